Background: an optimization exercise with open tools, aiming at small area and a short achievable clock period. Do not read the settings as production practice. Where RTL was checked, it was by simulation tests only, not by an equivalence proof against the original. Order is by start time. A run may have started before the one above it ended, and the first run may already hold edits. The series may have gaps, and a smaller design here may also do less where the tests do not look. Function not checked in runs 2, 7 to 10, 12, 13, 16 and 18: the RTL went through the layout flow alone. Power figures rest on the tool's default switching activity, not on a simulated workload.

--- flow/design.v ---
module float_adder(clk,rst_n,add_a,add_b,adder_out);
parameter E_ref = {(8-1){1'b1}};
parameter E_max = {(8){1'b1}};
input wire[8+23:0] add_a,add_b;			 
output wire[8+23:0] adder_out;
input rst_n,clk;
assign adder_out = {add_s2,add_e2,add_f2};
wire [8-1:0] a_e = add_a[8+23-1:23];
wire [8-1:0] b_e = add_b[8+23-1:23];
wire [2*23+1:0] a_f = {2'b01,add_a[23-1:0],{23{1'b0}}};	 
wire [2*23+1:0] b_f = {2'b01,add_b[23-1:0],{23{1'b0}}};	 
wire 				  a_s = add_a[8+23];
wire 				  b_s = add_b[8+23];
reg a_s0,b_s0,add_s1,add_s2;
reg sub_eq1;
reg[8-1:0] add_e0;					 
reg[8-1:0] add_e1;
reg[8-1:0] add_e2;
reg[2*23+1:0] a_f0,b_f0;					  
reg[2*23+1:0] add_f1;									
reg[23-1:0] add_f2;
wire[2*23+1:0] sub_shift_f1 = (add_f1 << (sub_shift-1'b1));
reg[8-1:0] sub_shift;
always @(posedge clk or negedge rst_n) begin
	if(!rst_n) begin					 
		a_s0 <= 0;
		b_s0 <= 0;
		add_e0 <= 23;
		a_f0 <= 0;
		b_f0 <= 0;
	end
	else begin
		if(add_a == 0 && add_b == 0)begin
			a_s0 <= 0;
			b_s0 <= 0;
			add_e0 <= 23;
			a_f0 <= 0;
			b_f0 <= 0;
		end
		else begin
			if((a_e < b_e)|| (a_e == b_e && a_f < b_f)) begin			
				a_s0 <= b_s;				 
				b_s0 <= a_s;				 
				add_e0 <= b_e;				 
				a_f0 <= b_f;				 
				b_f0 <= a_f>>(b_e-a_e);	 
			end
			else begin
				a_s0 <= a_s;			 
				b_s0 <= b_s;
				add_e0 <= a_e;
				a_f0 <= a_f;
				b_f0 <= b_f>>(a_e-b_e);	 
			end
		end
	end
end
always @(posedge clk or negedge rst_n) begin
	if(!rst_n) begin					 
		add_e1 <= 23;
		add_f1 <= 0;
		add_s1 <= 0;
		sub_eq1 <= 0;
	end
	else begin
		sub_eq1 <= 0;
		if(a_s0 == b_s0) begin		 
			add_f1 <= a_f0 + b_f0;
		end
		else begin  
			add_f1 <= a_f0 - b_f0;
			if(a_f0 == b_f0) begin		 
				sub_eq1 <= 1;
			end
		end
		add_s1 <= a_s0;
		add_e1 <= add_e0;
	end
end
always @(posedge clk or negedge rst_n) begin
	if(!rst_n) begin					 
		add_e2 <= 0;
		add_f2 <= 0;
		add_s2 <= 0;
	end
	else begin
		add_s2 <= add_s1;
		if(add_e1 == E_max) begin		 
				add_f2 <= 1;
				add_e2 <= {8{1'b1}};
		end
		else begin							 
			if(add_f1[2*23+1]) begin			 
				add_f2 <= add_f1[2*23:23+1]+add_f1[23];
				add_e2 <= add_e1+1'b1;
			end
			else begin
				if(sub_eq1 == 1) begin			 
					add_s2 <= 0;
					add_e2 <= 0;
					add_f2 <= 0;
				end
				else begin
					add_f2 <= sub_shift_f1[2*23-1:23]+sub_shift_f1[23-1];
					add_e2 <= add_e1 - (sub_shift-1'b1);
				end
			end
		end
	end
end
always @(add_f1) begin
	casex(add_f1[2*23+1:23+1])
		24'b1xxxxxxxxxxxxxxxxxxxxxxx: sub_shift=8'd0;
		24'b01xxxxxxxxxxxxxxxxxxxxxx: sub_shift=8'd1;
		24'b001xxxxxxxxxxxxxxxxxxxxx: sub_shift=8'd2;
		24'b0001xxxxxxxxxxxxxxxxxxxx: sub_shift=8'd3;
		24'b00001xxxxxxxxxxxxxxxxxxx: sub_shift=8'd4;
		24'b000001xxxxxxxxxxxxxxxxxx: sub_shift=8'd5;
		24'b0000001xxxxxxxxxxxxxxxxx: sub_shift=8'd6;
		24'b00000001xxxxxxxxxxxxxxxx: sub_shift=8'd7;
		24'b000000001xxxxxxxxxxxxxxx: sub_shift=8'd8;
		24'b0000000001xxxxxxxxxxxxxx: sub_shift=8'd9;
		24'b00000000001xxxxxxxxxxxxx: sub_shift=8'd10;
		24'b000000000001xxxxxxxxxxxx: sub_shift=8'd11;
		24'b0000000000001xxxxxxxxxxx: sub_shift=8'd12;
		24'b00000000000001xxxxxxxxxx: sub_shift=8'd13;
		24'b000000000000001xxxxxxxxx: sub_shift=8'd14;
		24'b0000000000000001xxxxxxxx: sub_shift=8'd15;
		24'b00000000000000001xxxxxxx: sub_shift=8'd16;
		24'b000000000000000001xxxxxx: sub_shift=8'd17;
		24'b0000000000000000001xxxxx: sub_shift=8'd18;
		24'b00000000000000000001xxxx: sub_shift=8'd19;
		24'b000000000000000000001xxx: sub_shift=8'd20;
		24'b0000000000000000000001xx: sub_shift=8'd21;
		24'b00000000000000000000001x: sub_shift=8'd22;
		24'b000000000000000000000001: sub_shift=8'd23;
		default: sub_shift = 8'd24;
	endcase
end
endmodule
module float_mult(clk,rst_n,mul_a,mul_b,out_a);
parameter E_ref = {(8-1){1'b1}};			 
parameter E_add_max = {(8){1'b1}}+E_ref-1;
input wire[8+23:0] mul_a,mul_b;			 
output wire[8+23:0] out_a;
input rst_n,clk;
assign out_a = {S[2],e2,f2};
wire[8:0] mul_a_e,mul_b_e;		 
wire[23:0] mul_a_f,mul_b_f;
wire S0;
assign S0 = mul_a[8+23]^mul_b[8+23];			 
assign mul_a_e = {1'b0,mul_a[8+23-1:23]};		 
assign mul_b_e = {1'b0,mul_b[8+23-1:23]};		 
assign mul_a_f = {1'b1,mul_a[23-1:0]};						 
assign mul_b_f = {1'b1,mul_b[23-1:0]};						 
reg[23*2+1:0] f0;								 
reg[23+1:0] f1;
reg[23-1:0] f2;
reg[8:0] e0,e1;							 
reg[8-1:0]e2;
reg[2:0] S;											 
always @(posedge clk or negedge rst_n) begin
	if(!rst_n) begin					 
		f0 <= 0;
		e0 <= 0;
		S <= 0;
	end
	else begin
		S <= {S[1:0],S0};			 
		if(mul_a_e == {1'b0,{(8){1'b1}}} || mul_b_e == {1'b0,{(8){1'b1}}})begin		 
			f0 <= 1;
			e0 <= E_add_max;
		end
		else begin
			f0 <= mul_a_f*mul_b_f;
			e0 <= mul_a_e+mul_b_e;
		end
	end
end
always @(posedge clk or negedge rst_n)begin
		if(!rst_n) begin					 
		f1 <= 0;
		e1 <= 0;
	end
	else begin
		if(e0 > E_ref) begin
			if(e0 >= E_add_max) begin		 
				e1 <= {(8+1){1'b1}};	 
				f1 <= 1;							 
			end
			else begin				 
				e1 <= (e0 - E_ref);
				f1 <= f0[23*2+1:23]+f0[23-1];			 
			end
		end
		else begin					 
			e1 <= 0;			 
			f1 <= 0;			 
		end
	end
end
always @(posedge clk or negedge rst_n)begin
	if(!rst_n) begin					 
		f2 <= 0;
		e2 <= 0;
	end
	else begin
		if(f1[23+1]) begin	 
			f2 <= f1[23:1];
			e2 <= e1[8-1:0]+1'b1;
		end
		else begin
			f2 <= f1[23-1:0];
			e2 <= e1[8-1:0];
		end
	end
end
endmodule
module float_comp(rst_n,clk,float_a,float_b,gt,eq,lt);
parameter E_bit = 8,F_bit = 23;
input clk,rst_n;
input [F_bit+E_bit:0] float_a,float_b;
output wire gt,eq,lt;
wire a_s = float_a[F_bit+E_bit];
wire b_s = float_b[F_bit+E_bit];
wire[E_bit-1:0] a_e = float_a[F_bit+E_bit-1:F_bit];
wire[E_bit-1:0] b_e = float_b[F_bit+E_bit-1:F_bit];
wire[F_bit-1:0] a_f = float_a[F_bit-1:0];
wire[F_bit-1:0] b_f = float_b[F_bit-1:0];
reg great_than,equal;
assign gt = great_than;
assign eq = equal;
assign lt = (~great_than)&(~equal);
always @(posedge clk or negedge rst_n)begin
	if(!rst_n)begin
		great_than <= 0;
		equal <= 0;
	end
	else begin
		great_than <= 0;
		equal <= 0;
		if(a_s == b_s) begin										 
			if(a_e > b_e) great_than <= 1'b1^a_s; 			 
			else if(a_e < b_e) great_than <= 1'b0^a_s;	 
			else begin												 
				if(a_f > b_f) great_than <= 1'b1^a_s;		 
				else if(a_f < b_f) great_than <= 1'b0^a_s;	 
				else	equal <= 1'b1;								 
			end
		end
		else if(a_s == 0)										 
			great_than <= 1'b1;
		else
			great_than <= 1'b0;
	end
end
endmodule
module float2int(clk,rst_n,float_in,int_out);
parameter E_bit = 8,F_bit = 23,INT_WIDTH = 32;
parameter E_int_ref = {(E_bit-1){1'b1}}+F_bit;			 
input wire clk,rst_n;
input wire[E_bit+F_bit:0] float_in;
output reg[INT_WIDTH-1:0] int_out;
reg [INT_WIDTH-1:0] abs_buf;
wire [E_bit-1:0] f_e = float_in[E_bit+F_bit-1:F_bit];
wire [F_bit:0] f_f = {1'b1,float_in[F_bit-1:0]};	 
wire f_s = float_in[E_bit+F_bit];
always @(posedge clk or negedge rst_n) begin
	if(!rst_n) begin
		abs_buf <= 0;
		int_out <= 0;
	end
	else begin
		if (f_e == E_int_ref)begin
			abs_buf = f_f;
		end
		else if(f_e > E_int_ref) begin
			abs_buf = f_f << (f_e-E_int_ref);
		end
		else begin
			abs_buf = f_f >> (E_int_ref-f_e);
		end
		if(f_s) begin
			int_out <= ~abs_buf+1;
		end
		else begin
			int_out <= abs_buf;
		end
	end
end
endmodule
module int2float(clk,rst_n,int_in,float_out);
parameter E_bit = 8,F_bit = 23,INT_WIDTH = 32;
parameter E_ref = {(E_bit-1){1'b1}};			 
input wire clk,rst_n;
input wire[INT_WIDTH-1:0] int_in;
output wire[E_bit+F_bit:0] float_out;
reg f_s;
reg[E_bit-1:0] f_e;
reg[F_bit-1:0] f_f;
assign float_out = {f_s,f_e,f_f};		 
wire int_s = int_in[INT_WIDTH-1];		 
wire[INT_WIDTH-1:0] abs_int = int_s?(~int_in+1):int_in;
reg[INT_WIDTH-1:0] int_shift_buf;
reg[E_bit-1:0] e_shift;
always @(posedge clk or negedge rst_n) begin
	if(!rst_n) begin
		f_s <= 0;
		f_e <= E_ref;
		f_f <= 0;
	end
	else begin
		if(e_shift > F_bit) begin		 
			int_shift_buf = abs_int>>(e_shift-F_bit);
		end
		else begin							 
			int_shift_buf = abs_int<<(F_bit-e_shift);
		end
		f_e <= E_ref + e_shift;
		f_f = int_shift_buf[F_bit-1:0];
		f_s <= int_s;
	end
end
always @(abs_int) begin
	casex(abs_int)
		32'b1xxxxxxxxxxxxxxxxxxxxxxxxxxxxxxx: e_shift=7'd31;
		32'b01xxxxxxxxxxxxxxxxxxxxxxxxxxxxxx: e_shift=7'd30;
		32'b001xxxxxxxxxxxxxxxxxxxxxxxxxxxxx: e_shift=7'd29;
		32'b0001xxxxxxxxxxxxxxxxxxxxxxxxxxxx: e_shift=7'd28;
		32'b00001xxxxxxxxxxxxxxxxxxxxxxxxxxx: e_shift=7'd27;
		32'b000001xxxxxxxxxxxxxxxxxxxxxxxxxx: e_shift=7'd26;
		32'b0000001xxxxxxxxxxxxxxxxxxxxxxxxx: e_shift=7'd25;
		32'b00000001xxxxxxxxxxxxxxxxxxxxxxxx: e_shift=7'd24;
		32'b000000001xxxxxxxxxxxxxxxxxxxxxxx: e_shift=7'd23;
		32'b0000000001xxxxxxxxxxxxxxxxxxxxxx: e_shift=7'd22;
		32'b00000000001xxxxxxxxxxxxxxxxxxxxx: e_shift=7'd21;
		32'b000000000001xxxxxxxxxxxxxxxxxxxx: e_shift=7'd20;
		32'b0000000000001xxxxxxxxxxxxxxxxxxx: e_shift=7'd19;
		32'b00000000000001xxxxxxxxxxxxxxxxxx: e_shift=7'd18;
		32'b000000000000001xxxxxxxxxxxxxxxxx: e_shift=7'd17;
		32'b0000000000000001xxxxxxxxxxxxxxxx: e_shift=7'd16;
		32'b00000000000000001xxxxxxxxxxxxxxx: e_shift=7'd15;
		32'b000000000000000001xxxxxxxxxxxxxx: e_shift=7'd14;
		32'b0000000000000000001xxxxxxxxxxxxx: e_shift=7'd13;
		32'b00000000000000000001xxxxxxxxxxxx: e_shift=7'd12;
		32'b000000000000000000001xxxxxxxxxxx: e_shift=7'd11;
		32'b0000000000000000000001xxxxxxxxxx: e_shift=7'd10;
		32'b00000000000000000000001xxxxxxxxx: e_shift=7'd9;
		32'b000000000000000000000001xxxxxxxx: e_shift=7'd8;
		32'b0000000000000000000000001xxxxxxx: e_shift=7'd7;
		32'b00000000000000000000000001xxxxxx: e_shift=7'd6;
		32'b000000000000000000000000001xxxxx: e_shift=7'd5;
		32'b0000000000000000000000000001xxxx: e_shift=7'd4;
		32'b00000000000000000000000000001xxx: e_shift=7'd3;
		32'b000000000000000000000000000001xx: e_shift=7'd2;
		32'b0000000000000000000000000000001x: e_shift=7'd1;
		32'b00000000000000000000000000000001: e_shift=7'd0;
		default: e_shift = 7'd0;
	endcase
end
endmodule
module float_ops(
	input         clk,
	input         rst_n,
	input  [31:0] add_a,
	input  [31:0] add_b,
	output [31:0] add_out,
	input  [31:0] mul_a,
	input  [31:0] mul_b,
	output [31:0] mul_out,
	input  [31:0] cmp_a,
	input  [31:0] cmp_b,
	output        cmp_gt,
	output        cmp_eq,
	output        cmp_lt,
	input  [31:0] f2i_in,
	output [31:0] f2i_out,
	input  [31:0] i2f_in,
	output [31:0] i2f_out
);
	float_adder u_add(.clk(clk), .rst_n(rst_n), .add_a(add_a), .add_b(add_b), .adder_out(add_out));
	float_mult  u_mul(.clk(clk), .rst_n(rst_n), .mul_a(mul_a), .mul_b(mul_b), .out_a(mul_out));
	float_comp  u_cmp(.rst_n(rst_n), .clk(clk), .float_a(cmp_a), .float_b(cmp_b), .gt(cmp_gt), .eq(cmp_eq), .lt(cmp_lt));
	float2int   u_f2i(.clk(clk), .rst_n(rst_n), .float_in(f2i_in), .int_out(f2i_out));
	int2float   u_i2f(.clk(clk), .rst_n(rst_n), .int_in(i2f_in), .float_out(i2f_out));
endmodule
--- flow/run.sh ---
#!/bin/bash
# synth_recipe.tcl (not shown) runs the flow's synth.tcl, then flattens the netlist and writes it again
# the make line also repeats each setting of config.mk as NAME=value (left out here)
make -C /OpenROAD-flow-scripts/flow DESIGN_CONFIG=/design/flow/config.mk WORK_HOME=/design/flow/orfs CLKGATE_MAP_FILE= SYNTH_SCRIPT=/design/flow/synth_recipe.tcl finish
--- flow/config.mk ---
export PLATFORM = sky130hd
export DESIGN_NAME = float_ops
export DESIGN_NICKNAME = float_ops
export VERILOG_FILES = /design/flow/design.v
export SDC_FILE = /design/flow/constraint.sdc
export NUM_CORES = 4
export LEC_CHECK = 0
export CAP_MARGIN = 20
export CORE_MARGIN = 2
export CORE_UTILIZATION = 40
export SLEW_MARGIN = 20
--- flow/constraint.sdc ---
create_clock -name core_clock -period 10.0 [get_ports {clk}]
set_input_delay 2.0000 -clock core_clock [delete_from_list [all_inputs] [get_ports {clk}]]
set_output_delay 2.0000 -clock core_clock [all_outputs]
set_load 0.01 [all_outputs]
==> summary.txt, run 1 <==
RSZ-0062 raised after global routing - false
EDFF count, synth - 0
Drt wl/cell - 21.96 microns
Initial antenna violation count - 12
CP Class - in -> reg
Routed via count - 45972
DRC violations left - 0
Slowest stage delay, CP - 0.56 ns
Wire length on met2 - 84.16 mm
Fin worst setup slack - 0.4534 ns
P_sw - 0.01089 W
Placed cells - 7947
Tmin final - 9.547 ns
Post-Route M1 WL - 75.26 mm
CTS Sinks - 339
Max-Cap Viols - 0
Gate power share - 82.0%
CTS tree - done
Slew @ Worst Pin - 1.120 ns
Crit path top cell by count - fa_1
Layout cell share with drive strength beyond 1 - 9.581%
Status - finished clean
Leak - 26.79 nW
Max Used Layer - met5
Hold Crit Class - reg -> reg
Largest net degree at the start of global routing - 94
Commonest non-fill, non-tap cell in the layout - inv_1
CP max FO - 12
Internal Pwr Total - 0.01090 W
Clock latency on the worst-skew pair - 0.60 ns
Slew Limit Fails - 0
Via density - 5.727
Clk network pwr share - 7.0%
Die H - 362.5 microns
Nets@finish - 7394
CP arrival - 9.98 ns
Peak supply drop - 0.8323 mV
PwrDens - 367.4 nW/um^2
Synth unique cells - 108
Final Skew - 0.04374 ns
Syn Std Cell Area - 51410 sq um
Fmax achieved - 0.1048 GHz
First-pass GRT wire length - 271.3 mm
Tot GR Track Use - 26.38%
Synthesis-to-finish area growth - 15.34%
Die Wd - 362.5 microns
TritonRoute pass-1 iters - 6
Gr ovfl total - 0
I/O pin count - 389
Share of synthesized registers carrying an async set or reset - 100.0%
Worst Hold Slack - 0.3295 ns
WL met3 - 10.42 mm
Ys flop type - dfrtp_1
GPL Wtd Cong - 0.9680
Hold_buf cts - 0
Seq pwr share - 11.0%
Most frequent cells in the layout - 741 x inv_1, 593 x nand2_1, 486 x fa_1
Setup TNS - 0 ns
Worst-case clock buffer depth - 3
Syn Area/Cell - 8.505 sq um
Sequential element share of the synthesized area - 16.54%
Worst slack, placed - -0.4606 ns
CP Capture Type - flop
Core area - 127500 sq um
Cells after Synth - 6044
Starting DRC count in detailed routing - 4189
Root Buffer - clkbuf_16
Final Cell Area - 59290 sq um
CP Data Required Time - 10.43 ns
Std cell rows - 131
Crit share post-route - 95.47%
Synth warnings - 5
Yosys reg bits - 339
Max transition margin - 24.37%
Top cell type by total area after synthesis - fa_1
Final hold viol count - 0
Finished Layout Cells - 8027
CTS buffer count - 39
Net Sw Frac - 49.98%
IO buf count - 388
Final antenna-violating net count - 0
# H-tree levels - 2
Overall routed net length - 176.3 mm
Yosys top cell area share - 18.93%
CP max-delay cell - fa_1
Initial core utilization - 40.31%
Worst setup SP type - input port
Final setup fails - 0
Placed cell areas - 57850 sq um
Synth area leaders - fa_1 19%, dfrtp_1 16%, ha_1 7.8%
DP HPWL - 143.2 mm
Worst-path clk slew - 0.06 ns
Vias in the first global route - 45293
Die area - 131400 sq um
[kinds of logic after synthesis]
kind of cell             count (synthesis)  share of synthesized area, %
AO/OA/AOI/OAI                         1196                         15.60
XOR/XNOR                               254                         4.342
adder cells (fa/ha/maj)                808                         26.76
buffers and inverters                 1153                         8.684
flip-flops                             339                         16.54
multiplexers                           361                         9.514
AND/OR/NAND/NOR                       1933                         18.56
[metrics by stage]
step	power [W]	util (%)
after floorplan	0.01352	-
after CTS	0.02210	46.44
final	0.02179	46.50
after detailed placement	0.02041	45.37
after global routing	0.02422	46.50
after global placement	0.02032	45.35
[cells in the mapped netlist, types with 17 or more instances]
master,count
nand2b_1,45
buf_1,37
xnor2_1,153
a21o_1,72
o22ai_1,38
or3_1,33
o221ai_1,22
a21oi_1,317
nor4_1,43
a22o_1,33
o21ai_0,237
o31ai_1,34
o211ai_1,40
o21bai_1,24
fa_1,486
nand4_1,56
nor2b_1,43
buf_2,32
mux2_2,78
a211oi_1,67
nor2_1,353
xor2_1,100
inv_1,741
clkbuf_1,315
nand2_1,593
dfrtp_1,324
and3_1,46
nand3_1,209
mux2i_1,189
o21a_1,30
ha_1,322
nor3_1,122
mux4_2,93
a211o_1,17
and2_1,280
a22oi_1,18
a31oi_1,31
[final timing paths]
path | slack [ns] | cells after the start | start | to
worst min register to register | 0.33 | 0 | u_add.add_e0[4]$_DFF_PN1_ | u_add.add_e1[4]$_DFF_PN1_
worst min-delay path | 0.33 | 0 | u_add.add_e0[4]$_DFF_PN1_ | u_add.add_e1[4]$_DFF_PN1_
min in group asynchronous | 1.41 | 1 | rst_n | u_add.add_s2$_DFF_PN0_
worst max-delay path | 0.45 | 31 | mul_b[0] | u_mul.f0[46]$_DFF_PN0_
max in group asynchronous | 6.68 | 3 | rst_n | u_mul.f2[21]$_DFF_PN0_
worst max register to register | 3.16 | 23 | u_add.add_f1[47]$_DFF_PN0_ | u_add.add_f2[18]$_DFF_PN0_
[sequential cells by signal, summed over array words and instances (netlist names), 9 cells and up]
register and flops:
u_f2i.int_out 32, u_mul.e0 9, u_add.add_f2 23, u_add.b_f0 47, u_i2f.f_f 23, u_mul.f1 25, u_add.a_f0 24, u_mul.f2 23
u_mul.f0 26, u_add.add_f1 48
[what timing repair did]
action / CTS / global route
resized for setup: 0 / 10
buffers inserted: 0 / 1
setup endpoints to repair: 0 / 9
[critical path: cells and delay by family]
family / cells / cell delay, ns
AO/OA/AOI/OAI: 10 / 2.01
XOR/XNOR: 1 / 0.17
adder cells (fa/ha/maj): 8 / 3.84
buffers and inverters: 9 / 1.27
AND/OR/NAND/NOR: 3 / 0.67
[power groups by stage]
stage,logic (W),clock network [W],registers (W)
floorplan,0.0112,0,0.00232
global placement,0.0179,0,0.00240
detailed placement,0.0180,0,0.00241
CTS,0.0181,0.00157,0.00239
global route,0.0201,0.00163,0.00246
finish,0.0179,0.00153,0.00240
[per-layer routing]
layer,track usage [%],vias to the layer above
li1,-,21207
met1,35.31,22764
met2,44.25,1680
met3,3.130,315
met4,8.706,6
met5,0,-
[layout make-up]
type | count | area [sq um]
Sequential cell | 339 | 8502
Multi-Input combinational cell | 4552 | 38610
Antenna cell | 9 | 22.52
Fill cell | 12457 | 68230
Timing Repair Buffer | 643 | 5879
Tap cell | 1662 | 2079
Clock inverter | 25 | 332.8
Inverter | 753 | 2829
Clock buffer | 44 | 1035
==> run 2: changes to the inputs <==
==> flow/design.v (replaced) <==
module float_adder(clk,rst_n,add_a,add_b,adder_out);
input wire [31:0] add_a,add_b;
output wire [31:0] adder_out;
input rst_n,clk;
wire a_lt_b = add_a[30:0] < add_b[30:0];
wire [31:0] bg   = a_lt_b ? add_b : add_a;
wire [31:0] sml = a_lt_b ? add_a : add_b;
wire [7:0]  d     = bg[30:23] - sml[30:23];
reg        s0, sub0, bz0, hb0;
reg [7:0]  e0;
reg [4:0]  d0;
reg [22:0] fa0, fb0;
always @(posedge clk) begin
	s0   <= bg[31];
	sub0 <= add_a[31] ^ add_b[31];
	bz0  <= ~|{add_a, add_b};
	e0   <= bg[30:23];
	d0   <= (d > 8'd27) ? 5'd31 : d[4:0];
	fa0  <= bg[22:0];
	hb0  <= (d <= 8'd46);
	fb0  <= (d <= 8'd46) ? sml[22:0] : 23'd0;
end
wire [26:0] ar = {2'b01, fa0, 2'b00};
wire [57:0] bw = {1'b0, hb0, fb0, 2'b00, 31'd0} >> d0;
wire        st = |bw[30:10];    
wire [26:0] br = bw[57:31];
wire [26:0] r  = sub0 ? (ar - br - {26'd0, st}) : (ar + br);
reg [26:0] r1;
reg        s1, bz1, nan1;
reg [7:0]  e1;
always @(posedge clk) begin
	r1   <= r;
	s1   <= s0;
	bz1  <= bz0;
	nan1 <= &e0;
	e1   <= e0;
end
reg [4:0] ss;
integer i;
always @(*) begin
	ss = 5'd24;
	for (i = 3; i <= 26; i = i + 1)
		if (r1[i]) ss = 26 - i;
end
wire [26:0] n    = r1 << ss;
wire [22:0] frac = n[25:3] + {22'd0, n[2]};
wire        zero = bz1 | ~|r1;
reg        s2;
reg [7:0]  e2;
reg [22:0] f2;
always @(posedge clk) begin
	if (nan1) begin
		s2 <= s1;
		e2 <= 8'hff;
		f2 <= 23'd1;
	end else if (zero) begin
		s2 <= 1'b0;
		e2 <= 8'd0;
		f2 <= 23'd0;
	end else begin
		s2 <= s1;
		e2 <= e1 + 8'd1 - {3'd0, ss};
		f2 <= frac;
	end
end
assign adder_out = {s2, e2, f2};
endmodule
module float_mult(clk,rst_n,mul_a,mul_b,out_a);
input wire [31:0] mul_a,mul_b;
output wire [31:0] out_a;
input rst_n,clk;
wire [8:0] esum = {1'b0, mul_a[30:23]} + {1'b0, mul_b[30:23]};
wire nan_in = (&mul_a[30:23]) | (&mul_b[30:23]);
reg [22:0] fa0, fb0;
reg        s0, ovf0, unf0;
reg [7:0]  e0;
always @(posedge clk) begin
	fa0  <= mul_a[22:0];
	fb0  <= mul_b[22:0];
	s0   <= mul_a[31] ^ mul_b[31];
	ovf0 <= nan_in | (esum >= 9'd381);
	unf0 <= ~nan_in & (esum <= 9'd127);
	e0   <= esum[7:0] - 8'd127;
end
wire [47:0] prod = {1'b1, fa0} * {1'b1, fb0} + 48'h400000;
reg [24:0] p1;
reg        s1, ovf1, unf1;
reg [7:0]  e1;
always @(posedge clk) begin
	p1   <= prod[47:23];
	s1   <= s0;
	ovf1 <= ovf0;
	unf1 <= unf0;
	e1   <= e0;
end
reg        s2;
reg [7:0]  e2;
reg [22:0] f2;
always @(posedge clk) begin
	s2 <= s1;
	if (ovf1) begin
		e2 <= 8'hff;
		f2 <= 23'd1;
	end else if (unf1) begin
		e2 <= 8'd0;
		f2 <= 23'd0;
	end else if (p1[24]) begin
		e2 <= e1 + 8'd1;
		f2 <= p1[23:1];
	end else begin
		e2 <= e1;
		f2 <= p1[22:0];
	end
end
assign out_a = {s2, e2, f2};
endmodule
module float_comp(rst_n,clk,float_a,float_b,gt,eq,lt);
input clk,rst_n;
input [31:0] float_a,float_b;
output wire gt,eq,lt;
reg gt_r, eq_r;
wire mag_gt = float_a[30:0] > float_b[30:0];
wire mag_lt = float_a[30:0] < float_b[30:0];
wire gt_d = (float_a[31] ^ float_b[31]) ? ~float_a[31] :
            (float_a[31] ? mag_lt : mag_gt);
always @(posedge clk) begin
	gt_r <= gt_d;
	eq_r <= (float_a == float_b);
end
assign gt = gt_r;
assign eq = eq_r;
assign lt = ~(gt_r | eq_r);
endmodule
module float2int(clk,rst_n,float_in,int_out);
input wire clk,rst_n;
input wire [31:0] float_in;
output reg [31:0] int_out;
wire [7:0]  e   = float_in[30:23];
wire [54:0] v   = {1'b1, float_in[22:0], 31'b0};
wire [7:0]  r   = 8'd181 - e;
wire        inr = (e >= 8'd127) && (e <= 8'd181);
wire [54:0] sh  = v >> r[5:0];
wire [31:0] mag = inr ? sh[31:0] : 32'd0;
always @(posedge clk)
	int_out <= float_in[31] ? (~mag + 32'd1) : mag;
endmodule
module int2float(clk,rst_n,int_in,float_out);
input wire clk,rst_n;
input wire [31:0] int_in;
output wire [31:0] float_out;
reg        f_s;
reg [7:0]  f_e;
reg [22:0] f_f;
assign float_out = {f_s, f_e, f_f};
wire        s   = int_in[31];
wire [31:0] x0  = s ? (~int_in + 32'd1) : int_in;
wire z4 = ~|x0[31:16];
wire [31:0] x1 = z4 ? {x0[15:0], 16'd0} : x0;
wire z3 = ~|x1[31:24];
wire [31:0] x2 = z3 ? {x1[23:0], 8'd0} : x1;
wire z2 = ~|x2[31:28];
wire [31:0] x3 = z2 ? {x2[27:0], 4'd0} : x2;
wire z1 = ~|x3[31:30];
wire [31:0] x4 = z1 ? {x3[29:0], 2'd0} : x3;
wire z0 = ~x4[31];
wire [31:0] x5 = z0 ? {x4[30:0], 1'b0} : x4;
wire [4:0] lz = {z4, z3, z2, z1, z0};
always @(posedge clk) begin
	f_s <= s;
	f_e <= 8'd158 - {3'd0, lz};
	f_f <= x5[30:8];
end
endmodule
module float_ops(
	input         clk,
	input         rst_n,
	input  [31:0] add_a,
	input  [31:0] add_b,
	output [31:0] add_out,
	input  [31:0] mul_a,
	input  [31:0] mul_b,
	output [31:0] mul_out,
	input  [31:0] cmp_a,
	input  [31:0] cmp_b,
	output        cmp_gt,
	output        cmp_eq,
	output        cmp_lt,
	input  [31:0] f2i_in,
	output [31:0] f2i_out,
	input  [31:0] i2f_in,
	output [31:0] i2f_out
);
	float_adder u_add(.clk(clk), .rst_n(rst_n), .add_a(add_a), .add_b(add_b), .adder_out(add_out));
	float_mult  u_mul(.clk(clk), .rst_n(rst_n), .mul_a(mul_a), .mul_b(mul_b), .out_a(mul_out));
	float_comp  u_cmp(.rst_n(rst_n), .clk(clk), .float_a(cmp_a), .float_b(cmp_b), .gt(cmp_gt), .eq(cmp_eq), .lt(cmp_lt));
	float2int   u_f2i(.clk(clk), .rst_n(rst_n), .float_in(f2i_in), .int_out(f2i_out));
	int2float   u_i2f(.clk(clk), .rst_n(rst_n), .int_in(i2f_in), .float_out(i2f_out));
endmodule
==> summary.txt, run 2 <==
Status - finished clean
Syn Area/Cell - 8.702 sq um (+2.3%)
Max-Cap Viols - 0 (unchanged)
Net Sw Frac - 49.48% (-0.50 points)
IO buf count - 387 (-0.26%)
TritonRoute pass-1 iters - 7 (+1)
CP Class - reg -> reg
Setup TNS - 0 ns (unchanged)
Share of synthesized registers carrying an async set or reset - 0% (-100 points)
Syn Std Cell Area - 40410 sq um (-21%)
Final hold viol count - 0 (unchanged)
Yosys top cell area share - 24.03% (+5.1 points)
DRC violations left - 0 (unchanged)
Worst setup SP type - flop
Worst Hold Slack - 0.3255 ns (-0.003925 ns)
Layout cell share with drive strength beyond 1 - 5.521% (-4.1 points)
Commonest non-fill, non-tap cell in the layout - inv_1
CP arrival - 9.19 ns (-0.79 ns)
Hold Crit Class - reg -> reg
First-pass GRT wire length - 185.5 mm (-32%)
Post-CTS setup buffers - 0 (unchanged)
DP HPWL - 93.93 mm (-34%)
P_sw - 0.007935 W (-27%)
Leak - 21.82 nW (-19%)
Nets@finish - 6024 (-19%)
Gr ovfl total - 0 (unchanged)
CP Data Required Time - 10.54 ns (+0.11 ns)
Die Wd - 321.9 microns (-11%)
Synthesis-to-finish area growth - 16.62%
Fill count - 9766 (-22%)
Clock latency on the worst-skew pair - 0.66 ns (+0.06 ns)
Overall routed net length - 117.7 mm (-33%)
Drt wl/cell - 18.79 microns (-14%)
Synth area leaders - fa_1 24%, dfxtp_1 16%, ha_1 11%
Synth warnings - 5 (unchanged)
Worst-path clk slew - 0.06 ns (about the same)
Synth top cells by count - 720 x inv_1, 506 x nand2_1, 485 x fa_1, 350 x ha_1, 324 x dfxtp_1
Peak supply drop - 0.7340 mV (-12%)
Core area - 100100 sq um (-21%)
GRT busiest layer - met2
Via density - 5.326 (-7.0%)
Ys flop type - dfxtp_1
CP max FO - 13 (+1)
Post_cts resized - 0 (unchanged)
Slew @ Worst Pin - 1.103 ns (-0.01772 ns)
Cells after Synth - 4644 (-23%)
Std cell rows - 116 (-11%)
Die area - 103600 sq um (-21%)
Final core utilization - 47.06% (+0.56 points)
Top cell type by total area after synthesis - fa_1
Count leader, synth - inv_1
Hold_buf cts - 0 (unchanged)
Most frequent cells in the layout - 720 x inv_1, 506 x nand2_1, 485 x fa_1
Initial antenna violation count - 7 (-5)
Placed cell areas - 45590 sq um (-21%)
Worst-case clock buffer depth - 3 (unchanged)
CTS tree - done
Starting DRC count in detailed routing - 2113 (-50%)
CTS Sinks - 324 (-4.4%)
Slew Limit Fails - 0 (unchanged)
GR Util met2 - 38.38% (-5.9 points)
Clk network pwr share - 10.3% (+3.3 points)
I/O pin count - 389 (unchanged)
Yosys reg bits - 324 (-4.4%)
Final setup fails - 0 (unchanged)
Synth unique cells - 101 (-6.5%)
Tot GR Track Use - 22.69% (-3.7 points)
Biggest register - u_f2i.int_out
Final Cell Area - 47130 sq um (-21%)
# H-tree levels - 2 (unchanged)
EDFF count, synth - 0 (unchanged)
Max transition margin - 24.59% (+0.23 points)
Sequential element share of the synthesized area - 16.05% (-0.49 points)
CTS buffer count - 42 (+7.7%)
PwrDens - 340.3 nW/um^2 (-7.4%)
Routed via count - 33354 (-27%)
Crit share post-route - 86.54% (-8.9 points)
Gate power share - 76.9% (-5.1 points)
Fmax achieved - 0.1155 GHz (+10%)
Largest register FFs - 32 (-33%)
Seq pwr share - 12.8% (+1.8 points)
Final Skew - 0.05185 ns (+0.008107 ns)
Tmin final - 8.654 ns (-0.8922 ns)
Root Buffer - clkbuf_16
GRT met3 Usage - 3.760% (+0.63 points)
Largest regs - u_f2i.int_out: 32 flops, u_add.r1: 27 flops, u_mul.p1: 25 flops
GPL Wtd Cong - 0.9085 (-6.1%)
Final antenna-violating net count - 0 (unchanged)
Global Route met1 Usage - 29.77% (-5.5 points)
Initial core utilization - 40.35% (+0.041 points)
Die H - 321.9 microns (-11%)
Internal Pwr Total - 0.008102 W (-26%)
RSZ-0062 raised after global routing - false
Largest net degree at the start of global routing - 88 (-6.4%)
CP Capture Type - flop
Vias in the first global route - 33425 (-26%)
run 2: through the flow:
step | setup slack [ns] | total power [W] | cells
3_5_place_dp | 1.415 | 0.01434 | 6185
2_1_floorplan | 2.971 | 0.01063 | 4644
4_1_cts | 1.310 | 0.01615 | 6261
6_report | 1.346 | 0.01604 | 6263
3_3_place_gp | 1.453 | 0.01418 | 6185
5_1_grt | 1.031 | 0.01779 | 6263
run 2: worst paths after layout:
kind | startpoint | endpoint | slack [ns] | cells after the start
worst min-delay path | u_mul.e0[2]$_DFF_P_ | u_mul.e1[2]$_DFF_P_ | 0.33 | 0
worst max register to register | u_mul.fb0[9]$_DFF_P_ | u_mul.p1[24]$_DFF_P_ | 1.35 | 26
worst max-delay path | u_mul.fb0[9]$_DFF_P_ | u_mul.p1[24]$_DFF_P_ | 1.35 | 26
worst min register to register | u_mul.e0[2]$_DFF_P_ | u_mul.e1[2]$_DFF_P_ | 0.33 | 0
run 2: logic make-up (layout without fill, tap and decap cells):
| logic type | Yosys count | in the layout | share of synthesized area (%) |
|---|---|---|---|
| compound gates | 736 | 736 | 12.29 |
| xor+xnor | 180 | 180 | 3.901 |
| fa+ha+maj | 835 | 835 | 34.86 |
| buf+inv | 949 | 1268 | 9.028 |
| flops | 324 | 324 | 16.05 |
| mux | 254 | 254 | 7.375 |
| other cells | 0 | 2 | 0 |
| simple gates | 1366 | 1366 | 16.50 |
run 2: area by class of cell:
type	instances	area, sq um	share of cell area (%)
Clock buffer	50	1131	2.400
Antenna cell	2	5.005	0.01062
Clock inverter	26	387.9	0.8230
Tap cell	1298	1624	3.446
Multi-Input combinational cell	3371	30310	64.32
Timing Repair Buffer	463	4444	9.430
Inverter	729	2736	5.806
Sequential cell	324	6486	13.76
run 2: routing by layer:
metal	share of wire (%)	vias up	wire, microns
li1	-	15826	-
met5	0.037	-	43
met4	2.8	8	3272
met3	6.3	189	7396
met2	48	1012	56200
met1	43	16319	50770
run 2: power groups by stage:
stage	Combinational [W]	Sequential, W	Clock [W]
after floorplan	0.00859	0.00204	0
after global placement	0.0121	0.00207	0
after detailed placement	0.0123	0.00208	0
after CTS	0.0124	0.00205	0.00172
after global routing	0.0139	0.00208	0.00176
final	0.0123	0.00205	0.00166
run 2: critical path, cell delays in order, from the launching register on:
cell and delay, ns:
dfxtp_1 0.77, buf_4 0.34, nand2_1 0.10, fa_1 0.55
fa_1 0.55, inv_1 0.05, fa_1 0.50, inv_1 0.05
fa_1 0.58, inv_1 0.07, fa_1 0.46, fa_1 0.50
inv_1 0.06, fa_1 0.49, inv_1 0.04, ha_1 0.30
a2111oi_0 0.50, o21ai_0 0.33, a32oi_1 0.54, a211oi_1 0.27
nand2_1 0.18, a311o_1 0.19, nand3_1 0.12, a41o_1 0.31
o41a_1 0.36, a21oi_1 0.21, xnor2_1 0.14
==> run 3: changes to the inputs <==
--- a/flow/design.v
+++ b/flow/design.v
@@ -4,6 +4,10 @@
 input rst_n,clk;
+wire [7:0] ea = add_a[30:23];
+wire [7:0] eb = add_b[30:23];
+wire [8:0] dab = {1'b0, ea} - {1'b0, eb};
+wire [8:0] dba = {1'b0, eb} - {1'b0, ea};
 wire a_lt_b = add_a[30:0] < add_b[30:0];
-wire [31:0] bg   = a_lt_b ? add_b : add_a;
-wire [31:0] sml = a_lt_b ? add_a : add_b;
-wire [7:0]  d     = bg[30:23] - sml[30:23];
+wire [7:0] d   = a_lt_b ? dba[7:0] : dab[7:0];
+wire [31:0] bg  = a_lt_b ? add_b : add_a;
+wire [22:0] sf  = a_lt_b ? add_a[22:0] : add_b[22:0];
 reg        s0, sub0, bz0, hb0;
@@ -20,9 +24,15 @@
 	hb0  <= (d <= 8'd46);
-	fb0  <= (d <= 8'd46) ? sml[22:0] : 23'd0;
+	fb0  <= (d <= 8'd46) ? sf : 23'd0;
 end
+wire [23:0] bm = {hb0, fb0};
 wire [26:0] ar = {2'b01, fa0, 2'b00};
-wire [57:0] bw = {1'b0, hb0, fb0, 2'b00, 31'd0} >> d0;
-wire        st = |bw[30:10];    
-wire [26:0] br = bw[57:31];
-wire [26:0] r  = sub0 ? (ar - br - {26'd0, st}) : (ar + br);
+wire [26:0] br = {1'b0, bm, 2'b00} >> d0;
+reg st;
+integer k;
+always @(*) begin
+	st = 1'b0;
+	for (k = 0; k < 24; k = k + 1)
+		if ((k + 3 <= d0) && (k + 23 >= d0)) st = st | bm[k];
+end
+wire [26:0] r = sub0 ? (ar - br - {26'd0, st}) : (ar + br);
 reg [26:0] r1;
@@ -44,4 +54,6 @@
 end
+wire [23:0] q    = r1[26] ? r1[25:2] : (r1[25] ? r1[24:1] : r1[23:0]);
+wire [22:0] fr   = q[23:1] + {22'd0, q[0]};
 wire [26:0] n    = r1 << ss;
-wire [22:0] frac = n[25:3] + {22'd0, n[2]};
+wire [22:0] frac = (r1[26] | r1[25] | r1[24]) ? fr : n[25:3];
 wire        zero = bz1 | ~|r1;
@@ -73,8 +85,15 @@
 wire nan_in = (&mul_a[30:23]) | (&mul_b[30:23]);
-reg [22:0] fa0, fb0;
+wire [25:0] y = {2'b01, mul_b[22:0], 1'b0};    
+reg [22:0] fa0;
+reg [11:0] neg, one, two;
 reg        s0, ovf0, unf0;
 reg [7:0]  e0;
+integer k;
 always @(posedge clk) begin
 	fa0  <= mul_a[22:0];
-	fb0  <= mul_b[22:0];
+	for (k = 0; k < 12; k = k + 1) begin
+		neg[k] <= y[2*k+2];
+		one[k] <= y[2*k+1] ^ y[2*k];
+		two[k] <= (y[2*k+2] & ~y[2*k+1] & ~y[2*k]) | (~y[2*k+2] & y[2*k+1] & y[2*k]);
+	end
 	s0   <= mul_a[31] ^ mul_b[31];
@@ -84,4 +103,634 @@
 end
-wire [47:0] prod = {1'b1, fa0} * {1'b1, fb0} + 48'h400000;
-reg [24:0] p1;
+wire [23:0] x = {1'b1, fa0};
+wire [25:0] xe = {1'b0, x, 1'b0};    
+wire [24:0] pp0, pp1, pp2, pp3, pp4, pp5, pp6, pp7, pp8, pp9, pp10, pp11;
+genvar gi, gj;
+generate for (gj = 0; gj < 25; gj = gj + 1) begin : g_pp
+	assign pp0[gj]  = ((one[0]  & xe[gj+1]) | (two[0]  & xe[gj])) ^ neg[0];
+	assign pp1[gj]  = ((one[1]  & xe[gj+1]) | (two[1]  & xe[gj])) ^ neg[1];
+	assign pp2[gj]  = ((one[2]  & xe[gj+1]) | (two[2]  & xe[gj])) ^ neg[2];
+	assign pp3[gj]  = ((one[3]  & xe[gj+1]) | (two[3]  & xe[gj])) ^ neg[3];
+	assign pp4[gj]  = ((one[4]  & xe[gj+1]) | (two[4]  & xe[gj])) ^ neg[4];
+	assign pp5[gj]  = ((one[5]  & xe[gj+1]) | (two[5]  & xe[gj])) ^ neg[5];
+	assign pp6[gj]  = ((one[6]  & xe[gj+1]) | (two[6]  & xe[gj])) ^ neg[6];
+	assign pp7[gj]  = ((one[7]  & xe[gj+1]) | (two[7]  & xe[gj])) ^ neg[7];
+	assign pp8[gj]  = ((one[8]  & xe[gj+1]) | (two[8]  & xe[gj])) ^ neg[8];
+	assign pp9[gj]  = ((one[9]  & xe[gj+1]) | (two[9]  & xe[gj])) ^ neg[9];
+	assign pp10[gj] = ((one[10] & xe[gj+1]) | (two[10] & xe[gj])) ^ neg[10];
+	assign pp11[gj] = ((one[11] & xe[gj+1]) | (two[11] & xe[gj])) ^ neg[11];
+end endgenerate
+wire hs1, hc1, hs2, hc2, fs1, fc1, hs3, hc3, fs2, fc2, hs4, hc4, fs3, fc3, fs4, fc4, hs5, hc5, fs5, fc5, fs6, fc6, hs6, hc6, fs7, fc7, fs8, fc8, fs9, fc9, hs7, hc7, fs10, fc10, fs11, fc11, fs12, fc12, fs13, fc13, fs14, fc14, fs15, fc15, hs8, hc8, fs16, fc16, fs17, fc17, fs18, fc18, hs9, hc9, fs19, fc19, fs20, fc20, fs21, fc21, fs22, fc22, hs10, hc10, fs23, fc23, fs24, fc24, fs25, fc25, fs26, fc26, hs11, hc11, fs27, fc27, fs28, fc28, fs29, fc29, fs30, fc30, fs31, fc31, hs12, hc12, fs32, fc32, fs33, fc33, fs34, fc34, fs35, fc35, fs36, fc36, hs13, hc13, fs37, fc37, fs38, fc38, fs39, fc39, fs40, fc40, fs41, fc41, fs42, fc42, hs14, hc14, fs43, fc43, fs44, fc44, fs45, fc45, fs46, fc46, fs47, fc47, fs48, fc48, hs15, hc15, fs49, fc49, fs50, fc50, fs51, fc51, fs52, fc52, fs53, fc53, fs54, fc54, fs55, fc55, hs16, hc16, fs56, fc56, fs57, fc57, fs58, fc58, fs59, fc59, fs60, fc60, fs61, fc61, fs62, fc62, hs17, hc17, fs63, fc63, fs64, fc64, fs65, fc65, fs66, fc66, fs67, fc67, fs68, fc68, fs69, fc69, fs70, fc70, hs18, hc18, fs71, fc71, fs72, fc72, fs73, fc73, fs74, fc74, fs75, fc75, fs76, fc76, fs77, fc77, fs78, fc78, hs19, hc19, fs79, fc79, fs80, fc80, fs81, fc81, fs82, fc82, fs83, fc83, fs84, fc84, fs85, fc85, fs86, fc86, fs87, fc87, hs20, hc20, fs88, fc88, fs89, fc89, fs90, fc90, fs91, fc91, fs92, fc92, fs93, fc93, fs94, fc94, fs95, fc95, fs96, fc96, hs21, hc21, fs97, fc97, fs98, fc98, fs99, fc99, fs100, fc100, fs101, fc101, fs102, fc102, fs103, fc103, fs104, fc104, fs105, fc105, fs106, fc106, fs107, fc107, fs108, fc108, fs109, fc109, fs110, fc110, fs111, fc111, fs112, fc112, fs113, fc113, fs114, fc114, fs115, fc115, fs116, fc116, fs117, fc117, hs22, hc22, fs118, fc118, fs119, fc119, fs120, fc120, fs121, fc121, fs122, fc122, fs123, fc123, fs124, fc124, fs125, fc125, fs126, fc126, fs127, fc127, fs128, fc128, fs129, fc129, fs130, fc130, fs131, fc131, fs132, fc132, fs133, fc133, fs134, fc134, fs135, fc135, fs136, fc136, fs137, fc137, fs138, fc138, fs139, fc139, hs23, hc23, fs140, fc140, fs141, fc141, fs142, fc142, fs143, fc143, fs144, fc144, fs145, fc145, fs146, fc146, fs147, fc147, fs148, fc148, fs149, fc149, fs150, fc150, hs24, hc24, fs151, fc151, fs152, fc152, fs153, fc153, fs154, fc154, fs155, fc155, fs156, fc156, fs157, fc157, fs158, fc158, fs159, fc159, fs160, fc160, fs161, fc161, fs162, fc162, fs163, fc163, fs164, fc164, fs165, fc165, fs166, fc166, fs167, fc167, fs168, fc168, fs169, fc169, fs170, fc170, fs171, fc171, hs25, hc25, fs172, fc172, fs173, fc173, fs174, fc174, fs175, fc175, fs176, fc176, fs177, fc177, fs178, fc178, fs179, fc179, fs180, fc180, fs181, fc181, fs182, fc182, fs183, fc183, fs184, fc184, fs185, fc185, fs186, fc186, fs187, fc187, fs188, fc188, fs189, fc189, fs190, fc190, hs26, hc26, fs191, fc191, fs192, fc192, fs193, fc193, fs194, fc194, fs195, fc195, fs196, fc196, fs197, fc197, fs198, fc198, fs199, fc199, fs200, fc200, fs201, fc201, fs202, fc202, fs203, fc203, fs204, fc204, fs205, fc205, fs206, fc206, fs207, fc207, hs27, hc27, fs208, fc208, fs209, fc209, fs210, fc210, fs211, fc211, fs212, fc212, fs213, fc213, fs214, fc214, fs215, fc215, fs216, fc216, fs217, fc217, fs218, fc218, fs219, fc219, fs220, fc220, fs221, fc221, fs222, fc222, hs28, hc28, fs223, fc223, fs224, fc224, fs225, fc225, fs226, fc226, fs227, fc227, fs228, fc228, fs229, fc229, fs230, fc230, fs231, fc231, fs232, fc232, fs233, fc233, fs234, fc234, fs235, fc235, hs29, hc29, fs236, fc236, fs237, fc237, fs238, fc238, fs239, fc239, fs240, fc240, fs241, fc241, fs242, fc242, fs243, fc243, fs244, fc244, fs245, fc245, fs246, fc246, hs30, hc30, fs247, fc247, fs248, fc248, fs249, fc249, fs250, fc250, fs251, fc251, fs252, fc252, fs253, fc253, fs254, fc254, fs255, fc255, hs31, hc31, fs256, fc256, fs257, fc257, fs258, fc258, fs259, fc259, fs260, fc260, fs261, fc261, fs262, fc262, hs32, hc32, fs263, fc263, fs264, fc264, fs265, fc265, fs266, fc266, fs267, fc267, hs33, hc33, fs268, fc268, fs269, fc269, fs270, fc270, hs34, hc34, fs271, fc271;
+assign hs1 = neg[0] ^ pp0[0];
+assign hc1 = neg[0] & pp0[0];
+assign hs2 = pp0[1] ^ hc1;
+assign hc2 = pp0[1] & hc1;
+assign fs1 = neg[1] ^ pp0[2] ^ pp1[0];
+assign fc1 = (neg[1] & pp0[2]) | (neg[1] & pp1[0]) | (pp0[2] & pp1[0]);
+assign hs3 = hc2 ^ fs1;
+assign hc3 = hc2 & fs1;
+assign fs2 = pp0[3] ^ pp1[1] ^ fc1;
+assign fc2 = (pp0[3] & pp1[1]) | (pp0[3] & fc1) | (pp1[1] & fc1);
+assign hs4 = fs2 ^ hc3;
+assign hc4 = fs2 & hc3;
+assign fs3 = neg[2] ^ pp0[4] ^ pp1[2];
+assign fc3 = (neg[2] & pp0[4]) | (neg[2] & pp1[2]) | (pp0[4] & pp1[2]);
+assign fs4 = pp2[0] ^ fs3 ^ fc2;
+assign fc4 = (pp2[0] & fs3) | (pp2[0] & fc2) | (fs3 & fc2);
+assign hs5 = hc4 ^ fs4;
+assign hc5 = hc4 & fs4;
+assign fs5 = pp0[5] ^ pp1[3] ^ pp2[1];
+assign fc5 = (pp0[5] & pp1[3]) | (pp0[5] & pp2[1]) | (pp1[3] & pp2[1]);
+assign fs6 = fc3 ^ fs5 ^ hc5;
+assign fc6 = (fc3 & fs5) | (fc3 & hc5) | (fs5 & hc5);
+assign hs6 = fs6 ^ fc4;
+assign hc6 = fs6 & fc4;
+assign fs7 = neg[3] ^ pp0[6] ^ pp1[4];
+assign fc7 = (neg[3] & pp0[6]) | (neg[3] & pp1[4]) | (pp0[6] & pp1[4]);
+assign fs8 = pp2[2] ^ pp3[0] ^ fc5;
+assign fc8 = (pp2[2] & pp3[0]) | (pp2[2] & fc5) | (pp3[0] & fc5);
+assign fs9 = fs7 ^ fs8 ^ hc6;
+assign fc9 = (fs7 & fs8) | (fs7 & hc6) | (fs8 & hc6);
+assign hs7 = fs9 ^ fc6;
+assign hc7 = fs9 & fc6;
+assign fs10 = pp0[7] ^ pp1[5] ^ pp2[3];
+assign fc10 = (pp0[7] & pp1[5]) | (pp0[7] & pp2[3]) | (pp1[5] & pp2[3]);
+assign fs11 = pp3[1] ^ fc7 ^ fs10;
+assign fc11 = (pp3[1] & fc7) | (pp3[1] & fs10) | (fc7 & fs10);
+assign fs12 = fc8 ^ fs11 ^ hc7;
+assign fc12 = (fc8 & fs11) | (fc8 & hc7) | (fs11 & hc7);
+assign fs13 = neg[4] ^ pp0[8] ^ pp1[6];
+assign fc13 = (neg[4] & pp0[8]) | (neg[4] & pp1[6]) | (pp0[8] & pp1[6]);
+assign fs14 = pp2[4] ^ pp3[2] ^ pp4[0];
+assign fc14 = (pp2[4] & pp3[2]) | (pp2[4] & pp4[0]) | (pp3[2] & pp4[0]);
+assign fs15 = fc10 ^ fs13 ^ fs14;
+assign fc15 = (fc10 & fs13) | (fc10 & fs14) | (fs13 & fs14);
+assign hs8 = fc11 ^ fs15;
+assign hc8 = fc11 & fs15;
+assign fs16 = pp0[9] ^ pp1[7] ^ pp2[5];
+assign fc16 = (pp0[9] & pp1[7]) | (pp0[9] & pp2[5]) | (pp1[7] & pp2[5]);
+assign fs17 = pp3[3] ^ pp4[1] ^ fc13;
+assign fc17 = (pp3[3] & pp4[1]) | (pp3[3] & fc13) | (pp4[1] & fc13);
+assign fs18 = fc14 ^ fs16 ^ fs17;
+assign fc18 = (fc14 & fs16) | (fc14 & fs17) | (fs16 & fs17);
+assign hs9 = fc15 ^ fs18;
+assign hc9 = fc15 & fs18;
+assign fs19 = neg[5] ^ pp0[10] ^ pp1[8];
+assign fc19 = (neg[5] & pp0[10]) | (neg[5] & pp1[8]) | (pp0[10] & pp1[8]);
+assign fs20 = pp2[6] ^ pp3[4] ^ pp4[2];
+assign fc20 = (pp2[6] & pp3[4]) | (pp2[6] & pp4[2]) | (pp3[4] & pp4[2]);
+assign fs21 = pp5[0] ^ fc16 ^ fs19;
+assign fc21 = (pp5[0] & fc16) | (pp5[0] & fs19) | (fc16 & fs19);
+assign fs22 = fs20 ^ fc17 ^ fc18;
+assign fc22 = (fs20 & fc17) | (fs20 & fc18) | (fc17 & fc18);
+assign hs10 = fs21 ^ hc9;
+assign hc10 = fs21 & hc9;
+assign fs23 = pp0[11] ^ pp1[9] ^ pp2[7];
+assign fc23 = (pp0[11] & pp1[9]) | (pp0[11] & pp2[7]) | (pp1[9] & pp2[7]);
+assign fs24 = pp3[5] ^ pp4[3] ^ pp5[1];
+assign fc24 = (pp3[5] & pp4[3]) | (pp3[5] & pp5[1]) | (pp4[3] & pp5[1]);
+assign fs25 = fc19 ^ fc20 ^ fs23;
+assign fc25 = (fc19 & fc20) | (fc19 & fs23) | (fc20 & fs23);
+assign fs26 = fs24 ^ fc21 ^ fs25;
+assign fc26 = (fs24 & fc21) | (fs24 & fs25) | (fc21 & fs25);
+assign hs11 = fc22 ^ fs26;
+assign hc11 = fc22 & fs26;
+assign fs27 = neg[6] ^ pp0[12] ^ pp1[10];
+assign fc27 = (neg[6] & pp0[12]) | (neg[6] & pp1[10]) | (pp0[12] & pp1[10]);
+assign fs28 = pp2[8] ^ pp3[6] ^ pp4[4];
+assign fc28 = (pp2[8] & pp3[6]) | (pp2[8] & pp4[4]) | (pp3[6] & pp4[4]);
+assign fs29 = pp5[2] ^ pp6[0] ^ fc23;
+assign fc29 = (pp5[2] & pp6[0]) | (pp5[2] & fc23) | (pp6[0] & fc23);
+assign fs30 = fc24 ^ fs27 ^ fs28;
+assign fc30 = (fc24 & fs27) | (fc24 & fs28) | (fs27 & fs28);
+assign fs31 = fs29 ^ fc25 ^ fs30;
+assign fc31 = (fs29 & fc25) | (fs29 & fs30) | (fc25 & fs30);
+assign hs12 = fc26 ^ fs31;
+assign hc12 = fc26 & fs31;
+assign fs32 = pp0[13] ^ pp1[11] ^ pp2[9];
+assign fc32 = (pp0[13] & pp1[11]) | (pp0[13] & pp2[9]) | (pp1[11] & pp2[9]);
+assign fs33 = pp3[7] ^ pp4[5] ^ pp5[3];
+assign fc33 = (pp3[7] & pp4[5]) | (pp3[7] & pp5[3]) | (pp4[5] & pp5[3]);
+assign fs34 = pp6[1] ^ fc27 ^ fc28;
+assign fc34 = (pp6[1] & fc27) | (pp6[1] & fc28) | (fc27 & fc28);
+assign fs35 = fs32 ^ fs33 ^ fc29;
+assign fc35 = (fs32 & fs33) | (fs32 & fc29) | (fs33 & fc29);
+assign fs36 = fc30 ^ fs34 ^ fs35;
+assign fc36 = (fc30 & fs34) | (fc30 & fs35) | (fs34 & fs35);
+assign hs13 = fc31 ^ fs36;
+assign hc13 = fc31 & fs36;
+assign fs37 = neg[7] ^ pp0[14] ^ pp1[12];
+assign fc37 = (neg[7] & pp0[14]) | (neg[7] & pp1[12]) | (pp0[14] & pp1[12]);
+assign fs38 = pp2[10] ^ pp3[8] ^ pp4[6];
+assign fc38 = (pp2[10] & pp3[8]) | (pp2[10] & pp4[6]) | (pp3[8] & pp4[6]);
+assign fs39 = pp5[4] ^ pp6[2] ^ pp7[0];
+assign fc39 = (pp5[4] & pp6[2]) | (pp5[4] & pp7[0]) | (pp6[2] & pp7[0]);
+assign fs40 = fc32 ^ fc33 ^ fs37;
+assign fc40 = (fc32 & fc33) | (fc32 & fs37) | (fc33 & fs37);
+assign fs41 = fs38 ^ fs39 ^ fc34;
+assign fc41 = (fs38 & fs39) | (fs38 & fc34) | (fs39 & fc34);
+assign fs42 = fs40 ^ fs41 ^ fc35;
+assign fc42 = (fs40 & fs41) | (fs40 & fc35) | (fs41 & fc35);
+assign hs14 = fc36 ^ fs42;
+assign hc14 = fc36 & fs42;
+assign fs43 = pp0[15] ^ pp1[13] ^ pp2[11];
+assign fc43 = (pp0[15] & pp1[13]) | (pp0[15] & pp2[11]) | (pp1[13] & pp2[11]);
+assign fs44 = pp3[9] ^ pp4[7] ^ pp5[5];
+assign fc44 = (pp3[9] & pp4[7]) | (pp3[9] & pp5[5]) | (pp4[7] & pp5[5]);
+assign fs45 = pp6[3] ^ pp7[1] ^ fc37;
+assign fc45 = (pp6[3] & pp7[1]) | (pp6[3] & fc37) | (pp7[1] & fc37);
+assign fs46 = fc38 ^ fc39 ^ fs43;
+assign fc46 = (fc38 & fc39) | (fc38 & fs43) | (fc39 & fs43);
+assign fs47 = fs44 ^ fs45 ^ fc40;
+assign fc47 = (fs44 & fs45) | (fs44 & fc40) | (fs45 & fc40);
+assign fs48 = fs46 ^ fs47 ^ fc41;
+assign fc48 = (fs46 & fs47) | (fs46 & fc41) | (fs47 & fc41);
+assign hs15 = fs48 ^ fc42;
+assign hc15 = fs48 & fc42;
+assign fs49 = neg[8] ^ pp0[16] ^ pp1[14];
+assign fc49 = (neg[8] & pp0[16]) | (neg[8] & pp1[14]) | (pp0[16] & pp1[14]);
+assign fs50 = pp2[12] ^ pp3[10] ^ pp4[8];
+assign fc50 = (pp2[12] & pp3[10]) | (pp2[12] & pp4[8]) | (pp3[10] & pp4[8]);
+assign fs51 = pp5[6] ^ pp6[4] ^ pp7[2];
+assign fc51 = (pp5[6] & pp6[4]) | (pp5[6] & pp7[2]) | (pp6[4] & pp7[2]);
+assign fs52 = pp8[0] ^ fc43 ^ fc44;
+assign fc52 = (pp8[0] & fc43) | (pp8[0] & fc44) | (fc43 & fc44);
+assign fs53 = fs49 ^ fs50 ^ fs51;
+assign fc53 = (fs49 & fs50) | (fs49 & fs51) | (fs50 & fs51);
+assign fs54 = fc45 ^ fc46 ^ fs52;
+assign fc54 = (fc45 & fc46) | (fc45 & fs52) | (fc46 & fs52);
+assign fs55 = fs53 ^ fc47 ^ fs54;
+assign fc55 = (fs53 & fc47) | (fs53 & fs54) | (fc47 & fs54);
+assign hs16 = fc48 ^ fs55;
+assign hc16 = fc48 & fs55;
+assign fs56 = pp0[17] ^ pp1[15] ^ pp2[13];
+assign fc56 = (pp0[17] & pp1[15]) | (pp0[17] & pp2[13]) | (pp1[15] & pp2[13]);
+assign fs57 = pp3[11] ^ pp4[9] ^ pp5[7];
+assign fc57 = (pp3[11] & pp4[9]) | (pp3[11] & pp5[7]) | (pp4[9] & pp5[7]);
+assign fs58 = pp6[5] ^ pp7[3] ^ pp8[1];
+assign fc58 = (pp6[5] & pp7[3]) | (pp6[5] & pp8[1]) | (pp7[3] & pp8[1]);
+assign fs59 = fc49 ^ fc50 ^ fc51;
+assign fc59 = (fc49 & fc50) | (fc49 & fc51) | (fc50 & fc51);
+assign fs60 = fs56 ^ fs57 ^ fs58;
+assign fc60 = (fs56 & fs57) | (fs56 & fs58) | (fs57 & fs58);
+assign fs61 = fc52 ^ fc53 ^ fs59;
+assign fc61 = (fc52 & fc53) | (fc52 & fs59) | (fc53 & fs59);
+assign fs62 = fs60 ^ fc54 ^ fs61;
+assign fc62 = (fs60 & fc54) | (fs60 & fs61) | (fc54 & fs61);
+assign hs17 = fc55 ^ fs62;
+assign hc17 = fc55 & fs62;
+assign fs63 = neg[9] ^ pp0[18] ^ pp1[16];
+assign fc63 = (neg[9] & pp0[18]) | (neg[9] & pp1[16]) | (pp0[18] & pp1[16]);
+assign fs64 = pp2[14] ^ pp3[12] ^ pp4[10];
+assign fc64 = (pp2[14] & pp3[12]) | (pp2[14] & pp4[10]) | (pp3[12] & pp4[10]);
+assign fs65 = pp5[8] ^ pp6[6] ^ pp7[4];
+assign fc65 = (pp5[8] & pp6[6]) | (pp5[8] & pp7[4]) | (pp6[6] & pp7[4]);
+assign fs66 = pp8[2] ^ pp9[0] ^ fc56;
+assign fc66 = (pp8[2] & pp9[0]) | (pp8[2] & fc56) | (pp9[0] & fc56);
+assign fs67 = fc57 ^ fc58 ^ fs63;
+assign fc67 = (fc57 & fc58) | (fc57 & fs63) | (fc58 & fs63);
+assign fs68 = fs64 ^ fs65 ^ fs66;
+assign fc68 = (fs64 & fs65) | (fs64 & fs66) | (fs65 & fs66);
+assign fs69 = fc59 ^ fc60 ^ fs67;
+assign fc69 = (fc59 & fc60) | (fc59 & fs67) | (fc60 & fs67);
+assign fs70 = fs68 ^ fc61 ^ fs69;
+assign fc70 = (fs68 & fc61) | (fs68 & fs69) | (fc61 & fs69);
+assign hs18 = fc62 ^ fs70;
+assign hc18 = fc62 & fs70;
+assign fs71 = pp0[19] ^ pp1[17] ^ pp2[15];
+assign fc71 = (pp0[19] & pp1[17]) | (pp0[19] & pp2[15]) | (pp1[17] & pp2[15]);
+assign fs72 = pp3[13] ^ pp4[11] ^ pp5[9];
+assign fc72 = (pp3[13] & pp4[11]) | (pp3[13] & pp5[9]) | (pp4[11] & pp5[9]);
+assign fs73 = pp6[7] ^ pp7[5] ^ pp8[3];
+assign fc73 = (pp6[7] & pp7[5]) | (pp6[7] & pp8[3]) | (pp7[5] & pp8[3]);
+assign fs74 = pp9[1] ^ fc63 ^ fc64;
+assign fc74 = (pp9[1] & fc63) | (pp9[1] & fc64) | (fc63 & fc64);
+assign fs75 = fc65 ^ fs71 ^ fs72;
+assign fc75 = (fc65 & fs71) | (fc65 & fs72) | (fs71 & fs72);
+assign fs76 = fs73 ^ fc66 ^ fc67;
+assign fc76 = (fs73 & fc66) | (fs73 & fc67) | (fc66 & fc67);
+assign fs77 = fc68 ^ fs74 ^ fs75;
+assign fc77 = (fc68 & fs74) | (fc68 & fs75) | (fs74 & fs75);
+assign fs78 = fs76 ^ fc69 ^ fs77;
+assign fc78 = (fs76 & fc69) | (fs76 & fs77) | (fc69 & fs77);
+assign hs19 = fc70 ^ fs78;
+assign hc19 = fc70 & fs78;
+assign fs79 = neg[10] ^ pp0[20] ^ pp1[18];
+assign fc79 = (neg[10] & pp0[20]) | (neg[10] & pp1[18]) | (pp0[20] & pp1[18]);
+assign fs80 = pp2[16] ^ pp3[14] ^ pp4[12];
+assign fc80 = (pp2[16] & pp3[14]) | (pp2[16] & pp4[12]) | (pp3[14] & pp4[12]);
+assign fs81 = pp5[10] ^ pp6[8] ^ pp7[6];
+assign fc81 = (pp5[10] & pp6[8]) | (pp5[10] & pp7[6]) | (pp6[8] & pp7[6]);
+assign fs82 = pp8[4] ^ pp9[2] ^ pp10[0];
+assign fc82 = (pp8[4] & pp9[2]) | (pp8[4] & pp10[0]) | (pp9[2] & pp10[0]);
+assign fs83 = fc71 ^ fc72 ^ fc73;
+assign fc83 = (fc71 & fc72) | (fc71 & fc73) | (fc72 & fc73);
+assign fs84 = fs79 ^ fs80 ^ fs81;
+assign fc84 = (fs79 & fs80) | (fs79 & fs81) | (fs80 & fs81);
+assign fs85 = fs82 ^ fc74 ^ fc75;
+assign fc85 = (fs82 & fc74) | (fs82 & fc75) | (fc74 & fc75);
+assign fs86 = fs83 ^ fs84 ^ fs85;
+assign fc86 = (fs83 & fs84) | (fs83 & fs85) | (fs84 & fs85);
+assign fs87 = fc76 ^ fc77 ^ fs86;
+assign fc87 = (fc76 & fc77) | (fc76 & fs86) | (fc77 & fs86);
+assign hs20 = fc78 ^ fs87;
+assign hc20 = fc78 & fs87;
+assign fs88 = pp0[21] ^ pp1[19] ^ pp2[17];
+assign fc88 = (pp0[21] & pp1[19]) | (pp0[21] & pp2[17]) | (pp1[19] & pp2[17]);
+assign fs89 = pp3[15] ^ pp4[13] ^ pp5[11];
+assign fc89 = (pp3[15] & pp4[13]) | (pp3[15] & pp5[11]) | (pp4[13] & pp5[11]);
+assign fs90 = pp6[9] ^ pp7[7] ^ pp8[5];
+assign fc90 = (pp6[9] & pp7[7]) | (pp6[9] & pp8[5]) | (pp7[7] & pp8[5]);
+assign fs91 = pp9[3] ^ pp10[1] ^ fc79;
+assign fc91 = (pp9[3] & pp10[1]) | (pp9[3] & fc79) | (pp10[1] & fc79);
+assign fs92 = fc80 ^ fc81 ^ fc82;
+assign fc92 = (fc80 & fc81) | (fc80 & fc82) | (fc81 & fc82);
+assign fs93 = fs88 ^ fs89 ^ fs90;
+assign fc93 = (fs88 & fs89) | (fs88 & fs90) | (fs89 & fs90);
+assign fs94 = fs91 ^ fc83 ^ fc84;
+assign fc94 = (fs91 & fc83) | (fs91 & fc84) | (fc83 & fc84);
+assign fs95 = fs92 ^ fs93 ^ fs94;
+assign fc95 = (fs92 & fs93) | (fs92 & fs94) | (fs93 & fs94);
+assign fs96 = fc85 ^ fs95 ^ fc86;
+assign fc96 = (fc85 & fs95) | (fc85 & fc86) | (fs95 & fc86);
+assign hs21 = fc87 ^ fs96;
+assign hc21 = fc87 & fs96;
+assign fs97 = 1'b1 ^ neg[11] ^ pp0[22];
+assign fc97 = (1'b1 & neg[11]) | (1'b1 & pp0[22]) | (neg[11] & pp0[22]);
+assign fs98 = fs97 ^ pp1[20] ^ pp2[18];
+assign fc98 = (fs97 & pp1[20]) | (fs97 & pp2[18]) | (pp1[20] & pp2[18]);
+assign fs99 = pp3[16] ^ pp4[14] ^ pp5[12];
+assign fc99 = (pp3[16] & pp4[14]) | (pp3[16] & pp5[12]) | (pp4[14] & pp5[12]);
+assign fs100 = pp6[10] ^ pp7[8] ^ pp8[6];
+assign fc100 = (pp6[10] & pp7[8]) | (pp6[10] & pp8[6]) | (pp7[8] & pp8[6]);
+assign fs101 = pp9[4] ^ pp10[2] ^ pp11[0];
+assign fc101 = (pp9[4] & pp10[2]) | (pp9[4] & pp11[0]) | (pp10[2] & pp11[0]);
+assign fs102 = fc88 ^ fc89 ^ fc90;
+assign fc102 = (fc88 & fc89) | (fc88 & fc90) | (fc89 & fc90);
+assign fs103 = fs98 ^ fs99 ^ fs100;
+assign fc103 = (fs98 & fs99) | (fs98 & fs100) | (fs99 & fs100);
+assign fs104 = fs101 ^ fc91 ^ fc92;
+assign fc104 = (fs101 & fc91) | (fs101 & fc92) | (fc91 & fc92);
+assign fs105 = fc93 ^ fs102 ^ fs103;
+assign fc105 = (fc93 & fs102) | (fc93 & fs103) | (fs102 & fs103);
+assign fs106 = fs104 ^ fc94 ^ fs105;
+assign fc106 = (fs104 & fc94) | (fs104 & fs105) | (fc94 & fs105);
+assign fs107 = fc95 ^ fs106 ^ fc96;
+assign fc107 = (fc95 & fs106) | (fc95 & fc96) | (fs106 & fc96);
+assign fs108 = pp0[23] ^ pp1[21] ^ pp2[19];
+assign fc108 = (pp0[23] & pp1[21]) | (pp0[23] & pp2[19]) | (pp1[21] & pp2[19]);
+assign fs109 = pp3[17] ^ pp4[15] ^ pp5[13];
+assign fc109 = (pp3[17] & pp4[15]) | (pp3[17] & pp5[13]) | (pp4[15] & pp5[13]);
+assign fs110 = pp6[11] ^ pp7[9] ^ pp8[7];
+assign fc110 = (pp6[11] & pp7[9]) | (pp6[11] & pp8[7]) | (pp7[9] & pp8[7]);
+assign fs111 = pp9[5] ^ pp10[3] ^ pp11[1];
+assign fc111 = (pp9[5] & pp10[3]) | (pp9[5] & pp11[1]) | (pp10[3] & pp11[1]);
+assign fs112 = fc97 ^ fc98 ^ fc99;
+assign fc112 = (fc97 & fc98) | (fc97 & fc99) | (fc98 & fc99);
+assign fs113 = fc100 ^ fc101 ^ fs108;
+assign fc113 = (fc100 & fc101) | (fc100 & fs108) | (fc101 & fs108);
+assign fs114 = fs109 ^ fs110 ^ fs111;
+assign fc114 = (fs109 & fs110) | (fs109 & fs111) | (fs110 & fs111);
+assign fs115 = fc102 ^ fc103 ^ fs112;
+assign fc115 = (fc102 & fc103) | (fc102 & fs112) | (fc103 & fs112);
+assign fs116 = fs113 ^ fs114 ^ fc104;
+assign fc116 = (fs113 & fs114) | (fs113 & fc104) | (fs114 & fc104);
+assign fs117 = fc105 ^ fs115 ^ fs116;
+assign fc117 = (fc105 & fs115) | (fc105 & fs116) | (fs115 & fs116);
+assign hs22 = fc106 ^ fs117;
+assign hc22 = fc106 & fs117;
+assign fs118 = x[0] ^ pp0[24] ^ pp1[22];
+assign fc118 = (x[0] & pp0[24]) | (x[0] & pp1[22]) | (pp0[24] & pp1[22]);
+assign fs119 = pp2[20] ^ pp3[18] ^ pp4[16];
+assign fc119 = (pp2[20] & pp3[18]) | (pp2[20] & pp4[16]) | (pp3[18] & pp4[16]);
+assign fs120 = pp5[14] ^ pp6[12] ^ pp7[10];
+assign fc120 = (pp5[14] & pp6[12]) | (pp5[14] & pp7[10]) | (pp6[12] & pp7[10]);
+assign fs121 = pp8[8] ^ pp9[6] ^ pp10[4];
+assign fc121 = (pp8[8] & pp9[6]) | (pp8[8] & pp10[4]) | (pp9[6] & pp10[4]);
+assign fs122 = pp11[2] ^ fc108 ^ fc109;
+assign fc122 = (pp11[2] & fc108) | (pp11[2] & fc109) | (fc108 & fc109);
+assign fs123 = fc110 ^ fc111 ^ fs118;
+assign fc123 = (fc110 & fc111) | (fc110 & fs118) | (fc111 & fs118);
+assign fs124 = fs119 ^ fs120 ^ fs121;
+assign fc124 = (fs119 & fs120) | (fs119 & fs121) | (fs120 & fs121);
+assign fs125 = fc112 ^ fc113 ^ fc114;
+assign fc125 = (fc112 & fc113) | (fc112 & fc114) | (fc113 & fc114);
+assign fs126 = fs122 ^ fs123 ^ fs124;
+assign fc126 = (fs122 & fs123) | (fs122 & fs124) | (fs123 & fs124);
+assign fs127 = fc115 ^ fs125 ^ fs126;
+assign fc127 = (fc115 & fs125) | (fc115 & fs126) | (fs125 & fs126);
+assign fs128 = fc116 ^ fc117 ^ fs127;
+assign fc128 = (fc116 & fc117) | (fc116 & fs127) | (fc117 & fs127);
+assign fs129 = 1'b1 ^ x[1] ^ ~neg[0];
+assign fc129 = (1'b1 & x[1]) | (1'b1 & ~neg[0]) | (x[1] & ~neg[0]);
+assign fs130 = fs129 ^ pp1[23] ^ pp2[21];
+assign fc130 = (fs129 & pp1[23]) | (fs129 & pp2[21]) | (pp1[23] & pp2[21]);
+assign fs131 = pp3[19] ^ pp4[17] ^ pp5[15];
+assign fc131 = (pp3[19] & pp4[17]) | (pp3[19] & pp5[15]) | (pp4[17] & pp5[15]);
+assign fs132 = pp6[13] ^ pp7[11] ^ pp8[9];
+assign fc132 = (pp6[13] & pp7[11]) | (pp6[13] & pp8[9]) | (pp7[11] & pp8[9]);
+assign fs133 = pp9[7] ^ pp10[5] ^ pp11[3];
+assign fc133 = (pp9[7] & pp10[5]) | (pp9[7] & pp11[3]) | (pp10[5] & pp11[3]);
+assign fs134 = fc118 ^ fc119 ^ fc120;
+assign fc134 = (fc118 & fc119) | (fc118 & fc120) | (fc119 & fc120);
+assign fs135 = fc121 ^ fs130 ^ fs131;
+assign fc135 = (fc121 & fs130) | (fc121 & fs131) | (fs130 & fs131);
+assign fs136 = fs132 ^ fs133 ^ fc122;
+assign fc136 = (fs132 & fs133) | (fs132 & fc122) | (fs133 & fc122);
+assign fs137 = fc123 ^ fc124 ^ fs134;
+assign fc137 = (fc123 & fc124) | (fc123 & fs134) | (fc124 & fs134);
+assign fs138 = fs135 ^ fs136 ^ fc125;
+assign fc138 = (fs135 & fs136) | (fs135 & fc125) | (fs136 & fc125);
+assign fs139 = fc126 ^ fs137 ^ fs138;
+assign fc139 = (fc126 & fs137) | (fc126 & fs138) | (fs137 & fs138);
+assign hs23 = fc127 ^ fs139;
+assign hc23 = fc127 & fs139;
+assign fs140 = 1'b1 ^ x[2] ^ fc129;
+assign fc140 = (1'b1 & x[2]) | (1'b1 & fc129) | (x[2] & fc129);
+assign fs141 = fs140 ^ pp1[24] ^ pp2[22];
+assign fc141 = (fs140 & pp1[24]) | (fs140 & pp2[22]) | (pp1[24] & pp2[22]);
+assign fs142 = pp3[20] ^ pp4[18] ^ pp5[16];
+assign fc142 = (pp3[20] & pp4[18]) | (pp3[20] & pp5[16]) | (pp4[18] & pp5[16]);
+assign fs143 = pp6[14] ^ pp7[12] ^ pp8[10];
+assign fc143 = (pp6[14] & pp7[12]) | (pp6[14] & pp8[10]) | (pp7[12] & pp8[10]);
+assign fs144 = pp9[8] ^ pp10[6] ^ pp11[4];
+assign fc144 = (pp9[8] & pp10[6]) | (pp9[8] & pp11[4]) | (pp10[6] & pp11[4]);
+assign fs145 = fc130 ^ fc131 ^ fc132;
+assign fc145 = (fc130 & fc131) | (fc130 & fc132) | (fc131 & fc132);
+assign fs146 = fc133 ^ fs141 ^ fs142;
+assign fc146 = (fc133 & fs141) | (fc133 & fs142) | (fs141 & fs142);
+assign fs147 = fs143 ^ fs144 ^ fc134;
+assign fc147 = (fs143 & fs144) | (fs143 & fc134) | (fs144 & fc134);
+assign fs148 = fc135 ^ fs145 ^ fs146;
+assign fc148 = (fc135 & fs145) | (fc135 & fs146) | (fs145 & fs146);
+assign fs149 = fs147 ^ fc136 ^ fc137;
+assign fc149 = (fs147 & fc136) | (fs147 & fc137) | (fc136 & fc137);
+assign fs150 = fs148 ^ fc138 ^ fs149;
+assign fc150 = (fs148 & fc138) | (fs148 & fs149) | (fc138 & fs149);
+assign hs24 = fc139 ^ hc23;
+assign hc24 = fc139 & hc23;
+assign fs151 = x[3] ^ ~neg[1] ^ pp2[23];
+assign fc151 = (x[3] & ~neg[1]) | (x[3] & pp2[23]) | (~neg[1] & pp2[23]);
+assign fs152 = pp3[21] ^ pp4[19] ^ pp5[17];
+assign fc152 = (pp3[21] & pp4[19]) | (pp3[21] & pp5[17]) | (pp4[19] & pp5[17]);
+assign fs153 = pp6[15] ^ pp7[13] ^ pp8[11];
+assign fc153 = (pp6[15] & pp7[13]) | (pp6[15] & pp8[11]) | (pp7[13] & pp8[11]);
+assign fs154 = pp9[9] ^ pp10[7] ^ pp11[5];
+assign fc154 = (pp9[9] & pp10[7]) | (pp9[9] & pp11[5]) | (pp10[7] & pp11[5]);
+assign fs155 = fs151 ^ fc140 ^ fc141;
+assign fc155 = (fs151 & fc140) | (fs151 & fc141) | (fc140 & fc141);
+assign fs156 = fc142 ^ fc143 ^ fc144;
+assign fc156 = (fc142 & fc143) | (fc142 & fc144) | (fc143 & fc144);
+assign fs157 = fs152 ^ fs153 ^ fs154;
+assign fc157 = (fs152 & fs153) | (fs152 & fs154) | (fs153 & fs154);
+assign fs158 = fc145 ^ fs155 ^ fc146;
+assign fc158 = (fc145 & fs155) | (fc145 & fc146) | (fs155 & fc146);
+assign fs159 = fs156 ^ fs157 ^ fc147;
+assign fc159 = (fs156 & fs157) | (fs156 & fc147) | (fs157 & fc147);
+assign fs160 = fs158 ^ fc148 ^ fs159;
+assign fc160 = (fs158 & fc148) | (fs158 & fs159) | (fc148 & fs159);
+assign fs161 = fc149 ^ fs160 ^ fc150;
+assign fc161 = (fc149 & fs160) | (fc149 & fc150) | (fs160 & fc150);
+assign fs162 = 1'b1 ^ x[4] ^ pp2[24];
+assign fc162 = (1'b1 & x[4]) | (1'b1 & pp2[24]) | (x[4] & pp2[24]);
+assign fs163 = fs162 ^ pp3[22] ^ pp4[20];
+assign fc163 = (fs162 & pp3[22]) | (fs162 & pp4[20]) | (pp3[22] & pp4[20]);
+assign fs164 = pp5[18] ^ pp6[16] ^ pp7[14];
+assign fc164 = (pp5[18] & pp6[16]) | (pp5[18] & pp7[14]) | (pp6[16] & pp7[14]);
+assign fs165 = pp8[12] ^ pp9[10] ^ pp10[8];
+assign fc165 = (pp8[12] & pp9[10]) | (pp8[12] & pp10[8]) | (pp9[10] & pp10[8]);
+assign fs166 = pp11[6] ^ fc151 ^ fc152;
+assign fc166 = (pp11[6] & fc151) | (pp11[6] & fc152) | (fc151 & fc152);
+assign fs167 = fc153 ^ fc154 ^ fs163;
+assign fc167 = (fc153 & fc154) | (fc153 & fs163) | (fc154 & fs163);
+assign fs168 = fs164 ^ fs165 ^ fc155;
+assign fc168 = (fs164 & fs165) | (fs164 & fc155) | (fs165 & fc155);
+assign fs169 = fc156 ^ fc157 ^ fs166;
+assign fc169 = (fc156 & fc157) | (fc156 & fs166) | (fc157 & fs166);
+assign fs170 = fs167 ^ fs168 ^ fc158;
+assign fc170 = (fs167 & fs168) | (fs167 & fc158) | (fs168 & fc158);
+assign fs171 = fs169 ^ fs170 ^ fc159;
+assign fc171 = (fs169 & fs170) | (fs169 & fc159) | (fs170 & fc159);
+assign hs25 = fc160 ^ fs171;
+assign hc25 = fc160 & fs171;
+assign fs172 = x[5] ^ ~neg[2] ^ pp3[23];
+assign fc172 = (x[5] & ~neg[2]) | (x[5] & pp3[23]) | (~neg[2] & pp3[23]);
+assign fs173 = pp4[21] ^ pp5[19] ^ pp6[17];
+assign fc173 = (pp4[21] & pp5[19]) | (pp4[21] & pp6[17]) | (pp5[19] & pp6[17]);
+assign fs174 = pp7[15] ^ pp8[13] ^ pp9[11];
+assign fc174 = (pp7[15] & pp8[13]) | (pp7[15] & pp9[11]) | (pp8[13] & pp9[11]);
+assign fs175 = pp10[9] ^ pp11[7] ^ fs172;
+assign fc175 = (pp10[9] & pp11[7]) | (pp10[9] & fs172) | (pp11[7] & fs172);
+assign fs176 = fc162 ^ fc163 ^ fc164;
+assign fc176 = (fc162 & fc163) | (fc162 & fc164) | (fc163 & fc164);
+assign fs177 = fc165 ^ fs173 ^ fs174;
+assign fc177 = (fc165 & fs173) | (fc165 & fs174) | (fs173 & fs174);
+assign fs178 = fs175 ^ fc166 ^ fc167;
+assign fc178 = (fs175 & fc166) | (fs175 & fc167) | (fc166 & fc167);
+assign fs179 = fs176 ^ fs177 ^ fc168;
+assign fc179 = (fs176 & fs177) | (fs176 & fc168) | (fs177 & fc168);
+assign fs180 = fs178 ^ fc169 ^ fs179;
+assign fc180 = (fs178 & fc169) | (fs178 & fs179) | (fc169 & fs179);
+assign fs181 = fc170 ^ fs180 ^ fc171;
+assign fc181 = (fc170 & fs180) | (fc170 & fc171) | (fs180 & fc171);
+assign fs182 = 1'b1 ^ x[6] ^ pp3[24];
+assign fc182 = (1'b1 & x[6]) | (1'b1 & pp3[24]) | (x[6] & pp3[24]);
+assign fs183 = fs182 ^ pp4[22] ^ pp5[20];
+assign fc183 = (fs182 & pp4[22]) | (fs182 & pp5[20]) | (pp4[22] & pp5[20]);
+assign fs184 = pp6[18] ^ pp7[16] ^ pp8[14];
+assign fc184 = (pp6[18] & pp7[16]) | (pp6[18] & pp8[14]) | (pp7[16] & pp8[14]);
+assign fs185 = pp9[12] ^ pp10[10] ^ pp11[8];
+assign fc185 = (pp9[12] & pp10[10]) | (pp9[12] & pp11[8]) | (pp10[10] & pp11[8]);
+assign fs186 = fc172 ^ fc173 ^ fc174;
+assign fc186 = (fc172 & fc173) | (fc172 & fc174) | (fc173 & fc174);
+assign fs187 = fc175 ^ fs183 ^ fs184;
+assign fc187 = (fc175 & fs183) | (fc175 & fs184) | (fs183 & fs184);
+assign fs188 = fs185 ^ fc176 ^ fc177;
+assign fc188 = (fs185 & fc176) | (fs185 & fc177) | (fc176 & fc177);
+assign fs189 = fs186 ^ fs187 ^ fs188;
+assign fc189 = (fs186 & fs187) | (fs186 & fs188) | (fs187 & fs188);
+assign fs190 = fc178 ^ fs189 ^ fc179;
+assign fc190 = (fc178 & fs189) | (fc178 & fc179) | (fs189 & fc179);
+assign hs26 = fc180 ^ fs190;
+assign hc26 = fc180 & fs190;
+assign fs191 = x[7] ^ ~neg[3] ^ pp4[23];
+assign fc191 = (x[7] & ~neg[3]) | (x[7] & pp4[23]) | (~neg[3] & pp4[23]);
+assign fs192 = pp5[21] ^ pp6[19] ^ pp7[17];
+assign fc192 = (pp5[21] & pp6[19]) | (pp5[21] & pp7[17]) | (pp6[19] & pp7[17]);
+assign fs193 = pp8[15] ^ pp9[13] ^ pp10[11];
+assign fc193 = (pp8[15] & pp9[13]) | (pp8[15] & pp10[11]) | (pp9[13] & pp10[11]);
+assign fs194 = pp11[9] ^ fs191 ^ fc182;
+assign fc194 = (pp11[9] & fs191) | (pp11[9] & fc182) | (fs191 & fc182);
+assign fs195 = fc183 ^ fc184 ^ fc185;
+assign fc195 = (fc183 & fc184) | (fc183 & fc185) | (fc184 & fc185);
+assign fs196 = fs192 ^ fs193 ^ fs194;
+assign fc196 = (fs192 & fs193) | (fs192 & fs194) | (fs193 & fs194);
+assign fs197 = fc186 ^ fc187 ^ fs195;
+assign fc197 = (fc186 & fc187) | (fc186 & fs195) | (fc187 & fs195);
+assign fs198 = fs196 ^ fc188 ^ fs197;
+assign fc198 = (fs196 & fc188) | (fs196 & fs197) | (fc188 & fs197);
+assign fs199 = fc189 ^ fs198 ^ fc190;
+assign fc199 = (fc189 & fs198) | (fc189 & fc190) | (fs198 & fc190);
+assign fs200 = 1'b1 ^ x[8] ^ pp4[24];
+assign fc200 = (1'b1 & x[8]) | (1'b1 & pp4[24]) | (x[8] & pp4[24]);
+assign fs201 = fs200 ^ pp5[22] ^ pp6[20];
+assign fc201 = (fs200 & pp5[22]) | (fs200 & pp6[20]) | (pp5[22] & pp6[20]);
+assign fs202 = pp7[18] ^ pp8[16] ^ pp9[14];
+assign fc202 = (pp7[18] & pp8[16]) | (pp7[18] & pp9[14]) | (pp8[16] & pp9[14]);
+assign fs203 = pp10[12] ^ pp11[10] ^ fc191;
+assign fc203 = (pp10[12] & pp11[10]) | (pp10[12] & fc191) | (pp11[10] & fc191);
+assign fs204 = fc192 ^ fc193 ^ fs201;
+assign fc204 = (fc192 & fc193) | (fc192 & fs201) | (fc193 & fs201);
+assign fs205 = fs202 ^ fs203 ^ fc194;
+assign fc205 = (fs202 & fs203) | (fs202 & fc194) | (fs203 & fc194);
+assign fs206 = fc195 ^ fc196 ^ fs204;
+assign fc206 = (fc195 & fc196) | (fc195 & fs204) | (fc196 & fs204);
+assign fs207 = fs205 ^ fc197 ^ fs206;
+assign fc207 = (fs205 & fc197) | (fs205 & fs206) | (fc197 & fs206);
+assign hs27 = fc198 ^ fs207;
+assign hc27 = fc198 & fs207;
+assign fs208 = x[9] ^ ~neg[4] ^ pp5[23];
+assign fc208 = (x[9] & ~neg[4]) | (x[9] & pp5[23]) | (~neg[4] & pp5[23]);
+assign fs209 = pp6[21] ^ pp7[19] ^ pp8[17];
+assign fc209 = (pp6[21] & pp7[19]) | (pp6[21] & pp8[17]) | (pp7[19] & pp8[17]);
+assign fs210 = pp9[15] ^ pp10[13] ^ pp11[11];
+assign fc210 = (pp9[15] & pp10[13]) | (pp9[15] & pp11[11]) | (pp10[13] & pp11[11]);
+assign fs211 = fs208 ^ fc200 ^ fc201;
+assign fc211 = (fs208 & fc200) | (fs208 & fc201) | (fc200 & fc201);
+assign fs212 = fc202 ^ fs209 ^ fs210;
+assign fc212 = (fc202 & fs209) | (fc202 & fs210) | (fs209 & fs210);
+assign fs213 = fc203 ^ fc204 ^ fs211;
+assign fc213 = (fc203 & fc204) | (fc203 & fs211) | (fc204 & fs211);
+assign fs214 = fs212 ^ fc205 ^ fc206;
+assign fc214 = (fs212 & fc205) | (fs212 & fc206) | (fc205 & fc206);
+assign fs215 = fs213 ^ fs214 ^ fc207;
+assign fc215 = (fs213 & fs214) | (fs213 & fc207) | (fs214 & fc207);
+assign fs216 = 1'b1 ^ x[10] ^ pp5[24];
+assign fc216 = (1'b1 & x[10]) | (1'b1 & pp5[24]) | (x[10] & pp5[24]);
+assign fs217 = fs216 ^ pp6[22] ^ pp7[20];
+assign fc217 = (fs216 & pp6[22]) | (fs216 & pp7[20]) | (pp6[22] & pp7[20]);
+assign fs218 = pp8[18] ^ pp9[16] ^ pp10[14];
+assign fc218 = (pp8[18] & pp9[16]) | (pp8[18] & pp10[14]) | (pp9[16] & pp10[14]);
+assign fs219 = pp11[12] ^ fc208 ^ fc209;
+assign fc219 = (pp11[12] & fc208) | (pp11[12] & fc209) | (fc208 & fc209);
+assign fs220 = fc210 ^ fs217 ^ fs218;
+assign fc220 = (fc210 & fs217) | (fc210 & fs218) | (fs217 & fs218);
+assign fs221 = fc211 ^ fc212 ^ fs219;
+assign fc221 = (fc211 & fc212) | (fc211 & fs219) | (fc212 & fs219);
+assign fs222 = fs220 ^ fc213 ^ fs221;
+assign fc222 = (fs220 & fc213) | (fs220 & fs221) | (fc213 & fs221);
+assign hs28 = fc214 ^ fs222;
+assign hc28 = fc214 & fs222;
+assign fs223 = x[11] ^ ~neg[5] ^ pp6[23];
+assign fc223 = (x[11] & ~neg[5]) | (x[11] & pp6[23]) | (~neg[5] & pp6[23]);
+assign fs224 = pp7[21] ^ pp8[19] ^ pp9[17];
+assign fc224 = (pp7[21] & pp8[19]) | (pp7[21] & pp9[17]) | (pp8[19] & pp9[17]);
+assign fs225 = pp10[15] ^ pp11[13] ^ fs223;
+assign fc225 = (pp10[15] & pp11[13]) | (pp10[15] & fs223) | (pp11[13] & fs223);
+assign fs226 = fc216 ^ fc217 ^ fc218;
+assign fc226 = (fc216 & fc217) | (fc216 & fc218) | (fc217 & fc218);
+assign fs227 = fs224 ^ fs225 ^ fc219;
+assign fc227 = (fs224 & fs225) | (fs224 & fc219) | (fs225 & fc219);
+assign fs228 = fc220 ^ fs226 ^ fs227;
+assign fc228 = (fc220 & fs226) | (fc220 & fs227) | (fs226 & fs227);
+assign fs229 = fc221 ^ fs228 ^ fc222;
+assign fc229 = (fc221 & fs228) | (fc221 & fc222) | (fs228 & fc222);
+assign fs230 = 1'b1 ^ x[12] ^ pp6[24];
+assign fc230 = (1'b1 & x[12]) | (1'b1 & pp6[24]) | (x[12] & pp6[24]);
+assign fs231 = fs230 ^ pp7[22] ^ pp8[20];
+assign fc231 = (fs230 & pp7[22]) | (fs230 & pp8[20]) | (pp7[22] & pp8[20]);
+assign fs232 = pp9[18] ^ pp10[16] ^ pp11[14];
+assign fc232 = (pp9[18] & pp10[16]) | (pp9[18] & pp11[14]) | (pp10[16] & pp11[14]);
+assign fs233 = fc223 ^ fc224 ^ fc225;
+assign fc233 = (fc223 & fc224) | (fc223 & fc225) | (fc224 & fc225);
+assign fs234 = fs231 ^ fs232 ^ fc226;
+assign fc234 = (fs231 & fs232) | (fs231 & fc226) | (fs232 & fc226);
+assign fs235 = fs233 ^ fs234 ^ fc227;
+assign fc235 = (fs233 & fs234) | (fs233 & fc227) | (fs234 & fc227);
+assign hs29 = fc228 ^ fs235;
+assign hc29 = fc228 & fs235;
+assign fs236 = x[13] ^ ~neg[6] ^ pp7[23];
+assign fc236 = (x[13] & ~neg[6]) | (x[13] & pp7[23]) | (~neg[6] & pp7[23]);
+assign fs237 = pp8[21] ^ pp9[19] ^ pp10[17];
+assign fc237 = (pp8[21] & pp9[19]) | (pp8[21] & pp10[17]) | (pp9[19] & pp10[17]);
+assign fs238 = pp11[15] ^ fs236 ^ fc230;
+assign fc238 = (pp11[15] & fs236) | (pp11[15] & fc230) | (fs236 & fc230);
+assign fs239 = fc231 ^ fc232 ^ fs237;
+assign fc239 = (fc231 & fc232) | (fc231 & fs237) | (fc232 & fs237);
+assign fs240 = fs238 ^ fc233 ^ fs239;
+assign fc240 = (fs238 & fc233) | (fs238 & fs239) | (fc233 & fs239);
+assign fs241 = fc234 ^ fs240 ^ fc235;
+assign fc241 = (fc234 & fs240) | (fc234 & fc235) | (fs240 & fc235);
+assign fs242 = 1'b1 ^ x[14] ^ pp7[24];
+assign fc242 = (1'b1 & x[14]) | (1'b1 & pp7[24]) | (x[14] & pp7[24]);
+assign fs243 = fs242 ^ pp8[22] ^ pp9[20];
+assign fc243 = (fs242 & pp8[22]) | (fs242 & pp9[20]) | (pp8[22] & pp9[20]);
+assign fs244 = pp10[18] ^ pp11[16] ^ fc236;
+assign fc244 = (pp10[18] & pp11[16]) | (pp10[18] & fc236) | (pp11[16] & fc236);
+assign fs245 = fc237 ^ fs243 ^ fs244;
+assign fc245 = (fc237 & fs243) | (fc237 & fs244) | (fs243 & fs244);
+assign fs246 = fc238 ^ fc239 ^ fs245;
+assign fc246 = (fc238 & fc239) | (fc238 & fs245) | (fc239 & fs245);
+assign hs30 = fc240 ^ fs246;
+assign hc30 = fc240 & fs246;
+assign fs247 = x[15] ^ ~neg[7] ^ pp8[23];
+assign fc247 = (x[15] & ~neg[7]) | (x[15] & pp8[23]) | (~neg[7] & pp8[23]);
+assign fs248 = pp9[21] ^ pp10[19] ^ pp11[17];
+assign fc248 = (pp9[21] & pp10[19]) | (pp9[21] & pp11[17]) | (pp10[19] & pp11[17]);
+assign fs249 = fs247 ^ fc242 ^ fc243;
+assign fc249 = (fs247 & fc242) | (fs247 & fc243) | (fc242 & fc243);
+assign fs250 = fs248 ^ fc244 ^ fc245;
+assign fc250 = (fs248 & fc244) | (fs248 & fc245) | (fc244 & fc245);
+assign fs251 = fs249 ^ fs250 ^ fc246;
+assign fc251 = (fs249 & fs250) | (fs249 & fc246) | (fs250 & fc246);
+assign fs252 = 1'b1 ^ x[16] ^ pp8[24];
+assign fc252 = (1'b1 & x[16]) | (1'b1 & pp8[24]) | (x[16] & pp8[24]);
+assign fs253 = fs252 ^ pp9[22] ^ pp10[20];
+assign fc253 = (fs252 & pp9[22]) | (fs252 & pp10[20]) | (pp9[22] & pp10[20]);
+assign fs254 = pp11[18] ^ fc247 ^ fc248;
+assign fc254 = (pp11[18] & fc247) | (pp11[18] & fc248) | (fc247 & fc248);
+assign fs255 = fs253 ^ fc249 ^ fs254;
+assign fc255 = (fs253 & fc249) | (fs253 & fs254) | (fc249 & fs254);
+assign hs31 = fs255 ^ fc250;
+assign hc31 = fs255 & fc250;
+assign fs256 = x[17] ^ ~neg[8] ^ pp9[23];
+assign fc256 = (x[17] & ~neg[8]) | (x[17] & pp9[23]) | (~neg[8] & pp9[23]);
+assign fs257 = pp10[21] ^ pp11[19] ^ fs256;
+assign fc257 = (pp10[21] & pp11[19]) | (pp10[21] & fs256) | (pp11[19] & fs256);
+assign fs258 = fc252 ^ fc253 ^ fs257;
+assign fc258 = (fc252 & fc253) | (fc252 & fs257) | (fc253 & fs257);
+assign fs259 = fc254 ^ fs258 ^ fc255;
+assign fc259 = (fc254 & fs258) | (fc254 & fc255) | (fs258 & fc255);
+assign fs260 = 1'b1 ^ x[18] ^ pp9[24];
+assign fc260 = (1'b1 & x[18]) | (1'b1 & pp9[24]) | (x[18] & pp9[24]);
+assign fs261 = fs260 ^ pp10[22] ^ pp11[20];
+assign fc261 = (fs260 & pp10[22]) | (fs260 & pp11[20]) | (pp10[22] & pp11[20]);
+assign fs262 = fc256 ^ fc257 ^ fs261;
+assign fc262 = (fc256 & fc257) | (fc256 & fs261) | (fc257 & fs261);
+assign hs32 = fc258 ^ fs262;
+assign hc32 = fc258 & fs262;
+assign fs263 = x[19] ^ ~neg[9] ^ pp10[23];
+assign fc263 = (x[19] & ~neg[9]) | (x[19] & pp10[23]) | (~neg[9] & pp10[23]);
+assign fs264 = pp11[21] ^ fs263 ^ fc260;
+assign fc264 = (pp11[21] & fs263) | (pp11[21] & fc260) | (fs263 & fc260);
+assign fs265 = fc261 ^ fs264 ^ fc262;
+assign fc265 = (fc261 & fs264) | (fc261 & fc262) | (fs264 & fc262);
+assign fs266 = 1'b1 ^ x[20] ^ pp10[24];
+assign fc266 = (1'b1 & x[20]) | (1'b1 & pp10[24]) | (x[20] & pp10[24]);
+assign fs267 = fs266 ^ pp11[22] ^ fc263;
+assign fc267 = (fs266 & pp11[22]) | (fs266 & fc263) | (pp11[22] & fc263);
+assign hs33 = fs267 ^ fc264;
+assign hc33 = fs267 & fc264;
+assign fs268 = x[21] ^ ~neg[10] ^ pp11[23];
+assign fc268 = (x[21] & ~neg[10]) | (x[21] & pp11[23]) | (~neg[10] & pp11[23]);
+assign fs269 = fs268 ^ fc266 ^ fc267;
+assign fc269 = (fs268 & fc266) | (fs268 & fc267) | (fc266 & fc267);
+assign fs270 = 1'b1 ^ x[22] ^ pp11[24];
+assign fc270 = (1'b1 & x[22]) | (1'b1 & pp11[24]) | (x[22] & pp11[24]);
+assign hs34 = fs270 ^ fc268;
+assign hc34 = fs270 & fc268;
+assign fs271 = x[23] ^ ~neg[11] ^ fc270;
+assign fc271 = (x[23] & ~neg[11]) | (x[23] & fc270) | (~neg[11] & fc270);
+wire [40:0] rowa = {hc34, fc269, hc33, fc265, hc32, fc259, hc31, fc251, hc30, fc241, hc29, fc229, hc28, fc215, hc27, fc199, hc26, fc181, hc25, fc161, hc24, fs150, fc128, hc22, fc107, hc21, hc20, hc19, hc18, hc17, hc16, hc15, hc14, hc13, hc12, hc11, hc10, fs22, hc8, fc12, fc9};
+wire [40:0] rowb = {fs271, hs34, fs269, hs33, fs265, hs32, fs259, hs31, fs251, hs30, fs241, hs29, fs229, hs28, fs215, hs27, fs199, hs26, fs181, hs25, fs161, hs24, hs23, fs128, hs22, fs107, hs21, hs20, hs19, hs18, hs17, hs16, hs15, hs14, hs13, hs12, hs11, hs10, hs9, hs8, fs12};
+reg [40:0] ra1, rb1;
 reg        s1, ovf1, unf1;
@@ -89,3 +738,4 @@
 always @(posedge clk) begin
-	p1   <= prod[47:23];
+	ra1  <= rowa;
+	rb1  <= rowb;
 	s1   <= s0;
@@ -95,2 +745,4 @@
 end
+wire [40:0] psum = ra1 + rb1;
+wire [24:0] p1 = psum[40:16];
 reg        s2;
@@ -138,7 +790,5 @@
 wire [7:0]  e   = float_in[30:23];
-wire [54:0] v   = {1'b1, float_in[22:0], 31'b0};
-wire [7:0]  r   = 8'd181 - e;
-wire        inr = (e >= 8'd127) && (e <= 8'd181);
-wire [54:0] sh  = v >> r[5:0];
-wire [31:0] mag = inr ? sh[31:0] : 32'd0;
+wire [86:0] w   = {63'd0, 1'b1, float_in[22:0]} << e[5:0];
+wire        mid = (e[7:6] == 2'b10) && (e[5:0] <= 6'd53);
+wire [31:0] mag = mid ? w[53:22] : {31'd0, e == 8'd127};
 always @(posedge clk)
@@ -155,18 +805,16 @@
 wire        s   = int_in[31];
-wire [31:0] x0  = s ? (~int_in + 32'd1) : int_in;
-wire z4 = ~|x0[31:16];
-wire [31:0] x1 = z4 ? {x0[15:0], 16'd0} : x0;
-wire z3 = ~|x1[31:24];
-wire [31:0] x2 = z3 ? {x1[23:0], 8'd0} : x1;
-wire z2 = ~|x2[31:28];
-wire [31:0] x3 = z2 ? {x2[27:0], 4'd0} : x2;
-wire z1 = ~|x3[31:30];
-wire [31:0] x4 = z1 ? {x3[29:0], 2'd0} : x3;
-wire z0 = ~x4[31];
-wire [31:0] x5 = z0 ? {x4[30:0], 1'b0} : x4;
-wire [4:0] lz = {z4, z3, z2, z1, z0};
+wire [31:0] y   = int_in ^ {32{s}};
+wire [31:0] mag = s ? (~int_in + 32'd1) : int_in;
+reg  [5:0]  c;
+integer i;
+always @(*) begin
+	c = 6'd32;
+	for (i = 0; i < 32; i = i + 1)
+		if (y[i]) c = 31 - i;
+end
+wire [31:0] n = mag << c;
 always @(posedge clk) begin
 	f_s <= s;
-	f_e <= 8'd158 - {3'd0, lz};
-	f_f <= x5[30:8];
+	f_e <= n[31] ? (8'd158 - {2'd0, c}) : (8'd159 - {2'd0, c});
+	f_f <= n[30:8];
 end
==> summary.txt, run 3 <==
Status - finished clean
Hold Crit Class - reg -> reg
Gate power share - 61.0% (-16 points)
Worst setup SP type - input port
Seq pwr share - 22.3% (+9.5 points)
Cells after Synth - 4538 (-2.3%)
CP arrival - 7.54 ns (-1.65 ns)
Most frequent cells in the layout - 462 x inv_1, 390 x dfxtp_1, 386 x clkdlybuf4s50_1
Die Wd - 315.0 microns (-2.1%)
Largest regs - u_mul.ra1: 41 flops, u_mul.rb1: 41 flops, u_f2i.int_out: 32 flops
RSZ-0062 raised after global routing - false
Final Skew - 0.02851 ns (-0.02334 ns)
CP Capture Type - flop
Tmin final - 7.004 ns (-1.650 ns)
Leak - 19.06 nW (-13%)
Hold_buf cts - 0 (unchanged)
Count leader, synth - inv_1
Yosys top cell area share - 20.33% (-3.7 points)
Largest net degree at the start of global routing - 98 (+11%)
Slew Limit Fails - 0 (unchanged)
Overall routed net length - 126.3 mm (+7.3%)
Synth unique cells - 89 (-12%)
Layout cell share with drive strength beyond 1 - 6.395% (+0.87 points)
Placed cell areas - 43560 sq um (-4.5%)
Nets@finish - 5498 (-8.7%)
Die H - 315.0 microns (-2.1%)
CTS Sinks - 393 (+21%)
Drt wl/cell - 20.88 microns (+11%)
GPL Wtd Cong - 0.9528 (+4.9%)
Core area - 96280 sq um (-3.9%)
Final setup fails - 0 (unchanged)
Setup TNS - 0 ns (unchanged)
Post-CTS setup buffers - 0 (unchanged)
Worst-path clk slew - 0.06 ns (about the same)
Initial core utilization - 40.19% (-0.17 points)
Syn Area/Cell - 8.527 sq um (-2.0%)
Initial antenna violation count - 13 (+6)
Final hold viol count - 0 (unchanged)
Yosys reg bits - 393 (+21%)
Worst-case clock buffer depth - 3 (unchanged)
Synth top cells by count - 462 x inv_1, 393 x dfxtp_1, 313 x xnor2_1, 276 x a22oi_1, 270 x clkbuf_1
Crit share post-route - 70.04% (-17 points)
Final core utilization - 46.94% (-0.12 points)
Synth area leaders - dfxtp_1 20%, fa_1 13%, ha_1 8.0%
# H-tree levels - 2 (unchanged)
I/O pin count - 389 (unchanged)
CP Data Required Time - 10.53 ns (about the same)
Max transition margin - 24.79% (+0.19 points)
Gr ovfl total - 0 (unchanged)
PwrDens - 236.7 nW/um^2 (-30%)
Slew @ Worst Pin - 1.128 ns (+0.02565 ns)
Share of synthesized registers carrying an async set or reset - 0% (unchanged)
Clk network pwr share - 16.7% (+6.4 points)
Die area - 99240 sq um (-4.2%)
Max-Cap Viols - 0 (unchanged)
Via density - 5.641 (+5.9%)
Vias in the first global route - 33361 (-0.19%)
Commonest non-fill, non-tap cell in the layout - inv_1
Fmax achieved - 0.1428 GHz (+24%)
CP Class - in -> reg
Net Sw Frac - 44.00% (-5.5 points)
CTS buffer count - 48 (+14%)
IO buf count - 387 (unchanged)
Peak supply drop - 0.1597 mV (-78%)
Final antenna-violating net count - 0 (unchanged)
Internal Pwr Total - 0.005991 W (-26%)
Syn Std Cell Area - 38690 sq um (-4.3%)
Final Cell Area - 45190 sq um (-4.1%)
DP HPWL - 93.44 mm (-0.52%)
CTS tree - done
Finished Layout Cells - 6049 (-3.4%)
Top cell type by total area after synthesis - dfxtp_1
Synthesis-to-finish area growth - 16.80%
Tot GR Track Use - 25.01% (+2.3 points)
Clock latency on the worst-skew pair - 0.65 ns (about the same)
CP max FO - 97 (+84)
Post_cts resized - 0 (unchanged)
Ys flop type - dfxtp_1
DRC violations left - 0 (unchanged)
P_sw - 0.004708 W (-41%)
Root Buffer - clkbuf_16
EDFF count, synth - 0 (unchanged)
Fill count - 9432 (-3.4%)
First-pass GRT wire length - 195.5 mm (+5.4%)
Placed cells - 5958 (-3.7%)
Synth warnings - 5 (unchanged)
Sequential element share of the synthesized area - 20.33% (+4.3 points)
Std cell rows - 114 (-1.7%)
TritonRoute pass-1 iters - 6 (-1)
Routed via count - 34124 (+2.3%)
Starting DRC count in detailed routing - 2920 (+38%)
==> run 3: cell count changes after synthesis, sizes merged, moves of 195 or more <==
cell   delta
a22oi   +256
fa      -225
xnor2   +195
inv     -254
and2    -216
nand2   -242
==> run 3: worst max-delay path: stages <==
cell and delay, ns:
clkdlybuf4s50_1 0.48, inv_1 0.11, ha_1 0.31, a21o_1 0.16, a21o_1 0.17, a221oi_1 0.26
o21ai_0 0.28, a2111o_1 0.50, a21oi_1 0.60, nand2_4 0.22, buf_4 0.42, a21o_1 0.28
a211o_1 0.23, mux2_2 0.23, nand3_1 0.72, a211oi_1 0.53
==> run 3: routing by layer <==
metal | global-route usage, % | share of wire, %
met3 | 5.532 | 8.8
met5 | 0 | 0.12
met2 | 38.91 | 44
met1 | 34.68 | 44
met4 | 7.175 | 2.8
==> run 3: cell families (layout without fill, tap and decap cells) <==
group	Yosys count	in the layout	synth area share, %
multiplexers	250	250	7.838
other	0	4	0
XOR/XNOR	446	446	10.10
AO/OA/AOI/OAI	1172	1172	20.23
buffers and inverters	794	1025	7.816
AND/OR/NAND/NOR	974	974	12.19
flip-flops	393	393	20.33
adder cells (fa/ha/maj)	509	509	21.50
==> run 3: power groups by stage <==
stage	registers, W	logic, W	clock network, W
6_report	0.00238	0.00653	0.00178
5_1_grt	0.00243	0.00745	0.00191
4_1_cts	0.00239	0.00657	0.00185
3_5_place_dp	0.00242	0.00654	0
3_3_place_gp	0.00241	0.00644	0
2_1_floorplan	0.00237	0.00431	0
==> run 3: worst paths after layout <==
path                           from                       end  slack [ns]  cells past startpoint
max                       add_b[12]  u_add.fb0[10]$_SDFF_PN0_        3.00                     16
min             u_mul.e0[3]$_DFF_P_       u_mul.e1[3]$_DFF_P_        0.33                      0
max reg2reg  u_add.d0[2]$_SDFF_PN1_      u_add.r1[25]$_DFF_P_        3.54                     23
min reg2reg     u_mul.e0[3]$_DFF_P_       u_mul.e1[3]$_DFF_P_        0.33                      0
==> run 3: final cells by class <==
cell class / instances / area (sq um) / area share, %
Clock inverter: 32 / 346.6 / 0.7669
Multi-Input combinational cell: 3351 / 27870 / 61.66
Clock buffer: 55 / 1277 / 2.827
Tap cell: 1276 / 1597 / 3.533
Antenna cell: 4 / 10.01 / 0.02215
Timing Repair Buffer: 464 / 4447 / 9.839
Inverter: 474 / 1779 / 3.937
Sequential cell: 393 / 7871 / 17.42
==> run 3: per-stage QoR <==
stage	worst slack [ns]	hold slack [ns]	power, W
2_1_floorplan	3.812	0.3096	0.006677
3_3_place_gp	2.392	0.3112	0.008848
3_5_place_dp	2.282	0.3121	0.008953
4_1_cts	2.967	0.3273	0.01080
5_1_grt	2.542	0.3297	0.01179
6_report	2.996	0.3266	0.01070
==> run 4: changes to the inputs <==
--- a/flow/config.mk
+++ b/flow/config.mk
@@ -9,3 +9,5 @@
 export CORE_MARGIN = 2
-export CORE_UTILIZATION = 40
+export CORE_UTILIZATION = 60
+export PLACE_DENSITY = 0.7
+export SETUP_SLACK_MARGIN = 5
 export SLEW_MARGIN = 20
==> summary.txt, run 4 <==
Net Sw Frac - 44.57% (+0.57 points)
Tmin final - 5.843 ns (-1.161 ns)
R2R Path End - u_mul.rb1[13]$_DFF_P_
DP HPWL - 86.55 mm (-7.4%)
Status - finished clean
CP arrival - 6.33 ns (-1.21 ns)
Syn Area/Cell - 8.527 sq um (unchanged)
Synth area leaders - dfxtp_1 20%, fa_1 13%, ha_1 8.0%
Share of synthesized registers carrying an async set or reset - 0% (unchanged)
Worst slack, placed - 2.312 ns (+0.03091 ns)
CTS Sinks - 393 (unchanged)
Max transition margin - 16.82% (-8.0 points)
Core area - 64120 sq um (-33%)
TritonRoute pass-1 iters - 7 (+1)
Count leader, synth - inv_1
Critical hold path startpoint - u_add.bz0$_DFF_P_
Root Buffer - clkbuf_16
Finished Layout Cells - 5799 (-4.1%)
Cells after Synth - 4538 (unchanged)
Main combinational cell family by area after synthesis - adder cells
Peak supply drop - 0.2013 mV (+26%)
Final hold viol count - 0 (unchanged)
RSZ-0062 raised after global routing - true
Sink of the worst hold path - u_add.bz1$_DFF_P_
Overall routed net length - 128.8 mm (+2.0%)
GPL Wtd Cong - 0.9909 (+4.0%)
Largest net degree at the start of global routing - 71 (-28%)
Synth Area in Compound Gates - 20.23% (unchanged)
Footprint of the multi-input gates - 29300 sq um (+5.1%)
Hold Crit Depth - 0 (unchanged)
R2r worst-path depth - 10 (-57%)
CTS tree - done
PwrDens - 233.4 nW/um^2 (-1.4%)
CP max FO - 5 (-95%)
CTS buffer count - 45 (-6.3%)
Reg-to-Reg Start - u_mul.neg[4]$_DFF_P_
Vias in the first global route - 35025 (+5.0%)
Std cell rows - 93 (-18%)
Gate power share - 63.2% (+2.2 points)
Die H - 257.9 microns (-18%)
Layout cell share with drive strength beyond 1 - 14.86% (+8.5 points)
Drt wl/cell - 22.21 microns (+6.4%)
I/O pin count - 389 (unchanged)
CP Class - in -> reg
First-pass GRT wire length - 193.8 mm (-0.85%)
Initial antenna violation count - 10 (-3)
Setup TNS - 0 ns (unchanged)
DRC violations left - 0 (unchanged)
Ys flop type - dfxtp_1
Max-Cap Viols - 0 (unchanged)
IO buf count - 387 (unchanged)
Final antenna-violating net count - 0 (unchanged)
Crit share post-route - 58.43% (-12 points)
Gr ovfl total - 0 (unchanged)
Post-synthesis xor/xnor area fraction - 10.10% (unchanged)
Yosys top cell area share - 20.33% (unchanged)
Final setup fails - 0 (unchanged)
Synth warnings - 5 (unchanged)
Routed via count - 36610 (+7.3%)
Yosys reg bits - 393 (unchanged)
Hold Crit Class - reg -> reg
Commonest non-fill, non-tap cell in the layout - inv_1
Slew Limit Fails - 0 (unchanged)
Die Wd - 257.9 microns (-18%)
Syn Std Cell Area - 38690 sq um (unchanged)
Final Skew - 0.02345 ns (-0.005066 ns)
Fin worst setup slack - 4.157 ns (+1.161 ns)
Fill count - 4809 (-49%)
Largest regs - u_mul.ra1: 41 flops, u_mul.rb1: 41 flops, u_f2i.int_out: 32 flops
Clk network pwr share - 15.4% (-1.3 points)
Internal Pwr Total - 0.006176 W (+3.1%)
Nets@finish - 5669 (+3.1%)
Slew @ Worst Pin - 1.243 ns (+0.1152 ns)
Leak - 20.54 nW (+7.7%)
Synthesis-to-finish area growth - 23.38%
Placed cells - 5535 (-7.1%)
Worst-path clk slew - 0.06 ns (about the same)
Sequential element share of the synthesized area - 20.33% (unchanged)
Initial core utilization - 60.35% (+20 points)
Top cell type by total area after synthesis - dfxtp_1
Reg area - 7886 sq um (+0.19%)
Post-synthesis simple-gate area fraction - 12.19% (unchanged)
Worst setup SP type - input port
Tot GR Track Use - 36.48% (+11 points)
Via density - 6.313 (+12%)
CP Data Required Time - 10.48 ns (-0.05 ns)
Seq pwr share - 21.4% (-0.9 points)
Worst R2R Setup Slack - 5.13 ns (+1.59 ns)
Worst-case clock buffer depth - 3 (unchanged)
Multiplexer area fraction after synthesis - 7.838% (unchanged)
Starting DRC count in detailed routing - 4443 (+52%)
Synth top cells by count - 462 x inv_1, 393 x dfxtp_1, 313 x xnor2_1, 276 x a22oi_1, 270 x clkbuf_1
EDFF count, synth - 0 (unchanged)
Hold_buf cts - 0 (unchanged)
Fmax achieved - 0.1711 GHz (+20%)
Most frequent cells in the layout - 436 x inv_1, 386 x dfxtp_1, 306 x xnor2_1
# H-tree levels - 2 (unchanged)
Post-Synth Adder-Cell Area - 21.50% (unchanged)
Die area - 66540 sq um (-33%)
Clock latency on the worst-skew pair - 0.61 ns (-0.04 ns)
P_sw - 0.004966 W (+5.5%)
CP Capture Type - flop
Synth unique cells - 89 (unchanged)
==> run 4: cell type report <==
| cell class | instances | share of cell area, % |
|---|---|---|
| Clock buffer | 56 | 2.571 |
| Timing Repair inverter | 2 | 0.03407 |
| Timing Repair Buffer | 629 | 12.66 |
| Inverter | 474 | 3.897 |
| Multi-Input combinational cell | 3358 | 61.37 |
| Clock inverter | 27 | 0.6788 |
| Sequential cell | 393 | 16.52 |
| Tap cell | 855 | 2.241 |
| Antenna cell | 5 | 0.02621 |
==> run 4: worst max path at each step <==
stage / from / end / slack [ns] / depth (start not counted)
floorplan: f2i_in[24] / u_f2i.int_out[27]$_DFF_P_ / 3.83 / 15
global placement: f2i_in[25] / u_f2i.int_out[27]$_DFF_P_ / 2.33 / 13
detailed placement: f2i_in[25] / u_f2i.int_out[27]$_DFF_P_ / 2.31 / 13
CTS: f2i_in[24] / u_f2i.int_out[27]$_DFF_P_ / 4.39 / 13
global route: f2i_in[24] / u_f2i.int_out[11]$_DFF_P_ / 4.15 / 27
finish: f2i_in[17] / u_f2i.int_out[11]$_DFF_P_ / 4.16 / 27
==> run 4: power by group through the flow <==
stage	combinational (W)	sequential, W	clock (W)
6_report	0.00704	0.00238	0.00172
5_1_grt	0.00781	0.00242	0.00181
4_1_cts	0.00678	0.00237	0.00174
3_5_place_dp	0.00653	0.00240	0
3_3_place_gp	0.00636	0.00239	0
2_1_floorplan	0.00432	0.00237	0
==> run 4: worst max-delay path: stages <==
cell     delay (ns)
buf_2          0.15
mux4_2         0.51
mux4_2         0.51
a22oi_2        0.21
o22ai_2        0.10
buf_4          0.15
buf_4          0.13
buf_4          0.12
buf_4          0.13
buf_4          0.12
buf_4          0.12
buf_4          0.13
buf_4          0.12
buf_4          0.13
buf_6          0.12
buf_4          0.13
buf_4          0.13
buf_4          0.15
buf_4          0.17
buf_4          0.14
buf_4          0.14
buf_4          0.13
buf_4          0.12
buf_4          0.12
buf_6          0.11
buf_6          0.11
xnor2_4        0.11
==> run 4: layer usage <==
| metal | GRT usage (%) | routed length [microns] | share of wire (%) | up-vias |
|---|---|---|---|---|
| met5 | 0 | 51 | 0.040 | - |
| met4 | 16.44 | 7027 | 5.5 | 8 |
| met3 | 8.431 | 13940 | 11 | 546 |
| met2 | 58.29 | 57430 | 45 | 2317 |
| met1 | 47.16 | 50380 | 39 | 17195 |
| li1 | - | - | - | 16544 |
==> run 4: kinds of logic (layout without fill, tap and decap cells) <==
logic type	Yosys count	after routing
AO/OA/AOI/OAI	1172	1172
AND/OR/NAND/NOR	974	979
XOR/XNOR	446	448
other	0	5
buffers and inverters	794	1188
multiplexers	250	250
flip-flops	393	393
adder cells (fa/ha/maj)	509	509
==> run 4: what timing repair did <==
action / CTS / global route
setup buffers: 106 / 49
gates resized for setup: 405 / 227
cloned: 13 / 8
setup endpoints to repair: 160 / 97
hold endpoints to repair: 0 / 0
pin swaps: 91 / 81
==> run 4: metrics by stage <==
step           hold slack, ns  total power [W]  instance area, sq um  utilization, %
3_5_place_dp           0.3121         0.008932                 43130           67.28
2_1_floorplan          0.3096         0.006695                 38940               -
4_1_cts                0.3173          0.01090                 46510           72.53
6_report               0.3172          0.01114                 47740           74.46
5_1_grt                0.3301          0.01204                 47740           74.46
3_3_place_gp           0.3103         0.008754                 43130           67.28
==> run 5: changes to the inputs <==
==> flow/flow/run.sh (new file) <==
#!/bin/bash
set -euo pipefail
export SETUP_SLACK_MARGIN=6
export BUFFER_PORTS_ARGS="-buffer_cell sky130_fd_sc_hd__buf_1"
bash standard.sh finish > standard_flow.log 2>&1
==> flow/standard.sh (new file) <==
#!/bin/bash
# synth_recipe.tcl (not shown) runs the flow's synth.tcl, then flattens the netlist and writes it again
# the make line also repeats each setting of config.mk as NAME=value (left out here)
make -C /OpenROAD-flow-scripts/flow DESIGN_CONFIG=/design/flow/config.mk WORK_HOME=/design/flow/orfs CLKGATE_MAP_FILE= SYNTH_SCRIPT=/design/flow/synth_recipe.tcl "${@:-finish}"
--- a/flow/config.mk
+++ b/flow/config.mk
@@ -9,5 +9,5 @@
 export CORE_MARGIN = 2
-export CORE_UTILIZATION = 60
-export PLACE_DENSITY = 0.7
-export SETUP_SLACK_MARGIN = 5
+export CORE_UTILIZATION = 40
 export SLEW_MARGIN = 20
+export SYNTH_HIERARCHICAL = 1
+export SYNTH_MINIMUM_KEEP_SIZE = 0
removed: flow/run.sh
==> summary.txt, run 5 <==
CTS buffer count - 49 (+8.9%)
Setup TNS - 0 ns (unchanged)
Synthesis-to-finish area growth - 27.11%
Share of synthesized registers carrying an async set or reset - 0% (unchanged)
Yosys reg bits - 393 (unchanged)
Starting DRC count in detailed routing - 3472 (-22%)
Final Cell Area - 51350 sq um (+7.6%)
Footprint of the multi-input gates - 32570 sq um (+11%)
Routed via count - 38137 (+4.2%)
Final antenna-violating net count - 0 (unchanged)
Die Wd - 321.8 microns (+25%)
First-pass GRT wire length - 217.5 mm (+12%)
Drt wl/cell - 22.14 microns (-0.34%)
Reg area - 7935 sq um (+0.62%)
Syn Area/Cell - 8.513 sq um (-0.15%)
Worst setup SP type - input port
Core area - 100100 sq um (+56%)
EDFF count, synth - 0 (unchanged)
Layout cell share with drive strength beyond 1 - 21.68% (+6.8 points)
Nets@finish - 5943 (+4.8%)
Fmax achieved - 0.2203 GHz (+29%)
CTS tree - done
Synth warnings - 11 (+6)
Hold Crit Class - reg -> reg
IO buf count - 387 (unchanged)
CP max FO - 5 (unchanged)
Vias in the first global route - 37152 (+6.1%)
Root Buffer - clkbuf_16
Via density - 5.847 (-7.4%)
Finished Layout Cells - 6523 (+12%)
Cells after Synth - 4745 (+4.6%)
Die H - 321.8 microns (+25%)
Worst-path clk slew - 0.06 ns (about the same)
Fill count - 9321 (+94%)
PwrDens - 235.9 nW/um^2 (+1.1%)
Overall routed net length - 144.4 mm (+12%)
Placed cell areas - 43140 sq um (about the same)
Max-Cap Viols - 0 (unchanged)
Clock latency on the worst-skew pair - 0.64 ns (+0.03 ns)
# H-tree levels - 2 (unchanged)
Final hold viol count - 0 (unchanged)
Synth top cells by count - 475 x inv_1, 393 x dfxtp_1, 319 x nand2_1, 301 x xnor2_1, 277 x a22oi_1
DRC violations left - 0 (unchanged)
Top cell type by total area after synthesis - dfxtp_1
RSZ-0062 raised after global routing - true
Slew Limit Fails - 0 (unchanged)
CP Class - in -> reg
Tot GR Track Use - 26.52% (-10 points)
Leak - 21.03 nW (+2.4%)
CP arrival - 5.05 ns (-1.28 ns)
Largest net degree at the start of global routing - 56 (-21%)
Yosys top cell area share - 19.48% (-0.86 points)
Sequential element share of the synthesized area - 19.48% (-0.86 points)
Peak supply drop - 0.2018 mV (+0.21%)
Largest regs - u_mul.ra1: 41 flops, u_mul.rb1: 41 flops, u_f2i.int_out: 32 flops
Max transition margin - 16.91% (+0.082 points)
Count leader, synth - inv_1
GPL Wtd Cong - 0.9595 (-3.2%)
Worst slack, placed - 2.730 ns (+0.4178 ns)
Synth area leaders - dfxtp_1 19%, fa_1 13%, ha_1 7.7%
Die area - 103500 sq um (+56%)
DP HPWL - 99.18 mm (+15%)
Synth unique cells - 123 (+38%)
Final Skew - 0.02424 ns (+0.0007887 ns)
Ys flop type - dfxtp_1
Std cell rows - 116 (+25%)
Tmin final - 4.539 ns (-1.304 ns)
CTS Sinks - 393 (unchanged)
Most frequent cells in the layout - 450 x inv_1, 373 x dfxtp_1, 322 x buf_1
Status - finished clean
Crit share post-route - 45.39% (-13 points)
Placed cells - 6182 (+12%)
TritonRoute pass-1 iters - 6 (-1)
Fin worst setup slack - 5.461 ns (+1.304 ns)
Slew @ Worst Pin - 1.246 ns (+0.002983 ns)
Initial core utilization - 40.34% (-20 points)
CP Capture Type - flop
Initial antenna violation count - 12 (+2)
Gr ovfl total - 0 (unchanged)
Syn Std Cell Area - 40400 sq um (+4.4%)
Worst-case clock buffer depth - 3 (unchanged)
I/O pin count - 389 (unchanged)
CP Data Required Time - 10.51 ns (+0.03 ns)
Commonest non-fill, non-tap cell in the layout - inv_1
Final setup fails - 0 (unchanged)
[run 5: cell count changes in the layout (fill, tap and decap cells not counted), moves of 23 or more]
cell             change
clkdlybuf4s50_1    -287
buf_6               +29
nor3_2              +23
mux2i_4             +27
buf_1              +322
o21ai_0             -58
buf_12              +38
nand2_1             +46
[run 5: Yosys stat by module (local to each module, per instance), excerpt]
module,cells inside,copies in the design,cell area [sq um],flip-flops and latches
int2float,644,1,4471,32
float_comp,117,1,898.4,2
float_adder,1635,1,12630,133
float_mult,1953,1,18950,194
float2int,396,1,3447,32
[run 5: report_power, final]
group          internal, W  switching [W]  total [W]
logic              0.00326        0.00452    0.00778
clock network      0.00111       0.000778    0.00189
registers          0.00213       0.000315    0.00245
total              0.00650        0.00561     0.0121
[run 5: logic make-up after synthesis]
logic type / Yosys count / share of synthesized area (%)
multiplexers: 274 / 7.880
XOR/XNOR: 451 / 9.778
AO/OA/AOI/OAI: 1215 / 20.85
flip-flops: 393 / 19.48
buffers and inverters: 820 / 8.084
AND/OR/NAND/NOR: 1084 / 13.37
adder cells (fa/ha/maj): 508 / 20.57
[run 5: final cells by class]
cell class,instances,area share (%)
Multi-Input combinational cell,3539,63.43
Sequential cell,393,15.45
Timing Repair Buffer,702,10.75
Inverter,490,3.806
Tap cell,1298,3.163
Clock buffer,56,2.561
Clock inverter,35,0.7675
Antenna cell,8,0.03899
Timing Repair inverter,2,0.03168
[run 5: timing repair]
action	4_1_cts	5_1_grt
hold endpoints to repair	0	0
pin swaps	148	137
buffers inserted	148	55
hold buffers	0	0
endpoints found under the setup margin	148	135
cloned	24	15
gates resized for setup	583	376
[run 5: worst paths after layout]
kind	from	to	slack, ns	cells after the start
min reg2reg	u_mul.e0[6]$_DFF_P_	u_mul.e1[6]$_DFF_P_	0.33	0
max reg2reg	u_add.d0[0]$_SDFF_PN1_	u_add.r1[26]$_DFF_P_	5.67	16
min	u_mul.e0[6]$_DFF_P_	u_mul.e1[6]$_DFF_P_	0.33	0
max	i2f_in[4]	u_i2f.f_f[18]$_SDFF_PP0_	5.46	13
[run 5: per-layer routing]
metal / track usage, % / wire, microns / up-vias
met1: 35.51 / 61270 / 18335
met5: 0 / 45 / -
li1: - / - / 17592
met2: 42.13 / 64940 / 1864
met3: 5.194 / 13080 / 340
met4: 10.08 / 5072 / 6
[run 5: critical path, cell delays in order]
cell     delay (ns)
buf_12         0.10
or4_4          0.53
or4_4          0.49
or2_4          0.32
buf_12         0.14
o31ai_4        0.20
xor2_2         0.21
mux2i_1        0.15
mux2i_1        0.27
buf_4          0.17
buf_4          0.09
a21oi_1        0.07
a311o_1        0.28
[run 5: through the flow]
stage	utilization, %	power (W)	hold slack, ns
after floorplan	-	0.007255	0.3096
after global placement	43.06	0.009391	0.3121
after detailed placement	43.08	0.009494	0.3135
after CTS	48.96	0.01189	0.3259
after global routing	51.27	0.01319	0.3302
final	51.27	0.01211	0.3255
==> run 6: changes to the inputs <==
==> flow/run.sh (new file) <==
#!/bin/bash
# synth_recipe.tcl (not shown) runs the flow's synth.tcl, then flattens the netlist and writes it again
# the make line also repeats each setting of config.mk as NAME=value (left out here)
make -C /OpenROAD-flow-scripts/flow DESIGN_CONFIG=/design/flow/config.mk WORK_HOME=/design/flow/orfs CLKGATE_MAP_FILE= SYNTH_SCRIPT=/design/flow/synth_recipe.tcl finish
--- a/flow/config.mk
+++ b/flow/config.mk
@@ -10,2 +10,3 @@
 export CORE_UTILIZATION = 40
+export SETUP_SLACK_MARGIN = 5
 export SLEW_MARGIN = 20
removed: flow/flow/run.sh
removed: flow/standard.sh
==> summary.txt, run 6 <==
Clk network pwr share - 16.5% (+0.9 points)
RSZ-0062 raised after global routing - true
First-pass GRT wire length - 208.1 mm (-4.3%)
Worst setup SP type - input port
Clock latency on the worst-skew pair - 0.64 ns (about the same)
Layout cell share with drive strength beyond 1 - 9.504% (-12 points)
Post-synthesis xor/xnor area fraction - 9.778% (unchanged)
Initial antenna violation count - 10 (-2)
Slew @ Worst Pin - 1.116 ns (-0.1305 ns)
Worst Hold Slack - 0.3250 ns (-0.0004670 ns)
Worst-path clk slew - 0.06 ns (about the same)
CTS Sinks - 393 (unchanged)
Most frequent cells in the layout - 471 x inv_1, 391 x dfxtp_1, 359 x clkdlybuf4s50_1
Finished Layout Cells - 6299 (-3.4%)
Routed via count - 36369 (-4.6%)
Synth warnings - 11 (unchanged)
Worst-case clock buffer depth - 3 (unchanged)
Max transition margin - 25.50% (+8.6 points)
DRC violations left - 0 (unchanged)
Tot GR Track Use - 25.56% (-0.96 points)
Share of synthesized registers carrying an async set or reset - 0% (unchanged)
Nets@finish - 5728 (-3.6%)
Drt wl/cell - 21.60 microns (-2.4%)
Slew Limit Fails - 0 (unchanged)
Overall routed net length - 136.1 mm (-5.8%)
Hold_buf cts - 0 (unchanged)
Root Buffer - clkbuf_16
Largest net degree at the start of global routing - 73 (+30%)
R2r worst-path depth - 18 (+2)
Seq pwr share - 20.8% (+0.6 points)
Fill count - 9656 (+3.6%)
Core area - 100100 sq um (unchanged)
Yosys top cell area share - 19.48% (unchanged)
Net Sw Frac - 45.02% (-1.3 points)
Synth area leaders - dfxtp_1 19%, fa_1 13%, ha_1 7.7%
I/O pin count - 389 (unchanged)
Sink of the worst hold path - u_mul.e1[1]$_DFF_P_
Crit share post-route - 49.52% (+4.1 points)
Synth top cells by count - 475 x inv_1, 393 x dfxtp_1, 319 x nand2_1, 301 x xnor2_1, 277 x a22oi_1
Max-Cap Viols - 0 (unchanged)
# H-tree levels - 2 (unchanged)
Vias in the first global route - 34958 (-5.9%)
Final Cell Area - 47740 sq um (-7.0%)
Multiplexer area fraction after synthesis - 7.880% (unchanged)
Syn Area/Cell - 8.513 sq um (unchanged)
CP arrival - 5.46 ns (+0.41 ns)
Peak supply drop - 0.1687 mV (-16%)
Hold Crit Class - reg -> reg
Power, Total - 0.01168 W (-3.6%)
Count leader, synth - inv_1
Std cell rows - 116 (unchanged)
Reg-to-Reg Start - u_add.d0[0]$_SDFF_PN1_
Yosys reg bits - 393 (unchanged)
Largest regs - u_mul.ra1: 41 flops, u_mul.rb1: 41 flops, u_f2i.int_out: 32 flops
CTS tree - done
TritonRoute pass-1 iters - 6 (unchanged)
CP max FO - 21 (+16)
CP Capture Type - flop
Top cell type by total area after synthesis - dfxtp_1
Main combinational cell family by area after synthesis - compound AO/OA/AOI/OAI gates
Leak - 19.94 nW (-5.2%)
Post-Synth Adder-Cell Area - 20.57% (unchanged)
Final antenna-violating net count - 0 (unchanged)
Final Skew - 0.01443 ns (-0.009804 ns)
Initial core utilization - 40.34% (unchanged)
IO buf count - 387 (unchanged)
Synth unique cells - 123 (unchanged)
Hold Crit Depth - 0 (unchanged)
Tmin final - 4.952 ns (+0.4131 ns)
Worst R2R Setup Slack - 5.19 ns (-0.48 ns)
CTS buffer count - 48 (-2.0%)
Status - finished clean
Post-synthesis simple-gate area fraction - 13.37% (unchanged)
R2R Path End - u_add.r1[26]$_DFF_P_
Final hold viol count - 0 (unchanged)
Die H - 321.8 microns (unchanged)
Commonest non-fill, non-tap cell in the layout - inv_1
EDFF count, synth - 0 (unchanged)
Setup TNS - 0 ns (unchanged)
Fmax achieved - 0.2020 GHz (-8.3%)
Critical hold path startpoint - u_mul.e0[1]$_DFF_P_
Die Wd - 321.8 microns (unchanged)
Cells after Synth - 4745 (unchanged)
Gate power share - 62.7% (-1.5 points)
GPL Wtd Cong - 0.9504 (-0.95%)
Die area - 103500 sq um (unchanged)
Via density - 5.774 (-1.2%)
Sequential element share of the synthesized area - 19.48% (unchanged)
Synth Area in Compound Gates - 20.84% (unchanged)
Synthesis-to-finish area growth - 18.17%
Placed cell areas - 45070 sq um (+4.5%)
Final setup fails - 0 (unchanged)
Gr ovfl total - 0 (unchanged)
Placed cells - 6180 (-0.032%)
PwrDens - 244.6 nW/um^2 (+3.7%)
Ys flop type - dfxtp_1
DP HPWL - 100.8 mm (+1.6%)
Internal Pwr Total - 0.006420 W (-1.2%)
Starting DRC count in detailed routing - 3241 (-6.7%)
Syn Std Cell Area - 40400 sq um (unchanged)
P_sw - 0.005257 W (-6.3%)
CP Class - in -> reg
CP Data Required Time - 10.50 ns (about the same)
==> run 6: cell count changes in the layout (fill, tap and decap cells not counted), moves of 42 or more <==
| cell | change |
|---|---|
| buf_12 | -46 |
| buf_4 | -87 |
| buf_1 | -322 |
| o21ai_0 | +60 |
| mux2i_1 | +42 |
| clkdlybuf4s50_1 | +359 |
| buf_6 | -59 |
==> run 6: kinds of logic (layout without fill, tap and decap cells) <==
| logic type | count (synthesis) | count (layout) |
|---|---|---|
| other | 0 | 3 |
| flip-flops | 393 | 393 |
| multiplexers | 274 | 274 |
| adder cells (fa/ha/maj) | 508 | 508 |
| AO/OA/AOI/OAI | 1215 | 1216 |
| AND/OR/NAND/NOR | 1084 | 1084 |
| buffers and inverters | 820 | 1072 |
| XOR/XNOR | 451 | 451 |
==> run 6: modules after synthesis, one instance, submodules excluded, a selection <==
module / cells inside / area (sq um) / flops+latches / copies in the design
float_mult: 1953 / 18950 / 194 / 1
float_adder: 1635 / 12630 / 133 / 1
int2float: 644 / 4471 / 32 / 1
float2int: 396 / 3447 / 32 / 1
float_comp: 117 / 898.4 / 2 / 1
==> run 6: critical path: stages <==
cell	delay [ns]
clkdlybuf4s50_1	0.57
nor2b_1	0.10
a2bb2oi_2	0.22
or4b_4	0.62
o21a_1	0.24
buf_12	0.17
clkinvlp_4	0.12
buf_4	0.14
mux2_2	0.37
o211a_1	0.21
o32ai_1	0.13
a211o_2	0.28
nand3_1	0.11
xnor2_1	0.16
==> run 6: metal layers <==
metal	vias to the layer above	part of all wire (%)	track usage, %
li1	17099	-	-
met3	267	7.6	4.332
met1	17475	44	35.29
met4	2	3.2	8.255
met2	1526	45	40.49
met5	-	0.0096	0
==> run 6: repair_timing <==
action / 4_1_cts / 5_1_grt
gates cloned: 4 / 2
gates resized for setup: 72 / 102
buffers inserted: 12 / 12
setup endpoints to repair: 82 / 75
pin swaps: 5 / 7
==> run 6: layout make-up <==
| cell class | count | area (sq um) | area share (%) |
|---|---|---|---|
| Antenna cell | 3 | 7.507 | 0.01573 |
| Clock buffer | 60 | 1328 | 2.781 |
| Clock inverter | 26 | 412.9 | 0.8650 |
| Inverter | 490 | 1867 | 3.911 |
| Multi-Input combinational cell | 3533 | 29880 | 62.59 |
| Sequential cell | 393 | 7870 | 16.49 |
| Tap cell | 1298 | 1624 | 3.402 |
| Timing Repair Buffer | 492 | 4723 | 9.895 |
| Timing Repair inverter | 4 | 27.53 | 0.05766 |
==> run 6: per-stage QoR <==
| stage | setup WS (ns) | utilization (%) |
|---|---|---|
| floorplan | 4.990 | - |
| global placement | 3.187 | 45.01 |
| detailed placement | 3.190 | 45.01 |
| CTS | 4.983 | 47.13 |
| global route | 4.957 | 47.67 |
| finish | 5.048 | 47.67 |
==> run 6: how the worst max path moves through the flow <==
stage                                       from                    to  slack [ns]  cells after the start
after floorplan                        i2f_in[5]  u_i2f.f_e[6]$_DFF_P_        4.99                     13
after global placement                i2f_in[20]  u_i2f.f_e[2]$_DFF_P_        3.19                     14
after detailed placement               i2f_in[0]  u_i2f.f_e[2]$_DFF_P_        3.19                     13
after CTS                              i2f_in[1]  u_i2f.f_e[2]$_DFF_P_        4.98                     14
after global routing      u_add.d0[0]$_SDFF_PN1_  u_add.r1[26]$_DFF_P_        4.96                     18
final                                 i2f_in[27]  u_i2f.f_e[3]$_DFF_P_        5.05                     14
==> run 6: power groups by stage <==
stage               combinational, W  clock [W]  sequential (W)
floorplan                    0.00481          0         0.00239
global route                 0.00825    0.00205         0.00247
global placement             0.00711          0         0.00245
detailed placement           0.00721          0         0.00246
finish                       0.00732    0.00193         0.00243
CTS                          0.00728    0.00200         0.00242
==> run 7: changes to the inputs <==
==> flow/design.v (replaced) <==
module float_adder(clk,rst_n,add_a,add_b,adder_out);
input wire [31:0] add_a,add_b;
output wire [31:0] adder_out;
input rst_n,clk;
wire [7:0] ea = add_a[30:23];
wire [7:0] eb = add_b[30:23];
wire [8:0] dab = {1'b0, ea} - {1'b0, eb};
wire [8:0] dba = {1'b0, eb} - {1'b0, ea};
wire a_lt_b = add_a[30:0] < add_b[30:0];
wire [7:0] d   = a_lt_b ? dba[7:0] : dab[7:0];
wire [31:0] bg  = a_lt_b ? add_b : add_a;
wire [22:0] sf  = a_lt_b ? add_a[22:0] : add_b[22:0];
reg        s0, sub0, bz0, hb0;
reg [7:0]  e0;
reg [4:0]  d0;
reg [22:0] fa0, fb0;
always @(posedge clk) begin
	s0   <= bg[31];
	sub0 <= add_a[31] ^ add_b[31];
	bz0  <= ~|{add_a, add_b};
	e0   <= bg[30:23];
	d0   <= (d > 8'd27) ? 5'd31 : d[4:0];
	fa0  <= bg[22:0];
	hb0  <= (d <= 8'd46);
	fb0  <= (d <= 8'd46) ? sf : 23'd0;
end
wire [23:0] bm = {hb0, fb0};
wire [26:0] ar = {2'b01, fa0, 2'b00};
wire [26:0] br = {1'b0, bm, 2'b00} >> d0;
reg st;
integer k;
always @(*) begin
	st = 1'b0;
	for (k = 0; k < 24; k = k + 1)
		if ((k + 3 <= d0) && (k + 23 >= d0)) st = st | bm[k];
end
wire [26:0] r = sub0 ? (ar - br - {26'd0, st}) : (ar + br);
reg [26:0] r1;
reg        s1, bz1, nan1;
reg [7:0]  e1;
always @(posedge clk) begin
	r1   <= r;
	s1   <= s0;
	bz1  <= bz0;
	nan1 <= &e0;
	e1   <= e0;
end
reg [4:0] ss;
integer i;
always @(*) begin
	ss = 5'd24;
	for (i = 3; i <= 26; i = i + 1)
		if (r1[i]) ss = 26 - i;
end
wire [23:0] q    = r1[26] ? r1[25:2] : (r1[25] ? r1[24:1] : r1[23:0]);
wire [22:0] fr   = q[23:1] + {22'd0, q[0]};
wire [26:0] n    = r1 << ss;
wire [22:0] frac = (r1[26] | r1[25] | r1[24]) ? fr : n[25:3];
wire        zero = bz1 | ~|r1;
reg        s2;
reg [7:0]  e2;
reg [22:0] f2;
always @(posedge clk) begin
	if (nan1) begin
		s2 <= s1;
		e2 <= 8'hff;
		f2 <= 23'd1;
	end else if (zero) begin
		s2 <= 1'b0;
		e2 <= 8'd0;
		f2 <= 23'd0;
	end else begin
		s2 <= s1;
		e2 <= e1 + 8'd1 - {3'd0, ss};
		f2 <= frac;
	end
end
assign adder_out = {s2, e2, f2};
endmodule
module float_mult(clk,rst_n,mul_a,mul_b,out_a);
input wire [31:0] mul_a,mul_b;
output wire [31:0] out_a;
input rst_n,clk;
wire [8:0] esum = {1'b0, mul_a[30:23]} + {1'b0, mul_b[30:23]};
wire nan_in = (&mul_a[30:23]) | (&mul_b[30:23]);
wire [25:0] y = {2'b01, mul_b[22:0], 1'b0};    
reg [22:0] fa0;
reg [11:0] neg, one, two;
reg        s0, ovf0, unf0;
reg [7:0]  e0;
integer k;
always @(posedge clk) begin
	fa0  <= mul_a[22:0];
	for (k = 0; k < 12; k = k + 1) begin
		neg[k] <= y[2*k+2];
		one[k] <= y[2*k+1] ^ y[2*k];
		two[k] <= (y[2*k+2] & ~y[2*k+1] & ~y[2*k]) | (~y[2*k+2] & y[2*k+1] & y[2*k]);
	end
	s0   <= mul_a[31] ^ mul_b[31];
	ovf0 <= nan_in | (esum >= 9'd381);
	unf0 <= ~nan_in & (esum <= 9'd127);
	e0   <= esum[7:0] - 8'd127;
end
wire [23:0] x = {1'b1, fa0};
wire [25:0] xe = {1'b0, x, 1'b0};    
wire [24:0] pp0, pp1, pp2, pp3, pp4, pp5, pp6, pp7, pp8, pp9, pp10, pp11;
genvar gi, gj;
generate for (gj = 0; gj < 25; gj = gj + 1) begin : g_pp
	assign pp0[gj]  = ((one[0]  & xe[gj+1]) | (two[0]  & xe[gj])) ^ neg[0];
	assign pp1[gj]  = ((one[1]  & xe[gj+1]) | (two[1]  & xe[gj])) ^ neg[1];
	assign pp2[gj]  = ((one[2]  & xe[gj+1]) | (two[2]  & xe[gj])) ^ neg[2];
	assign pp3[gj]  = ((one[3]  & xe[gj+1]) | (two[3]  & xe[gj])) ^ neg[3];
	assign pp4[gj]  = ((one[4]  & xe[gj+1]) | (two[4]  & xe[gj])) ^ neg[4];
	assign pp5[gj]  = ((one[5]  & xe[gj+1]) | (two[5]  & xe[gj])) ^ neg[5];
	assign pp6[gj]  = ((one[6]  & xe[gj+1]) | (two[6]  & xe[gj])) ^ neg[6];
	assign pp7[gj]  = ((one[7]  & xe[gj+1]) | (two[7]  & xe[gj])) ^ neg[7];
	assign pp8[gj]  = ((one[8]  & xe[gj+1]) | (two[8]  & xe[gj])) ^ neg[8];
	assign pp9[gj]  = ((one[9]  & xe[gj+1]) | (two[9]  & xe[gj])) ^ neg[9];
	assign pp10[gj] = ((one[10] & xe[gj+1]) | (two[10] & xe[gj])) ^ neg[10];
	assign pp11[gj] = ((one[11] & xe[gj+1]) | (two[11] & xe[gj])) ^ neg[11];
end endgenerate
wire hs1, hc1, hs2, hc2, fs1, fc1, hs3, hc3, fs2, fc2, hs4, hc4, fs3, fc3, fs4, fc4, hs5, hc5, fs5, fc5, fs6, fc6, hs6, hc6, fs7, fc7, fs8, fc8, fs9, fc9, hs7, hc7, fs10, fc10, fs11, fc11, fs12, fc12, fs13, fc13, fs14, fc14, fs15, fc15, hs8, hc8, fs16, fc16, fs17, fc17, fs18, fc18, hs9, hc9, fs19, fc19, fs20, fc20, fs21, fc21, fs22, fc22, hs10, hc10, fs23, fc23, fs24, fc24, fs25, fc25, fs26, fc26, hs11, hc11, fs27, fc27, fs28, fc28, fs29, fc29, fs30, fc30, fs31, fc31, hs12, hc12, fs32, fc32, fs33, fc33, fs34, fc34, fs35, fc35, fs36, fc36, hs13, hc13, fs37, fc37, fs38, fc38, fs39, fc39, fs40, fc40, fs41, fc41, fs42, fc42, hs14, hc14, fs43, fc43, fs44, fc44, fs45, fc45, fs46, fc46, fs47, fc47, fs48, fc48, hs15, hc15, fs49, fc49, fs50, fc50, fs51, fc51, fs52, fc52, fs53, fc53, fs54, fc54, fs55, fc55, hs16, hc16, fs56, fc56, fs57, fc57, fs58, fc58, fs59, fc59, fs60, fc60, fs61, fc61, fs62, fc62, hs17, hc17, fs63, fc63, fs64, fc64, fs65, fc65, fs66, fc66, fs67, fc67, fs68, fc68, fs69, fc69, fs70, fc70, hs18, hc18, fs71, fc71, fs72, fc72, fs73, fc73, fs74, fc74, fs75, fc75, fs76, fc76, fs77, fc77, fs78, fc78, hs19, hc19, fs79, fc79, fs80, fc80, fs81, fc81, fs82, fc82, fs83, fc83, fs84, fc84, fs85, fc85, fs86, fc86, fs87, fc87, hs20, hc20, fs88, fc88, fs89, fc89, fs90, fc90, fs91, fc91, fs92, fc92, fs93, fc93, fs94, fc94, fs95, fc95, fs96, fc96, hs21, hc21, fs97, fc97, fs98, fc98, fs99, fc99, fs100, fc100, fs101, fc101, fs102, fc102, fs103, fc103, fs104, fc104, fs105, fc105, fs106, fc106, fs107, fc107, fs108, fc108, fs109, fc109, fs110, fc110, fs111, fc111, fs112, fc112, fs113, fc113, fs114, fc114, fs115, fc115, fs116, fc116, fs117, fc117, hs22, hc22, fs118, fc118, fs119, fc119, fs120, fc120, fs121, fc121, fs122, fc122, fs123, fc123, fs124, fc124, fs125, fc125, fs126, fc126, fs127, fc127, fs128, fc128, fs129, fc129, fs130, fc130, fs131, fc131, fs132, fc132, fs133, fc133, fs134, fc134, fs135, fc135, fs136, fc136, fs137, fc137, fs138, fc138, fs139, fc139, hs23, hc23, fs140, fc140, fs141, fc141, fs142, fc142, fs143, fc143, fs144, fc144, fs145, fc145, fs146, fc146, fs147, fc147, fs148, fc148, fs149, fc149, fs150, fc150, hs24, hc24, fs151, fc151, fs152, fc152, fs153, fc153, fs154, fc154, fs155, fc155, fs156, fc156, fs157, fc157, fs158, fc158, fs159, fc159, fs160, fc160, fs161, fc161, fs162, fc162, fs163, fc163, fs164, fc164, fs165, fc165, fs166, fc166, fs167, fc167, fs168, fc168, fs169, fc169, fs170, fc170, fs171, fc171, hs25, hc25, fs172, fc172, fs173, fc173, fs174, fc174, fs175, fc175, fs176, fc176, fs177, fc177, fs178, fc178, fs179, fc179, fs180, fc180, fs181, fc181, fs182, fc182, fs183, fc183, fs184, fc184, fs185, fc185, fs186, fc186, fs187, fc187, fs188, fc188, fs189, fc189, fs190, fc190, hs26, hc26, fs191, fc191, fs192, fc192, fs193, fc193, fs194, fc194, fs195, fc195, fs196, fc196, fs197, fc197, fs198, fc198, fs199, fc199, fs200, fc200, fs201, fc201, fs202, fc202, fs203, fc203, fs204, fc204, fs205, fc205, fs206, fc206, fs207, fc207, hs27, hc27, fs208, fc208, fs209, fc209, fs210, fc210, fs211, fc211, fs212, fc212, fs213, fc213, fs214, fc214, fs215, fc215, fs216, fc216, fs217, fc217, fs218, fc218, fs219, fc219, fs220, fc220, fs221, fc221, fs222, fc222, hs28, hc28, fs223, fc223, fs224, fc224, fs225, fc225, fs226, fc226, fs227, fc227, fs228, fc228, fs229, fc229, fs230, fc230, fs231, fc231, fs232, fc232, fs233, fc233, fs234, fc234, fs235, fc235, hs29, hc29, fs236, fc236, fs237, fc237, fs238, fc238, fs239, fc239, fs240, fc240, fs241, fc241, fs242, fc242, fs243, fc243, fs244, fc244, fs245, fc245, fs246, fc246, hs30, hc30, fs247, fc247, fs248, fc248, fs249, fc249, fs250, fc250, fs251, fc251, fs252, fc252, fs253, fc253, fs254, fc254, fs255, fc255, hs31, hc31, fs256, fc256, fs257, fc257, fs258, fc258, fs259, fc259, fs260, fc260, fs261, fc261, fs262, fc262, hs32, hc32, fs263, fc263, fs264, fc264, fs265, fc265, fs266, fc266, fs267, fc267, hs33, hc33, fs268, fc268, fs269, fc269, fs270, fc270, hs34, hc34, fs271, fc271;
mul_ha u_ha1(.a(neg[0]), .b(pp0[0]), .s(hs1), .co(hc1));
mul_ha u_ha2(.a(pp0[1]), .b(hc1), .s(hs2), .co(hc2));
mul_fa u_fa1(.a(neg[1]), .b(pp0[2]), .ci(pp1[0]), .s(fs1), .co(fc1));
mul_ha u_ha3(.a(hc2), .b(fs1), .s(hs3), .co(hc3));
mul_fa u_fa2(.a(pp0[3]), .b(pp1[1]), .ci(fc1), .s(fs2), .co(fc2));
mul_ha u_ha4(.a(fs2), .b(hc3), .s(hs4), .co(hc4));
mul_fa u_fa3(.a(neg[2]), .b(pp0[4]), .ci(pp1[2]), .s(fs3), .co(fc3));
mul_fa u_fa4(.a(pp2[0]), .b(fs3), .ci(fc2), .s(fs4), .co(fc4));
mul_ha u_ha5(.a(hc4), .b(fs4), .s(hs5), .co(hc5));
mul_fa u_fa5(.a(pp0[5]), .b(pp1[3]), .ci(pp2[1]), .s(fs5), .co(fc5));
mul_fa u_fa6(.a(fc3), .b(fs5), .ci(hc5), .s(fs6), .co(fc6));
mul_ha u_ha6(.a(fs6), .b(fc4), .s(hs6), .co(hc6));
mul_fa u_fa7(.a(neg[3]), .b(pp0[6]), .ci(pp1[4]), .s(fs7), .co(fc7));
mul_fa u_fa8(.a(pp2[2]), .b(pp3[0]), .ci(fc5), .s(fs8), .co(fc8));
mul_fa u_fa9(.a(fs7), .b(fs8), .ci(hc6), .s(fs9), .co(fc9));
mul_ha u_ha7(.a(fs9), .b(fc6), .s(hs7), .co(hc7));
mul_fa u_fa10(.a(pp0[7]), .b(pp1[5]), .ci(pp2[3]), .s(fs10), .co(fc10));
mul_fa u_fa11(.a(pp3[1]), .b(fc7), .ci(fs10), .s(fs11), .co(fc11));
mul_fa u_fa12(.a(fc8), .b(fs11), .ci(hc7), .s(fs12), .co(fc12));
mul_fa u_fa13(.a(neg[4]), .b(pp0[8]), .ci(pp1[6]), .s(fs13), .co(fc13));
mul_fa u_fa14(.a(pp2[4]), .b(pp3[2]), .ci(pp4[0]), .s(fs14), .co(fc14));
mul_fa u_fa15(.a(fc10), .b(fs13), .ci(fs14), .s(fs15), .co(fc15));
mul_ha u_ha8(.a(fc11), .b(fs15), .s(hs8), .co(hc8));
mul_fa u_fa16(.a(pp0[9]), .b(pp1[7]), .ci(pp2[5]), .s(fs16), .co(fc16));
mul_fa u_fa17(.a(pp3[3]), .b(pp4[1]), .ci(fc13), .s(fs17), .co(fc17));
mul_fa u_fa18(.a(fc14), .b(fs16), .ci(fs17), .s(fs18), .co(fc18));
mul_ha u_ha9(.a(fc15), .b(fs18), .s(hs9), .co(hc9));
mul_fa u_fa19(.a(neg[5]), .b(pp0[10]), .ci(pp1[8]), .s(fs19), .co(fc19));
mul_fa u_fa20(.a(pp2[6]), .b(pp3[4]), .ci(pp4[2]), .s(fs20), .co(fc20));
mul_fa u_fa21(.a(pp5[0]), .b(fc16), .ci(fs19), .s(fs21), .co(fc21));
mul_fa u_fa22(.a(fs20), .b(fc17), .ci(fc18), .s(fs22), .co(fc22));
mul_ha u_ha10(.a(fs21), .b(hc9), .s(hs10), .co(hc10));
mul_fa u_fa23(.a(pp0[11]), .b(pp1[9]), .ci(pp2[7]), .s(fs23), .co(fc23));
mul_fa u_fa24(.a(pp3[5]), .b(pp4[3]), .ci(pp5[1]), .s(fs24), .co(fc24));
mul_fa u_fa25(.a(fc19), .b(fc20), .ci(fs23), .s(fs25), .co(fc25));
mul_fa u_fa26(.a(fs24), .b(fc21), .ci(fs25), .s(fs26), .co(fc26));
mul_ha u_ha11(.a(fc22), .b(fs26), .s(hs11), .co(hc11));
mul_fa u_fa27(.a(neg[6]), .b(pp0[12]), .ci(pp1[10]), .s(fs27), .co(fc27));
mul_fa u_fa28(.a(pp2[8]), .b(pp3[6]), .ci(pp4[4]), .s(fs28), .co(fc28));
mul_fa u_fa29(.a(pp5[2]), .b(pp6[0]), .ci(fc23), .s(fs29), .co(fc29));
mul_fa u_fa30(.a(fc24), .b(fs27), .ci(fs28), .s(fs30), .co(fc30));
mul_fa u_fa31(.a(fs29), .b(fc25), .ci(fs30), .s(fs31), .co(fc31));
mul_ha u_ha12(.a(fc26), .b(fs31), .s(hs12), .co(hc12));
mul_fa u_fa32(.a(pp0[13]), .b(pp1[11]), .ci(pp2[9]), .s(fs32), .co(fc32));
mul_fa u_fa33(.a(pp3[7]), .b(pp4[5]), .ci(pp5[3]), .s(fs33), .co(fc33));
mul_fa u_fa34(.a(pp6[1]), .b(fc27), .ci(fc28), .s(fs34), .co(fc34));
mul_fa u_fa35(.a(fs32), .b(fs33), .ci(fc29), .s(fs35), .co(fc35));
mul_fa u_fa36(.a(fc30), .b(fs34), .ci(fs35), .s(fs36), .co(fc36));
mul_ha u_ha13(.a(fc31), .b(fs36), .s(hs13), .co(hc13));
mul_fa u_fa37(.a(neg[7]), .b(pp0[14]), .ci(pp1[12]), .s(fs37), .co(fc37));
mul_fa u_fa38(.a(pp2[10]), .b(pp3[8]), .ci(pp4[6]), .s(fs38), .co(fc38));
mul_fa u_fa39(.a(pp5[4]), .b(pp6[2]), .ci(pp7[0]), .s(fs39), .co(fc39));
mul_fa u_fa40(.a(fc32), .b(fc33), .ci(fs37), .s(fs40), .co(fc40));
mul_fa u_fa41(.a(fs38), .b(fs39), .ci(fc34), .s(fs41), .co(fc41));
mul_fa u_fa42(.a(fs40), .b(fs41), .ci(fc35), .s(fs42), .co(fc42));
mul_ha u_ha14(.a(fc36), .b(fs42), .s(hs14), .co(hc14));
mul_fa u_fa43(.a(pp0[15]), .b(pp1[13]), .ci(pp2[11]), .s(fs43), .co(fc43));
mul_fa u_fa44(.a(pp3[9]), .b(pp4[7]), .ci(pp5[5]), .s(fs44), .co(fc44));
mul_fa u_fa45(.a(pp6[3]), .b(pp7[1]), .ci(fc37), .s(fs45), .co(fc45));
mul_fa u_fa46(.a(fc38), .b(fc39), .ci(fs43), .s(fs46), .co(fc46));
mul_fa u_fa47(.a(fs44), .b(fs45), .ci(fc40), .s(fs47), .co(fc47));
mul_fa u_fa48(.a(fs46), .b(fs47), .ci(fc41), .s(fs48), .co(fc48));
mul_ha u_ha15(.a(fs48), .b(fc42), .s(hs15), .co(hc15));
mul_fa u_fa49(.a(neg[8]), .b(pp0[16]), .ci(pp1[14]), .s(fs49), .co(fc49));
mul_fa u_fa50(.a(pp2[12]), .b(pp3[10]), .ci(pp4[8]), .s(fs50), .co(fc50));
mul_fa u_fa51(.a(pp5[6]), .b(pp6[4]), .ci(pp7[2]), .s(fs51), .co(fc51));
mul_fa u_fa52(.a(pp8[0]), .b(fc43), .ci(fc44), .s(fs52), .co(fc52));
mul_fa u_fa53(.a(fs49), .b(fs50), .ci(fs51), .s(fs53), .co(fc53));
mul_fa u_fa54(.a(fc45), .b(fc46), .ci(fs52), .s(fs54), .co(fc54));
mul_fa u_fa55(.a(fs53), .b(fc47), .ci(fs54), .s(fs55), .co(fc55));
mul_ha u_ha16(.a(fc48), .b(fs55), .s(hs16), .co(hc16));
mul_fa u_fa56(.a(pp0[17]), .b(pp1[15]), .ci(pp2[13]), .s(fs56), .co(fc56));
mul_fa u_fa57(.a(pp3[11]), .b(pp4[9]), .ci(pp5[7]), .s(fs57), .co(fc57));
mul_fa u_fa58(.a(pp6[5]), .b(pp7[3]), .ci(pp8[1]), .s(fs58), .co(fc58));
mul_fa u_fa59(.a(fc49), .b(fc50), .ci(fc51), .s(fs59), .co(fc59));
mul_fa u_fa60(.a(fs56), .b(fs57), .ci(fs58), .s(fs60), .co(fc60));
mul_fa u_fa61(.a(fc52), .b(fc53), .ci(fs59), .s(fs61), .co(fc61));
mul_fa u_fa62(.a(fs60), .b(fc54), .ci(fs61), .s(fs62), .co(fc62));
mul_ha u_ha17(.a(fc55), .b(fs62), .s(hs17), .co(hc17));
mul_fa u_fa63(.a(neg[9]), .b(pp0[18]), .ci(pp1[16]), .s(fs63), .co(fc63));
mul_fa u_fa64(.a(pp2[14]), .b(pp3[12]), .ci(pp4[10]), .s(fs64), .co(fc64));
mul_fa u_fa65(.a(pp5[8]), .b(pp6[6]), .ci(pp7[4]), .s(fs65), .co(fc65));
mul_fa u_fa66(.a(pp8[2]), .b(pp9[0]), .ci(fc56), .s(fs66), .co(fc66));
mul_fa u_fa67(.a(fc57), .b(fc58), .ci(fs63), .s(fs67), .co(fc67));
mul_fa u_fa68(.a(fs64), .b(fs65), .ci(fs66), .s(fs68), .co(fc68));
mul_fa u_fa69(.a(fc59), .b(fc60), .ci(fs67), .s(fs69), .co(fc69));
mul_fa u_fa70(.a(fs68), .b(fc61), .ci(fs69), .s(fs70), .co(fc70));
mul_ha u_ha18(.a(fc62), .b(fs70), .s(hs18), .co(hc18));
mul_fa u_fa71(.a(pp0[19]), .b(pp1[17]), .ci(pp2[15]), .s(fs71), .co(fc71));
mul_fa u_fa72(.a(pp3[13]), .b(pp4[11]), .ci(pp5[9]), .s(fs72), .co(fc72));
mul_fa u_fa73(.a(pp6[7]), .b(pp7[5]), .ci(pp8[3]), .s(fs73), .co(fc73));
mul_fa u_fa74(.a(pp9[1]), .b(fc63), .ci(fc64), .s(fs74), .co(fc74));
mul_fa u_fa75(.a(fc65), .b(fs71), .ci(fs72), .s(fs75), .co(fc75));
mul_fa u_fa76(.a(fs73), .b(fc66), .ci(fc67), .s(fs76), .co(fc76));
mul_fa u_fa77(.a(fc68), .b(fs74), .ci(fs75), .s(fs77), .co(fc77));
mul_fa u_fa78(.a(fs76), .b(fc69), .ci(fs77), .s(fs78), .co(fc78));
mul_ha u_ha19(.a(fc70), .b(fs78), .s(hs19), .co(hc19));
mul_fa u_fa79(.a(neg[10]), .b(pp0[20]), .ci(pp1[18]), .s(fs79), .co(fc79));
mul_fa u_fa80(.a(pp2[16]), .b(pp3[14]), .ci(pp4[12]), .s(fs80), .co(fc80));
mul_fa u_fa81(.a(pp5[10]), .b(pp6[8]), .ci(pp7[6]), .s(fs81), .co(fc81));
mul_fa u_fa82(.a(pp8[4]), .b(pp9[2]), .ci(pp10[0]), .s(fs82), .co(fc82));
mul_fa u_fa83(.a(fc71), .b(fc72), .ci(fc73), .s(fs83), .co(fc83));
mul_fa u_fa84(.a(fs79), .b(fs80), .ci(fs81), .s(fs84), .co(fc84));
mul_fa u_fa85(.a(fs82), .b(fc74), .ci(fc75), .s(fs85), .co(fc85));
mul_fa u_fa86(.a(fs83), .b(fs84), .ci(fs85), .s(fs86), .co(fc86));
mul_fa u_fa87(.a(fc76), .b(fc77), .ci(fs86), .s(fs87), .co(fc87));
mul_ha u_ha20(.a(fc78), .b(fs87), .s(hs20), .co(hc20));
mul_fa u_fa88(.a(pp0[21]), .b(pp1[19]), .ci(pp2[17]), .s(fs88), .co(fc88));
mul_fa u_fa89(.a(pp3[15]), .b(pp4[13]), .ci(pp5[11]), .s(fs89), .co(fc89));
mul_fa u_fa90(.a(pp6[9]), .b(pp7[7]), .ci(pp8[5]), .s(fs90), .co(fc90));
mul_fa u_fa91(.a(pp9[3]), .b(pp10[1]), .ci(fc79), .s(fs91), .co(fc91));
mul_fa u_fa92(.a(fc80), .b(fc81), .ci(fc82), .s(fs92), .co(fc92));
mul_fa u_fa93(.a(fs88), .b(fs89), .ci(fs90), .s(fs93), .co(fc93));
mul_fa u_fa94(.a(fs91), .b(fc83), .ci(fc84), .s(fs94), .co(fc94));
mul_fa u_fa95(.a(fs92), .b(fs93), .ci(fs94), .s(fs95), .co(fc95));
mul_fa u_fa96(.a(fc85), .b(fs95), .ci(fc86), .s(fs96), .co(fc96));
mul_ha u_ha21(.a(fc87), .b(fs96), .s(hs21), .co(hc21));
assign fs97 = ~(neg[11] ^ pp0[22]);
assign fc97 = neg[11] | pp0[22];
mul_fa u_fa98(.a(fs97), .b(pp1[20]), .ci(pp2[18]), .s(fs98), .co(fc98));
mul_fa u_fa99(.a(pp3[16]), .b(pp4[14]), .ci(pp5[12]), .s(fs99), .co(fc99));
mul_fa u_fa100(.a(pp6[10]), .b(pp7[8]), .ci(pp8[6]), .s(fs100), .co(fc100));
mul_fa u_fa101(.a(pp9[4]), .b(pp10[2]), .ci(pp11[0]), .s(fs101), .co(fc101));
mul_fa u_fa102(.a(fc88), .b(fc89), .ci(fc90), .s(fs102), .co(fc102));
mul_fa u_fa103(.a(fs98), .b(fs99), .ci(fs100), .s(fs103), .co(fc103));
mul_fa u_fa104(.a(fs101), .b(fc91), .ci(fc92), .s(fs104), .co(fc104));
mul_fa u_fa105(.a(fc93), .b(fs102), .ci(fs103), .s(fs105), .co(fc105));
mul_fa u_fa106(.a(fs104), .b(fc94), .ci(fs105), .s(fs106), .co(fc106));
mul_fa u_fa107(.a(fc95), .b(fs106), .ci(fc96), .s(fs107), .co(fc107));
mul_fa u_fa108(.a(pp0[23]), .b(pp1[21]), .ci(pp2[19]), .s(fs108), .co(fc108));
mul_fa u_fa109(.a(pp3[17]), .b(pp4[15]), .ci(pp5[13]), .s(fs109), .co(fc109));
mul_fa u_fa110(.a(pp6[11]), .b(pp7[9]), .ci(pp8[7]), .s(fs110), .co(fc110));
mul_fa u_fa111(.a(pp9[5]), .b(pp10[3]), .ci(pp11[1]), .s(fs111), .co(fc111));
mul_fa u_fa112(.a(fc97), .b(fc98), .ci(fc99), .s(fs112), .co(fc112));
mul_fa u_fa113(.a(fc100), .b(fc101), .ci(fs108), .s(fs113), .co(fc113));
mul_fa u_fa114(.a(fs109), .b(fs110), .ci(fs111), .s(fs114), .co(fc114));
mul_fa u_fa115(.a(fc102), .b(fc103), .ci(fs112), .s(fs115), .co(fc115));
mul_fa u_fa116(.a(fs113), .b(fs114), .ci(fc104), .s(fs116), .co(fc116));
mul_fa u_fa117(.a(fc105), .b(fs115), .ci(fs116), .s(fs117), .co(fc117));
mul_ha u_ha22(.a(fc106), .b(fs117), .s(hs22), .co(hc22));
mul_fa u_fa118(.a(x[0]), .b(pp0[24]), .ci(pp1[22]), .s(fs118), .co(fc118));
mul_fa u_fa119(.a(pp2[20]), .b(pp3[18]), .ci(pp4[16]), .s(fs119), .co(fc119));
mul_fa u_fa120(.a(pp5[14]), .b(pp6[12]), .ci(pp7[10]), .s(fs120), .co(fc120));
mul_fa u_fa121(.a(pp8[8]), .b(pp9[6]), .ci(pp10[4]), .s(fs121), .co(fc121));
mul_fa u_fa122(.a(pp11[2]), .b(fc108), .ci(fc109), .s(fs122), .co(fc122));
mul_fa u_fa123(.a(fc110), .b(fc111), .ci(fs118), .s(fs123), .co(fc123));
mul_fa u_fa124(.a(fs119), .b(fs120), .ci(fs121), .s(fs124), .co(fc124));
mul_fa u_fa125(.a(fc112), .b(fc113), .ci(fc114), .s(fs125), .co(fc125));
mul_fa u_fa126(.a(fs122), .b(fs123), .ci(fs124), .s(fs126), .co(fc126));
mul_fa u_fa127(.a(fc115), .b(fs125), .ci(fs126), .s(fs127), .co(fc127));
mul_fa u_fa128(.a(fc116), .b(fc117), .ci(fs127), .s(fs128), .co(fc128));
assign fs129 = ~(x[1] ^ ~neg[0]);
assign fc129 = x[1] | ~neg[0];
mul_fa u_fa130(.a(fs129), .b(pp1[23]), .ci(pp2[21]), .s(fs130), .co(fc130));
mul_fa u_fa131(.a(pp3[19]), .b(pp4[17]), .ci(pp5[15]), .s(fs131), .co(fc131));
mul_fa u_fa132(.a(pp6[13]), .b(pp7[11]), .ci(pp8[9]), .s(fs132), .co(fc132));
mul_fa u_fa133(.a(pp9[7]), .b(pp10[5]), .ci(pp11[3]), .s(fs133), .co(fc133));
mul_fa u_fa134(.a(fc118), .b(fc119), .ci(fc120), .s(fs134), .co(fc134));
mul_fa u_fa135(.a(fc121), .b(fs130), .ci(fs131), .s(fs135), .co(fc135));
mul_fa u_fa136(.a(fs132), .b(fs133), .ci(fc122), .s(fs136), .co(fc136));
mul_fa u_fa137(.a(fc123), .b(fc124), .ci(fs134), .s(fs137), .co(fc137));
mul_fa u_fa138(.a(fs135), .b(fs136), .ci(fc125), .s(fs138), .co(fc138));
mul_fa u_fa139(.a(fc126), .b(fs137), .ci(fs138), .s(fs139), .co(fc139));
mul_ha u_ha23(.a(fc127), .b(fs139), .s(hs23), .co(hc23));
assign fs140 = ~(x[2] ^ fc129);
assign fc140 = x[2] | fc129;
mul_fa u_fa141(.a(fs140), .b(pp1[24]), .ci(pp2[22]), .s(fs141), .co(fc141));
mul_fa u_fa142(.a(pp3[20]), .b(pp4[18]), .ci(pp5[16]), .s(fs142), .co(fc142));
mul_fa u_fa143(.a(pp6[14]), .b(pp7[12]), .ci(pp8[10]), .s(fs143), .co(fc143));
mul_fa u_fa144(.a(pp9[8]), .b(pp10[6]), .ci(pp11[4]), .s(fs144), .co(fc144));
mul_fa u_fa145(.a(fc130), .b(fc131), .ci(fc132), .s(fs145), .co(fc145));
mul_fa u_fa146(.a(fc133), .b(fs141), .ci(fs142), .s(fs146), .co(fc146));
mul_fa u_fa147(.a(fs143), .b(fs144), .ci(fc134), .s(fs147), .co(fc147));
mul_fa u_fa148(.a(fc135), .b(fs145), .ci(fs146), .s(fs148), .co(fc148));
mul_fa u_fa149(.a(fs147), .b(fc136), .ci(fc137), .s(fs149), .co(fc149));
mul_fa u_fa150(.a(fs148), .b(fc138), .ci(fs149), .s(fs150), .co(fc150));
mul_ha u_ha24(.a(fc139), .b(hc23), .s(hs24), .co(hc24));
mul_fa u_fa151(.a(x[3]), .b(~neg[1]), .ci(pp2[23]), .s(fs151), .co(fc151));
mul_fa u_fa152(.a(pp3[21]), .b(pp4[19]), .ci(pp5[17]), .s(fs152), .co(fc152));
mul_fa u_fa153(.a(pp6[15]), .b(pp7[13]), .ci(pp8[11]), .s(fs153), .co(fc153));
mul_fa u_fa154(.a(pp9[9]), .b(pp10[7]), .ci(pp11[5]), .s(fs154), .co(fc154));
mul_fa u_fa155(.a(fs151), .b(fc140), .ci(fc141), .s(fs155), .co(fc155));
mul_fa u_fa156(.a(fc142), .b(fc143), .ci(fc144), .s(fs156), .co(fc156));
mul_fa u_fa157(.a(fs152), .b(fs153), .ci(fs154), .s(fs157), .co(fc157));
mul_fa u_fa158(.a(fc145), .b(fs155), .ci(fc146), .s(fs158), .co(fc158));
mul_fa u_fa159(.a(fs156), .b(fs157), .ci(fc147), .s(fs159), .co(fc159));
mul_fa u_fa160(.a(fs158), .b(fc148), .ci(fs159), .s(fs160), .co(fc160));
mul_fa u_fa161(.a(fc149), .b(fs160), .ci(fc150), .s(fs161), .co(fc161));
assign fs162 = ~(x[4] ^ pp2[24]);
assign fc162 = x[4] | pp2[24];
mul_fa u_fa163(.a(fs162), .b(pp3[22]), .ci(pp4[20]), .s(fs163), .co(fc163));
mul_fa u_fa164(.a(pp5[18]), .b(pp6[16]), .ci(pp7[14]), .s(fs164), .co(fc164));
mul_fa u_fa165(.a(pp8[12]), .b(pp9[10]), .ci(pp10[8]), .s(fs165), .co(fc165));
mul_fa u_fa166(.a(pp11[6]), .b(fc151), .ci(fc152), .s(fs166), .co(fc166));
mul_fa u_fa167(.a(fc153), .b(fc154), .ci(fs163), .s(fs167), .co(fc167));
mul_fa u_fa168(.a(fs164), .b(fs165), .ci(fc155), .s(fs168), .co(fc168));
mul_fa u_fa169(.a(fc156), .b(fc157), .ci(fs166), .s(fs169), .co(fc169));
mul_fa u_fa170(.a(fs167), .b(fs168), .ci(fc158), .s(fs170), .co(fc170));
mul_fa u_fa171(.a(fs169), .b(fs170), .ci(fc159), .s(fs171), .co(fc171));
mul_ha u_ha25(.a(fc160), .b(fs171), .s(hs25), .co(hc25));
mul_fa u_fa172(.a(x[5]), .b(~neg[2]), .ci(pp3[23]), .s(fs172), .co(fc172));
mul_fa u_fa173(.a(pp4[21]), .b(pp5[19]), .ci(pp6[17]), .s(fs173), .co(fc173));
mul_fa u_fa174(.a(pp7[15]), .b(pp8[13]), .ci(pp9[11]), .s(fs174), .co(fc174));
mul_fa u_fa175(.a(pp10[9]), .b(pp11[7]), .ci(fs172), .s(fs175), .co(fc175));
mul_fa u_fa176(.a(fc162), .b(fc163), .ci(fc164), .s(fs176), .co(fc176));
mul_fa u_fa177(.a(fc165), .b(fs173), .ci(fs174), .s(fs177), .co(fc177));
mul_fa u_fa178(.a(fs175), .b(fc166), .ci(fc167), .s(fs178), .co(fc178));
mul_fa u_fa179(.a(fs176), .b(fs177), .ci(fc168), .s(fs179), .co(fc179));
mul_fa u_fa180(.a(fs178), .b(fc169), .ci(fs179), .s(fs180), .co(fc180));
mul_fa u_fa181(.a(fc170), .b(fs180), .ci(fc171), .s(fs181), .co(fc181));
assign fs182 = ~(x[6] ^ pp3[24]);
assign fc182 = x[6] | pp3[24];
mul_fa u_fa183(.a(fs182), .b(pp4[22]), .ci(pp5[20]), .s(fs183), .co(fc183));
mul_fa u_fa184(.a(pp6[18]), .b(pp7[16]), .ci(pp8[14]), .s(fs184), .co(fc184));
mul_fa u_fa185(.a(pp9[12]), .b(pp10[10]), .ci(pp11[8]), .s(fs185), .co(fc185));
mul_fa u_fa186(.a(fc172), .b(fc173), .ci(fc174), .s(fs186), .co(fc186));
mul_fa u_fa187(.a(fc175), .b(fs183), .ci(fs184), .s(fs187), .co(fc187));
mul_fa u_fa188(.a(fs185), .b(fc176), .ci(fc177), .s(fs188), .co(fc188));
mul_fa u_fa189(.a(fs186), .b(fs187), .ci(fs188), .s(fs189), .co(fc189));
mul_fa u_fa190(.a(fc178), .b(fs189), .ci(fc179), .s(fs190), .co(fc190));
mul_ha u_ha26(.a(fc180), .b(fs190), .s(hs26), .co(hc26));
mul_fa u_fa191(.a(x[7]), .b(~neg[3]), .ci(pp4[23]), .s(fs191), .co(fc191));
mul_fa u_fa192(.a(pp5[21]), .b(pp6[19]), .ci(pp7[17]), .s(fs192), .co(fc192));
mul_fa u_fa193(.a(pp8[15]), .b(pp9[13]), .ci(pp10[11]), .s(fs193), .co(fc193));
mul_fa u_fa194(.a(pp11[9]), .b(fs191), .ci(fc182), .s(fs194), .co(fc194));
mul_fa u_fa195(.a(fc183), .b(fc184), .ci(fc185), .s(fs195), .co(fc195));
mul_fa u_fa196(.a(fs192), .b(fs193), .ci(fs194), .s(fs196), .co(fc196));
mul_fa u_fa197(.a(fc186), .b(fc187), .ci(fs195), .s(fs197), .co(fc197));
mul_fa u_fa198(.a(fs196), .b(fc188), .ci(fs197), .s(fs198), .co(fc198));
mul_fa u_fa199(.a(fc189), .b(fs198), .ci(fc190), .s(fs199), .co(fc199));
assign fs200 = ~(x[8] ^ pp4[24]);
assign fc200 = x[8] | pp4[24];
mul_fa u_fa201(.a(fs200), .b(pp5[22]), .ci(pp6[20]), .s(fs201), .co(fc201));
mul_fa u_fa202(.a(pp7[18]), .b(pp8[16]), .ci(pp9[14]), .s(fs202), .co(fc202));
mul_fa u_fa203(.a(pp10[12]), .b(pp11[10]), .ci(fc191), .s(fs203), .co(fc203));
mul_fa u_fa204(.a(fc192), .b(fc193), .ci(fs201), .s(fs204), .co(fc204));
mul_fa u_fa205(.a(fs202), .b(fs203), .ci(fc194), .s(fs205), .co(fc205));
mul_fa u_fa206(.a(fc195), .b(fc196), .ci(fs204), .s(fs206), .co(fc206));
mul_fa u_fa207(.a(fs205), .b(fc197), .ci(fs206), .s(fs207), .co(fc207));
mul_ha u_ha27(.a(fc198), .b(fs207), .s(hs27), .co(hc27));
mul_fa u_fa208(.a(x[9]), .b(~neg[4]), .ci(pp5[23]), .s(fs208), .co(fc208));
mul_fa u_fa209(.a(pp6[21]), .b(pp7[19]), .ci(pp8[17]), .s(fs209), .co(fc209));
mul_fa u_fa210(.a(pp9[15]), .b(pp10[13]), .ci(pp11[11]), .s(fs210), .co(fc210));
mul_fa u_fa211(.a(fs208), .b(fc200), .ci(fc201), .s(fs211), .co(fc211));
mul_fa u_fa212(.a(fc202), .b(fs209), .ci(fs210), .s(fs212), .co(fc212));
mul_fa u_fa213(.a(fc203), .b(fc204), .ci(fs211), .s(fs213), .co(fc213));
mul_fa u_fa214(.a(fs212), .b(fc205), .ci(fc206), .s(fs214), .co(fc214));
mul_fa u_fa215(.a(fs213), .b(fs214), .ci(fc207), .s(fs215), .co(fc215));
assign fs216 = ~(x[10] ^ pp5[24]);
assign fc216 = x[10] | pp5[24];
mul_fa u_fa217(.a(fs216), .b(pp6[22]), .ci(pp7[20]), .s(fs217), .co(fc217));
mul_fa u_fa218(.a(pp8[18]), .b(pp9[16]), .ci(pp10[14]), .s(fs218), .co(fc218));
mul_fa u_fa219(.a(pp11[12]), .b(fc208), .ci(fc209), .s(fs219), .co(fc219));
mul_fa u_fa220(.a(fc210), .b(fs217), .ci(fs218), .s(fs220), .co(fc220));
mul_fa u_fa221(.a(fc211), .b(fc212), .ci(fs219), .s(fs221), .co(fc221));
mul_fa u_fa222(.a(fs220), .b(fc213), .ci(fs221), .s(fs222), .co(fc222));
mul_ha u_ha28(.a(fc214), .b(fs222), .s(hs28), .co(hc28));
mul_fa u_fa223(.a(x[11]), .b(~neg[5]), .ci(pp6[23]), .s(fs223), .co(fc223));
mul_fa u_fa224(.a(pp7[21]), .b(pp8[19]), .ci(pp9[17]), .s(fs224), .co(fc224));
mul_fa u_fa225(.a(pp10[15]), .b(pp11[13]), .ci(fs223), .s(fs225), .co(fc225));
mul_fa u_fa226(.a(fc216), .b(fc217), .ci(fc218), .s(fs226), .co(fc226));
mul_fa u_fa227(.a(fs224), .b(fs225), .ci(fc219), .s(fs227), .co(fc227));
mul_fa u_fa228(.a(fc220), .b(fs226), .ci(fs227), .s(fs228), .co(fc228));
mul_fa u_fa229(.a(fc221), .b(fs228), .ci(fc222), .s(fs229), .co(fc229));
assign fs230 = ~(x[12] ^ pp6[24]);
assign fc230 = x[12] | pp6[24];
mul_fa u_fa231(.a(fs230), .b(pp7[22]), .ci(pp8[20]), .s(fs231), .co(fc231));
mul_fa u_fa232(.a(pp9[18]), .b(pp10[16]), .ci(pp11[14]), .s(fs232), .co(fc232));
mul_fa u_fa233(.a(fc223), .b(fc224), .ci(fc225), .s(fs233), .co(fc233));
mul_fa u_fa234(.a(fs231), .b(fs232), .ci(fc226), .s(fs234), .co(fc234));
mul_fa u_fa235(.a(fs233), .b(fs234), .ci(fc227), .s(fs235), .co(fc235));
mul_ha u_ha29(.a(fc228), .b(fs235), .s(hs29), .co(hc29));
mul_fa u_fa236(.a(x[13]), .b(~neg[6]), .ci(pp7[23]), .s(fs236), .co(fc236));
mul_fa u_fa237(.a(pp8[21]), .b(pp9[19]), .ci(pp10[17]), .s(fs237), .co(fc237));
mul_fa u_fa238(.a(pp11[15]), .b(fs236), .ci(fc230), .s(fs238), .co(fc238));
mul_fa u_fa239(.a(fc231), .b(fc232), .ci(fs237), .s(fs239), .co(fc239));
mul_fa u_fa240(.a(fs238), .b(fc233), .ci(fs239), .s(fs240), .co(fc240));
mul_fa u_fa241(.a(fc234), .b(fs240), .ci(fc235), .s(fs241), .co(fc241));
assign fs242 = ~(x[14] ^ pp7[24]);
assign fc242 = x[14] | pp7[24];
mul_fa u_fa243(.a(fs242), .b(pp8[22]), .ci(pp9[20]), .s(fs243), .co(fc243));
mul_fa u_fa244(.a(pp10[18]), .b(pp11[16]), .ci(fc236), .s(fs244), .co(fc244));
mul_fa u_fa245(.a(fc237), .b(fs243), .ci(fs244), .s(fs245), .co(fc245));
mul_fa u_fa246(.a(fc238), .b(fc239), .ci(fs245), .s(fs246), .co(fc246));
mul_ha u_ha30(.a(fc240), .b(fs246), .s(hs30), .co(hc30));
mul_fa u_fa247(.a(x[15]), .b(~neg[7]), .ci(pp8[23]), .s(fs247), .co(fc247));
mul_fa u_fa248(.a(pp9[21]), .b(pp10[19]), .ci(pp11[17]), .s(fs248), .co(fc248));
mul_fa u_fa249(.a(fs247), .b(fc242), .ci(fc243), .s(fs249), .co(fc249));
mul_fa u_fa250(.a(fs248), .b(fc244), .ci(fc245), .s(fs250), .co(fc250));
mul_fa u_fa251(.a(fs249), .b(fs250), .ci(fc246), .s(fs251), .co(fc251));
assign fs252 = ~(x[16] ^ pp8[24]);
assign fc252 = x[16] | pp8[24];
mul_fa u_fa253(.a(fs252), .b(pp9[22]), .ci(pp10[20]), .s(fs253), .co(fc253));
mul_fa u_fa254(.a(pp11[18]), .b(fc247), .ci(fc248), .s(fs254), .co(fc254));
mul_fa u_fa255(.a(fs253), .b(fc249), .ci(fs254), .s(fs255), .co(fc255));
mul_ha u_ha31(.a(fs255), .b(fc250), .s(hs31), .co(hc31));
mul_fa u_fa256(.a(x[17]), .b(~neg[8]), .ci(pp9[23]), .s(fs256), .co(fc256));
mul_fa u_fa257(.a(pp10[21]), .b(pp11[19]), .ci(fs256), .s(fs257), .co(fc257));
mul_fa u_fa258(.a(fc252), .b(fc253), .ci(fs257), .s(fs258), .co(fc258));
mul_fa u_fa259(.a(fc254), .b(fs258), .ci(fc255), .s(fs259), .co(fc259));
assign fs260 = ~(x[18] ^ pp9[24]);
assign fc260 = x[18] | pp9[24];
mul_fa u_fa261(.a(fs260), .b(pp10[22]), .ci(pp11[20]), .s(fs261), .co(fc261));
mul_fa u_fa262(.a(fc256), .b(fc257), .ci(fs261), .s(fs262), .co(fc262));
mul_ha u_ha32(.a(fc258), .b(fs262), .s(hs32), .co(hc32));
mul_fa u_fa263(.a(x[19]), .b(~neg[9]), .ci(pp10[23]), .s(fs263), .co(fc263));
mul_fa u_fa264(.a(pp11[21]), .b(fs263), .ci(fc260), .s(fs264), .co(fc264));
mul_fa u_fa265(.a(fc261), .b(fs264), .ci(fc262), .s(fs265), .co(fc265));
assign fs266 = ~(x[20] ^ pp10[24]);
assign fc266 = x[20] | pp10[24];
mul_fa u_fa267(.a(fs266), .b(pp11[22]), .ci(fc263), .s(fs267), .co(fc267));
mul_ha u_ha33(.a(fs267), .b(fc264), .s(hs33), .co(hc33));
mul_fa u_fa268(.a(x[21]), .b(~neg[10]), .ci(pp11[23]), .s(fs268), .co(fc268));
mul_fa u_fa269(.a(fs268), .b(fc266), .ci(fc267), .s(fs269), .co(fc269));
assign fs270 = ~(x[22] ^ pp11[24]);
assign fc270 = x[22] | pp11[24];
mul_ha u_ha34(.a(fs270), .b(fc268), .s(hs34), .co(hc34));
mul_fa u_fa271(.a(x[23]), .b(~neg[11]), .ci(fc270), .s(fs271), .co(fc271));
wire [40:0] rowa = {hc34, fc269, hc33, fc265, hc32, fc259, hc31, fc251, hc30, fc241, hc29, fc229, hc28, fc215, hc27, fc199, hc26, fc181, hc25, fc161, hc24, fs150, fc128, hc22, fc107, hc21, hc20, hc19, hc18, hc17, hc16, hc15, hc14, hc13, hc12, hc11, hc10, fs22, hc8, fc12, fc9};
wire [40:0] rowb = {fs271, hs34, fs269, hs33, fs265, hs32, fs259, hs31, fs251, hs30, fs241, hs29, fs229, hs28, fs215, hs27, fs199, hs26, fs181, hs25, fs161, hs24, hs23, fs128, hs22, fs107, hs21, hs20, hs19, hs18, hs17, hs16, hs15, hs14, hs13, hs12, hs11, hs10, hs9, hs8, fs12};
reg [40:0] ra1, rb1;
reg        s1, ovf1, unf1;
reg [7:0]  e1;
always @(posedge clk) begin
	ra1  <= rowa;
	rb1  <= rowb;
	s1   <= s0;
	ovf1 <= ovf0;
	unf1 <= unf0;
	e1   <= e0;
end
wire [40:0] psum = ra1 + rb1;
wire [24:0] p1 = psum[40:16];
reg        s2;
reg [7:0]  e2;
reg [22:0] f2;
always @(posedge clk) begin
	s2 <= s1;
	if (ovf1) begin
		e2 <= 8'hff;
		f2 <= 23'd1;
	end else if (unf1) begin
		e2 <= 8'd0;
		f2 <= 23'd0;
	end else if (p1[24]) begin
		e2 <= e1 + 8'd1;
		f2 <= p1[23:1];
	end else begin
		e2 <= e1;
		f2 <= p1[22:0];
	end
end
assign out_a = {s2, e2, f2};
endmodule
module mul_fa(a, b, ci, s, co);
input  wire a, b, ci;
output wire s, co;
assign s  = a ^ b ^ ci;
assign co = (a & b) | (a & ci) | (b & ci);
endmodule
module mul_ha(a, b, s, co);
input  wire a, b;
output wire s, co;
assign s  = a ^ b;
assign co = a & b;
endmodule
module float_comp(rst_n,clk,float_a,float_b,gt,eq,lt);
input clk,rst_n;
input [31:0] float_a,float_b;
output wire gt,eq,lt;
reg gt_r, eq_r;
wire mag_gt = float_a[30:0] > float_b[30:0];
wire mag_lt = float_a[30:0] < float_b[30:0];
wire gt_d = (float_a[31] ^ float_b[31]) ? ~float_a[31] :
            (float_a[31] ? mag_lt : mag_gt);
always @(posedge clk) begin
	gt_r <= gt_d;
	eq_r <= (float_a == float_b);
end
assign gt = gt_r;
assign eq = eq_r;
assign lt = ~(gt_r | eq_r);
endmodule
module float2int(clk,rst_n,float_in,int_out);
input wire clk,rst_n;
input wire [31:0] float_in;
output wire [31:0] int_out;
wire [7:0]  e   = float_in[30:23];
wire [86:0] w   = {63'd0, 1'b1, float_in[22:0]} << e[5:0];
wire        mid = (e[7:6] == 2'b10) && (e[5:0] <= 6'd53);
wire [31:0] mag = mid ? w[53:22] : {31'd0, e == 8'd127};
reg        s_r;
reg [31:0] m_r;
always @(posedge clk) begin
	s_r <= float_in[31];
	m_r <= mag;
end
assign int_out = s_r ? (~m_r + 32'd1) : m_r;
endmodule
module int2float(clk,rst_n,int_in,float_out);
input wire clk,rst_n;
input wire [31:0] int_in;
output wire [31:0] float_out;
wire        s   = int_in[31];
wire [31:0] y   = int_in ^ {32{s}};
wire [31:0] mag = s ? (~int_in + 32'd1) : int_in;
reg  [5:0]  c;
integer i;
always @(*) begin
	c = 6'd32;
	for (i = 0; i < 32; i = i + 1)
		if (y[i]) c = 31 - i;
end
wire [31:0] m8 = mag << {c[5:3], 3'b000};
reg        s_r;
reg [5:0]  c_r;
reg [31:0] m_r;
always @(posedge clk) begin
	s_r <= s;
	c_r <= c;
	m_r <= m8;
end
wire [31:0] n = m_r << c_r[2:0];
assign float_out = {s_r, n[31] ? (8'd158 - {2'd0, c_r}) : (8'd159 - {2'd0, c_r}), n[30:8]};
endmodule
module float_ops(
	input         clk,
	input         rst_n,
	input  [31:0] add_a,
	input  [31:0] add_b,
	output [31:0] add_out,
	input  [31:0] mul_a,
	input  [31:0] mul_b,
	output [31:0] mul_out,
	input  [31:0] cmp_a,
	input  [31:0] cmp_b,
	output        cmp_gt,
	output        cmp_eq,
	output        cmp_lt,
	input  [31:0] f2i_in,
	output [31:0] f2i_out,
	input  [31:0] i2f_in,
	output [31:0] i2f_out
);
	float_adder u_add(.clk(clk), .rst_n(rst_n), .add_a(add_a), .add_b(add_b), .adder_out(add_out));
	float_mult  u_mul(.clk(clk), .rst_n(rst_n), .mul_a(mul_a), .mul_b(mul_b), .out_a(mul_out));
	float_comp  u_cmp(.rst_n(rst_n), .clk(clk), .float_a(cmp_a), .float_b(cmp_b), .gt(cmp_gt), .eq(cmp_eq), .lt(cmp_lt));
	float2int   u_f2i(.clk(clk), .rst_n(rst_n), .float_in(f2i_in), .int_out(f2i_out));
	int2float   u_i2f(.clk(clk), .rst_n(rst_n), .int_in(i2f_in), .float_out(i2f_out));
endmodule
==> summary.txt, run 7 <==
Status - finished clean
Global Route met1 Usage - 31.95% (-3.3 points)
Syn Area/Cell - 8.937 sq um (+5.0%)
Synth Area in Compound Gates - 19.38% (-1.5 points)
I/O pin count - 389 (unchanged)
Count leader, synth - dfxtp_1
Worst-case clock buffer depth - 3 (unchanged)
Hold_buf cts - 0 (unchanged)
Commonest non-fill, non-tap cell in the layout - dfxtp_1
TritonRoute pass-1 iters - 6 (unchanged)
Syn Std Cell Area - 38260 sq um (-5.3%)
Synthesis-to-finish area growth - 17.81%
Gr ovfl total - 0 (unchanged)
CTS buffer count - 49 (+2.1%)
GPL Wtd Cong - 0.9704 (+2.1%)
Slew Limit Fails - 0 (unchanged)
DP HPWL - 89.71 mm (-11%)
Ys flop type - dfxtp_1
EDFF count, synth - 0 (unchanged)
Post-synthesis simple-gate area fraction - 12.19% (-1.2 points)
CTS tree - done
Worst-path clk slew - 0.06 ns (about the same)
Fmax achieved - 0.2019 GHz (about the same)
Main combinational cell family by area after synthesis - adder cells
Die Wd - 313.3 microns (-2.6%)
Cells after Synth - 4281 (-9.8%)
Yosys top cell area share - 20.93% (+1.5 points)
CP Class - reg -> out
Largest net degree at the start of global routing - 78 (+6.8%)
Tot GR Track Use - 24.20% (-1.4 points)
Synth area leaders - dfxtp_1 21%, fa_1 14%, xnor2_1 8.9%
Overall routed net length - 123.1 mm (-9.6%)
Post-synthesis xor/xnor area fraction - 10.62% (+0.84 points)
PwrDens - 249.9 nW/um^2 (+2.1%)
Root Buffer - clkbuf_16
Via density - 5.682 (-1.6%)
RSZ-0062 raised after global routing - true
DRC violations left - 0 (unchanged)
Die H - 313.3 microns (-2.6%)
GR Util met2 - 38.80% (-1.7 points)
Most frequent cells in the layout - 399 x dfxtp_1, 386 x xnor2_1, 368 x clkdlybuf4s50_1
Synth warnings - 11 (unchanged)
Sequential element share of the synthesized area - 20.93% (+1.5 points)
CTS Sinks - 400 (+1.8%)
Core area - 94870 sq um (-5.3%)
Routed via count - 32975 (-9.3%)
GRT met3 Usage - 6.795% (+2.5 points)
Nets@finish - 5275 (-7.9%)
Setup TNS - 0 ns (unchanged)
Initial core utilization - 40.33% (about the same)
Multiplexer area fraction after synthesis - 8.814% (+0.93 points)
Largest regs - u_mul.ra1: 41 flops, u_mul.rb1: 41 flops, u_f2i.m_r: 32 flops
Synth unique cells - 111 (-9.8%)
Final core utilization - 47.51% (-0.16 points)
Final setup fails - 0 (unchanged)
CP max FO - 6 (-71%)
Final antenna-violating net count - 0 (unchanged)
Drt wl/cell - 21.21 microns (-1.8%)
Clock latency on the worst-skew pair - 0.64 ns (about the same)
Starting DRC count in detailed routing - 2817 (-13%)
Std cell rows - 113 (-2.6%)
Tmin final - 4.953 ns (+0.001710 ns)
Layout cell share with drive strength beyond 1 - 9.369% (-0.13 points)
Hold Crit Class - reg -> reg
Worst setup SP type - flop
Share of synthesized registers carrying an async set or reset - 0% (unchanged)
Crit share post-route - 49.53% (about the same)
Leak - 18.30 nW (-8.2%)
Vias in the first global route - 32198 (-7.9%)
Synth top cells by count - 400 x dfxtp_1, 387 x xnor2_1, 271 x a22oi_1, 270 x nor2_1, 266 x nand2_1
Yosys reg bits - 400 (+1.8%)
Die area - 98140 sq um (-5.2%)
Max-Cap Viols - 0 (unchanged)
Peak supply drop - 0.2597 mV (+54%)
Slew @ Worst Pin - 0.9622 ns (-0.1538 ns)
Top cell type by total area after synthesis - dfxtp_1
Post-Synth Adder-Cell Area - 22.07% (+1.5 points)
GRT busiest layer - met2
Worst Hold Slack - 0.3244 ns (-0.0006350 ns)
Final Skew - 0.03272 ns (+0.01829 ns)
First-pass GRT wire length - 187.9 mm (-9.7%)
CP arrival - 2.95 ns (-2.51 ns)
Final hold viol count - 0 (unchanged)
CP Data Required Time - 8.00 ns (-2.50 ns)
IO buf count - 387 (unchanged)
Max transition margin - 34.20% (+8.7 points)
CP Capture Type - output pin
# H-tree levels - 2 (unchanged)
Initial antenna violation count - 16 (+6)
## run 7: cell count changes in the layout (fill, tap and decap cells not counted), moves of 27 or more
cell     previous run  this run
mux2_2             53        80
xor2_1            145        77
nand2_1           318       263
inv_1             471       243
xnor2_1           297       386
nand4_1            55        27
## run 7: metal layers
layer / share of wire (%) / wire [microns] / vias to the layer above
met4: 2.3 / 2885 / 26
met5: 0.13 / 164 / -
li1: - / - / 15542
met2: 45 / 55640 / 1375
met3: 9.7 / 11930 / 197
met1: 43 / 52450 / 15835
## run 7: stage by stage
step | worst slack [ns] | cell area (sq um) | std cells | total power (W)
after floorplan | 5.344 | 38260 | 4282 | 0.006790
after global placement | 3.574 | 42990 | 5702 | 0.009211
after detailed placement | 3.578 | 42990 | 5702 | 0.009271
after CTS | 4.907 | 44810 | 5792 | 0.01118
after global routing | 4.881 | 45070 | 5802 | 0.01219
final | 5.047 | 45070 | 5803 | 0.01126
## run 7: logic make-up (layout without fill, tap and decap cells)
family / after synthesis / after routing
other: 2 / 5
AO/OA/AOI/OAI: 1089 / 1089
XOR/XNOR: 464 / 464
AND/OR/NAND/NOR: 952 / 952
buffers and inverters: 563 / 817
multiplexers: 294 / 294
adder cells (fa/ha/maj): 517 / 517
flip-flops: 400 / 400
## run 7: what timing repair did
item,in CTS,in global routing
endpoints found under the setup margin,79,62
resized for setup,44,47
endpoints found under the hold margin,0,0
pin swaps,3,6
gates cloned,0,1
setup buffers,3,7
## run 7: layout make-up
cell class,count,area (sq um)
antenna,2,5.005
inverter,251,958.4
fill,9085,49800
multi-input combinational,3319,28200
tap,1265,1583
clock buffer,58,1310
clock inverter,29,345.3
timing repair buffer,479,4664
sequential,400,8011
## run 7: path summary, 6_finish.rpt
kind,start,to,slack (ns),cells after the start
setup / recovery,u_f2i.m_r[8]$_SDFF_PP0_,f2i_out[17],5.05,6
hold / removal,u_mul.e0[2]$_DFF_P_,u_mul.e1[2]$_DFF_P_,0.32,0
setup reg to reg,u_add.d0[0]$_SDFF_PN1_,u_add.r1[24]$_DFF_P_,5.26,17
hold reg to reg,u_mul.e0[2]$_DFF_P_,u_mul.e1[2]$_DFF_P_,0.32,0
## run 7: modules after synthesis, one instance, submodules excluded, excerpt
module       flops+latches  copies in the design  cells  cell area [sq um]
float2int               33                     1    379               3174
float_adder            133                     1   1564              12340
float_comp               2                     1    117              898.4
int2float               38                     1    514               3829
mul_fa                   0                   258      1              20.02
mul_ha                   0                    34      1              12.51
## run 7: worst max-delay path, cell delays in order (launching register included)
cell     delay (ns)
dfxtp_1        0.35
or4_4          0.59
or4_4          0.54
or3_4          0.36
o31ai_4        0.21
xnor2_2        0.14
buf_2          0.15
## run 7: power by group
part	internal, W	switching [W]
Sequential	0.00213	0.000265
Clock	0.00106	0.000766
Combinational	0.00308	0.00396
Total	0.00627	0.00499
==> run 8: changes to the inputs <==
--- a/flow/design.v
+++ b/flow/design.v
@@ -36,3 +36,3 @@
 end
-wire [26:0] r = sub0 ? (ar - br - {26'd0, st}) : (ar + br);
+wire [26:0] r = ar + (br ^ {27{sub0}}) + {26'd0, sub0 & ~st};
 reg [26:0] r1;
@@ -453,4 +453,153 @@
 end
-wire [40:0] psum = ra1 + rb1;
-wire [24:0] p1 = psum[40:16];
+wire [40:0] bk_g0, bk_p0;
+assign bk_g0 = ra1 & rb1;
+assign bk_p0 = ra1 ^ rb1;
+wire bk_g1 = bk_g0[1] | (bk_p0[1] & bk_g0[0]);
+wire bk_p1 = bk_p0[1] & bk_p0[0];
+wire bk_g2 = bk_g0[3] | (bk_p0[3] & bk_g0[2]);
+wire bk_p2 = bk_p0[3] & bk_p0[2];
+wire bk_g3 = bk_g0[5] | (bk_p0[5] & bk_g0[4]);
+wire bk_p3 = bk_p0[5] & bk_p0[4];
+wire bk_g4 = bk_g0[7] | (bk_p0[7] & bk_g0[6]);
+wire bk_p4 = bk_p0[7] & bk_p0[6];
+wire bk_g5 = bk_g0[9] | (bk_p0[9] & bk_g0[8]);
+wire bk_p5 = bk_p0[9] & bk_p0[8];
+wire bk_g6 = bk_g0[11] | (bk_p0[11] & bk_g0[10]);
+wire bk_p6 = bk_p0[11] & bk_p0[10];
+wire bk_g7 = bk_g0[13] | (bk_p0[13] & bk_g0[12]);
+wire bk_p7 = bk_p0[13] & bk_p0[12];
+wire bk_g8 = bk_g0[15] | (bk_p0[15] & bk_g0[14]);
+wire bk_p8 = bk_p0[15] & bk_p0[14];
+wire bk_g9 = bk_g0[17] | (bk_p0[17] & bk_g0[16]);
+wire bk_p9 = bk_p0[17] & bk_p0[16];
+wire bk_g10 = bk_g0[19] | (bk_p0[19] & bk_g0[18]);
+wire bk_p10 = bk_p0[19] & bk_p0[18];
+wire bk_g11 = bk_g0[21] | (bk_p0[21] & bk_g0[20]);
+wire bk_p11 = bk_p0[21] & bk_p0[20];
+wire bk_g12 = bk_g0[23] | (bk_p0[23] & bk_g0[22]);
+wire bk_p12 = bk_p0[23] & bk_p0[22];
+wire bk_g13 = bk_g0[25] | (bk_p0[25] & bk_g0[24]);
+wire bk_p13 = bk_p0[25] & bk_p0[24];
+wire bk_g14 = bk_g0[27] | (bk_p0[27] & bk_g0[26]);
+wire bk_p14 = bk_p0[27] & bk_p0[26];
+wire bk_g15 = bk_g0[29] | (bk_p0[29] & bk_g0[28]);
+wire bk_p15 = bk_p0[29] & bk_p0[28];
+wire bk_g16 = bk_g0[31] | (bk_p0[31] & bk_g0[30]);
+wire bk_p16 = bk_p0[31] & bk_p0[30];
+wire bk_g17 = bk_g0[33] | (bk_p0[33] & bk_g0[32]);
+wire bk_p17 = bk_p0[33] & bk_p0[32];
+wire bk_g18 = bk_g0[35] | (bk_p0[35] & bk_g0[34]);
+wire bk_p18 = bk_p0[35] & bk_p0[34];
+wire bk_g19 = bk_g0[37] | (bk_p0[37] & bk_g0[36]);
+wire bk_p19 = bk_p0[37] & bk_p0[36];
+wire bk_g20 = bk_g0[39] | (bk_p0[39] & bk_g0[38]);
+wire bk_p20 = bk_p0[39] & bk_p0[38];
+wire bk_g21 = bk_g2 | (bk_p2 & bk_g1);
+wire bk_p21 = bk_p2 & bk_p1;
+wire bk_g22 = bk_g4 | (bk_p4 & bk_g3);
+wire bk_p22 = bk_p4 & bk_p3;
+wire bk_g23 = bk_g6 | (bk_p6 & bk_g5);
+wire bk_p23 = bk_p6 & bk_p5;
+wire bk_g24 = bk_g8 | (bk_p8 & bk_g7);
+wire bk_p24 = bk_p8 & bk_p7;
+wire bk_g25 = bk_g10 | (bk_p10 & bk_g9);
+wire bk_p25 = bk_p10 & bk_p9;
+wire bk_g26 = bk_g12 | (bk_p12 & bk_g11);
+wire bk_p26 = bk_p12 & bk_p11;
+wire bk_g27 = bk_g14 | (bk_p14 & bk_g13);
+wire bk_p27 = bk_p14 & bk_p13;
+wire bk_g28 = bk_g16 | (bk_p16 & bk_g15);
+wire bk_p28 = bk_p16 & bk_p15;
+wire bk_g29 = bk_g18 | (bk_p18 & bk_g17);
+wire bk_p29 = bk_p18 & bk_p17;
+wire bk_g30 = bk_g20 | (bk_p20 & bk_g19);
+wire bk_p30 = bk_p20 & bk_p19;
+wire bk_g31 = bk_g22 | (bk_p22 & bk_g21);
+wire bk_p31 = bk_p22 & bk_p21;
+wire bk_g32 = bk_g24 | (bk_p24 & bk_g23);
+wire bk_p32 = bk_p24 & bk_p23;
+wire bk_g33 = bk_g26 | (bk_p26 & bk_g25);
+wire bk_p33 = bk_p26 & bk_p25;
+wire bk_g34 = bk_g28 | (bk_p28 & bk_g27);
+wire bk_p34 = bk_p28 & bk_p27;
+wire bk_g35 = bk_g30 | (bk_p30 & bk_g29);
+wire bk_p35 = bk_p30 & bk_p29;
+wire bk_g36 = bk_g32 | (bk_p32 & bk_g31);
+wire bk_p36 = bk_p32 & bk_p31;
+wire bk_g37 = bk_g34 | (bk_p34 & bk_g33);
+wire bk_p37 = bk_p34 & bk_p33;
+wire bk_g38 = bk_g37 | (bk_p37 & bk_g36);
+wire bk_p38 = bk_p37 & bk_p36;
+wire bk_g39 = bk_g33 | (bk_p33 & bk_g36);
+wire bk_p39 = bk_p33 & bk_p36;
+wire bk_g40 = bk_g35 | (bk_p35 & bk_g38);
+wire bk_p40 = bk_p35 & bk_p38;
+wire bk_g41 = bk_g23 | (bk_p23 & bk_g31);
+wire bk_p41 = bk_p23 & bk_p31;
+wire bk_g42 = bk_g25 | (bk_p25 & bk_g36);
+wire bk_p42 = bk_p25 & bk_p36;
+wire bk_g43 = bk_g27 | (bk_p27 & bk_g39);
+wire bk_p43 = bk_p27 & bk_p39;
+wire bk_g44 = bk_g29 | (bk_p29 & bk_g38);
+wire bk_p44 = bk_p29 & bk_p38;
+wire bk_g45 = bk_g3 | (bk_p3 & bk_g21);
+wire bk_p45 = bk_p3 & bk_p21;
+wire bk_g46 = bk_g5 | (bk_p5 & bk_g31);
+wire bk_p46 = bk_p5 & bk_p31;
+wire bk_g47 = bk_g7 | (bk_p7 & bk_g41);
+wire bk_p47 = bk_p7 & bk_p41;
+wire bk_g48 = bk_g9 | (bk_p9 & bk_g36);
+wire bk_p48 = bk_p9 & bk_p36;
+wire bk_g49 = bk_g11 | (bk_p11 & bk_g42);
+wire bk_p49 = bk_p11 & bk_p42;
+wire bk_g50 = bk_g13 | (bk_p13 & bk_g39);
+wire bk_p50 = bk_p13 & bk_p39;
+wire bk_g51 = bk_g15 | (bk_p15 & bk_g43);
+wire bk_p51 = bk_p15 & bk_p43;
+wire bk_g52 = bk_g17 | (bk_p17 & bk_g38);
+wire bk_p52 = bk_p17 & bk_p38;
+wire bk_g53 = bk_g19 | (bk_p19 & bk_g44);
+wire bk_p53 = bk_p19 & bk_p44;
+wire bk_g54 = bk_g0[2] | (bk_p0[2] & bk_g1);
+wire bk_p54 = bk_p0[2] & bk_p1;
+wire bk_g55 = bk_g0[4] | (bk_p0[4] & bk_g21);
+wire bk_p55 = bk_p0[4] & bk_p21;
+wire bk_g56 = bk_g0[6] | (bk_p0[6] & bk_g45);
+wire bk_p56 = bk_p0[6] & bk_p45;
+wire bk_g57 = bk_g0[8] | (bk_p0[8] & bk_g31);
+wire bk_p57 = bk_p0[8] & bk_p31;
+wire bk_g58 = bk_g0[10] | (bk_p0[10] & bk_g46);
+wire bk_p58 = bk_p0[10] & bk_p46;
+wire bk_g59 = bk_g0[12] | (bk_p0[12] & bk_g41);
+wire bk_p59 = bk_p0[12] & bk_p41;
+wire bk_g60 = bk_g0[14] | (bk_p0[14] & bk_g47);
+wire bk_p60 = bk_p0[14] & bk_p47;
+wire bk_g61 = bk_g0[16] | (bk_p0[16] & bk_g36);
+wire bk_p61 = bk_p0[16] & bk_p36;
+wire bk_g62 = bk_g0[18] | (bk_p0[18] & bk_g48);
+wire bk_p62 = bk_p0[18] & bk_p48;
+wire bk_g63 = bk_g0[20] | (bk_p0[20] & bk_g42);
+wire bk_p63 = bk_p0[20] & bk_p42;
+wire bk_g64 = bk_g0[22] | (bk_p0[22] & bk_g49);
+wire bk_p64 = bk_p0[22] & bk_p49;
+wire bk_g65 = bk_g0[24] | (bk_p0[24] & bk_g39);
+wire bk_p65 = bk_p0[24] & bk_p39;
+wire bk_g66 = bk_g0[26] | (bk_p0[26] & bk_g50);
+wire bk_p66 = bk_p0[26] & bk_p50;
+wire bk_g67 = bk_g0[28] | (bk_p0[28] & bk_g43);
+wire bk_p67 = bk_p0[28] & bk_p43;
+wire bk_g68 = bk_g0[30] | (bk_p0[30] & bk_g51);
+wire bk_p68 = bk_p0[30] & bk_p51;
+wire bk_g69 = bk_g0[32] | (bk_p0[32] & bk_g38);
+wire bk_p69 = bk_p0[32] & bk_p38;
+wire bk_g70 = bk_g0[34] | (bk_p0[34] & bk_g52);
+wire bk_p70 = bk_p0[34] & bk_p52;
+wire bk_g71 = bk_g0[36] | (bk_p0[36] & bk_g44);
+wire bk_p71 = bk_p0[36] & bk_p44;
+wire bk_g72 = bk_g0[38] | (bk_p0[38] & bk_g53);
+wire bk_p72 = bk_p0[38] & bk_p53;
+wire bk_g73 = bk_g0[40] | (bk_p0[40] & bk_g40);
+wire bk_p73 = bk_p0[40] & bk_p40;
+wire [24:0] bk_sum = {bk_p0[40] ^ bk_g40, bk_p0[39] ^ bk_g72, bk_p0[38] ^ bk_g53, bk_p0[37] ^ bk_g71, bk_p0[36] ^ bk_g44, bk_p0[35] ^ bk_g70, bk_p0[34] ^ bk_g52, bk_p0[33] ^ bk_g69, bk_p0[32] ^ bk_g38, bk_p0[31] ^ bk_g68, bk_p0[30] ^ bk_g51, bk_p0[29] ^ bk_g67, bk_p0[28] ^ bk_g43, bk_p0[27] ^ bk_g66, bk_p0[26] ^ bk_g50, bk_p0[25] ^ bk_g65, bk_p0[24] ^ bk_g39, bk_p0[23] ^ bk_g64, bk_p0[22] ^ bk_g49, bk_p0[21] ^ bk_g63, bk_p0[20] ^ bk_g42, bk_p0[19] ^ bk_g62, bk_p0[18] ^ bk_g48, bk_p0[17] ^ bk_g61, bk_p0[16] ^ bk_g36};
+wire [24:0] p1 = bk_sum;
 reg        s2;
==> flow/flow/run.sh (new file) <==
#!/bin/bash
# Own layout flow: the standard flow (standard synthesis unchanged), with
# the ports buffered by the smallest plain buffer instead of the default
# delay-cell buffer; timing repair upsizes it where a path needs it.
set -euo pipefail
export BUFFER_PORTS_ARGS="-buffer_cell sky130_fd_sc_hd__buf_1"
bash standard.sh finish > standard_flow.log 2>&1
==> flow/standard.sh (new file) <==
#!/bin/bash
# synth_recipe.tcl (not shown) runs the flow's synth.tcl, then flattens the netlist and writes it again
# the make line also repeats each setting of config.mk as NAME=value (left out here)
make -C /OpenROAD-flow-scripts/flow DESIGN_CONFIG=/design/flow/config.mk WORK_HOME=/design/flow/orfs CLKGATE_MAP_FILE= SYNTH_SCRIPT=/design/flow/synth_recipe.tcl "${@:-finish}"
removed: flow/run.sh
==> summary.txt, run 8 <==
Fill count - 8844 (-2.7%)
Final Cell Area - 40770 sq um (-9.5%)
Slew @ Worst Pin - 1.010 ns (+0.04816 ns)
Cells after Synth - 4009 (-6.4%)
Initial core utilization - 40.49% (+0.17 points)
Largest regs - u_mul.ra1: 41 flops, u_mul.rb1: 41 flops, u_f2i.m_r: 32 flops
DRC violations left - 0 (unchanged)
CP max-delay cell - or3b_2
Buf/Inv on CP - 3 (+2)
Leak - 16.20 nW (-11%)
Largest net degree at the start of global routing - 84 (+7.7%)
Fmax achieved - 0.2017 GHz (about the same)
Syn Area/Cell - 9.133 sq um (+2.2%)
Drt wl/cell - 20.68 microns (-2.5%)
Most frequent cells in the layout - 396 x dfxtp_1, 382 x buf_1, 370 x xnor2_1
Synthesis-to-finish area growth - 11.35%
Syn Std Cell Area - 36620 sq um (-4.3%)
IO buf count - 387 (unchanged)
Synth area leaders - dfxtp_1 22%, fa_1 15%, xnor2_1 8.9%
Root Buffer - clkbuf_16
Ordered list of cells on the worst path - buf_1 -> inv_1 -> ha_1 -> nand3_1 -> nor3_4 -> nand2_1 -> a2111o_1 -> o21ai_4 -> buf_12 -> mux2i_4 -> xor2_2 -> or3b_2
Die Wd - 306.6 microns (-2.1%)
Hold_buf cts - 0 (unchanged)
Tmin final - 4.958 ns (+0.004270 ns)
Synth top cells by count - 400 x dfxtp_1, 370 x xnor2_1, 274 x a22oi_1, 274 x fa_1, 271 x nand2_1
Hold Crit Class - reg -> reg
Std cell rows - 110 (-2.7%)
Delay-heaviest family, CP - simple AND/OR/NAND/NOR gates
First-pass GRT wire length - 174.1 mm (-7.3%)
CP Capture Type - flop
PwrDens - 272.0 nW/um^2 (+8.9%)
Worst setup SP type - input port
Vias in the first global route - 30344 (-5.8%)
Layout cell share with drive strength beyond 1 - 8.329% (-1.0 points)
Core area - 90420 sq um (-4.7%)
Die area - 93970 sq um (-4.2%)
Clock latency on the worst-skew pair - 0.64 ns (about the same)
Max-Cap Viols - 0 (unchanged)
Crit share post-route - 49.58% (about the same)
Overall routed net length - 112.4 mm (-8.7%)
Tot GR Track Use - 23.28% (-0.92 points)
Placed cell areas - 38830 sq um (-9.7%)
Status - finished clean
Reg area - 8018 sq um (about the same)
Final hold viol count - 0 (unchanged)
Nets@finish - 4948 (-6.2%)
Starting DRC count in detailed routing - 2553 (-9.4%)
Footprint of the multi-input gates - 26670 sq um (-5.4%)
Worst-path clk slew - 0.06 ns (about the same)
CP Class - in -> reg
Slowest stage delay, CP - 0.53 ns (-0.06 ns)
CP max FO - 14 (+8)
Top cell type by total area after synthesis - dfxtp_1
CTS buffer count - 49 (unchanged)
Yosys top cell area share - 21.87% (+0.94 points)
Synth unique cells - 109 (-1.8%)
Worst-case clock buffer depth - 3 (unchanged)
# H-tree levels - 2 (unchanged)
Setup TNS - 0 ns (unchanged)
CTS Sinks - 400 (unchanged)
Sequential element share of the synthesized area - 21.87% (+0.94 points)
CTS tree - done
Share of synthesized registers carrying an async set or reset - 0% (unchanged)
Via density - 5.682 (about the same)
DP HPWL - 81.06 mm (-9.6%)
Initial antenna violation count - 12 (-4)
Count leader, synth - dfxtp_1
Yosys reg bits - 400 (unchanged)
TritonRoute pass-1 iters - 8 (+2)
Ys flop type - dfxtp_1
Peak supply drop - 0.1938 mV (-25%)
Final core utilization - 45.09% (-2.4 points)
Routed via count - 30871 (-6.4%)
EDFF count, synth - 0 (unchanged)
Final Skew - 0.03105 ns (-0.001669 ns)
Final setup fails - 0 (unchanged)
Max transition margin - 32.65% (-1.6 points)
Slew Limit Fails - 0 (unchanged)
Gr ovfl total - 0 (unchanged)
CP Data Required Time - 10.50 ns (+2.50 ns)
Synth warnings - 11 (unchanged)
I/O pin count - 389 (unchanged)
CP arrival - 5.46 ns (+2.51 ns)
Die H - 306.6 microns (-2.1%)
Final antenna-violating net count - 0 (unchanged)
GPL Wtd Cong - 0.9302 (-4.1%)
RSZ-0062 raised after global routing - true
Commonest non-fill, non-tap cell in the layout - dfxtp_1
## run 8: metal layers
layer	share of wire, %	global-route usage [%]	up-vias
li1	-	-	14632
met1	44	31.65	14831
met2	46	37.12	1210
met3	7.6	4.583	194
met4	2.9	7.524	4
met5	0.024	0	-
## run 8: repair_timing
action | in CTS | in global routing
gates cloned | 0 | 1
resized for setup | 7 | 12
pin swaps | 0 | 2
setup buffers | 0 | 3
endpoints found under the setup margin | 45 | 49
## run 8: cell type report
type | instances | area share (%)
Inverter | 193 | 1.798
Multi-Input combinational cell | 3099 | 65.43
Tap cell | 1176 | 3.609
Antenna cell | 7 | 0.04296
Sequential cell | 400 | 19.67
Timing Repair Buffer | 466 | 5.122
Clock buffer | 62 | 3.250
Clock inverter | 30 | 1.086
## run 8: per-stage QoR
step	total power [W]	std cells	setup slack (ns)	hold WS, ns
floorplan	0.007103	4010	5.310	0.3096
global placement	0.009009	5330	3.821	0.3095
detailed placement	0.009104	5330	3.816	0.3121
CTS	0.01113	5422	5.014	0.3256
global route	0.01213	5429	4.923	0.3285
finish	0.01109	5433	5.042	0.3249
## run 8: path summary, 6_finish.rpt
kind                            slack (ns)  cells past startpoint                     end                   start
worst min-delay path                  0.32                      0     u_mul.e1[4]$_DFF_P_     u_mul.e0[4]$_DFF_P_
worst max register to register        5.18                     16    u_add.r1[25]$_DFF_P_  u_add.d0[2]$_SDFF_PN1_
worst min register to register        0.32                      0     u_mul.e1[4]$_DFF_P_     u_mul.e0[4]$_DFF_P_
worst max-delay path                  5.04                     12  u_add.d0[4]$_SDFF_PN1_               add_a[26]
## run 8: power breakdown
part / internal (W) / leakage [nW] / total (W) / switching (W)
combinational: 0.00288 / 12.0 / 0.00664 / 0.00376
sequential: 0.00216 / 3.35 / 0.00252 / 0.000362
clock: 0.00116 / 0.849 / 0.00193 / 0.000770
## run 8: cells by family (layout without fill, tap and decap cells)
group           count (synthesis)  after routing  share of synthesized area, %
compound gates               1005           1005                         18.86
fa+ha+maj                     482            482                         22.08
flops                         400            400                         21.87
mux                           278            278                         8.663
other cells                     2             10                       0.02051
xor+xnor                      461            462                         11.05
simple gates                  869            869                         11.79
buf+inv                       512            751                         5.662
## run 8: modules after synthesis, one instance, submodules excluded, excerpt
module	area, sq um	flops+latches
float_mult	12030	194
float_adder	11090	133
int2float	3829	38
float2int	3174	33
float_comp	898.4	2
mul_fa	20.02	0
mul_ha	12.51	0
==> run 9: changes to the inputs <==
--- a/flow/design.v
+++ b/flow/design.v
@@ -664,7 +664,26 @@
 reg [31:0] m_r;
+reg [2:0]  any_r;
 always @(posedge clk) begin
-	s_r <= float_in[31];
-	m_r <= mag;
+	s_r   <= float_in[31];
+	m_r   <= mag;
+	any_r <= {|mag[23:16], |mag[15:8], |mag[7:0]};
 end
-assign int_out = s_r ? (~m_r + 32'd1) : m_r;
+wire [31:0] below;
+genvar i;
+generate for (i = 0; i < 32; i = i + 1) begin : g_below
+	if (i % 8 == 0) begin : g_first
+		if (i == 0) begin : g_zero
+			assign below[i] = 1'b0;
+		end else begin : g_lower
+			assign below[i] = |any_r[i/8-1:0];
+		end
+	end else begin : g_rest
+		if (i < 8) begin : g_byte0
+			assign below[i] = |m_r[i-1:0];
+		end else begin : g_upper
+			assign below[i] = (|m_r[i-1:(i/8)*8]) | (|any_r[i/8-1:0]);
+		end
+	end
+end endgenerate
+assign int_out = m_r ^ ({32{s_r}} & below);
 endmodule
==> summary.txt, run 9 <==
Status - finished clean
Largest regs - u_mul.ra1: 41 flops, u_mul.rb1: 41 flops, u_f2i.m_r: 32 flops
Slew Limit Fails - 0 (unchanged)
Die H - 308.5 microns (+0.62%)
Worst-case clock buffer depth - 3 (unchanged)
Final hold viol count - 0 (unchanged)
Gr ovfl total - 0 (unchanged)
Crit. Startpoint - add_a[28]
Layout cell share with drive strength beyond 1 - 8.641% (+0.31 points)
Starting DRC count in detailed routing - 3044 (+19%)
Syn Std Cell Area - 37080 sq um (+1.3%)
Core area - 91800 sq um (+1.5%)
Worst-path clk slew - 0.06 ns (about the same)
CTS Sinks - 403 (+0.75%)
Most frequent cells in the layout - 401 x dfxtp_1, 384 x buf_1, 362 x xnor2_1
CP Capture Type - flop
Yosys top cell area share - 21.76% (-0.11 points)
CP Class - in -> reg
Synthesis-to-finish area growth - 10.93%
Final setup fails - 0 (unchanged)
Synth top cells by count - 403 x dfxtp_1, 363 x xnor2_1, 281 x a22oi_1, 274 x fa_1, 240 x nand2_1
Tot GR Track Use - 24.05% (+0.77 points)
Critical hold path startpoint - u_add.bz0$_DFF_P_
Worst setup SP type - input port
CP Data Required Time - 10.52 ns (+0.02 ns)
Reg-to-Reg Start - u_add.d0[1]$_SDFF_PN1_
Drt wl/cell - 21.19 microns (+2.5%)
PwrDens - 272.1 nW/um^2 (about the same)
Synth warnings - 11 (unchanged)
RSZ-0062 raised after global routing - true
Max transition margin - 29.47% (-3.2 points)
Peak supply drop - 0.2506 mV (+29%)
CTS tree - done
Sequential element share of the synthesized area - 21.76% (-0.11 points)
Max-Cap Viols - 0 (unchanged)
Setup TNS - 0 ns (unchanged)
# H-tree levels - 2 (unchanged)
Syn Area/Cell - 9.117 sq um (-0.18%)
DP HPWL - 84.44 mm (+4.2%)
Fin worst setup slack - 5.220 ns (+0.1775 ns)
Crit share post-route - 47.80% (-1.8 points)
CTS buffer count - 47 (-4.1%)
Worst slack, placed - 4.108 ns (+0.2920 ns)
Slew @ Worst Pin - 1.044 ns (+0.03338 ns)
CP max FO - 32 (+18)
Synth unique cells - 108 (-0.92%)
Clock latency on the worst-skew pair - 0.62 ns (-0.02 ns)
DRC violations left - 0 (unchanged)
Top cell type by total area after synthesis - dfxtp_1
I/O pin count - 389 (unchanged)
Overall routed net length - 117.6 mm (+4.7%)
IO buf count - 387 (unchanged)
GPL Wtd Cong - 0.9410 (+1.2%)
Count leader, synth - dfxtp_1
Fmax achieved - 0.2092 GHz (+3.7%)
Via density - 5.732 (+0.87%)
Leak - 16.34 nW (+0.86%)
First-pass GRT wire length - 179.7 mm (+3.2%)
Die area - 95150 sq um (+1.3%)
Hold Crit Class - reg -> reg
Hold_buf cts - 0 (unchanged)
Cells after Synth - 4067 (+1.4%)
Die Wd - 308.5 microns (+0.62%)
Commonest non-fill, non-tap cell in the layout - dfxtp_1
Root Buffer - clkbuf_16
Nets@finish - 5006 (+1.2%)
Ys flop type - dfxtp_1
Std cell rows - 111 (+0.91%)
CP arrival - 5.30 ns (-0.16 ns)
Tmin final - 4.780 ns (-0.1775 ns)
Share of synthesized registers carrying an async set or reset - 0% (unchanged)
Yosys reg bits - 403 (+0.75%)
Vias in the first global route - 30827 (+1.6%)
Final Skew - 0.02980 ns (-0.001253 ns)
Final antenna-violating net count - 0 (unchanged)
Initial antenna violation count - 11 (-1)
Routed via count - 31806 (+3.0%)
EDFF count, synth - 0 (unchanged)
Synth area leaders - dfxtp_1 22%, fa_1 15%, xnor2_1 8.6%
Initial core utilization - 40.39% (-0.10 points)
Largest net degree at the start of global routing - 78 (-7.1%)
TritonRoute pass-1 iters - 8 (unchanged)
==> run 9: changes by cell type in the layout (fill, tap and decap cells not counted), moves of 17 or more <==
cell / previous run / this run
nor3_1: 49 / 98
a21oi_1: 161 / 209
nand2_1: 270 / 240
mux2i_1: 181 / 153
o21ai_0: 189 / 162
mux2_2: 70 / 90
a211oi_1: 57 / 40
==> run 9: logic make-up (layout without fill, tap and decap cells) <==
logic type / after synthesis / after routing / share of synthesized area [%]
other cells: 2 / 4 / 0.02025
fa+ha+maj: 482 / 482 / 21.80
buf+inv: 519 / 756 / 5.635
simple gates: 909 / 909 / 12.23
xor+xnor: 458 / 458 / 10.82
compound gates: 1008 / 1008 / 18.52
mux: 286 / 286 / 9.212
flops: 403 / 403 / 21.76
==> run 9: critical path, cell delays in order <==
cell and delay [ns]:
buf_1 0.14, inv_1 0.07, ha_1 0.43, nand4_1 0.23, nor2_1 0.14, nand3_1 0.14
nor4b_1 0.66, nor2_4 0.17, buf_12 0.23, mux2_2 0.31, xnor2_2 0.20, o32ai_2 0.12
buf_4 0.23, nor3_1 0.21
==> run 9: worst paths after layout <==
check	slack [ns]	cells after the start	to
worst min-delay path	0.32	0	u_add.bz1$_DFF_P_
worst max-delay path	5.22	14	u_add.fb0[13]$_SDFF_PN0_
worst min register to register	0.32	0	u_add.bz1$_DFF_P_
worst max register to register	5.23	19	u_add.r1[24]$_DFF_P_
==> run 9: power breakdown <==
| group | total, W | switching (W) | internal, W |
|---|---|---|---|
| clock network | 0.00181 | 0.000756 | 0.00105 |
| logic | 0.00687 | 0.00396 | 0.00290 |
| registers | 0.00251 | 0.000346 | 0.00217 |
==> run 9: per-layer routing <==
metal / share of wire, % / GRT usage, % / vias to the layer above / wire [microns]
met3: 8.8 / 5.628 / 215 / 10330
met2: 44 / 37.06 / 1380 / 51470
met4: 2.9 / 7.533 / 16 / 3365
met1: 45 / 33.21 / 15332 / 52340
li1: - / - / 14863 / -
met5: 0.094 / 0 / - / 110
==> run 9: timing repair <==
| action | 4_1_cts | 5_1_grt |
|---|---|---|
| endpoints found under the setup margin | 32 | 43 |
| setup buffers | 0 | 3 |
| pin swaps | 0 | 1 |
| gates cloned | 1 | 2 |
| resized for setup | 7 | 13 |
==> run 9: cell type report <==
cell class	count	area [sq um]
antenna	1	2.502
clock buffer	59	1291
tap	1243	1555
multi-input combinational	3146	27000
clock inverter	27	317.8
sequential	403	8073
timing repair buffer	474	2151
timing repair inverter	2	10.01
fill	8965	50670
inverter	194	735.7
==> run 9: stage by stage <==
step                total power [W]  hold WS [ns]  util (%)  cell area (sq um)  cells
floorplan                  0.007035        0.3096         -              37080   4068
global placement           0.009191        0.3117     42.89              39380   5456
detailed placement         0.009315        0.3136     42.89              39380   5456
CTS                         0.01122        0.3289     44.68              41010   5543
global route                0.01211        0.3362     44.80              41130   5548
finish                      0.01119        0.3213     44.81              41130   5549
==> run 9: per-module statistics from Yosys, one instance, submodules excluded, excerpt <==
module       cells  copies in the design  area (sq um)  flops+latches
int2float      514                     1          3829             38
float_adder   1390                     1         11150            133
float2int      389                     1          3405             36
float_comp     117                     1         898.4              2
mul_fa           1                   258         20.02              0
float_mult    1365                     1         12200            194
mul_ha           1                    34         12.51              0
==> run 10: changes to the inputs <==
==> flow/design.v (replaced) <==
module float_adder(clk,rst_n,add_a,add_b,adder_out);
input wire [31:0] add_a,add_b;
output wire [31:0] adder_out;
input rst_n,clk;
wire [7:0] ea = add_a[30:23];
wire [7:0] eb = add_b[30:23];
wire [8:0] dab = {1'b0, ea} - {1'b0, eb};
wire [8:0] dba = {1'b0, eb} - {1'b0, ea};
wire e_lt  = dab[8];                       
wire a_lt_b = add_a[30:0] < add_b[30:0];
wire [7:0] d    = e_lt ? dba[7:0] : dab[7:0];
wire       sat  = e_lt ? (dba[7:0] > 8'd27) : (dab[7:0] > 8'd27);
wire       near = e_lt ? (dba[7:0] <= 8'd46) : (dab[7:0] <= 8'd46);
wire [22:0] fam = add_a[22:0] & {23{near}};
wire [22:0] fbm = add_b[22:0] & {23{near}};
reg        s0, sub0, bz0, hb0;
reg [7:0]  e0;
reg [4:0]  d0;
reg [22:0] fa0, fb0;
always @(posedge clk) begin
	s0   <= a_lt_b ? add_b[31] : add_a[31];
	sub0 <= add_a[31] ^ add_b[31];
	bz0  <= ~|{add_a, add_b};
	e0   <= e_lt ? eb : ea;
	d0   <= sat ? 5'd31 : d[4:0];
	fa0  <= a_lt_b ? add_b[22:0] : add_a[22:0];
	hb0  <= near;
	fb0  <= a_lt_b ? fam : fbm;
end
wire [23:0] bm = {hb0, fb0};
wire [26:0] ar = {2'b01, fa0, 2'b00};
wire [26:0] br = {1'b0, bm, 2'b00} >> d0;
reg st;
integer k;
always @(*) begin
	st = 1'b0;
	for (k = 0; k < 24; k = k + 1)
		if ((k + 3 <= d0) && (k + 23 >= d0)) st = st | bm[k];
end
wire [26:0] r = ar + (br ^ {27{sub0}}) + {26'd0, sub0 & ~st};
reg [26:0] r1;
reg        s1, bz1, nan1;
reg [7:0]  e1;
always @(posedge clk) begin
	r1   <= r;
	s1   <= s0;
	bz1  <= bz0;
	nan1 <= &e0;
	e1   <= e0;
end
reg [4:0] ss;
integer i;
always @(*) begin
	ss = 5'd24;
	for (i = 3; i <= 26; i = i + 1)
		if (r1[i]) ss = 26 - i;
end
wire [23:0] q    = r1[26] ? r1[25:2] : (r1[25] ? r1[24:1] : r1[23:0]);
wire [22:0] fr   = q[23:1] + {22'd0, q[0]};
wire [26:0] n    = r1 << ss;
wire [22:0] frac = (r1[26] | r1[25] | r1[24]) ? fr : n[25:3];
wire        zero = bz1 | ~|r1;
reg        s2;
reg [7:0]  e2;
reg [22:0] f2;
always @(posedge clk) begin
	if (nan1) begin
		s2 <= s1;
		e2 <= 8'hff;
		f2 <= 23'd1;
	end else if (zero) begin
		s2 <= 1'b0;
		e2 <= 8'd0;
		f2 <= 23'd0;
	end else begin
		s2 <= s1;
		e2 <= e1 + 8'd1 - {3'd0, ss};
		f2 <= frac;
	end
end
assign adder_out = {s2, e2, f2};
endmodule
module float_mult(clk,rst_n,mul_a,mul_b,out_a);
input wire [31:0] mul_a,mul_b;
output wire [31:0] out_a;
input rst_n,clk;
wire [8:0] esum = {1'b0, mul_a[30:23]} + {1'b0, mul_b[30:23]};
wire nan_in = (&mul_a[30:23]) | (&mul_b[30:23]);
wire [25:0] y = {2'b01, mul_b[22:0], 1'b0};    
reg [22:0] fa0;
reg [11:0] neg, one, two;
reg        s0, ovf0, unf0;
reg [7:0]  e0;
integer k;
always @(posedge clk) begin
	fa0  <= mul_a[22:0];
	for (k = 0; k < 12; k = k + 1) begin
		neg[k] <= y[2*k+2];
		one[k] <= y[2*k+1] ^ y[2*k];
		two[k] <= (y[2*k+2] & ~y[2*k+1] & ~y[2*k]) | (~y[2*k+2] & y[2*k+1] & y[2*k]);
	end
	s0   <= mul_a[31] ^ mul_b[31];
	ovf0 <= nan_in | (esum >= 9'd381);
	unf0 <= ~nan_in & (esum <= 9'd127);
	e0   <= esum[7:0] - 8'd127;
end
wire [23:0] x = {1'b1, fa0};
wire [25:0] xe = {1'b0, x, 1'b0};    
wire [24:0] pp0, pp1, pp2, pp3, pp4, pp5, pp6, pp7, pp8, pp9, pp10, pp11;
genvar gi, gj;
generate for (gj = 0; gj < 25; gj = gj + 1) begin : g_pp
	assign pp0[gj]  = ((one[0]  & xe[gj+1]) | (two[0]  & xe[gj])) ^ neg[0];
	assign pp1[gj]  = ((one[1]  & xe[gj+1]) | (two[1]  & xe[gj])) ^ neg[1];
	assign pp2[gj]  = ((one[2]  & xe[gj+1]) | (two[2]  & xe[gj])) ^ neg[2];
	assign pp3[gj]  = ((one[3]  & xe[gj+1]) | (two[3]  & xe[gj])) ^ neg[3];
	assign pp4[gj]  = ((one[4]  & xe[gj+1]) | (two[4]  & xe[gj])) ^ neg[4];
	assign pp5[gj]  = ((one[5]  & xe[gj+1]) | (two[5]  & xe[gj])) ^ neg[5];
	assign pp6[gj]  = ((one[6]  & xe[gj+1]) | (two[6]  & xe[gj])) ^ neg[6];
	assign pp7[gj]  = ((one[7]  & xe[gj+1]) | (two[7]  & xe[gj])) ^ neg[7];
	assign pp8[gj]  = ((one[8]  & xe[gj+1]) | (two[8]  & xe[gj])) ^ neg[8];
	assign pp9[gj]  = ((one[9]  & xe[gj+1]) | (two[9]  & xe[gj])) ^ neg[9];
	assign pp10[gj] = ((one[10] & xe[gj+1]) | (two[10] & xe[gj])) ^ neg[10];
	assign pp11[gj] = ((one[11] & xe[gj+1]) | (two[11] & xe[gj])) ^ neg[11];
end endgenerate
wire hs1, hc1, hs2, hc2, fs1, fc1, hs3, hc3, fs2, fc2, fs3, fc3, hs4, hc4, fs4, fc4, hs5, hc5, fs5, fc5, fs6, fc6, hs6, hc6, fs7, fc7, fs8, fc8, hs7, hc7, fs9, fc9, fs10, fc10, fs11, fc11, hs8, hc8, fs12, fc12, fs13, fc13, fs14, fc14, hs9, hc9, fs15, fc15, fs16, fc16, fs17, fc17, fs18, fc18, hs10, hc10, fs19, fc19, fs20, fc20, fs21, fc21, fs22, fc22, hs11, hc11, fs23, fc23, fs24, fc24, fs25, fc25, fs26, fc26, fs27, fc27, hs12, hc12, fs28, fc28, fs29, fc29, fs30, fc30, fs31, fc31, fs32, fc32, hs13, hc13, fs33, fc33, fs34, fc34, fs35, fc35, fs36, fc36, fs37, fc37, fs38, fc38, hs14, hc14, fs39, fc39, fs40, fc40, fs41, fc41, fs42, fc42, fs43, fc43, fs44, fc44, hs15, hc15, fs45, fc45, fs46, fc46, fs47, fc47, fs48, fc48, fs49, fc49, fs50, fc50, fs51, fc51, hs16, hc16, fs52, fc52, fs53, fc53, fs54, fc54, fs55, fc55, fs56, fc56, fs57, fc57, fs58, fc58, hs17, hc17, fs59, fc59, fs60, fc60, fs61, fc61, fs62, fc62, fs63, fc63, fs64, fc64, fs65, fc65, fs66, fc66, hs18, hc18, fs67, fc67, fs68, fc68, fs69, fc69, fs70, fc70, fs71, fc71, fs72, fc72, fs73, fc73, fs74, fc74, hs19, hc19, fs75, fc75, fs76, fc76, fs77, fc77, fs78, fc78, fs79, fc79, fs80, fc80, fs81, fc81, fs82, fc82, fs83, fc83, hs20, hc20, fs84, fc84, fs85, fc85, fs86, fc86, fs87, fc87, fs88, fc88, fs89, fc89, fs90, fc90, fs91, fc91, fs92, fc92, hs21, hc21, fs93, fc93, fs94, fc94, fs95, fc95, fs96, fc96, fs97, fc97, fs98, fc98, fs99, fc99, fs100, fc100, fs101, fc101, fs102, fc102, fs103, fc103, fs104, fc104, fs105, fc105, fs106, fc106, fs107, fc107, fs108, fc108, fs109, fc109, fs110, fc110, fs111, fc111, fs112, fc112, fs113, fc113, hs22, hc22, fs114, fc114, fs115, fc115, fs116, fc116, fs117, fc117, fs118, fc118, fs119, fc119, fs120, fc120, fs121, fc121, fs122, fc122, fs123, fc123, fs124, fc124, fs125, fc125, fs126, fc126, fs127, fc127, fs128, fc128, fs129, fc129, fs130, fc130, fs131, fc131, fs132, fc132, fs133, fc133, fs134, fc134, fs135, fc135, hs23, hc23, fs136, fc136, fs137, fc137, fs138, fc138, fs139, fc139, fs140, fc140, fs141, fc141, fs142, fc142, fs143, fc143, fs144, fc144, fs145, fc145, fs146, fc146, hs24, hc24, fs147, fc147, fs148, fc148, fs149, fc149, fs150, fc150, fs151, fc151, fs152, fc152, fs153, fc153, fs154, fc154, fs155, fc155, fs156, fc156, fs157, fc157, fs158, fc158, fs159, fc159, fs160, fc160, fs161, fc161, fs162, fc162, fs163, fc163, fs164, fc164, fs165, fc165, fs166, fc166, fs167, fc167, hs25, hc25, fs168, fc168, fs169, fc169, fs170, fc170, fs171, fc171, fs172, fc172, fs173, fc173, fs174, fc174, fs175, fc175, fs176, fc176, fs177, fc177, fs178, fc178, fs179, fc179, fs180, fc180, fs181, fc181, fs182, fc182, fs183, fc183, fs184, fc184, fs185, fc185, fs186, fc186, hs26, hc26, fs187, fc187, fs188, fc188, fs189, fc189, fs190, fc190, fs191, fc191, fs192, fc192, fs193, fc193, fs194, fc194, fs195, fc195, fs196, fc196, fs197, fc197, fs198, fc198, fs199, fc199, fs200, fc200, fs201, fc201, fs202, fc202, fs203, fc203, hs27, hc27, fs204, fc204, fs205, fc205, fs206, fc206, fs207, fc207, fs208, fc208, fs209, fc209, fs210, fc210, fs211, fc211, fs212, fc212, fs213, fc213, fs214, fc214, fs215, fc215, fs216, fc216, fs217, fc217, fs218, fc218, hs28, hc28, fs219, fc219, fs220, fc220, fs221, fc221, fs222, fc222, fs223, fc223, fs224, fc224, fs225, fc225, fs226, fc226, fs227, fc227, fs228, fc228, fs229, fc229, fs230, fc230, fs231, fc231, hs29, hc29, fs232, fc232, fs233, fc233, fs234, fc234, fs235, fc235, fs236, fc236, fs237, fc237, fs238, fc238, fs239, fc239, fs240, fc240, fs241, fc241, fs242, fc242, hs30, hc30, fs243, fc243, fs244, fc244, fs245, fc245, fs246, fc246, fs247, fc247, fs248, fc248, fs249, fc249, fs250, fc250, fs251, fc251, hs31, hc31, fs252, fc252, fs253, fc253, fs254, fc254, fs255, fc255, fs256, fc256, fs257, fc257, fs258, fc258, hs32, hc32, fs259, fc259, fs260, fc260, fs261, fc261, fs262, fc262, fs263, fc263, hs33, hc33, fs264, fc264, fs265, fc265, fs266, fc266, hs34, hc34, fs267, fc267;
mul_ha u_ha1(.a(neg[0]), .b(pp0[0]), .s(hs1), .co(hc1));
mul_ha u_ha2(.a(pp0[1]), .b(hc1), .s(hs2), .co(hc2));
mul_fa u_fa1(.a(neg[1]), .b(pp0[2]), .ci(pp1[0]), .s(fs1), .co(fc1));
mul_ha u_ha3(.a(hc2), .b(fs1), .s(hs3), .co(hc3));
mul_fa u_fa2(.a(pp0[3]), .b(pp1[1]), .ci(fc1), .s(fs2), .co(fc2));
mul_fa u_fa3(.a(neg[2]), .b(pp0[4]), .ci(pp1[2]), .s(fs3), .co(fc3));
mul_ha u_ha4(.a(pp2[0]), .b(fs3), .s(hs4), .co(hc4));
mul_fa u_fa4(.a(pp0[5]), .b(pp1[3]), .ci(pp2[1]), .s(fs4), .co(fc4));
mul_ha u_ha5(.a(fc3), .b(fs4), .s(hs5), .co(hc5));
mul_fa u_fa5(.a(neg[3]), .b(pp0[6]), .ci(pp1[4]), .s(fs5), .co(fc5));
mul_fa u_fa6(.a(pp2[2]), .b(pp3[0]), .ci(fc4), .s(fs6), .co(fc6));
mul_ha u_ha6(.a(fs5), .b(fs6), .s(hs6), .co(hc6));
mul_fa u_fa7(.a(pp0[7]), .b(pp1[5]), .ci(pp2[3]), .s(fs7), .co(fc7));
mul_fa u_fa8(.a(pp3[1]), .b(fc5), .ci(fs7), .s(fs8), .co(fc8));
mul_ha u_ha7(.a(hc6), .b(fc6), .s(hs7), .co(hc7));
mul_fa u_fa9(.a(neg[4]), .b(pp0[8]), .ci(pp1[6]), .s(fs9), .co(fc9));
mul_fa u_fa10(.a(pp2[4]), .b(pp3[2]), .ci(pp4[0]), .s(fs10), .co(fc10));
mul_fa u_fa11(.a(fc7), .b(fs9), .ci(fs10), .s(fs11), .co(fc11));
mul_ha u_ha8(.a(fc8), .b(fs11), .s(hs8), .co(hc8));
mul_fa u_fa12(.a(pp0[9]), .b(pp1[7]), .ci(pp2[5]), .s(fs12), .co(fc12));
mul_fa u_fa13(.a(pp3[3]), .b(pp4[1]), .ci(fc9), .s(fs13), .co(fc13));
mul_fa u_fa14(.a(fc10), .b(fs12), .ci(fs13), .s(fs14), .co(fc14));
mul_ha u_ha9(.a(fc11), .b(fs14), .s(hs9), .co(hc9));
mul_fa u_fa15(.a(neg[5]), .b(pp0[10]), .ci(pp1[8]), .s(fs15), .co(fc15));
mul_fa u_fa16(.a(pp2[6]), .b(pp3[4]), .ci(pp4[2]), .s(fs16), .co(fc16));
mul_fa u_fa17(.a(pp5[0]), .b(fc12), .ci(fs15), .s(fs17), .co(fc17));
mul_fa u_fa18(.a(fs16), .b(fc13), .ci(fc14), .s(fs18), .co(fc18));
mul_ha u_ha10(.a(fs17), .b(hc9), .s(hs10), .co(hc10));
mul_fa u_fa19(.a(pp0[11]), .b(pp1[9]), .ci(pp2[7]), .s(fs19), .co(fc19));
mul_fa u_fa20(.a(pp3[5]), .b(pp4[3]), .ci(pp5[1]), .s(fs20), .co(fc20));
mul_fa u_fa21(.a(fc15), .b(fc16), .ci(fs19), .s(fs21), .co(fc21));
mul_fa u_fa22(.a(fs20), .b(fc17), .ci(fs21), .s(fs22), .co(fc22));
mul_ha u_ha11(.a(fc18), .b(fs22), .s(hs11), .co(hc11));
mul_fa u_fa23(.a(neg[6]), .b(pp0[12]), .ci(pp1[10]), .s(fs23), .co(fc23));
mul_fa u_fa24(.a(pp2[8]), .b(pp3[6]), .ci(pp4[4]), .s(fs24), .co(fc24));
mul_fa u_fa25(.a(pp5[2]), .b(pp6[0]), .ci(fc19), .s(fs25), .co(fc25));
mul_fa u_fa26(.a(fc20), .b(fs23), .ci(fs24), .s(fs26), .co(fc26));
mul_fa u_fa27(.a(fs25), .b(fc21), .ci(fs26), .s(fs27), .co(fc27));
mul_ha u_ha12(.a(fc22), .b(fs27), .s(hs12), .co(hc12));
mul_fa u_fa28(.a(pp0[13]), .b(pp1[11]), .ci(pp2[9]), .s(fs28), .co(fc28));
mul_fa u_fa29(.a(pp3[7]), .b(pp4[5]), .ci(pp5[3]), .s(fs29), .co(fc29));
mul_fa u_fa30(.a(pp6[1]), .b(fc23), .ci(fc24), .s(fs30), .co(fc30));
mul_fa u_fa31(.a(fs28), .b(fs29), .ci(fc25), .s(fs31), .co(fc31));
mul_fa u_fa32(.a(fc26), .b(fs30), .ci(fs31), .s(fs32), .co(fc32));
mul_ha u_ha13(.a(fc27), .b(fs32), .s(hs13), .co(hc13));
mul_fa u_fa33(.a(neg[7]), .b(pp0[14]), .ci(pp1[12]), .s(fs33), .co(fc33));
mul_fa u_fa34(.a(pp2[10]), .b(pp3[8]), .ci(pp4[6]), .s(fs34), .co(fc34));
mul_fa u_fa35(.a(pp5[4]), .b(pp6[2]), .ci(pp7[0]), .s(fs35), .co(fc35));
mul_fa u_fa36(.a(fc28), .b(fc29), .ci(fs33), .s(fs36), .co(fc36));
mul_fa u_fa37(.a(fs34), .b(fs35), .ci(fc30), .s(fs37), .co(fc37));
mul_fa u_fa38(.a(fs36), .b(fs37), .ci(fc31), .s(fs38), .co(fc38));
mul_ha u_ha14(.a(fc32), .b(fs38), .s(hs14), .co(hc14));
mul_fa u_fa39(.a(pp0[15]), .b(pp1[13]), .ci(pp2[11]), .s(fs39), .co(fc39));
mul_fa u_fa40(.a(pp3[9]), .b(pp4[7]), .ci(pp5[5]), .s(fs40), .co(fc40));
mul_fa u_fa41(.a(pp6[3]), .b(pp7[1]), .ci(fc33), .s(fs41), .co(fc41));
mul_fa u_fa42(.a(fc34), .b(fc35), .ci(fs39), .s(fs42), .co(fc42));
mul_fa u_fa43(.a(fs40), .b(fs41), .ci(fc36), .s(fs43), .co(fc43));
mul_fa u_fa44(.a(fs42), .b(fs43), .ci(fc37), .s(fs44), .co(fc44));
mul_ha u_ha15(.a(fs44), .b(fc38), .s(hs15), .co(hc15));
mul_fa u_fa45(.a(neg[8]), .b(pp0[16]), .ci(pp1[14]), .s(fs45), .co(fc45));
mul_fa u_fa46(.a(pp2[12]), .b(pp3[10]), .ci(pp4[8]), .s(fs46), .co(fc46));
mul_fa u_fa47(.a(pp5[6]), .b(pp6[4]), .ci(pp7[2]), .s(fs47), .co(fc47));
mul_fa u_fa48(.a(pp8[0]), .b(fc39), .ci(fc40), .s(fs48), .co(fc48));
mul_fa u_fa49(.a(fs45), .b(fs46), .ci(fs47), .s(fs49), .co(fc49));
mul_fa u_fa50(.a(fc41), .b(fc42), .ci(fs48), .s(fs50), .co(fc50));
mul_fa u_fa51(.a(fs49), .b(fc43), .ci(fs50), .s(fs51), .co(fc51));
mul_ha u_ha16(.a(fc44), .b(fs51), .s(hs16), .co(hc16));
mul_fa u_fa52(.a(pp0[17]), .b(pp1[15]), .ci(pp2[13]), .s(fs52), .co(fc52));
mul_fa u_fa53(.a(pp3[11]), .b(pp4[9]), .ci(pp5[7]), .s(fs53), .co(fc53));
mul_fa u_fa54(.a(pp6[5]), .b(pp7[3]), .ci(pp8[1]), .s(fs54), .co(fc54));
mul_fa u_fa55(.a(fc45), .b(fc46), .ci(fc47), .s(fs55), .co(fc55));
mul_fa u_fa56(.a(fs52), .b(fs53), .ci(fs54), .s(fs56), .co(fc56));
mul_fa u_fa57(.a(fc48), .b(fc49), .ci(fs55), .s(fs57), .co(fc57));
mul_fa u_fa58(.a(fs56), .b(fc50), .ci(fs57), .s(fs58), .co(fc58));
mul_ha u_ha17(.a(fc51), .b(fs58), .s(hs17), .co(hc17));
mul_fa u_fa59(.a(neg[9]), .b(pp0[18]), .ci(pp1[16]), .s(fs59), .co(fc59));
mul_fa u_fa60(.a(pp2[14]), .b(pp3[12]), .ci(pp4[10]), .s(fs60), .co(fc60));
mul_fa u_fa61(.a(pp5[8]), .b(pp6[6]), .ci(pp7[4]), .s(fs61), .co(fc61));
mul_fa u_fa62(.a(pp8[2]), .b(pp9[0]), .ci(fc52), .s(fs62), .co(fc62));
mul_fa u_fa63(.a(fc53), .b(fc54), .ci(fs59), .s(fs63), .co(fc63));
mul_fa u_fa64(.a(fs60), .b(fs61), .ci(fs62), .s(fs64), .co(fc64));
mul_fa u_fa65(.a(fc55), .b(fc56), .ci(fs63), .s(fs65), .co(fc65));
mul_fa u_fa66(.a(fs64), .b(fc57), .ci(fs65), .s(fs66), .co(fc66));
mul_ha u_ha18(.a(fc58), .b(fs66), .s(hs18), .co(hc18));
mul_fa u_fa67(.a(pp0[19]), .b(pp1[17]), .ci(pp2[15]), .s(fs67), .co(fc67));
mul_fa u_fa68(.a(pp3[13]), .b(pp4[11]), .ci(pp5[9]), .s(fs68), .co(fc68));
mul_fa u_fa69(.a(pp6[7]), .b(pp7[5]), .ci(pp8[3]), .s(fs69), .co(fc69));
mul_fa u_fa70(.a(pp9[1]), .b(fc59), .ci(fc60), .s(fs70), .co(fc70));
mul_fa u_fa71(.a(fc61), .b(fs67), .ci(fs68), .s(fs71), .co(fc71));
mul_fa u_fa72(.a(fs69), .b(fc62), .ci(fc63), .s(fs72), .co(fc72));
mul_fa u_fa73(.a(fc64), .b(fs70), .ci(fs71), .s(fs73), .co(fc73));
mul_fa u_fa74(.a(fs72), .b(fc65), .ci(fs73), .s(fs74), .co(fc74));
mul_ha u_ha19(.a(fc66), .b(fs74), .s(hs19), .co(hc19));
mul_fa u_fa75(.a(neg[10]), .b(pp0[20]), .ci(pp1[18]), .s(fs75), .co(fc75));
mul_fa u_fa76(.a(pp2[16]), .b(pp3[14]), .ci(pp4[12]), .s(fs76), .co(fc76));
mul_fa u_fa77(.a(pp5[10]), .b(pp6[8]), .ci(pp7[6]), .s(fs77), .co(fc77));
mul_fa u_fa78(.a(pp8[4]), .b(pp9[2]), .ci(pp10[0]), .s(fs78), .co(fc78));
mul_fa u_fa79(.a(fc67), .b(fc68), .ci(fc69), .s(fs79), .co(fc79));
mul_fa u_fa80(.a(fs75), .b(fs76), .ci(fs77), .s(fs80), .co(fc80));
mul_fa u_fa81(.a(fs78), .b(fc70), .ci(fc71), .s(fs81), .co(fc81));
mul_fa u_fa82(.a(fs79), .b(fs80), .ci(fs81), .s(fs82), .co(fc82));
mul_fa u_fa83(.a(fc72), .b(fc73), .ci(fs82), .s(fs83), .co(fc83));
mul_ha u_ha20(.a(fc74), .b(fs83), .s(hs20), .co(hc20));
mul_fa u_fa84(.a(pp0[21]), .b(pp1[19]), .ci(pp2[17]), .s(fs84), .co(fc84));
mul_fa u_fa85(.a(pp3[15]), .b(pp4[13]), .ci(pp5[11]), .s(fs85), .co(fc85));
mul_fa u_fa86(.a(pp6[9]), .b(pp7[7]), .ci(pp8[5]), .s(fs86), .co(fc86));
mul_fa u_fa87(.a(pp9[3]), .b(pp10[1]), .ci(fc75), .s(fs87), .co(fc87));
mul_fa u_fa88(.a(fc76), .b(fc77), .ci(fc78), .s(fs88), .co(fc88));
mul_fa u_fa89(.a(fs84), .b(fs85), .ci(fs86), .s(fs89), .co(fc89));
mul_fa u_fa90(.a(fs87), .b(fc79), .ci(fc80), .s(fs90), .co(fc90));
mul_fa u_fa91(.a(fs88), .b(fs89), .ci(fs90), .s(fs91), .co(fc91));
mul_fa u_fa92(.a(fc81), .b(fs91), .ci(fc82), .s(fs92), .co(fc92));
mul_ha u_ha21(.a(fc83), .b(fs92), .s(hs21), .co(hc21));
assign fs93 = ~(neg[11] ^ pp0[22]);
assign fc93 = neg[11] | pp0[22];
mul_fa u_fa94(.a(fs93), .b(pp1[20]), .ci(pp2[18]), .s(fs94), .co(fc94));
mul_fa u_fa95(.a(pp3[16]), .b(pp4[14]), .ci(pp5[12]), .s(fs95), .co(fc95));
mul_fa u_fa96(.a(pp6[10]), .b(pp7[8]), .ci(pp8[6]), .s(fs96), .co(fc96));
mul_fa u_fa97(.a(pp9[4]), .b(pp10[2]), .ci(pp11[0]), .s(fs97), .co(fc97));
mul_fa u_fa98(.a(fc84), .b(fc85), .ci(fc86), .s(fs98), .co(fc98));
mul_fa u_fa99(.a(fs94), .b(fs95), .ci(fs96), .s(fs99), .co(fc99));
mul_fa u_fa100(.a(fs97), .b(fc87), .ci(fc88), .s(fs100), .co(fc100));
mul_fa u_fa101(.a(fc89), .b(fs98), .ci(fs99), .s(fs101), .co(fc101));
mul_fa u_fa102(.a(fs100), .b(fc90), .ci(fs101), .s(fs102), .co(fc102));
mul_fa u_fa103(.a(fc91), .b(fs102), .ci(fc92), .s(fs103), .co(fc103));
mul_fa u_fa104(.a(pp0[23]), .b(pp1[21]), .ci(pp2[19]), .s(fs104), .co(fc104));
mul_fa u_fa105(.a(pp3[17]), .b(pp4[15]), .ci(pp5[13]), .s(fs105), .co(fc105));
mul_fa u_fa106(.a(pp6[11]), .b(pp7[9]), .ci(pp8[7]), .s(fs106), .co(fc106));
mul_fa u_fa107(.a(pp9[5]), .b(pp10[3]), .ci(pp11[1]), .s(fs107), .co(fc107));
mul_fa u_fa108(.a(fc93), .b(fc94), .ci(fc95), .s(fs108), .co(fc108));
mul_fa u_fa109(.a(fc96), .b(fc97), .ci(fs104), .s(fs109), .co(fc109));
mul_fa u_fa110(.a(fs105), .b(fs106), .ci(fs107), .s(fs110), .co(fc110));
mul_fa u_fa111(.a(fc98), .b(fc99), .ci(fs108), .s(fs111), .co(fc111));
mul_fa u_fa112(.a(fs109), .b(fs110), .ci(fc100), .s(fs112), .co(fc112));
mul_fa u_fa113(.a(fc101), .b(fs111), .ci(fs112), .s(fs113), .co(fc113));
mul_ha u_ha22(.a(fc102), .b(fs113), .s(hs22), .co(hc22));
mul_fa u_fa114(.a(x[0]), .b(pp0[24]), .ci(pp1[22]), .s(fs114), .co(fc114));
mul_fa u_fa115(.a(pp2[20]), .b(pp3[18]), .ci(pp4[16]), .s(fs115), .co(fc115));
mul_fa u_fa116(.a(pp5[14]), .b(pp6[12]), .ci(pp7[10]), .s(fs116), .co(fc116));
mul_fa u_fa117(.a(pp8[8]), .b(pp9[6]), .ci(pp10[4]), .s(fs117), .co(fc117));
mul_fa u_fa118(.a(pp11[2]), .b(fc104), .ci(fc105), .s(fs118), .co(fc118));
mul_fa u_fa119(.a(fc106), .b(fc107), .ci(fs114), .s(fs119), .co(fc119));
mul_fa u_fa120(.a(fs115), .b(fs116), .ci(fs117), .s(fs120), .co(fc120));
mul_fa u_fa121(.a(fc108), .b(fc109), .ci(fc110), .s(fs121), .co(fc121));
mul_fa u_fa122(.a(fs118), .b(fs119), .ci(fs120), .s(fs122), .co(fc122));
mul_fa u_fa123(.a(fc111), .b(fs121), .ci(fs122), .s(fs123), .co(fc123));
mul_fa u_fa124(.a(fc112), .b(fc113), .ci(fs123), .s(fs124), .co(fc124));
assign fs125 = ~(x[1] ^ ~neg[0]);
assign fc125 = x[1] | ~neg[0];
mul_fa u_fa126(.a(fs125), .b(pp1[23]), .ci(pp2[21]), .s(fs126), .co(fc126));
mul_fa u_fa127(.a(pp3[19]), .b(pp4[17]), .ci(pp5[15]), .s(fs127), .co(fc127));
mul_fa u_fa128(.a(pp6[13]), .b(pp7[11]), .ci(pp8[9]), .s(fs128), .co(fc128));
mul_fa u_fa129(.a(pp9[7]), .b(pp10[5]), .ci(pp11[3]), .s(fs129), .co(fc129));
mul_fa u_fa130(.a(fc114), .b(fc115), .ci(fc116), .s(fs130), .co(fc130));
mul_fa u_fa131(.a(fc117), .b(fs126), .ci(fs127), .s(fs131), .co(fc131));
mul_fa u_fa132(.a(fs128), .b(fs129), .ci(fc118), .s(fs132), .co(fc132));
mul_fa u_fa133(.a(fc119), .b(fc120), .ci(fs130), .s(fs133), .co(fc133));
mul_fa u_fa134(.a(fs131), .b(fs132), .ci(fc121), .s(fs134), .co(fc134));
mul_fa u_fa135(.a(fc122), .b(fs133), .ci(fs134), .s(fs135), .co(fc135));
mul_ha u_ha23(.a(fc123), .b(fs135), .s(hs23), .co(hc23));
assign fs136 = ~(x[2] ^ fc125);
assign fc136 = x[2] | fc125;
mul_fa u_fa137(.a(fs136), .b(pp1[24]), .ci(pp2[22]), .s(fs137), .co(fc137));
mul_fa u_fa138(.a(pp3[20]), .b(pp4[18]), .ci(pp5[16]), .s(fs138), .co(fc138));
mul_fa u_fa139(.a(pp6[14]), .b(pp7[12]), .ci(pp8[10]), .s(fs139), .co(fc139));
mul_fa u_fa140(.a(pp9[8]), .b(pp10[6]), .ci(pp11[4]), .s(fs140), .co(fc140));
mul_fa u_fa141(.a(fc126), .b(fc127), .ci(fc128), .s(fs141), .co(fc141));
mul_fa u_fa142(.a(fc129), .b(fs137), .ci(fs138), .s(fs142), .co(fc142));
mul_fa u_fa143(.a(fs139), .b(fs140), .ci(fc130), .s(fs143), .co(fc143));
mul_fa u_fa144(.a(fc131), .b(fs141), .ci(fs142), .s(fs144), .co(fc144));
mul_fa u_fa145(.a(fs143), .b(fc132), .ci(fc133), .s(fs145), .co(fc145));
mul_fa u_fa146(.a(fs144), .b(fc134), .ci(fs145), .s(fs146), .co(fc146));
mul_ha u_ha24(.a(fc135), .b(hc23), .s(hs24), .co(hc24));
mul_fa u_fa147(.a(x[3]), .b(~neg[1]), .ci(pp2[23]), .s(fs147), .co(fc147));
mul_fa u_fa148(.a(pp3[21]), .b(pp4[19]), .ci(pp5[17]), .s(fs148), .co(fc148));
mul_fa u_fa149(.a(pp6[15]), .b(pp7[13]), .ci(pp8[11]), .s(fs149), .co(fc149));
mul_fa u_fa150(.a(pp9[9]), .b(pp10[7]), .ci(pp11[5]), .s(fs150), .co(fc150));
mul_fa u_fa151(.a(fs147), .b(fc136), .ci(fc137), .s(fs151), .co(fc151));
mul_fa u_fa152(.a(fc138), .b(fc139), .ci(fc140), .s(fs152), .co(fc152));
mul_fa u_fa153(.a(fs148), .b(fs149), .ci(fs150), .s(fs153), .co(fc153));
mul_fa u_fa154(.a(fc141), .b(fs151), .ci(fc142), .s(fs154), .co(fc154));
mul_fa u_fa155(.a(fs152), .b(fs153), .ci(fc143), .s(fs155), .co(fc155));
mul_fa u_fa156(.a(fs154), .b(fc144), .ci(fs155), .s(fs156), .co(fc156));
mul_fa u_fa157(.a(fc145), .b(fs156), .ci(fc146), .s(fs157), .co(fc157));
assign fs158 = ~(x[4] ^ pp2[24]);
assign fc158 = x[4] | pp2[24];
mul_fa u_fa159(.a(fs158), .b(pp3[22]), .ci(pp4[20]), .s(fs159), .co(fc159));
mul_fa u_fa160(.a(pp5[18]), .b(pp6[16]), .ci(pp7[14]), .s(fs160), .co(fc160));
mul_fa u_fa161(.a(pp8[12]), .b(pp9[10]), .ci(pp10[8]), .s(fs161), .co(fc161));
mul_fa u_fa162(.a(pp11[6]), .b(fc147), .ci(fc148), .s(fs162), .co(fc162));
mul_fa u_fa163(.a(fc149), .b(fc150), .ci(fs159), .s(fs163), .co(fc163));
mul_fa u_fa164(.a(fs160), .b(fs161), .ci(fc151), .s(fs164), .co(fc164));
mul_fa u_fa165(.a(fc152), .b(fc153), .ci(fs162), .s(fs165), .co(fc165));
mul_fa u_fa166(.a(fs163), .b(fs164), .ci(fc154), .s(fs166), .co(fc166));
mul_fa u_fa167(.a(fs165), .b(fs166), .ci(fc155), .s(fs167), .co(fc167));
mul_ha u_ha25(.a(fc156), .b(fs167), .s(hs25), .co(hc25));
mul_fa u_fa168(.a(x[5]), .b(~neg[2]), .ci(pp3[23]), .s(fs168), .co(fc168));
mul_fa u_fa169(.a(pp4[21]), .b(pp5[19]), .ci(pp6[17]), .s(fs169), .co(fc169));
mul_fa u_fa170(.a(pp7[15]), .b(pp8[13]), .ci(pp9[11]), .s(fs170), .co(fc170));
mul_fa u_fa171(.a(pp10[9]), .b(pp11[7]), .ci(fs168), .s(fs171), .co(fc171));
mul_fa u_fa172(.a(fc158), .b(fc159), .ci(fc160), .s(fs172), .co(fc172));
mul_fa u_fa173(.a(fc161), .b(fs169), .ci(fs170), .s(fs173), .co(fc173));
mul_fa u_fa174(.a(fs171), .b(fc162), .ci(fc163), .s(fs174), .co(fc174));
mul_fa u_fa175(.a(fs172), .b(fs173), .ci(fc164), .s(fs175), .co(fc175));
mul_fa u_fa176(.a(fs174), .b(fc165), .ci(fs175), .s(fs176), .co(fc176));
mul_fa u_fa177(.a(fc166), .b(fs176), .ci(fc167), .s(fs177), .co(fc177));
assign fs178 = ~(x[6] ^ pp3[24]);
assign fc178 = x[6] | pp3[24];
mul_fa u_fa179(.a(fs178), .b(pp4[22]), .ci(pp5[20]), .s(fs179), .co(fc179));
mul_fa u_fa180(.a(pp6[18]), .b(pp7[16]), .ci(pp8[14]), .s(fs180), .co(fc180));
mul_fa u_fa181(.a(pp9[12]), .b(pp10[10]), .ci(pp11[8]), .s(fs181), .co(fc181));
mul_fa u_fa182(.a(fc168), .b(fc169), .ci(fc170), .s(fs182), .co(fc182));
mul_fa u_fa183(.a(fc171), .b(fs179), .ci(fs180), .s(fs183), .co(fc183));
mul_fa u_fa184(.a(fs181), .b(fc172), .ci(fc173), .s(fs184), .co(fc184));
mul_fa u_fa185(.a(fs182), .b(fs183), .ci(fs184), .s(fs185), .co(fc185));
mul_fa u_fa186(.a(fc174), .b(fs185), .ci(fc175), .s(fs186), .co(fc186));
mul_ha u_ha26(.a(fc176), .b(fs186), .s(hs26), .co(hc26));
mul_fa u_fa187(.a(x[7]), .b(~neg[3]), .ci(pp4[23]), .s(fs187), .co(fc187));
mul_fa u_fa188(.a(pp5[21]), .b(pp6[19]), .ci(pp7[17]), .s(fs188), .co(fc188));
mul_fa u_fa189(.a(pp8[15]), .b(pp9[13]), .ci(pp10[11]), .s(fs189), .co(fc189));
mul_fa u_fa190(.a(pp11[9]), .b(fs187), .ci(fc178), .s(fs190), .co(fc190));
mul_fa u_fa191(.a(fc179), .b(fc180), .ci(fc181), .s(fs191), .co(fc191));
mul_fa u_fa192(.a(fs188), .b(fs189), .ci(fs190), .s(fs192), .co(fc192));
mul_fa u_fa193(.a(fc182), .b(fc183), .ci(fs191), .s(fs193), .co(fc193));
mul_fa u_fa194(.a(fs192), .b(fc184), .ci(fs193), .s(fs194), .co(fc194));
mul_fa u_fa195(.a(fc185), .b(fs194), .ci(fc186), .s(fs195), .co(fc195));
assign fs196 = ~(x[8] ^ pp4[24]);
assign fc196 = x[8] | pp4[24];
mul_fa u_fa197(.a(fs196), .b(pp5[22]), .ci(pp6[20]), .s(fs197), .co(fc197));
mul_fa u_fa198(.a(pp7[18]), .b(pp8[16]), .ci(pp9[14]), .s(fs198), .co(fc198));
mul_fa u_fa199(.a(pp10[12]), .b(pp11[10]), .ci(fc187), .s(fs199), .co(fc199));
mul_fa u_fa200(.a(fc188), .b(fc189), .ci(fs197), .s(fs200), .co(fc200));
mul_fa u_fa201(.a(fs198), .b(fs199), .ci(fc190), .s(fs201), .co(fc201));
mul_fa u_fa202(.a(fc191), .b(fc192), .ci(fs200), .s(fs202), .co(fc202));
mul_fa u_fa203(.a(fs201), .b(fc193), .ci(fs202), .s(fs203), .co(fc203));
mul_ha u_ha27(.a(fc194), .b(fs203), .s(hs27), .co(hc27));
mul_fa u_fa204(.a(x[9]), .b(~neg[4]), .ci(pp5[23]), .s(fs204), .co(fc204));
mul_fa u_fa205(.a(pp6[21]), .b(pp7[19]), .ci(pp8[17]), .s(fs205), .co(fc205));
mul_fa u_fa206(.a(pp9[15]), .b(pp10[13]), .ci(pp11[11]), .s(fs206), .co(fc206));
mul_fa u_fa207(.a(fs204), .b(fc196), .ci(fc197), .s(fs207), .co(fc207));
mul_fa u_fa208(.a(fc198), .b(fs205), .ci(fs206), .s(fs208), .co(fc208));
mul_fa u_fa209(.a(fc199), .b(fc200), .ci(fs207), .s(fs209), .co(fc209));
mul_fa u_fa210(.a(fs208), .b(fc201), .ci(fc202), .s(fs210), .co(fc210));
mul_fa u_fa211(.a(fs209), .b(fs210), .ci(fc203), .s(fs211), .co(fc211));
assign fs212 = ~(x[10] ^ pp5[24]);
assign fc212 = x[10] | pp5[24];
mul_fa u_fa213(.a(fs212), .b(pp6[22]), .ci(pp7[20]), .s(fs213), .co(fc213));
mul_fa u_fa214(.a(pp8[18]), .b(pp9[16]), .ci(pp10[14]), .s(fs214), .co(fc214));
mul_fa u_fa215(.a(pp11[12]), .b(fc204), .ci(fc205), .s(fs215), .co(fc215));
mul_fa u_fa216(.a(fc206), .b(fs213), .ci(fs214), .s(fs216), .co(fc216));
mul_fa u_fa217(.a(fc207), .b(fc208), .ci(fs215), .s(fs217), .co(fc217));
mul_fa u_fa218(.a(fs216), .b(fc209), .ci(fs217), .s(fs218), .co(fc218));
mul_ha u_ha28(.a(fc210), .b(fs218), .s(hs28), .co(hc28));
mul_fa u_fa219(.a(x[11]), .b(~neg[5]), .ci(pp6[23]), .s(fs219), .co(fc219));
mul_fa u_fa220(.a(pp7[21]), .b(pp8[19]), .ci(pp9[17]), .s(fs220), .co(fc220));
mul_fa u_fa221(.a(pp10[15]), .b(pp11[13]), .ci(fs219), .s(fs221), .co(fc221));
mul_fa u_fa222(.a(fc212), .b(fc213), .ci(fc214), .s(fs222), .co(fc222));
mul_fa u_fa223(.a(fs220), .b(fs221), .ci(fc215), .s(fs223), .co(fc223));
mul_fa u_fa224(.a(fc216), .b(fs222), .ci(fs223), .s(fs224), .co(fc224));
mul_fa u_fa225(.a(fc217), .b(fs224), .ci(fc218), .s(fs225), .co(fc225));
assign fs226 = ~(x[12] ^ pp6[24]);
assign fc226 = x[12] | pp6[24];
mul_fa u_fa227(.a(fs226), .b(pp7[22]), .ci(pp8[20]), .s(fs227), .co(fc227));
mul_fa u_fa228(.a(pp9[18]), .b(pp10[16]), .ci(pp11[14]), .s(fs228), .co(fc228));
mul_fa u_fa229(.a(fc219), .b(fc220), .ci(fc221), .s(fs229), .co(fc229));
mul_fa u_fa230(.a(fs227), .b(fs228), .ci(fc222), .s(fs230), .co(fc230));
mul_fa u_fa231(.a(fs229), .b(fs230), .ci(fc223), .s(fs231), .co(fc231));
mul_ha u_ha29(.a(fc224), .b(fs231), .s(hs29), .co(hc29));
mul_fa u_fa232(.a(x[13]), .b(~neg[6]), .ci(pp7[23]), .s(fs232), .co(fc232));
mul_fa u_fa233(.a(pp8[21]), .b(pp9[19]), .ci(pp10[17]), .s(fs233), .co(fc233));
mul_fa u_fa234(.a(pp11[15]), .b(fs232), .ci(fc226), .s(fs234), .co(fc234));
mul_fa u_fa235(.a(fc227), .b(fc228), .ci(fs233), .s(fs235), .co(fc235));
mul_fa u_fa236(.a(fs234), .b(fc229), .ci(fs235), .s(fs236), .co(fc236));
mul_fa u_fa237(.a(fc230), .b(fs236), .ci(fc231), .s(fs237), .co(fc237));
assign fs238 = ~(x[14] ^ pp7[24]);
assign fc238 = x[14] | pp7[24];
mul_fa u_fa239(.a(fs238), .b(pp8[22]), .ci(pp9[20]), .s(fs239), .co(fc239));
mul_fa u_fa240(.a(pp10[18]), .b(pp11[16]), .ci(fc232), .s(fs240), .co(fc240));
mul_fa u_fa241(.a(fc233), .b(fs239), .ci(fs240), .s(fs241), .co(fc241));
mul_fa u_fa242(.a(fc234), .b(fc235), .ci(fs241), .s(fs242), .co(fc242));
mul_ha u_ha30(.a(fc236), .b(fs242), .s(hs30), .co(hc30));
mul_fa u_fa243(.a(x[15]), .b(~neg[7]), .ci(pp8[23]), .s(fs243), .co(fc243));
mul_fa u_fa244(.a(pp9[21]), .b(pp10[19]), .ci(pp11[17]), .s(fs244), .co(fc244));
mul_fa u_fa245(.a(fs243), .b(fc238), .ci(fc239), .s(fs245), .co(fc245));
mul_fa u_fa246(.a(fs244), .b(fc240), .ci(fc241), .s(fs246), .co(fc246));
mul_fa u_fa247(.a(fs245), .b(fs246), .ci(fc242), .s(fs247), .co(fc247));
assign fs248 = ~(x[16] ^ pp8[24]);
assign fc248 = x[16] | pp8[24];
mul_fa u_fa249(.a(fs248), .b(pp9[22]), .ci(pp10[20]), .s(fs249), .co(fc249));
mul_fa u_fa250(.a(pp11[18]), .b(fc243), .ci(fc244), .s(fs250), .co(fc250));
mul_fa u_fa251(.a(fs249), .b(fc245), .ci(fs250), .s(fs251), .co(fc251));
mul_ha u_ha31(.a(fs251), .b(fc246), .s(hs31), .co(hc31));
mul_fa u_fa252(.a(x[17]), .b(~neg[8]), .ci(pp9[23]), .s(fs252), .co(fc252));
mul_fa u_fa253(.a(pp10[21]), .b(pp11[19]), .ci(fs252), .s(fs253), .co(fc253));
mul_fa u_fa254(.a(fc248), .b(fc249), .ci(fs253), .s(fs254), .co(fc254));
mul_fa u_fa255(.a(fc250), .b(fs254), .ci(fc251), .s(fs255), .co(fc255));
assign fs256 = ~(x[18] ^ pp9[24]);
assign fc256 = x[18] | pp9[24];
mul_fa u_fa257(.a(fs256), .b(pp10[22]), .ci(pp11[20]), .s(fs257), .co(fc257));
mul_fa u_fa258(.a(fc252), .b(fc253), .ci(fs257), .s(fs258), .co(fc258));
mul_ha u_ha32(.a(fc254), .b(fs258), .s(hs32), .co(hc32));
mul_fa u_fa259(.a(x[19]), .b(~neg[9]), .ci(pp10[23]), .s(fs259), .co(fc259));
mul_fa u_fa260(.a(pp11[21]), .b(fs259), .ci(fc256), .s(fs260), .co(fc260));
mul_fa u_fa261(.a(fc257), .b(fs260), .ci(fc258), .s(fs261), .co(fc261));
assign fs262 = ~(x[20] ^ pp10[24]);
assign fc262 = x[20] | pp10[24];
mul_fa u_fa263(.a(fs262), .b(pp11[22]), .ci(fc259), .s(fs263), .co(fc263));
mul_ha u_ha33(.a(fs263), .b(fc260), .s(hs33), .co(hc33));
mul_fa u_fa264(.a(x[21]), .b(~neg[10]), .ci(pp11[23]), .s(fs264), .co(fc264));
mul_fa u_fa265(.a(fs264), .b(fc262), .ci(fc263), .s(fs265), .co(fc265));
assign fs266 = ~(x[22] ^ pp11[24]);
assign fc266 = x[22] | pp11[24];
mul_ha u_ha34(.a(fs266), .b(fc264), .s(hs34), .co(hc34));
mul_fa u_fa267(.a(x[23]), .b(~neg[11]), .ci(fc266), .s(fs267), .co(fc267));
wire [24:0] rowa = {hc34, fc265, hc33, fc261, hc32, fc255, hc31, fc247, hc30, fc237, hc29, fc225, hc28, fc211, hc27, fc195, hc26, fc177, hc25, fc157, hc24, fs146, fc124, hc22, fc103};
wire [24:0] rowb = {fs267, hs34, fs265, hs33, fs261, hs32, fs255, hs31, fs247, hs30, fs237, hs29, fs225, hs28, fs211, hs27, fs195, hs26, fs177, hs25, fs157, hs24, hs23, fs124, hs22};
wire [19:0] lowa = {hc21, hc20, hc19, hc18, hc17, hc16, hc15, hc14, hc13, hc12, hc11, hc10, fs18, hc8, hc7, fs8, hc5, hc4, fc2, hc3};
wire [19:0] lowb = {fs103, hs21, hs20, hs19, hs18, hs17, hs16, hs15, hs14, hs13, hs12, hs11, hs10, hs9, hs8, hs7, hs6, hs5, hs4, fs2};
wire [19:0] lg0 = lowa & lowb;
wire [19:0] lp0 = lowa ^ lowb;
wire lg1_ = lg0[1] | (lp0[1] & lg0[0]);
wire lp1_ = lp0[1] & lp0[0];
wire lg2_ = lg0[3] | (lp0[3] & lg0[2]);
wire lp2_ = lp0[3] & lp0[2];
wire lg3_ = lg0[5] | (lp0[5] & lg0[4]);
wire lp3_ = lp0[5] & lp0[4];
wire lg4_ = lg0[7] | (lp0[7] & lg0[6]);
wire lp4_ = lp0[7] & lp0[6];
wire lg5_ = lg0[9] | (lp0[9] & lg0[8]);
wire lp5_ = lp0[9] & lp0[8];
wire lg6_ = lg0[11] | (lp0[11] & lg0[10]);
wire lp6_ = lp0[11] & lp0[10];
wire lg7_ = lg0[13] | (lp0[13] & lg0[12]);
wire lp7_ = lp0[13] & lp0[12];
wire lg8_ = lg0[15] | (lp0[15] & lg0[14]);
wire lp8_ = lp0[15] & lp0[14];
wire lg9_ = lg0[17] | (lp0[17] & lg0[16]);
wire lp9_ = lp0[17] & lp0[16];
wire lg10_ = lg0[19] | (lp0[19] & lg0[18]);
wire lp10_ = lp0[19] & lp0[18];
wire lg11_ = lg2_ | (lp2_ & lg1_);
wire lp11_ = lp2_ & lp1_;
wire lg12_ = lg4_ | (lp4_ & lg3_);
wire lp12_ = lp4_ & lp3_;
wire lg13_ = lg6_ | (lp6_ & lg5_);
wire lp13_ = lp6_ & lp5_;
wire lg14_ = lg8_ | (lp8_ & lg7_);
wire lp14_ = lp8_ & lp7_;
wire lg15_ = lg10_ | (lp10_ & lg9_);
wire lp15_ = lp10_ & lp9_;
wire lg16_ = lg12_ | (lp12_ & lg11_);
wire lp16_ = lp12_ & lp11_;
wire lg17_ = lg14_ | (lp14_ & lg13_);
wire lp17_ = lp14_ & lp13_;
wire lg18_ = lg17_ | (lp17_ & lg16_);
wire lp18_ = lp17_ & lp16_;
wire lg19_ = lg15_ | (lp15_ & lg18_);
wire lp19_ = lp15_ & lp18_;
wire lcarry = lg19_;
reg [24:0] ra1, rb1;
reg        cl1;
reg        s1, ovf1, unf1;
reg [7:0]  e1;
always @(posedge clk) begin
	ra1  <= rowa;
	rb1  <= rowb;
	cl1  <= lcarry;
	s1   <= s0;
	ovf1 <= ovf0;
	unf1 <= unf0;
	e1   <= e0;
end
wire [25:0] bk_g0, bk_p0;
assign bk_g0 = {ra1, cl1} & {rb1, cl1};
assign bk_p0 = {ra1, cl1} ^ {rb1, cl1};
wire bk_g1 = bk_g0[1] | (bk_p0[1] & bk_g0[0]);
wire bk_p1 = bk_p0[1] & bk_p0[0];
wire bk_g2 = bk_g0[3] | (bk_p0[3] & bk_g0[2]);
wire bk_p2 = bk_p0[3] & bk_p0[2];
wire bk_g3 = bk_g0[5] | (bk_p0[5] & bk_g0[4]);
wire bk_p3 = bk_p0[5] & bk_p0[4];
wire bk_g4 = bk_g0[7] | (bk_p0[7] & bk_g0[6]);
wire bk_p4 = bk_p0[7] & bk_p0[6];
wire bk_g5 = bk_g0[9] | (bk_p0[9] & bk_g0[8]);
wire bk_p5 = bk_p0[9] & bk_p0[8];
wire bk_g6 = bk_g0[11] | (bk_p0[11] & bk_g0[10]);
wire bk_p6 = bk_p0[11] & bk_p0[10];
wire bk_g7 = bk_g0[13] | (bk_p0[13] & bk_g0[12]);
wire bk_p7 = bk_p0[13] & bk_p0[12];
wire bk_g8 = bk_g0[15] | (bk_p0[15] & bk_g0[14]);
wire bk_p8 = bk_p0[15] & bk_p0[14];
wire bk_g9 = bk_g0[17] | (bk_p0[17] & bk_g0[16]);
wire bk_p9 = bk_p0[17] & bk_p0[16];
wire bk_g10 = bk_g0[19] | (bk_p0[19] & bk_g0[18]);
wire bk_p10 = bk_p0[19] & bk_p0[18];
wire bk_g11 = bk_g0[21] | (bk_p0[21] & bk_g0[20]);
wire bk_p11 = bk_p0[21] & bk_p0[20];
wire bk_g12 = bk_g0[23] | (bk_p0[23] & bk_g0[22]);
wire bk_p12 = bk_p0[23] & bk_p0[22];
wire bk_g13 = bk_g0[25] | (bk_p0[25] & bk_g0[24]);
wire bk_p13 = bk_p0[25] & bk_p0[24];
wire bk_g14 = bk_g2 | (bk_p2 & bk_g1);
wire bk_p14 = bk_p2 & bk_p1;
wire bk_g15 = bk_g4 | (bk_p4 & bk_g3);
wire bk_p15 = bk_p4 & bk_p3;
wire bk_g16 = bk_g6 | (bk_p6 & bk_g5);
wire bk_p16 = bk_p6 & bk_p5;
wire bk_g17 = bk_g8 | (bk_p8 & bk_g7);
wire bk_p17 = bk_p8 & bk_p7;
wire bk_g18 = bk_g10 | (bk_p10 & bk_g9);
wire bk_p18 = bk_p10 & bk_p9;
wire bk_g19 = bk_g12 | (bk_p12 & bk_g11);
wire bk_p19 = bk_p12 & bk_p11;
wire bk_g20 = bk_g15 | (bk_p15 & bk_g14);
wire bk_p20 = bk_p15 & bk_p14;
wire bk_g21 = bk_g17 | (bk_p17 & bk_g16);
wire bk_p21 = bk_p17 & bk_p16;
wire bk_g22 = bk_g19 | (bk_p19 & bk_g18);
wire bk_p22 = bk_p19 & bk_p18;
wire bk_g23 = bk_g21 | (bk_p21 & bk_g20);
wire bk_p23 = bk_p21 & bk_p20;
wire bk_g24 = bk_g22 | (bk_p22 & bk_g23);
wire bk_p24 = bk_p22 & bk_p23;
wire bk_g25 = bk_g16 | (bk_p16 & bk_g20);
wire bk_p25 = bk_p16 & bk_p20;
wire bk_g26 = bk_g18 | (bk_p18 & bk_g23);
wire bk_p26 = bk_p18 & bk_p23;
wire bk_g27 = bk_g3 | (bk_p3 & bk_g14);
wire bk_p27 = bk_p3 & bk_p14;
wire bk_g28 = bk_g5 | (bk_p5 & bk_g20);
wire bk_p28 = bk_p5 & bk_p20;
wire bk_g29 = bk_g7 | (bk_p7 & bk_g25);
wire bk_p29 = bk_p7 & bk_p25;
wire bk_g30 = bk_g9 | (bk_p9 & bk_g23);
wire bk_p30 = bk_p9 & bk_p23;
wire bk_g31 = bk_g11 | (bk_p11 & bk_g26);
wire bk_p31 = bk_p11 & bk_p26;
wire bk_g32 = bk_g13 | (bk_p13 & bk_g24);
wire bk_p32 = bk_p13 & bk_p24;
wire bk_g33 = bk_g0[2] | (bk_p0[2] & bk_g1);
wire bk_p33 = bk_p0[2] & bk_p1;
wire bk_g34 = bk_g0[4] | (bk_p0[4] & bk_g14);
wire bk_p34 = bk_p0[4] & bk_p14;
wire bk_g35 = bk_g0[6] | (bk_p0[6] & bk_g27);
wire bk_p35 = bk_p0[6] & bk_p27;
wire bk_g36 = bk_g0[8] | (bk_p0[8] & bk_g20);
wire bk_p36 = bk_p0[8] & bk_p20;
wire bk_g37 = bk_g0[10] | (bk_p0[10] & bk_g28);
wire bk_p37 = bk_p0[10] & bk_p28;
wire bk_g38 = bk_g0[12] | (bk_p0[12] & bk_g25);
wire bk_p38 = bk_p0[12] & bk_p25;
wire bk_g39 = bk_g0[14] | (bk_p0[14] & bk_g29);
wire bk_p39 = bk_p0[14] & bk_p29;
wire bk_g40 = bk_g0[16] | (bk_p0[16] & bk_g23);
wire bk_p40 = bk_p0[16] & bk_p23;
wire bk_g41 = bk_g0[18] | (bk_p0[18] & bk_g30);
wire bk_p41 = bk_p0[18] & bk_p30;
wire bk_g42 = bk_g0[20] | (bk_p0[20] & bk_g26);
wire bk_p42 = bk_p0[20] & bk_p26;
wire bk_g43 = bk_g0[22] | (bk_p0[22] & bk_g31);
wire bk_p43 = bk_p0[22] & bk_p31;
wire bk_g44 = bk_g0[24] | (bk_p0[24] & bk_g24);
wire bk_p44 = bk_p0[24] & bk_p24;
wire [24:0] bk_sum = {bk_p0[25] ^ bk_g44, bk_p0[24] ^ bk_g24, bk_p0[23] ^ bk_g43, bk_p0[22] ^ bk_g31, bk_p0[21] ^ bk_g42, bk_p0[20] ^ bk_g26, bk_p0[19] ^ bk_g41, bk_p0[18] ^ bk_g30, bk_p0[17] ^ bk_g40, bk_p0[16] ^ bk_g23, bk_p0[15] ^ bk_g39, bk_p0[14] ^ bk_g29, bk_p0[13] ^ bk_g38, bk_p0[12] ^ bk_g25, bk_p0[11] ^ bk_g37, bk_p0[10] ^ bk_g28, bk_p0[9] ^ bk_g36, bk_p0[8] ^ bk_g20, bk_p0[7] ^ bk_g35, bk_p0[6] ^ bk_g27, bk_p0[5] ^ bk_g34, bk_p0[4] ^ bk_g14, bk_p0[3] ^ bk_g33, bk_p0[2] ^ bk_g1, bk_p0[1] ^ bk_g0[0]};
wire [24:0] p1 = bk_sum;
reg        s2;
reg [7:0]  e2;
reg [22:0] f2;
always @(posedge clk) begin
	s2 <= s1;
	if (ovf1) begin
		e2 <= 8'hff;
		f2 <= 23'd1;
	end else if (unf1) begin
		e2 <= 8'd0;
		f2 <= 23'd0;
	end else if (p1[24]) begin
		e2 <= e1 + 8'd1;
		f2 <= p1[23:1];
	end else begin
		e2 <= e1;
		f2 <= p1[22:0];
	end
end
assign out_a = {s2, e2, f2};
endmodule
module mul_fa(a, b, ci, s, co);
input  wire a, b, ci;
output wire s, co;
assign s  = a ^ b ^ ci;
assign co = (a & b) | (a & ci) | (b & ci);
endmodule
module mul_ha(a, b, s, co);
input  wire a, b;
output wire s, co;
assign s  = a ^ b;
assign co = a & b;
endmodule
module float_comp(rst_n,clk,float_a,float_b,gt,eq,lt);
input clk,rst_n;
input [31:0] float_a,float_b;
output wire gt,eq,lt;
reg gt_r, eq_r;
wire mag_gt = float_a[30:0] > float_b[30:0];
wire mag_lt = float_a[30:0] < float_b[30:0];
wire gt_d = (float_a[31] ^ float_b[31]) ? ~float_a[31] :
            (float_a[31] ? mag_lt : mag_gt);
always @(posedge clk) begin
	gt_r <= gt_d;
	eq_r <= (float_a == float_b);
end
assign gt = gt_r;
assign eq = eq_r;
assign lt = ~(gt_r | eq_r);
endmodule
module float2int(clk,rst_n,float_in,int_out);
input wire clk,rst_n;
input wire [31:0] float_in;
output wire [31:0] int_out;
wire [7:0]  e   = float_in[30:23];
wire [86:0] w   = {63'd0, 1'b1, float_in[22:0]} << e[5:0];
wire        mid = (e[7:6] == 2'b10) && (e[5:0] <= 6'd53);
wire [31:0] mag = mid ? w[53:22] : {31'd0, e == 8'd127};
reg        s_r;
reg [31:0] m_r;
reg [2:0]  any_r;
always @(posedge clk) begin
	s_r   <= float_in[31];
	m_r   <= mag;
	any_r <= {|mag[23:16], |mag[15:8], |mag[7:0]};
end
wire [31:0] below;
genvar i;
generate for (i = 0; i < 32; i = i + 1) begin : g_below
	if (i % 8 == 0) begin : g_first
		if (i == 0) begin : g_zero
			assign below[i] = 1'b0;
		end else begin : g_lower
			assign below[i] = |any_r[i/8-1:0];
		end
	end else begin : g_rest
		if (i < 8) begin : g_byte0
			assign below[i] = |m_r[i-1:0];
		end else begin : g_upper
			assign below[i] = (|m_r[i-1:(i/8)*8]) | (|any_r[i/8-1:0]);
		end
	end
end endgenerate
assign int_out = m_r ^ ({32{s_r}} & below);
endmodule
module int2float(clk,rst_n,int_in,float_out);
input wire clk,rst_n;
input wire [31:0] int_in;
output wire [31:0] float_out;
wire        s   = int_in[31];
wire [31:0] y   = int_in ^ {32{s}};
wire [31:0] mag = s ? (~int_in + 32'd1) : int_in;
reg  [5:0]  c;
integer i;
always @(*) begin
	c = 6'd32;
	for (i = 0; i < 32; i = i + 1)
		if (y[i]) c = 31 - i;
end
wire [31:0] m8 = mag << {c[5:3], 3'b000};
reg        s_r;
reg [5:0]  c_r;
reg [31:0] m_r;
always @(posedge clk) begin
	s_r <= s;
	c_r <= c;
	m_r <= m8;
end
wire [31:0] n = m_r << c_r[2:0];
assign float_out = {s_r, n[31] ? (8'd158 - {2'd0, c_r}) : (8'd159 - {2'd0, c_r}), n[30:8]};
endmodule
module float_ops(
	input         clk,
	input         rst_n,
	input  [31:0] add_a,
	input  [31:0] add_b,
	output [31:0] add_out,
	input  [31:0] mul_a,
	input  [31:0] mul_b,
	output [31:0] mul_out,
	input  [31:0] cmp_a,
	input  [31:0] cmp_b,
	output        cmp_gt,
	output        cmp_eq,
	output        cmp_lt,
	input  [31:0] f2i_in,
	output [31:0] f2i_out,
	input  [31:0] i2f_in,
	output [31:0] i2f_out
);
	float_adder u_add(.clk(clk), .rst_n(rst_n), .add_a(add_a), .add_b(add_b), .adder_out(add_out));
	float_mult  u_mul(.clk(clk), .rst_n(rst_n), .mul_a(mul_a), .mul_b(mul_b), .out_a(mul_out));
	float_comp  u_cmp(.rst_n(rst_n), .clk(clk), .float_a(cmp_a), .float_b(cmp_b), .gt(cmp_gt), .eq(cmp_eq), .lt(cmp_lt));
	float2int   u_f2i(.clk(clk), .rst_n(rst_n), .float_in(f2i_in), .int_out(f2i_out));
	int2float   u_i2f(.clk(clk), .rst_n(rst_n), .int_in(i2f_in), .float_out(i2f_out));
endmodule
--- a/flow/config.mk
+++ b/flow/config.mk
@@ -10,2 +10,4 @@
 export CORE_UTILIZATION = 40
+export CTS_BUF_LIST = sky130_fd_sc_hd__clkbuf_4 sky130_fd_sc_hd__clkbuf_8
+export CTS_CLUSTER_SIZE = 20
 export SETUP_SLACK_MARGIN = 5
==> summary.txt, run 10 <==
Fin worst setup slack - 5.180 ns (-0.03961 ns)
Fmax achieved - 0.2075 GHz (-0.82%)
PwrDens - 273.5 nW/um^2 (+0.53%)
Ys flop type - dfxtp_1
CP max FO - 24 (-25%)
Drt wl/cell - 20.56 microns (-3.0%)
Routed via count - 31176 (-2.0%)
CP arrival - 5.36 ns (+0.06 ns)
Largest net degree at the start of global routing - 78 (unchanged)
Top cell type by total area after synthesis - dfxtp_1
Main combinational cell family by area after synthesis - adder cells
Synth unique cells - 121 (+12%)
Final hold viol count - 0 (unchanged)
Initial core utilization - 40.37% (about the same)
Final setup fails - 0 (unchanged)
DRC violations left - 0 (unchanged)
Yosys reg bits - 372 (-7.7%)
Post-synthesis simple-gate area fraction - 12.12% (-0.11 points)
Layout cell share with drive strength beyond 1 - 9.188% (+0.55 points)
DP HPWL - 81.12 mm (-3.9%)
Root Buffer - clkbuf_8
Hold_buf cts - 0 (unchanged)
Worst-case clock buffer depth - 3 (unchanged)
GPL Wtd Cong - 0.9265 (-1.5%)
RSZ-0062 raised after global routing - true
CP Capture Type - flop
Vias in the first global route - 30504 (-1.0%)
Yosys top cell area share - 20.46% (-1.3 points)
Synth warnings - 11 (unchanged)
Core area - 90150 sq um (-1.8%)
Leak - 15.89 nW (-2.7%)
Std cell rows - 110 (-0.90%)
Slew @ Worst Pin - 1.073 ns (+0.02907 ns)
CTS tree - done
Gr ovfl total - 0 (unchanged)
CP Data Required Time - 10.54 ns (+0.02 ns)
Post-Synth Adder-Cell Area - 22.06% (+0.26 points)
Clock latency on the worst-skew pair - 0.69 ns (+0.07 ns)
Finished Layout Cells - 5467 (-1.5%)
Overall routed net length - 112.4 mm (-4.4%)
Nets@finish - 4969 (-0.74%)
Multiplexer area fraction after synthesis - 8.536% (-0.68 points)
Worst-path clk slew - 0.06 ns (about the same)
Via density - 5.703 (-0.51%)
CTS buffer count - 68 (+45%)
Synth top cells by count - 389 x xnor2_1, 372 x dfxtp_1, 289 x a22oi_1, 271 x fa_1, 243 x nor2_1
EDFF count, synth - 0 (unchanged)
Placed cells - 5337 (-2.2%)
First-pass GRT wire length - 174.8 mm (-2.7%)
Crit share post-route - 48.20% (+0.40 points)
TritonRoute pass-1 iters - 6 (-2)
Final antenna-violating net count - 0 (unchanged)
Max transition margin - 28.38% (-1.1 points)
Reg area - 7458 sq um (-7.6%)
Worst slack, placed - 4.596 ns (+0.4880 ns)
Die H - 305.6 microns (-0.91%)
Setup TNS - 0 ns (unchanged)
Cells after Synth - 4012 (-1.4%)
Share of synthesized registers carrying an async set or reset - 0% (unchanged)
CTS Sinks - 372 (-7.7%)
Largest register FFs - 32
Slew Limit Fails - 0 (unchanged)
Post-synthesis xor/xnor area fraction - 11.14% (+0.32 points)
Footprint of the multi-input gates - 26870 sq um (-0.47%)
Syn Std Cell Area - 36390 sq um (-1.8%)
Gate power share - 64.4% (+3.0 points)
Synth area leaders - dfxtp_1 20%, fa_1 15%, xnor2_1 9.4%
Fill count - 8881 (-0.94%)
Starting DRC count in detailed routing - 2519 (-17%)
Most frequent cells in the layout - 388 x xnor2_1, 384 x buf_1, 367 x dfxtp_1
I/O pin count - 389 (unchanged)
Count leader, synth - xnor2_1
Syn Area/Cell - 9.072 sq um (-0.50%)
Seq pwr share - 20.7% (-1.8 points)
Net Sw Frac - 45.59% (+0.32 points)
Status - finished clean
Commonest non-fill, non-tap cell in the layout - xnor2_1
Post-CTS setup buffers - 0 (unchanged)
# H-tree levels - 3 (+1)
Sequential element share of the synthesized area - 20.46% (-1.3 points)
Internal Pwr Total - 0.005995 W (-2.1%)
Initial antenna violation count - 3 (-8)
Worst setup SP type - flop
P_sw - 0.005024 W (-0.85%)
Die area - 93420 sq um (-1.8%)
Die Wd - 305.6 microns (-0.91%)
IO buf count - 387 (unchanged)
Hold Crit Class - reg -> reg
Synthesis-to-finish area growth - 10.68%
Peak supply drop - 0.2267 mV (-9.5%)
Biggest register - u_f2i.m_r
Tmin final - 4.820 ns (+0.03961 ns)
Tot GR Track Use - 23.49% (-0.56 points)
Synth Area in Compound Gates - 19.88% (+1.4 points)
Clk network pwr share - 14.9% (-1.3 points)
Max-Cap Viols - 0 (unchanged)
Final Skew - 0.02781 ns (-0.001986 ns)
Largest regs - u_f2i.m_r: 32 flops, u_i2f.m_r: 31 flops, u_add.r1: 27 flops
CP Class - reg -> reg
[run 10: cell types whose count changed in the layout (fill, tap and decap cells not counted), sizes merged, moves of 19 or more]
| cell | before | now |
|---|---|---|
| dfxtp | 403 | 372 |
| nand3 | 64 | 84 |
| clkbuf | 63 | 100 |
| xor2 | 95 | 72 |
| nor2 | 219 | 249 |
| a21o | 41 | 61 |
| o21ai | 176 | 195 |
| xnor2 | 363 | 390 |
| nand2 | 240 | 217 |
| nor3 | 99 | 50 |
| mux2i | 153 | 133 |
[run 10: Yosys stat by module, one instance, submodules excluded, excerpt]
module	times used	cell area, sq um	flops+latches	cells inside
float2int	1	3405	36	389
float_adder	1	11370	133	1419
float_comp	1	898.4	2	117
float_mult	1	11380	163	1285
int2float	1	3829	38	514
mul_fa	254	20.02	0	1
mul_ha	34	12.51	0	1
[run 10: path summary, 6_finish.rpt]
kind	startpoint	end	slack [ns]	cells past startpoint
setup / recovery	u_mul.two[6]$_DFF_P_	u_mul.cl1$_DFF_P_	5.18	14
hold / removal	u_mul.s1$_DFF_P_	u_mul.s2$_DFF_P_	0.31	0
setup reg to reg	u_mul.two[6]$_DFF_P_	u_mul.cl1$_DFF_P_	5.18	14
hold reg to reg	u_mul.s1$_DFF_P_	u_mul.s2$_DFF_P_	0.31	0
[run 10: logic make-up after synthesis]
logic type	count (synthesis)
AOI/OAI and AO/OA	1051
and+or+nand+nor	876
buffers and inverters	515
adders and majority gates	479
xor gates and xnor gates	462
DFF	372
muxes	255
other	2
[run 10: critical path, cell delays in order (launching register included)]
cell	delay, ns
dfxtp_1	0.32
buf_4	0.37
a22oi_1	0.17
xnor2_1	0.19
fa_1	0.46
fa_1	0.42
fa_1	0.53
fa_1	0.44
fa_1	0.43
fa_1	0.48
ha_1	0.33
nand4_1	0.13
nor2_1	0.07
a211oi_2	0.21
o41ai_1	0.10
[run 10: metal layers]
layer | track usage [%] | vias to the layer above | wire, microns
li1 | - | 14707 | -
met1 | 31.52 | 15095 | 49710
met2 | 38.23 | 1202 | 52090
met3 | 3.709 | 170 | 7544
met4 | 8.374 | 2 | 3057
met5 | 0 | - | 11
[run 10: power groups by stage]
stage / combinational (W) / clock (W) / sequential [W]
3_5_place_dp: 0.00698 / 0 / 0.00231
5_1_grt: 0.00797 / 0.00175 / 0.00232
3_3_place_gp: 0.00686 / 0 / 0.00230
4_1_cts: 0.00703 / 0.00169 / 0.00228
6_report: 0.00710 / 0.00164 / 0.00228
2_1_floorplan: 0.00506 / 0 / 0.00218
[run 10: layout make-up]
cell class                 count  share of cell area (%)
antenna                        3                 0.01864
clock buffer                  96                   3.125
clock inverter                30                  0.7517
inverter                     194                   1.839
multi-input combinational   3126                   66.70
sequential                   372                   18.52
tap                         1176                   3.653
timing repair buffer         470                   5.395
[run 10: per-stage QoR]
stage | total power [W] | hold WS (ns) | cell area (sq um) | util, %
after floorplan | 0.007237 | 0.3096 | 36400 | -
after global placement | 0.009169 | 0.3102 | 38590 | 42.80
after detailed placement | 0.009283 | 0.3121 | 38590 | 42.80
after CTS | 0.01100 | 0.3260 | 40150 | 44.54
after global routing | 0.01205 | 0.3285 | 40280 | 44.68
final | 0.01102 | 0.3121 | 40280 | 44.68
[run 10: repair_timing]
action,4_1_cts,5_1_grt
gates cloned,0,1
endpoints found under the setup margin,7,14
pin swaps,0,3
gates resized for setup,2,27
==> run 11: changes to the inputs <==
--- a/flow/design.v
+++ b/flow/design.v
@@ -8,9 +8,6 @@
 wire [8:0] dba = {1'b0, eb} - {1'b0, ea};
-wire e_lt  = dab[8];                       
 wire a_lt_b = add_a[30:0] < add_b[30:0];
-wire [7:0] d    = e_lt ? dba[7:0] : dab[7:0];
-wire       sat  = e_lt ? (dba[7:0] > 8'd27) : (dab[7:0] > 8'd27);
-wire       near = e_lt ? (dba[7:0] <= 8'd46) : (dab[7:0] <= 8'd46);
-wire [22:0] fam = add_a[22:0] & {23{near}};
-wire [22:0] fbm = add_b[22:0] & {23{near}};
+wire [7:0] d   = a_lt_b ? dba[7:0] : dab[7:0];
+wire [31:0] bg  = a_lt_b ? add_b : add_a;
+wire [22:0] sf  = a_lt_b ? add_a[22:0] : add_b[22:0];
 reg        s0, sub0, bz0, hb0;
@@ -20,10 +17,10 @@
 always @(posedge clk) begin
-	s0   <= a_lt_b ? add_b[31] : add_a[31];
+	s0   <= bg[31];
 	sub0 <= add_a[31] ^ add_b[31];
 	bz0  <= ~|{add_a, add_b};
-	e0   <= e_lt ? eb : ea;
-	d0   <= sat ? 5'd31 : d[4:0];
-	fa0  <= a_lt_b ? add_b[22:0] : add_a[22:0];
-	hb0  <= near;
-	fb0  <= a_lt_b ? fam : fbm;
+	e0   <= bg[30:23];
+	d0   <= (d > 8'd27) ? 5'd31 : d[4:0];
+	fa0  <= bg[22:0];
+	hb0  <= (d <= 8'd46);
+	fb0  <= (d <= 8'd46) ? sf : 23'd0;
 end
--- a/flow/config.mk
+++ b/flow/config.mk
@@ -10,4 +10,2 @@
 export CORE_UTILIZATION = 40
-export CTS_BUF_LIST = sky130_fd_sc_hd__clkbuf_4 sky130_fd_sc_hd__clkbuf_8
-export CTS_CLUSTER_SIZE = 20
 export SETUP_SLACK_MARGIN = 5
==> summary.txt, run 11 <==
Status - finished clean
Fmax achieved - 0.2083 GHz (+0.38%)
# H-tree levels - 2 (-1)
Biggest register - u_f2i.m_r
Via density - 5.742 (+0.69%)
Post-Synth Adder-Cell Area - 22.25% (+0.19 points)
Largest register FFs - 32 (unchanged)
Peak supply drop - 0.2457 mV (+8.4%)
Synth unique cells - 106 (-12%)
Synth area leaders - dfxtp_1 21%, fa_1 15%, xnor2_1 8.9%
Crit path top cell by count - a211o_1
I/O pin count - 389 (unchanged)
GPL Wtd Cong - 0.9104 (-1.7%)
Synth top cells by count - 372 x dfxtp_1, 366 x xnor2_1, 280 x a22oi_1, 271 x fa_1, 244 x nor2_1
Die H - 304.7 microns (-0.30%)
Die area - 92850 sq um (-0.60%)
CP Class - reg -> reg
Final Skew - 0.04424 ns (+0.01642 ns)
Final setup fails - 0 (unchanged)
Main combinational cell family by area after synthesis - adder cells
Worst-case clock buffer depth - 3 (unchanged)
Hold Crit Class - reg -> reg
CP Capture Type - flop
CP arrival - 5.26 ns (-0.10 ns)
Hold_buf cts - 0 (unchanged)
CTS tree - done
CP max-delay cell - or4b_2
Worst-path clk slew - 0.06 ns (about the same)
Gr ovfl total - 0 (unchanged)
Top cell type by total area after synthesis - dfxtp_1
Post-synthesis simple-gate area fraction - 12.21% (+0.088 points)
Share of synthesized registers carrying an async set or reset - 0% (unchanged)
CTS Sinks - 372 (unchanged)
PwrDens - 274.1 nW/um^2 (+0.20%)
Overall routed net length - 109.9 mm (-2.2%)
Die Wd - 304.7 microns (-0.30%)
CP max FO - 59 (+150%)
Ys flop type - dfxtp_1
CTS buffer count - 43 (-37%)
Max-Cap Viols - 0 (unchanged)
Leak - 15.94 nW (+0.30%)
Clock latency on the worst-skew pair - 0.61 ns (-0.08 ns)
RSZ-0062 raised after global routing - false
Synth warnings - 11 (unchanged)
Tot GR Track Use - 23.07% (-0.42 points)
Crit share post-route - 48.02% (-0.18 points)
Buf/Inv on CP - 1 (unchanged)
Layout cell share with drive strength beyond 1 - 8.667% (-0.52 points)
Commonest non-fill, non-tap cell in the layout - buf_1
Multiplexer area fraction after synthesis - 9.470% (+0.93 points)
CP Data Required Time - 10.45 ns (-0.09 ns)
Initial core utilization - 40.25% (-0.12 points)
Final antenna-violating net count - 0 (unchanged)
Syn Std Cell Area - 36170 sq um (-0.61%)
Final hold viol count - 0 (unchanged)
Core area - 89870 sq um (-0.31%)
Largest net degree at the start of global routing - 78 (unchanged)
Slowest stage delay, CP - 0.70 ns (+0.17 ns)
Initial antenna violation count - 2 (-1)
Slew Limit Fails - 0 (unchanged)
Synthesis-to-finish area growth - 10.68% (about the same)
Yosys top cell area share - 20.59% (+0.13 points)
Worst setup SP type - flop
IO buf count - 387 (unchanged)
Synth Area in Compound Gates - 18.50% (-1.4 points)
Setup TNS - 0 ns (unchanged)
Sequential element share of the synthesized area - 20.59% (+0.13 points)
Routed via count - 31006 (-0.55%)
Delay-heaviest family, CP - compound AO/OA/AOI/OAI gates
Slew @ Worst Pin - 0.9492 ns (-0.1236 ns)
Post-synthesis xor/xnor area fraction - 11.23% (+0.096 points)
First-pass GRT wire length - 172.4 mm (-1.4%)
Count leader, synth - dfxtp_1
Starting DRC count in detailed routing - 2729 (+8.3%)
Drt wl/cell - 20.35 microns (-1.0%)
Max transition margin - 36.72% (+8.3 points)
Ordered list of cells on the worst path - buf_8 -> and2_1 -> maj3_1 -> o22a_1 -> a211o_1 -> or4b_2 -> a221oi_2 -> ha_1 -> ha_1 -> a21o_1 -> a21oi_1 -> o21ai_2 -> a211o_1 -> a31o_2 -> a211oi_2 -> o21ai_0 -> a21oi_1 -> a211o_1
Nets@finish - 4927 (-0.85%)
Final core utilization - 44.55% (-0.14 points)
Cells after Synth - 3989 (-0.57%)
Vias in the first global route - 30241 (-0.86%)
Yosys reg bits - 372 (unchanged)
Largest regs - u_f2i.m_r: 32 flops, u_i2f.m_r: 31 flops, u_add.r1: 27 flops
DRC violations left - 0 (unchanged)
Root Buffer - clkbuf_16
Most frequent cells in the layout - 384 x buf_1, 368 x dfxtp_1, 365 x xnor2_1
EDFF count, synth - 0 (unchanged)
Syn Area/Cell - 9.068 sq um (about the same)
Tmin final - 4.802 ns (-0.01823 ns)
TritonRoute pass-1 iters - 6 (unchanged)
Std cell rows - 110 (unchanged)
DP HPWL - 77.97 mm (-3.9%)
[run 11: cell types whose count changed after synthesis, moves of 26 or more]
cell | previous run | this run
nand3_1 | 83 | 49
nor3_1 | 48 | 77
buf_2 | 31 | 60
xor2_1 | 72 | 98
a21o_1 | 61 | 35
mux2_2 | 55 | 90
nand2_1 | 212 | 239
[run 11: area by class of cell]
cell class                 count  area (sq um)
multi-input combinational   3108         26750
clock buffer                  52          1170
inverter                     191         726.9
timing repair inverter         1         5.005
fill                        8889         49840
timing repair buffer         473          2178
tap                         1176          1471
sequential                   372          7460
clock inverter                26         275.3
antenna                        1         2.502
[run 11: worst register-to-register path, cell delays in order, from the launching register on]
cell and delay [ns]:
dfxtp_2 0.32, buf_8 0.21, and2_1 0.26, maj3_1 0.35
o22a_1 0.17, a211o_1 0.27, or4b_2 0.70, a221oi_2 0.37
ha_1 0.28, ha_1 0.20, a21o_1 0.12, a21oi_1 0.10
o21ai_2 0.20, a211o_1 0.20, a31o_2 0.23, a211oi_2 0.12
o21ai_0 0.20, a21oi_1 0.09, a211o_1 0.30
[run 11: metal layers]
layer  wire length (microns)  track usage, %  vias to the layer above
met3                    7155           3.379                      218
met5                       0               0                        -
met2                   50240           37.20                     1236
li1                        -               -                    14543
met1                   48590           31.40                    15009
met4                    3928           8.301                        0
[run 11: repair_timing]
| item | in CTS | in global routing |
|---|---|---|
| setup endpoints to repair | 39 | 35 |
| resized for setup | 13 | 19 |
| cloned | 1 | 1 |
| pin swaps | 0 | 2 |
| setup buffers | 0 | 5 |
[run 11: stage by stage]
step	area, sq um	hold WS (ns)	setup WS [ns]	total power, W	std cells
global route	40040	0.3286	5.000	0.01199	5400
detailed placement	38380	0.3121	4.124	0.009240	5314
floorplan	36180	0.3096	5.258	0.007213	3990
finish	40040	0.3233	5.198	0.01097	5400
global placement	38380	0.3096	4.207	0.009144	5314
CTS	39870	0.3252	4.952	0.01095	5393
[run 11: worst paths after layout]
check / end / depth (start not counted) / startpoint / slack (ns)
setup / recovery: u_add.r1[26]$_DFF_P_ / 18 / u_add.d0[1]$_SDFF_PN1_ / 5.20
hold / removal: u_mul.e1[7]$_DFF_P_ / 0 / u_mul.e0[7]$_DFF_P_ / 0.32
setup reg to reg: u_add.r1[26]$_DFF_P_ / 18 / u_add.d0[1]$_SDFF_PN1_ / 5.20
hold reg to reg: u_mul.e1[7]$_DFF_P_ / 0 / u_mul.e0[7]$_DFF_P_ / 0.32
[run 11: cells by family after synthesis]
family | Yosys count
flops | 372
compound gates | 981
mux | 287
buf+inv | 510
xor+xnor | 464
fa+ha+maj | 481
simple gates | 892
other cells | 2
[run 11: modules after synthesis (local to each module, per instance), a selection]
| module | copies in the design | cell area (sq um) |
|---|---|---|
| float_adder | 1 | 11150 |
| int2float | 1 | 3829 |
| float2int | 1 | 3405 |
| float_comp | 1 | 898.4 |
| mul_fa | 254 | 20.02 |
| mul_ha | 34 | 12.51 |
[run 11: power breakdown]
group,internal [W],switching (W)
Combinational,0.00312,0.00397
Clock,0.000943,0.000674
Sequential,0.00195,0.000311
Total,0.00602,0.00496
==> run 12: changes to the inputs <==
--- a/flow/design.v
+++ b/flow/design.v
@@ -8,6 +8,9 @@
 wire [8:0] dba = {1'b0, eb} - {1'b0, ea};
+wire e_lt  = dab[8];                       
 wire a_lt_b = add_a[30:0] < add_b[30:0];
-wire [7:0] d   = a_lt_b ? dba[7:0] : dab[7:0];
-wire [31:0] bg  = a_lt_b ? add_b : add_a;
-wire [22:0] sf  = a_lt_b ? add_a[22:0] : add_b[22:0];
+wire [7:0] d    = e_lt ? dba[7:0] : dab[7:0];
+wire       sat  = e_lt ? (dba[7:0] > 8'd27) : (dab[7:0] > 8'd27);
+wire       near = e_lt ? (dba[7:0] <= 8'd46) : (dab[7:0] <= 8'd46);
+wire [22:0] fam = add_a[22:0] & {23{near}};
+wire [22:0] fbm = add_b[22:0] & {23{near}};
 reg        s0, sub0, bz0, hb0;
@@ -17,10 +20,10 @@
 always @(posedge clk) begin
-	s0   <= bg[31];
+	s0   <= a_lt_b ? add_b[31] : add_a[31];
 	sub0 <= add_a[31] ^ add_b[31];
 	bz0  <= ~|{add_a, add_b};
-	e0   <= bg[30:23];
-	d0   <= (d > 8'd27) ? 5'd31 : d[4:0];
-	fa0  <= bg[22:0];
-	hb0  <= (d <= 8'd46);
-	fb0  <= (d <= 8'd46) ? sf : 23'd0;
+	e0   <= e_lt ? eb : ea;
+	d0   <= sat ? 5'd31 : d[4:0];
+	fa0  <= a_lt_b ? add_b[22:0] : add_a[22:0];
+	hb0  <= near;
+	fb0  <= a_lt_b ? fam : fbm;
 end
==> flow/flow/run.sh (replaced) <==
#!/bin/bash
set -euo pipefail
export BUFFER_PORTS_ARGS="-buffer_cell sky130_fd_sc_hd__buf_1"
export SETUP_SLACK_MARGIN=5.5
bash standard.sh finish > standard_flow.log 2>&1
--- a/flow/config.mk
+++ b/flow/config.mk
@@ -10,3 +10,2 @@
 export CORE_UTILIZATION = 40
-export SETUP_SLACK_MARGIN = 5
 export SLEW_MARGIN = 20
==> summary.txt, run 12 <==
Status - finished clean
Root Buffer - clkbuf_16
Drt wl/cell - 21.41 microns (+5.2%)
Crit. Startpoint - u_mul.neg[4]$_DFF_P_
Final Skew - 0.03865 ns (-0.005588 ns)
Peak supply drop - 0.2604 mV (+6.0%)
CP arrival - 5.03 ns (-0.23 ns)
Synth warnings - 11 (unchanged)
Slowest stage delay, CP - 0.55 ns (-0.15 ns)
Die Wd - 305.6 microns (+0.30%)
Core area - 90150 sq um (+0.31%)
Commonest non-fill, non-tap cell in the layout - buf_1
Crit path top cell by count - fa_1
Worst setup SP type - flop
Synth area leaders - dfxtp_1 20%, fa_1 15%, xnor2_1 9.4%
DRC violations left - 0 (unchanged)
Die area - 93420 sq um (+0.60%)
Max transition margin - 38.66% (+1.9 points)
Worst R2R Setup Slack - 5.44 ns (+0.24 ns)
Std cell rows - 110 (unchanged)
Fmax achieved - 0.2194 GHz (+5.4%)
CP Class - reg -> reg
Sequential element share of the synthesized area - 20.46% (-0.13 points)
CP Capture Type - flop
CP Data Required Time - 10.47 ns (+0.02 ns)
First-pass GRT wire length - 179.0 mm (+3.8%)
Initial core utilization - 40.37% (+0.12 points)
I/O pin count - 389 (unchanged)
Placed cells - 5333 (+0.36%)
Syn Std Cell Area - 36390 sq um (+0.61%)
Yosys reg bits - 372 (unchanged)
Top cell type by total area after synthesis - dfxtp_1
Buf/Inv on CP - 1 (unchanged)
Slew @ Worst Pin - 0.9190 ns (-0.03013 ns)
PwrDens - 274.6 nW/um^2 (+0.18%)
Largest net degree at the start of global routing - 78 (unchanged)
Syn Area/Cell - 9.072 sq um (about the same)
Via density - 5.825 (+1.4%)
CP max FO - 27 (-54%)
Initial antenna violation count - 1 (-1)
Largest register FFs - 32 (unchanged)
Starting DRC count in detailed routing - 2808 (+2.9%)
Setup TNS - 0 ns (unchanged)
Ordered list of cells on the worst path - buf_6 -> xnor2_1 -> fa_1 -> fa_2 -> fa_1 -> fa_1 -> fa_2 -> fa_1 -> ha_4 -> nand4_1 -> nor2_1 -> a211oi_2 -> o41ai_2
Hold_buf cts - 0 (unchanged)
Layout cell share with drive strength beyond 1 - 10.87% (+2.2 points)
Delay-heaviest family, CP - adder cells
Final core utilization - 46.40% (+1.9 points)
Worst-path clk slew - 0.06 ns (about the same)
EDFF count, synth - 0 (unchanged)
Gate power share - 64.5% (-0.2 points)
R2R Path End - u_mul.cl1$_DFF_P_
Final hold viol count - 0 (unchanged)
Most frequent cells in the layout - 380 x buf_1, 378 x xnor2_1, 345 x dfxtp_1
Reg-to-Reg Start - u_mul.neg[4]$_DFF_P_
Die H - 305.6 microns (+0.30%)
Final setup fails - 0 (unchanged)
Clk network pwr share - 15.5% (+0.8 points)
R2r worst-path depth - 13 (-5)
Gr ovfl total - 0 (unchanged)
Nets@finish - 4970 (+0.87%)
P_sw - 0.005176 W (+4.4%)
Yosys top cell area share - 20.46% (-0.13 points)
Cells after Synth - 4012 (+0.58%)
Seq pwr share - 19.9% (-0.7 points)
CTS buffer count - 45 (+4.7%)
Biggest register - u_f2i.m_r
Max-Cap Viols - 0 (unchanged)
Synthesis-to-finish area growth - 14.93%
Net Sw Frac - 45.07% (-0.10 points)
CP Capture Point - u_mul.cl1$_DFF_P_
Ys flop type - dfxtp_1
Synth unique cells - 121 (+14%)
Clock latency on the worst-skew pair - 0.63 ns (+0.02 ns)
Finished Layout Cells - 5446 (+0.85%)
GPL Wtd Cong - 0.9233 (+1.4%)
CTS tree - done
TritonRoute pass-1 iters - 6 (unchanged)
Hold Crit Class - reg -> reg
RSZ-0062 raised after global routing - true
Overall routed net length - 116.6 mm (+6.1%)
Count leader, synth - xnor2_1
Routed via count - 31723 (+2.3%)
Crit share post-route - 45.58% (-2.4 points)
Share of synthesized registers carrying an async set or reset - 0% (unchanged)
Vias in the first global route - 30892 (+2.2%)
Internal Pwr Total - 0.006309 W (+4.9%)
DP HPWL - 80.73 mm (+3.5%)
CTS Sinks - 372 (unchanged)
Leak - 16.49 nW (+3.5%)
Critical path depth - 13 (-5)
Tot GR Track Use - 24.12% (+1.1 points)
CP max-delay cell - fa_1
# H-tree levels - 2 (unchanged)
Slew Limit Fails - 0 (unchanged)
Worst-case clock buffer depth - 3 (unchanged)
Largest regs - u_f2i.m_r: 32 flops, u_i2f.m_r: 31 flops, u_add.r1: 27 flops
Tmin final - 4.558 ns (-0.2439 ns)
Number of diodes - 0 (-1)
Final antenna-violating net count - 0 (unchanged)
Synth top cells by count - 389 x xnor2_1, 372 x dfxtp_1, 289 x a22oi_1, 271 x fa_1, 243 x nor2_1
IO buf count - 387 (unchanged)
Fill count - 8632 (-2.9%)
[run 12: cell types whose count changed in the layout (fill, tap and decap cells not counted), sizes merged, moves of 21 or more]
cell | previous run | this run
xor2 | 98 | 72
mux2i | 154 | 133
xnor2 | 366 | 390
nand2 | 239 | 217
a21o | 35 | 61
nor3 | 78 | 50
nand3 | 50 | 84
[run 12: worst min-delay path by stage]
stage               slack [ns]                  end                 from  cells past startpoint
finish                    0.32    u_add.bz1$_DFF_P_    u_add.bz0$_DFF_P_                      0
global placement          0.31     u_mul.s2$_DFF_P_     u_mul.s1$_DFF_P_                      0
floorplan                 0.31    u_add.bz1$_DFF_P_    u_add.bz0$_DFF_P_                      0
CTS                       0.30    u_add.bz1$_DFF_P_    u_add.bz0$_DFF_P_                      0
detailed placement        0.31  u_mul.e1[3]$_DFF_P_  u_mul.e0[3]$_DFF_P_                      0
global route              0.32    u_add.bz1$_DFF_P_    u_add.bz0$_DFF_P_                      0
[run 12: modules after synthesis (local to each module, per instance), excerpt]
module,copies in the design,cell area [sq um],flip-flops and latches
float_mult,1,11380,163
float_adder,1,11370,133
float2int,1,3405,36
float_comp,1,898.4,2
mul_fa,254,20.02,0
mul_ha,34,12.51,0
[run 12: cell families after synthesis]
family | share of synthesized area [%]
compound gates | 19.88
xor+xnor | 11.14
fa+ha+maj | 22.06
buf+inv | 5.782
flops | 20.46
mux | 8.536
other cells | 0.02063
simple gates | 12.12
[run 12: cell type report]
cell class / instances / area, sq um / area share (%)
clock buffer: 56 / 1247 / 2.982
clock inverter: 28 / 396.6 / 0.9482
inverter: 194 / 748.2 / 1.789
multi-input combinational: 3127 / 27280 / 65.23
sequential: 372 / 7516 / 17.97
tap: 1176 / 1471 / 3.518
timing repair buffer: 493 / 3164 / 7.565
[run 12: power by group through the flow]
stage	Combinational (W)	Sequential [W]	Clock [W]
after floorplan	0.00506	0.00218	0
after global placement	0.00684	0.00231	0
after detailed placement	0.00695	0.00231	0
after CTS	0.00719	0.00228	0.00183
after global routing	0.00827	0.00233	0.00190
final	0.00741	0.00229	0.00178
[run 12: worst reg2reg max path, cell delays in order, from the launching register on]
cell	delay [ns]
dfxtp_1	0.34
buf_6	0.38
xnor2_1	0.22
fa_1	0.49
fa_2	0.39
fa_1	0.51
fa_1	0.44
fa_2	0.36
fa_1	0.55
ha_4	0.22
nand4_1	0.13
nor2_1	0.07
a211oi_2	0.20
o41ai_2	0.11
[run 12: stage by stage]
step | hold WS [ns] | area, sq um | setup slack, ns | total power [W]
6_report | 0.3179 | 41830 | 5.442 | 0.01148
5_1_grt | 0.3180 | 41830 | 5.330 | 0.01251
4_1_cts | 0.3022 | 41440 | 5.458 | 0.01130
3_5_place_dp | 0.3121 | 38610 | 4.456 | 0.009264
3_3_place_gp | 0.3103 | 38590 | 4.531 | 0.009151
2_1_floorplan | 0.3096 | 36470 | 5.359 | 0.007241
[run 12: repair_timing]
item | 4_1_cts | 5_1_grt
setup endpoints to repair | 91 | 93
pin swaps | 19 | 17
buffers inserted | 10 | 1
resized for setup | 168 | 68
gates cloned | 15 | 3
[run 12: routing by layer]
metal  vias to the layer above  routed length, microns  global-route usage (%)
li1                      14734                       -                       -
met2                      1282                   54190                   39.30
met3                       197                    8479                   4.014
met4                         0                    3039                   6.862
met5                         -                       0                       0
met1                     15510                   50910                   32.86
==> run 13: changes to the inputs <==
--- a/flow/design.v
+++ b/flow/design.v
@@ -57,6 +57,4 @@
 end
-wire [23:0] q    = r1[26] ? r1[25:2] : (r1[25] ? r1[24:1] : r1[23:0]);
-wire [22:0] fr   = q[23:1] + {22'd0, q[0]};
 wire [26:0] n    = r1 << ss;
-wire [22:0] frac = (r1[26] | r1[25] | r1[24]) ? fr : n[25:3];
+wire [22:0] frac = n[25:3] + {22'd0, n[2]};
 wire        zero = bz1 | ~|r1;
==> flow/flow/run.sh (replaced) <==
#!/bin/bash
# Own layout flow: the standard flow (standard synthesis unchanged), with
# the ports buffered by the smallest plain buffer instead of the default
# delay-cell buffer; timing repair upsizes it where a path needs it.
set -euo pipefail
export BUFFER_PORTS_ARGS="-buffer_cell sky130_fd_sc_hd__buf_1"
bash standard.sh finish > standard_flow.log 2>&1
--- a/flow/config.mk
+++ b/flow/config.mk
@@ -9,3 +9,4 @@
 export CORE_MARGIN = 2
-export CORE_UTILIZATION = 40
+export CORE_UTILIZATION = 55
+export SETUP_SLACK_MARGIN = 5
 export SLEW_MARGIN = 20
==> summary.txt, run 13 <==
Status - finished clean
Nets@finish - 4937 (-0.66%)
Largest register FFs - 32 (unchanged)
Top cell type by total area after synthesis - dfxtp_1
TritonRoute pass-1 iters - 6 (unchanged)
Peak supply drop - 0.7152 mV (+170%)
Worst slack, placed - 4.584 ns (+0.1284 ns)
Std cell rows - 93 (-15%)
Die area - 67340 sq um (-28%)
Delay-heaviest family, CP - compound AO/OA/AOI/OAI gates
Die H - 259.5 microns (-15%)
Net Sw Frac - 46.05% (+0.98 points)
Sequential element share of the synthesized area - 20.74% (+0.28 points)
GR Util met2 - 49.24% (+9.9 points)
Cells after Synth - 3988 (-0.60%)
Worst setup SP type - input port
Setup TNS - 0 ns (unchanged)
Fill count - 5893 (-32%)
Final hold viol count - 0 (unchanged)
Overall routed net length - 107.3 mm (-8.0%)
Global Route met1 Usage - 43.28% (+10 points)
Root Buffer - clkbuf_16
Reg-to-Reg Start - u_mul.one[4]$_DFF_P_
EDFF count, synth - 0 (unchanged)
Worst Hold Slack - 0.3241 ns (+0.006167 ns)
Fin worst setup slack - 5.074 ns (-0.3688 ns)
Critical path depth - 14 (+1)
DRC violations left - 0 (unchanged)
CP arrival - 5.36 ns (+0.33 ns)
Commonest non-fill, non-tap cell in the layout - buf_1
Synth area leaders - dfxtp_1 21%, fa_1 15%, xnor2_1 9.0%
Max transition margin - 27.01% (-12 points)
Tot GR Track Use - 31.20% (+7.1 points)
Clk network pwr share - 14.4% (-1.1 points)
Slew @ Worst Pin - 1.095 ns (+0.1758 ns)
GRT met3 Usage - 6.210% (+2.2 points)
Count leader, synth - dfxtp_1
CP Capture Type - flop
Yosys top cell area share - 20.74% (+0.28 points)
CP max-delay cell - o21ai_0
Gate power share - 65.6% (+1.1 points)
Fmax achieved - 0.2030 GHz (-7.5%)
CTS Sinks - 372 (unchanged)
Hold Crit Class - reg -> reg
Worst R2R Setup Slack - 5.21 ns (-0.23 ns)
Core area - 64460 sq um (-28%)
Reg area - 7456 sq um (-0.80%)
Final Cell Area - 39490 sq um (-5.6%)
Yosys reg bits - 372 (unchanged)
Syn Area/Cell - 9.003 sq um (-0.76%)
DP HPWL - 76.31 mm (-5.5%)
CTS buffer count - 43 (-4.4%)
Slowest stage delay, CP - 0.63 ns (+0.08 ns)
Placed cell areas - 37790 sq um (-2.1%)
First-pass GRT wire length - 168.0 mm (-6.1%)
Initial core utilization - 55.69% (+15 points)
Via density - 6.140 (+5.4%)
Hold_buf cts - 0 (unchanged)
Gr ovfl total - 0 (unchanged)
Synth top cells by count - 372 x dfxtp_1, 370 x xnor2_1, 282 x a22oi_1, 271 x fa_1, 271 x nor2_1
Footprint of the multi-input gates - 26510 sq um (-2.8%)
Share of synthesized registers carrying an async set or reset - 0% (unchanged)
Largest net degree at the start of global routing - 78 (unchanged)
Max-Cap Viols - 0 (unchanged)
Ordered list of cells on the worst path - buf_1 -> inv_1 -> ha_1 -> a21o_1 -> a21o_1 -> a21o_1 -> a21o_1 -> a21o_1 -> a21o_1 -> a221o_1 -> a41oi_1 -> o31ai_4 -> buf_4 -> o21ai_0
Die Wd - 259.5 microns (-15%)
GPL Wtd Cong - 0.9379 (+1.6%)
Tmin final - 4.926 ns (+0.3688 ns)
Final setup fails - 0 (unchanged)
Routed via count - 31270 (-1.4%)
Clock latency on the worst-skew pair - 0.60 ns (-0.03 ns)
P_sw - 0.005179 W (about the same)
Slew Limit Fails - 0 (unchanged)
Vias in the first global route - 30382 (-1.7%)
Seq pwr share - 20.0% (about the same)
Biggest register - u_f2i.m_r
Initial antenna violation count - 2 (+1)
Largest regs - u_f2i.m_r: 32 flops, u_i2f.m_r: 31 flops, u_add.r1: 27 flops
Synthesis-to-finish area growth - 9.977%
CTS tree - done
Final Skew - 0.02915 ns (-0.009498 ns)
PwrDens - 284.8 nW/um^2 (+3.7%)
I/O pin count - 389 (unchanged)
R2r worst-path depth - 15 (+2)
Crit. Startpoint - add_b[16]
Crit share post-route - 49.26% (+3.7 points)
CP max FO - 69 (+160%)
Internal Pwr Total - 0.006067 W (-3.8%)
CP Class - in -> reg
Buf/Inv on CP - 3 (+2)
Synth unique cells - 121 (unchanged)
CP Data Required Time - 10.43 ns (-0.04 ns)
CP Capture Point - u_add.fa0[6]$_DFF_P_
IO buf count - 387 (unchanged)
Worst-case clock buffer depth - 3 (unchanged)
Final antenna-violating net count - 0 (unchanged)
Leak - 15.58 nW (-5.5%)
Most frequent cells in the layout - 384 x buf_1, 369 x xnor2_1, 369 x dfxtp_1
Syn Std Cell Area - 35900 sq um (-1.4%)
GRT busiest layer - met2
Synth warnings - 11 (unchanged)
Layout cell share with drive strength beyond 1 - 8.077% (-2.8 points)
Ys flop type - dfxtp_1
R2R Path End - u_mul.cl1$_DFF_P_
Starting DRC count in detailed routing - 3017 (+7.4%)
Worst-path clk slew - 0.06 ns (about the same)
Crit path top cell by count - a21o_1
Drt wl/cell - 21.07 microns (-1.6%)
# H-tree levels - 2 (unchanged)
RSZ-0062 raised after global routing - true
run 13: worst min-delay path by stage:
stage                  startpoint                  to  slack (ns)  cells after the start
2_1_floorplan   u_add.bz0$_DFF_P_   u_add.bz1$_DFF_P_        0.31                      0
3_3_place_gp   u_mul.ovf0$_DFF_P_  u_mul.ovf1$_DFF_P_        0.31                      0
3_5_place_dp    u_add.bz0$_DFF_P_   u_add.bz1$_DFF_P_        0.31                      0
4_1_cts         u_add.bz0$_DFF_P_   u_add.bz1$_DFF_P_        0.33                      0
5_1_grt         u_add.bz0$_DFF_P_   u_add.bz1$_DFF_P_        0.33                      0
6_report        u_add.bz0$_DFF_P_   u_add.bz1$_DFF_P_        0.32                      0
run 13: routing by layer:
layer  wire length (microns)  up-vias  part of all wire (%)
met5                       0        -                     0
met4                    2785        0                   2.6
met3                    8806      223                   8.2
met2                   48470     1346                    45
met1                   47230    15053                    44
li1                        -    14648                     -
run 13: cells by family (layout without fill, tap and decap cells):
kind of cell,after synthesis,count (layout),synth area share (%)
buffers and inverters,498,743,5.653
other,2,7,0.02092
and+or+nand+nor,938,938,13.00
DFF,372,372,20.74
AOI/OAI and AO/OA,1056,1056,20.48
muxes,188,188,6.625
adders and majority gates,480,480,22.39
xor gates and xnor gates,454,454,11.10
run 13: power groups by stage:
stage / clock network, W / registers [W] / logic, W
CTS: 0.00166 / 0.00225 / 0.00729
detailed placement: 0 / 0.00228 / 0.00719
finish: 0.00162 / 0.00225 / 0.00738
global placement: 0 / 0.00227 / 0.00712
global route: 0.00172 / 0.00229 / 0.00832
floorplan: 0 / 0.00222 / 0.00517
run 13: final cells by class:
class                   count  share of cell area [%]
multi-input cells        3119                   67.14
flip-flops and latches    372                   18.88
repair buffers            470                   5.663
clock buffers              58                   3.147
well taps                 855                   2.709
inverters                 193                   1.854
clock inverters            21                  0.5704
diodes                      4                 0.02535
repair inverters            1                 0.01268
run 13: worst reg2reg max path, stage by stage (launching register included):
cell	delay, ns
dfxtp_1	0.30
buf_4	0.35
a22oi_1	0.15
xnor2_1	0.17
fa_1	0.41
fa_1	0.41
fa_1	0.48
fa_1	0.51
ha_1	0.30
ha_1	0.28
nand2_1	0.09
nor2_1	0.05
a2111oi_1	0.38
o21ai_1	0.14
a221oi_2	0.44
o21ai_2	0.17
run 13: what timing repair did:
| action | 4_1_cts | 5_1_grt |
|---|---|---|
| pin swaps | 0 | 1 |
| buffers inserted | 0 | 1 |
| hold endpoints to repair | 0 | 0 |
| cloned | 0 | 1 |
| endpoints found under the setup margin | 12 | 21 |
| resized for setup | 12 | 39 |
run 13: through the flow:
stage	std cells	util (%)	power, W
2_1_floorplan	3989	-	0.007386
3_3_place_gp	5007	58.60	0.009392
3_5_place_dp	5008	58.62	0.009471
4_1_cts	5087	60.95	0.01120
5_1_grt	5089	61.24	0.01233
6_report	5093	61.25	0.01125
run 13: modules after synthesis (local to each module, per instance), a selection:
| module | cells inside | copies in the design | flops+latches |
|---|---|---|---|
| float_comp | 117 | 1 | 2 |
| float2int | 389 | 1 | 36 |
| mul_ha | 1 | 34 | 0 |
| mul_fa | 1 | 254 | 0 |
| float_adder | 1397 | 1 | 133 |
| int2float | 514 | 1 | 38 |
| float_mult | 1283 | 1 | 163 |
==> run 14: changes to the inputs <==
--- a/flow/design.v
+++ b/flow/design.v
@@ -687,3 +687,3 @@
 end
-wire [31:0] m8 = mag << {c[5:3], 3'b000};
+wire [31:0] m8 = mag << {c[5:2], 2'b00};
 reg        s_r;
@@ -696,3 +696,3 @@
 end
-wire [31:0] n = m_r << c_r[2:0];
+wire [31:0] n = m_r << c_r[1:0];
 assign float_out = {s_r, n[31] ? (8'd158 - {2'd0, c_r}) : (8'd159 - {2'd0, c_r}), n[30:8]};
==> flow/flow/run.sh (replaced) <==
#!/bin/bash
set -euo pipefail
export BUFFER_PORTS_ARGS="-buffer_cell sky130_fd_sc_hd__buf_1"
export SETUP_SLACK_MARGIN=6
bash standard.sh finish > standard_flow.log 2>&1
--- a/flow/config.mk
+++ b/flow/config.mk
@@ -9,4 +9,3 @@
 export CORE_MARGIN = 2
-export CORE_UTILIZATION = 55
-export SETUP_SLACK_MARGIN = 5
+export CORE_UTILIZATION = 40
 export SLEW_MARGIN = 20
==> summary.txt, run 14 <==
Status - finished clean
Final Skew - 0.01749 ns (-0.01166 ns)
Biggest register - u_f2i.m_r
Initial core utilization - 40.37% (-15 points)
Slowest stage delay, CP - 0.53 ns (-0.10 ns)
Fmax achieved - 0.2220 GHz (+9.3%)
EDFF count, synth - 0 (unchanged)
Worst-path clk slew - 0.06 ns (about the same)
Fin worst setup slack - 5.494 ns (+0.4210 ns)
Yosys top cell area share - 20.27% (-0.47 points)
GPL Wtd Cong - 0.9352 (-0.29%)
I/O pin count - 389 (unchanged)
Clock latency on the worst-skew pair - 0.60 ns (about the same)
Crit share post-route - 45.06% (-4.2 points)
Largest register FFs - 32 (unchanged)
Max-Cap Viols - 0 (unchanged)
DP HPWL - 82.32 mm (+7.9%)
Slew Limit Fails - 0 (unchanged)
# H-tree levels - 2 (unchanged)
Worst setup SP type - flop
Std cell rows - 110 (+18%)
Buf/Inv on CP - 1 (-2)
Syn Std Cell Area - 36340 sq um (+1.2%)
CP max-delay cell - fa_1
Hold Crit Class - reg -> reg
Final antenna-violating net count - 0 (unchanged)
Syn Area/Cell - 8.970 sq um (-0.36%)
CP Capture Type - flop
Most frequent cells in the layout - 361 x xnor2_1, 334 x buf_1, 327 x dfxtp_1
Worst-case clock buffer depth - 3 (unchanged)
DRC violations left - 0 (unchanged)
CP Data Required Time - 10.47 ns (+0.04 ns)
Largest net degree at the start of global routing - 47 (-40%)
Largest regs - u_f2i.m_r: 32 flops, u_add.r1: 27 flops, u_i2f.m_r: 27 flops
Die Wd - 305.4 microns (+18%)
Count leader, synth - xnor2_1
Layout cell share with drive strength beyond 1 - 18.78% (+11 points)
Cells after Synth - 4051 (+1.6%)
TritonRoute pass-1 iters - 6 (unchanged)
Leak - 17.19 nW (+10%)
Setup TNS - 0 ns (unchanged)
Die H - 305.4 microns (+18%)
Fill count - 8404 (+43%)
CTS tree - done
Vias in the first global route - 32015 (+5.4%)
Gr ovfl total - 0 (unchanged)
Synth top cells by count - 373 x xnor2_1, 368 x dfxtp_1, 280 x a22oi_1, 271 x fa_1, 249 x nor2_1
Share of synthesized registers carrying an async set or reset - 0% (unchanged)
Max Used Layer - met5
Drt wl/cell - 22.18 microns (+5.3%)
Core area - 90010 sq um (+40%)
Finished Layout Cells - 5605 (+10%)
Via density - 5.971 (-2.8%)
PwrDens - 278.4 nW/um^2 (-2.2%)
Final setup fails - 0 (unchanged)
Worst slack, placed - 4.342 ns (-0.2424 ns)
Synthesis-to-finish area growth - 21.95%
Overall routed net length - 124.3 mm (+16%)
RSZ-0062 raised after global routing - true
Routed via count - 33466 (+7.0%)
WL met3 - 12.14 mm (+38%)
Placed cells - 5376 (+7.3%)
Footprint of the multi-input gates - 28550 sq um (+7.7%)
IO buf count - 387 (unchanged)
CTS buffer count - 45 (+4.7%)
Top cell type by total area after synthesis - dfxtp_1
Sequential element share of the synthesized area - 20.27% (-0.47 points)
CP arrival - 4.97 ns (-0.39 ns)
Tot GR Track Use - 25.05% (-6.2 points)
Commonest non-fill, non-tap cell in the layout - xnor2_1
Post-Route M1 WL - 52.09 mm (+10%)
Initial antenna violation count - 8 (+6)
CTS Sinks - 368 (-1.1%)
Reg area - 7491 sq um (+0.47%)
Nets@finish - 5127 (+3.8%)
Synth area leaders - dfxtp_1 20%, fa_1 15%, xnor2_1 9.0%
CP Class - reg -> reg
Crit path top cell by count - fa_1
Root Buffer - clkbuf_16
Final hold viol count - 0 (unchanged)
Die area - 93270 sq um (+39%)
Synth warnings - 11 (unchanged)
Delay-heaviest family, CP - adder cells
Ordered list of cells on the worst path - buf_12 -> a22oi_2 -> xnor2_2 -> fa_2 -> fa_2 -> fa_1 -> fa_1 -> fa_1 -> ha_4 -> ha_4 -> a21o_1 -> a21o_1 -> a21oi_2 -> o21ai_4
Tmin final - 4.506 ns (-0.4210 ns)
Ys flop type - dfxtp_1
Max transition margin - 33.20% (+6.2 points)
CP max FO - 12 (-83%)
Slew @ Worst Pin - 0.9928 ns (-0.1020 ns)
Synth unique cells - 131 (+8.3%)
Peak supply drop - 0.2991 mV (-58%)
Yosys reg bits - 368 (-1.1%)
First-pass GRT wire length - 186.3 mm (+11%)
Starting DRC count in detailed routing - 3108 (+3.0%)
Wire length on met2 - 56.27 mm (+16%)
run 14: cell type report:
type / count / area share [%]
repair inverters: 3 / 0.03953
diodes: 3 / 0.01694
inverters: 195 / 1.824
well taps: 1176 / 3.320
repair buffers: 598 / 10.06
flip-flops and latches: 368 / 16.90
clock buffers: 57 / 2.778
multi-input cells: 3179 / 64.43
clock inverters: 26 / 0.6212
run 14: logic make-up after synthesis:
family	Yosys count	synth area share (%)
flip-flops	368	20.27
multiplexers	183	6.983
buffers and inverters	508	5.822
AND/OR/NAND/NOR	922	12.65
other	2	0.02067
XOR/XNOR	449	10.86
AO/OA/AOI/OAI	1139	21.27
adder cells (fa/ha/maj)	480	22.12
run 14: power by group:
part / internal, W / leakage (nW) / switching, W
sequential: 0.00194 / 3.09 / 0.000380
combinational: 0.00373 / 13.4 / 0.00465
clock: 0.000942 / 0.735 / 0.000697
run 14: repair_timing:
| item | CTS | global route |
|---|---|---|
| endpoints found under the hold margin | 0 | 0 |
| resized for setup | 348 | 262 |
| buffers inserted | 74 | 39 |
| endpoints found under the setup margin | 205 | 144 |
| pin swaps | 97 | 116 |
| cloned | 17 | 13 |
| hold buffers | 0 | 0 |
run 14: per-module statistics from Yosys (local to each module, per instance), excerpt:
module / cell area [sq um] / times used / flip-flops and latches / cells inside
float_comp: 898.4 / 1 / 2 / 117
int2float: 4110 / 1 / 34 / 525
mul_fa: 20.02 / 254 / 0 / 1
mul_ha: 12.51 / 34 / 0 / 1
float_adder: 11070 / 1 / 133 / 1449
float_mult: 11350 / 1 / 163 / 1283
float2int: 3405 / 1 / 36 / 389
run 14: metrics by stage:
stage	util, %	power, W	cell area [sq um]	hold WS [ns]
6_report	49.23	0.01234	44320	0.3257
5_1_grt	49.23	0.01334	44310	0.3283
4_1_cts	47.42	0.01178	42680	0.3261
3_5_place_dp	43.09	0.009453	38790	0.3121
3_3_place_gp	43.09	0.009355	38790	0.3096
2_1_floorplan	-	0.007394	37020	0.3096
run 14: worst paths after layout:
path                                           start                   to  slack (ns)  cells past startpoint
worst max-delay path            u_mul.two[2]$_DFF_P_    u_mul.cl1$_DFF_P_        5.49                     14
worst min-delay path             u_mul.e0[3]$_DFF_P_  u_mul.e1[3]$_DFF_P_        0.33                      0
worst max register to register  u_mul.two[2]$_DFF_P_    u_mul.cl1$_DFF_P_        5.49                     14
worst min register to register   u_mul.e0[3]$_DFF_P_  u_mul.e1[3]$_DFF_P_        0.33                      0
run 14: layer usage:
layer	global-route usage, %	up-vias
met2	39.74	1822
li1	-	15247
met3	5.110	279
met5	0	-
met4	7.481	8
met1	34.33	16110
run 14: worst register-to-register path: stages (launching register included):
cell and delay, ns:
dfxtp_4 0.37, buf_12 0.16, a22oi_2 0.23, xnor2_2 0.17, fa_2 0.49, fa_2 0.40
fa_1 0.47, fa_1 0.53, fa_1 0.46, ha_4 0.30, ha_4 0.19, a21o_1 0.16
a21o_1 0.17, a21oi_2 0.18, o21ai_4 0.10
==> run 15: changes to the inputs <==
==> flow/flow/run.sh (replaced) <==
#!/bin/bash
set -euo pipefail
export BUFFER_PORTS_ARGS="-buffer_cell sky130_fd_sc_hd__buf_1"
export SETUP_SLACK_MARGIN=5.5
bash standard.sh finish > standard_flow.log 2>&1
==> summary.txt, run 15 <==
Status - finished clean
Ordered list of cells on the worst path - nor2_1 -> o311a_1 -> and4_1 -> nor2_4 -> inv_4 -> mux2_2 -> mux2i_1 -> buf_4 -> nor2_1 -> ha_1 -> ha_1 -> o2111ai_1 -> nor3_2 -> nand2_1 -> nor4_1 -> mux2_1
Die H - 305.4 microns (unchanged)
R2R Path End - u_add.f2[22]$_SDFF_PP0_
Via density - 5.938 (-0.54%)
CP max-delay cell - dfxtp_1
Drt wl/cell - 21.38 microns (-3.6%)
CTS buffer count - 43 (-4.4%)
# H-tree levels - 2 (unchanged)
CP max FO - 26 (+14)
Critical hold path startpoint - u_add.s0$_DFF_P_
Synth warnings - 11 (unchanged)
Setup TNS - 0 ns (unchanged)
Synth unique cells - 131 (unchanged)
Hold_buf cts - 0 (unchanged)
RSZ-0062 raised after global routing - true
Final hold viol count - 0 (unchanged)
Leak - 16.49 nW (-4.1%)
Synthesis-to-finish area growth - 16.44%
Vias in the first global route - 31256 (-2.4%)
Syn Std Cell Area - 36340 sq um (unchanged)
Internal Pwr Total - 0.006311 W (-4.6%)
Post-Route M1 WL - 50.48 mm (-3.1%)
Synth area leaders - dfxtp_1 20%, fa_1 15%, xnor2_1 9.0%
Count leader, synth - xnor2_1
Placed cells - 5383 (+0.13%)
Commonest non-fill, non-tap cell in the layout - buf_1
Finished Layout Cells - 5529 (-1.4%)
Post-synthesis simple-gate area fraction - 12.65% (unchanged)
Worst Hold Slack - 0.3224 ns (-0.003304 ns)
Share of synthesized registers carrying an async set or reset - 0% (unchanged)
Gr ovfl total - 0 (unchanged)
Core area - 90010 sq um (unchanged)
Clock latency on the worst-skew pair - 0.61 ns (about the same)
Multiplexer area fraction after synthesis - 6.983% (unchanged)
Nets@finish - 5056 (-1.4%)
Starting DRC count in detailed routing - 3162 (+1.7%)
IO buf count - 387 (unchanged)
Slew @ Worst Pin - 1.064 ns (+0.07112 ns)
Crit share post-route - 44.42% (-0.64 points)
Synth Area in Compound Gates - 21.27% (unchanged)
CP Capture Type - flop
CP arrival - 4.94 ns (-0.03 ns)
Sequential element share of the synthesized area - 20.27% (unchanged)
Slew Limit Fails - 0 (unchanged)
Reg-to-Reg Start - u_add.r1[10]$_DFF_P_
Root Buffer - clkbuf_16
GPL Wtd Cong - 0.9297 (-0.59%)
Worst-path clk slew - 0.07 ns (about the same)
Post-Synth Adder-Cell Area - 22.12% (unchanged)
Hold Crit Class - reg -> reg
First-pass GRT wire length - 178.4 mm (-4.2%)
Buf/Inv on CP - 2 (+1)
Max Used Layer - met5
Clk network pwr share - 14.1% (+0.8 points)
Sink of the worst hold path - u_add.s1$_DFF_P_
R2r worst-path depth - 16 (+2)
Max transition margin - 28.64% (-4.6 points)
WL met3 - 10.85 mm (-11%)
Die area - 93270 sq um (unchanged)
Cells after Synth - 4051 (unchanged)
Tot GR Track Use - 23.84% (-1.2 points)
Final setup fails - 0 (unchanged)
Yosys top cell area share - 20.27% (unchanged)
Top cell type by total area after synthesis - dfxtp_1
CP Class - reg -> reg
Initial core utilization - 40.37% (unchanged)
CTS tree - done
Most frequent cells in the layout - 379 x buf_1, 367 x xnor2_1, 342 x dfxtp_1
Ys flop type - dfxtp_1
Largest net degree at the start of global routing - 66 (+40%)
Final antenna-violating net count - 0 (unchanged)
Largest regs - u_f2i.m_r: 32 flops, u_add.r1: 27 flops, u_i2f.m_r: 27 flops
Peak supply drop - 0.2675 mV (-11%)
Std cell rows - 110 (unchanged)
Largest register FFs - 32 (unchanged)
Worst setup SP type - flop
P_sw - 0.005357 W (-6.4%)
Worst R2R Setup Slack - 5.56 ns (+0.06 ns)
Max-Cap Viols - 0 (unchanged)
Main combinational cell family by area after synthesis - adder cells
DRC violations left - 0 (unchanged)
Delay-heaviest family, CP - simple AND/OR/NAND/NOR gates
Layout cell share with drive strength beyond 1 - 12.34% (-6.4 points)
DP HPWL - 80.95 mm (-1.7%)
Initial antenna violation count - 11 (+3)
Slowest stage delay, CP - 0.55 ns (+0.02 ns)
Post-synthesis xor/xnor area fraction - 10.86% (unchanged)
Gate power share - 66.6% (-1.3 points)
I/O pin count - 389 (unchanged)
Tmin final - 4.442 ns (-0.06352 ns)
Worst slack, placed - 4.408 ns (+0.06570 ns)
Final Skew - 0.02744 ns (+0.009957 ns)
TritonRoute pass-1 iters - 6 (unchanged)
CP Data Required Time - 10.50 ns (+0.03 ns)
Hold Crit Depth - 0 (unchanged)
Worst-case clock buffer depth - 3 (unchanged)
Fin worst setup slack - 5.558 ns (+0.06352 ns)
Routed via count - 32833 (-1.9%)
Synth top cells by count - 373 x xnor2_1, 368 x dfxtp_1, 280 x a22oi_1, 271 x fa_1, 249 x nor2_1
Biggest register - u_f2i.m_r
EDFF count, synth - 0 (unchanged)
Overall routed net length - 118.2 mm (-4.9%)
PwrDens - 275.8 nW/um^2 (-0.96%)
Seq pwr share - 19.3% (+0.5 points)
CTS Sinks - 368 (unchanged)
Final core utilization - 47.01% (-2.2 points)
Net Sw Frac - 45.91% (-0.47 points)
Fmax achieved - 0.2251 GHz (+1.4%)
Yosys reg bits - 368 (unchanged)
Die Wd - 305.4 microns (unchanged)
Wire length on met2 - 53.91 mm (-4.2%)
Syn Area/Cell - 8.970 sq um (unchanged)
==> run 15: cell count changes in the layout (fill, tap and decap cells not counted), sizes merged <==
| cell | change |
|---|---|
| buf | -55 |
| bufinv | +2 |
| clkbuf | -17 |
| clkinv | -6 |
| clkinvlp | -1 |
| diode | -2 |
| inv | +5 |
| nand2 | -1 |
| o21ba | -1 |
==> run 15: how the worst max path moves through the flow <==
stage / from / endpoint / cells past startpoint
floorplan: u_mul.fa0[18]$_DFF_P_ / u_mul.cl1$_DFF_P_ / 15
global placement: add_b[1] / u_add.fa0[12]$_DFF_P_ / 15
detailed placement: add_b[1] / u_add.fa0[12]$_DFF_P_ / 15
CTS: u_add.d0[1]$_SDFF_PP1_ / u_add.r1[26]$_DFF_P_ / 22
global route: u_add.r1[12]$_DFF_P_ / u_add.f2[22]$_SDFF_PP0_ / 15
finish: u_add.r1[10]$_DFF_P_ / u_add.f2[22]$_SDFF_PP0_ / 16
==> run 15: power by group through the flow <==
stage / registers [W] / clock network [W] / logic, W
after floorplan: 0.00219 / 0 / 0.00515
after global placement: 0.00227 / 0 / 0.00699
after detailed placement: 0.00227 / 0 / 0.00712
after CTS: 0.00225 / 0.00170 / 0.00727
after global routing: 0.00229 / 0.00176 / 0.00862
final: 0.00225 / 0.00165 / 0.00777
==> run 15: logic make-up after synthesis <==
| family | after synthesis |
|---|---|
| buffers and inverters | 508 |
| XOR/XNOR | 449 |
| AND/OR/NAND/NOR | 922 |
| flip-flops | 368 |
| multiplexers | 183 |
| AO/OA/AOI/OAI | 1139 |
| adder cells (fa/ha/maj) | 480 |
| other | 2 |
==> run 15: per-stage QoR <==
step	area (sq um)	total power, W
after floorplan	36380	0.007341
after global routing	42310	0.01267
after CTS	41040	0.01122
after global placement	38520	0.009258
after detailed placement	38540	0.009386
final	42310	0.01167
==> run 15: metal layers <==
layer / up-vias / GRT usage (%)
li1: 15099 / -
met1: 15898 / 32.62
met2: 1597 / 38.11
met3: 221 / 4.922
met4: 18 / 6.530
met5: - / 0
==> run 15: timing repair <==
item,in CTS,in global routing
cloned,11,16
setup endpoints to repair,93,61
gates resized for setup,167,168
hold endpoints to repair,0,0
setup buffers,11,29
pin swaps,10,39
==> run 15: cell type report <==
cell class	count	area, sq um
Clock inverter	27	337.8
Timing Repair inverter	2	12.51
Clock buffer	51	1146
Timing Repair Buffer	532	3593
Sequential cell	368	7447
Inverter	195	757.0
Antenna cell	1	2.502
Tap cell	1176	1471
Fill cell	8688	47700
Multi-Input combinational cell	3177	27550
==> run 15: Yosys stat by module, one instance, submodules excluded, excerpt <==
module	area, sq um	copies in the design
float_mult	11350	1
float_adder	11070	1
int2float	4110	1
float2int	3405	1
float_comp	898.4	1
mul_fa	20.02	254
mul_ha	12.51	34
==> run 16: changes to the inputs <==
--- a/flow/design.v
+++ b/flow/design.v
@@ -437,8 +437,8 @@
 mul_fa u_fa267(.a(x[23]), .b(~neg[11]), .ci(fc266), .s(fs267), .co(fc267));
-wire [24:0] rowa = {hc34, fc265, hc33, fc261, hc32, fc255, hc31, fc247, hc30, fc237, hc29, fc225, hc28, fc211, hc27, fc195, hc26, fc177, hc25, fc157, hc24, fs146, fc124, hc22, fc103};
-wire [24:0] rowb = {fs267, hs34, fs265, hs33, fs261, hs32, fs255, hs31, fs247, hs30, fs237, hs29, fs225, hs28, fs211, hs27, fs195, hs26, fs177, hs25, fs157, hs24, hs23, fs124, hs22};
-wire [19:0] lowa = {hc21, hc20, hc19, hc18, hc17, hc16, hc15, hc14, hc13, hc12, hc11, hc10, fs18, hc8, hc7, fs8, hc5, hc4, fc2, hc3};
-wire [19:0] lowb = {fs103, hs21, hs20, hs19, hs18, hs17, hs16, hs15, hs14, hs13, hs12, hs11, hs10, hs9, hs8, hs7, hs6, hs5, hs4, fs2};
-wire [19:0] lg0 = lowa & lowb;
-wire [19:0] lp0 = lowa ^ lowb;
+wire [28:0] rowa = {hc34, fc265, hc33, fc261, hc32, fc255, hc31, fc247, hc30, fc237, hc29, fc225, hc28, fc211, hc27, fc195, hc26, fc177, hc25, fc157, hc24, fs146, fc124, hc22, fc103, hc21, hc20, hc19, hc18};
+wire [28:0] rowb = {fs267, hs34, fs265, hs33, fs261, hs32, fs255, hs31, fs247, hs30, fs237, hs29, fs225, hs28, fs211, hs27, fs195, hs26, fs177, hs25, fs157, hs24, hs23, fs124, hs22, fs103, hs21, hs20, hs19};
+wire [15:0] lowa = {hc17, hc16, hc15, hc14, hc13, hc12, hc11, hc10, fs18, hc8, hc7, fs8, hc5, hc4, fc2, hc3};
+wire [15:0] lowb = {hs18, hs17, hs16, hs15, hs14, hs13, hs12, hs11, hs10, hs9, hs8, hs7, hs6, hs5, hs4, fs2};
+wire [15:0] lg0 = lowa & lowb;
+wire [15:0] lp0 = lowa ^ lowb;
 wire lg1_ = lg0[1] | (lp0[1] & lg0[0]);
@@ -459,26 +459,18 @@
 wire lp8_ = lp0[15] & lp0[14];
-wire lg9_ = lg0[17] | (lp0[17] & lg0[16]);
-wire lp9_ = lp0[17] & lp0[16];
-wire lg10_ = lg0[19] | (lp0[19] & lg0[18]);
-wire lp10_ = lp0[19] & lp0[18];
-wire lg11_ = lg2_ | (lp2_ & lg1_);
-wire lp11_ = lp2_ & lp1_;
-wire lg12_ = lg4_ | (lp4_ & lg3_);
-wire lp12_ = lp4_ & lp3_;
-wire lg13_ = lg6_ | (lp6_ & lg5_);
-wire lp13_ = lp6_ & lp5_;
-wire lg14_ = lg8_ | (lp8_ & lg7_);
-wire lp14_ = lp8_ & lp7_;
-wire lg15_ = lg10_ | (lp10_ & lg9_);
-wire lp15_ = lp10_ & lp9_;
-wire lg16_ = lg12_ | (lp12_ & lg11_);
-wire lp16_ = lp12_ & lp11_;
-wire lg17_ = lg14_ | (lp14_ & lg13_);
-wire lp17_ = lp14_ & lp13_;
-wire lg18_ = lg17_ | (lp17_ & lg16_);
-wire lp18_ = lp17_ & lp16_;
-wire lg19_ = lg15_ | (lp15_ & lg18_);
-wire lp19_ = lp15_ & lp18_;
-wire lcarry = lg19_;
-reg [24:0] ra1, rb1;
+wire lg9_ = lg2_ | (lp2_ & lg1_);
+wire lp9_ = lp2_ & lp1_;
+wire lg10_ = lg4_ | (lp4_ & lg3_);
+wire lp10_ = lp4_ & lp3_;
+wire lg11_ = lg6_ | (lp6_ & lg5_);
+wire lp11_ = lp6_ & lp5_;
+wire lg12_ = lg8_ | (lp8_ & lg7_);
+wire lp12_ = lp8_ & lp7_;
+wire lg13_ = lg10_ | (lp10_ & lg9_);
+wire lp13_ = lp10_ & lp9_;
+wire lg14_ = lg12_ | (lp12_ & lg11_);
+wire lp14_ = lp12_ & lp11_;
+wire lg15_ = lg14_ | (lp14_ & lg13_);
+wire lp15_ = lp14_ & lp13_;
+wire lcarry = lg15_;
+reg [28:0] ra1, rb1;
 reg        cl1;
@@ -495,3 +487,3 @@
 end
-wire [25:0] bk_g0, bk_p0;
+wire [29:0] bk_g0, bk_p0;
 assign bk_g0 = {ra1, cl1} & {rb1, cl1};
@@ -524,65 +516,79 @@
 wire bk_p13 = bk_p0[25] & bk_p0[24];
-wire bk_g14 = bk_g2 | (bk_p2 & bk_g1);
-wire bk_p14 = bk_p2 & bk_p1;
-wire bk_g15 = bk_g4 | (bk_p4 & bk_g3);
-wire bk_p15 = bk_p4 & bk_p3;
-wire bk_g16 = bk_g6 | (bk_p6 & bk_g5);
-wire bk_p16 = bk_p6 & bk_p5;
-wire bk_g17 = bk_g8 | (bk_p8 & bk_g7);
-wire bk_p17 = bk_p8 & bk_p7;
-wire bk_g18 = bk_g10 | (bk_p10 & bk_g9);
-wire bk_p18 = bk_p10 & bk_p9;
-wire bk_g19 = bk_g12 | (bk_p12 & bk_g11);
-wire bk_p19 = bk_p12 & bk_p11;
-wire bk_g20 = bk_g15 | (bk_p15 & bk_g14);
-wire bk_p20 = bk_p15 & bk_p14;
-wire bk_g21 = bk_g17 | (bk_p17 & bk_g16);
-wire bk_p21 = bk_p17 & bk_p16;
-wire bk_g22 = bk_g19 | (bk_p19 & bk_g18);
-wire bk_p22 = bk_p19 & bk_p18;
-wire bk_g23 = bk_g21 | (bk_p21 & bk_g20);
-wire bk_p23 = bk_p21 & bk_p20;
-wire bk_g24 = bk_g22 | (bk_p22 & bk_g23);
-wire bk_p24 = bk_p22 & bk_p23;
-wire bk_g25 = bk_g16 | (bk_p16 & bk_g20);
-wire bk_p25 = bk_p16 & bk_p20;
-wire bk_g26 = bk_g18 | (bk_p18 & bk_g23);
-wire bk_p26 = bk_p18 & bk_p23;
-wire bk_g27 = bk_g3 | (bk_p3 & bk_g14);
-wire bk_p27 = bk_p3 & bk_p14;
-wire bk_g28 = bk_g5 | (bk_p5 & bk_g20);
-wire bk_p28 = bk_p5 & bk_p20;
-wire bk_g29 = bk_g7 | (bk_p7 & bk_g25);
-wire bk_p29 = bk_p7 & bk_p25;
-wire bk_g30 = bk_g9 | (bk_p9 & bk_g23);
-wire bk_p30 = bk_p9 & bk_p23;
-wire bk_g31 = bk_g11 | (bk_p11 & bk_g26);
-wire bk_p31 = bk_p11 & bk_p26;
-wire bk_g32 = bk_g13 | (bk_p13 & bk_g24);
-wire bk_p32 = bk_p13 & bk_p24;
-wire bk_g33 = bk_g0[2] | (bk_p0[2] & bk_g1);
-wire bk_p33 = bk_p0[2] & bk_p1;
-wire bk_g34 = bk_g0[4] | (bk_p0[4] & bk_g14);
-wire bk_p34 = bk_p0[4] & bk_p14;
-wire bk_g35 = bk_g0[6] | (bk_p0[6] & bk_g27);
-wire bk_p35 = bk_p0[6] & bk_p27;
-wire bk_g36 = bk_g0[8] | (bk_p0[8] & bk_g20);
-wire bk_p36 = bk_p0[8] & bk_p20;
-wire bk_g37 = bk_g0[10] | (bk_p0[10] & bk_g28);
-wire bk_p37 = bk_p0[10] & bk_p28;
-wire bk_g38 = bk_g0[12] | (bk_p0[12] & bk_g25);
-wire bk_p38 = bk_p0[12] & bk_p25;
-wire bk_g39 = bk_g0[14] | (bk_p0[14] & bk_g29);
-wire bk_p39 = bk_p0[14] & bk_p29;
-wire bk_g40 = bk_g0[16] | (bk_p0[16] & bk_g23);
-wire bk_p40 = bk_p0[16] & bk_p23;
-wire bk_g41 = bk_g0[18] | (bk_p0[18] & bk_g30);
-wire bk_p41 = bk_p0[18] & bk_p30;
-wire bk_g42 = bk_g0[20] | (bk_p0[20] & bk_g26);
-wire bk_p42 = bk_p0[20] & bk_p26;
-wire bk_g43 = bk_g0[22] | (bk_p0[22] & bk_g31);
-wire bk_p43 = bk_p0[22] & bk_p31;
-wire bk_g44 = bk_g0[24] | (bk_p0[24] & bk_g24);
-wire bk_p44 = bk_p0[24] & bk_p24;
-wire [24:0] bk_sum = {bk_p0[25] ^ bk_g44, bk_p0[24] ^ bk_g24, bk_p0[23] ^ bk_g43, bk_p0[22] ^ bk_g31, bk_p0[21] ^ bk_g42, bk_p0[20] ^ bk_g26, bk_p0[19] ^ bk_g41, bk_p0[18] ^ bk_g30, bk_p0[17] ^ bk_g40, bk_p0[16] ^ bk_g23, bk_p0[15] ^ bk_g39, bk_p0[14] ^ bk_g29, bk_p0[13] ^ bk_g38, bk_p0[12] ^ bk_g25, bk_p0[11] ^ bk_g37, bk_p0[10] ^ bk_g28, bk_p0[9] ^ bk_g36, bk_p0[8] ^ bk_g20, bk_p0[7] ^ bk_g35, bk_p0[6] ^ bk_g27, bk_p0[5] ^ bk_g34, bk_p0[4] ^ bk_g14, bk_p0[3] ^ bk_g33, bk_p0[2] ^ bk_g1, bk_p0[1] ^ bk_g0[0]};
+wire bk_g14 = bk_g0[27] | (bk_p0[27] & bk_g0[26]);
+wire bk_p14 = bk_p0[27] & bk_p0[26];
+wire bk_g15 = bk_g0[29] | (bk_p0[29] & bk_g0[28]);
+wire bk_p15 = bk_p0[29] & bk_p0[28];
+wire bk_g16 = bk_g2 | (bk_p2 & bk_g1);
+wire bk_p16 = bk_p2 & bk_p1;
+wire bk_g17 = bk_g4 | (bk_p4 & bk_g3);
+wire bk_p17 = bk_p4 & bk_p3;
+wire bk_g18 = bk_g6 | (bk_p6 & bk_g5);
+wire bk_p18 = bk_p6 & bk_p5;
+wire bk_g19 = bk_g8 | (bk_p8 & bk_g7);
+wire bk_p19 = bk_p8 & bk_p7;
+wire bk_g20 = bk_g10 | (bk_p10 & bk_g9);
+wire bk_p20 = bk_p10 & bk_p9;
+wire bk_g21 = bk_g12 | (bk_p12 & bk_g11);
+wire bk_p21 = bk_p12 & bk_p11;
+wire bk_g22 = bk_g14 | (bk_p14 & bk_g13);
+wire bk_p22 = bk_p14 & bk_p13;
+wire bk_g23 = bk_g17 | (bk_p17 & bk_g16);
+wire bk_p23 = bk_p17 & bk_p16;
+wire bk_g24 = bk_g19 | (bk_p19 & bk_g18);
+wire bk_p24 = bk_p19 & bk_p18;
+wire bk_g25 = bk_g21 | (bk_p21 & bk_g20);
+wire bk_p25 = bk_p21 & bk_p20;
+wire bk_g26 = bk_g24 | (bk_p24 & bk_g23);
+wire bk_p26 = bk_p24 & bk_p23;
+wire bk_g27 = bk_g25 | (bk_p25 & bk_g26);
+wire bk_p27 = bk_p25 & bk_p26;
+wire bk_g28 = bk_g18 | (bk_p18 & bk_g23);
+wire bk_p28 = bk_p18 & bk_p23;
+wire bk_g29 = bk_g20 | (bk_p20 & bk_g26);
+wire bk_p29 = bk_p20 & bk_p26;
+wire bk_g30 = bk_g22 | (bk_p22 & bk_g27);
+wire bk_p30 = bk_p22 & bk_p27;
+wire bk_g31 = bk_g3 | (bk_p3 & bk_g16);
+wire bk_p31 = bk_p3 & bk_p16;
+wire bk_g32 = bk_g5 | (bk_p5 & bk_g23);
+wire bk_p32 = bk_p5 & bk_p23;
+wire bk_g33 = bk_g7 | (bk_p7 & bk_g28);
+wire bk_p33 = bk_p7 & bk_p28;
+wire bk_g34 = bk_g9 | (bk_p9 & bk_g26);
+wire bk_p34 = bk_p9 & bk_p26;
+wire bk_g35 = bk_g11 | (bk_p11 & bk_g29);
+wire bk_p35 = bk_p11 & bk_p29;
+wire bk_g36 = bk_g13 | (bk_p13 & bk_g27);
+wire bk_p36 = bk_p13 & bk_p27;
+wire bk_g37 = bk_g15 | (bk_p15 & bk_g30);
+wire bk_p37 = bk_p15 & bk_p30;
+wire bk_g38 = bk_g0[2] | (bk_p0[2] & bk_g1);
+wire bk_p38 = bk_p0[2] & bk_p1;
+wire bk_g39 = bk_g0[4] | (bk_p0[4] & bk_g16);
+wire bk_p39 = bk_p0[4] & bk_p16;
+wire bk_g40 = bk_g0[6] | (bk_p0[6] & bk_g31);
+wire bk_p40 = bk_p0[6] & bk_p31;
+wire bk_g41 = bk_g0[8] | (bk_p0[8] & bk_g23);
+wire bk_p41 = bk_p0[8] & bk_p23;
+wire bk_g42 = bk_g0[10] | (bk_p0[10] & bk_g32);
+wire bk_p42 = bk_p0[10] & bk_p32;
+wire bk_g43 = bk_g0[12] | (bk_p0[12] & bk_g28);
+wire bk_p43 = bk_p0[12] & bk_p28;
+wire bk_g44 = bk_g0[14] | (bk_p0[14] & bk_g33);
+wire bk_p44 = bk_p0[14] & bk_p33;
+wire bk_g45 = bk_g0[16] | (bk_p0[16] & bk_g26);
+wire bk_p45 = bk_p0[16] & bk_p26;
+wire bk_g46 = bk_g0[18] | (bk_p0[18] & bk_g34);
+wire bk_p46 = bk_p0[18] & bk_p34;
+wire bk_g47 = bk_g0[20] | (bk_p0[20] & bk_g29);
+wire bk_p47 = bk_p0[20] & bk_p29;
+wire bk_g48 = bk_g0[22] | (bk_p0[22] & bk_g35);
+wire bk_p48 = bk_p0[22] & bk_p35;
+wire bk_g49 = bk_g0[24] | (bk_p0[24] & bk_g27);
+wire bk_p49 = bk_p0[24] & bk_p27;
+wire bk_g50 = bk_g0[26] | (bk_p0[26] & bk_g36);
+wire bk_p50 = bk_p0[26] & bk_p36;
+wire bk_g51 = bk_g0[28] | (bk_p0[28] & bk_g30);
+wire bk_p51 = bk_p0[28] & bk_p30;
+wire [24:0] bk_sum = {bk_p0[29] ^ bk_g51, bk_p0[28] ^ bk_g30, bk_p0[27] ^ bk_g50, bk_p0[26] ^ bk_g36, bk_p0[25] ^ bk_g49, bk_p0[24] ^ bk_g27, bk_p0[23] ^ bk_g48, bk_p0[22] ^ bk_g35, bk_p0[21] ^ bk_g47, bk_p0[20] ^ bk_g29, bk_p0[19] ^ bk_g46, bk_p0[18] ^ bk_g34, bk_p0[17] ^ bk_g45, bk_p0[16] ^ bk_g26, bk_p0[15] ^ bk_g44, bk_p0[14] ^ bk_g33, bk_p0[13] ^ bk_g43, bk_p0[12] ^ bk_g28, bk_p0[11] ^ bk_g42, bk_p0[10] ^ bk_g32, bk_p0[9] ^ bk_g41, bk_p0[8] ^ bk_g23, bk_p0[7] ^ bk_g40, bk_p0[6] ^ bk_g31, bk_p0[5] ^ bk_g39};
 wire [24:0] p1 = bk_sum;
--- a/flow/config.mk
+++ b/flow/config.mk
@@ -10,2 +10,4 @@
 export CORE_UTILIZATION = 40
+export CTS_CLUSTER_DIAMETER = 150
+export CTS_CLUSTER_SIZE = 24
 export SLEW_MARGIN = 20
==> summary.txt, run 16 <==
Status - finished clean
Hold_buf cts - 0 (unchanged)
Synth unique cells - 127 (-3.1%)
Power, Total - 0.01045 W (-10%)
Commonest non-fill, non-tap cell in the layout - buf_1
Crit share post-route - 44.93% (+0.51 points)
Post-synthesis simple-gate area fraction - 12.61% (-0.044 points)
Die H - 306.1 microns (+0.24%)
Drt wl/cell - 21.35 microns (-0.15%)
Final setup fails - 0 (unchanged)
Tmin final - 4.493 ns (+0.05087 ns)
Largest net degree at the start of global routing - 66 (unchanged)
CTS tree - done
Final core utilization - 45.51% (-1.5 points)
Peak supply drop - 0.1727 mV (-35%)
CP arrival - 4.99 ns (+0.05 ns)
Biggest register - u_f2i.m_r
Final hold viol count - 0 (unchanged)
DP HPWL - 81.16 mm (+0.25%)
Synth area leaders - dfxtp_1 21%, fa_1 15%, xnor2_1 8.9%
Largest regs - u_f2i.m_r: 32 flops, u_mul.ra1: 29 flops, u_mul.rb1: 29 flops
RSZ-0062 raised after global routing - true
Root Buffer - clkbuf_16
Layout cell share with drive strength beyond 1 - 10.40% (-1.9 points)
Starting DRC count in detailed routing - 2892 (-8.5%)
Most frequent cells in the layout - 381 x buf_1, 369 x xnor2_1, 359 x dfxtp_1
Worst-path clk slew - 0.09 ns (+0.02 ns)
Post-synthesis xor/xnor area fraction - 10.83% (-0.028 points)
Slew Limit Fails - 0 (unchanged)
Yosys reg bits - 376 (+2.2%)
Post-Synth Adder-Cell Area - 21.99% (-0.13 points)
PwrDens - 254.3 nW/um^2 (-7.8%)
Die area - 93720 sq um (+0.48%)
Leak - 16.07 nW (-2.6%)
Core area - 90290 sq um (+0.31%)
Share of synthesized registers carrying an async set or reset - 0% (unchanged)
IO buf count - 387 (unchanged)
Synthesis-to-finish area growth - 12.52%
Cells after Synth - 4041 (-0.25%)
First-pass GRT wire length - 174.7 mm (-2.0%)
Gr ovfl total - 0 (unchanged)
Final Skew - 0.02414 ns (-0.003301 ns)
Largest register FFs - 32 (unchanged)
Fmax achieved - 0.2226 GHz (-1.1%)
Initial antenna violation count - 20 (+9)
Ys flop type - dfxtp_1
Sequential element share of the synthesized area - 20.61% (+0.34 points)
I/O pin count - 389 (unchanged)
GPL Wtd Cong - 0.9534 (+2.5%)
Std cell rows - 110 (unchanged)
CTS buffer count - 21 (-51%)
Main combinational cell family by area after synthesis - adder cells
Vias in the first global route - 30670 (-1.9%)
Worst setup SP type - flop
Max-Cap Viols - 0 (unchanged)
Max transition margin - 47.48% (+19 points)
Count leader, synth - dfxtp_1
CTS Sinks - 376 (+2.2%)
Final antenna-violating net count - 0 (unchanged)
Yosys top cell area share - 20.61% (+0.34 points)
Synth Area in Compound Gates - 21.04% (-0.23 points)
# H-tree levels - 1 (-1)
Routed via count - 32250 (-1.8%)
Hold Crit Depth - 0 (unchanged)
Nets@finish - 5029 (-0.53%)
Hold Crit Class - reg -> reg
Syn Area/Cell - 9.036 sq um (+0.73%)
Die Wd - 306.1 microns (+0.24%)
Multiplexer area fraction after synthesis - 7.086% (+0.10 points)
Via density - 5.882 (-0.95%)
Clock latency on the worst-skew pair - 0.59 ns (-0.02 ns)
TritonRoute pass-1 iters - 6 (unchanged)
EDFF count, synth - 0 (unchanged)
CP max FO - 4 (-85%)
Fill count - 8867 (+2.1%)
Synth warnings - 11 (unchanged)
Top cell type by total area after synthesis - dfxtp_1
Worst-case clock buffer depth - 3 (unchanged)
R2r worst-path depth - 25 (+9)
CP Capture Type - flop
CP Class - reg -> reg
Overall routed net length - 117.1 mm (-0.98%)
DRC violations left - 0 (unchanged)
Synth top cells by count - 376 x dfxtp_1, 371 x xnor2_1, 280 x a22oi_1, 270 x fa_1, 258 x nor2_1
Setup TNS - 0 ns (unchanged)
Initial core utilization - 40.44% (+0.072 points)
Slew @ Worst Pin - 0.7877 ns (-0.2762 ns)
Tot GR Track Use - 23.21% (-0.63 points)
Syn Std Cell Area - 36520 sq um (+0.49%)
CP Data Required Time - 10.50 ns (about the same)
run 16: worst paths after layout:
path / from / end / slack [ns]
setup reg to reg: u_add.d0[1]$_SDFF_PP1_ / u_add.r1[24]$_DFF_P_ / 5.51
setup / recovery: u_add.d0[1]$_SDFF_PP1_ / u_add.r1[24]$_DFF_P_ / 5.51
hold / removal: u_mul.e0[7]$_DFF_P_ / u_mul.e1[7]$_DFF_P_ / 0.33
hold reg to reg: u_mul.e0[7]$_DFF_P_ / u_mul.e1[7]$_DFF_P_ / 0.33
run 16: kinds of logic after synthesis:
family                   after synthesis
flip-flops                           376
other                                  2
XOR/XNOR                             450
AND/OR/NAND/NOR                      922
adder cells (fa/ha/maj)              480
buffers and inverters                500
AO/OA/AOI/OAI                       1123
multiplexers                         188
run 16: cell type report:
cell class / instances / area, sq um / area share [%]
flip-flops and latches: 376 / 7584 / 18.46
clock buffers: 22 / 529.3 / 1.288
clock inverters: 7 / 77.57 / 0.1888
diodes: 9 / 22.52 / 0.05482
repair buffers: 526 / 3292 / 8.012
inverters: 200 / 772.0 / 1.879
well taps: 1176 / 1471 / 3.581
multi-input cells: 3167 / 27340 / 66.54
run 16: power by group:
part	internal [W]	switching (W)
Combinational	0.00313	0.00406
Clock	0.000396	0.000550
Sequential	0.00200	0.000310
run 16: critical path: stages, from the launching register on:
cell	delay [ns]
dfxtp_4	0.39
buf_12	0.12
buf_4	0.12
buf_4	0.11
nand2_2	0.07
o21bai_1	0.21
a21oi_1	0.11
o311ai_2	0.36
o21ai_1	0.11
nand4_1	0.12
a21oi_2	0.07
ha_2	0.25
ha_4	0.17
a21oi_2	0.14
nor2_1	0.05
nor2_1	0.16
o21bai_1	0.12
a31oi_2	0.24
o21ai_2	0.12
a221oi_4	0.30
o21ai_4	0.11
o211ai_1	0.30
a31oi_2	0.19
a21o_1	0.20
a21oi_2	0.12
xnor2_1	0.13
run 16: layer usage:
metal | share of wire (%) | wire [microns] | global-route usage (%) | vias up
met1 | 42 | 49670 | 31.57 | 15575
met3 | 8.2 | 9598 | 3.892 | 262
met4 | 3.4 | 3941 | 8.117 | 16
met5 | 0.088 | 103 | 0 | -
met2 | 46 | 53750 | 37.25 | 1428
li1 | - | - | - | 14969
run 16: timing repair:
action / 4_1_cts / 5_1_grt
setup endpoints to repair: 65 / 93
pin swaps: 9 / 41
gates cloned: 3 / 13
resized for setup: 73 / 189
buffers inserted: 14 / 30
run 16: per-module statistics from Yosys, one instance, submodules excluded, a selection:
module / copies in the design / area, sq um
float2int: 1 / 3405
float_adder: 1 / 10980
float_comp: 1 / 898.4
float_mult: 1 / 11610
int2float: 1 / 4110
mul_fa: 254 / 20.02
mul_ha: 34 / 12.51
run 16: metrics by stage:
stage	cell area (sq um)	std cells	hold WS, ns	setup WS (ns)
2_1_floorplan	36540	4042	0.3096	5.510
3_3_place_gp	38720	5385	0.3104	4.343
3_5_place_dp	38720	5385	0.3121	4.377
4_1_cts	39760	5431	0.3284	5.358
5_1_grt	41080	5482	0.3453	5.261
6_report	41090	5483	0.3281	5.507
==> run 17: changes to the inputs <==
==> flow/design.v: back to that of run 14 <==
==> summary.txt, run 17 <==
Final hold viol count - 0 (unchanged)
GPL Wtd Cong - 0.9297 (-2.5%)
Std cell rows - 110 (unchanged)
Share of synthesized registers carrying an async set or reset - 0% (unchanged)
Via density - 5.959 (+1.3%)
Nets@finish - 5042 (+0.26%)
Layout cell share with drive strength beyond 1 - 11.72% (+1.3 points)
Biggest register - u_f2i.m_r
Max-Cap Viols - 0 (unchanged)
TritonRoute pass-1 iters - 7 (+1)
EDFF count, synth - 0 (unchanged)
Fill count - 8760 (-1.2%)
Commonest non-fill, non-tap cell in the layout - buf_1
Max transition margin - 27.69% (-20 points)
Initial antenna violation count - 11 (-45%)
Most frequent cells in the layout - 381 x buf_1, 367 x xnor2_1, 335 x dfxtp_1
Synth warnings - 11 (unchanged)
Die Wd - 305.4 microns (-0.24%)
Slew Limit Fails - 0 (unchanged)
Fmax achieved - 0.2242 GHz (+0.72%)
CP arrival - 4.93 ns (-0.06 ns)
Leak - 16.08 nW (+0.11%)
Status - finished clean
CP max-delay cell - fa_1
RSZ-0062 raised after global routing - true
Placed cells - 5383 (-0.037%)
Largest regs - u_f2i.m_r: 32 flops, u_add.r1: 27 flops, u_i2f.m_r: 27 flops
IO buf count - 387 (unchanged)
Worst slack, placed - 4.408 ns (+0.03034 ns)
PwrDens - 261.7 nW/um^2 (+2.9%)
Clock latency on the worst-skew pair - 0.58 ns (about the same)
CTS Sinks - 368 (-2.1%)
Gate power share - 71.5% (+2.7 points)
Synth area leaders - dfxtp_1 20%, fa_1 15%, xnor2_1 9.0%
Cells after Synth - 4051 (+0.25%)
Final setup fails - 0 (unchanged)
Top cell type by total area after synthesis - dfxtp_1
Ordered list of cells on the worst path - buf_12 -> a22oi_2 -> xnor2_2 -> fa_1 -> fa_2 -> fa_1 -> fa_1 -> fa_1 -> ha_4 -> ha_4 -> a21o_1 -> a21o_1 -> a21oi_2 -> o21ai_2
Worst-case clock buffer depth - 3 (unchanged)
CP Capture Type - flop
Worst-path clk slew - 0.10 ns (about the same)
Routed via count - 32690 (+1.4%)
Die area - 93270 sq um (-0.48%)
Setup TNS - 0 ns (unchanged)
Core area - 90010 sq um (-0.30%)
Footprint of the multi-input gates - 27530 sq um (+0.71%)
Drt wl/cell - 21.64 microns (+1.4%)
Syn Area/Cell - 8.970 sq um (-0.73%)
Tmin final - 4.461 ns (-0.03226 ns)
Hold_buf cts - 0 (unchanged)
Yosys reg bits - 368 (-2.1%)
CP Class - reg -> reg
Final antenna-violating net count - 0 (unchanged)
Initial core utilization - 40.37% (-0.072 points)
Root Buffer - clkbuf_16
Largest net degree at the start of global routing - 66 (unchanged)
Gr ovfl total - 0 (unchanged)
Tot GR Track Use - 23.39% (+0.18 points)
Delay-heaviest family, CP - adder cells
Buf/Inv on CP - 1 (-2)
Slew @ Worst Pin - 1.078 ns (+0.2904 ns)
Vias in the first global route - 30815 (+0.47%)
Reg area - 7478 sq um (-1.4%)
Overall routed net length - 118.7 mm (+1.4%)
Final Skew - 0.05012 ns (+0.02598 ns)
Slowest stage delay, CP - 0.58 ns (+0.19 ns)
CTS buffer count - 19 (-9.5%)
Seq pwr share - 20.7% (-1.4 points)
DP HPWL - 80.95 mm (-0.25%)
Net Sw Frac - 47.35% (+0.30 points)
CP max FO - 25 (+21)
DRC violations left - 0 (unchanged)
Fin worst setup slack - 5.539 ns (+0.03226 ns)
Starting DRC count in detailed routing - 3187 (+10%)
Crit share post-route - 44.61% (-0.32 points)
Yosys top cell area share - 20.27% (-0.34 points)
Sequential element share of the synthesized area - 20.27% (-0.34 points)
I/O pin count - 389 (unchanged)
Count leader, synth - xnor2_1
Synth unique cells - 131 (+3.1%)
Peak supply drop - 0.2749 mV (+59%)
Finished Layout Cells - 5486 (+0.055%)
Synthesis-to-finish area growth - 14.41%
Syn Std Cell Area - 36340 sq um (-0.48%)
Die H - 305.4 microns (-0.24%)
Synth top cells by count - 373 x xnor2_1, 368 x dfxtp_1, 280 x a22oi_1, 271 x fa_1, 249 x nor2_1
Crit path top cell by count - fa_1
Internal Pwr Total - 0.005728 W (+3.6%)
CTS tree - done
Ys flop type - dfxtp_1
P_sw - 0.005152 W (+4.8%)
Clk network pwr share - 7.8% (-1.3 points)
Final core utilization - 46.19% (+0.68 points)
CP Data Required Time - 10.47 ns (-0.03 ns)
Hold Crit Class - reg -> reg
First-pass GRT wire length - 176.2 mm (+0.81%)
Largest register FFs - 32 (unchanged)
# H-tree levels - 1 (unchanged)
Worst setup SP type - flop
Power, Total - 0.01088 W (+4.1%)
==> run 17: cell count changes in the layout (fill, tap and decap cells not counted), moves of 9 or more <==
| cell | before | now |
|---|---|---|
| dfxtp_4 | 14 | 28 |
| nand4_1 | 39 | 48 |
| o21ai_0 | 184 | 193 |
| buf_6 | 25 | 9 |
| clkbuf_16 | 33 | 45 |
| a22oi_2 | 3 | 17 |
| buf_12 | 27 | 36 |
| dfxtp_1 | 359 | 335 |
| a22oi_1 | 278 | 264 |
==> run 17: cells by family (layout without fill, tap and decap cells) <==
kind of cell	after synthesis	after routing	share of synthesized area [%]
AO/OA/AOI/OAI	1139	1141	21.27
XOR/XNOR	449	449	10.86
adder cells (fa/ha/maj)	480	480	22.12
buffers and inverters	508	762	5.822
flip-flops	368	368	20.27
multiplexers	183	183	6.983
other	2	5	0.02067
AND/OR/NAND/NOR	922	922	12.65
==> run 17: area by class of cell <==
| type | count | area share [%] |
|---|---|---|
| clock buffers | 22 | 1.219 |
| inverters | 195 | 1.836 |
| multi-input cells | 3178 | 66.23 |
| repair buffers | 541 | 9.089 |
| repair inverters | 2 | 0.03010 |
| flip-flops and latches | 368 | 17.99 |
| well taps | 1176 | 3.539 |
| diodes | 2 | 0.01204 |
| clock inverters | 2 | 0.06019 |
==> run 17: what timing repair did <==
action | in CTS | in global routing
gates cloned | 7 | 28
pin swaps | 10 | 41
buffers inserted | 11 | 31
gates resized for setup | 145 | 222
endpoints found under the setup margin | 96 | 58
endpoints found under the hold margin | 0 | 0
==> run 17: final timing paths <==
path	slack [ns]	depth (start not counted)	start	endpoint
min reg2reg	0.33	0	u_add.s0$_DFF_P_	u_add.s1$_DFF_P_
max	5.54	14	u_mul.fa0[16]$_DFF_P_	u_mul.cl1$_DFF_P_
max reg2reg	5.54	14	u_mul.fa0[16]$_DFF_P_	u_mul.cl1$_DFF_P_
min	0.33	0	u_add.s0$_DFF_P_	u_add.s1$_DFF_P_
==> run 17: metrics by stage <==
stage | hold WS, ns | area, sq um
detailed placement | 0.3135 | 38540
floorplan | 0.3096 | 36380
global route | 0.3429 | 41570
global placement | 0.3116 | 38520
CTS | 0.3367 | 39860
finish | 0.3331 | 41570
==> run 17: per-module statistics from Yosys (local to each module, per instance), excerpt <==
module       cells inside  times used  cell area (sq um)
float2int             389           1               3405
float_adder          1449           1              11070
float_comp            117           1              898.4
float_mult           1283           1              11350
int2float             525           1               4110
mul_fa                  1         254              20.02
mul_ha                  1          34              12.51
==> run 17: power by group through the flow <==
stage / combinational, W / clock, W / sequential, W
2_1_floorplan: 0.00515 / 0 / 0.00219
3_3_place_gp: 0.00699 / 0 / 0.00227
3_5_place_dp: 0.00712 / 0 / 0.00227
4_1_cts: 0.00726 / 0.000890 / 0.00224
5_1_grt: 0.00861 / 0.000937 / 0.00229
6_report: 0.00778 / 0.000848 / 0.00225
==> run 17: metal layers <==
metal / global-route usage [%] / routed length (microns) / vias up / share of wire [%]
met5: 0 / 109 / - / 0.092
met4: 5.476 / 3023 / 18 / 2.5
met3: 4.139 / 10950 / 205 / 9.2
met2: 37.67 / 54370 / 1528 / 46
met1: 32.57 / 50270 / 15897 / 42
li1: - / - / 15042 / -
==> run 18: changes to the inputs <==
--- a/flow/design.v
+++ b/flow/design.v
@@ -4,13 +4,8 @@
 input rst_n,clk;
-wire [7:0] ea = add_a[30:23];
-wire [7:0] eb = add_b[30:23];
-wire [8:0] dab = {1'b0, ea} - {1'b0, eb};
-wire [8:0] dba = {1'b0, eb} - {1'b0, ea};
-wire e_lt  = dab[8];                       
-wire a_lt_b = add_a[30:0] < add_b[30:0];
-wire [7:0] d    = e_lt ? dba[7:0] : dab[7:0];
-wire       sat  = e_lt ? (dba[7:0] > 8'd27) : (dab[7:0] > 8'd27);
-wire       near = e_lt ? (dba[7:0] <= 8'd46) : (dab[7:0] <= 8'd46);
-wire [22:0] fam = add_a[22:0] & {23{near}};
-wire [22:0] fbm = add_b[22:0] & {23{near}};
+wire        s_d, sub_d, bz_d, hb_d;
+wire [7:0]  e_d;
+wire [4:0]  d_d;
+wire [22:0] fa_d, fb_d;
+add_order u_ord(.a(add_a), .b(add_b), .s(s_d), .sub(sub_d), .bz(bz_d), .hb(hb_d),
+	.e(e_d), .d(d_d), .fa(fa_d), .fb(fb_d));
 reg        s0, sub0, bz0, hb0;
@@ -20,10 +15,10 @@
 always @(posedge clk) begin
-	s0   <= a_lt_b ? add_b[31] : add_a[31];
-	sub0 <= add_a[31] ^ add_b[31];
-	bz0  <= ~|{add_a, add_b};
-	e0   <= e_lt ? eb : ea;
-	d0   <= sat ? 5'd31 : d[4:0];
-	fa0  <= a_lt_b ? add_b[22:0] : add_a[22:0];
-	hb0  <= near;
-	fb0  <= a_lt_b ? fam : fbm;
+	s0   <= s_d;
+	sub0 <= sub_d;
+	bz0  <= bz_d;
+	e0   <= e_d;
+	d0   <= d_d;
+	fa0  <= fa_d;
+	hb0  <= hb_d;
+	fb0  <= fb_d;
 end
@@ -39,3 +34,4 @@
 end
-wire [26:0] r = ar + (br ^ {27{sub0}}) + {26'd0, sub0 & ~st};
+wire [26:0] r;
+add_sum27 u_sum(.a(ar), .b(br ^ {27{sub0}}), .ci(sub0 & ~st), .s(r));
 reg [26:0] r1;
@@ -50,2 +46,55 @@
 end
+wire        s_n;
+wire [7:0]  e_n;
+wire [22:0] f_n;
+add_norm u_nrm(.r(r1), .s(s1), .bz(bz1), .nan(nan1), .e(e1), .so(s_n), .eo(e_n), .fo(f_n));
+reg        s2;
+reg [7:0]  e2;
+reg [22:0] f2;
+always @(posedge clk) begin
+	s2 <= s_n;
+	e2 <= e_n;
+	f2 <= f_n;
+end
+assign adder_out = {s2, e2, f2};
+endmodule
+module add_sum27(a, b, ci, s);
+input  wire [26:0] a, b;
+input  wire        ci;
+output wire [26:0] s;
+assign s = a + b + {26'd0, ci};
+endmodule
+module add_order(a, b, s, sub, bz, hb, e, d, fa, fb);
+input  wire [31:0] a, b;
+output wire        s, sub, bz, hb;
+output wire [7:0]  e;
+output wire [4:0]  d;
+output wire [22:0] fa, fb;
+wire [7:0] ea = a[30:23];
+wire [7:0] eb = b[30:23];
+wire [8:0] dab = {1'b0, ea} - {1'b0, eb};
+wire [8:0] dba = {1'b0, eb} - {1'b0, ea};
+wire e_lt  = dab[8];                       
+wire a_lt_b = a[30:0] < b[30:0];
+wire [7:0] dd   = e_lt ? dba[7:0] : dab[7:0];
+wire       sat  = e_lt ? (dba[7:0] > 8'd27) : (dab[7:0] > 8'd27);
+wire       near = e_lt ? (dba[7:0] <= 8'd46) : (dab[7:0] <= 8'd46);
+wire [22:0] fam = a[22:0] & {23{near}};
+wire [22:0] fbm = b[22:0] & {23{near}};
+assign s   = a_lt_b ? b[31] : a[31];
+assign sub = a[31] ^ b[31];
+assign bz  = ~|{a, b};
+assign e   = e_lt ? b[30:23] : a[30:23];
+assign d   = sat ? 5'd31 : dd[4:0];
+assign fa  = a_lt_b ? b[22:0] : a[22:0];
+assign hb  = near;
+assign fb  = a_lt_b ? fam : fbm;
+endmodule
+module add_norm(r, s, bz, nan, e, so, eo, fo);
+input  wire [26:0] r;
+input  wire        s, bz, nan;
+input  wire [7:0]  e;
+output reg         so;
+output reg  [7:0]  eo;
+output reg  [22:0] fo;
 reg [4:0] ss;
@@ -55,26 +104,22 @@
 	for (i = 3; i <= 26; i = i + 1)
-		if (r1[i]) ss = 26 - i;
+		if (r[i]) ss = 26 - i;
 end
-wire [26:0] n    = r1 << ss;
+wire [26:0] n    = r << ss;
 wire [22:0] frac = n[25:3] + {22'd0, n[2]};
-wire        zero = bz1 | ~|r1;
-reg        s2;
-reg [7:0]  e2;
-reg [22:0] f2;
-always @(posedge clk) begin
-	if (nan1) begin
-		s2 <= s1;
-		e2 <= 8'hff;
-		f2 <= 23'd1;
+wire        zero = bz | ~|r;
+always @(*) begin
+	if (nan) begin
+		so = s;
+		eo = 8'hff;
+		fo = 23'd1;
 	end else if (zero) begin
-		s2 <= 1'b0;
-		e2 <= 8'd0;
-		f2 <= 23'd0;
+		so = 1'b0;
+		eo = 8'd0;
+		fo = 23'd0;
 	end else begin
-		s2 <= s1;
-		e2 <= e1 + 8'd1 - {3'd0, ss};
-		f2 <= frac;
+		so = s;
+		eo = e + 8'd1 - {3'd0, ss};
+		fo = frac;
 	end
 end
-assign adder_out = {s2, e2, f2};
 endmodule
@@ -437,48 +482,9 @@
 mul_fa u_fa267(.a(x[23]), .b(~neg[11]), .ci(fc266), .s(fs267), .co(fc267));
-wire [24:0] rowa = {hc34, fc265, hc33, fc261, hc32, fc255, hc31, fc247, hc30, fc237, hc29, fc225, hc28, fc211, hc27, fc195, hc26, fc177, hc25, fc157, hc24, fs146, fc124, hc22, fc103};
-wire [24:0] rowb = {fs267, hs34, fs265, hs33, fs261, hs32, fs255, hs31, fs247, hs30, fs237, hs29, fs225, hs28, fs211, hs27, fs195, hs26, fs177, hs25, fs157, hs24, hs23, fs124, hs22};
-wire [19:0] lowa = {hc21, hc20, hc19, hc18, hc17, hc16, hc15, hc14, hc13, hc12, hc11, hc10, fs18, hc8, hc7, fs8, hc5, hc4, fc2, hc3};
-wire [19:0] lowb = {fs103, hs21, hs20, hs19, hs18, hs17, hs16, hs15, hs14, hs13, hs12, hs11, hs10, hs9, hs8, hs7, hs6, hs5, hs4, fs2};
-wire [19:0] lg0 = lowa & lowb;
-wire [19:0] lp0 = lowa ^ lowb;
-wire lg1_ = lg0[1] | (lp0[1] & lg0[0]);
-wire lp1_ = lp0[1] & lp0[0];
-wire lg2_ = lg0[3] | (lp0[3] & lg0[2]);
-wire lp2_ = lp0[3] & lp0[2];
-wire lg3_ = lg0[5] | (lp0[5] & lg0[4]);
-wire lp3_ = lp0[5] & lp0[4];
-wire lg4_ = lg0[7] | (lp0[7] & lg0[6]);
-wire lp4_ = lp0[7] & lp0[6];
-wire lg5_ = lg0[9] | (lp0[9] & lg0[8]);
-wire lp5_ = lp0[9] & lp0[8];
-wire lg6_ = lg0[11] | (lp0[11] & lg0[10]);
-wire lp6_ = lp0[11] & lp0[10];
-wire lg7_ = lg0[13] | (lp0[13] & lg0[12]);
-wire lp7_ = lp0[13] & lp0[12];
-wire lg8_ = lg0[15] | (lp0[15] & lg0[14]);
-wire lp8_ = lp0[15] & lp0[14];
-wire lg9_ = lg0[17] | (lp0[17] & lg0[16]);
-wire lp9_ = lp0[17] & lp0[16];
-wire lg10_ = lg0[19] | (lp0[19] & lg0[18]);
-wire lp10_ = lp0[19] & lp0[18];
-wire lg11_ = lg2_ | (lp2_ & lg1_);
-wire lp11_ = lp2_ & lp1_;
-wire lg12_ = lg4_ | (lp4_ & lg3_);
-wire lp12_ = lp4_ & lp3_;
-wire lg13_ = lg6_ | (lp6_ & lg5_);
-wire lp13_ = lp6_ & lp5_;
-wire lg14_ = lg8_ | (lp8_ & lg7_);
-wire lp14_ = lp8_ & lp7_;
-wire lg15_ = lg10_ | (lp10_ & lg9_);
-wire lp15_ = lp10_ & lp9_;
-wire lg16_ = lg12_ | (lp12_ & lg11_);
-wire lp16_ = lp12_ & lp11_;
-wire lg17_ = lg14_ | (lp14_ & lg13_);
-wire lp17_ = lp14_ & lp13_;
-wire lg18_ = lg17_ | (lp17_ & lg16_);
-wire lp18_ = lp17_ & lp16_;
-wire lg19_ = lg15_ | (lp15_ & lg18_);
-wire lp19_ = lp15_ & lp18_;
-wire lcarry = lg19_;
-reg [24:0] ra1, rb1;
+wire [28:0] rowa = {hc34, fc265, hc33, fc261, hc32, fc255, hc31, fc247, hc30, fc237, hc29, fc225, hc28, fc211, hc27, fc195, hc26, fc177, hc25, fc157, hc24, fs146, fc124, hc22, fc103, hc21, hc20, hc19, hc18};
+wire [28:0] rowb = {fs267, hs34, fs265, hs33, fs261, hs32, fs255, hs31, fs247, hs30, fs237, hs29, fs225, hs28, fs211, hs27, fs195, hs26, fs177, hs25, fs157, hs24, hs23, fs124, hs22, fs103, hs21, hs20, hs19};
+wire [15:0] lowa = {hc17, hc16, hc15, hc14, hc13, hc12, hc11, hc10, fs18, hc8, hc7, fs8, hc5, hc4, fc2, hc3};
+wire [15:0] lowb = {hs18, hs17, hs16, hs15, hs14, hs13, hs12, hs11, hs10, hs9, hs8, hs7, hs6, hs5, hs4, fs2};
+wire lcarry;
+mul_lowc u_lowc(.lowa(lowa), .lowb(lowb), .c(lcarry));
+reg [28:0] ra1, rb1;
 reg        cl1;
@@ -495,3 +501,3 @@
 end
-wire [25:0] bk_g0, bk_p0;
+wire [29:0] bk_g0, bk_p0;
 assign bk_g0 = {ra1, cl1} & {rb1, cl1};
@@ -524,65 +530,79 @@
 wire bk_p13 = bk_p0[25] & bk_p0[24];
-wire bk_g14 = bk_g2 | (bk_p2 & bk_g1);
-wire bk_p14 = bk_p2 & bk_p1;
-wire bk_g15 = bk_g4 | (bk_p4 & bk_g3);
-wire bk_p15 = bk_p4 & bk_p3;
-wire bk_g16 = bk_g6 | (bk_p6 & bk_g5);
-wire bk_p16 = bk_p6 & bk_p5;
-wire bk_g17 = bk_g8 | (bk_p8 & bk_g7);
-wire bk_p17 = bk_p8 & bk_p7;
-wire bk_g18 = bk_g10 | (bk_p10 & bk_g9);
-wire bk_p18 = bk_p10 & bk_p9;
-wire bk_g19 = bk_g12 | (bk_p12 & bk_g11);
-wire bk_p19 = bk_p12 & bk_p11;
-wire bk_g20 = bk_g15 | (bk_p15 & bk_g14);
-wire bk_p20 = bk_p15 & bk_p14;
-wire bk_g21 = bk_g17 | (bk_p17 & bk_g16);
-wire bk_p21 = bk_p17 & bk_p16;
-wire bk_g22 = bk_g19 | (bk_p19 & bk_g18);
-wire bk_p22 = bk_p19 & bk_p18;
-wire bk_g23 = bk_g21 | (bk_p21 & bk_g20);
-wire bk_p23 = bk_p21 & bk_p20;
-wire bk_g24 = bk_g22 | (bk_p22 & bk_g23);
-wire bk_p24 = bk_p22 & bk_p23;
-wire bk_g25 = bk_g16 | (bk_p16 & bk_g20);
-wire bk_p25 = bk_p16 & bk_p20;
-wire bk_g26 = bk_g18 | (bk_p18 & bk_g23);
-wire bk_p26 = bk_p18 & bk_p23;
-wire bk_g27 = bk_g3 | (bk_p3 & bk_g14);
-wire bk_p27 = bk_p3 & bk_p14;
-wire bk_g28 = bk_g5 | (bk_p5 & bk_g20);
-wire bk_p28 = bk_p5 & bk_p20;
-wire bk_g29 = bk_g7 | (bk_p7 & bk_g25);
-wire bk_p29 = bk_p7 & bk_p25;
-wire bk_g30 = bk_g9 | (bk_p9 & bk_g23);
-wire bk_p30 = bk_p9 & bk_p23;
-wire bk_g31 = bk_g11 | (bk_p11 & bk_g26);
-wire bk_p31 = bk_p11 & bk_p26;
-wire bk_g32 = bk_g13 | (bk_p13 & bk_g24);
-wire bk_p32 = bk_p13 & bk_p24;
-wire bk_g33 = bk_g0[2] | (bk_p0[2] & bk_g1);
-wire bk_p33 = bk_p0[2] & bk_p1;
-wire bk_g34 = bk_g0[4] | (bk_p0[4] & bk_g14);
-wire bk_p34 = bk_p0[4] & bk_p14;
-wire bk_g35 = bk_g0[6] | (bk_p0[6] & bk_g27);
-wire bk_p35 = bk_p0[6] & bk_p27;
-wire bk_g36 = bk_g0[8] | (bk_p0[8] & bk_g20);
-wire bk_p36 = bk_p0[8] & bk_p20;
-wire bk_g37 = bk_g0[10] | (bk_p0[10] & bk_g28);
-wire bk_p37 = bk_p0[10] & bk_p28;
-wire bk_g38 = bk_g0[12] | (bk_p0[12] & bk_g25);
-wire bk_p38 = bk_p0[12] & bk_p25;
-wire bk_g39 = bk_g0[14] | (bk_p0[14] & bk_g29);
-wire bk_p39 = bk_p0[14] & bk_p29;
-wire bk_g40 = bk_g0[16] | (bk_p0[16] & bk_g23);
-wire bk_p40 = bk_p0[16] & bk_p23;
-wire bk_g41 = bk_g0[18] | (bk_p0[18] & bk_g30);
-wire bk_p41 = bk_p0[18] & bk_p30;
-wire bk_g42 = bk_g0[20] | (bk_p0[20] & bk_g26);
-wire bk_p42 = bk_p0[20] & bk_p26;
-wire bk_g43 = bk_g0[22] | (bk_p0[22] & bk_g31);
-wire bk_p43 = bk_p0[22] & bk_p31;
-wire bk_g44 = bk_g0[24] | (bk_p0[24] & bk_g24);
-wire bk_p44 = bk_p0[24] & bk_p24;
-wire [24:0] bk_sum = {bk_p0[25] ^ bk_g44, bk_p0[24] ^ bk_g24, bk_p0[23] ^ bk_g43, bk_p0[22] ^ bk_g31, bk_p0[21] ^ bk_g42, bk_p0[20] ^ bk_g26, bk_p0[19] ^ bk_g41, bk_p0[18] ^ bk_g30, bk_p0[17] ^ bk_g40, bk_p0[16] ^ bk_g23, bk_p0[15] ^ bk_g39, bk_p0[14] ^ bk_g29, bk_p0[13] ^ bk_g38, bk_p0[12] ^ bk_g25, bk_p0[11] ^ bk_g37, bk_p0[10] ^ bk_g28, bk_p0[9] ^ bk_g36, bk_p0[8] ^ bk_g20, bk_p0[7] ^ bk_g35, bk_p0[6] ^ bk_g27, bk_p0[5] ^ bk_g34, bk_p0[4] ^ bk_g14, bk_p0[3] ^ bk_g33, bk_p0[2] ^ bk_g1, bk_p0[1] ^ bk_g0[0]};
+wire bk_g14 = bk_g0[27] | (bk_p0[27] & bk_g0[26]);
+wire bk_p14 = bk_p0[27] & bk_p0[26];
+wire bk_g15 = bk_g0[29] | (bk_p0[29] & bk_g0[28]);
+wire bk_p15 = bk_p0[29] & bk_p0[28];
+wire bk_g16 = bk_g2 | (bk_p2 & bk_g1);
+wire bk_p16 = bk_p2 & bk_p1;
+wire bk_g17 = bk_g4 | (bk_p4 & bk_g3);
+wire bk_p17 = bk_p4 & bk_p3;
+wire bk_g18 = bk_g6 | (bk_p6 & bk_g5);
+wire bk_p18 = bk_p6 & bk_p5;
+wire bk_g19 = bk_g8 | (bk_p8 & bk_g7);
+wire bk_p19 = bk_p8 & bk_p7;
+wire bk_g20 = bk_g10 | (bk_p10 & bk_g9);
+wire bk_p20 = bk_p10 & bk_p9;
+wire bk_g21 = bk_g12 | (bk_p12 & bk_g11);
+wire bk_p21 = bk_p12 & bk_p11;
+wire bk_g22 = bk_g14 | (bk_p14 & bk_g13);
+wire bk_p22 = bk_p14 & bk_p13;
+wire bk_g23 = bk_g17 | (bk_p17 & bk_g16);
+wire bk_p23 = bk_p17 & bk_p16;
+wire bk_g24 = bk_g19 | (bk_p19 & bk_g18);
+wire bk_p24 = bk_p19 & bk_p18;
+wire bk_g25 = bk_g21 | (bk_p21 & bk_g20);
+wire bk_p25 = bk_p21 & bk_p20;
+wire bk_g26 = bk_g24 | (bk_p24 & bk_g23);
+wire bk_p26 = bk_p24 & bk_p23;
+wire bk_g27 = bk_g25 | (bk_p25 & bk_g26);
+wire bk_p27 = bk_p25 & bk_p26;
+wire bk_g28 = bk_g18 | (bk_p18 & bk_g23);
+wire bk_p28 = bk_p18 & bk_p23;
+wire bk_g29 = bk_g20 | (bk_p20 & bk_g26);
+wire bk_p29 = bk_p20 & bk_p26;
+wire bk_g30 = bk_g22 | (bk_p22 & bk_g27);
+wire bk_p30 = bk_p22 & bk_p27;
+wire bk_g31 = bk_g3 | (bk_p3 & bk_g16);
+wire bk_p31 = bk_p3 & bk_p16;
+wire bk_g32 = bk_g5 | (bk_p5 & bk_g23);
+wire bk_p32 = bk_p5 & bk_p23;
+wire bk_g33 = bk_g7 | (bk_p7 & bk_g28);
+wire bk_p33 = bk_p7 & bk_p28;
+wire bk_g34 = bk_g9 | (bk_p9 & bk_g26);
+wire bk_p34 = bk_p9 & bk_p26;
+wire bk_g35 = bk_g11 | (bk_p11 & bk_g29);
+wire bk_p35 = bk_p11 & bk_p29;
+wire bk_g36 = bk_g13 | (bk_p13 & bk_g27);
+wire bk_p36 = bk_p13 & bk_p27;
+wire bk_g37 = bk_g15 | (bk_p15 & bk_g30);
+wire bk_p37 = bk_p15 & bk_p30;
+wire bk_g38 = bk_g0[2] | (bk_p0[2] & bk_g1);
+wire bk_p38 = bk_p0[2] & bk_p1;
+wire bk_g39 = bk_g0[4] | (bk_p0[4] & bk_g16);
+wire bk_p39 = bk_p0[4] & bk_p16;
+wire bk_g40 = bk_g0[6] | (bk_p0[6] & bk_g31);
+wire bk_p40 = bk_p0[6] & bk_p31;
+wire bk_g41 = bk_g0[8] | (bk_p0[8] & bk_g23);
+wire bk_p41 = bk_p0[8] & bk_p23;
+wire bk_g42 = bk_g0[10] | (bk_p0[10] & bk_g32);
+wire bk_p42 = bk_p0[10] & bk_p32;
+wire bk_g43 = bk_g0[12] | (bk_p0[12] & bk_g28);
+wire bk_p43 = bk_p0[12] & bk_p28;
+wire bk_g44 = bk_g0[14] | (bk_p0[14] & bk_g33);
+wire bk_p44 = bk_p0[14] & bk_p33;
+wire bk_g45 = bk_g0[16] | (bk_p0[16] & bk_g26);
+wire bk_p45 = bk_p0[16] & bk_p26;
+wire bk_g46 = bk_g0[18] | (bk_p0[18] & bk_g34);
+wire bk_p46 = bk_p0[18] & bk_p34;
+wire bk_g47 = bk_g0[20] | (bk_p0[20] & bk_g29);
+wire bk_p47 = bk_p0[20] & bk_p29;
+wire bk_g48 = bk_g0[22] | (bk_p0[22] & bk_g35);
+wire bk_p48 = bk_p0[22] & bk_p35;
+wire bk_g49 = bk_g0[24] | (bk_p0[24] & bk_g27);
+wire bk_p49 = bk_p0[24] & bk_p27;
+wire bk_g50 = bk_g0[26] | (bk_p0[26] & bk_g36);
+wire bk_p50 = bk_p0[26] & bk_p36;
+wire bk_g51 = bk_g0[28] | (bk_p0[28] & bk_g30);
+wire bk_p51 = bk_p0[28] & bk_p30;
+wire [24:0] bk_sum = {bk_p0[29] ^ bk_g51, bk_p0[28] ^ bk_g30, bk_p0[27] ^ bk_g50, bk_p0[26] ^ bk_g36, bk_p0[25] ^ bk_g49, bk_p0[24] ^ bk_g27, bk_p0[23] ^ bk_g48, bk_p0[22] ^ bk_g35, bk_p0[21] ^ bk_g47, bk_p0[20] ^ bk_g29, bk_p0[19] ^ bk_g46, bk_p0[18] ^ bk_g34, bk_p0[17] ^ bk_g45, bk_p0[16] ^ bk_g26, bk_p0[15] ^ bk_g44, bk_p0[14] ^ bk_g33, bk_p0[13] ^ bk_g43, bk_p0[12] ^ bk_g28, bk_p0[11] ^ bk_g42, bk_p0[10] ^ bk_g32, bk_p0[9] ^ bk_g41, bk_p0[8] ^ bk_g23, bk_p0[7] ^ bk_g40, bk_p0[6] ^ bk_g31, bk_p0[5] ^ bk_g39};
 wire [24:0] p1 = bk_sum;
@@ -609,2 +629,40 @@
 endmodule
+module mul_lowc(lowa, lowb, c);
+input  wire [15:0] lowa, lowb;
+output wire c;
+wire [15:0] lg0 = lowa & lowb;
+wire [15:0] lp0 = lowa ^ lowb;
+wire lg1_ = lg0[1] | (lp0[1] & lg0[0]);
+wire lp1_ = lp0[1] & lp0[0];
+wire lg2_ = lg0[3] | (lp0[3] & lg0[2]);
+wire lp2_ = lp0[3] & lp0[2];
+wire lg3_ = lg0[5] | (lp0[5] & lg0[4]);
+wire lp3_ = lp0[5] & lp0[4];
+wire lg4_ = lg0[7] | (lp0[7] & lg0[6]);
+wire lp4_ = lp0[7] & lp0[6];
+wire lg5_ = lg0[9] | (lp0[9] & lg0[8]);
+wire lp5_ = lp0[9] & lp0[8];
+wire lg6_ = lg0[11] | (lp0[11] & lg0[10]);
+wire lp6_ = lp0[11] & lp0[10];
+wire lg7_ = lg0[13] | (lp0[13] & lg0[12]);
+wire lp7_ = lp0[13] & lp0[12];
+wire lg8_ = lg0[15] | (lp0[15] & lg0[14]);
+wire lp8_ = lp0[15] & lp0[14];
+wire lg9_ = lg2_ | (lp2_ & lg1_);
+wire lp9_ = lp2_ & lp1_;
+wire lg10_ = lg4_ | (lp4_ & lg3_);
+wire lp10_ = lp4_ & lp3_;
+wire lg11_ = lg6_ | (lp6_ & lg5_);
+wire lp11_ = lp6_ & lp5_;
+wire lg12_ = lg8_ | (lp8_ & lg7_);
+wire lp12_ = lp8_ & lp7_;
+wire lg13_ = lg10_ | (lp10_ & lg9_);
+wire lp13_ = lp10_ & lp9_;
+wire lg14_ = lg12_ | (lp12_ & lg11_);
+wire lp14_ = lp12_ & lp11_;
+wire lg15_ = lg14_ | (lp14_ & lg13_);
+wire lp15_ = lp14_ & lp13_;
+wire lcarry = lg15_;
+assign c = lcarry;
+endmodule
 module mul_fa(a, b, ci, s, co);
@@ -642,6 +700,5 @@
 output wire [31:0] int_out;
-wire [7:0]  e   = float_in[30:23];
-wire [86:0] w   = {63'd0, 1'b1, float_in[22:0]} << e[5:0];
-wire        mid = (e[7:6] == 2'b10) && (e[5:0] <= 6'd53);
-wire [31:0] mag = mid ? w[53:22] : {31'd0, e == 8'd127};
+wire [31:0] mag;
+wire [2:0]  any;
+f2i_mag u_mag(.f(float_in[30:0]), .mag(mag), .any(any));
 reg        s_r;
@@ -652,4 +709,11 @@
 	m_r   <= mag;
-	any_r <= {|mag[23:16], |mag[15:8], |mag[7:0]};
+	any_r <= any;
 end
+f2i_neg u_neg(.m(m_r), .any(any_r), .s(s_r), .y(int_out));
+endmodule
+module f2i_neg(m, any, s, y);
+input  wire [31:0] m;
+input  wire [2:0]  any;
+input  wire        s;
+output wire [31:0] y;
 wire [31:0] below;
@@ -661,3 +725,3 @@
 		end else begin : g_lower
-			assign below[i] = |any_r[i/8-1:0];
+			assign below[i] = |any[i/8-1:0];
 		end
@@ -665,5 +729,5 @@
 		if (i < 8) begin : g_byte0
-			assign below[i] = |m_r[i-1:0];
+			assign below[i] = |m[i-1:0];
 		end else begin : g_upper
-			assign below[i] = (|m_r[i-1:(i/8)*8]) | (|any_r[i/8-1:0]);
+			assign below[i] = (|m[i-1:(i/8)*8]) | (|any[i/8-1:0]);
 		end
@@ -671,3 +735,13 @@
 end endgenerate
-assign int_out = m_r ^ ({32{s_r}} & below);
+assign y = m ^ ({32{s}} & below);
+endmodule
+module f2i_mag(f, mag, any);
+input  wire [30:0] f;
+output wire [31:0] mag;
+output wire [2:0]  any;
+wire [7:0]  e   = f[30:23];
+wire [86:0] w   = {63'd0, 1'b1, f[22:0]} << e[5:0];
+wire        mid = (e[7:6] == 2'b10) && (e[5:0] <= 6'd53);
+assign mag = mid ? w[53:22] : {31'd0, e == 8'd127};
+assign any = {|mag[23:16], |mag[15:8], |mag[7:0]};
 endmodule
@@ -679,3 +753,4 @@
 wire [31:0] y   = int_in ^ {32{s}};
-wire [31:0] mag = s ? (~int_in + 32'd1) : int_in;
+wire [31:0] mag;
+i2f_mag u_mag(.x(int_in), .m(mag));
 reg  [5:0]  c;
@@ -699,2 +774,7 @@
 endmodule
+module i2f_mag(x, m);
+input  wire [31:0] x;
+output wire [31:0] m;
+assign m = x[31] ? (~x + 32'd1) : x;
+endmodule
 module float_ops(
==> summary.txt, run 18 <==
Slew @ Worst Pin - 0.9547 ns (-0.1235 ns)
Post-Route M1 WL - 50.41 mm (+0.28%)
PwrDens - 247.8 nW/um^2 (-5.3%)
Net Sw Frac - 47.19% (-0.16 points)
CTS buffer count - 19 (unchanged)
Vias in the first global route - 30863 (+0.16%)
Slowest stage delay, CP - 0.59 ns (about the same)
CP Capture Type - flop
Status - finished clean
CTS Sinks - 376 (+2.2%)
DP HPWL - 82.81 mm (+2.3%)
CP max FO - 13 (-48%)
Routed via count - 32036 (-2.0%)
Clk network pwr share - 8.4% (+0.6 points)
Finished Layout Cells - 5502 (+0.29%)
Worst slack, placed - 4.949 ns (+0.5415 ns)
Gate power share - 68.6% (-2.9 points)
Biggest register - u_f2i.m_r
CP Class - reg -> reg
Internal Pwr Total - 0.005359 W (-6.4%)
Nets@finish - 4987 (-1.1%)
Largest regs - u_f2i.m_r: 32 flops, u_mul.ra1: 29 flops, u_mul.rb1: 29 flops
Synth area leaders - dfxtp_1 20%, fa_1 15%, xnor2_1 9.2%
Count leader, synth - xnor2_1
Starting DRC count in detailed routing - 3008 (-5.6%)
Yosys reg bits - 376 (+2.2%)
Largest net degree at the start of global routing - 75 (+14%)
DRC violations left - 0 (unchanged)
Synth unique cells - 126 (-3.8%)
Tot GR Track Use - 22.99% (-0.40 points)
Layout cell share with drive strength beyond 1 - 8.832% (-2.9 points)
TritonRoute pass-1 iters - 6 (-1)
Yosys top cell area share - 20.07% (-0.21 points)
Synth warnings - 12 (+1)
Top cell type by total area after synthesis - dfxtp_1
Fill count - 9121 (+4.1%)
Cells after Synth - 4030 (-0.52%)
GPL Wtd Cong - 0.9236 (-0.66%)
Drt wl/cell - 20.92 microns (-3.3%)
Peak supply drop - 0.1592 mV (-42%)
CTS tree - done
Tmin final - 4.401 ns (-0.05967 ns)
Core area - 93190 sq um (+3.5%)
Crit share post-route - 44.01% (-0.60 points)
Synth Area in Compound Gates - 19.98% (-1.3 points)
Initial antenna violation count - 8 (-3)
Multiplexer area fraction after synthesis - 9.226% (+2.2 points)
Most frequent cells in the layout - 391 x xnor2_1, 384 x buf_1, 368 x dfxtp_1
Gr ovfl total - 0 (unchanged)
Slew Limit Fails - 0 (unchanged)
EDFF count, synth - 0 (unchanged)
Max Used Layer - met5
Final setup fails - 0 (unchanged)
Via density - 5.823 (-2.3%)
Worst-case clock buffer depth - 3 (unchanged)
Seq pwr share - 23.0% (+2.3 points)
Reg area - 7547 sq um (+0.92%)
Syn Std Cell Area - 37510 sq um (+3.2%)
Post-synthesis xor/xnor area fraction - 10.60% (-0.26 points)
Commonest non-fill, non-tap cell in the layout - xnor2_1
IO buf count - 387 (unchanged)
Main combinational cell family by area after synthesis - adder cells
Final antenna-violating net count - 0 (unchanged)
Die H - 310.2 microns (+1.6%)
Synth top cells by count - 394 x xnor2_1, 376 x dfxtp_1, 284 x a22oi_1, 272 x fa_1, 251 x nor2_1
Worst setup SP type - flop
Die Wd - 310.2 microns (+1.6%)
RSZ-0062 raised after global routing - false
Placed cells - 5470 (+1.6%)
I/O pin count - 389 (unchanged)
Initial core utilization - 40.25% (-0.12 points)
Final Skew - 0.02675 ns (-0.02337 ns)
Wire length on met2 - 53.33 mm (-1.9%)
Max-Cap Viols - 0 (unchanged)
Synthesis-to-finish area growth - 9.176%
Footprint of the multi-input gates - 28060 sq um (+1.9%)
Max transition margin - 35.68% (+8.0 points)
P_sw - 0.004789 W (-7.0%)
Post-synthesis simple-gate area fraction - 12.95% (+0.30 points)
Final hold viol count - 0 (unchanged)
Worst-path clk slew - 0.10 ns (about the same)
Post-Synth Adder-Cell Area - 21.55% (-0.57 points)
Ordered list of cells on the worst path - buf_12 -> a22oi_2 -> xnor2_2 -> fa_1 -> fa_1 -> fa_1 -> fa_1 -> ha_1 -> ha_1 -> nand4_1 -> a21oi_1 -> or4_1
# H-tree levels - 1 (unchanged)
Fmax achieved - 0.2272 GHz (+1.4%)
CP Data Required Time - 10.44 ns (-0.03 ns)
Hold Crit Class - reg -> reg
Root Buffer - clkbuf_16
Hold_buf cts - 0 (unchanged)
Crit path top cell by count - fa_1
CP max-delay cell - fa_1
Largest register FFs - 32 (unchanged)
First-pass GRT wire length - 176.9 mm (+0.41%)
Share of synthesized registers carrying an async set or reset - 0% (unchanged)
Syn Area/Cell - 9.308 sq um (+3.8%)
Fin worst setup slack - 5.599 ns (+0.05967 ns)
Std cell rows - 112 (+1.8%)
Clock latency on the worst-skew pair - 0.57 ns (about the same)
Sequential element share of the synthesized area - 20.07% (-0.21 points)
Overall routed net length - 115.1 mm (-3.0%)
WL met3 - 8.448 mm (-23%)
Ys flop type - dfxtp_1
Leak - 15.75 nW (-2.1%)
CP arrival - 4.84 ns (-0.09 ns)
Setup TNS - 0 ns (unchanged)
Die area - 96250 sq um (+3.2%)
run 18: cell count changes after synthesis, sizes merged, moves of 12 or more:
| cell | previous run | this run |
|---|---|---|
| o21ai | 232 | 153 |
| clkbuf | 213 | 170 |
| a21oi | 228 | 191 |
| mux2i | 87 | 118 |
| xnor2 | 374 | 394 |
| mux4 | 51 | 69 |
| buf | 100 | 116 |
| mux2 | 45 | 61 |
| nor3 | 76 | 60 |
| a31oi | 32 | 17 |
| xor2 | 75 | 60 |
| o221ai | 6 | 20 |
| a211oi | 45 | 57 |
| nand2 | 231 | 219 |
run 18: per-layer routing:
layer / global-route usage, % / vias to the layer above
li1: - / 15003
met1: 31.54 / 15545
met2: 37.85 / 1278
met3: 3.494 / 198
met4: 5.741 / 12
met5: 0 / -
run 18: worst max-delay path: cells and delay by family, from the launching register on:
family,cells,cell delay (ns)
buffers and inverters,1,0.19
adder cells (fa/ha/maj),6,2.58
flip-flops,1,0.45
XOR/XNOR,1,0.17
AO/OA/AOI/OAI,2,0.18
AND/OR/NAND/NOR,2,0.70
run 18: per-module statistics from Yosys (local to each module, per instance), excerpt:
module	copies in the design	flops+latches
mul_ha	34	0
int2float	1	34
f2i_neg	1	0
add_norm	1	0
f2i_mag	1	0
float_mult	1	171
float2int	1	36
float_adder	1	133
mul_fa	254	0
add_sum27	1	0
mul_lowc	1	0
i2f_mag	1	0
float_comp	1	2
add_order	1	0
run 18: power by group through the flow:
stage	combinational (W)	sequential, W	clock, W
2_1_floorplan	0.00504	0.00227	0
3_3_place_gp	0.00676	0.00236	0
3_5_place_dp	0.00682	0.00236	0
4_1_cts	0.00687	0.00233	0.000894
5_1_grt	0.00782	0.00238	0.000938
6_report	0.00696	0.00233	0.000857
run 18: worst paths after layout:
check / from / end / slack (ns) / depth (start not counted)
setup / recovery: u_mul.fa0[17]$_DFF_P_ / u_mul.cl1$_DFF_P_ / 5.60 / 12
hold / removal: u_mul.e0[2]$_DFF_P_ / u_mul.e1[2]$_DFF_P_ / 0.33 / 0
setup reg to reg: u_mul.fa0[17]$_DFF_P_ / u_mul.cl1$_DFF_P_ / 5.60 / 12
hold reg to reg: u_mul.e0[2]$_DFF_P_ / u_mul.e1[2]$_DFF_P_ / 0.33 / 0
run 18: layout make-up:
type	instances	share of cell area, %
multi-input cells	3174	68.50
flip-flops and latches	376	18.43
repair buffers	475	6.156
well taps	1254	3.831
inverters	200	1.851
clock buffers	20	1.195
clock inverters	1	0.02139
diodes	2	0.01222
run 18: timing repair:
action,4_1_cts,5_1_grt
buffers inserted,0,4
resized for setup,4,101
endpoints found under the setup margin,8,49
pin swaps,0,7
gates cloned,0,5
run 18: kinds of logic after synthesis:
kind of cell / after synthesis
and+or+nand+nor: 941
adders and majority gates: 483
muxes: 248
other: 4
buffers and inverters: 486
DFF: 376
AOI/OAI and AO/OA: 1038
xor gates and xnor gates: 454
run 18: per-stage QoR:
stage | hold WS [ns] | cell area (sq um) | total power [W] | util [%]
after floorplan | 0.3096 | 37530 | 0.007315 | -
after global placement | 0.3107 | 39870 | 0.009121 | 42.78
after detailed placement | 0.3121 | 39870 | 0.009182 | 42.78
after CTS | 0.3359 | 40380 | 0.01010 | 43.33
after global routing | 0.3409 | 40950 | 0.01114 | 43.94
final | 0.3329 | 40950 | 0.01015 | 43.95
==> run 19: changes to the inputs <==
--- a/flow/design.v
+++ b/flow/design.v
@@ -46,6 +46,12 @@
 end
-wire        s_n;
-wire [7:0]  e_n;
-wire [22:0] f_n;
-add_norm u_nrm(.r(r1), .s(s1), .bz(bz1), .nan(nan1), .e(e1), .so(s_n), .eo(e_n), .fo(f_n));
+reg [4:0] ss;
+integer i;
+always @(*) begin
+	ss = 5'd24;
+	for (i = 3; i <= 26; i = i + 1)
+		if (r1[i]) ss = 26 - i;
+end
+wire [26:0] n    = r1 << ss;
+wire [22:0] frac = n[25:3] + {22'd0, n[2]};
+wire        zero = bz1 | ~|r1;
 reg        s2;
@@ -54,5 +60,15 @@
 always @(posedge clk) begin
-	s2 <= s_n;
-	e2 <= e_n;
-	f2 <= f_n;
+	if (nan1) begin
+		s2 <= s1;
+		e2 <= 8'hff;
+		f2 <= 23'd1;
+	end else if (zero) begin
+		s2 <= 1'b0;
+		e2 <= 8'd0;
+		f2 <= 23'd0;
+	end else begin
+		s2 <= s1;
+		e2 <= e1 + 8'd1 - {3'd0, ss};
+		f2 <= frac;
+	end
 end
@@ -92,35 +108,2 @@
 endmodule
-module add_norm(r, s, bz, nan, e, so, eo, fo);
-input  wire [26:0] r;
-input  wire        s, bz, nan;
-input  wire [7:0]  e;
-output reg         so;
-output reg  [7:0]  eo;
-output reg  [22:0] fo;
-reg [4:0] ss;
-integer i;
-always @(*) begin
-	ss = 5'd24;
-	for (i = 3; i <= 26; i = i + 1)
-		if (r[i]) ss = 26 - i;
-end
-wire [26:0] n    = r << ss;
-wire [22:0] frac = n[25:3] + {22'd0, n[2]};
-wire        zero = bz | ~|r;
-always @(*) begin
-	if (nan) begin
-		so = s;
-		eo = 8'hff;
-		fo = 23'd1;
-	end else if (zero) begin
-		so = 1'b0;
-		eo = 8'd0;
-		fo = 23'd0;
-	end else begin
-		so = s;
-		eo = e + 8'd1 - {3'd0, ss};
-		fo = frac;
-	end
-end
-endmodule
 module float_mult(clk,rst_n,mul_a,mul_b,out_a);
@@ -700,5 +683,6 @@
 output wire [31:0] int_out;
-wire [31:0] mag;
-wire [2:0]  any;
-f2i_mag u_mag(.f(float_in[30:0]), .mag(mag), .any(any));
+wire [7:0]  e   = float_in[30:23];
+wire [86:0] w   = {63'd0, 1'b1, float_in[22:0]} << e[5:0];
+wire        mid = (e[7:6] == 2'b10) && (e[5:0] <= 6'd53);
+wire [31:0] mag = mid ? w[53:22] : {31'd0, e == 8'd127};
 reg        s_r;
@@ -709,3 +693,3 @@
 	m_r   <= mag;
-	any_r <= any;
+	any_r <= {|mag[23:16], |mag[15:8], |mag[7:0]};
 end
@@ -737,12 +721,2 @@
 endmodule
-module f2i_mag(f, mag, any);
-input  wire [30:0] f;
-output wire [31:0] mag;
-output wire [2:0]  any;
-wire [7:0]  e   = f[30:23];
-wire [86:0] w   = {63'd0, 1'b1, f[22:0]} << e[5:0];
-wire        mid = (e[7:6] == 2'b10) && (e[5:0] <= 6'd53);
-assign mag = mid ? w[53:22] : {31'd0, e == 8'd127};
-assign any = {|mag[23:16], |mag[15:8], |mag[7:0]};
-endmodule
 module int2float(clk,rst_n,int_in,float_out);
==> flow/flow/run.sh (replaced) <==
#!/bin/bash
set -euo pipefail
export BUFFER_PORTS_ARGS="-buffer_cell sky130_fd_sc_hd__buf_1"
export SETUP_SLACK_MARGIN=5.75
bash standard.sh finish > standard_flow.log 2>&1
==> summary.txt, run 19 <==
CTS tree - done
Synthesis-to-finish area growth - 15.30%
CP Capture Type - flop
Setup TNS - 0 ns (unchanged)
Nets@finish - 5121 (+2.7%)
Final Skew - 0.03269 ns (+0.005940 ns)
RSZ-0062 raised after global routing - true
Slew @ Worst Pin - 0.9540 ns (-0.0006769 ns)
Synth unique cells - 131 (+4.0%)
Worst R2R Setup Slack - 5.82 ns (+0.22 ns)
Synth top cells by count - 388 x xnor2_1, 376 x dfxtp_1, 277 x a22oi_1, 272 x fa_1, 255 x nor2_1
Clock latency on the worst-skew pair - 0.57 ns (about the same)
Gr ovfl total - 0 (unchanged)
Biggest register - u_f2i.m_r
Largest regs - u_f2i.m_r: 32 flops, u_mul.ra1: 29 flops, u_mul.rb1: 29 flops
Yosys top cell area share - 20.17% (+0.11 points)
CTS buffer count - 19 (unchanged)
Fmax achieved - 0.2379 GHz (+4.7%)
Max transition margin - 34.75% (-0.93 points)
Syn Area/Cell - 9.163 sq um (-1.6%)
DP HPWL - 83.14 mm (+0.40%)
Leak - 16.66 nW (+5.8%)
Sequential element share of the synthesized area - 20.17% (+0.11 points)
CP max FO - 46 (+33)
Die Wd - 309.4 microns (-0.26%)
Final antenna-violating net count - 0 (unchanged)
Power, Total - 0.01078 W (+6.2%)
Cells after Synth - 4072 (+1.0%)
Slew Limit Fails - 0 (unchanged)
Layout cell share with drive strength beyond 1 - 13.18% (+4.3 points)
Core area - 92910 sq um (-0.30%)
Share of synthesized registers carrying an async set or reset - 0% (unchanged)
Yosys reg bits - 376 (unchanged)
Hold Crit Depth - 0 (unchanged)
EDFF count, synth - 0 (unchanged)
Critical hold path startpoint - u_mul.s1$_DFF_P_
Die H - 309.4 microns (-0.26%)
CTS Sinks - 376 (unchanged)
R2R Path End - u_mul.cl1$_DFF_P_
CP arrival - 4.62 ns (-0.22 ns)
IO buf count - 387 (unchanged)
Hold_buf cts - 0 (unchanged)
I/O pin count - 389 (unchanged)
Worst-case clock buffer depth - 3 (unchanged)
CP Class - in -> reg
Top cell type by total area after synthesis - dfxtp_1
Final setup fails - 0 (unchanged)
Fill count - 8993 (-1.4%)
Crit share post-route - 42.03% (-2.0 points)
TritonRoute pass-1 iters - 7 (+1)
Worst setup SP type - input port
Ys flop type - dfxtp_1
# H-tree levels - 1 (unchanged)
Initial core utilization - 40.16% (-0.093 points)
Via density - 5.903 (+1.4%)
Tot GR Track Use - 23.52% (+0.53 points)
Tmin final - 4.203 ns (-0.1977 ns)
First-pass GRT wire length - 179.8 mm (+1.6%)
Sink of the worst hold path - u_mul.s2$_DFF_P_
Root Buffer - clkbuf_16
Largest register FFs - 32 (unchanged)
R2r worst-path depth - 12 (unchanged)
Vias in the first global route - 31355 (+1.6%)
Reg-to-Reg Start - u_mul.fa0[18]$_DFF_P_
Starting DRC count in detailed routing - 3501 (+16%)
DRC violations left - 0 (unchanged)
Largest net degree at the start of global routing - 75 (unchanged)
Count leader, synth - xnor2_1
Most frequent cells in the layout - 377 x buf_1, 376 x xnor2_1, 336 x dfxtp_1
GPL Wtd Cong - 0.9273 (+0.40%)
Status - finished clean
Initial antenna violation count - 9 (+1)
Die area - 95740 sq um (-0.52%)
Synth area leaders - dfxtp_1 20%, fa_1 15%, xnor2_1 9.1%
Std cell rows - 112 (unchanged)
Overall routed net length - 124.5 mm (+8.2%)
Synth warnings - 11 (-1)
Syn Std Cell Area - 37310 sq um (-0.53%)
Peak supply drop - 0.2319 mV (+46%)
Max-Cap Viols - 0 (unchanged)
Drt wl/cell - 22.10 microns (+5.6%)
Routed via count - 33265 (+3.8%)
Hold Crit Class - reg -> reg
Worst-path clk slew - 0.09 ns (about the same)
Worst Hold Slack - 0.3329 ns (-0.00007600 ns)
CP Data Required Time - 10.42 ns (-0.02 ns)
Final hold viol count - 0 (unchanged)
Commonest non-fill, non-tap cell in the layout - buf_1
PwrDens - 250.6 nW/um^2 (+1.1%)
==> run 19: stage by stage <==
step | util (%) | worst slack, ns | std cells | cell area (sq um)
floorplan | - | 5.537 | 4076 | 37430
global placement | 42.83 | 4.668 | 5507 | 39800
detailed placement | 42.83 | 4.652 | 5507 | 39800
CTS | 44.07 | 5.667 | 5550 | 40950
global route | 46.31 | 5.649 | 5635 | 43020
finish | 46.31 | 5.797 | 5635 | 43020
==> run 19: power breakdown <==
part,switching [W],internal (W)
clock network,0.000499,0.000344
registers,0.000365,0.00200
logic,0.00423,0.00334
total,0.00510,0.00569
==> run 19: modules after synthesis (local to each module, per instance), excerpt <==
| module | area (sq um) | flip-flops and latches |
|---|---|---|
| float_mult | 11190 | 171 |
| float_adder | 7831 | 133 |
| int2float | 3264 | 34 |
| float2int | 2978 | 36 |
| add_order | 2435 | 0 |
| add_sum27 | 1536 | 0 |
| float_comp | 898.4 | 2 |
| i2f_mag | 777.0 | 0 |
| f2i_neg | 575.6 | 0 |
| mul_lowc | 312.8 | 0 |
| mul_fa | 20.02 | 0 |
| mul_ha | 12.51 | 0 |
==> run 19: layout make-up <==
type	count	area, sq um	share of cell area [%]
Clock buffer	19	475.5	1.105
Inverter	195	782.0	1.818
Timing Repair inverter	1	7.507	0.01745
Tap cell	1254	1569	3.647
Clock inverter	1	8.758	0.02036
Antenna cell	2	5.005	0.01163
Multi-Input combinational cell	3213	28460	66.16
Timing Repair Buffer	574	4064	9.446
Sequential cell	376	7647	17.77
==> run 19: cell families after synthesis <==
kind of cell,synth area share (%)
other,0.04023
multiplexers,8.279
flip-flops,20.17
AO/OA/AOI/OAI,20.67
XOR/XNOR,10.70
adder cells (fa/ha/maj),21.70
buffers and inverters,5.412
AND/OR/NAND/NOR,13.03
==> run 19: routing by layer <==
metal,up-vias,part of all wire [%],global-route usage (%)
met5,-,0.067,0
met4,14,3.4,6.615
met3,283,8.3,3.402
met2,1515,46,39.48
met1,16143,42,31.44
li1,15310,-,-
==> run 19: worst max-delay path by stage <==
stage | startpoint | endpoint | slack [ns] | cells after the start
after floorplan | u_mul.neg[8]$_DFF_P_ | u_mul.cl1$_DFF_P_ | 5.54 | 12
after global placement | f2i_in[23] | u_f2i.any_r[0]$_DFF_P_ | 4.67 | 7
after detailed placement | f2i_in[23] | u_f2i.any_r[0]$_DFF_P_ | 4.65 | 6
after CTS | u_mul.fa0[14]$_DFF_P_ | u_mul.cl1$_DFF_P_ | 5.67 | 12
after global routing | u_add.d0[2]$_DFF_P_ | u_add.r1[26]$_DFF_P_ | 5.65 | 17
final | f2i_in[24] | u_f2i.any_r[1]$_DFF_P_ | 5.80 | 7
==> run 19: worst max-delay path, stage by stage <==
cell      delay [ns]
clkbuf_8        0.30
mux2_2          0.42
mux4_2          0.55
and2_1          0.19
o21ai_0         0.28
or3b_2          0.46
or4_1           0.41
==> run 19: timing repair <==
item	4_1_cts	5_1_grt
endpoints found under the setup margin	116	108
pin swaps	9	63
buffers inserted	18	53
cloned	5	30
resized for setup	103	239
==> run 20: changes to the inputs <==
==> flow/flow/run.sh (replaced) <==
#!/bin/bash
set -euo pipefail
export BUFFER_PORTS_ARGS="-buffer_cell sky130_fd_sc_hd__buf_1"
export SETUP_SLACK_MARGIN=5.5
bash standard.sh finish > standard_flow.log 2>&1
==> summary.txt, run 20 <==
Status - finished clean
Gr ovfl total - 0 (unchanged)
Multiplexer area fraction after synthesis - 8.279% (unchanged)
Core area - 92910 sq um (unchanged)
Main combinational cell family by area after synthesis - adder cells
CP max FO - 33 (-28%)
Die Wd - 309.4 microns (unchanged)
Biggest register - u_f2i.m_r
Hold Crit Class - reg -> reg
Sequential element share of the synthesized area - 20.17% (unchanged)
Tmin final - 4.368 ns (+0.1650 ns)
Worst setup SP type - input port
Final setup fails - 0 (unchanged)
Tot GR Track Use - 23.25% (-0.27 points)
Post-Synth Adder-Cell Area - 21.70% (unchanged)
Clock latency on the worst-skew pair - 0.58 ns (about the same)
Slew @ Worst Pin - 1.169 ns (+0.2153 ns)
CP Data Required Time - 10.45 ns (+0.03 ns)
Leak - 15.81 nW (-5.1%)
IO buf count - 387 (unchanged)
Post-synthesis simple-gate area fraction - 13.03% (unchanged)
Most frequent cells in the layout - 387 x xnor2_1, 384 x buf_1, 361 x dfxtp_1
Ys flop type - dfxtp_1
Placed cells - 5505 (-0.036%)
Initial antenna violation count - 8 (-1)
Max transition margin - 20.03% (-15 points)
Syn Std Cell Area - 37310 sq um (unchanged)
Die area - 95740 sq um (unchanged)
Synth area leaders - dfxtp_1 20%, fa_1 15%, xnor2_1 9.1%
CP Class - in -> reg
Starting DRC count in detailed routing - 3032 (-13%)
Worst-path clk slew - 0.10 ns (about the same)
EDFF count, synth - 0 (unchanged)
Layout cell share with drive strength beyond 1 - 8.529% (-4.6 points)
First-pass GRT wire length - 178.3 mm (-0.81%)
CP Capture Type - flop
Routed via count - 32356 (-2.7%)
Final Skew - 0.02600 ns (-0.006692 ns)
CTS buffer count - 20 (+1)
Worst-case clock buffer depth - 3 (unchanged)
Setup TNS - 0 ns (unchanged)
CTS Sinks - 376 (unchanged)
Crit share post-route - 43.68% (+1.7 points)
Syn Area/Cell - 9.163 sq um (unchanged)
Fmax achieved - 0.2289 GHz (-3.8%)
Peak supply drop - 0.1930 mV (-17%)
Post-synthesis xor/xnor area fraction - 10.70% (unchanged)
Synth top cells by count - 388 x xnor2_1, 376 x dfxtp_1, 277 x a22oi_1, 272 x fa_1, 255 x nor2_1
Vias in the first global route - 31161 (-0.62%)
Yosys reg bits - 376 (unchanged)
Synth warnings - 11 (unchanged)
Synth Area in Compound Gates - 20.67% (unchanged)
Cells after Synth - 4072 (unchanged)
Largest register FFs - 32 (unchanged)
Final antenna-violating net count - 0 (unchanged)
DP HPWL - 83.11 mm (about the same)
Share of synthesized registers carrying an async set or reset - 0% (unchanged)
Initial core utilization - 40.16% (unchanged)
GPL Wtd Cong - 0.9388 (+1.2%)
Top cell type by total area after synthesis - dfxtp_1
Largest regs - u_f2i.m_r: 32 flops, u_mul.ra1: 29 flops, u_mul.rb1: 29 flops
Die H - 309.4 microns (unchanged)
Drt wl/cell - 21.03 microns (-4.8%)
DRC violations left - 0 (unchanged)
RSZ-0062 raised after global routing - true
I/O pin count - 389 (unchanged)
TritonRoute pass-1 iters - 7 (unchanged)
Count leader, synth - xnor2_1
Commonest non-fill, non-tap cell in the layout - xnor2_1
Max-Cap Viols - 0 (unchanged)
# H-tree levels - 1 (unchanged)
Via density - 5.832 (-1.2%)
Std cell rows - 112 (unchanged)
CTS tree - done
Yosys top cell area share - 20.17% (unchanged)
Synthesis-to-finish area growth - 9.949%
Slew Limit Fails - 0 (unchanged)
Nets@finish - 5030 (-1.8%)
Root Buffer - clkbuf_16
Synth unique cells - 131 (unchanged)
Power, Total - 0.01030 W (-4.5%)
Finished Layout Cells - 5548 (-1.5%)
CP arrival - 4.81 ns (+0.19 ns)
Overall routed net length - 116.7 mm (-6.3%)
Worst Hold Slack - 0.3255 ns (-0.007378 ns)
PwrDens - 251.0 nW/um^2 (+0.15%)
Final hold viol count - 0 (unchanged)
Largest net degree at the start of global routing - 75 (unchanged)
## run 20: cell counts after synthesis
Identical to the previous run, type by type.
## run 20: report_power, final
group          total [W]  internal [W]  switching, W
Combinational    0.00705       0.00305       0.00400
Sequential       0.00236       0.00200      0.000356
Clock           0.000894      0.000371      0.000522
## run 20: final timing paths
kind / startpoint / slack [ns] / end / depth (start not counted)
setup / recovery: f2i_in[23] / 5.63 / u_f2i.any_r[0]$_DFF_P_ / 7
hold / removal: u_mul.s1$_DFF_P_ / 0.33 / u_mul.s2$_DFF_P_ / 0
hold reg to reg: u_mul.s1$_DFF_P_ / 0.33 / u_mul.s2$_DFF_P_ / 0
setup reg to reg: u_add.r1[10]$_DFF_P_ / 5.64 / u_add.f2[22]$_SDFF_PP0_ / 13
## run 20: cell families after synthesis
| kind of cell | after synthesis |
|---|---|
| fa+ha+maj | 484 |
| other cells | 4 |
| simple gates | 958 |
| buf+inv | 489 |
| mux | 235 |
| flops | 376 |
| xor+xnor | 456 |
| compound gates | 1070 |
## run 20: final cells by class
class,instances,area [sq um]
Fill cell,9225,51880
Multi-Input combinational cell,3212,27930
Sequential cell,376,7569
Timing Repair Buffer,484,2645
Tap cell,1254,1569
Inverter,195,754.5
Clock buffer,20,500.5
Clock inverter,4,53.80
Antenna cell,3,7.507
## run 20: per-layer routing
layer	routed length, microns	vias to the layer above	share of wire [%]	track usage, %
li1	-	15121	-	-
met1	50010	15591	43	31.34
met2	54770	1412	47	38.23
met3	8836	220	7.6	3.730
met4	2991	12	2.6	6.954
met5	64	-	0.055	0
## run 20: critical path: stages
cell,delay (ns)
clkbuf_4,0.40
mux4_1,0.65
mux2_2,0.33
a211o_1,0.30
o211a_1,0.14
or4_1,0.50
or4b_1,0.49
## run 20: per-module statistics from Yosys, one instance, submodules excluded, a selection
module,times used,flops+latches,cells
float2int,1,36,319
add_sum27,1,0,222
float_adder,1,133,915
i2f_mag,1,0,102
mul_fa,254,0,1
mul_lowc,1,0,36
int2float,1,34,395
## run 20: what timing repair did
action	4_1_cts	5_1_grt
gates cloned	0	7
hold endpoints to repair	0	0
endpoints found under the setup margin	18	72
pin swaps	1	9
setup buffers	2	7
gates resized for setup	17	105
hold buffers	0	0
## run 20: metrics by stage
stage | util (%) | setup slack, ns | area (sq um)
2_1_floorplan | - | 5.500 | 37340
3_3_place_gp | 42.77 | 4.790 | 39740
3_5_place_dp | 42.77 | 4.789 | 39740
4_1_cts | 43.43 | 5.504 | 40360
5_1_grt | 44.15 | 5.404 | 41020
6_report | 44.16 | 5.632 | 41030
==> run 21: changes to the inputs <==
--- a/flow/config.mk
+++ b/flow/config.mk
@@ -12,2 +12,3 @@
 export CTS_CLUSTER_SIZE = 24
+export GPL_ROUTABILITY_DRIVEN = 0
 export SLEW_MARGIN = 20
==> summary.txt, run 21 <==
Die Wd - 309.4 microns (unchanged)
Initial antenna violation count - 15 (+7)
Tmin final - 4.415 ns (+0.04651 ns)
Fin worst setup slack - 5.585 ns (-0.04651 ns)
Worst Hold Slack - 0.3324 ns (+0.006895 ns)
Yosys top cell area share - 20.17% (unchanged)
Buf/Inv on CP - 1 (unchanged)
PwrDens - 250.4 nW/um^2 (-0.21%)
Gate power share - 68.6% (+0.2 points)
TritonRoute pass-1 iters - 6 (-1)
CP Data Required Time - 10.46 ns (about the same)
Final hold viol count - 0 (unchanged)
Slew @ Worst Pin - 1.047 ns (-0.1226 ns)
Max transition margin - 28.42% (+8.4 points)
Ordered list of cells on the worst path - buf_4 -> mux4_1 -> mux2_2 -> a211o_1 -> o211a_1 -> or4_1 -> or4b_1
Synth unique cells - 131 (unchanged)
Final antenna-violating net count - 0 (unchanged)
Root Buffer - clkbuf_16
Top cell type by total area after synthesis - dfxtp_1
Biggest register - u_f2i.m_r
Worst-path clk slew - 0.09 ns (about the same)
Share of synthesized registers carrying an async set or reset - 0% (unchanged)
Syn Std Cell Area - 37310 sq um (unchanged)
Std cell rows - 112 (unchanged)
CP Class - in -> reg
Count leader, synth - xnor2_1
RSZ-0062 raised after global routing - true
Final setup fails - 0 (unchanged)
Slew Limit Fails - 0 (unchanged)
Die area - 95740 sq um (unchanged)
Internal Pwr Total - 0.005442 W (+0.44%)
Tot GR Track Use - 22.88% (-0.37 points)
Layout cell share with drive strength beyond 1 - 8.672% (+0.14 points)
Commonest non-fill, non-tap cell in the layout - xnor2_1
Starting DRC count in detailed routing - 3349 (+10%)
Cells after Synth - 4072 (unchanged)
Worst slack, placed - 4.676 ns (-0.1130 ns)
Routed via count - 32552 (+0.61%)
Synth warnings - 11 (unchanged)
Synthesis-to-finish area growth - 10.52%
Synth area leaders - dfxtp_1 20%, fa_1 15%, xnor2_1 9.1%
CP Capture Type - flop
IO buf count - 387 (unchanged)
Sequential element share of the synthesized area - 20.17% (unchanged)
CTS tree - done
Overall routed net length - 115.0 mm (-1.5%)
Syn Area/Cell - 9.163 sq um (unchanged)
Slowest stage delay, CP - 0.68 ns (+0.03 ns)
EDFF count, synth - 0 (unchanged)
P_sw - 0.004886 W (+0.16%)
Hold Crit Class - reg -> reg
Setup TNS - 0 ns (unchanged)
Ys flop type - dfxtp_1
Largest regs - u_f2i.m_r: 32 flops, u_mul.ra1: 29 flops, u_mul.rb1: 29 flops
Fmax achieved - 0.2265 GHz (-1.1%)
Drt wl/cell - 20.67 microns (-1.7%)
CP max FO - 33 (unchanged)
I/O pin count - 389 (unchanged)
Crit share post-route - 44.15% (+0.47 points)
Synth top cells by count - 388 x xnor2_1, 376 x dfxtp_1, 277 x a22oi_1, 272 x fa_1, 255 x nor2_1
Worst-case clock buffer depth - 3 (unchanged)
DRC violations left - 0 (unchanged)
Clock latency on the worst-skew pair - 0.58 ns (about the same)
Most frequent cells in the layout - 387 x xnor2_1, 384 x buf_1, 363 x dfxtp_1
Yosys reg bits - 376 (unchanged)
Net Sw Frac - 47.31% (-0.069 points)
First-pass GRT wire length - 176.4 mm (-1.1%)
Seq pwr share - 22.7% (-0.2 points)
Gr ovfl total - 0 (unchanged)
Delay-heaviest family, CP - multiplexers
CP arrival - 4.87 ns (+0.06 ns)
Peak supply drop - 0.1990 mV (+3.1%)
Initial core utilization - 40.16% (unchanged)
Largest net degree at the start of global routing - 75 (unchanged)
CP max-delay cell - mux4_1
Clk network pwr share - 8.7% (about the same)
Vias in the first global route - 31040 (-0.39%)
Final Skew - 0.01863 ns (-0.007369 ns)
Via density - 5.852 (+0.33%)
Largest register FFs - 32 (unchanged)
Final core utilization - 44.39% (+0.23 points)
Status - finished clean
Leak - 15.89 nW (+0.52%)
CTS buffer count - 20 (unchanged)
Max-Cap Viols - 0 (unchanged)
Die H - 309.4 microns (unchanged)
CTS Sinks - 376 (unchanged)
DP HPWL - 81.78 mm (-1.6%)
Worst setup SP type - input port
# H-tree levels - 1 (unchanged)
Nets@finish - 5040 (+0.20%)
Core area - 92910 sq um (unchanged)
## run 21: cell counts after synthesis
No cell type changed its count.
## run 21: area by class of cell
cell class / instances / area [sq um]
Inverter: 195 / 755.7
Clock buffer: 21 / 525.5
Fill cell: 9063 / 51670
Clock inverter: 3 / 33.78
Multi-Input combinational cell: 3212 / 27910
Antenna cell: 8 / 20.02
Timing Repair Buffer: 494 / 2858
Tap cell: 1254 / 1569
Sequential cell: 376 / 7569
## run 21: cells by family (layout without fill, tap and decap cells)
kind of cell               count (synthesis)  count (layout)  synth area share (%)
AOI/OAI and AO/OA                       1070            1071                 20.67
and+or+nand+nor                          958             958                 13.03
buffers and inverters                    489             713                 5.412
adders and majority gates                484             484                 21.70
xor gates and xnor gates                 456             456                 10.70
DFF                                      376             376                 20.17
muxes                                    235             235                 8.279
other                                      4              16               0.04023
## run 21: power groups by stage
stage          Sequential, W  Clock, W  Combinational [W]
2_1_floorplan        0.00227         0            0.00509
3_3_place_gp         0.00237         0            0.00683
3_5_place_dp         0.00237         0            0.00693
4_1_cts              0.00233  0.000936            0.00698
5_1_grt              0.00238  0.000978            0.00800
6_report             0.00234  0.000900            0.00709
## run 21: Yosys stat by module, one instance, submodules excluded, a selection
module,flip-flops and latches,cells inside,area [sq um],times used
f2i_neg,0,75,575.6,1
float2int,36,319,2978,1
i2f_mag,0,102,777.0,1
add_order,0,343,2435,1
int2float,34,395,3264,1
float_mult,171,1260,11190,1
mul_lowc,0,36,312.8,1
mul_ha,0,1,12.51,34
mul_fa,0,1,20.02,254
add_sum27,0,222,1536,1
float_adder,133,915,7831,1
float_comp,2,117,898.4,1
## run 21: through the flow
step	instances	power, W	instance area [sq um]
after floorplan	4076	0.007355	37340
after global placement	5507	0.009196	39750
after detailed placement	5507	0.009294	39760
after CTS	5532	0.01025	40370
after global routing	5563	0.01137	41240
final	5563	0.01033	41240
## run 21: what timing repair did
item,4_1_cts,5_1_grt
gates resized for setup,12,133
cloned,0,8
endpoints found under the setup margin,16,64
pin swaps,1,10
setup buffers,1,15
hold buffers,0,0
## run 21: path summary, 6_finish.rpt
check                                            from                     end  slack, ns  cells past startpoint
worst min register to register    u_mul.e0[4]$_DFF_P_     u_mul.e1[4]$_DFF_P_       0.33                      0
worst max register to register  u_mul.fa0[13]$_DFF_P_       u_mul.cl1$_DFF_P_       5.62                     12
worst max-delay path                       f2i_in[23]  u_f2i.any_r[0]$_DFF_P_       5.59                      7
worst min-delay path              u_mul.e0[4]$_DFF_P_     u_mul.e1[4]$_DFF_P_       0.33                      0
## run 21: per-layer routing
layer	vias to the layer above	share of wire (%)	track usage, %
li1	15130	-	-
met4	16	2.9	7.214
met1	15759	43	31.24
met3	209	7.4	3.224
met2	1438	46	37.30
met5	-	0.093	0
==> run 22: changes to the inputs <==
--- a/flow/config.mk
+++ b/flow/config.mk
@@ -12,3 +12,3 @@
 export CTS_CLUSTER_SIZE = 24
-export GPL_ROUTABILITY_DRIVEN = 0
+export PLACE_DENSITY = 0.75
 export SLEW_MARGIN = 20
==> summary.txt, run 22 <==
Drt wl/cell - 20.71 microns (+0.19%)
Main combinational cell family by area after synthesis - adder cells
Die area - 95740 sq um (unchanged)
Slew Limit Fails - 0 (unchanged)
Clock latency on the worst-skew pair - 0.58 ns (about the same)
Synth top cells by count - 388 x xnor2_1, 376 x dfxtp_1, 277 x a22oi_1, 272 x fa_1, 255 x nor2_1
TritonRoute pass-1 iters - 8 (+2)
Via density - 5.995 (+2.5%)
Multiplexer area fraction after synthesis - 8.279% (unchanged)
Syn Std Cell Area - 37310 sq um (unchanged)
Post-synthesis simple-gate area fraction - 13.03% (unchanged)
# H-tree levels - 1 (unchanged)
Ys flop type - dfxtp_1
Status - finished clean
Sequential element share of the synthesized area - 20.17% (unchanged)
Cells after Synth - 4072 (unchanged)
Sink of the worst hold path - u_add.bz1$_DFF_P_
Ordered list of cells on the worst path - clkbuf_4 -> mux2_2 -> a222oi_1 -> inv_1 -> a221o_1 -> or3b_2 -> or4_1
IO buf count - 387 (unchanged)
CTS tree - done
Final Skew - 0.01832 ns (-0.0003101 ns)
CP Capture Type - flop
Hold Crit Depth - 0 (unchanged)
Core area - 92910 sq um (unchanged)
Yosys reg bits - 376 (unchanged)
Post-Synth Adder-Cell Area - 21.70% (unchanged)
Root Buffer - clkbuf_16
CTS buffer count - 19 (-5.0%)
Fmax achieved - 0.2258 GHz (-0.30%)
Std cell rows - 112 (unchanged)
Leak - 15.85 nW (-0.29%)
GPL Wtd Cong - 0.9587
Vias in the first global route - 31624 (+1.9%)
Final hold viol count - 0 (unchanged)
Slew @ Worst Pin - 1.040 ns (-0.007123 ns)
Synth area leaders - dfxtp_1 20%, fa_1 15%, xnor2_1 9.1%
Commonest non-fill, non-tap cell in the layout - xnor2_1
Initial core utilization - 40.16% (unchanged)
Largest regs - u_f2i.m_r: 32 flops, u_mul.ra1: 29 flops, u_mul.rb1: 29 flops
Worst R2R Setup Slack - 5.63 ns (about the same)
R2r worst-path depth - 12 (unchanged)
Routed via count - 33273 (+2.2%)
Synth Area in Compound Gates - 20.67% (unchanged)
Largest register FFs - 32 (unchanged)
Tot GR Track Use - 22.52% (-0.36 points)
Final core utilization - 44.33% (-0.061 points)
Tmin final - 4.428 ns (+0.01325 ns)
CP Class - in -> reg
Worst-path clk slew - 0.10 ns (about the same)
Die Wd - 309.4 microns (unchanged)
CP max-delay cell - a222oi_1
Final antenna-violating net count - 0 (unchanged)
Syn Area/Cell - 9.163 sq um (unchanged)
PwrDens - 252.6 nW/um^2 (+0.86%)
Max-Cap Viols - 0 (unchanged)
Synthesis-to-finish area growth - 10.37%
Gr ovfl total - 0 (unchanged)
Crit share post-route - 44.28% (+0.13 points)
Overall routed net length - 114.9 mm (about the same)
Nets@finish - 5034 (-0.12%)
Top cell type by total area after synthesis - dfxtp_1
Hold Crit Class - reg -> reg
Largest net degree at the start of global routing - 75 (unchanged)
Layout cell share with drive strength beyond 1 - 8.850% (+0.18 points)
Synth warnings - 11 (unchanged)
CP Data Required Time - 10.45 ns (about the same)
Worst setup SP type - input port
Worst-case clock buffer depth - 3 (unchanged)
First-pass GRT wire length - 174.2 mm (-1.2%)
RSZ-0062 raised after global routing - true
Critical hold path startpoint - u_add.bz0$_DFF_P_
I/O pin count - 389 (unchanged)
Count leader, synth - xnor2_1
Initial antenna violation count - 12 (-3)
Final setup fails - 0 (unchanged)
DRC violations left - 0 (unchanged)
Yosys top cell area share - 20.17% (unchanged)
R2R Path End - u_mul.cl1$_DFF_P_
Post-synthesis xor/xnor area fraction - 10.70% (unchanged)
Die H - 309.4 microns (unchanged)
Starting DRC count in detailed routing - 3133 (-6.4%)
Slowest stage delay, CP - 0.63 ns (-0.05 ns)
EDFF count, synth - 0 (unchanged)
Biggest register - u_f2i.m_r
Peak supply drop - 0.1921 mV (-3.4%)
Synth unique cells - 131 (unchanged)
CP arrival - 4.87 ns (about the same)
Max transition margin - 28.91% (+0.49 points)
CTS Sinks - 376 (unchanged)
Buf/Inv on CP - 2 (+1)
Setup TNS - 0 ns (unchanged)
Share of synthesized registers carrying an async set or reset - 0% (unchanged)
CP max FO - 46 (+39%)
Most frequent cells in the layout - 386 x xnor2_1, 384 x buf_1, 361 x dfxtp_1
Reg-to-Reg Start - u_mul.fa0[15]$_DFF_P_
DP HPWL - 81.56 mm (-0.28%)
Delay-heaviest family, CP - compound AO/OA/AOI/OAI gates
-- run 22: cell counts after synthesis --
No cell type changed its count.
-- run 22: where the power goes --
group | internal, W | switching, W
clock network | 0.000352 | 0.000494
registers | 0.00200 | 0.000342
logic | 0.00312 | 0.00410
-- run 22: routing by layer --
metal,vias up,wire (microns),track usage (%)
met5,-,104,0
met4,16,3472,6.695
met3,272,11570,4.338
met2,1810,52630,36.35
met1,16064,47140,30.49
li1,15111,-,-
-- run 22: worst max-delay path by stage --
stage	start	end	slack [ns]	depth (start not counted)
after detailed placement	f2i_in[23]	u_f2i.any_r[0]$_DFF_P_	4.66	7
after global routing	u_add.r1[11]$_DFF_P_	u_add.f2[21]$_SDFF_PP0_	5.40	13
after CTS	u_mul.two[2]$_DFF_P_	u_mul.cl1$_DFF_P_	5.44	11
after global placement	f2i_in[23]	u_f2i.any_r[0]$_DFF_P_	4.69	7
after floorplan	u_mul.neg[5]$_DFF_P_	u_mul.cl1$_DFF_P_	5.50	12
final	f2i_in[24]	u_f2i.any_r[1]$_DFF_P_	5.57	7
-- run 22: area by class of cell --
class,instances,area (sq um)
clock buffer,20,489.2
sequential,376,7569
fill,8867,51730
clock inverter,2,17.52
timing repair buffer,488,2769
multi-input combinational,3213,28000
inverter,195,767.0
antenna,2,5.005
tap,1254,1569
-- run 22: repair_timing --
| item | 4_1_cts | 5_1_grt |
|---|---|---|
| setup buffers | 0 | 11 |
| endpoints found under the setup margin | 20 | 76 |
| resized for setup | 16 | 137 |
| hold buffers | 0 | 0 |
| cloned | 1 | 10 |
| pin swaps | 1 | 14 |
-- run 22: per-module statistics from Yosys (local to each module, per instance), excerpt --
module,flip-flops and latches,times used
add_order,0,1
float2int,36,1
f2i_neg,0,1
float_comp,2,1
mul_fa,0,254
add_sum27,0,1
int2float,34,1
mul_ha,0,34
float_adder,133,1
i2f_mag,0,1
float_mult,171,1
mul_lowc,0,1
-- run 22: metrics by stage --
| stage | setup WS [ns] | instances | cell area (sq um) | hold WS [ns] | total power, W |
|---|---|---|---|---|---|
| after global routing | 5.404 | 5548 | 41180 | 0.3397 | 0.01139 |
| after CTS | 5.442 | 5527 | 40310 | 0.3236 | 0.01023 |
| final | 5.572 | 5550 | 41180 | 0.3241 | 0.01040 |
| after global placement | 4.695 | 5504 | 39730 | 0.3115 | 0.009088 |
| after detailed placement | 4.660 | 5504 | 39730 | 0.3121 | 0.009294 |
| after floorplan | 5.500 | 4076 | 37340 | 0.3096 | 0.007355 |
-- run 22: kinds of logic after synthesis --
logic type,Yosys count
buf+inv,489
mux,235
xor+xnor,456
compound gates,1070
fa+ha+maj,484
simple gates,958
other cells,4
flops,376
==> run 23: changes to the inputs <==
--- a/flow/config.mk
+++ b/flow/config.mk
@@ -7,2 +7,3 @@
 export LEC_CHECK = 0
+export ABC_AREA = 1
 export CAP_MARGIN = 20
@@ -12,3 +13,2 @@
 export CTS_CLUSTER_SIZE = 24
-export PLACE_DENSITY = 0.75
 export SLEW_MARGIN = 20
==> summary.txt, run 23 <==
R2r worst-path depth - 11 (-1)
Max transition margin - 41.14% (+12 points)
GPL Wtd Cong - 0.9563 (-0.25%)
Post-synthesis simple-gate area fraction - 26.05% (+13 points)
Die H - 310.9 microns (+0.49%)
Via density - 5.322 (-11%)
Synthesis-to-finish area growth - 9.931%
CTS tree - done
Layout cell share with drive strength beyond 1 - 7.832% (-1.0 points)
Seq pwr share - 22.4% (about the same)
Root Buffer - clkbuf_16
Clock latency on the worst-skew pair - 0.60 ns (+0.02 ns)
Reg-to-Reg Start - u_mul.fa0[7]$_DFF_P_
Synth Area in Compound Gates - 11.50% (-9.2 points)
Internal Pwr Total - 0.005057 W (-7.6%)
Status - finished clean
Tot GR Track Use - 24.24% (+1.7 points)
Share of synthesized registers carrying an async set or reset - 0% (unchanged)
Buf/Inv on CP - 2 (unchanged)
Worst-path clk slew - 0.10 ns (about the same)
Cells after Synth - 5209 (+28%)
CP max-delay cell - fa_1
Crit path top cell by count - fa_1
Starting DRC count in detailed routing - 3452 (+10%)
Biggest register - u_f2i.m_r
Hold_buf cts - 0 (unchanged)
Post-Synth Adder-Cell Area - 21.46% (-0.24 points)
CP Capture Type - flop
CP arrival - 4.91 ns (+0.04 ns)
IO buf count - 387 (unchanged)
Commonest non-fill, non-tap cell in the layout - nand2_1
Crit share post-route - 44.47% (+0.19 points)
Max-Cap Viols - 0 (unchanged)
Vias in the first global route - 33881 (+7.1%)
Gate power share - 68.3% (-1.0 points)
Peak supply drop - 0.2333 mV (+21%)
Largest register FFs - 32 (unchanged)
Largest net degree at the start of global routing - 71 (-5.3%)
Placed cell areas - 39860 sq um (+0.32%)
Final setup fails - 0 (unchanged)
Synth unique cells - 76 (-42%)
Critical path depth - 11 (+4)
Top cell type by total area after synthesis - dfxtp_1
Clk network pwr share - 9.3% (+1.2 points)
Main combinational cell family by area after synthesis - simple AND/OR/NAND/NOR gates
Die Wd - 310.9 microns (+0.49%)
Gr ovfl total - 0 (unchanged)
Worst-case clock buffer depth - 3 (unchanged)
Yosys reg bits - 376 (unchanged)
Final antenna-violating net count - 0 (unchanged)
Sink of the worst hold path - u_mul.e1[0]$_DFF_P_
Yosys top cell area share - 19.97% (-0.20 points)
Fmax achieved - 0.2249 GHz (-0.42%)
Ys flop type - dfxtp_1
Multiplexer area fraction after synthesis - 1.624% (-6.7 points)
Setup TNS - 0 ns (unchanged)
Initial core utilization - 40.38% (+0.22 points)
Final Cell Area - 41430 sq um (+0.59%)
CP Class - reg -> reg
CP max FO - 13 (-72%)
Syn Std Cell Area - 37680 sq um (+0.99%)
RSZ-0062 raised after global routing - false
Synth area leaders - dfxtp_1 20%, fa_1 14%, nand2_1 12%
Drt wl/cell - 18.01 microns (-13%)
DP HPWL - 90.77 mm (+11%)
Worst R2R Setup Slack - 5.55 ns (-0.08 ns)
Finished Layout Cells - 6758 (+22%)
Placed cells - 6645 (+21%)
Final hold viol count - 0 (unchanged)
Critical hold path startpoint - u_mul.e0[0]$_DFF_P_
Count leader, synth - nand2_1
Overall routed net length - 121.7 mm (+5.9%)
Synth top cells by count - 1215 x nand2_1, 600 x inv_1, 443 x nand3_1, 376 x dfxtp_1, 345 x xor2_1
EDFF count, synth - 0 (unchanged)
# H-tree levels - 1 (unchanged)
Most frequent cells in the layout - 1214 x nand2_1, 574 x inv_1, 443 x nand3_1
Leak - 19.46 nW (+23%)
TritonRoute pass-1 iters - 10 (+2)
Core area - 93330 sq um (+0.45%)
Std cell rows - 112 (unchanged)
Ordered list of cells on the worst path - inv_1 -> buf_4 -> o22ai_1 -> xor2_1 -> fa_1 -> fa_1 -> fa_1 -> fa_1 -> fa_1 -> ha_1 -> ha_1
Net Sw Frac - 49.68% (+2.3 points)
Slew Limit Fails - 0 (unchanged)
CTS Sinks - 376 (unchanged)
CTS buffer count - 20 (+1)
Syn Area/Cell - 7.234 sq um (-21%)
I/O pin count - 389 (unchanged)
Nets@finish - 6241 (+24%)
Slowest stage delay, CP - 0.53 ns (-0.10 ns)
Worst setup SP type - flop
Largest regs - u_f2i.m_r: 32 flops, u_mul.ra1: 29 flops, u_mul.rb1: 29 flops
First-pass GRT wire length - 189.0 mm (+8.5%)
DRC violations left - 0 (unchanged)
Die area - 96680 sq um (+0.98%)
Hold Crit Class - reg -> reg
P_sw - 0.004992 W (+1.2%)
Initial antenna violation count - 17 (+5)
CP Data Required Time - 10.47 ns (+0.02 ns)
Hold Crit Depth - 0 (unchanged)
Slew @ Worst Pin - 0.8819 ns (-0.1576 ns)
Final Skew - 0.03154 ns (+0.01322 ns)
PwrDens - 242.6 nW/um^2 (-4.0%)
Delay-heaviest family, CP - adder cells
Tmin final - 4.447 ns (+0.01886 ns)
R2R Path End - u_mul.rb1[7]$_DFF_P_
Routed via count - 35966 (+8.1%)
Synth warnings - 11 (unchanged)
Post-synthesis xor/xnor area fraction - 9.586% (-1.1 points)
Sequential element share of the synthesized area - 19.97% (-0.20 points)
==> run 23: metal layers <==
metal  vias to the layer above  wire length [microns]  part of all wire (%)  track usage (%)
li1                      17449                      -                     -                -
met3                       257                  11240                   9.2            5.732
met1                     16760                  54200                    45            33.63
met5                         -                    166                  0.14                0
met2                      1472                  53090                    44            37.93
met4                        28                   3012                   2.5            5.918
==> run 23: cell type report <==
| cell class | instances | area (sq um) |
|---|---|---|
| sequential | 376 | 7579 |
| tap | 1254 | 1569 |
| timing repair buffer | 504 | 2455 |
| fill | 9711 | 51900 |
| multi-input combinational | 3930 | 26540 |
| timing repair inverter | 20 | 140.1 |
| clock inverter | 5 | 82.58 |
| clock buffer | 20 | 500.5 |
| antenna | 1 | 2.502 |
| inverter | 648 | 2555 |
==> run 23: repair_timing <==
action                                  in CTS  in global routing
gates resized for setup                     38                 80
pin swaps                                    1                  4
setup buffers                               30                 36
gates cloned                                16                  5
endpoints found under the setup margin      36                 51
==> run 23: worst max path at each step <==
stage	startpoint	to	slack, ns
floorplan	i2f_in[31]	u_i2f.m_r[23]$_SDFF_PP0_	5.92
CTS	u_i2f.c_r[0]$_SDFF_PN1_	i2f_out[28]	5.48
global route	u_i2f.c_r[0]$_SDFF_PN1_	i2f_out[28]	5.48
global placement	i2f_in[31]	u_i2f.m_r[19]$_SDFF_PP0_	4.70
finish	u_mul.fa0[7]$_DFF_P_	u_mul.rb1[7]$_DFF_P_	5.55
detailed placement	i2f_in[31]	u_i2f.m_r[19]$_SDFF_PP0_	4.69
==> run 23: cell families after synthesis <==
kind of cell	count (synthesis)
compound gates	747
fa+ha+maj	483
flops	376
other cells	4
simple gates	2223
buf+inv	907
xor+xnor	409
mux	60
==> run 23: power groups by stage <==
stage                     Combinational [W]  Clock (W)  Sequential (W)
after global routing                0.00784    0.00103         0.00229
after detailed placement            0.00676          0         0.00227
after floorplan                     0.00467          0         0.00224
after CTS                           0.00684   0.000981         0.00225
after global placement              0.00665          0         0.00227
final                               0.00687   0.000931         0.00225
==> run 23: worst reg2reg max path: stages, from the launching register on <==
cell and delay, ns:
dfxtp_1 0.36, inv_1 0.40, buf_4 0.35, o22ai_1 0.15
xor2_1 0.20, fa_1 0.48, fa_1 0.46, fa_1 0.46
fa_1 0.53, fa_1 0.47, ha_1 0.21, ha_1 0.26
==> run 23: stage by stage <==
| stage | total power, W | setup WS, ns | hold WS [ns] | utilization [%] |
|---|---|---|---|---|
| floorplan | 0.006914 | 5.918 | 0.3096 | - |
| global placement | 0.008923 | 4.699 | 0.3116 | 42.70 |
| detailed placement | 0.009034 | 4.692 | 0.3121 | 42.70 |
| CTS | 0.01007 | 5.483 | 0.3080 | 43.87 |
| global route | 0.01116 | 5.477 | 0.3265 | 44.38 |
| finish | 0.01005 | 5.553 | 0.3330 | 44.39 |
==> run 23: modules after synthesis, one instance, submodules excluded, a selection <==
module      flip-flops and latches  times used  cell area [sq um]
add_order                        0           1               2599
add_sum27                        0           1               1961
float2int                       36           1               2944
float_comp                       2           1              992.2
float_mult                     171           1              11390
i2f_mag                          0           1               1038
int2float                       34           1               2947
mul_fa                           0         254              20.02
mul_ha                           0          34              12.51
mul_lowc                         0           1              332.8
==> run 24: changes to the inputs <==
==> flow/flow/run.sh (replaced) <==
#!/bin/bash
set -euo pipefail
export BUFFER_PORTS_ARGS="-buffer_cell sky130_fd_sc_hd__buf_1"
export SETUP_SLACK_MARGIN=5.75
bash standard.sh finish > standard_flow.log 2>&1
==> summary.txt, run 24 <==
Status - finished clean
Final Skew - 0.02578 ns (-0.005758 ns)
Worst setup SP type - flop
Cells after Synth - 5209 (unchanged)
Core area - 93330 sq um (unchanged)
CTS buffer count - 20 (unchanged)
Yosys reg bits - 376 (unchanged)
Gr ovfl total - 0 (unchanged)
IO buf count - 387 (unchanged)
Die H - 310.9 microns (unchanged)
Initial antenna violation count - 14 (-3)
Largest net degree at the start of global routing - 71 (unchanged)
Syn Std Cell Area - 37680 sq um (unchanged)
Peak supply drop - 0.2125 mV (-8.9%)
Yosys top cell area share - 19.97% (unchanged)
CP Capture Type - flop
Final core utilization - 45.02% (+0.63 points)
Die Wd - 310.9 microns (unchanged)
Final setup fails - 0 (unchanged)
Clock latency on the worst-skew pair - 0.60 ns (about the same)
Count leader, synth - nand2_1
Commonest non-fill, non-tap cell in the layout - nand2_1
Slew Limit Fails - 0 (unchanged)
Max transition margin - 41.60% (+0.46 points)
Critical hold path startpoint - u_mul.e0[0]$_DFF_P_
Tmin final - 4.271 ns (-0.1760 ns)
CTS tree - done
CP Data Required Time - 10.53 ns (+0.06 ns)
Starting DRC count in detailed routing - 3376 (-2.2%)
Hold_buf cts - 0 (unchanged)
GPL Wtd Cong - 0.9563 (unchanged)
Slew @ Worst Pin - 0.8750 ns (-0.006881 ns)
Synthesis-to-finish area growth - 11.50%
Initial core utilization - 40.38% (unchanged)
Synth top cells by count - 1215 x nand2_1, 600 x inv_1, 443 x nand3_1, 376 x dfxtp_1, 345 x xor2_1
P_sw - 0.005029 W (+0.74%)
Final hold viol count - 0 (unchanged)
Std cell rows - 112 (unchanged)
CP Class - reg -> reg
Synth unique cells - 76 (unchanged)
DRC violations left - 0 (unchanged)
First-pass GRT wire length - 190.4 mm (+0.73%)
Layout cell share with drive strength beyond 1 - 9.155% (+1.3 points)
RSZ-0062 raised after global routing - true
Fmax achieved - 0.2341 GHz (+4.1%)
Clk network pwr share - 9.2% (about the same)
Ys flop type - dfxtp_1
Syn Area/Cell - 7.234 sq um (unchanged)
Leak - 19.65 nW (+0.95%)
Via density - 5.311 (-0.21%)
Gate power share - 68.7% (+0.4 points)
Fill count - 9643 (-0.70%)
# H-tree levels - 1 (unchanged)
Drt wl/cell - 18.02 microns (about the same)
Reg-to-Reg Start - u_mul.two[1]$_DFF_P_
Internal Pwr Total - 0.005123 W (+1.3%)
PwrDens - 241.6 nW/um^2 (-0.39%)
I/O pin count - 389 (unchanged)
Max-Cap Viols - 0 (unchanged)
Top cell type by total area after synthesis - dfxtp_1
Tot GR Track Use - 24.43% (+0.18 points)
Hold Crit Class - reg -> reg
Largest register FFs - 32 (unchanged)
TritonRoute pass-1 iters - 6 (-4)
Final antenna-violating net count - 0 (unchanged)
EDFF count, synth - 0 (unchanged)
Net Sw Frac - 49.54% (-0.14 points)
Synth area leaders - dfxtp_1 20%, fa_1 14%, nand2_1 12%
Nets@finish - 6265 (+0.38%)
Vias in the first global route - 34149 (+0.79%)
Biggest register - u_f2i.m_r
Worst-path clk slew - 0.10 ns (about the same)
Most frequent cells in the layout - 1213 x nand2_1, 571 x inv_1, 442 x nand3_1
Overall routed net length - 122.2 mm (+0.39%)
Setup TNS - 0 ns (unchanged)
Crit share post-route - 42.71% (-1.8 points)
DP HPWL - 90.77 mm (unchanged)
Seq pwr share - 22.1% (-0.3 points)
CP arrival - 4.80 ns (-0.11 ns)
Root Buffer - clkbuf_16
Share of synthesized registers carrying an async set or reset - 0% (unchanged)
CP max FO - 8 (-5)
CTS Sinks - 376 (unchanged)
Synth warnings - 11 (unchanged)
Routed via count - 36017 (+0.14%)
Die area - 96680 sq um (unchanged)
Worst-case clock buffer depth - 3 (unchanged)
Largest regs - u_f2i.m_r: 32 flops, u_mul.ra1: 29 flops, u_mul.rb1: 29 flops
Crit. Startpoint - u_mul.two[1]$_DFF_P_
Sequential element share of the synthesized area - 19.97% (unchanged)
## run 24: stage by stage
step / cell area (sq um) / power, W / hold WS (ns) / setup WS [ns] / std cells
4_1_cts: 41430 / 0.01011 / 0.3080 / 5.621 / 6755
3_3_place_gp: 39860 / 0.008923 / 0.3116 / 4.699 / 6645
6_report: 42020 / 0.01015 / 0.3331 / 5.729 / 6782
3_5_place_dp: 39860 / 0.009034 / 0.3121 / 4.692 / 6645
5_1_grt: 42010 / 0.01128 / 0.3291 / 5.545 / 6781
2_1_floorplan: 37700 / 0.006914 / 0.3096 / 5.918 / 5213
## run 24: area by class of cell
cell class,count,area [sq um],share of cell area [%]
clock buffers,20,500.5,1.191
well taps,1254,1569,3.734
inverters,648,2581,6.143
diodes,1,2.502,0.005956
repair inverters,18,135.1,0.3216
flip-flops and latches,376,7619,18.13
clock inverters,5,82.58,0.1965
repair buffers,529,2746,6.536
multi-input cells,3931,26780,63.74
## run 24: what timing repair did
item / CTS / global route
setup endpoints to repair: 57 / 112
buffers inserted: 66 / 24
pin swaps: 7 / 17
gates cloned: 19 / 2
gates resized for setup: 99 / 104
## run 24: path summary, 6_finish.rpt
path | to | slack [ns] | depth (start not counted)
hold reg to reg | u_mul.e1[0]$_DFF_P_ | 0.33 | 0
setup reg to reg | u_mul.cl1$_DFF_P_ | 5.73 | 15
hold / removal | u_mul.e1[0]$_DFF_P_ | 0.33 | 0
setup / recovery | u_mul.cl1$_DFF_P_ | 5.73 | 15
## run 24: cells by family (layout without fill, tap and decap cells)
group | count (synthesis) | after routing | share of synthesized area (%)
other | 4 | 9 | 0.03983
flip-flops | 376 | 376 | 19.97
AND/OR/NAND/NOR | 2223 | 2224 | 26.05
adder cells (fa/ha/maj) | 483 | 483 | 21.46
XOR/XNOR | 409 | 409 | 9.586
AO/OA/AOI/OAI | 747 | 747 | 11.50
buffers and inverters | 907 | 1220 | 9.768
multiplexers | 60 | 60 | 1.624
## run 24: metal layers
metal | wire, microns | track usage, % | vias to the layer above | part of all wire [%]
met1 | 54490 | 33.70 | 16761 | 45
met5 | 152 | 0 | - | 0.12
met4 | 3437 | 6.401 | 26 | 2.8
met2 | 53070 | 38.14 | 1457 | 43
li1 | - | - | 17499 | -
met3 | 11040 | 5.905 | 274 | 9.0
## run 24: power groups by stage
stage          sequential, W  clock [W]  combinational [W]
2_1_floorplan        0.00224          0            0.00467
3_3_place_gp         0.00227          0            0.00665
3_5_place_dp         0.00227          0            0.00676
4_1_cts              0.00225   0.000981            0.00688
5_1_grt              0.00229    0.00103            0.00796
6_report             0.00225   0.000932            0.00697
## run 24: critical path: stages (launching register included)
cell        delay [ns]
dfxtp_4           0.38
clkinvlp_4        0.24
buf_6             0.21
buf_4             0.13
o22ai_1           0.13
xor2_1            0.27
fa_2              0.51
fa_2              0.36
fa_1              0.51
fa_1              0.43
ha_1              0.30
ha_1              0.27
nand2_1           0.07
nor4_2            0.24
nand2_1           0.07
nand2_1           0.08
## run 24: modules after synthesis (local to each module, per instance), excerpt
module | flip-flops and latches | cell area (sq um) | copies in the design
float2int | 36 | 2944 | 1
mul_lowc | 0 | 332.8 | 1
float_comp | 2 | 992.2 | 1
add_sum27 | 0 | 1961 | 1
add_order | 0 | 2599 | 1
f2i_neg | 0 | 805.8 | 1

afterwards: timing with drivers on the ports:
No port has a modelled driver above. Below, the same layouts with a new extraction and two added sets of constraints.
Step 1 sets driving cells, clkbuf_16 on the clock port and buf_2 on the other inputs (assumed; they add their load-dependent delay and slew).
Step 2 also shifts input and output timing later by t, the mid clock arrival at the registers, as if the neighbouring blocks saw the same clock.
Three values: ideal, step 1, step 2; two values: the first two.
run	t (ns)	setup WS [ns]	worst data-port slew with drivers (ns)
run 1	0.643	0.453 / 0.499 / -0.144	0.15
run 2	0.691	1.346 / 1.346 / 1.346	0.13
run 3	0.699	2.996 / 3.036 / 2.337	0.18
run 4	0.659	4.157 / 4.058 / 3.399	0.17
run 5	0.692	5.461 / 5.455 / 4.763	0.16
run 6	0.698	5.048 / 5.090 / 4.391	0.11
run 7	0.696	5.047 / 4.974 / 4.437	0.13
run 8	0.686	5.042 / 5.023 / 4.392	0.14
run 9	0.675	5.220 / 5.228 / 4.590	0.10
run 10	0.748	5.180 / 5.180 / 4.692	0.05
run 11	0.652	5.198 / 5.198 / 4.630	0.08
run 12	0.672	5.442 / 5.442 / 4.938	0.08
run 13	0.657	5.074 / 5.116 / 4.460	0.09
run 14	0.659	5.494 / 5.494 / 5.358	0.16
run 15	0.669	5.558 / 5.545 / 4.954	0.16
run 16	0.643	5.507 / 5.507 / 5.007	0.16
run 17	0.627	5.539 / 5.539 / 5.030	0.16
run 18	0.630	5.599 / 5.599 / 5.068	0.15
run 19	0.613	5.797 / 5.751 / 5.137	0.15
run 20	0.638	5.632 / 5.565 / 5.040	0.15
run 21	0.643	5.585 / 5.576 / 4.992	0.16
run 22	0.633	5.572 / 5.601 / 4.982	0.17
run 23	0.651	5.553 / 5.553 / 5.211	0.14
run 24	0.651	5.729 / 5.729 / 5.389	0.14
Met with ideal ports but missed after step 2: setup timing in run 1. The setup slack of run 4, which loses most, moves by -0.099 ns with the drivers and by -0.758 ns with both steps.
